This design comes from an exercise in tuning for small area and a short achievable clock period on the open sky130 flow, not from production work.
At most, simulation tests tie the RTL to the original design; equivalence was not proved.
Order is by start time. A run may have started before the one above it ended, and the first run may already hold edits.
Not every run is shown, and edits may drop behaviour that the tests do not exercise.
For runs 1, 4 to 8, 10, 11, 14 to 16, 21 to 23, 32, 33, 38, 39, 41, 43 and 53, only the layout was checked, not whether the RTL still works.
The clock input has no modelled driver; a real chip could not lean on it and would need a root buffer or a full tree.
No activity file was given, so power comes from the tool's default toggle rates.

[flow/design.v]
module moving_avg_filt(
  input clk,
  input signed [7:0] signal_in,
  output reg signed [7:0] signal_out
  );
  parameter N = 64;  
  reg signed [7:0] input_signal_queue [0:N-1];
  reg signed [13:0] signal_in_sum;
  integer iter;
  always @ (posedge clk) begin
    input_signal_queue[0] <= signal_in;
    for (iter = 0; iter < N - 1; iter = iter + 1)
    begin
      input_signal_queue[iter + 1] <= input_signal_queue[iter];
    end  
  end
  always @(*) begin
    signal_in_sum = 0;
    for (iter = 0; iter < N; iter = iter + 1) begin
      signal_in_sum = signal_in_sum + input_signal_queue[iter];
    end
  end
  always@(posedge clk) begin
    signal_out <= signal_in_sum >>> 6;
  end  
endmodule
[flow/config.mk]
export PLATFORM = sky130hd
export DESIGN_NAME = moving_avg_filt
export DESIGN_NICKNAME = moving_avg_filt
export VERILOG_FILES = /design/flow/design.v
export SDC_FILE = /design/flow/constraint.sdc
export NUM_CORES = 4
export LEC_CHECK = 0
export CAP_MARGIN = 20
export CORE_MARGIN = 2
export CORE_UTILIZATION = 40
export SLEW_MARGIN = 20
[flow/constraint.sdc]
create_clock -name core_clock -period 8.0 [get_ports {clk}]
set_input_delay 1.6000 -clock core_clock [delete_from_list [all_inputs] [get_ports {clk}]]
set_output_delay 1.6000 -clock core_clock [all_outputs]
set_load 0.01 [all_outputs]
[flow/run.sh]
#!/bin/bash
# synth_recipe.tcl (not shown) runs the flow's synth.tcl, then flattens the netlist and writes it again
# the make line also repeats each setting of config.mk as NAME=value (left out here)
make -C /OpenROAD-flow-scripts/flow DESIGN_CONFIG=/design/flow/config.mk WORK_HOME=/design/flow/orfs CLKGATE_MAP_FILE= SYNTH_SCRIPT=/design/flow/synth_recipe.tcl finish
==> summary.md, run 1 <==
| Metric | Value |
|---|---|
| Status | complete, no violations |
| Reg-to-Reg Start | input_signal_queue[51][4] |
| Final Cycle Share | 92.9% |
| Htree depth | 2 |
| Share of cells above drive strength 1 | 5.07% |
| Worst Max-Slew Pin Slew | 395 ps |
| Diodes inserted | 0 |
| Critical Path End Type | register |
| Crit Path Class | register to register |
| Worst setup SP type | register |
| CTS max path bufs | 3 |
| Non-Filler Instances | 2828 |
| Commonest non-fill, non-tap cells in the layout | inv_1, fa_1, dfxtp_1 |
| Drt total wl | 34.8 mm |
| Fill count | 5563 |
| Hold Path Stages | 0 |
| Fmax | 0.135 GHz |
| RSZ-0062 raised after global routing | false |
| Sequential share of the synthesized area | 41.8% |
| FF-to-FF End | signal_out[7] |
| Die H | 253 µm |
| Initial Utilization | 40.4% |
| Hold endpoint | input_signal_queue[38][4] |
| Number of core rows | 91 |
| Total CTS buffers | 55 |
| Number of remaining DRC errors | 0 |
| Clock root buffer master | clkbuf_16 |
| Critical Path AT | 7900 ps |
| Worst Skew | 27.0 ps |
| Vias | 11000 |
| Post-synth net total | 2471 |
| TritonCTS Sinks | 520 |
| PortBufs | 16 |
| Worst Hold Launch | input_signal_queue[37][4] |
| Post-CTS setup buffer count | 0 |
| Placed Cells | 2725 |
| First-pass GRT wire length | 63.5 mm |
| ANT nets after route | 0 |
| Total GRT Usage | 12.4% |
| YS warnings | 2 |
| Final Max Slew Viols | 0 |
| Final TNS setup | 0 ps |
| Number of cells on the worst reg-to-reg path | 23 |
| Unique cell type count in the Yosys netlist | 24 |
| Num ports | 17 |
| Synth-to-layout area growth | 12.9% |
| Multi-input gate area | 11800 µm² |
| DR WL/cell | 12.3 µm |
| Endpoints failing hold | 0 |
| Clock latency on the worst-skew pair | 610 ps |
| Largest net degree at the start of global routing | 16 |
| Core area | 61600 µm² |
| DRT iter0 DRCs | 310 |
| Final setup vio count | 0 |
| Flop2flop setup slack | 570 ps |
| Total congestion overflow | 0 |
| Initial antenna violation count | 0 |
| Vias in the first global route | 13300 |
| CTS Hold Bufs | 0 |
| Hold WC Path Type | register to register |
| Critical Path Fanout Max | 3 |
| Post-CTS Resized | 0 |
| Count of state elements after synthesis | 520 |
| CTS tree | yes |
| Die W | 253 µm |
| Reg clk slew, reported paths | 60 ps |
| Syn Inst Count | 1872 |
| Reg area | 10400 µm² |
| Max_cap viols | 0 |
| Die area | 64200 µm² |
| Syn Area/Cell | 13.3 µm² |
| Most common cell after layout, fill and taps aside | inv_1 |
| Gpl congestion | 0.765 |
| Cell area after synthesis | 24900 µm² |
| DP HPWL | 28.9 mm |
| CP Data Required Time | 8470 ps |
| Post-layout net count | 2544 |
| Slew Limit Headroom | 73.6% |
| Crit path time final | 7430 ps |
| Vias per std cell | 3.89 |
| WHS | 329 ps |
| Detailed-router iteration count before antenna repair | 4 |
## worst max-delay path by stage
| stage | startpoint | to | slack [ps] |
|---|---|---|---|
| finish | input_signal_queue[51][4] | signal_out[7] | 570 |
| global route | input_signal_queue[51][4] | signal_out[7] | 290 |
| CTS | input_signal_queue[51][4] | signal_out[7] | 520 |
| detailed placement | input_signal_queue[51][4] | signal_out[7] | 580 |
| global placement | input_signal_queue[48][4] | signal_out[7] | 720 |
| floorplan | input_signal_queue[39][7] | signal_out[5] | 960 |
## sequential cells by signal, indices dropped and copies added, names as in the netlist
register / flops
input_signal_queue: 512
signal_out: 8
## synth_stat cells
cell type,number,area (µm²)
nand3_1,1,5.00
a221o_1,1,10.0
nor2_1,5,18.8
ha_1,49,613
fa_1,541,10800
and2_4,1,8.76
a21oi_1,2,10.0
nand4_1,1,6.26
dfxtp_1,520,10400
nand2_1,1,3.75
nor3_1,3,15.0
a21o_1,2,15.0
o21a_1,2,15.0
xnor2_1,16,140
o21ai_2,1,8.76
and2_1,1,6.26
a21oi_2,1,8.76
a22oi_1,2,15.0
inv_1,716,2690
a31o_1,1,8.76
nand2b_1,2,12.5
a311o_1,1,10.0
a31oi_2,1,12.5
o21ai_0,1,5.00
## cell type report
| type | count | share of cell area (%) |
|---|---|---|
| multi-input combinational | 636 | 41.9 |
| clock buffer | 71 | 5.47 |
| inverter | 716 | 9.57 |
| sequential | 520 | 37.1 |
| timing repair buffer | 16 | 0.570 |
| tap | 837 | 3.73 |
| clock inverter | 32 | 1.64 |
## routing by layer
layer	part of all wire, %	GRT usage, %	up-vias
met5	0	0	-
met4	2.4	4.02	0
met3	3.4	2.00	62
met2	54	22.2	85
met1	40	15.3	5633
li1	-	-	5216
## critical path: stages (launching register included)
cell	delay (ps)
dfxtp_1	320
inv_1	60
fa_1	530
inv_1	50
fa_1	530
fa_1	460
fa_1	580
inv_1	60
fa_1	470
fa_1	570
inv_1	70
fa_1	510
fa_1	430
fa_1	510
inv_1	40
fa_1	470
inv_1	40
ha_1	310
and2_4	180
a221o_1	330
a31oi_2	250
o21ai_2	140
a31o_1	250
xnor2_1	120
## stage by stage
| step | setup slack, ps | utilization, % | cell area, µm² |
|---|---|---|---|
| 6_report | 570 | 45.6 | 28100 |
| 5_1_grt | 287 | 45.6 | 28100 |
| 4_1_cts | 525 | 45.6 | 28100 |
| 3_5_place_dp | 582 | 42.3 | 26100 |
| 3_3_place_gp | 722 | 42.3 | 26100 |
| 2_1_floorplan | 956 | - | 24900 |
## logic make-up (layout without fill, tap and decap cells)
logic type      Yosys count  in the layout  synth area share (%)
buf+inv                 716            835                  10.8
fa+ha+maj               590            590                  46.0
flops                   520            520                  41.8
xor+xnor                 16             16                 0.563
compound gates           15             15                 0.478
simple gates             15             15                 0.307
Power of run 1 is not shown: default switching activity piles up to over one toggle a cycle in this logic, so the estimate is an artifact.
==> run 2, diff against run 1 <==
==> flow/design.v (replaced) <==
module moving_avg_filt(
  input clk,
  input signed [7:0] signal_in,
  output signed [7:0] signal_out
  );
  parameter N = 64;  
  reg signed [7:0] q [0:N];
  reg signed [13:0] sum;
  reg signed [13:0] acc;
  reg [5:0] phase;
  integer i;
  wire load = &phase;
  wire signed [13:0] base = load ? acc : (sum - q[N]);
  always @(posedge clk) begin
    q[0] <= signal_in;
    for (i = 0; i < N; i = i + 1)
      q[i + 1] <= q[i];
    phase <= phase + 6'd1;
    sum <= base + q[0];
    acc <= load ? 14'sd0 : acc + q[0];
  end
  assign signal_out = sum[13:6];
endmodule
==> run 2 against run 1 <==
  * First-iteration DRC count up 9.4%
  * Synthesized area fell by 47%
  * Critical path type unchanged
  * Critical path depth decreased by 8
  * Via count down 50%
  * Synthesized cell count down 55%
  * Non-clock buffer count unchanged
  * Count of clock-buffer cells in the layout shrank 2
  * Hold slack worse by 17 ps
  * Global-route usage fell by 3.0 points
  * Largest cell class is now sequential cells
  * Register-to-register slack gained 3700 ps
  * Still clean on timing, DRC and antenna
==> summary.md, run 2 <==
| Metric | Value |
|---|---|
| Status | complete, no violations (unchanged) |
| Number of core rows | 66 (was 91) |
| Post-CTS Resized | 0 (unchanged) |
| CTS max path bufs | 3 (unchanged) |
| Share of cells above drive strength 1 | 10.0% (was 5.07%) |
| Sequential share of the synthesized area | 84.7% (was 41.8%) |
| Main flop type after synthesis | dfxtp_1 (unchanged) |
| Reg-to-Reg Start | phase[0] (was input_signal_queue[51][4]) |
| Number of remaining DRC errors | 0 (unchanged) |
| Hold WC Path Type | register to register (unchanged) |
| Most common cell after layout, fill and taps aside | dfxtp_1 (was inv_1) |
| Largest net degree at the start of global routing | 23 (was 16) |
| Num ports | 17 (unchanged) |
| DR WL/cell | 11.0 µm (was 12.3 µm) |
| Synth cell count leaders | dfxtp_1, ha_1, nor2_1, a21oi_1, o21ai_0 (was inv_1, fa_1, dfxtp_1, ha_1, xnor2_1) |
| Total congestion overflow | 0 (unchanged) |
| Post-synth EDFFs | 0 (unchanged) |
| Post-layout net count | 952 (was 2544) |
| YS warnings | 2 (unchanged) |
| Synth top area cells | dfxtp_1, ha_1, xor2_1, a21oi_1, xnor2_1 (was fa_1, dfxtp_1, inv_1, ha_1, xnor2_1) |
| CP Data Required Time | 8460 ps (was 8470 ps) |
| DRT iter0 DRCs | 339 (was 310) |
| Crit Path Class | register to register (unchanged) |
| Launch point of the worst path | phase[0] (was input_signal_queue[51][4]) |
| Commonest non-fill, non-tap cells in the layout | dfxtp_1, clkbuf_16, ha_1 (was inv_1, fa_1, dfxtp_1) |
| Cell area after synthesis | 13100 µm² (was 24900 µm²) |
| CTS tree | yes (unchanged) |
| Crit path time final | 3690 ps (was 7430 ps) |
| Final TNS setup | 0 ps (unchanged) |
| Non-Filler Instances | 1382 (was 2828) |
| Worst Max-Slew Pin Slew | 861 ps (was 395 ps) |
| Critical Path AT | 4150 ps (was 7900 ps) |
| Die W | 185 µm (was 253 µm) |
| Count leader, synth | dfxtp_1 (was inv_1) |
| Endpoints failing hold | 0 (unchanged) |
| Post-synth net total | 896 (was 2471) |
| Worst Skew | 16.6 ps (was 27.0 ps) |
| Top Registers | q (520), acc (14), sum (14) (was input_signal_queue (512), signal_out (8)) |
| Fmax | 0.271 GHz (was 0.135 GHz) |
| PortBufs | 16 (unchanged) |
| Post-CTS setup buffer count | 0 (unchanged) |
| Vias | 5527 (was 11000) |
| Gpl congestion | 0.747 (was 0.765) |
| First-pass GRT wire length | 25.7 mm (was 63.5 mm) |
| Total CTS buffers | 50 (was 55) |
| Fill count | 2819 (was 5563) |
| RSZ-0062 raised after global routing | false (unchanged) |
| Critical Path Fanout Max | 20 (was 3) |
| Core area | 32400 µm² (was 61600 µm²) |
| Placement Setup Slack | 4310 ps (was 582 ps) |
| Slew Limit Headroom | 42.6% (was 73.6%) |
| Vias in the first global route | 5299 (was 13300) |
| Detailed-router iteration count before antenna repair | 4 (unchanged) |
| Max_cap viols | 0 (unchanged) |
| Synth-to-layout area growth | 18.5% (was 12.9%) |
| Syn Inst Count | 843 (was 1872) |
| Final worst setup slack | 4310 ps (was 570 ps) |
| Area share of the leading cell type in the synthesized netlist | 84.7% (was 43.5%) |
| TritonCTS Sinks | 554 (was 520) |
| Die H | 185 µm (was 253 µm) |
| Initial Utilization | 40.4% (about the same) |
| Reg clk slew, reported paths | 70 ps (was 60 ps) |
| Drt total wl | 15.2 mm (was 34.8 mm) |
| Syn Area/Cell | 15.5 µm² (was 13.3 µm²) |
| Largest reg by FF count | q (was input_signal_queue) |
| Count of state elements after synthesis | 554 (was 520) |
| Worst setup SP type | register (unchanged) |
| Htree depth | 2 (unchanged) |
| Total GRT Usage | 9.42% (was 12.4%) |
| Max reg flops | 520 (was 512) |
| Vias per std cell | 4.00 (was 3.89) |
[run 2: cell count changes after synthesis, sizes merged, moves of 9 or more]
cell / previous run / this run
xor2: 0 / 19
nand2: 1 / 16
dfxtp: 520 / 554
o21ai: 2 / 21
buf: 0 / 9
nor2: 5 / 34
a21oi: 3 / 32
inv: 716 / 17
nand3: 1 / 12
fa: 541 / 3
[run 2: worst max-delay path, stage by stage, from the launching register on]
cell     delay (ps)
dfxtp_1         370
ha_1            190
and3_1          210
nand3_1         500
nor2_1          260
a21oi_1          70
ha_1            240
fa_1            410
a21o_1          170
a21oi_1         250
o21ai_0         130
a21oi_1         230
nor2b_1          70
o21ai_0         200
nor2b_1         180
xnor2_1         130
[run 2: where the power goes]
part | internal (µW) | switching (µW)
clock | 1480 | 976
sequential | 2950 | 70.8
combinational | 320 | 358
total | 4750 | 1410
[run 2: cell families after synthesis]
| kind of cell | share of synthesized area, % |
|---|---|
| AO/OA/AOI/OAI | 3.94 |
| XOR/XNOR | 2.41 |
| adder cells (fa/ha/maj) | 4.38 |
| buffers and inverters | 1.06 |
| flip-flops | 84.7 |
| AND/OR/NAND/NOR | 3.50 |
[run 2: path summary, 6_finish.rpt]
path	to	slack, ps	depth (start not counted)
setup / recovery	sum[10]	4310	15
hold / removal	q[9][6]	310	0
setup reg to reg	sum[10]	4310	15
hold reg to reg	q[9][6]	310	0
[run 2: layout make-up]
class / instances / area (µm²) / share of cell area, %
multi-input cells: 260 / 1860 / 12.0
inverters: 17 / 63.8 / 0.411
clock inverters: 24 / 327 / 2.11
flip-flops and latches: 554 / 11100 / 71.5
well taps: 442 / 553 / 3.57
repair buffers: 16 / 160 / 1.03
clock buffers: 69 / 1450 / 9.37
[run 2: stage by stage]
step | utilization, % | cell area, µm² | total power, µW | hold slack, ps
finish | 47.9 | 15500 | 6150 | 312
global route | 47.9 | 15500 | 6460 | 319
CTS | 47.9 | 15500 | 6230 | 312
detailed placement | 42.4 | 13700 | 3750 | 312
global placement | 42.4 | 13700 | 3740 | 310
floorplan | - | 13100 | 3600 | 310
[run 2: per-layer routing]
layer | track usage, % | share of wire (%) | vias to the layer above
met2 | 12.6 | 38 | 95
met1 | 13.7 | 54 | 2534
li1 | - | - | 2856
met3 | 2.93 | 5.0 | 42
met5 | 0 | 0 | -
met4 | 4.29 | 2.8 | 0
==> run 3, diff against run 2 <==
--- a/flow/config.mk
+++ b/flow/config.mk
@@ -5,7 +5,11 @@
 export SDC_FILE = /design/flow/constraint.sdc
 export NUM_CORES = 4
 export LEC_CHECK = 0
+export ABC_CLOCK_PERIOD_IN_PS = 2000
 export CAP_MARGIN = 20
 export CORE_MARGIN = 2
-export CORE_UTILIZATION = 40
+export CORE_UTILIZATION = 60
+export HOLD_SLACK_MARGIN = 0
+export PLACE_DENSITY = 0.75
+export SETUP_SLACK_MARGIN = 5
 export SLEW_MARGIN = 20
==> run 3 against run 2 <==
  * Critical path type unchanged
  * Maximum frequency increased by 16%
  * Highest routed layer unchanged
  * Combinational power rose by 16%
  * Setup slack improved by 500 ps
==> summary.md, run 3 <==
| Metric | Value |
|---|---|
| Largest reg by FF count | q (unchanged) |
| Slew Limit Headroom | 52.8% (was 42.6%) |
| Initial Utilization | 60.5% (was 40.4%) |
| Non-Filler Instances | 1232 (was 1382) |
| Post-layout net count | 968 (was 952) |
| Max_cap viols | 0 (unchanged) |
| DRT iter0 DRCs | 221 (was 339) |
| Count leader, synth | dfxtp_1 (unchanged) |
| Die area | 23000 µm² (was 34200 µm²) |
| Vias in the first global route | 5774 (was 5299) |
| Initial antenna violation count | 0 (unchanged) |
| Commonest non-fill, non-tap cells in the layout | dfxtp_1, clkbuf_16, ha_1 (unchanged) |
| Vias per std cell | 4.58 (was 4.00) |
| Die W | 152 µm (was 185 µm) |
| Sequential share of the synthesized area | 84.7% (unchanged) |
| Largest stage delay, worst path | 350 ps (was 500 ps) |
| Most common cell after layout, fill and taps aside | dfxtp_1 (unchanged) |
| Worst Max-Slew Pin Slew | 708 ps (was 861 ps) |
| FFs w/ async S/R, synth | 0% (unchanged) |
| Placed Cells | 1128 (was 1289) |
| Crit Path Class | register to register (unchanged) |
| Critical Path End Type | register (unchanged) |
| Largest net degree at the start of global routing | 18 (was 23) |
| Top Registers | q (520), acc (14), sum (14) (unchanged) |
| Flop2flop setup slack | 4810 ps (was 4310 ps) |
| Crit path time final | 3190 ps (was 3690 ps) |
| Synth top area cells | dfxtp_1, ha_1, xor2_1, a21oi_1, xnor2_1 (unchanged) |
| Hold WC Path Type | register to register (unchanged) |
| Placement Setup Slack | 4320 ps (was 4310 ps) |
| Critical Path, Cell by Cell | inv_2 > ha_4 > fa_2 > nor2b_2 > o31a_1 > o21ai_1 > nand2b_1 > xnor2_2 > o21ai_1 > ha_1 > a211o_1 > o21a_1 > o21ai_1 > nand2b_1 > a21o_1 > a21oi_2 > xnor2_1 (was ha_1 > and3_1 > nand3_1 > nor2_1 > a21oi_1 > ha_1 > fa_1 > a21o_1 > a21oi_1 > o21ai_0 > a21oi_1 > nor2b_1 > o21ai_0 > nor2b_1 > xnor2_1) |
| Unique cell type count in the Yosys netlist | 40 (unchanged) |
| Gpl congestion | 0.790 (was 0.747) |
| Syn Area/Cell | 15.5 µm² (unchanged) |
| Num ports | 17 (unchanged) |
| Final setup vio count | 0 (unchanged) |
| Status | complete, no violations (unchanged) |
| Clock latency on the worst-skew pair | 560 ps (was 550 ps) |
| CTS Hold Bufs | 0 (unchanged) |
| Synth cell count leaders | dfxtp_1, ha_1, nor2_1, a21oi_1, o21ai_0 (unchanged) |
| Critical Path Fanout Max | 3 (was 20) |
| Htree depth | 2 (unchanged) |
| DR WL/cell | 14.5 µm (was 11.0 µm) |
| Diodes inserted | 0 (unchanged) |
| RSZ-0062 raised after global routing | true (was false) |
| Drt total wl | 17.8 mm (was 15.2 mm) |
| DP HPWL | 8.74 mm (was 8.52 mm) |
| Reg clk slew, reported paths | 70 ps (about the same) |
| Fmax | 0.313 GHz (was 0.271 GHz) |
| Design Power | 6180 µW (was 6150 µW) |
| CP Data Required Time | 8480 ps (was 8460 ps) |
| Total CTS buffers | 47 (was 50) |
| Total GRT Usage | 15.9% (was 9.42%) |
| Most used cell, CP | o21ai_1 (was a21oi_1) |
| Post-synth EDFFs | 0 (unchanged) |
| Final TNS setup | 0 ps (unchanged) |
| ANT nets after route | 0 (unchanged) |
| WHS | 309 ps (was 312 ps) |
| Worst setup SP type | register (unchanged) |
| Max reg flops | 520 (unchanged) |
| CTS max path bufs | 3 (unchanged) |
| PortBufs | 16 (unchanged) |
| Number of core rows | 54 (was 66) |
| Number of remaining DRC errors | 0 (unchanged) |
| Critical Path AT | 3670 ps (was 4150 ps) |
| Hold Path Stages | 0 (unchanged) |
| Endpoints failing hold | 0 (unchanged) |
| Syn Inst Count | 843 (unchanged) |
| Final Cycle Share | 39.9% (was 46.1%) |
| Area share of the leading cell type in the synthesized netlist | 84.7% (unchanged) |
| First-pass GRT wire length | 28.4 mm (was 25.7 mm) |
| Number of cells on the worst reg-to-reg path | 17 (was 15) |
==> run 3: cell counts after synthesis <==
Identical to the previous run, type by type.
==> run 3: final cells by class <==
| type | instances | area, µm² |
|---|---|---|
| inverter | 17 | 63.8 |
| multi-input combinational | 261 | 2050 |
| sequential | 554 | 11100 |
| clock buffer | 68 | 1370 |
| clock inverter | 18 | 299 |
| tap | 280 | 350 |
| timing repair buffer | 34 | 289 |
| fill | 1333 | 6110 |
==> run 3: critical path: cells and delay by family, from the launching register on <==
kind,cells,cell delay [ps]
buf+inv,1,40
flops,1,320
simple gates,3,380
xor+xnor,2,260
compound gates,8,1290
fa+ha+maj,3,830
==> run 3: where the power goes <==
group	switching [µW]	internal, µW
clock network	964	1400
registers	81.4	2950
logic	410	379
total	1450	4720
==> run 3: what timing repair did <==
action,in CTS,in global routing
endpoints found under the setup margin,15,6
pin swaps,18,19
cloned,1,0
buffers inserted,11,6
gates resized for setup,29,22
==> run 3: path summary, 6_finish.rpt <==
check	startpoint	to
setup / recovery	sum[0]	sum[11]
hold / removal	q[25][7]	q[26][7]
setup reg to reg	sum[0]	sum[11]
hold reg to reg	q[25][7]	q[26][7]
==> run 3: logic make-up (layout without fill, tap and decap cells) <==
kind of cell	Yosys count	after routing	share of synthesized area, %
xor gates and xnor gates	36	36	2.41
DFF	554	554	84.7
AOI/OAI and AO/OA	84	84	3.94
and+or+nand+nor	96	97	3.50
adders and majority gates	44	44	4.38
buffers and inverters	29	137	1.06
==> run 3: stage by stage <==
step | utilization (%) | area (µm²)
6_report | 71.7 | 15500
5_1_grt | 71.7 | 15500
4_1_cts | 71.1 | 15400
3_5_place_dp | 62.6 | 13500
3_3_place_gp | 62.6 | 13500
2_1_floorplan | - | 13100
==> run 3: routing by layer <==
layer | up-vias | wire [µm] | share of wire [%] | track usage, %
met5 | - | 0 | 0 | 0
met4 | 0 | 281 | 1.6 | 5.51
met3 | 26 | 685 | 3.8 | 4.13
met2 | 82 | 8280 | 46 | 25.6
met1 | 2643 | 8600 | 48 | 21.1
li1 | 2887 | - | - | -
==> run 4, diff against run 3 <==
==> flow/design.v (replaced) <==
module moving_avg_filt(
  input clk,
  input signed [7:0] signal_in,
  output signed [7:0] signal_out
  );
  parameter N = 64;  
  reg signed [7:0] q [0:N-1];
  reg signed [8:0] d;
  reg signed [13:0] sum;
  reg signed [13:0] acc;
  reg [5:0] phase;
  integer i;
  wire load = &phase;
  always @(posedge clk) begin
    q[0] <= signal_in;
    for (i = 0; i < N - 1; i = i + 1)
      q[i + 1] <= q[i];
    d <= signal_in - q[N-1];
    phase <= phase + 6'd1;
    sum <= (load ? acc : sum) + d;
    acc <= (load ? 14'sd0 : acc) + q[0];
  end
  assign signal_out = sum[13:6];
endmodule
--- a/flow/config.mk
+++ b/flow/config.mk
@@ -9,6 +9,9 @@
 export CAP_MARGIN = 20
 export CORE_MARGIN = 2
 export CORE_UTILIZATION = 60
+export CTS_BUF_LIST = sky130_fd_sc_hd__clkbuf_8 sky130_fd_sc_hd__clkbuf_16
+export CTS_CLUSTER_DIAMETER = 50
+export CTS_CLUSTER_SIZE = 20
 export HOLD_SLACK_MARGIN = 0
 export PLACE_DENSITY = 0.75
 export SETUP_SLACK_MARGIN = 5
==> run 4 against run 3 <==
  * Synthesized area barely moved
  * Core utilization is 3.8 points lower
  * Via count is 5.7% lower
  * Non-clock buffer count down 11
  * Global-route usage is 1.1 points lower
  * Largest power group unchanged
  * Highest routed layer is now met5
==> summary.md, run 4 <==
| Metric | Value |
|---|---|
| Largest net degree at the start of global routing | 29 (was 18) |
| Final Cycle Share | 36.6% (was 39.9%) |
| Main flop type after synthesis | dfxtp_1 (unchanged) |
| Slew Limit Headroom | 69.6% (was 52.8%) |
| DP HPWL | 8.80 mm (was 8.74 mm) |
| Vias in the first global route | 5210 (was 5774) |
| Critical Path AT | 3340 ps (was 3670 ps) |
| Final TNS setup | 0 ps (unchanged) |
| YS warnings | 2 (unchanged) |
| Detailed-router iteration count before antenna repair | 4 (unchanged) |
| Critical Path End Type | register (unchanged) |
| Vias per std cell | 4.59 (was 4.58) |
| Max reg flops | 512 (was 520) |
| VDD IR max | 0.239 mV (was 0.254 mV) |
| Total CTS buffers | 36 (was 47) |
| Fmax | 0.341 GHz (was 0.313 GHz) |
| Final Max Slew Viols | 0 (unchanged) |
| Leak | 0.00616 µW (was 0.00654 µW) |
| Post-synth net total | 868 (was 896) |
| Synth top area cells | dfxtp_1, ha_1, xnor2_1, mux2_2, nor2b_1 (was dfxtp_1, ha_1, xor2_1, a21oi_1, xnor2_1) |
| Max_cap viols | 0 (unchanged) |
| Status | complete, no violations (unchanged) |
| Count leader, synth | dfxtp_1 (unchanged) |
| Worst setup SP type | primary input (was register) |
| Final Util | 67.9% (was 71.7%) |
| Final setup vio count | 0 (unchanged) |
| Commonest non-fill, non-tap cells in the layout | dfxtp_1, clkbuf_16, ha_1 (unchanged) |
| Post-layout net count | 918 (was 968) |
| Initial antenna violation count | 1 (was 0) |
| Worst Max-Slew Pin Slew | 456 ps (was 708 ps) |
| Clock root buffer master | clkbuf_16 (unchanged) |
| Cell area after synthesis | 13100 µm² (about the same) |
| Worst Skew | 19.6 ps (was 27.3 ps) |
| Clock latency on the worst-skew pair | 520 ps (was 560 ps) |
| Initial Utilization | 60.5% (about the same) |
| Num ports | 17 (unchanged) |
| Core area | 21600 µm² (unchanged) |
| Post-synth EDFFs | 0 (unchanged) |
| DRT iter0 DRCs | 190 (was 221) |
| Die W | 152 µm (about the same) |
| Synth area leader | dfxtp_1 (unchanged) |
| Placement Setup Slack | 4420 ps (was 4320 ps) |
| Die area | 23000 µm² (about the same) |
| Endpoints failing hold | 0 (unchanged) |
| Diodes inserted | 0 (unchanged) |
| Most common cell after layout, fill and taps aside | dfxtp_1 (unchanged) |
| Count of state elements after synthesis | 555 (was 554) |
| FFs w/ async S/R, synth | 0% (unchanged) |
| First-pass GRT wire length | 26.5 mm (was 28.4 mm) |
| Syn Inst Count | 818 (was 843) |
| Crit path time final | 2930 ps (was 3190 ps) |
| Total GRT Usage | 14.8% (was 15.9%) |
| Die H | 152 µm (about the same) |
| CTS Hold Bufs | 0 (unchanged) |
| Syn Area/Cell | 16.0 µm² (was 15.5 µm²) |
| Unique cell type count in the Yosys netlist | 44 (was 40) |
| Area share of the leading cell type in the synthesized netlist | 84.9% (was 84.7%) |
| TritonCTS Sinks | 555 (was 554) |
| Power per cell area | 371 nW/µm² (was 398 nW/µm²) |
| Reg clk slew, reported paths | 80 ps (was 70 ps) |
| Flop2flop setup slack | 5140 ps (was 4810 ps) |
| CTS max path bufs | 3 (unchanged) |
| Top Registers | q (512), acc (14), sum (14) (was q (520), acc (14), sum (14)) |
| ANT nets after route | 0 (unchanged) |
| Crit Path Class | primary input to register (was register to register) |
| Share of cells above drive strength 1 | 9.78% (was 14.0%) |
| Drt total wl | 16.4 mm (was 17.8 mm) |
| Htree depth | 2 (unchanged) |
| Number of core rows | 54 (unchanged) |
| Hold WC Path Type | register to register (unchanged) |
| Final worst setup slack | 5070 ps (was 4810 ps) |
| Gpl congestion | 0.806 (was 0.790) |
| Vias | 5318 (was 5638) |
| Number of remaining DRC errors | 0 (unchanged) |
| RSZ-0062 raised after global routing | true (unchanged) |
| CTS tree | yes (unchanged) |
| DR WL/cell | 14.1 µm (was 14.5 µm) |
| Total congestion overflow | 0 (unchanged) |
| Critical Path Fanout Max | 3 (unchanged) |
| Largest reg by FF count | q (unchanged) |
| Sequential share of the synthesized area | 84.9% (was 84.7%) |
| CP Data Required Time | 8410 ps (was 8480 ps) |
| Synth cell count leaders | dfxtp_1, ha_1, xnor2_1, nor2_1, inv_1 (was dfxtp_1, ha_1, nor2_1, a21oi_1, o21ai_0) |
| PortBufs | 16 (unchanged) |
| Synth-to-layout area growth | 12.3% (was 18.5%) |
run 4: cell types whose count changed after synthesis, moves of 4 or more:
cell | previous run | this run
a21oi_1 | 30 | 17
mux2_2 | 0 | 13
nor2_1 | 34 | 21
nor2b_1 | 7 | 19
xor2_1 | 19 | 7
xnor2_1 | 17 | 25
nand2_1 | 16 | 10
nand3_1 | 12 | 7
nor3_1 | 9 | 4
o21ai_0 | 20 | 16
run 4: cells by family (layout without fill, tap and decap cells):
| group | count (synthesis) | in the layout | share of synthesized area, % |
|---|---|---|---|
| adder cells (fa/ha/maj) | 41 | 41 | 4.09 |
| flip-flops | 555 | 555 | 84.9 |
| multiplexers | 14 | 14 | 1.20 |
| AND/OR/NAND/NOR | 77 | 77 | 3.00 |
| buffers and inverters | 31 | 92 | 1.16 |
| XOR/XNOR | 32 | 32 | 2.14 |
| AO/OA/AOI/OAI | 68 | 68 | 3.47 |
run 4: stage by stage:
stage	instances	hold WS (ps)	instance area, µm²	total power, µW
after floorplan	818	310	13100	3620
after global placement	1104	311	13500	3740
after detailed placement	1104	312	13500	3760
after CTS	1155	312	14600	5500
after global routing	1159	322	14700	5700
final	1159	315	14700	5450
run 4: final timing paths:
path              endpoint  depth (start not counted)          from
setup reg to reg   sum[12]                         11      phase[1]
hold / removal    q[35][4]                          0      q[34][4]
setup / recovery      d[6]                          8  signal_in[2]
hold reg to reg   q[35][4]                          0      q[34][4]
run 4: final cells by class:
class                      instances  area [µm²]
clock buffer                      39         942
clock inverter                    10         128
fill                            1430        6930
inverter                          20        75.1
multi-input combinational        232        1840
sequential                       555       11100
tap                              280         350
timing repair buffer              23         239
run 4: repair_timing:
item / 4_1_cts / 5_1_grt
buffers inserted: 2 / 3
setup endpoints to repair: 12 / 10
gates resized for setup: 12 / 14
pin swaps: 4 / 4
gates cloned: 0 / 1
run 4: power by group:
part           total [µW]  internal, µW  switching [µW]
sequential           3020          2960            67.1
clock                1750           892             859
combinational         672           336             336
run 4: routing by layer:
metal	part of all wire, %	up-vias	GRT usage (%)
li1	-	2733	-
met1	51	2495	21.4
met2	43	58	21.8
met3	3.5	30	3.71
met4	2.0	2	5.46
met5	0.061	-	0
run 4: critical path, stage by stage:
cell and delay, ps:
clkdlybuf4s50_1 450, ha_1 370, nor2b_2 170, o21a_1 200
buf_4 140, o21a_1 180, o21ai_0 140, a21oi_1 80
==> run 5, diff against run 4 <==
==> flow/flow/run.sh (new file) <==
#!/bin/bash
# Standard ORFS layout with port buffers of a plain buffer cell and no CTS dummy loads.
set -euo pipefail
bash standard.sh \
  BUFFER_PORTS_ARGS="-buffer_cell sky130_fd_sc_hd__buf_2" \
  CTS_ARGS="-sink_clustering_enable -repair_clock_nets -dont_use_dummy_load -sink_clustering_size 20 -sink_clustering_max_diameter 50 -buf_list {sky130_fd_sc_hd__clkbuf_8 sky130_fd_sc_hd__clkbuf_16}" \
  finish > flow.log 2>&1
==> flow/standard.sh (new file) <==
#!/bin/bash
# synth_recipe.tcl (not shown) runs the flow's synth.tcl, then flattens the netlist and writes it again
# the make line also repeats each setting of config.mk as NAME=value (left out here)
make -C /OpenROAD-flow-scripts/flow DESIGN_CONFIG=/design/flow/config.mk WORK_HOME=/design/flow/orfs CLKGATE_MAP_FILE= SYNTH_SCRIPT=/design/flow/synth_recipe.tcl "${@:-finish}"
removed: flow/run.sh
==> run 5 against run 4 <==
  * Still clean on timing, DRC and antenna
  * First-iteration DRC count is 8.9% lower
  * Synthesized area stayed put
  * Combinational power is 0.9% lower
  * Register-to-register slack hardly changed
  * Critical path depth is 3 higher
  * Hold slack worse by 26 ps
  * Sequential share of layout area is 1.6 points higher
  * Non-clock buffer count is 5 lower
  * Global-route usage is 0.28 points lower
==> summary.md, run 5 <==
| Metric | Value |
|---|---|
| Status | complete, no violations (unchanged) |
| Design area | 14400 µm² (was 14700 µm²) |
| Largest net degree at the start of global routing | 21 (was 29) |
| CP Data Required Time | 8350 ps (was 8410 ps) |
| Clock latency on the worst-skew pair | 520 ps (about the same) |
| Leak | 0.00602 µW (was 0.00616 µW) |
| Number of cells on the worst reg-to-reg path | 11 (unchanged) |
| Synth top area cells | dfxtp_1, ha_1, xnor2_1, mux2_2, nor2b_1 (unchanged) |
| Cell area after synthesis | 13100 µm² (unchanged) |
| Worst Max-Slew Pin Slew | 497 ps (was 456 ps) |
| Count leader, synth | dfxtp_1 (unchanged) |
| ANT nets after route | 0 (unchanged) |
| Diodes inserted | 0 (unchanged) |
| Post-synth EDFFs | 0 (unchanged) |
| Top Registers | q (512), acc (14), sum (14) (unchanged) |
| Synth area leader | dfxtp_1 (unchanged) |
| Drt total wl | 16.2 mm (was 16.4 mm) |
| Die area | 23000 µm² (unchanged) |
| Fmax | 0.351 GHz (was 0.341 GHz) |
| TritonCTS Sinks | 555 (unchanged) |
| Post-CTS setup buffer count | 0 (was 2) |
| Area share of the leading cell type in the synthesized netlist | 84.9% (unchanged) |
| Area post-placement | 13400 µm² (was 13500 µm²) |
| Sequential share of the synthesized area | 84.9% (unchanged) |
| CTS tree | yes (unchanged) |
| Final Cycle Share | 35.6% (was 36.6%) |
| Max reg flops | 512 (unchanged) |
| Share of cells above drive strength 1 | 9.42% (was 9.78%) |
| Critical Path End Type | register (unchanged) |
| Htree depth | 2 (unchanged) |
| Vias per std cell | 4.54 (was 4.59) |
| Endpoints failing hold | 0 (unchanged) |
| Worst setup SP type | register (was primary input) |
| YS warnings | 2 (unchanged) |
| Count of state elements after synthesis | 555 (unchanged) |
| Final TNS setup | 0 ps (unchanged) |
| Vias in the first global route | 5211 (was 5210) |
| Most common cell after layout, fill and taps aside | dfxtp_1 (unchanged) |
| Number of remaining DRC errors | 0 (unchanged) |
| Vias | 5171 (was 5318) |
| VDD IR max | 0.251 mV (was 0.239 mV) |
| Hold Path Stages | 0 (unchanged) |
| Total congestion overflow | 0 (unchanged) |
| Gpl congestion | 0.787 (was 0.806) |
| First-pass GRT wire length | 26.1 mm (was 26.5 mm) |
| Initial antenna violation count | 1 (unchanged) |
| Syn Area/Cell | 16.0 µm² (unchanged) |
| Critical Path AT | 3200 ps (was 3340 ps) |
| Clock root buffer master | clkbuf_16 (unchanged) |
| Total GRT Usage | 14.6% (was 14.8%) |
| Worst Skew | 53.4 ps (was 19.6 ps) |
| RSZ-0062 raised after global routing | false (was true) |
| Die W | 152 µm (unchanged) |
| Synth-to-layout area growth | 9.97% (was 12.3%) |
| Reg clk slew, reported paths | 70 ps (was 80 ps) |
| Commonest non-fill, non-tap cells in the layout | dfxtp_1, ha_1, clkbuf_16 (was dfxtp_1, clkbuf_16, ha_1) |
| Crit Path Class | register to register (was primary input to register) |
| Power per cell area | 365 nW/µm² (was 371 nW/µm²) |
| Number of core rows | 54 (unchanged) |
| Largest reg by FF count | q (unchanged) |
| CTS max path bufs | 3 (unchanged) |
| Detailed-router iteration count before antenna repair | 4 (unchanged) |
| Critical Path Fanout Max | 14 (was 3) |
| Final Max Slew Viols | 0 (unchanged) |
| DRT iter0 DRCs | 173 (was 190) |
| Main flop type after synthesis | dfxtp_1 (unchanged) |
| Syn Inst Count | 818 (unchanged) |
| Slew Limit Headroom | 66.9% (was 69.6%) |
| Unique cell type count in the Yosys netlist | 44 (unchanged) |
| Hold WC Path Type | register to register (unchanged) |
| Num ports | 17 (unchanged) |
| Die H | 152 µm (unchanged) |
| Flop2flop setup slack | 5150 ps (was 5140 ps) |
| DR WL/cell | 14.2 µm (was 14.1 µm) |
| Final setup vio count | 0 (unchanged) |
| Core area | 21600 µm² (unchanged) |
| Post-synth net total | 868 (unchanged) |
| Total CTS buffers | 35 (was 36) |
| CTS Hold Bufs | 0 (unchanged) |
| Initial Utilization | 60.5% (unchanged) |
| Post-layout net count | 912 (was 918) |
| PortBufs | 16 (unchanged) |
| Max_cap viols | 0 (unchanged) |
| Crit path time final | 2850 ps (was 2930 ps) |
| DP HPWL | 9.01 mm (was 8.80 mm) |
| Synth cell count leaders | dfxtp_1, ha_1, xnor2_1, nor2_1, inv_1 (unchanged) |
| FFs w/ async S/R, synth | 0% (unchanged) |
-- run 5: cell types whose count changed in the layout (fill, tap and decap cells not counted), moves of 3 or more --
cell,change
buf_2,+16
clkdlybuf4s50_1,-7
dlygate4sd2_1,-7
buf_4,-5
clkbuf_8,-3
-- run 5: stage by stage --
step,std cells,utilization (%),hold slack [ps],setup slack [ps],total power (µW)
finish,1140,66.5,289,5150,5250
global route,1140,66.5,296,5010,5500
CTS,1140,66.5,289,5010,5290
detailed placement,1104,62.2,312,4850,3740
global placement,1104,62.2,310,4880,3720
floorplan,818,-,310,5080,3620
-- run 5: critical path, cell delays in order, from the launching register on --
cell     delay (ps)
dfxtp_2         350
ha_2            200
and3_4          230
buf_12          150
mux2_2          340
ha_1            210
fa_2            360
a21o_1          230
a22o_1          200
o21ai_0         160
o21ai_0         130
xor2_1          150
-- run 5: kinds of logic (layout without fill, tap and decap cells) --
| logic type | Yosys count | count (layout) | synth area share, % |
|---|---|---|---|
| xor gates and xnor gates | 32 | 32 | 2.14 |
| AOI/OAI and AO/OA | 68 | 68 | 3.47 |
| adders and majority gates | 41 | 41 | 4.09 |
| and+or+nand+nor | 77 | 77 | 3.00 |
| DFF | 555 | 555 | 84.9 |
| buffers and inverters | 31 | 73 | 1.16 |
| muxes | 14 | 14 | 1.20 |
-- run 5: report_power, final --
part           leakage (µW)  total [µW]  switching (µW)  internal (µW)
Clock              0.000431        1560             786            777
Combinational      0.000946         666             341            324
Sequential          0.00464        3020            64.3           2960
Total               0.00602        5250            1190           4060
-- run 5: timing repair --
item	CTS	global route
cloned	1	0
setup endpoints to repair	4	4
gates resized for setup	6	8
pin swaps	1	1
-- run 5: layout make-up --
class	count	area, µm²
sequential	555	11100
fill	1500	7240
multi-input combinational	232	1840
clock buffer	35	876
tap	280	350
timing repair buffer	18	133
inverter	20	75.1
-- run 5: path summary, 6_finish.rpt --
| kind | to | startpoint |
|---|---|---|
| setup / recovery | sum[12] | phase[0] |
| hold / removal | q[50][0] | q[49][0] |
| setup reg to reg | sum[12] | phase[0] |
| hold reg to reg | q[50][0] | q[49][0] |
-- run 5: layer usage --
metal  up-vias  GRT usage, %  part of all wire [%]
met5         -             0                 0.080
met4         2          5.42                   2.6
met3        35          3.38                   3.6
met2        57          22.0                    42
met1      2374          20.6                    51
li1       2703             -                     -
==> run 6, diff against run 5 <==
--- a/flow/design.v
+++ b/flow/design.v
@@ -9,14 +9,15 @@
   reg signed [13:0] sum;
   reg signed [13:0] acc;
   reg [5:0] phase;
+  reg load;    
   integer i;
-  wire load = &phase;
   always @(posedge clk) begin
     q[0] <= signal_in;
     for (i = 0; i < N - 1; i = i + 1)
       q[i + 1] <= q[i];
     d <= signal_in - q[N-1];
     phase <= phase + 6'd1;
+    load <= (phase == 6'd62);
     sum <= (load ? acc : sum) + d;
     acc <= (load ? 14'sd0 : acc) + q[0];
   end
==> flow/flow/run.sh (replaced) <==
#!/bin/bash
# Standard ORFS layout (standard synthesis unchanged) with port buffers of a
# plain buffer cell, no CTS dummy loads, and a tighter setup repair target.
set -euo pipefail
bash standard.sh \
  BUFFER_PORTS_ARGS="-buffer_cell sky130_fd_sc_hd__buf_2" \
  CTS_ARGS="-sink_clustering_enable -repair_clock_nets -dont_use_dummy_load -sink_clustering_size 20 -sink_clustering_max_diameter 50 -buf_list {sky130_fd_sc_hd__clkbuf_8 sky130_fd_sc_hd__clkbuf_16}" \
  SETUP_SLACK_MARGIN=5.6 \
  finish > flow.log 2>&1
--- a/flow/config.mk
+++ b/flow/config.mk
@@ -9,10 +9,6 @@
 export CAP_MARGIN = 20
 export CORE_MARGIN = 2
 export CORE_UTILIZATION = 60
-export CTS_BUF_LIST = sky130_fd_sc_hd__clkbuf_8 sky130_fd_sc_hd__clkbuf_16
-export CTS_CLUSTER_DIAMETER = 50
-export CTS_CLUSTER_SIZE = 20
 export HOLD_SLACK_MARGIN = 0
 export PLACE_DENSITY = 0.75
-export SETUP_SLACK_MARGIN = 5
 export SLEW_MARGIN = 20
==> run 6 against run 5 <==
  * Cell count is 1.9% higher
  * Die area is 0.50% higher
  * Setup slack better by 330 ps
  * Critical path type is now register to output pin
  * Largest power group unchanged
==> summary.md, run 6 <==
| Metric | Value |
|---|---|
| Status | complete, no violations (unchanged) |
| FFs w/ async S/R, synth | 0% (unchanged) |
| Worst Skew | 66.4 ps (was 53.4 ps) |
| Gpl congestion | 0.843 (was 0.787) |
| Final Max Slew Viols | 0 (unchanged) |
| Main flop type after synthesis | dfxtp_1 (unchanged) |
| Placement Setup Slack | 4890 ps (was 4850 ps) |
| Sequential share of the synthesized area | 84.7% (was 84.9%) |
| Crit Path Class | register to output pin (was register to register) |
| Synth cell count leaders | dfxtp_1, ha_1, inv_1, xnor2_1 (was dfxtp_1, ha_1, xnor2_1, nor2_1, inv_1) |
| Hold WC Path Type | register to register (unchanged) |
| Fill count | 1436 (was 1500) |
| DRT iter0 DRCs | 181 (was 173) |
| Die W | 152 µm (about the same) |
| Fmax | 0.396 GHz (was 0.351 GHz) |
| Flop2flop setup slack | 5620 ps (was 5150 ps) |
| Initial Utilization | 60.6% (was 60.5%) |
| Final TNS setup | 0 ps (unchanged) |
| Largest stage delay, worst path | 330 ps (was 360 ps) |
| Synth Area in Adders | 3.88% (was 4.09%) |
| TritonCTS Sinks | 556 (was 555) |
| Largest family of logic cells by synthesized area | adder cells (unchanged) |
| Design area | 14800 µm² (was 14400 µm²) |
| Detailed-router iteration count before antenna repair | 4 (unchanged) |
| Vias per std cell | 4.62 (was 4.54) |
| VDD IR max | 0.239 mV (was 0.251 mV) |
| Die area | 23100 µm² (was 23000 µm²) |
| Critical Path Fanout Max | 2 (was 14) |
| Post-synthesis xor/xnor area fraction | 1.87% (was 2.14%) |
| Worst setup path end | signal_out[4] (was sum[12]) |
| Power per cell area | 365 nW/µm² (about the same) |
| Post-layout net count | 932 (was 912) |
| Core area | 21700 µm² (was 21600 µm²) |
| Leak | 0.00616 µW (was 0.00602 µW) |
| PortBufs | 16 (unchanged) |
| WP depth | 1 (was 11) |
| Die H | 152 µm (about the same) |
| Endpoints failing hold | 0 (unchanged) |
| Worst Max-Slew Pin Slew | 425 ps (was 497 ps) |
| Number of cells on the worst reg-to-reg path | 10 (was 11) |
| RSZ-0062 raised after global routing | true (was false) |
| DR WL/cell | 13.9 µm (was 14.2 µm) |
| Area post-placement | 13600 µm² (was 13400 µm²) |
| Most common cell after layout, fill and taps aside | dfxtp_1 (unchanged) |
| Reg-to-Reg Start | load (was phase[0]) |
| Slew Limit Headroom | 71.6% (was 66.9%) |
| Reg area | 11100 µm² (about the same) |
| Post-synth net total | 880 (was 868) |
| Count of state elements after synthesis | 556 (was 555) |
| Crit path time final | 2520 ps (was 2850 ps) |
| Mux cell area share after synthesis | 1.26% (was 1.20%) |
| Initial antenna violation count | 0 (was 1) |
| Final Cycle Share | 31.6% (was 35.6%) |
| Drt total wl | 16.1 mm (was 16.2 mm) |
| YS warnings | 2 (unchanged) |
| CP Data Required Time | 6400 ps (was 8350 ps) |
| Count leader, synth | dfxtp_1 (unchanged) |
| DP HPWL | 8.85 mm (was 9.01 mm) |
| Vias | 5371 (was 5171) |
| Critical Path AT | 920 ps (was 3200 ps) |
| Vias in the first global route | 5367 (was 5211) |
| FF-to-FF End | acc[10] (was sum[12]) |
| Delay-heaviest family, CP | flip-flops (was adder cells) |
| Synth area leader | dfxtp_1 (unchanged) |
| Total congestion overflow | 0 (unchanged) |
| ANT nets after route | 0 (unchanged) |
| Launch point of the worst path | sum[10] (was phase[0]) |
| Final Util | 68.0% (was 66.5%) |
| Reg clk slew, reported paths | 70 ps (about the same) |
| Synth top area cells | dfxtp_1, ha_1, xnor2_1, nor2b_1, mux2_1 (was dfxtp_1, ha_1, xnor2_1, mux2_2, nor2b_1) |
| Syn Area/Cell | 15.8 µm² (was 16.0 µm²) |
run 6: changes by cell type in the layout (fill, tap and decap cells not counted), moves of 5 or more:
cell,delta
mux2_2,-11
mux2_1,+10
o21ai_0,-10
buf_2,-9
buf_4,+8
buf_6,+8
ha_1,-7
a21oi_2,+5
inv_1,+5
nand2b_1,+5
run 6: what timing repair did:
action                                  in CTS  in global routing
cloned                                       1                  1
hold buffers                                 0                  0
setup buffers                                3                  5
gates resized for setup                     25                 18
pin swaps                                    6                  3
endpoints found under the setup margin      21                 19
run 6: kinds of logic (layout without fill, tap and decap cells):
| logic type | after synthesis | after routing |
|---|---|---|
| AO/OA/AOI/OAI | 63 | 63 |
| multiplexers | 15 | 15 |
| flip-flops | 556 | 556 |
| AND/OR/NAND/NOR | 90 | 90 |
| XOR/XNOR | 28 | 28 |
| adder cells (fa/ha/maj) | 39 | 39 |
| buffers and inverters | 41 | 91 |
run 6: worst min path at each step:
stage / start / end / slack [ps]
after floorplan: q[9][0] / q[10][0] / 310
after global placement: q[50][7] / q[51][7] / 310
after detailed placement: q[22][7] / q[23][7] / 310
after CTS: q[25][0] / q[26][0] / 280
after global routing: q[33][1] / q[34][1] / 290
final: q[22][1] / q[23][1] / 290
run 6: power breakdown:
group / internal (µW) / switching [µW] / leakage, µW
sequential: 2970 / 72.6 / 0.00465
combinational: 370 / 370 / 0.00105
clock: 819 / 793 / 0.000456
run 6: metal layers:
metal / track usage (%) / vias to the layer above / routed length (µm)
li1: - / 2761 / -
met1: 21.2 / 2488 / 8410
met2: 20.7 / 78 / 6660
met3: 3.02 / 44 / 579
met4: 5.07 / 0 / 470
met5: 0 / - / 0
run 6: area by class of cell:
type	instances	area share, %
Inverter	27	0.738
Timing Repair Buffer	27	1.88
Sequential cell	556	75.5
Multi-Input combinational cell	235	13.2
Tap cell	280	2.37
Clock buffer	37	6.27
run 6: worst register-to-register path, delay by kind of cell, from the launching register on:
family                     cells  cell delay [ps]
AOI/OAI and AO/OA              2              720
buffers and inverters          2              190
and+or+nand+nor                4              610
adders and majority gates      2              420
DFF                            1              390
run 6: metrics by stage:
stage                     cells  hold slack, ps
final                      1162             286
after global placement     1115             310
after CTS                  1156             285
after floorplan             832             310
after detailed placement   1115             312
after global routing       1162             292
==> run 7, diff against run 6 <==
==> flow/flow/run.sh (replaced) <==
#!/bin/bash
set -euo pipefail
bash standard.sh \
  BUFFER_PORTS_ARGS="-buffer_cell sky130_fd_sc_hd__buf_2" \
  CTS_ARGS="-sink_clustering_enable -repair_clock_nets -dont_use_dummy_load -sink_clustering_size 30 -sink_clustering_max_diameter 60 -buf_list {sky130_fd_sc_hd__clkbuf_16}" \
  SETUP_SLACK_MARGIN=5.6 \
  finish > flow.log 2>&1
==> run 7 against run 6 <==
  * Still clean
  * Via count down 2.3%
  * Synthesized area is the same
  * Setup slack lost 36 ps
  * Maximum frequency fell by 1.4%
  * Flip-flop and latch count unchanged
  * Non-clock buffer count fell by 2
  * Die area stayed put
  * Clock skew down 13 ps
  * Count of clock-buffer cells in the layout down 10
  * Critical endpoint unchanged
  * Largest cell class unchanged
==> summary.md, run 7 <==
| Metric | Value |
|---|---|
| Final Max Slew Viols | 0 (unchanged) |
| Mux cell area share after synthesis | 1.26% (unchanged) |
| Unique cell type count in the Yosys netlist | 51 (unchanged) |
| Worst Max-Slew Pin Slew | 446 ps (was 425 ps) |
| Synth area leader | dfxtp_1 (unchanged) |
| DR WL/cell | 13.5 µm (was 13.9 µm) |
| Design area | 14500 µm² (was 14800 µm²) |
| Flop2flop setup slack | 5620 ps (about the same) |
| WHS | 267 ps (was 286 ps) |
| ANT nets after route | 0 (unchanged) |
| Critical Path AT | 960 ps (was 920 ps) |
| PortBufs | 16 (unchanged) |
| Worst setup SP type | register (unchanged) |
| Gpl congestion | 0.843 (unchanged) |
| Slowest cell on the critical path | dfxtp_2 (unchanged) |
| Critical Path Fanout Max | 2 (unchanged) |
| CP Data Required Time | 6400 ps (about the same) |
| Critical Path End Type | output pin (unchanged) |
| DP HPWL | 8.85 mm (unchanged) |
| Critical Path, Cell by Cell | buf_6 (unchanged) |
| Crit path time final | 2560 ps (was 2520 ps) |
| Top Registers | q (512), acc (14), sum (14) (unchanged) |
| Main flop type after synthesis | dfxtp_1 (unchanged) |
| FF-to-FF End | acc[10] (unchanged) |
| Hold endpoint | q[23][1] (unchanged) |
| Largest reg by FF count | q (unchanged) |
| Die W | 152 µm (unchanged) |
| FFs w/ async S/R, synth | 0% (unchanged) |
| Leak | 0.00602 µW (was 0.00616 µW) |
| Cell area after synthesis | 13100 µm² (unchanged) |
| Fill count | 1488 (was 1436) |
| Synth top area cells | dfxtp_1, ha_1, xnor2_1, nor2b_1, mux2_1 (unchanged) |
| Syn Area/Cell | 15.8 µm² (unchanged) |
| Synth Area in Adders | 3.88% (unchanged) |
| Initial Utilization | 60.6% (unchanged) |
| Count of state elements after synthesis | 556 (unchanged) |
| TritonCTS Sinks | 556 (unchanged) |
| Total CTS buffers | 27 (was 37) |
| YS warnings | 2 (unchanged) |
| Max_cap viols | 0 (unchanged) |
| VDD IR max | 0.201 mV (was 0.239 mV) |
| Delay-heaviest family, CP | flip-flops (unchanged) |
| First-pass GRT wire length | 26.0 mm (was 26.7 mm) |
| Vias | 5248 (was 5371) |
| Buffers & Inverters on Critical Path | 1 (unchanged) |
| Worst Skew | 53.5 ps (was 66.4 ps) |
| Post-layout net count | 920 (was 932) |
| Design Power | 5120 µW (was 5390 µW) |
| RSZ-0062 raised after global routing | true (unchanged) |
| Crit Path Class | register to output pin (unchanged) |
| Final Cycle Share | 32.0% (was 31.6%) |
| Worst Hold Launch | q[22][1] (unchanged) |
| Core area | 21700 µm² (unchanged) |
| Htree depth | 1 (was 2) |
| Commonest non-fill, non-tap cells in the layout | dfxtp_1, ha_1, clkbuf_16 (was dfxtp_1, clkbuf_16, ha_1) |
| Die H | 152 µm (unchanged) |
| Post-synth EDFFs | 0 (unchanged) |
| Simple-gate area share of the yosys netlist | 3.74% (unchanged) |
| Most common cell after layout, fill and taps aside | dfxtp_1 (unchanged) |
| Power per cell area | 354 nW/µm² (was 365 nW/µm²) |
| Total GRT Usage | 13.6% (was 14.2%) |
| WP depth | 1 (unchanged) |
| Hold WC Path Type | register to register (unchanged) |
| Synth Area in Compound Gates | 3.19% (unchanged) |
| Status | complete, no violations (unchanged) |
| Reg clk slew, reported paths | 100 ps (was 70 ps) |
| Syn Inst Count | 832 (unchanged) |
| Endpoints failing hold | 0 (unchanged) |
| Slew Limit Headroom | 70.2% (was 71.6%) |
| CTS max path bufs | 3 (unchanged) |
| Largest family of logic cells by synthesized area | adder cells (unchanged) |
[run 7: cell types whose count changed in the layout (fill, tap and decap cells not counted), sizes merged]
cell    before  now
clkbuf      38   27
buf         25   24
[run 7: timing repair]
item | 4_1_cts | 5_1_grt
gates cloned | 1 | 0
pin swaps | 6 | 7
buffers inserted | 2 | 5
setup endpoints to repair | 20 | 19
resized for setup | 26 | 12
[run 7: worst max-delay path by stage]
stage	from	endpoint	slack [ps]
final	sum[10]	signal_out[4]	5440
after global placement	signal_in[0]	d[8]	4890
after CTS	sum[10]	signal_out[4]	5420
after floorplan	signal_in[0]	d[8]	5160
after global routing	sum[10]	signal_out[4]	5410
after detailed placement	signal_in[0]	d[8]	4890
[run 7: routing by layer]
metal / GRT usage (%) / wire [µm]
met2: 20.4 / 6300
met3: 2.62 / 471
met5: 0 / 0
met1: 20.8 / 8500
met4: 3.25 / 313
[run 7: through the flow]
stage               setup WS (ps)  utilization, %  cells
floorplan                    5160               -    832
global placement             4890            62.5   1115
detailed placement           4890            62.5   1115
CTS                          5420            66.3   1145
global route                 5410            66.7   1150
finish                       5440            66.7   1150
[run 7: where the power goes]
group	switching (µW)	total [µW]	internal, µW
registers	72.5	3040	2970
logic	367	730	363
clock network	751	1350	601
total	1190	5120	3930
[run 7: area by class of cell]
cell class | instances | area (µm²) | share of cell area (%)
Timing Repair Buffer | 25 | 258 | 1.78
Inverter | 27 | 109 | 0.752
Clock buffer | 27 | 676 | 4.67
Tap cell | 280 | 350 | 2.42
Sequential cell | 556 | 11100 | 77.0
Multi-Input combinational cell | 235 | 1930 | 13.3
[run 7: kinds of logic after synthesis]
group | after synthesis
fa+ha+maj | 39
mux | 15
xor+xnor | 28
simple gates | 90
compound gates | 63
buf+inv | 41
flops | 556
==> run 8, diff against run 7 <==
==> flow/flow/run.sh (replaced) <==
#!/bin/bash
set -euo pipefail
bash standard.sh \
  BUFFER_PORTS_ARGS="-buffer_cell sky130_fd_sc_hd__buf_2" \
  CTS_ARGS="-sink_clustering_enable -repair_clock_nets -dont_use_dummy_load -sink_clustering_size 34 -sink_clustering_max_diameter 70 -buf_list {sky130_fd_sc_hd__clkbuf_16}" \
  SETUP_SLACK_MARGIN=5.6 \
  finish > flow.log 2>&1
==> run 8 against run 7 <==
  * Still clean
  * Critical path depth unchanged
  * Via count decreased by 0.42%
  * Register-to-register slack improved by 30 ps
  * Clock power is 11% lower
  * Die area unchanged
  * Critical path type unchanged
  * Critical endpoint is now signal_out[0]
==> summary.md, run 8 <==
| Metric | Value |
|---|---|
| Reg area | 11100 µm² (unchanged) |
| RSZ-0062 raised after global routing | true (unchanged) |
| Vias in the first global route | 5095 (was 5256) |
| Delay-heaviest family, CP | flip-flops (unchanged) |
| Critical Path, Cell by Cell | buf_6 (unchanged) |
| Non-Filler Instances | 1147 (was 1150) |
| GR peak layer | met1 (unchanged) |
| Count leader, synth | dfxtp_1 (unchanged) |
| Cell area after synthesis | 13100 µm² (unchanged) |
| Total congestion overflow | 0 (unchanged) |
| DRT iter0 DRCs | 173 (was 170) |
| GRT met1 Usage | 21.2% (was 20.8%) |
| Slew Limit Headroom | 70.0% (was 70.2%) |
| Detailed-router iteration count before antenna repair | 4 (unchanged) |
| Buffers & Inverters on Critical Path | 1 (unchanged) |
| FFs w/ async S/R, synth | 0% (unchanged) |
| Num ports | 17 (unchanged) |
| Fill count | 1490 (was 1488) |
| WHS | 289 ps (was 267 ps) |
| Unique cell type count in the Yosys netlist | 51 (unchanged) |
| Vias per std cell | 4.56 (about the same) |
| Max_cap viols | 0 (unchanged) |
| Initial antenna violation count | 0 (unchanged) |
| Initial Utilization | 60.6% (unchanged) |
| Clock latency on the worst-skew pair | 530 ps (was 550 ps) |
| DR WL/cell | 13.6 µm (was 13.5 µm) |
| Core area | 21700 µm² (unchanged) |
| Reg clk slew, reported paths | 110 ps (was 100 ps) |
| First-pass GRT wire length | 25.5 mm (was 26.0 mm) |
| Placed Cells | 1115 (unchanged) |
| Share of cells above drive strength 1 | 10.0% (was 9.77%) |
| Fmax | 0.393 GHz (was 0.391 GHz) |
| Critical Path Fanout Max | 2 (unchanged) |
| Post-synth net total | 880 (unchanged) |
| Diodes inserted | 0 (unchanged) |
| Multi-input gate area | 1970 µm² (was 1930 µm²) |
| Worst Skew | 43.5 ps (was 53.5 ps) |
| Final Util | 66.3% (was 66.7%) |
| Leak | 0.00597 µW (was 0.00602 µW) |
| Synth top area cells | dfxtp_1, ha_1, xnor2_1, nor2b_1, mux2_1 (unchanged) |
| Post-synth EDFFs | 0 (unchanged) |
| Worst setup SP type | register (unchanged) |
| Hold WC Path Type | register to register (unchanged) |
| TritonCTS Sinks | 556 (unchanged) |
| Critical Path End Type | output pin (unchanged) |
| Area share of the leading cell type in the synthesized netlist | 84.7% (unchanged) |
| Die area | 23100 µm² (unchanged) |
| Htree depth | 1 (unchanged) |
| Synth cell count leaders | dfxtp_1, ha_1, inv_1, xnor2_1 (unchanged) |
| Total CTS buffers | 21 (was 27) |
| VDD IR max | 0.211 mV (was 0.201 mV) |
| Synth-to-layout area growth | 9.39% (was 10.0%) |
| Count of state elements after synthesis | 556 (unchanged) |
| Status | complete, no violations (unchanged) |
| Largest reg by FF count | q (unchanged) |
| YS warnings | 2 (unchanged) |
| Top Registers | q (512), acc (14), sum (14) (unchanged) |
| Final Cycle Share | 31.8% (was 32.0%) |
| Most common cell after layout, fill and taps aside | dfxtp_1 (unchanged) |
| CTS tree | yes (unchanged) |
| Sequential share of the synthesized area | 84.7% (unchanged) |
| Die W | 152 µm (unchanged) |
| Met2 usage | 19.0% (was 20.4%) |
| DP HPWL | 8.85 mm (unchanged) |
| Largest net degree at the start of global routing | 35 (was 31) |
| Slowest cell on the critical path | dfxtp_2 (unchanged) |
| Syn Area/Cell | 15.8 µm² (unchanged) |
| Synth area leader | dfxtp_1 (unchanged) |
| ANT nets after route | 0 (unchanged) |
| Gpl congestion | 0.843 (unchanged) |
| Post-layout net count | 917 (was 920) |
run 8: area by class of cell:
cell class | count | share of cell area [%]
inverters | 27 | 0.757
clock buffers | 21 | 3.65
well taps | 280 | 2.44
multi-input cells | 235 | 13.7
repair buffers | 28 | 1.98
flip-flops and latches | 556 | 77.5
run 8: timing repair:
| item | in CTS | in global routing |
|---|---|---|
| pin swaps | 6 | 7 |
| hold buffers | 0 | 0 |
| buffers inserted | 3 | 6 |
| resized for setup | 26 | 20 |
| endpoints found under the setup margin | 20 | 19 |
| gates cloned | 1 | 1 |
run 8: per-stage QoR:
stage | worst slack [ps] | power [µW]
2_1_floorplan | 5160 | 3630
3_3_place_gp | 4890 | 3730
3_5_place_dp | 4890 | 3750
4_1_cts | 5420 | 4980
5_1_grt | 5410 | 5220
6_report | 5450 | 4980
run 8: where the power goes:
part | switching, µW | leakage [µW] | total, µW | internal (µW)
combinational | 371 | 0.00106 | 745 | 374
clock | 724 | 0.000259 | 1200 | 476
sequential | 72.1 | 0.00465 | 3040 | 2970
total | 1170 | 0.00597 | 4980 | 3820
run 8: kinds of logic (layout without fill, tap and decap cells):
group,count (synthesis),in the layout,synth area share (%)
adder cells (fa/ha/maj),39,39,3.88
flip-flops,556,556,84.7
multiplexers,15,15,1.26
AND/OR/NAND/NOR,90,90,3.74
buffers and inverters,41,76,1.41
XOR/XNOR,28,28,1.87
AO/OA/AOI/OAI,63,63,3.19
run 8: worst paths after layout:
path              startpoint            end  cells after the start
setup / recovery      sum[6]  signal_out[0]                      1
hold / removal       q[7][1]        q[8][1]                      0
setup reg to reg        load        acc[10]                     10
hold reg to reg      q[7][1]        q[8][1]                      0
run 8: worst reg2reg max path: stages, from the launching register on:
cell and delay (ps):
dfxtp_4 400, buf_12 130, nor2b_1 50, ha_1 190
inv_1 80, fa_2 240, nor2b_4 50, o31a_1 280
o32a_1 370, or4_1 420, nand3_1 100
run 8: routing by layer:
layer | vias to the layer above | part of all wire [%]
met2 | 44 | 40
met1 | 2421 | 55
met3 | 29 | 2.5
met4 | 0 | 2.5
li1 | 2732 | -
met5 | - | 0
==> run 9, diff against run 8 <==
==> flow/design.v (replaced) <==
module moving_avg_filt(
  input clk,
  input signed [7:0] signal_in,
  output signed [7:0] signal_out
  );
  parameter N = 64;  
  reg signed [7:0] q [0:N-1];
  reg signed [8:0] d;
  reg signed [13:0] sum;
  reg [13:0] acc;
  reg [5:0] phase;
  reg load;    
  wire signed [13:0] acc_sum = {~acc[13], acc[12:0]};
  integer i;
  always @(posedge clk) begin
    q[0] <= signal_in;
    for (i = 0; i < N - 1; i = i + 1)
      q[i + 1] <= q[i];
    d <= signal_in - q[N-1];
    phase <= phase + 6'd1;
    load <= (phase == 6'd62);
    sum <= (load ? acc_sum : sum) + d;
    acc <= (load ? 14'd0 : acc) + {~q[0][7], q[0][6:0]};
  end
  assign signal_out = sum[13:6];
endmodule
==> run 9 against run 8 <==
  * Maximum frequency shrank 2.4%
  * Flip-flop and latch count unchanged
  * Largest cell class unchanged
  * Count of clock-buffer cells in the layout increased by 1
  * Sequential share of layout area fell by 0.16 points
  * Clock skew is 0.70 ps lower
  * Core utilization increased by 0.35 points
  * Via count increased by 3.8%
  * Die area fell by 0.14%
  * Non-clock buffer count increased by 5
  * Synthesized cell count stayed put
  * Critical path depth unchanged
==> summary.md, run 9 <==
| Metric | Value |
|---|---|
| Worst Hold Launch | q[40][5] (was q[7][1]) |
| Power per cell area | 349 nW/µm² (was 347 nW/µm²) |
| Cell area after synthesis | 13100 µm² (about the same) |
| CTS tree | yes (unchanged) |
| Max reg flops | 512 (unchanged) |
| Vias | 5426 (was 5226) |
| Sequential share of the synthesized area | 84.8% (was 84.7%) |
| Detailed-router iteration count before antenna repair | 4 (unchanged) |
| Reg clk slew, reported paths | 110 ps (about the same) |
| Final Max Slew Viols | 0 (unchanged) |
| Number of cells on the worst reg-to-reg path | 9 (was 10) |
| WP depth | 1 (unchanged) |
| Non-Filler Instances | 1156 (was 1147) |
| Status | complete, no violations (unchanged) |
| Drt total wl | 15.9 mm (was 15.6 mm) |
| Initial Utilization | 60.7% (was 60.6%) |
| Clock root buffer master | clkbuf_16 (unchanged) |
| Crit path time final | 2610 ps (was 2550 ps) |
| Final setup vio count | 0 (unchanged) |
| Reg area | 11100 µm² (unchanged) |
| Endpoints failing hold | 0 (unchanged) |
| Hold endpoint | q[41][5] (was q[8][1]) |
| Syn Area/Cell | 15.8 µm² (about the same) |
| Unique cell type count in the Yosys netlist | 49 (was 51) |
| Count of state elements after synthesis | 556 (unchanged) |
| Worst Skew | 42.8 ps (was 43.5 ps) |
| TritonCTS Sinks | 556 (unchanged) |
| Total GRT Usage | 13.8% (was 13.4%) |
| Largest reg by FF count | q (unchanged) |
| Synth area leader | dfxtp_1 (unchanged) |
| Flop2flop setup slack | 5480 ps (was 5650 ps) |
| Critical Path End Type | output pin (unchanged) |
| ANT nets after route | 0 (unchanged) |
| Synth-to-layout area growth | 9.78% (was 9.39%) |
| Post-synth EDFFs | 0 (unchanged) |
| Crit Path Class | register to output pin (unchanged) |
| Total congestion overflow | 0 (unchanged) |
| Total CTS buffers | 22 (was 21) |
| Synth top area cells | dfxtp_1, ha_1, xnor2_1, mux2_2, nor2b_1 (was dfxtp_1, ha_1, xnor2_1, nor2b_1, mux2_1) |
| Buffers & Inverters on Critical Path | 1 (unchanged) |
| CTS max path bufs | 3 (unchanged) |
| Die area | 23100 µm² (about the same) |
| Top Registers | q (512), acc (14), sum (14) (unchanged) |
| Placed Cells | 1117 (was 1115) |
| FF-to-FF End | sum[12] (was acc[10]) |
| Hold Path Stages | 0 (unchanged) |
| Slowest cell on the critical path | dfxtp_2 (unchanged) |
| Htree depth | 1 (unchanged) |
| Main flop type after synthesis | dfxtp_1 (unchanged) |
| Synth cell count leaders | dfxtp_1, ha_1, inv_1, nor2_1 (was dfxtp_1, ha_1, inv_1, xnor2_1) |
| First-pass GRT wire length | 26.3 mm (was 25.5 mm) |
| Critical Path Fanout Max | 2 (unchanged) |
| Initial antenna violation count | 1 (was 0) |
| Commonest non-fill, non-tap cells in the layout | dfxtp_1, inv_1, ha_1 (was dfxtp_1, ha_1, inv_1) |
| Fill count | 1516 (was 1490) |
| DR WL/cell | 13.7 µm (was 13.6 µm) |
| Post-synth net total | 875 (was 880) |
| Number of core rows | 54 (unchanged) |
| Num ports | 17 (unchanged) |
| Critical Path, Cell by Cell | buf_6 (unchanged) |
| Largest net degree at the start of global routing | 35 (unchanged) |
| Syn Inst Count | 832 (unchanged) |
| VDD IR max | 0.258 mV (was 0.211 mV) |
| Vias in the first global route | 5360 (was 5095) |
| DRT iter0 DRCs | 290 (was 173) |
| Largest stage delay, worst path | 370 ps (was 350 ps) |
| Delay-heaviest family, CP | flip-flops (unchanged) |
| Area share of the leading cell type in the synthesized netlist | 84.8% (was 84.7%) |
| DP HPWL | 9.02 mm (was 8.85 mm) |
| Vias per std cell | 4.69 (was 4.56) |
| Core area | 21600 µm² (was 21700 µm²) |
[run 9: report_power, final]
group | total, µW | internal [µW] | switching (µW) | leakage [µW]
combinational | 756 | 377 | 379 | 0.00103
clock | 1230 | 497 | 736 | 0.000271
sequential | 3050 | 2960 | 82.0 | 0.00465
[run 9: worst max-delay path by stage]
stage                      start       endpoint  slack, ps
floorplan           signal_in[0]           d[8]       5160
global placement    signal_in[0]           d[8]       4920
detailed placement  signal_in[0]           d[8]       4880
CTS                       sum[6]  signal_out[0]       5350
global route              sum[6]  signal_out[0]       5340
finish                    sum[6]  signal_out[0]       5390
[run 9: cell families after synthesis]
kind of cell | Yosys count | share of synthesized area (%)
and+or+nand+nor | 92 | 3.67
DFF | 556 | 84.8
adders and majority gates | 34 | 3.41
xor gates and xnor gates | 20 | 1.33
muxes | 16 | 1.38
AOI/OAI and AO/OA | 75 | 4.08
buffers and inverters | 39 | 1.34
[run 9: per-layer routing]
layer	share of wire, %	global-route usage, %	up-vias
li1	-	-	2772
met1	52	20.4	2524
met2	41	21.0	94
met3	4.0	2.65	36
met4	2.9	3.78	0
met5	0	0	-
[run 9: cell type report]
type                       instances  share of cell area, %
timing repair buffer              33                   1.91
sequential                       556                   77.3
multi-input combinational        237                   13.7
clock buffer                      22                   3.82
inverter                          28                  0.781
tap                              280                   2.43
[run 9: metrics by stage]
stage / area (µm²) / power [µW] / setup slack (ps) / util, %
floorplan: 13200 / 3610 / 5160 / -
global placement: 13500 / 3720 / 4920 / 62.6
detailed placement: 13500 / 3730 / 4880 / 62.6
CTS: 14300 / 5010 / 5350 / 66.1
global route: 14400 / 5260 / 5340 / 66.7
finish: 14400 / 5040 / 5390 / 66.7
[run 9: timing repair]
item / 4_1_cts / 5_1_grt
gates resized for setup: 29 / 16
setup endpoints to repair: 23 / 16
hold buffers: 0 / 0
buffers inserted: 10 / 7
gates cloned: 0 / 0
pin swaps: 8 / 12
==> run 10, diff against run 9 <==
==> flow/design.v (replaced) <==
module moving_avg_filt(
  input clk,
  input signed [7:0] signal_in,
  output signed [7:0] signal_out
  );
  parameter N = 64;  
  reg signed [7:0] q [0:N-1];
  reg signed [8:0] d;
  reg signed [13:0] sum;
  reg [13:0] acc;
  reg [5:0] phase;
  reg load;    
  integer i;
  wire [13:0] sum_base = load ? {~acc[13], acc[12:0]} : sum;
  wire [13:0] sum_next;
  wire [13:0] acc_next;
  bk_add #(.W(14)) sum_add (.a(sum_base), .b({{5{d[8]}}, d}), .s(sum_next));
  bk_add #(.W(14)) acc_add (.a(load ? 14'd0 : acc), .b({6'd0, ~q[0][7], q[0][6:0]}), .s(acc_next));
  always @(posedge clk) begin
    q[0] <= signal_in;
    for (i = 0; i < N - 1; i = i + 1)
      q[i + 1] <= q[i];
    d <= signal_in - q[N-1];
    phase <= phase + 6'd1;
    load <= (phase == 6'd62);
    sum <= sum_next;
    acc <= acc_next;
  end
  assign signal_out = sum[13:6];
endmodule
module bk_add #(parameter W = 14) (
  input [W-1:0] a,
  input [W-1:0] b,
  output [W-1:0] s
  );
  localparam M = 1 << $clog2(W);
  wire [W-1:0] p0 = a ^ b;
  wire [W-1:0] g0 = a & b;
  reg [M-1:0] g, p;
  integer i, k;
  always @* begin
    g = 0; p = 0;
    g[W-1:0] = g0; p[W-1:0] = p0;
    for (k = 1; k < M; k = k * 2)
      for (i = 2*k - 1; i < M; i = i + 2*k) begin
        g[i] = g[i] | (p[i] & g[i-k]);
        p[i] = p[i] & p[i-k];
      end
    for (k = M / 4; k >= 1; k = k / 2)
      for (i = 3*k - 1; i < M; i = i + 2*k) begin
        g[i] = g[i] | (p[i] & g[i-k]);
        p[i] = p[i] & p[i-k];
      end
  end
  assign s = p0 ^ {g[W-2:0], 1'b0};
endmodule
==> run 10 against run 9 <==
  * Global-route usage is 0.29 points higher
  * Core utilization is 1.5 points higher
  * Count of clock-buffer cells in the layout fell by 2
  * Critical path type is now register to register
  * Largest cell class unchanged
  * Wire length is 4.0% lower
  * Critical path depth grew 10
  * Register-to-register slack worse by 140 ps
==> summary.md, run 10 <==
| Metric | Value |
|---|---|
| Status | complete, no violations (unchanged) |
| VDD IR max | 0.222 mV (was 0.258 mV) |
| Slew Limit Headroom | 66.1% (was 72.7%) |
| Reg clk slew, reported paths | 110 ps (about the same) |
| Core area | 21000 µm² (was 21600 µm²) |
| Synth cell count leaders | dfxtp_1, inv_1, ha_1, xnor2_1 (was dfxtp_1, ha_1, inv_1, nor2_1) |
| Vias per std cell | 4.42 (was 4.69) |
| Main flop type after synthesis | dfxtp_1 (unchanged) |
| Max reg flops | 512 (unchanged) |
| CTS tree | yes (unchanged) |
| ANT nets after route | 0 (unchanged) |
| TritonCTS Sinks | 556 (unchanged) |
| Die W | 150 µm (was 152 µm) |
| Area share of the leading cell type in the synthesized netlist | 87.1% (was 84.8%) |
| Syn Inst Count | 752 (was 832) |
| Buffers & Inverters on Critical Path | 0 (was 1) |
| Vias | 4774 (was 5426) |
| YS warnings | 3 (was 2) |
| Worst setup SP type | register (unchanged) |
| Initial antenna violation count | 0 (was 1) |
| Detailed-router iteration count before antenna repair | 4 (unchanged) |
| Post-synth EDFFs | 0 (unchanged) |
| Clock root buffer master | clkbuf_16 (unchanged) |
| Max_cap viols | 0 (unchanged) |
| Slowest cell on the critical path | dfxtp_4 (was dfxtp_2) |
| Critical Path End Type | register (was output pin) |
| Total congestion overflow | 0 (unchanged) |
| Final TNS setup | 0 ps (unchanged) |
| Die area | 22500 µm² (was 23100 µm²) |
| DP HPWL | 8.11 mm (was 9.02 mm) |
| Most common cell after layout, fill and taps aside | dfxtp_1 (unchanged) |
| Largest reg by FF count | q (unchanged) |
| Total GRT Usage | 14.1% (was 13.8%) |
| Synth top area cells | dfxtp_1, ha_1, fa_1, xnor2_1, inv_1 (was dfxtp_1, ha_1, xnor2_1, mux2_2, nor2b_1) |
| Vias in the first global route | 5083 (was 5360) |
| Commonest non-fill, non-tap cells in the layout | dfxtp_1, inv_1, clkbuf_16, buf_4, xnor2_1 (was dfxtp_1, inv_1, ha_1) |
| Largest stage delay, worst path | 420 ps (was 370 ps) |
| CTS Hold Bufs | 0 (unchanged) |
| Syn Area/Cell | 17.0 µm² (was 15.8 µm²) |
| Critical Path, Cell by Cell | mux2_4 > ha_4 > fa_2 > a21o_1 > a21oi_2 > o21ai_2 > a31oi_4 > o21ai_2 > fa_2 > xor2_1 > xnor2_1 (was buf_6) |
| Fmax | 0.375 GHz (was 0.383 GHz) |
| Critical Path Fanout Max | 6 (was 2) |
| Die H | 150 µm (was 152 µm) |
| Worst Skew | 23.9 ps (was 42.8 ps) |
| RSZ-0062 raised after global routing | true (unchanged) |
| Worst Max-Slew Pin Slew | 507 ps (was 400 ps) |
| Crit Path Class | register to register (was register to output pin) |
| Final setup vio count | 0 (unchanged) |
| Fill count | 1380 (was 1516) |
| Crit path time final | 2660 ps (was 2610 ps) |
| Power per cell area | 342 nW/µm² (was 349 nW/µm²) |
| Number of remaining DRC errors | 0 (unchanged) |
| Hold WC Path Type | register to register (unchanged) |
| Post-synth net total | 804 (was 875) |
| Share of cells above drive strength 1 | 16.3% (was 12.0%) |
| DRT iter0 DRCs | 144 (was 290) |
| CP Data Required Time | 8400 ps (was 6400 ps) |
| Clock latency on the worst-skew pair | 520 ps (was 540 ps) |
| First-pass GRT wire length | 25.4 mm (was 26.3 mm) |
| Final worst setup slack | 5340 ps (was 5390 ps) |
| Post-layout net count | 859 (was 921) |
| Design Power | 4890 µW (was 5040 µW) |
| Cell area after synthesis | 12800 µm² (was 13100 µm²) |
| Final Util | 68.2% (was 66.7%) |
| Synth-to-layout area growth | 11.8% (was 9.78%) |
| Leak | 0.00596 µW (was 0.00595 µW) |
| Top Registers | q (512), acc (14), sum (14) (unchanged) |
| Count leader, synth | dfxtp_1 (unchanged) |
| Largest net degree at the start of global routing | 35 (unchanged) |
| Final Max Slew Viols | 0 (unchanged) |
| PortBufs | 16 (unchanged) |
| Final Cycle Share | 33.3% (was 32.6%) |
| Unique cell type count in the Yosys netlist | 37 (was 49) |
| Endpoints failing hold | 0 (unchanged) |
| FFs w/ async S/R, synth | 0% (unchanged) |
| Total CTS buffers | 20 (was 22) |
| Count of state elements after synthesis | 556 (unchanged) |
| Diodes inserted | 0 (unchanged) |
| Placement Setup Slack | 4860 ps (was 4880 ps) |
| Initial Utilization | 61.0% (was 60.7%) |
| Drt total wl | 15.3 mm (was 15.9 mm) |
| CTS max path bufs | 3 (unchanged) |
| Num ports | 17 (unchanged) |
| Htree depth | 1 (unchanged) |
| Critical Path AT | 3070 ps (was 1010 ps) |
| Delay-heaviest family, CP | adder cells (was flip-flops) |
| Sequential share of the synthesized area | 87.1% (was 84.8%) |
| DR WL/cell | 14.1 µm (was 13.7 µm) |
| Gpl congestion | 0.731 (was 0.808) |
| Synth area leader | dfxtp_1 (unchanged) |
| Number of core rows | 53 (was 54) |
## run 10: repair_timing
item	in CTS	in global routing
gates resized for setup	52	26
pin swaps	16	18
setup endpoints to repair	30	29
buffers inserted	17	11
## run 10: power by group
part           internal, µW  switching (µW)
combinational           365             306
sequential             2970            84.4
clock                   455             715
total                  3790            1110
## run 10: worst paths after layout
path | slack [ps] | cells after the start | endpoint | from
min reg2reg | 310 | 0 | q[4][4] | q[3][4]
max reg2reg | 5340 | 11 | sum[13] | load
min | 310 | 0 | q[4][4] | q[3][4]
max | 5340 | 11 | sum[13] | load
## run 10: metrics by stage
stage | hold slack [ps] | std cells | cell area (µm²)
2_1_floorplan | 310 | 752 | 12900
3_3_place_gp | 312 | 1032 | 13200
3_5_place_dp | 312 | 1032 | 13200
4_1_cts | 313 | 1069 | 14100
5_1_grt | 315 | 1080 | 14300
6_report | 308 | 1080 | 14300
## run 10: cell type report
class / instances / area [µm²] / area share [%]
inverter: 38 / 150 / 1.05
tap: 275 / 344 / 2.41
timing repair buffer: 44 / 383 / 2.68
multi-input combinational: 147 / 1770 / 12.4
sequential: 556 / 11100 / 78.0
clock buffer: 20 / 500 / 3.50
## run 10: logic make-up after synthesis
family                   share of synthesized area [%]
adder cells (fa/ha/maj)                           4.91
buffers and inverters                             1.70
multiplexers                                      1.18
AND/OR/NAND/NOR                                   1.70
flip-flops                                        87.1
AO/OA/AOI/OAI                                     1.83
XOR/XNOR                                          1.58
## run 10: metal layers
| metal | wire length, µm | global-route usage [%] | vias up |
|---|---|---|---|
| li1 | - | - | 2427 |
| met5 | 0 | 0 | - |
| met2 | 6740 | 21.6 | 43 |
| met3 | 492 | 2.65 | 20 |
| met4 | 332 | 4.39 | 0 |
| met1 | 7700 | 20.5 | 2284 |
==> run 11, diff against run 10 <==
==> flow/design.v (replaced) <==
module moving_avg_filt(
  input clk,
  input signed [7:0] signal_in,
  output signed [7:0] signal_out
  );
  parameter N = 64;  
  reg signed [7:0] q [0:N-1];
  reg signed [8:0] d;
  reg signed [13:0] sum;
  reg [13:0] acc;
  reg [5:0] phase;
  reg load;    
  integer i;
  wire [13:0] base = load ? {~acc[13], acc[12:0]} : sum;
  wire [9:0] lo = {1'b0, base[8:0]} + {1'b0, d[8:0]};
  wire [4:0] hi_up = base[13:9] + 5'd1;
  wire [4:0] hi_dn = base[13:9] - 5'd1;
  wire [4:0] hi = (lo[9] == d[8]) ? base[13:9] : (lo[9] ? hi_up : hi_dn);
  wire [7:0] acc_lo = load ? 8'd0 : acc[7:0];
  wire [8:0] alo = {1'b0, acc_lo} + {1'b0, ~q[0][7], q[0][6:0]};
  wire [5:0] ahi_up = acc[13:8] + 6'd1;
  wire [5:0] ahi = load ? 6'd0 : (alo[8] ? ahi_up : acc[13:8]);
  always @(posedge clk) begin
    q[0] <= signal_in;
    for (i = 0; i < N - 1; i = i + 1)
      q[i + 1] <= q[i];
    d <= signal_in - q[N-1];
    phase <= phase + 6'd1;
    load <= (phase == 6'd62);
    sum <= {hi, lo[8:0]};
    acc <= {ahi, alo[7:0]};
  end
  assign signal_out = sum[13:6];
endmodule
==> run 11 against run 10 <==
  * Power rose by 5.0%
  * Sequential share of layout area fell by 0.82 points
  * Cell count rose by 3.7%
  * Non-clock buffer count rose by 2
  * Wire length rose by 6.1%
  * Hold slack got worse by 2.6 ps
  * Core utilization rose by 0.30 points
  * Sequential power barely moved
  * Clock skew rose by 4.5 ps
  * Critical path type unchanged
  * Largest cell class unchanged
  * Largest power group unchanged
==> summary.md, run 11 <==
| Metric | Value |
|---|---|
| FFs w/ async S/R, synth | 0% (unchanged) |
| Count of state elements after synthesis | 556 (unchanged) |
| Vias in the first global route | 5310 (was 5083) |
| CP Data Required Time | 8400 ps (about the same) |
| Status | complete, no violations (unchanged) |
| Largest stage delay, worst path | 430 ps (was 420 ps) |
| Unique cell type count in the Yosys netlist | 42 (was 37) |
| Drt total wl | 16.2 mm (was 15.3 mm) |
| ANT nets after route | 0 (unchanged) |
| Synth cell count leaders | dfxtp_1, ha_1, inv_1, nor2_1, xnor2_1 (was dfxtp_1, inv_1, ha_1, xnor2_1) |
| DRT iter0 DRCs | 159 (was 144) |
| Number of remaining DRC errors | 0 (unchanged) |
| Htree depth | 1 (unchanged) |
| Total congestion overflow | 0 (unchanged) |
| Reg area | 11100 µm² (unchanged) |
| Synth-to-layout area growth | 11.7% (was 11.8%) |
| Cell area after synthesis | 12900 µm² (was 12800 µm²) |
| Initial Utilization | 61.3% (was 61.0%) |
| TritonCTS Sinks | 556 (unchanged) |
| Buffers & Inverters on Critical Path | 3 (was 0) |
| Initial antenna violation count | 0 (unchanged) |
| VDD IR max | 0.224 mV (was 0.222 mV) |
| PortBufs | 16 (unchanged) |
| Worst setup SP type | register (unchanged) |
| Syn Inst Count | 789 (was 752) |
| Post-synth net total | 833 (was 804) |
| Endpoints failing hold | 0 (unchanged) |
| Non-Filler Instances | 1120 (was 1080) |
| Crit Path Class | register to register (unchanged) |
| WHS | 306 ps (was 308 ps) |
| CTS max path bufs | 3 (unchanged) |
| Slew Limit Headroom | 54.7% (was 66.1%) |
| Die H | 151 µm (was 150 µm) |
| Critical Path AT | 3400 ps (was 3070 ps) |
| Die area | 22700 µm² (was 22500 µm²) |
| Power per cell area | 356 nW/µm² (was 342 nW/µm²) |
| Gpl congestion | 0.761 (was 0.731) |
| Final worst setup slack | 4990 ps (was 5340 ps) |
| Max_cap viols | 0 (unchanged) |
| CTS tree | yes (unchanged) |
| DR WL/cell | 14.5 µm (was 14.1 µm) |
| Placed Cells | 1069 (was 1032) |
| First-pass GRT wire length | 26.3 mm (was 25.4 mm) |
| Die W | 151 µm (was 150 µm) |
| Diodes inserted | 0 (unchanged) |
| Placement Setup Slack | 4390 ps (was 4860 ps) |
| Top Registers | q (512), acc (14), sum (14) (unchanged) |
| Critical Path End Type | register (unchanged) |
| Share of cells above drive strength 1 | 15.9% (was 16.3%) |
| Final setup vio count | 0 (unchanged) |
| Total CTS buffers | 21 (was 20) |
| Worst Skew | 28.4 ps (was 23.9 ps) |
| Synth area leader | dfxtp_1 (unchanged) |
| Total GRT Usage | 14.5% (was 14.1%) |
| Leak | 0.00600 µW (was 0.00596 µW) |
| Detailed-router iteration count before antenna repair | 4 (unchanged) |
| Final Cycle Share | 37.6% (was 33.3%) |
| Delay-heaviest family, CP | simple AND/OR/NAND/NOR gates (was adder cells) |
| Slowest cell on the critical path | or4_4 (was dfxtp_4) |
| Vias per std cell | 4.53 (was 4.42) |
| RSZ-0062 raised after global routing | true (unchanged) |
| Count leader, synth | dfxtp_1 (unchanged) |
| Clock root buffer master | clkbuf_16 (unchanged) |
| Multi-input gate area | 1900 µm² (was 1770 µm²) |
| Crit path time final | 3010 ps (was 2660 ps) |
| DP HPWL | 8.87 mm (was 8.11 mm) |
| Synth top area cells | dfxtp_1, ha_1, xnor2_1, mux2_2, inv_1 (was dfxtp_1, ha_1, fa_1, xnor2_1, inv_1) |
| Most common cell after layout, fill and taps aside | dfxtp_1 (unchanged) |
| Commonest non-fill, non-tap cells in the layout | dfxtp_1, inv_1, buf_4 (was dfxtp_1, inv_1, clkbuf_16, buf_4, xnor2_1) |
| Critical Path Fanout Max | 6 (unchanged) |
| Syn Area/Cell | 16.4 µm² (was 17.0 µm²) |
## run 11: where the power goes
part | switching [µW] | internal (µW) | total [µW] | leakage (µW)
clock | 729 | 476 | 1210 | 0.000259
combinational | 412 | 469 | 882 | 0.00109
sequential | 81.9 | 2960 | 3050 | 0.00465
## run 11: cell type report
cell class | count | area share, %
clock buffer | 21 | 3.64
inverter | 29 | 0.823
multi-input combinational | 193 | 13.2
sequential | 556 | 77.2
tap | 275 | 2.38
timing repair buffer | 46 | 2.82
## run 11: stage by stage
step | util, % | power, µW | area (µm²)
final | 68.5 | 5130 | 14400
after global routing | 68.5 | 5360 | 14400
after CTS | 67.6 | 5080 | 14300
after detailed placement | 63.8 | 3800 | 13500
after global placement | 63.8 | 3740 | 13500
after floorplan | - | 3660 | 13100
## run 11: cell families after synthesis
logic type                 Yosys count  synth area share (%)
adders and majority gates           35                  3.62
AOI/OAI and AO/OA                   46                  2.62
buffers and inverters               40                  1.47
and+or+nand+nor                     64                  2.56
muxes                               20                  1.73
xor gates and xnor gates            28                  1.90
DFF                                556                  86.1
## run 11: path summary, 6_finish.rpt
path	start	endpoint	slack, ps	depth (start not counted)
hold reg to reg	q[43][3]	q[44][3]	310	0
setup reg to reg	load	sum[13]	4990	14
setup / recovery	load	sum[13]	4990	14
hold / removal	q[43][3]	q[44][3]	310	0
## run 11: what timing repair did
item | CTS | global route
hold buffers | 0 | 0
pin swaps | 21 | 22
buffers inserted | 20 | 10
setup endpoints to repair | 20 | 25
gates cloned | 0 | 0
gates resized for setup | 28 | 27
## run 11: worst register-to-register path: stages (launching register included)
cell and delay [ps]:
dfxtp_4 390, buf_12 150, buf_12 120, mux2_4 300, ha_4 300, nand2_4 70
or4_4 430, o211ai_4 130, inv_4 80, ha_4 270, nor2b_4 130, o21ai_2 70
a21oi_1 170, mux2i_1 130, xnor2_1 150
## run 11: per-layer routing
layer  track usage, %  vias up  share of wire [%]
li1                 -     2587                  -
met1             20.7     2401                 49
met2             23.0       52                 45
met3             2.38       38                2.6
met4             4.63        0                3.2
met5                0        -                  0
==> run 12, diff against run 11 <==
==> flow/design.v (replaced) <==
module moving_avg_filt(
  input clk,
  input signed [7:0] signal_in,
  output signed [7:0] signal_out
  );
  parameter N = 64;  
  reg signed [7:0] q [0:N-1];
  reg signed [8:0] d;
  reg signed [13:0] sum;
  reg [13:0] acc;
  reg [5:0] phase;
  reg load;    
  wire signed [13:0] acc_sum = {~acc[13], acc[12:0]};
  integer i;
  always @(posedge clk) begin
    q[0] <= signal_in;
    for (i = 0; i < N - 1; i = i + 1)
      q[i + 1] <= q[i];
    d <= signal_in - q[N-1];
    phase <= phase + 6'd1;
    load <= (phase == 6'd62);
    sum <= (load ? acc_sum : sum) + d;
    acc <= (load ? 14'd0 : acc) + {~q[0][7], q[0][6:0]};
  end
  assign signal_out = sum[13:6];
endmodule
==> flow/flow/run.sh (replaced) <==
#!/bin/bash
set -euo pipefail
bash standard.sh \
  BUFFER_PORTS_ARGS="-buffer_cell sky130_fd_sc_hd__buf_2" \
  CTS_ARGS="-sink_clustering_enable -repair_clock_nets -dont_use_dummy_load -sink_clustering_size 34 -sink_clustering_max_diameter 70 -buf_list {sky130_fd_sc_hd__clkbuf_16}" \
  SETUP_SLACK_MARGIN=5.2 \
  finish > flow.log 2>&1
==> run 12 against run 11 <==
  * Synthesized area increased by 1.5%
  * Setup slack improved by 310 ps
  * Count of clock-buffer cells in the layout unchanged
  * Core utilization decreased by 3.5 points
  * Power decreased by 4.8%
  * Critical path type unchanged
  * Sequential power about the same
  * Non-clock buffer count decreased by 29
  * Flip-flop and latch count unchanged
  * Combinational power decreased by 27%
  * Critical path depth decreased by 4
  * Largest cell class unchanged
  * Hold slack got worse by 12 ps
  * Still clean on timing, DRC and antenna
  * First-iteration DRC count increased by 120%
==> summary.md, run 12 <==
| Metric | Value |
|---|---|
| ANT nets after route | 0 (unchanged) |
| Hold Path Stages | 0 (unchanged) |
| Post-CTS setup buffer count | 0 (was 20) |
| VDD IR max | 0.251 mV (was 0.224 mV) |
| Diodes inserted | 0 (unchanged) |
| Delay-heaviest family, CP | compound AO/OA/AOI/OAI gates (was simple AND/OR/NAND/NOR gates) |
| Worst Max-Slew Pin Slew | 544 ps (was 673 ps) |
| Final TNS setup | 0 ps (unchanged) |
| Vias in the first global route | 5270 (was 5310) |
| Synth cell count leaders | dfxtp_1, ha_1, inv_1, nor2_1 (was dfxtp_1, ha_1, inv_1, nor2_1, xnor2_1) |
| Post-layout net count | 904 (was 891) |
| Num ports | 17 (unchanged) |
| RSZ-0062 raised after global routing | false (was true) |
| Buffers & Inverters on Critical Path | 2 (was 3) |
| Power per cell area | 348 nW/µm² (was 356 nW/µm²) |
| Reg-to-Reg Start | load (unchanged) |
| Synth-to-layout area growth | 7.03% (was 11.7%) |
| First-pass GRT wire length | 26.1 mm (was 26.3 mm) |
| Max reg flops | 512 (unchanged) |
| Final setup vio count | 0 (unchanged) |
| Die W | 152 µm (was 151 µm) |
| Leak | 0.00581 µW (was 0.00600 µW) |
| Critical Path, Cell by Cell | buf_8 > mux2_2 > ha_1 > inv_1 > fa_1 > nor2b_4 > o31a_1 > o21a_1 > o311ai_0 > nand3_1 (was buf_12 > buf_12 > mux2_4 > ha_4 > nand2_4 > or4_4 > o211ai_4 > inv_4 > ha_4 > nor2b_4 > o21ai_2 > a21oi_1 > mux2i_1 > xnor2_1) |
| Count of state elements after synthesis | 556 (unchanged) |
| Syn Inst Count | 832 (was 789) |
| Top Registers | q (512), acc (14), sum (14) (unchanged) |
| Number of core rows | 54 (was 53) |
| Worst Hold Launch | q[1][2] (was q[43][3]) |
| Unique cell type count in the Yosys netlist | 49 (was 42) |
| Slew Limit Headroom | 63.7% (was 54.7%) |
| Number of cells on the worst reg-to-reg path | 10 (was 14) |
| Status | complete, no violations (unchanged) |
| Critical Path Fanout Max | 34 (was 6) |
| Clock latency on the worst-skew pair | 520 ps (about the same) |
| Initial antenna violation count | 1 (was 0) |
| CTS max path bufs | 3 (unchanged) |
| Hold endpoint | q[2][2] (was q[44][3]) |
| Die area | 23100 µm² (was 22700 µm²) |
| Synth area leader | dfxtp_1 (unchanged) |
| Largest stage delay, worst path | 410 ps (was 430 ps) |
| TritonCTS Sinks | 556 (unchanged) |
| DRT iter0 DRCs | 344 (was 159) |
| Total CTS buffers | 21 (unchanged) |
| Total congestion overflow | 0 (unchanged) |
| Number of remaining DRC errors | 0 (unchanged) |
| Worst Skew | 57.4 ps (was 28.4 ps) |
| Fill count | 1566 (was 1356) |
| Most common cell after layout, fill and taps aside | dfxtp_1 (unchanged) |
| Sequential share of the synthesized area | 84.8% (was 86.1%) |
| Largest net degree at the start of global routing | 35 (unchanged) |
| Crit Path Class | register to register (unchanged) |
| Share of cells above drive strength 1 | 6.98% (was 15.9%) |
| Endpoints failing hold | 0 (unchanged) |
| DP HPWL | 9.05 mm (was 8.87 mm) |
| Initial Utilization | 60.7% (was 61.3%) |
| Slowest cell on the critical path | o311ai_0 (was or4_4) |
| Worst setup SP type | register (unchanged) |
| Final Cycle Share | 33.8% (was 37.6%) |
| Critical Path AT | 3040 ps (was 3400 ps) |
| Core area | 21600 µm² (was 21100 µm²) |
| Drt total wl | 15.6 mm (was 16.2 mm) |
| Post-synth EDFFs | 0 (unchanged) |
| DR WL/cell | 13.7 µm (was 14.5 µm) |
| Hold WC Path Type | register to register (unchanged) |
| Crit path time final | 2700 ps (was 3010 ps) |
| Critical Path End Type | register (unchanged) |
| Gpl congestion | 0.819 (was 0.761) |
| CP Data Required Time | 8340 ps (was 8400 ps) |
| Syn Area/Cell | 15.8 µm² (was 16.4 µm²) |
| Largest reg by FF count | q (unchanged) |
| Total GRT Usage | 13.7% (was 14.5%) |
-- run 12: cell type report --
class / instances / area, µm² / share of cell area [%]
clock buffers: 21 / 526 / 3.74
inverters: 28 / 113 / 0.801
multi-input cells: 237 / 1840 / 13.1
flip-flops and latches: 556 / 11100 / 79.2
well taps: 280 / 350 / 2.49
repair buffers: 17 / 95.1 / 0.677
-- run 12: per-layer routing --
metal	part of all wire (%)	wire (µm)	up-vias	GRT usage, %
met5	0	0	-	0
met4	2.4	380	0	3.83
met3	3.2	497	35	2.45
met2	41	6340	60	20.2
met1	54	8400	2486	20.9
li1	-	-	2739	-
-- run 12: worst max-delay path by stage --
stage                     cells after the start  slack (ps)         start       to
final                                        10        5300          load  sum[12]
after global routing                         10        5210          load  sum[12]
after CTS                                    10        5220          load  sum[12]
after detailed placement                      9        4820  signal_in[0]     d[8]
after global placement                        9        4910  signal_in[0]     d[8]
after floorplan                               8        5160  signal_in[0]     d[8]
-- run 12: logic make-up after synthesis --
family                     after synthesis  share of synthesized area [%]
AOI/OAI and AO/OA                       75                           4.08
xor gates and xnor gates                20                           1.33
adders and majority gates               34                           3.41
buffers and inverters                   39                           1.34
DFF                                    556                           84.8
muxes                                   16                           1.38
and+or+nand+nor                         92                           3.67
-- run 12: worst reg2reg max path, stage by stage, from the launching register on --
cell and delay (ps):
dfxtp_1 330, buf_8 230, mux2_2 390, ha_1 190, inv_1 70, fa_1 250
nor2b_4 60, o31a_1 290, o21a_1 240, o311ai_0 410, nand3_1 110
-- run 12: what timing repair did --
item                                    in CTS  in global routing
hold endpoints to repair                     0                  0
gates resized for setup                      0                  3
endpoints found under the setup margin       0                  4
-- run 12: through the flow --
step	total power (µW)	std cells	utilization, %	area (µm²)	setup WS [ps]
floorplan	3610	832	-	13200	5160
global placement	3710	1118	62.5	13500	4910
detailed placement	3730	1118	62.5	13500	4820
CTS	4920	1139	65.0	14000	5220
global route	5120	1139	65.0	14100	5210
finish	4890	1139	65.0	14100	5300
-- run 12: where the power goes --
| group | internal (µW) | switching [µW] | total [µW] |
|---|---|---|---|
| clock | 476 | 731 | 1210 |
| combinational | 298 | 350 | 648 |
| sequential | 2960 | 73.3 | 3030 |
==> run 13, diff against run 12 <==
==> flow/flow/run.sh (replaced) <==
#!/bin/bash
set -euo pipefail
bash standard.sh \
  BUFFER_PORTS_ARGS="-buffer_cell sky130_fd_sc_hd__buf_2" \
  CTS_ARGS="-sink_clustering_enable -repair_clock_nets -dont_use_dummy_load -sink_clustering_size 34 -sink_clustering_max_diameter 70 -buf_list {sky130_fd_sc_hd__clkbuf_16}" \
  SETUP_SLACK_MARGIN=5.4 \
  finish > flow.log 2>&1
==> run 13 against run 12 <==
  * Maximum frequency is 5.5% higher
  * Combinational power is 2% higher
  * Critical path type is now register to output pin
  * Hold slack worse by 19 ps
  * Non-clock buffer count is 2 higher
  * Count of clock-buffer cells in the layout is 1 lower
  * Wire length hardly changed
  * Synthesized area stayed put
  * Largest power group unchanged
  * Cell count hardly changed
  * Critical endpoint is now signal_out[7]
  * Sequential share of layout area is 0.34 points lower
  * Clock skew is 2.9 ps lower
==> summary.md, run 13 <==
| Metric | Value |
|---|---|
| Endpoints failing hold | 0 (unchanged) |
| Slew Limit Headroom | 70.7% (was 63.7%) |
| Gpl congestion | 0.774 (was 0.819) |
| Count leader, synth | dfxtp_1 (unchanged) |
| CTS Hold Bufs | 0 (unchanged) |
| Commonest non-fill, non-tap cells in the layout | dfxtp_1, ha_1, inv_1 (unchanged) |
| Count of state elements after synthesis | 556 (unchanged) |
| Leak | 0.00583 µW (was 0.00581 µW) |
| ANT nets after route | 0 (unchanged) |
| Worst setup SP type | register (unchanged) |
| Clk pwr share | 24.1% (was 24.7%) |
| Cell area after synthesis | 13100 µm² (unchanged) |
| Max reg flops | 512 (unchanged) |
| Top Registers | q (512), acc (14), sum (14) (unchanged) |
| Reg power frac | 62.3% (was 62.1%) |
| Most common cell after layout, fill and taps aside | dfxtp_1 (unchanged) |
| Clock root buffer master | clkbuf_16 (unchanged) |
| Critical Path, Cell by Cell | buf_2 (was buf_8 > mux2_2 > ha_1 > inv_1 > fa_1 > nor2b_4 > o31a_1 > o21a_1 > o311ai_0 > nand3_1) |
| Largest family of logic cells by synthesized area | compound AO/OA/AOI/OAI gates (unchanged) |
| Hold WC Path Type | register to register (unchanged) |
| Core area | 21600 µm² (unchanged) |
| Total GRT Usage | 13.5% (was 13.7%) |
| Mux cell area share after synthesis | 1.38% (unchanged) |
| Vias | 5225 (was 5320) |
| Synth area leader | dfxtp_1 (unchanged) |
| Initial antenna violation count | 0 (was 1) |
| Combinational fraction of design power | 13.6% (was 13.3%) |
| Final Cycle Share | 32.0% (was 33.8%) |
| DP HPWL | 8.96 mm (was 9.05 mm) |
| Unique cell type count in the Yosys netlist | 49 (unchanged) |
| Syn Area/Cell | 15.8 µm² (unchanged) |
| Initial Utilization | 60.7% (unchanged) |
| Buffers & Inverters on Critical Path | 1 (was 2) |
| Num ports | 17 (unchanged) |
| Detailed-router iteration count before antenna repair | 4 (unchanged) |
| First-pass GRT wire length | 25.6 mm (was 26.1 mm) |
| DR WL/cell | 13.7 µm (about the same) |
| Status | complete, no violations (unchanged) |
| Share of cells above drive strength 1 | 9.19% (was 6.98%) |
| Fmax | 0.391 GHz (was 0.370 GHz) |
| Drt total wl | 15.6 mm (about the same) |
| CTS tree | yes (unchanged) |
| Placement Setup Slack | 4900 ps (was 4820 ps) |
| Sequential share of the synthesized area | 84.8% (unchanged) |
| Largest stage delay, worst path | 340 ps (was 410 ps) |
| Simple-gate area share of the yosys netlist | 3.67% (unchanged) |
| Final setup vio count | 0 (unchanged) |
| Critical Path End Type | output pin (was register) |
| Diodes inserted | 0 (unchanged) |
| Crit Path Class | register to output pin (was register to register) |
| Post-layout net count | 905 (was 904) |
| PortBufs | 16 (unchanged) |
| Post-synth EDFFs | 0 (unchanged) |
| YS warnings | 2 (unchanged) |
| Synth-to-layout area growth | 7.62% (was 7.03%) |
| Syn Inst Count | 832 (unchanged) |
| CP Data Required Time | 6400 ps (was 8340 ps) |
| Vias per std cell | 4.58 (was 4.67) |
| Main flop type after synthesis | dfxtp_1 (unchanged) |
| Die W | 152 µm (unchanged) |
| Crit path time final | 2560 ps (was 2700 ps) |
| RSZ-0062 raised after global routing | false (unchanged) |
| Synth cell count leaders | dfxtp_1, ha_1, inv_1, nor2_1 (unchanged) |
| Power per cell area | 345 nW/µm² (was 348 nW/µm²) |
| Vias in the first global route | 5142 (was 5270) |
| Post-synth net total | 875 (unchanged) |
| Critical Path AT | 960 ps (was 3040 ps) |
| Die area | 23100 µm² (unchanged) |
| Largest reg by FF count | q (unchanged) |
| Worst Skew | 54.5 ps (was 57.4 ps) |
| Area share of the leading cell type in the synthesized netlist | 84.8% (unchanged) |
[run 13: final timing paths]
kind | cells past startpoint | startpoint | slack, ps | endpoint
setup / recovery | 1 | sum[13] | 5440 | signal_out[7]
hold / removal | 0 | q[1][7] | 270 | q[2][7]
setup reg to reg | 8 | load | 5520 | sum[10]
hold reg to reg | 0 | q[1][7] | 270 | q[2][7]
[run 13: logic make-up (layout without fill, tap and decap cells)]
family,Yosys count,count (layout)
AO/OA/AOI/OAI,75,75
XOR/XNOR,20,20
multiplexers,16,16
buffers and inverters,39,67
flip-flops,556,556
adder cells (fa/ha/maj),34,34
AND/OR/NAND/NOR,92,92
[run 13: layout make-up]
| type | instances | area (µm²) | share of cell area (%) |
|---|---|---|---|
| Clock buffer | 20 | 500 | 3.54 |
| Inverter | 28 | 113 | 0.797 |
| Multi-Input combinational cell | 237 | 1880 | 13.3 |
| Sequential cell | 556 | 11100 | 78.9 |
| Tap cell | 280 | 350 | 2.48 |
| Timing Repair Buffer | 19 | 141 | 1.00 |
[run 13: power by group through the flow]
stage	clock network (µW)	registers (µW)	logic [µW]
floorplan	0	3060	545
global placement	0	3090	616
detailed placement	0	3090	636
CTS	1210	3040	644
global route	1300	3060	739
finish	1180	3040	662
[run 13: per-layer routing]
metal	share of wire, %	global-route usage (%)
met1	54	20.7
met2	41	20.1
met3	2.4	2.22
met4	2.3	3.56
met5	0	0
[run 13: repair_timing]
item | 4_1_cts | 5_1_grt
setup endpoints to repair | 10 | 12
setup buffers | 0 | 1
pin swaps | 0 | 3
gates cloned | 0 | 1
resized for setup | 11 | 15
[run 13: per-stage QoR]
step                      area [µm²]  utilization, %  power (µW)  hold slack [ps]
after global placement         13500            62.6        3710              310
after detailed placement       13500            62.6        3730              312
final                          14100            65.4        4880              275
after floorplan                13200               -        3610              310
after CTS                      14100            65.0        4900              280
after global routing           14100            65.4        5100              277
==> run 14, diff against run 13 <==
==> flow/design.v (replaced) <==
module moving_avg_filt(
  input clk,
  input signed [7:0] signal_in,
  output signed [7:0] signal_out
  );
  parameter N = 64;  
  reg signed [7:0] q [0:N];
  reg signed [13:0] sum;
  reg [13:0] acc;
  reg [5:0] phase;
  reg load;    
  integer i;
  wire signed [13:0] acc_sum = {~acc[13], acc[12:0]};
  always @(posedge clk) begin
    q[0] <= signal_in;
    for (i = 0; i < N; i = i + 1)
      q[i + 1] <= q[i];
    phase <= phase + 6'd1;
    load <= (phase == 6'd62);
    sum <= (load ? acc_sum : sum) + q[0] - q[N];
    acc <= (load ? 14'd0 : acc) + {~q[0][7], q[0][6:0]};
  end
  assign signal_out = sum[13:6];
endmodule
==> run 14 against run 13 <==
  * Sequential power about the same
  * Largest cell class unchanged
  * Global-route usage up 0.79 points
  * Combinational power up 49%
==> summary.md, run 14 <==
| Metric | Value |
|---|---|
| DRT iter0 DRCs | 167 (was 256) |
| Fmax | 0.357 GHz (was 0.391 GHz) |
| Endpoints failing hold | 0 (unchanged) |
| FF-to-FF End | sum[13] (was sum[10]) |
| Critical Path AT | 3200 ps (was 960 ps) |
| Delay-heaviest family, CP | adder cells (was flip-flops) |
| Die W | 151 µm (was 152 µm) |
| Final setup vio count | 0 (unchanged) |
| Critical Path, Cell by Cell | buf_12 > buf_4 > mux2i_1 > fa_1 > inv_1 > ha_1 > a21oi_2 > o21ai_1 > a21o_1 > nor3_1 > o31ai_1 > and3_1 (was buf_2) |
| Buffers & Inverters on Critical Path | 3 (was 1) |
| Vias | 4965 (was 5225) |
| Final Max Slew Viols | 0 (unchanged) |
| Synth cell count leaders | dfxtp_1, inv_1, ha_1, xnor2_1 (was dfxtp_1, ha_1, inv_1, nor2_1) |
| Diodes inserted | 0 (unchanged) |
| Unique cell type count in the Yosys netlist | 38 (was 49) |
| YS warnings | 2 (unchanged) |
| Leak | 0.00590 µW (was 0.00583 µW) |
| Clk pwr share | 22.5% (was 24.1%) |
| Core area | 21000 µm² (was 21600 µm²) |
| Hold WC Path Type | register to register (unchanged) |
| Max reg flops | 520 (was 512) |
| PortBufs | 16 (unchanged) |
| Total GRT Usage | 14.3% (was 13.5%) |
| Area share of the leading cell type in the synthesized netlist | 86.2% (was 84.8%) |
| Synth top area cells | dfxtp_1, ha_1, fa_1, inv_1, xnor2_1 (was dfxtp_1, ha_1, xnor2_1, mux2_2, nor2b_1) |
| Commonest non-fill, non-tap cells in the layout | dfxtp_1, inv_1, ha_1, clkbuf_16, buf_4 (was dfxtp_1, ha_1, inv_1) |
| Status | complete, no violations (unchanged) |
| Number of core rows | 53 (was 54) |
| Worst Max-Slew Pin Slew | 461 ps (was 428 ps) |
| Most common cell after layout, fill and taps aside | dfxtp_1 (unchanged) |
| DP HPWL | 8.83 mm (was 8.96 mm) |
| VDD IR max | 0.219 mV (was 0.229 mV) |
| Count of state elements after synthesis | 555 (was 556) |
| Vias in the first global route | 5253 (was 5142) |
| Number of remaining DRC errors | 0 (unchanged) |
| ANT nets after route | 0 (unchanged) |
| CTS max path bufs | 3 (unchanged) |
| Slew Limit Headroom | 69.2% (was 70.7%) |
| Reg clk slew, reported paths | 120 ps (was 110 ps) |
| Max_cap viols | 0 (unchanged) |
| RSZ-0062 raised after global routing | true (was false) |
| CP Data Required Time | 8400 ps (was 6400 ps) |
| Initial antenna violation count | 0 (unchanged) |
| Initial Utilization | 61.3% (was 60.7%) |
| Final TNS setup | 0 ps (unchanged) |
| Drt total wl | 15.3 mm (was 15.6 mm) |
| Hold endpoint | q[4][3] (was q[2][7]) |
| Share of cells above drive strength 1 | 10.6% (was 9.19%) |
| Top Registers | q (520), acc (14), sum (14) (was q (512), acc (14), sum (14)) |
| Synth-to-layout area growth | 9.38% (was 7.62%) |
| Post-synth EDFFs | 0 (unchanged) |
| Worst Hold Launch | q[3][3] (was q[1][7]) |
| Clock root buffer master | clkbuf_16 (unchanged) |
| Clock latency on the worst-skew pair | 530 ps (was 540 ps) |
| Largest reg by FF count | q (unchanged) |
| Synth area leader | dfxtp_1 (unchanged) |
| Flop2flop setup slack | 5200 ps (was 5520 ps) |
| Worst Skew | 40.0 ps (was 54.5 ps) |
| Largest stage delay, worst path | 490 ps (was 340 ps) |
| Hold Path Stages | 0 (unchanged) |
| CTS Hold Bufs | 0 (unchanged) |
| Final Cycle Share | 35.0% (was 32.0%) |
| Cell area after synthesis | 12900 µm² (was 13100 µm²) |
| Total congestion overflow | 0 (unchanged) |
| Count leader, synth | dfxtp_1 (unchanged) |
| Die H | 151 µm (was 152 µm) |
| DR WL/cell | 13.8 µm (was 13.7 µm) |
| Sequential share of the synthesized area | 86.2% (was 84.8%) |
| Worst setup SP type | register (unchanged) |
| Syn Area/Cell | 16.4 µm² (was 15.8 µm²) |
| FFs w/ async S/R, synth | 0% (unchanged) |
## run 14: layout make-up
type	instances	area (µm²)
flip-flops and latches	555	11100
repair buffers	37	305
multi-input cells	178	1670
clock buffers	20	500
well taps	275	344
inverters	41	154
fillers	1376	6930
## run 14: metrics by stage
stage               total power [µW]  instances  worst slack [ps]  area (µm²)
floorplan                       3720        785              5290       13000
global placement                3840       1065              4960       13300
detailed placement              3890       1065              4860       13300
CTS                             5140       1100              5280       14000
global route                    5460       1106              5070       14100
finish                          5210       1106              5200       14100
## run 14: worst max-delay path by stage
stage                     startpoint       to  slack [ps]  depth (start not counted)
after CTS                       load  sum[12]        5280                         11
after floorplan                 load  sum[13]        5290                         12
after global routing            load  sum[10]        5070                         11
after detailed placement        load  sum[12]        4860                         12
final                           load  sum[13]        5200                         12
after global placement          load  sum[12]        4960                         12
## run 14: layer usage
metal	wire [µm]	GRT usage [%]
met1	8020	21.4
met2	6430	21.5
met3	551	2.76
met4	293	3.77
met5	0	0
## run 14: power groups by stage
stage	Combinational [µW]	Sequential [µW]	Clock, µW
after floorplan	659	3060	0
after global placement	740	3100	0
after detailed placement	783	3100	0
after CTS	889	3050	1200
after global routing	1090	3070	1300
final	987	3050	1170
## run 14: kinds of logic after synthesis
family	synth area share, %
flip-flops	86.2
AND/OR/NAND/NOR	2.10
buffers and inverters	1.78
AO/OA/AOI/OAI	2.40
adder cells (fa/ha/maj)	4.60
XOR/XNOR	1.89
multiplexers	1.01
## run 14: repair_timing
action | 4_1_cts | 5_1_grt
setup buffers | 15 | 6
endpoints found under the setup margin | 21 | 18
resized for setup | 21 | 14
pin swaps | 12 | 2
hold endpoints to repair | 0 | 0
==> run 15, diff against run 14 <==
--- a/flow/design.v
+++ b/flow/design.v
@@ -11,13 +11,18 @@
   reg load;    
   integer i;
   wire signed [13:0] acc_sum = {~acc[13], acc[12:0]};
+  wire [13:0] base = load ? acc_sum : sum;
+  wire [13:0] x = {{6{q[0][7]}}, q[0]};
+  wire [13:0] y = ~{{6{q[N][7]}}, q[N]};
+  wire [13:0] s3 = base ^ x ^ y;
+  wire [13:0] c3 = (base & x) | (base & y) | (x & y);
   always @(posedge clk) begin
     q[0] <= signal_in;
     for (i = 0; i < N; i = i + 1)
       q[i + 1] <= q[i];
     phase <= phase + 6'd1;
     load <= (phase == 6'd62);
-    sum <= (load ? acc_sum : sum) + q[0] - q[N];
+    sum <= s3 + {c3[12:0], 1'b1};
     acc <= (load ? 14'd0 : acc) + {~q[0][7], q[0][6:0]};
   end
   assign signal_out = sum[13:6];
==> run 15 against run 14 <==
  * Synthesized area up 0.39%
  * Register-to-register slack better by 180 ps
  * Global-route usage up 0.22 points
  * Largest power group unchanged
==> summary.md, run 15 <==
| Metric | Value |
|---|---|
| Status | complete, no violations (unchanged) |
| Worst Max-Slew Pin Slew | 437 ps (was 461 ps) |
| Vias | 5050 (was 4965) |
| CTS tree | yes (unchanged) |
| Post-synth EDFFs | 0 (unchanged) |
| Count leader, synth | dfxtp_1 (unchanged) |
| Largest reg by FF count | q (unchanged) |
| Critical Path End Type | output pin (was register) |
| Max reg flops | 520 (unchanged) |
| Detailed-router iteration count before antenna repair | 5 (was 4) |
| Total CTS buffers | 20 (unchanged) |
| Design area | 14100 µm² (about the same) |
| Final TNS setup | 0 ps (unchanged) |
| Delay-heaviest family, CP | flip-flops (was adder cells) |
| CTS Hold Bufs | 0 (unchanged) |
| Commonest non-fill, non-tap cells in the layout | dfxtp_1, inv_1, clkbuf_16 (was dfxtp_1, inv_1, ha_1, clkbuf_16, buf_4) |
| Final Cycle Share | 32.7% (was 35.0%) |
| Largest stage delay, worst path | 350 ps (was 490 ps) |
| Syn Area/Cell | 16.3 µm² (was 16.4 µm²) |
| Unique cell type count in the Yosys netlist | 39 (was 38) |
| Sequential share of the synthesized area | 85.9% (was 86.2%) |
| Area share of the leading cell type in the synthesized netlist | 85.9% (was 86.2%) |
| CTS max path bufs | 3 (unchanged) |
| Area post-placement | 13300 µm² (about the same) |
| Critical Path AT | 1020 ps (was 3200 ps) |
| Post-layout net count | 885 (was 881) |
| Max_cap viols | 0 (unchanged) |
| Core area | 21100 µm² (was 21000 µm²) |
| Post-synth net total | 841 (was 833) |
| Gpl congestion | 0.763 (was 0.800) |
| Diodes inserted | 0 (unchanged) |
| Power per cell area | 365 nW/µm² (was 370 nW/µm²) |
| Fmax | 0.382 GHz (was 0.357 GHz) |
| Vias per std cell | 4.54 (was 4.49) |
| Cell area after synthesis | 12900 µm² (about the same) |
| Slowest cell on the critical path | dfxtp_2 (was fa_1) |
| TritonCTS Sinks | 555 (unchanged) |
| Critical Path Fanout Max | 2 (was 5) |
| Die area | 22800 µm² (was 22700 µm²) |
| Hold WC Path Type | register to register (unchanged) |
| Main flop type after synthesis | dfxtp_1 (unchanged) |
| Final Max Slew Viols | 0 (unchanged) |
| Worst Skew | 76.9 ps (was 40.0 ps) |
| Syn Inst Count | 795 (was 785) |
| Synth-to-layout area growth | 9.10% (was 9.38%) |
| Die W | 151 µm (about the same) |
| Num ports | 17 (unchanged) |
| Final Util | 66.9% (was 67.0%) |
| Die H | 151 µm (about the same) |
| DRT iter0 DRCs | 202 (was 167) |
| Clock latency on the worst-skew pair | 550 ps (was 530 ps) |
| Leak | 0.00586 µW (was 0.00590 µW) |
| FFs w/ async S/R, synth | 0% (unchanged) |
| Clock root buffer master | clkbuf_16 (unchanged) |
| Initial Utilization | 61.3% (about the same) |
| Synth cell count leaders | dfxtp_1, inv_1, ha_1, xnor2_1, a21oi_1 (was dfxtp_1, inv_1, ha_1, xnor2_1) |
| Total congestion overflow | 0 (unchanged) |
| Largest net degree at the start of global routing | 35 (unchanged) |
| First-pass GRT wire length | 26.1 mm (was 25.9 mm) |
| Crit path time final | 2620 ps (was 2800 ps) |
| DR WL/cell | 14.2 µm (was 13.8 µm) |
| Initial antenna violation count | 0 (unchanged) |
| Endpoints failing hold | 0 (unchanged) |
| PortBufs | 16 (unchanged) |
| Count of state elements after synthesis | 555 (unchanged) |
| Drt total wl | 15.8 mm (was 15.3 mm) |
| YS warnings | 2 (unchanged) |
| Top Registers | q (520), acc (14), sum (14) (unchanged) |
| Buffers & Inverters on Critical Path | 1 (was 3) |
| Slew Limit Headroom | 70.8% (was 69.2%) |
| Number of remaining DRC errors | 0 (unchanged) |
| CP Data Required Time | 6400 ps (was 8400 ps) |
| Share of cells above drive strength 1 | 10.2% (was 10.6%) |
| Total GRT Usage | 14.5% (was 14.3%) |
| Critical Path, Cell by Cell | buf_6 (was buf_12 > buf_4 > mux2i_1 > fa_1 > inv_1 > ha_1 > a21oi_2 > o21ai_1 > a21o_1 > nor3_1 > o31ai_1 > and3_1) |
| ANT nets after route | 0 (unchanged) |
| Synth area leader | dfxtp_1 (unchanged) |
| Crit Path Class | register to output pin (was register to register) |
| Most common cell after layout, fill and taps aside | dfxtp_1 (unchanged) |
| Synth top area cells | dfxtp_1, fa_1, ha_1, xnor2_1, inv_1 (was dfxtp_1, ha_1, fa_1, inv_1, xnor2_1) |
| Vias in the first global route | 5236 (was 5253) |
| DP HPWL | 9.46 mm (was 8.83 mm) |
| Number of core rows | 53 (unchanged) |
| Worst setup SP type | register (unchanged) |
| Final setup vio count | 0 (unchanged) |
| Reg clk slew, reported paths | 120 ps (about the same) |
| RSZ-0062 raised after global routing | true (unchanged) |
| Htree depth | 1 (unchanged) |
| Design Power | 5150 µW (was 5210 µW) |
| VDD IR max | 0.239 mV (was 0.219 mV) |
run 15: changes by cell type after synthesis, sizes merged, moves of 3 or more:
cell,before,now
o211ai,1,5
a211oi,1,4
ha,25,22
nand3,9,6
o21a,4,0
o31ai,4,0
o21ai,9,15
nor2,14,9
nor3,3,0
nand2,8,11
nand2b,1,5
a21oi,14,17
run 15: worst paths after layout:
kind	startpoint	slack [ps]	cells past startpoint	endpoint
setup / recovery	sum[13]	5380	1	signal_out[7]
hold reg to reg	q[56][7]	300	0	q[57][7]
setup reg to reg	load	5380	11	sum[12]
hold / removal	q[56][7]	300	0	q[57][7]
run 15: final cells by class:
class,instances,area (µm²)
tap,275,344
clock buffer,20,500
multi-input combinational,187,1670
timing repair buffer,33,313
inverter,42,161
sequential,555,11100
fill,1419,6970
run 15: stage by stage:
step / hold WS [ps] / std cells / setup WS (ps)
final: 297 / 1112 / 5380
after floorplan: 310 / 795 / 5410
after global routing: 303 / 1112 / 5260
after global placement: 312 / 1076 / 5230
after CTS: 303 / 1106 / 5350
after detailed placement: 312 / 1076 / 5150
run 15: logic make-up (layout without fill, tap and decap cells):
group           Yosys count  after routing  share of synthesized area, %
mux                      14             14                          1.09
compound gates           54             54                          2.70
fa+ha+maj                37             37                          4.45
flops                   555            555                          85.9
xor+xnor                 27             27                          1.83
simple gates             55             55                          2.25
buf+inv                  53             95                          1.79
run 15: what timing repair did:
action	CTS	global route
setup buffers	9	5
pin swaps	4	4
resized for setup	35	7
cloned	1	1
endpoints found under the setup margin	17	15
run 15: where the power goes:
part           total, µW  internal [µW]  switching [µW]
Clock               1170            454             716
Sequential          3050           2960            84.3
Combinational        930            449             481
Total               5150           3860            1280
run 15: metal layers:
metal  up-vias  share of wire (%)  GRT usage [%]
met2        70                 44           22.9
met4         0                2.9           4.39
li1       2563                  -              -
met5         -                  0              0
met1      2387                 50           20.9
met3        30                3.1           2.20
==> run 16, diff against run 15 <==
==> flow/design.v (replaced) <==
module moving_avg_filt(
  input clk,
  input signed [7:0] signal_in,
  output signed [7:0] signal_out
  );
  parameter N = 64;  
  reg signed [7:0] q [0:N-1];
  reg signed [8:0] d;
  reg signed [13:0] sum;
  reg [13:0] acc;
  reg [5:0] phase;
  reg load;    
  wire signed [13:0] acc_sum = {~acc[13], acc[12:0]};
  wire [7:0] acc_lo = load ? 8'd0 : acc[7:0];
  wire [8:0] alo = {1'b0, acc_lo} + {1'b0, ~q[0][7], q[0][6:0]};
  wire [5:0] ahi_up = acc[13:8] + 6'd1;
  wire [5:0] ahi = load ? 6'd0 : (alo[8] ? ahi_up : acc[13:8]);
  integer i;
  always @(posedge clk) begin
    q[0] <= signal_in;
    for (i = 0; i < N - 1; i = i + 1)
      q[i + 1] <= q[i];
    d <= signal_in - q[N-1];
    phase <= phase + 6'd1;
    load <= (phase == 6'd62);
    sum <= (load ? acc_sum : sum) + d;
    acc <= {ahi, alo[7:0]};
  end
  assign signal_out = sum[13:6];
endmodule
==> run 16 against run 15 <==
  * Synthesized cell count down 0.25%
  * Clock skew down 38 ps
  * Power down 5.5%
  * Global-route usage up 0.30 points
  * Critical path depth unchanged
  * Via count down 0.57%
  * Flip-flop and latch count up 1
  * Critical path type unchanged
  * Critical endpoint unchanged
  * Largest cell class unchanged
  * Largest power group unchanged
  * Highest routed layer unchanged
==> summary.md, run 16 <==
| Metric | Value |
|---|---|
| Gpl congestion | 0.812 (was 0.763) |
| Non-Filler Instances | 1095 (was 1112) |
| Number of core rows | 53 (unchanged) |
| Cell area after synthesis | 12900 µm² (about the same) |
| Top Registers | q (512), acc (14), sum (14) (was q (520), acc (14), sum (14)) |
| Synth area leader | dfxtp_1 (unchanged) |
| Die H | 151 µm (about the same) |
| Detailed-router iteration count before antenna repair | 4 (was 5) |
| Placed Cells | 1071 (was 1076) |
| Fill count | 1412 (was 1419) |
| Number of remaining DRC errors | 0 (unchanged) |
| Main flop type after synthesis | dfxtp_1 (unchanged) |
| RSZ-0062 raised after global routing | true (unchanged) |
| Critical Path Fanout Max | 2 (unchanged) |
| CP Data Required Time | 6400 ps (about the same) |
| Num ports | 17 (unchanged) |
| TritonCTS Sinks | 556 (was 555) |
| Core area | 21100 µm² (unchanged) |
| Buffers & Inverters on Critical Path | 1 (unchanged) |
| Crit Path Class | register to output pin (unchanged) |
| Unique cell type count in the Yosys netlist | 44 (was 39) |
| Initial antenna violation count | 0 (unchanged) |
| Reg clk slew, reported paths | 110 ps (was 120 ps) |
| DRT iter0 DRCs | 229 (was 202) |
| Syn Area/Cell | 16.3 µm² (about the same) |
| Largest stage delay, worst path | 340 ps (was 350 ps) |
| Design area | 13900 µm² (was 14100 µm²) |
| Post-synth EDFFs | 0 (unchanged) |
| Synth top area cells | dfxtp_1, ha_1, xnor2_1, inv_1, nor2_1 (was dfxtp_1, fa_1, ha_1, xnor2_1, inv_1) |
| Endpoints failing hold | 0 (unchanged) |
| Count leader, synth | dfxtp_1 (unchanged) |
| Worst Skew | 39.0 ps (was 76.9 ps) |
| Largest net degree at the start of global routing | 35 (unchanged) |
| Max_cap viols | 0 (unchanged) |
| Flop2flop setup slack | 5540 ps (was 5380 ps) |
| Multi-input gate area | 1670 µm² (about the same) |
| Post-synth net total | 837 (was 841) |
| Critical Path AT | 970 ps (was 1020 ps) |
| CTS tree | yes (unchanged) |
| Final Util | 66.0% (was 66.9%) |
| DR WL/cell | 14.6 µm (was 14.2 µm) |
| Worst setup SP type | register (unchanged) |
| Slew Limit Headroom | 71.8% (was 70.8%) |
| Vias in the first global route | 5231 (was 5236) |
| WHS | 284 ps (was 297 ps) |
| Total CTS buffers | 21 (was 20) |
| Final Max Slew Viols | 0 (unchanged) |
| Worst Max-Slew Pin Slew | 420 ps (was 437 ps) |
| Count of state elements after synthesis | 556 (was 555) |
| Delay-heaviest family, CP | flip-flops (unchanged) |
| Htree depth | 1 (unchanged) |
| Reg area | 11100 µm² (about the same) |
| Synth-to-layout area growth | 7.52% (was 9.10%) |
| Total congestion overflow | 0 (unchanged) |
| Hold WC Path Type | register to register (unchanged) |
| Clock latency on the worst-skew pair | 530 ps (was 550 ps) |
| CTS max path bufs | 3 (unchanged) |
| Slowest cell on the critical path | dfxtp_2 (unchanged) |
| Vias | 5021 (was 5050) |
| Critical Path End Type | output pin (unchanged) |
| Vias per std cell | 4.59 (was 4.54) |
| Fmax | 0.389 GHz (was 0.382 GHz) |
| PortBufs | 16 (unchanged) |
| Post-layout net count | 866 (was 885) |
| Power per cell area | 350 nW/µm² (was 365 nW/µm²) |
| Crit path time final | 2570 ps (was 2620 ps) |
| YS warnings | 2 (unchanged) |
| First-pass GRT wire length | 26.6 mm (was 26.1 mm) |
| Leak | 0.00577 µW (was 0.00586 µW) |
| Status | complete, no violations (unchanged) |
| VDD IR max | 0.223 mV (was 0.239 mV) |
run 16: cell count changes after synthesis, sizes merged, moves of 8 or more:
cell / change
fa: -12
ha: +10
inv: -18
mux2: +11
mux2i: -10
nor2: +15
o21a: +8
run 16: cell type report:
type / instances / share of cell area (%)
Inverter: 24 / 0.701
Multi-Input combinational cell: 200 / 12.0
Tap cell: 275 / 2.47
Clock buffer: 21 / 3.78
Sequential cell: 556 / 80.1
Timing Repair Buffer: 19 / 0.962
run 16: report_power, final:
group / leakage (µW) / internal (µW) / switching, µW
clock network: 0.000259 / 476 / 734
logic: 0.000860 / 296 / 315
registers: 0.00465 / 2970 / 77.1
total: 0.00577 / 3740 / 1130
run 16: logic make-up (layout without fill, tap and decap cells):
logic type | count (synthesis) | count (layout) | synth area share (%)
AO/OA/AOI/OAI | 50 | 50 | 3.00
adder cells (fa/ha/maj) | 35 | 35 | 3.56
AND/OR/NAND/NOR | 71 | 71 | 2.88
XOR/XNOR | 29 | 29 | 1.96
buffers and inverters | 37 | 64 | 1.32
flip-flops | 556 | 556 | 86.0
multiplexers | 15 | 15 | 1.28
run 16: through the flow:
stage / total power, µW / setup slack (ps)
final: 4860 / 5430
after global routing: 5080 / 5300
after CTS: 4880 / 5400
after detailed placement: 3680 / 4860
after global placement: 3640 / 4890
after floorplan: 3570 / 5160
run 16: per-layer routing:
metal  up-vias  share of wire (%)  global-route usage (%)
li1       2561                  -                       -
met1      2372                 51                    21.6
met2        58                 44                    23.0
met3        30                2.9                    2.47
met4         0                2.2                    4.35
met5         -                  0                       0
run 16: final timing paths:
kind | startpoint | endpoint | cells after the start
worst max-delay path | sum[13] | signal_out[7] | 1
worst min-delay path | q[50][0] | q[51][0] | 0
worst max register to register | load | sum[12] | 9
worst min register to register | q[50][0] | q[51][0] | 0
run 16: what timing repair did:
item | 4_1_cts | 5_1_grt
setup buffers | 0 | 3
pin swaps | 1 | 3
gates resized for setup | 10 | 7
endpoints found under the setup margin | 26 | 13
==> run 17, diff against run 16 <==
==> flow/design.v (replaced) <==
module moving_avg_filt(
  input clk,
  input signed [7:0] signal_in,
  output signed [7:0] signal_out
  );
  parameter N = 64;  
  reg signed [7:0] q [0:N-1];
  reg signed [8:0] d;
  reg signed [13:0] sum;
  reg [13:0] acc;
  reg [5:0] phase;
  reg load;    
  wire signed [13:0] acc_sum = {~acc[13], acc[12:0]};
  integer i;
  always @(posedge clk) begin
    q[0] <= signal_in;
    for (i = 0; i < N - 1; i = i + 1)
      q[i + 1] <= q[i];
    d <= signal_in - q[N-1];
    phase <= phase + 6'd1;
    load <= (phase == 6'd62);
    sum <= (load ? acc_sum : sum) + d;
    acc <= (load ? 14'd0 : acc) + {~q[0][7], q[0][6:0]};
  end
  assign signal_out = sum[13:6];
endmodule
==> flow/flow/run.sh (replaced) <==
#!/bin/bash
set -euo pipefail
bash standard.sh \
  BUFFER_PORTS_ARGS="-buffer_cell sky130_fd_sc_hd__buf_2" \
  CTS_ARGS="-sink_clustering_enable -repair_clock_nets -dont_use_dummy_load -branching_point_buffers_distance 1000 -distance_between_buffers 1000 -sink_clustering_size 34 -sink_clustering_max_diameter 70 -buf_list {sky130_fd_sc_hd__clkbuf_16}" \
  SETUP_SLACK_MARGIN=5.4 \
  finish > flow.log 2>&1
==> run 17 against run 16 <==
  * Register-to-register slack got worse by 20 ps
  * Core utilization decreased by 0.64 points
  * Highest routed layer unchanged
  * Global-route usage decreased by 1.3 points
  * Hold slack got worse by 9.8 ps
  * Largest power group unchanged
  * Sequential share of layout area decreased by 1.2 points
  * Maximum frequency increased by 0.35%
  * Die area increased by 1.4%
  * Critical path depth unchanged
  * Flip-flop and latch count unchanged
==> summary.md, run 17 <==
| Metric | Value |
|---|---|
| Final TNS setup | 0 ps (unchanged) |
| Reg area | 11100 µm² (unchanged) |
| Number of core rows | 54 (was 53) |
| Sequential share of the synthesized area | 84.8% (was 86.0%) |
| CP Data Required Time | 6400 ps (about the same) |
| Diodes inserted | 0 (unchanged) |
| Worst Skew | 54.5 ps (was 39.0 ps) |
| Clock latency on the worst-skew pair | 540 ps (was 530 ps) |
| Final Cycle Share | 32.0% (was 32.1%) |
| CTS Hold Bufs | 0 (unchanged) |
| Largest reg by FF count | q (unchanged) |
| Commonest non-fill, non-tap cells in the layout | dfxtp_1, ha_1, inv_1 (was dfxtp_1, ha_1, nor2_1) |
| Critical Path Fanout Max | 2 (unchanged) |
| CTS max path bufs | 3 (unchanged) |
| VDD IR max | 0.229 mV (was 0.223 mV) |
| Die area | 23100 µm² (was 22800 µm²) |
| Syn Area/Cell | 15.8 µm² (was 16.3 µm²) |
| CTS tree | yes (unchanged) |
| Synth top area cells | dfxtp_1, ha_1, xnor2_1, mux2_2, nor2b_1 (was dfxtp_1, ha_1, xnor2_1, inv_1, nor2_1) |
| Count leader, synth | dfxtp_1 (unchanged) |
| Worst Max-Slew Pin Slew | 428 ps (was 420 ps) |
| Die H | 152 µm (was 151 µm) |
| Most common cell after layout, fill and taps aside | dfxtp_1 (unchanged) |
| First-pass GRT wire length | 25.6 mm (was 26.6 mm) |
| Launch point of the worst path | sum[13] (unchanged) |
| Critical Path End Type | output pin (unchanged) |
| Max reg flops | 512 (unchanged) |
| Reg clk slew, reported paths | 110 ps (about the same) |
| DRT iter0 DRCs | 256 (was 229) |
| Clock root buffer master | clkbuf_16 (unchanged) |
| Buffers & Inverters on Critical Path | 1 (unchanged) |
| WHS | 275 ps (was 284 ps) |
| Final worst setup slack | 5440 ps (was 5430 ps) |
| Final setup vio count | 0 (unchanged) |
| Critical Path, Cell by Cell | buf_2 (unchanged) |
| Num ports | 17 (unchanged) |
| Final Max Slew Viols | 0 (unchanged) |
| Total CTS buffers | 20 (was 21) |
| Gpl congestion | 0.774 (was 0.812) |
| Detailed-router iteration count before antenna repair | 4 (unchanged) |
| Crit path time final | 2560 ps (was 2570 ps) |
| Design Power | 4880 µW (was 4860 µW) |
| ANT nets after route | 0 (unchanged) |
| Top Registers | q (512), acc (14), sum (14) (unchanged) |
| Hold WC Path Type | register to register (unchanged) |
| Placed Cells | 1118 (was 1071) |
| Post-layout net count | 905 (was 866) |
| Crit Path Class | register to output pin (unchanged) |
| Vias per std cell | 4.58 (was 4.59) |
| Largest net degree at the start of global routing | 35 (unchanged) |
| Die W | 152 µm (was 151 µm) |
| TritonCTS Sinks | 556 (unchanged) |
| Drt total wl | 15.6 mm (was 16.0 mm) |
| Slew Limit Headroom | 70.7% (was 71.8%) |
| Worst setup SP type | register (unchanged) |
| Vias | 5225 (was 5021) |
| Leak | 0.00583 µW (was 0.00577 µW) |
| Total congestion overflow | 0 (unchanged) |
| Share of cells above drive strength 1 | 9.19% (was 8.41%) |
| RSZ-0062 raised after global routing | false (was true) |
| Post-synth net total | 875 (was 837) |
| DP HPWL | 8.96 mm (was 9.27 mm) |
| Multi-input gate area | 1880 µm² (was 1670 µm²) |
| Cell area after synthesis | 13100 µm² (was 12900 µm²) |
| Critical Path AT | 960 ps (was 970 ps) |
| PortBufs | 16 (unchanged) |
| Placement Setup Slack | 4900 ps (was 4860 ps) |
| Endpoints failing hold | 0 (unchanged) |
| YS warnings | 2 (unchanged) |
| Status | complete, no violations (unchanged) |
| Worst Hold Launch | q[1][7] (was q[50][0]) |
run 17: changes by cell type after synthesis, moves of 6 or more:
cell	previous run	this run
nand2_1	6	13
mux2_1	7	0
nand2b_1	2	8
o21ai_0	5	12
mux2_2	5	13
nor3_1	2	10
run 17: layout make-up:
cell class / instances / share of cell area [%]
clock buffer: 20 / 3.54
multi-input combinational: 237 / 13.3
inverter: 28 / 0.797
timing repair buffer: 19 / 1.00
sequential: 556 / 78.9
tap: 280 / 2.48
run 17: logic make-up (layout without fill, tap and decap cells):
logic type               count (synthesis)  count (layout)  share of synthesized area (%)
AO/OA/AOI/OAI                           75              75                           4.08
XOR/XNOR                                20              20                           1.33
adder cells (fa/ha/maj)                 34              34                           3.41
buffers and inverters                   39              67                           1.34
flip-flops                             556             556                           84.8
multiplexers                            16              16                           1.38
AND/OR/NAND/NOR                         92              92                           3.67
run 17: metal layers:
layer  part of all wire [%]  track usage [%]  vias to the layer above
met3                    2.4             2.22                       24
met5                      0                0                        -
met4                    2.3             3.56                        0
met2                     41             20.1                       52
met1                     54             20.7                     2419
li1                       -                -                     2730
run 17: power by group:
group / leakage [µW] / switching (µW) / internal (µW)
combinational: 0.000936 / 353 / 309
clock: 0.000246 / 722 / 455
sequential: 0.00465 / 73.3 / 2960
total: 0.00583 / 1150 / 3730
run 17: path summary, 6_finish.rpt:
kind                                      end  slack, ps  cells past startpoint
worst min-delay path                  q[2][7]        270                      0
worst min register to register        q[2][7]        270                      0
worst max register to register        sum[10]       5520                      8
worst max-delay path            signal_out[7]       5440                      1
run 17: stage by stage:
step	util (%)	area, µm²
finish	65.4	14100
global route	65.4	14100
CTS	65.0	14100
detailed placement	62.6	13500
global placement	62.6	13500
floorplan	-	13200
run 17: what timing repair did:
item / in CTS / in global routing
gates resized for setup: 11 / 15
cloned: 0 / 1
setup endpoints to repair: 10 / 12
setup buffers: 0 / 1
pin swaps: 0 / 3
==> run 18, diff against run 17 <==
==> flow/flow/run.sh (replaced) <==
#!/bin/bash
# Standard ORFS layout (standard synthesis unchanged) with port buffers of a
# plain buffer cell, no CTS dummy loads, a tighter setup repair target, and
# the clock tree's branch level removed after CTS (flow/collapse.tcl).
set -euo pipefail
bash standard.sh \
  BUFFER_PORTS_ARGS="-buffer_cell sky130_fd_sc_hd__buf_2" \
  CTS_ARGS="-sink_clustering_enable -repair_clock_nets -dont_use_dummy_load -sink_clustering_size 34 -sink_clustering_max_diameter 70 -buf_list {sky130_fd_sc_hd__clkbuf_16}" \
  POST_CTS_TCL="$PWD/flow/collapse.tcl" \
  SETUP_SLACK_MARGIN=5.4 \
  finish > flow.log 2>&1
==> flow/flow/collapse.tcl (new file) <==
# Remove the branch level of the clock tree: every clock buffer that the root
# buffer drives and that itself drives only clock buffers is taken out, and the
# buffers it drove are fed by the root buffer directly. All leaf buffers stay
# one level below the root, so every register's clock keeps the same depth.
set block [ord::get_db_block]
set clk_net [$block findNet clk]
set root ""
foreach it [$clk_net getITerms] {
  if {[$it isInputSignal]} { set root [$it getInst] }
}
set root_out [[$root findITerm X] getNet]
set removed 0
foreach it [$root_out getITerms] {
  set inst [$it getInst]
  if {$inst == $root} { continue }
  set x [$inst findITerm X]
  if {$x == "NULL" || $x == ""} { continue }
  set out [$x getNet]
  set loads {}
  set all_bufs 1
  foreach lt [$out getITerms] {
    if {[$lt getInst] == $inst} { continue }
    if {![string match "sky130_fd_sc_hd__clkbuf_*" [[[$lt getInst] getMaster] getName]]} { set all_bufs 0 }
    lappend loads $lt
  }
  if {!$all_bufs} { continue }
  foreach lt $loads {
    $lt disconnect
    $lt connect $root_out
  }
  $x disconnect
  $it disconnect
  odb::dbInst_destroy $inst
  odb::dbNet_destroy $out
  incr removed
}
puts "collapse.tcl: removed $removed branch clock buffers"
estimate_parasitics -placement
report_clock_skew
==> run 18 against run 17 <==
  * Still clean
  * Setup slack better by 15 ps
  * Non-clock buffer count did not move
  * Sequential power hardly changed
  * Hold slack gained 30 ps
  * Synthesized area did not move
  * Largest cell class unchanged
==> summary.md, run 18 <==
| Metric | Value |
|---|---|
| Final setup vio count | 0 (unchanged) |
| Die H | 152 µm (unchanged) |
| Final Max Slew Viols | 0 (unchanged) |
| Initial antenna violation count | 0 (unchanged) |
| Num ports | 17 (unchanged) |
| Number of remaining DRC errors | 0 (unchanged) |
| PortBufs | 16 (unchanged) |
| Area share of the leading cell type in the synthesized netlist | 84.8% (unchanged) |
| RSZ-0062 raised after global routing | false (unchanged) |
| YS warnings | 2 (unchanged) |
| Reg clk slew, reported paths | 110 ps (about the same) |
| Syn Area/Cell | 15.8 µm² (unchanged) |
| Worst Skew | 26.6 ps (was 54.5 ps) |
| Die W | 152 µm (unchanged) |
| Initial Utilization | 60.7% (unchanged) |
| DR WL/cell | 13.6 µm (was 13.7 µm) |
| Critical Path Fanout Max | 2 (unchanged) |
| Post-synth net total | 875 (unchanged) |
| Post-synth EDFFs | 0 (unchanged) |
| Final Util | 65.1% (was 65.4%) |
| Leak | 0.00581 µW (was 0.00583 µW) |
| Crit path time final | 2550 ps (was 2560 ps) |
| Most common cell after layout, fill and taps aside | dfxtp_1 (unchanged) |
| Vias | 5194 (was 5225) |
| Hold WC Path Type | register to register (unchanged) |
| Total congestion overflow | 0 (unchanged) |
| Synth cell count leaders | dfxtp_1, ha_1, inv_1, nor2_1 (unchanged) |
| Top Registers | q (512), acc (14), sum (14) (unchanged) |
| Delay-heaviest family, CP | flip-flops (unchanged) |
| VDD IR max | 0.228 mV (was 0.229 mV) |
| Synth top area cells | dfxtp_1, ha_1, xnor2_1, mux2_2, nor2b_1 (unchanged) |
| Drt total wl | 15.5 mm (was 15.6 mm) |
| TritonCTS Sinks | 556 (unchanged) |
| Detailed-router iteration count before antenna repair | 4 (unchanged) |
| Die area | 23100 µm² (unchanged) |
| Final Cycle Share | 31.8% (was 32.0%) |
| Flop2flop setup slack | 5520 ps (about the same) |
| Critical Path End Type | output pin (unchanged) |
| Synth-to-layout area growth | 7.24% (was 7.62%) |
| Post-layout net count | 903 (was 905) |
| Buffers & Inverters on Critical Path | 1 (unchanged) |
| ANT nets after route | 0 (unchanged) |
| Worst Max-Slew Pin Slew | 445 ps (was 428 ps) |
| Max_cap viols | 0 (unchanged) |
| Count of state elements after synthesis | 556 (unchanged) |
| Fill count | 1544 (was 1537) |
| Critical Path AT | 950 ps (was 960 ps) |
| Worst setup SP type | register (unchanged) |
| Final TNS setup | 0 ps (unchanged) |
| Diodes inserted | 0 (unchanged) |
| Vias in the first global route | 5110 (was 5142) |
| Syn Inst Count | 832 (unchanged) |
| Hold Path Stages | 0 (unchanged) |
| WP depth | 1 (unchanged) |
| Power per cell area | 342 nW/µm² (was 345 nW/µm²) |
| DP HPWL | 8.96 mm (unchanged) |
| Largest stage delay, worst path | 340 ps (about the same) |
| Count leader, synth | dfxtp_1 (unchanged) |
| Vias per std cell | 4.56 (was 4.58) |
| Max reg flops | 512 (unchanged) |
| Core area | 21600 µm² (unchanged) |
| CP Data Required Time | 6400 ps (about the same) |
| Critical Path, Cell by Cell | buf_2 (unchanged) |
| Status | complete, no violations (unchanged) |
| Fmax | 0.393 GHz (was 0.391 GHz) |
| Number of cells on the worst reg-to-reg path | 8 (unchanged) |
| Clock latency on the worst-skew pair | 490 ps (was 540 ps) |
| Total GRT Usage | 14.3% (was 13.5%) |
| Slowest cell on the critical path | dfxtp_2 (unchanged) |
| Number of core rows | 54 (unchanged) |
| Largest net degree at the start of global routing | 35 (unchanged) |
| DRT iter0 DRCs | 206 (was 256) |
| Share of cells above drive strength 1 | 8.97% (was 9.19%) |
| Main flop type after synthesis | dfxtp_1 (unchanged) |
| Unique cell type count in the Yosys netlist | 49 (unchanged) |
| Largest reg by FF count | q (unchanged) |
| First-pass GRT wire length | 25.5 mm (was 25.6 mm) |
| Sequential share of the synthesized area | 84.8% (unchanged) |
| FFs w/ async S/R, synth | 0% (unchanged) |
| Gpl congestion | 0.774 (unchanged) |
| Commonest non-fill, non-tap cells in the layout | dfxtp_1, ha_1, inv_1 (unchanged) |
| Slew Limit Headroom | 70.3% (was 70.7%) |
| Synth area leader | dfxtp_1 (unchanged) |
| Cell area after synthesis | 13100 µm² (unchanged) |
| Endpoints failing hold | 0 (unchanged) |
| Crit Path Class | register to output pin (unchanged) |
## run 18: layer usage
metal,part of all wire [%],global-route usage [%],wire (µm),vias up
li1,-,-,-,2726
met1,55,20.7,8450,2416
met2,41,20.1,6390,35
met3,2.2,3.94,343,17
met4,1.9,6.50,296,0
met5,0,0,0,-
## run 18: kinds of logic (layout without fill, tap and decap cells)
group | after synthesis | after routing | synth area share, %
mux | 16 | 16 | 1.38
fa+ha+maj | 34 | 34 | 3.41
flops | 556 | 556 | 84.8
buf+inv | 39 | 65 | 1.34
simple gates | 92 | 92 | 3.67
compound gates | 75 | 75 | 4.08
xor+xnor | 20 | 20 | 1.33
## run 18: area by class of cell
type | count | area [µm²] | share of cell area [%]
clock buffers | 18 | 450 | 3.20
inverters | 28 | 113 | 0.800
multi-input cells | 237 | 1880 | 13.4
flip-flops and latches | 556 | 11100 | 79.2
well taps | 280 | 350 | 2.49
repair buffers | 19 | 141 | 1.00
## run 18: final timing paths
kind         startpoint            end
min reg2reg     q[1][7]        q[2][7]
min             q[1][7]        q[2][7]
max             sum[13]  signal_out[7]
max reg2reg        load        sum[10]
## run 18: metrics by stage
stage                     instance area (µm²)  power [µW]  worst slack [ps]  hold slack [ps]  cells
after floorplan                         13200        3610              5160              310    832
after global placement                  13500        3710              4900              310   1118
after detailed placement                13500        3730              4900              312   1118
after global routing                    14100        5030              5400              310   1138
final                                   14100        4810              5450              304   1138
## run 18: power by group
group	leakage (µW)	total, µW	switching [µW]	internal (µW)
Combinational	0.000936	660	352	309
Clock	0.000222	1120	711	405
Sequential	0.00465	3040	73.4	2960
==> run 19, diff against run 18 <==
--- a/flow/design.v
+++ b/flow/design.v
@@ -9,8 +9,13 @@
   reg signed [13:0] sum;
   reg [13:0] acc;
   reg [5:0] phase;
-  reg load;    
+  reg load;
+  reg keep;
   wire signed [13:0] acc_sum = {~acc[13], acc[12:0]};
+  wire [7:0] acc_lo = keep ? acc[7:0] : 8'd0;
+  wire [8:0] alo = {1'b0, acc_lo} + {1'b0, ~q[0][7], q[0][6:0]};
+  wire [5:0] ahi_up = acc[13:8] + 6'd1;
+  wire [5:0] ahi = keep ? (alo[8] ? ahi_up : acc[13:8]) : 6'd0;
   integer i;
   always @(posedge clk) begin
     q[0] <= signal_in;
@@ -19,8 +24,9 @@
     d <= signal_in - q[N-1];
     phase <= phase + 6'd1;
     load <= (phase == 6'd62);
+    keep <= (phase != 6'd62);
     sum <= (load ? acc_sum : sum) + d;
-    acc <= (load ? 14'd0 : acc) + {~q[0][7], q[0][6:0]};
+    acc <= {ahi, alo[7:0]};
   end
   assign signal_out = sum[13:6];
 endmodule
==> flow/flow/run.sh (replaced) <==
#!/bin/bash
set -euo pipefail
bash standard.sh \
  BUFFER_PORTS_ARGS="-buffer_cell sky130_fd_sc_hd__buf_2" \
  CTS_ARGS="-sink_clustering_enable -repair_clock_nets -dont_use_dummy_load -sink_clustering_size 34 -sink_clustering_max_diameter 70 -buf_list {sky130_fd_sc_hd__clkbuf_16}" \
  SETUP_SLACK_MARGIN=5.4 \
  finish > flow.log 2>&1
removed: flow/flow/collapse.tcl
==> run 19 against run 18 <==
  * Highest routed layer unchanged
  * Die area decreased by 2.0%
  * Non-clock buffer count decreased by 1
  * Count of clock-buffer cells in the layout increased by 3
  * Critical path type unchanged
  * Global-route usage decreased by 0.49 points
  * Via count decreased by 5.2%
  * Flip-flop and latch count increased by 1
  * Core utilization increased by 0.57 points
  * Power decreased by 6.0%
  * Maximum frequency decreased by 0.40%
==> summary.md, run 19 <==
| Metric | Value |
|---|---|
| Num ports | 17 (unchanged) |
| Number of cells on the worst reg-to-reg path | 7 (was 8) |
| Share of cells above drive strength 1 | 8.57% (was 8.97%) |
| Total GRT Usage | 13.8% (was 14.3%) |
| Cell area after synthesis | 12900 µm² (was 13100 µm²) |
| Synth top area cells | dfxtp_1, ha_1, xnor2_1, mux2_2, a21oi_1 (was dfxtp_1, ha_1, xnor2_1, mux2_2, nor2b_1) |
| Met3 WL | 416 µm (was 343 µm) |
| Total congestion overflow | 0 (unchanged) |
| Hold Path Stages | 0 (unchanged) |
| Slowest cell on the critical path | dfxtp_2 (unchanged) |
| Core area | 21000 µm² (was 21600 µm²) |
| Final worst setup slack | 5440 ps (was 5450 ps) |
| Post-synth EDFFs | 0 (unchanged) |
| Worst Hold Launch | q[45][7] (was q[1][7]) |
| YS warnings | 2 (unchanged) |
| M1 wire length | 7.78 mm (was 8.45 mm) |
| Die H | 150 µm (was 152 µm) |
| Hold endpoint | q[46][7] (was q[2][7]) |
| Crit path time final | 2560 ps (was 2550 ps) |
| WHS | 283 ps (was 304 ps) |
| Post-layout net count | 863 (was 903) |
| Clock root buffer master | clkbuf_16 |
| Max reg flops | 512 (unchanged) |
| Crit Path Class | register to output pin (unchanged) |
| Largest stage delay, worst path | 340 ps (about the same) |
| Leak | 0.00573 µW (was 0.00581 µW) |
| Hold WC Path Type | register to register (unchanged) |
| Die area | 22600 µm² (was 23100 µm²) |
| DRT iter0 DRCs | 252 (was 206) |
| Slew Limit Headroom | 73.1% (was 70.3%) |
| Htree depth | 1 |
| Syn Inst Count | 789 (was 832) |
| Worst Skew | 46.9 ps (was 26.6 ps) |
| Fmax | 0.391 GHz (was 0.393 GHz) |
| Worst Max-Slew Pin Slew | 398 ps (was 445 ps) |
| Fill count | 1431 (was 1544) |
| Placed Cells | 1069 (was 1118) |
| Worst setup SP type | register (unchanged) |
| Synth cell count leaders | dfxtp_1, ha_1, xnor2_1, a21oi_1, inv_1 (was dfxtp_1, ha_1, inv_1, nor2_1) |
| Routed met2 length | 6.39 mm (unchanged) |
| CP Data Required Time | 6400 ps (about the same) |
| Top Registers | q (512), acc (14), sum (14) (unchanged) |
| Final Max Slew Viols | 0 (unchanged) |
| Endpoints failing hold | 0 (unchanged) |
| TritonCTS Sinks | 557 (was 556) |
| Main flop type after synthesis | dfxtp_1 (unchanged) |
| Max_cap viols | 0 (unchanged) |
| Final setup vio count | 0 (unchanged) |
| Vias | 4926 (was 5194) |
| Synth area leader | dfxtp_1 (unchanged) |
| Non-Filler Instances | 1092 (was 1138) |
| Critical Path AT | 960 ps (was 950 ps) |
| Number of remaining DRC errors | 0 (unchanged) |
| Status | complete, no violations (unchanged) |
| Vias per std cell | 4.51 (was 4.56) |
| Total CTS buffers | 21 |
| Drt total wl | 15.0 mm (was 15.5 mm) |
| ANT nets after route | 0 (unchanged) |
| Critical Path Fanout Max | 2 (unchanged) |
| Buffers & Inverters on Critical Path | 1 (unchanged) |
| Initial antenna violation count | 0 (unchanged) |
| First-pass GRT wire length | 24.7 mm (was 25.5 mm) |
| Critical Path, Cell by Cell | buf_2 (unchanged) |
| Detailed-router iteration count before antenna repair | 4 (unchanged) |
| Gpl congestion | 0.783 (was 0.774) |
| Most common cell after layout, fill and taps aside | dfxtp_1 (unchanged) |
| Reg clk slew, reported paths | 110 ps (about the same) |
| Diodes inserted | 0 (unchanged) |
| Reg-to-Reg Start | load (unchanged) |
| Syn Area/Cell | 16.3 µm² (was 15.8 µm²) |
| Final Cycle Share | 31.9% (was 31.8%) |
run 19: changes by cell type in the layout (fill, tap and decap cells not counted), sizes merged, moves of 6 or more:
cell	before	now
a21oi	13	19
and2	2	8
inv	28	19
nor2b	18	3
nor3	10	4
run 19: layout make-up:
type	count	area, µm²	area share [%]
Sequential cell	557	11200	80.8
Tap cell	275	344	2.49
Multi-Input combinational cell	202	1600	11.6
Timing Repair Buffer	18	97.6	0.707
Inverter	19	78.8	0.571
Clock buffer	21	526	3.81
run 19: through the flow:
step / area (µm²) / total power (µW)
3_3_place_gp: 13200 / 3380
6_report: 13800 / 4530
4_1_cts: 13800 / 4560
3_5_place_dp: 13200 / 3390
5_1_grt: 13800 / 4720
2_1_floorplan: 12900 / 3330
run 19: timing repair:
| action | in CTS | in global routing |
|---|---|---|
| setup endpoints to repair | 10 | 8 |
| gates resized for setup | 6 | 8 |
| pin swaps | 0 | 3 |
| setup buffers | 2 | 0 |
run 19: per-layer routing:
metal / global-route usage [%] / vias up
li1: - / 2564
met1: 20.2 / 2288
met2: 21.3 / 46
met3: 2.33 / 28
met4: 4.01 / 0
met5: 0 / -
run 19: power breakdown:
part           internal, µW  switching [µW]  total [µW]
sequential             2930            45.5        2980
clock                   476             721        1200
combinational           175             177         352
run 19: logic make-up (layout without fill, tap and decap cells):
kind of cell,after synthesis,after routing,share of synthesized area [%]
xor+xnor,27,27,1.84
fa+ha+maj,35,35,3.58
simple gates,70,70,2.86
mux,15,15,1.29
buf+inv,30,58,1.14
flops,557,557,86.7
compound gates,55,55,2.63
run 19: worst max path at each step:
stage / from / end / slack, ps / cells after the start
CTS: sum[11] / signal_out[5] / 5400 / 1
finish: sum[6] / signal_out[0] / 5440 / 1
global route: load / sum[10] / 5390 / 8
global placement: signal_in[0] / d[8] / 4920 / 9
detailed placement: signal_in[0] / d[8] / 4850 / 9
floorplan: signal_in[0] / d[8] / 5160 / 8
==> run 20, diff against run 19 <==
==> flow/flow/run.sh (replaced) <==
#!/bin/bash
# Standard ORFS layout (standard synthesis unchanged) with port buffers of a
# plain buffer cell, no CTS dummy loads, a tighter setup repair target, and
# the clock tree's branch level removed after CTS (flow/collapse.tcl).
set -euo pipefail
bash standard.sh \
  BUFFER_PORTS_ARGS="-buffer_cell sky130_fd_sc_hd__buf_2" \
  CTS_ARGS="-sink_clustering_enable -repair_clock_nets -dont_use_dummy_load -sink_clustering_size 34 -sink_clustering_max_diameter 70 -buf_list {sky130_fd_sc_hd__clkbuf_16}" \
  POST_CTS_TCL="$PWD/flow/collapse.tcl" \
  SETUP_SLACK_MARGIN=5.4 \
  finish > flow.log 2>&1
==> flow/flow/collapse.tcl (new file) <==
# Remove the branch level of the clock tree: every clock buffer that the root
# buffer drives and that itself drives only clock buffers is taken out, and the
# buffers it drove are fed by the root buffer directly. All leaf buffers stay
# one level below the root, so every register's clock keeps the same depth.
set block [ord::get_db_block]
set clk_net [$block findNet clk]
set root ""
foreach it [$clk_net getITerms] {
  if {[$it isInputSignal]} { set root [$it getInst] }
}
set root_out [[$root findITerm X] getNet]
set removed 0
foreach it [$root_out getITerms] {
  set inst [$it getInst]
  if {$inst == $root} { continue }
  set x [$inst findITerm X]
  if {$x == "NULL" || $x == ""} { continue }
  set out [$x getNet]
  set loads {}
  set all_bufs 1
  foreach lt [$out getITerms] {
    if {[$lt getInst] == $inst} { continue }
    if {![string match "sky130_fd_sc_hd__clkbuf_*" [[[$lt getInst] getMaster] getName]]} { set all_bufs 0 }
    lappend loads $lt
  }
  if {!$all_bufs} { continue }
  foreach lt $loads {
    $lt disconnect
    $lt connect $root_out
  }
  $x disconnect
  $it disconnect
  odb::dbInst_destroy $inst
  odb::dbNet_destroy $out
  incr removed
}
puts "collapse.tcl: removed $removed branch clock buffers"
estimate_parasitics -placement
report_clock_skew
==> run 20 against run 19 <==
  * Non-clock buffer count unchanged
  * Core utilization shrank 0.24 points
  * Highest routed layer unchanged
  * Maximum frequency grew 0.55%
  * Still clean on timing, DRC and antenna
==> summary.md, run 20 <==
| Metric | Value |
|---|---|
| Slowest cell on the critical path | dfxtp_2 (unchanged) |
| Power per cell area | 324 nW/µm² (was 328 nW/µm²) |
| Die W | 150 µm (unchanged) |
| Critical Path Fanout Max | 2 (unchanged) |
| Worst Max-Slew Pin Slew | 398 ps (about the same) |
| Gpl congestion | 0.783 (unchanged) |
| TritonCTS Sinks | 557 (unchanged) |
| FFs w/ async S/R, synth | 0% (unchanged) |
| Die area | 22600 µm² (unchanged) |
| Reg clk slew, reported paths | 110 ps (about the same) |
| First-pass GRT wire length | 24.7 mm (about the same) |
| Max reg flops | 512 (unchanged) |
| Initial antenna violation count | 0 (unchanged) |
| DP HPWL | 9.07 mm (unchanged) |
| CP Data Required Time | 6400 ps (about the same) |
| ANT nets after route | 0 (unchanged) |
| Synth-to-layout area growth | 6.93% (was 7.33%) |
| Most common cell after layout, fill and taps aside | dfxtp_1 (unchanged) |
| Fmax | 0.393 GHz (was 0.391 GHz) |
| Top Registers | q (512), acc (14), sum (14) (unchanged) |
| Number of core rows | 53 (unchanged) |
| Area share of the leading cell type in the synthesized netlist | 86.7% (unchanged) |
| Sequential share of the synthesized area | 86.7% (unchanged) |
| Critical Path End Type | output pin (unchanged) |
| Design area | 13800 µm² (about the same) |
| Final Max Slew Viols | 0 (unchanged) |
| Post-synth EDFFs | 0 (unchanged) |
| Largest net degree at the start of global routing | 35 (unchanged) |
| Delay-heaviest family, CP | flip-flops (unchanged) |
| VDD IR max | 0.252 mV (was 0.254 mV) |
| Crit Path Class | register to output pin (unchanged) |
| Buffers & Inverters on Critical Path | 1 (unchanged) |
| WP depth | 1 (unchanged) |
| Main flop type after synthesis | dfxtp_1 (unchanged) |
| PortBufs | 16 (unchanged) |
| Synth area leader | dfxtp_1 (unchanged) |
| Share of cells above drive strength 1 | 8.22% (was 8.57%) |
| Hold Path Stages | 0 (unchanged) |
| Cell area after synthesis | 12900 µm² (unchanged) |
| Vias per std cell | 4.51 (about the same) |
| Final setup vio count | 0 (unchanged) |
| Endpoints failing hold | 0 (unchanged) |
| Area post-placement | 13200 µm² (unchanged) |
| Count of state elements after synthesis | 557 (unchanged) |
| Unique cell type count in the Yosys netlist | 39 (unchanged) |
| Number of remaining DRC errors | 0 (unchanged) |
| Max_cap viols | 0 (unchanged) |
| Critical Path, Cell by Cell | buf_2 (unchanged) |
| RSZ-0062 raised after global routing | true (unchanged) |
| Vias in the first global route | 5101 (was 5125) |
| Critical Path AT | 940 ps (was 960 ps) |
| DR WL/cell | 13.7 µm (about the same) |
| Synth cell count leaders | dfxtp_1, ha_1, xnor2_1, a21oi_1, inv_1 (unchanged) |
| Slew Limit Headroom | 73.1% (unchanged) |
| Largest reg by FF count | q (unchanged) |
| Total congestion overflow | 0 (unchanged) |
| Syn Area/Cell | 16.3 µm² (unchanged) |
| Core area | 21000 µm² (unchanged) |
| Post-synth net total | 833 (unchanged) |
| Clock latency on the worst-skew pair | 510 ps (was 530 ps) |
| Commonest non-fill, non-tap cells in the layout | dfxtp_1, ha_1, xnor2_1 (was dfxtp_1, ha_1, clkbuf_16) |
| Syn Inst Count | 789 (unchanged) |
| Count leader, synth | dfxtp_1 (unchanged) |
| Die H | 150 µm (unchanged) |
| DRT iter0 DRCs | 282 (was 252) |
| Post-layout net count | 861 (was 863) |
| Leak | 0.00571 µW (was 0.00573 µW) |
| Placement Setup Slack | 4850 ps (unchanged) |
| Diodes inserted | 0 (unchanged) |
| Worst Skew | 34.2 ps (was 46.9 ps) |
| Detailed-router iteration count before antenna repair | 4 (unchanged) |
| Final worst setup slack | 5460 ps (was 5440 ps) |
| Synth top area cells | dfxtp_1, ha_1, xnor2_1, mux2_2, a21oi_1 (unchanged) |
| YS warnings | 2 (unchanged) |
| Final Cycle Share | 31.8% (was 31.9%) |
| Final TNS setup | 0 ps (unchanged) |
| Hold WC Path Type | register to register (unchanged) |
| Total GRT Usage | 14.7% (was 13.8%) |
| Vias | 4919 (was 4926) |
| Drt total wl | 14.9 mm (was 15.0 mm) |
| Status | complete, no violations (unchanged) |
| Worst setup SP type | register (unchanged) |
| Number of cells on the worst reg-to-reg path | 7 (unchanged) |
| Crit path time final | 2540 ps (was 2560 ps) |
| Largest stage delay, worst path | 340 ps (about the same) |
| Initial Utilization | 61.2% (unchanged) |
| Num ports | 17 (unchanged) |
## run 20: worst register-to-register path, delay by kind of cell, from the launching register on
family	cells	cell delay [ps]
compound gates	1	250
simple gates	3	1110
fa+ha+maj	1	210
flops	1	360
buf+inv	1	160
mux	1	350
## run 20: metal layers
metal	wire length (µm)	track usage, %	up-vias
met5	0	0	-
met4	335	7.12	0
met3	434	4.55	26
met2	6380	21.3	41
met1	7790	20.2	2298
li1	-	-	2554
## run 20: final timing paths
kind / startpoint / to / slack (ps)
worst max-delay path: sum[6] / signal_out[0] / 5460
worst min-delay path: q[45][7] / q[46][7] / 300
worst max register to register: load / sum[10] / 5520
worst min register to register: q[45][7] / q[46][7] / 300
## run 20: cells by family (layout without fill, tap and decap cells)
logic type                 Yosys count  count (layout)  share of synthesized area [%]
AOI/OAI and AO/OA                   55              55                           2.63
xor gates and xnor gates            27              27                           1.84
adders and majority gates           35              35                           3.58
buffers and inverters               30              56                           1.14
DFF                                557             557                           86.7
muxes                               15              15                           1.29
and+or+nand+nor                     70              70                           2.86
## run 20: metrics by stage
stage,util [%],cells,hold WS [ps],total power [µW]
2_1_floorplan,-,789,310,3330
3_3_place_gp,63.0,1069,312,3380
3_5_place_dp,63.0,1069,312,3390
5_1_grt,65.4,1090,306,4650
6_report,65.4,1090,298,4460
## run 20: cell type report
| type | instances | area (µm²) |
|---|---|---|
| Tap cell | 275 | 344 |
| Clock buffer | 19 | 475 |
| Sequential cell | 557 | 11200 |
| Timing Repair Buffer | 18 | 97.6 |
| Fill cell | 1436 | 7260 |
| Multi-Input combinational cell | 202 | 1600 |
| Inverter | 19 | 78.8 |
## run 20: power by group
part / total [µW] / internal (µW) / switching [µW]
Sequential: 2980 / 2930 / 45.4
Combinational: 352 / 175 / 177
Clock: 1140 / 425 / 711
Total: 4460 / 3530 / 933
==> run 21, diff against run 20 <==
--- a/flow/design.v
+++ b/flow/design.v
@@ -16,6 +16,11 @@
   wire [8:0] alo = {1'b0, acc_lo} + {1'b0, ~q[0][7], q[0][6:0]};
   wire [5:0] ahi_up = acc[13:8] + 6'd1;
   wire [5:0] ahi = keep ? (alo[8] ? ahi_up : acc[13:8]) : 6'd0;
+  wire [13:0] base = load ? acc_sum : sum;
+  wire [9:0] lo = {1'b0, base[8:0]} + {1'b0, d[8:0]};
+  wire [4:0] hi_up = base[13:9] + 5'd1;
+  wire [4:0] hi_dn = base[13:9] - 5'd1;
+  wire [4:0] hi = (lo[9] == d[8]) ? base[13:9] : (lo[9] ? hi_up : hi_dn);
   integer i;
   always @(posedge clk) begin
     q[0] <= signal_in;
@@ -25,7 +30,7 @@
     phase <= phase + 6'd1;
     load <= (phase == 6'd62);
     keep <= (phase != 6'd62);
-    sum <= (load ? acc_sum : sum) + d;
+    sum <= {hi, lo[8:0]};
     acc <= {ahi, alo[7:0]};
   end
   assign signal_out = sum[13:6];
==> run 21 against run 20 <==
  * Maximum frequency fell by 8.0%
  * Setup slack got worse by 220 ps
  * Largest cell class unchanged
  * Still clean on timing, DRC and antenna
  * Sequential share of layout area fell by 1.7 points
  * Count of clock-buffer cells in the layout did not move
  * Flip-flop and latch count did not move
  * Hold slack got worse by 39 ps
  * Sequential power barely moved
==> summary.md, run 21 <==
| Metric | Value |
|---|---|
| Psw | 1010 µW (was 933 µW) |
| Delay-heaviest family, CP | compound AO/OA/AOI/OAI gates (was flip-flops) |
| Slowest cell on the critical path | dfxtp_4 (was dfxtp_2) |
| ANT nets after route | 0 (unchanged) |
| Number of cells on the worst reg-to-reg path | 13 (was 7) |
| DRT iter0 DRCs | 154 (was 282) |
| Hold WC Path Type | register to register (unchanged) |
| Post-synth EDFFs | 0 (unchanged) |
| P_int | 3650 µW (was 3530 µW) |
| Worst setup SP type | register (unchanged) |
| Number of core rows | 53 (unchanged) |
| Diodes inserted | 0 (unchanged) |
| Final TNS setup | 0 ps (unchanged) |
| Synth area leader | dfxtp_1 (unchanged) |
| Critical Path, Cell by Cell | buf_6 > mux2_4 > ha_4 > a211oi_2 > nor2_2 > a211oi_4 > inv_2 > fa_2 > nand2b_4 > o2bb2ai_2 > and2_1 > mux2i_1 > xnor2_1 (was buf_2) |
| Leak | 0.00579 µW (was 0.00571 µW) |
| Design Power | 4670 µW (was 4460 µW) |
| Hold Path Stages | 0 (unchanged) |
| Most common cell after layout, fill and taps aside | dfxtp_1 (unchanged) |
| Vias per std cell | 4.47 (was 4.51) |
| RSZ-0062 raised after global routing | true (unchanged) |
| Count leader, synth | dfxtp_1 (unchanged) |
| Synth top area cells | dfxtp_1, ha_1, xnor2_1, mux2_2, inv_1 (was dfxtp_1, ha_1, xnor2_1, mux2_2, a21oi_1) |
| Total congestion overflow | 0 (unchanged) |
| Launch point of the worst path | load (was sum[6]) |
| Worst Hold Launch | q[38][0] (was q[45][7]) |
| Largest net degree at the start of global routing | 35 (unchanged) |
| Share of cells above drive strength 1 | 10.9% (was 8.22%) |
| Power per cell area | 332 nW/µm² (was 324 nW/µm²) |
| Fmax | 0.362 GHz (was 0.393 GHz) |
| Reg area | 11200 µm² (about the same) |
| Slew Limit Headroom | 68.9% (was 73.1%) |
| Clock latency on the worst-skew pair | 500 ps (was 510 ps) |
| Die area | 22700 µm² (was 22600 µm²) |
| Sequential share of the synthesized area | 86.5% (was 86.7%) |
| Num ports | 17 (unchanged) |
| Fill count | 1437 (was 1436) |
| Unique cell type count in the Yosys netlist | 38 (was 39) |
| Endpoints failing hold | 0 (unchanged) |
| Reg power frac | 63.9% (was 66.7%) |
| Clk pwr share | 24.4% (was 25.4%) |
| Hold endpoint | q[39][0] (was q[46][7]) |
| Critical Path AT | 3120 ps (was 940 ps) |
| FFs w/ async S/R, synth | 0% (unchanged) |
| Final Cycle Share | 34.5% (was 31.8%) |
| Largest stage delay, worst path | 360 ps (was 340 ps) |
| Count of state elements after synthesis | 557 (unchanged) |
| Final Max Slew Viols | 0 (unchanged) |
| Crit Path Class | register to register (was register to output pin) |
| Total GRT Usage | 15.0% (was 14.7%) |
| VDD IR max | 0.209 mV (was 0.252 mV) |
| Synth-to-layout area growth | 8.96% (was 6.93%) |
| Detailed-router iteration count before antenna repair | 4 (unchanged) |
| First-pass GRT wire length | 25.6 mm (was 24.7 mm) |
| Crit path time final | 2760 ps (was 2540 ps) |
| DP HPWL | 9.23 mm (was 9.07 mm) |
| Gpl congestion | 0.804 (was 0.783) |
| Cell area after synthesis | 12900 µm² (about the same) |
| Multi-input gate area | 1770 µm² (was 1600 µm²) |
| PortBufs | 16 (unchanged) |
| Die H | 151 µm (was 150 µm) |
| Area share of the leading cell type in the synthesized netlist | 86.5% (was 86.7%) |
| YS warnings | 2 (unchanged) |
| Post-layout net count | 875 (was 861) |
| Vias | 4937 (was 4919) |
| Drt total wl | 15.4 mm (was 14.9 mm) |
| Status | complete, no violations (unchanged) |
| Max reg flops | 512 (unchanged) |
| Buffers & Inverters on Critical Path | 2 (was 1) |
| Post-synth net total | 839 (was 833) |
| Syn Area/Cell | 16.2 µm² (was 16.3 µm²) |
## run 21: area by class of cell
cell class	count	share of cell area, %
Tap cell	275	2.45
Sequential cell	557	79.4
Clock buffer	19	3.38
Multi-Input combinational cell	198	12.6
Timing Repair Buffer	25	1.32
Inverter	30	0.855
## run 21: layer usage
layer	up-vias	global-route usage [%]	part of all wire (%)
li1	2559	-	-
met4	0	7.57	2.5
met1	2316	20.1	51
met5	-	0	0
met3	27	4.09	2.4
met2	35	22.8	44
## run 21: cell families after synthesis
kind of cell	Yosys count	synth area share, %
AO/OA/AOI/OAI	50	2.45
XOR/XNOR	26	1.82
adder cells (fa/ha/maj)	35	3.63
buffers and inverters	40	1.41
flip-flops	557	86.5
multiplexers	19	1.59
AND/OR/NAND/NOR	68	2.63
## run 21: power groups by stage
stage,Sequential (µW),Clock (µW),Combinational (µW)
after floorplan,3020,0,428
after global placement,3040,0,460
after detailed placement,3040,0,501
after global routing,3000,1260,599
final,2980,1140,544
## run 21: worst max-delay path by stage
stage	to	slack, ps	depth (start not counted)
final	sum[13]	5240	13
after global routing	sum[13]	5100	13
after detailed placement	sum[13]	4780	13
after global placement	sum[13]	4890	13
after floorplan	sum[13]	5070	15
## run 21: metrics by stage
| step | cells | util (%) | worst slack, ps | instance area, µm² | hold WS (ps) |
|---|---|---|---|---|---|
| after detailed placement | 1076 | 63.7 | 4780 | 13400 | 312 |
| after floorplan | 795 | - | 5070 | 13100 | 310 |
| after global placement | 1076 | 63.7 | 4890 | 13400 | 312 |
| final | 1104 | 66.6 | 5240 | 14100 | 259 |
| after global routing | 1104 | 66.6 | 5100 | 14100 | 258 |
==> run 22, diff against run 21 <==
==> flow/design.v (replaced) <==
module moving_avg_filt(
  input clk,
  input signed [7:0] signal_in,
  output signed [7:0] signal_out
  );
  parameter N = 64;  
  reg signed [7:0] q [0:N];
  reg signed [13:0] sum;
  reg [13:0] acc;
  reg [5:0] phase;
  reg load;
  reg keep;
  wire signed [13:0] acc_sum = {~acc[13], acc[12:0]};
  wire [13:0] base = load ? acc_sum : sum;
  wire [7:0] u = {~q[0][7], q[0][6:0]};
  wire [7:0] v = {q[N][7], ~q[N][6:0]};
  wire [7:0] s3 = base[7:0] ^ u ^ v;
  wire [7:0] c3 = (base[7:0] & u) | (base[7:0] & v) | (u & v);
  wire [7:0] acc_lo = keep ? acc[7:0] : 8'd0;
  wire [8:0] alo = {1'b0, acc_lo} + {1'b0, ~q[0][7], q[0][6:0]};
  wire [5:0] ahi_up = acc[13:8] + 6'd1;
  wire [5:0] ahi = keep ? (alo[8] ? ahi_up : acc[13:8]) : 6'd0;
  integer i;
  always @(posedge clk) begin
    q[0] <= signal_in;
    for (i = 0; i < N; i = i + 1)
      q[i + 1] <= q[i];
    phase <= phase + 6'd1;
    load <= (phase == 6'd62);
    keep <= (phase != 6'd62);
    sum <= {base[13:8] - 6'd1, s3} + {5'd0, c3, 1'b1};
    acc <= {ahi, alo[7:0]};
  end
  assign signal_out = sum[13:6];
endmodule
==> run 22 against run 21 <==
  * Sequential share of layout area up 1.8 points
  * First-iteration DRC count up 18%
  * Synthesized area down 1.4%
  * Synthesized cell count down 4.2%
  * Critical endpoint unchanged
  * Highest routed layer unchanged
==> summary.md, run 22 <==
| Metric | Value |
|---|---|
| Multi-input gate area | 1490 µm² (was 1770 µm²) |
| Syn Area/Cell | 16.7 µm² (was 16.2 µm²) |
| Clock latency on the worst-skew pair | 500 ps (about the same) |
| Worst Max-Slew Pin Slew | 490 ps (was 462 ps) |
| Status | complete, no violations (unchanged) |
| FF-to-FF End | sum[13] (unchanged) |
| Count leader, synth | dfxtp_1 (unchanged) |
| Synth-to-layout area growth | 7.94% (was 8.96%) |
| Core area | 20900 µm² (was 21100 µm²) |
| DR WL/cell | 13.9 µm (was 14.0 µm) |
| Critical Path Fanout Max | 6 (was 5) |
| Final Util | 65.7% (was 66.6%) |
| Reg power frac | 63.2% (was 63.9%) |
| CP Data Required Time | 8390 ps (was 8360 ps) |
| DP HPWL | 8.59 mm (was 9.23 mm) |
| Worst setup SP type | register (unchanged) |
| Most used cell, CP | mux2i_1 |
| ANT nets after route | 0 (unchanged) |
| Crit Path Class | register to register (unchanged) |
| Synth area leader | dfxtp_1 (unchanged) |
| Final Cycle Share | 35.0% (was 34.5%) |
| Die W | 150 µm (was 151 µm) |
| VDD IR max | 0.226 mV (was 0.209 mV) |
| Flop2flop setup slack | 5200 ps (was 5240 ps) |
| DRT iter0 DRCs | 182 (was 154) |
| Reg area | 11100 µm² (was 11200 µm²) |
| Sw Ratio | 22.8% (was 21.7%) |
| FFs w/ async S/R, synth | 0% (unchanged) |
| Final Max Slew Viols | 0 (unchanged) |
| Crit path time final | 2800 ps (was 2760 ps) |
| Combinational fraction of design power | 13.3% (was 11.7%) |
| Endpoints failing hold | 0 (unchanged) |
| Number of core rows | 53 (unchanged) |
| Synth cell count leaders | dfxtp_1, inv_1, ha_1, mux2i_1, xnor2_1 (was dfxtp_1, ha_1, inv_1, nor2_1, xnor2_1) |
| Hold Path Stages | 0 (unchanged) |
| Top Registers | q (520), acc (14), sum (14) (was q (512), acc (14), sum (14)) |
| Commonest non-fill, non-tap cells in the layout | dfxtp_1, inv_1, clkbuf_16 (was dfxtp_1, inv_1, xnor2_1) |
| Total GRT Usage | 14.6% (was 15.0%) |
| Design area | 13700 µm² (was 14100 µm²) |
| Initial antenna violation count | 0 (unchanged) |
| Drt total wl | 14.8 mm (was 15.4 mm) |
| Critical Path, Cell by Cell | buf_6 > mux2i_1 > fa_1 > inv_1 > ha_2 > o21a_1 > o31a_1 > o2111ai_2 > a31oi_2 > mux2i_1 > xnor2_1 (was buf_6 > mux2_4 > ha_4 > a211oi_2 > nor2_2 > a211oi_4 > inv_2 > fa_2 > nand2b_4 > o2bb2ai_2 > and2_1 > mux2i_1 > xnor2_1) |
| Largest stage delay, worst path | 480 ps (was 360 ps) |
| Syn Inst Count | 762 (was 795) |
| Final setup vio count | 0 (unchanged) |
| Num ports | 17 (unchanged) |
| Die H | 150 µm (was 151 µm) |
| Max_cap viols | 0 (unchanged) |
| Hold endpoint | q[9][1] (was q[39][0]) |
| Worst Hold Launch | q[8][1] (was q[38][0]) |
| Psw | 1080 µW (was 1010 µW) |
| Initial Utilization | 60.9% (was 61.2%) |
| WHS | 323 ps (was 259 ps) |
| Slowest cell on the critical path | fa_1 (was dfxtp_4) |
| TritonCTS Sinks | 556 (was 557) |
| Total congestion overflow | 0 (unchanged) |
| Critical Path AT | 3190 ps (was 3120 ps) |
| Most common cell after layout, fill and taps aside | dfxtp_1 (unchanged) |
| Max reg flops | 520 (was 512) |
| Number of remaining DRC errors | 0 (unchanged) |
| Number of cells on the worst reg-to-reg path | 11 (was 13) |
| Count of state elements after synthesis | 556 (was 557) |
| Area share of the leading cell type in the synthesized netlist | 87.6% (was 86.5%) |
| Largest reg by FF count | q (unchanged) |
| Largest net degree at the start of global routing | 35 (unchanged) |
| Slew Limit Headroom | 67.0% (was 68.9%) |
| Area post-placement | 13100 µm² (was 13400 µm²) |
| Post-layout net count | 834 (was 875) |
| Share of cells above drive strength 1 | 10.2% (was 10.9%) |
| Post-synth EDFFs | 0 (unchanged) |
| Vias in the first global route | 4837 (was 5152) |
run 22: metal layers:
metal	vias to the layer above	GRT usage, %	routed length, µm	share of wire [%]
met5	-	0	0	0
met1	2289	19.7	7470	50
met2	57	21.6	6490	44
li1	2423	-	-	-
met4	0	6.05	330	2.2
met3	29	5.27	529	3.6
run 22: cell families after synthesis:
family / after synthesis / share of synthesized area (%)
xor+xnor: 24 / 1.71
mux: 20 / 1.62
simple gates: 52 / 2.19
flops: 556 / 87.6
fa+ha+maj: 30 / 3.54
compound gates: 36 / 1.77
buf+inv: 44 / 1.59
run 22: worst max path at each step:
stage	slack [ps]	end	cells past startpoint	startpoint
final	5200	sum[13]	11	load
after global routing	5090	sum[13]	11	load
after detailed placement	4610	sum[12]	9	load
after global placement	4730	sum[12]	9	load
after floorplan	5210	sum[12]	11	load
run 22: stage by stage:
| step | setup WS [ps] | instances | total power, µW |
|---|---|---|---|
| 6_report | 5200 | 1069 | 4710 |
| 5_1_grt | 5090 | 1068 | 4930 |
| 3_5_place_dp | 4610 | 1041 | 3540 |
| 3_3_place_gp | 4730 | 1041 | 3510 |
| 2_1_floorplan | 5210 | 762 | 3440 |
run 22: area by class of cell:
| class | instances | area share [%] |
|---|---|---|
| Antenna cell | 1 | 0.0182 |
| Clock buffer | 18 | 3.28 |
| Inverter | 32 | 0.875 |
| Multi-Input combinational cell | 162 | 10.9 |
| Sequential cell | 556 | 81.2 |
| Tap cell | 275 | 2.51 |
| Timing Repair Buffer | 25 | 1.19 |
run 22: critical path, delay by kind of cell, from the launching register on:
kind	cells	cell delay, ps
fa+ha+maj	2	830
compound gates	4	760
flops	1	390
mux	2	390
buf+inv	2	190
xor+xnor	1	150
run 22: power groups by stage:
stage / clock network [µW] / logic [µW] / registers [µW]
finish: 1110 / 626 / 2980
detailed placement: 0 / 505 / 3040
floorplan: 0 / 426 / 3010
global route: 1240 / 689 / 3000
global placement: 0 / 477 / 3030
==> run 23, diff against run 22 <==
--- a/flow/design.v
+++ b/flow/design.v
@@ -12,10 +12,10 @@
   reg keep;
   wire signed [13:0] acc_sum = {~acc[13], acc[12:0]};
   wire [13:0] base = load ? acc_sum : sum;
-  wire [7:0] u = {~q[0][7], q[0][6:0]};
-  wire [7:0] v = {q[N][7], ~q[N][6:0]};
-  wire [7:0] s3 = base[7:0] ^ u ^ v;
-  wire [7:0] c3 = (base[7:0] & u) | (base[7:0] & v) | (u & v);
+  wire [13:0] x = {{6{q[0][7]}}, q[0]};
+  wire [13:0] y = ~{{6{q[N][7]}}, q[N]};
+  wire [13:0] s3 = base ^ x ^ y;
+  wire [13:0] c3 = (base & x) | (base & y) | (x & y);
   wire [7:0] acc_lo = keep ? acc[7:0] : 8'd0;
   wire [8:0] alo = {1'b0, acc_lo} + {1'b0, ~q[0][7], q[0][6:0]};
   wire [5:0] ahi_up = acc[13:8] + 6'd1;
@@ -28,7 +28,7 @@
     phase <= phase + 6'd1;
     load <= (phase == 6'd62);
     keep <= (phase != 6'd62);
-    sum <= {base[13:8] - 6'd1, s3} + {5'd0, c3, 1'b1};
+    sum <= s3 + {c3[12:0], 1'b1};
     acc <= {ahi, alo[7:0]};
   end
   assign signal_out = sum[13:6];
==> run 23 against run 22 <==
  * Still clean
  * Critical path depth shrank 3
  * Via count grew 3.5%
  * Cell count grew 4.0%
  * Register-to-register slack gained 140 ps
  * Setup slack gained 140 ps
  * Sequential power is essentially flat
  * Core utilization grew 0.90 points
  * Flip-flop and latch count is the same
  * Design area grew 2.3%
  * Synthesized cell count grew 5.4%
  * Hold slack lost 56 ps
  * Global-route usage grew 0.46 points
  * Critical endpoint unchanged
  * Largest power group unchanged
==> summary.md, run 23 <==
| Metric | Value |
|---|---|
| Slew Limit Headroom | 69.7% (was 67.0%) |
| CP Data Required Time | 8410 ps (was 8390 ps) |
| Critical Path AT | 3060 ps (was 3190 ps) |
| Most common cell after layout, fill and taps aside | dfxtp_1 (unchanged) |
| Gpl congestion | 0.813 (was 0.805) |
| Die area | 22800 µm² (was 22400 µm²) |
| Count of state elements after synthesis | 556 (unchanged) |
| Number of remaining DRC errors | 0 (unchanged) |
| Vias in the first global route | 5113 (was 4837) |
| Post-layout net count | 886 (was 834) |
| Clock latency on the worst-skew pair | 510 ps (was 500 ps) |
| Final TNS setup | 0 ps (unchanged) |
| DRT iter0 DRCs | 200 (was 182) |
| Max reg flops | 520 (unchanged) |
| Fill count | 1467 (was 1430) |
| WHS | 267 ps (was 323 ps) |
| ANT nets after route | 0 (unchanged) |
| DP HPWL | 9.12 mm (was 8.59 mm) |
| Non-Filler Instances | 1112 (was 1069) |
| Synth cell count leaders | dfxtp_1, inv_1, ha_1, xnor2_1, nor2_1 (was dfxtp_1, inv_1, ha_1, mux2i_1, xnor2_1) |
| Endpoints failing hold | 0 (unchanged) |
| FFs w/ async S/R, synth | 0% (unchanged) |
| Main flop type after synthesis | dfxtp_1 (unchanged) |
| Share of cells above drive strength 1 | 9.92% (was 10.2%) |
| Placement Setup Slack | 4720 ps (was 4610 ps) |
| Largest net degree at the start of global routing | 35 (unchanged) |
| Synth top area cells | dfxtp_1, fa_1, ha_1, xnor2_1, inv_1 (was dfxtp_1, ha_1, fa_1, mux2i_1, xnor2_1) |
| Max_cap viols | 0 (unchanged) |
| Commonest non-fill, non-tap cells in the layout | dfxtp_1, inv_1, xnor2_1, ha_1, clkbuf_16 (was dfxtp_1, inv_1, clkbuf_16) |
| Crit path time final | 2660 ps (was 2800 ps) |
| Power per cell area | 343 nW/µm² (about the same) |
| Largest reg by FF count | q (unchanged) |
| TritonCTS Sinks | 556 (unchanged) |
| Reg area | 11200 µm² (was 11100 µm²) |
| Worst Skew | 54.5 ps (was 29.4 ps) |
| Reg clk slew, reported paths | 110 ps (about the same) |
| Final Util | 66.6% (was 65.7%) |
| Drt total wl | 15.3 mm (was 14.8 mm) |
| Syn Area/Cell | 16.1 µm² (was 16.7 µm²) |
| Top Registers | q (520), acc (14), sum (14) (unchanged) |
| Synth area leader | dfxtp_1 (unchanged) |
| Total GRT Usage | 15.1% (was 14.6%) |
| Cell area after synthesis | 13000 µm² (was 12700 µm²) |
| Worst setup SP type | register (unchanged) |
| RSZ-0062 raised after global routing | true (unchanged) |
| Final setup vio count | 0 (unchanged) |
| Initial antenna violation count | 0 (unchanged) |
| Detailed-router iteration count before antenna repair | 4 (unchanged) |
| Post-synth EDFFs | 0 (unchanged) |
| Multi-input gate area | 1700 µm² (was 1490 µm²) |
| Fmax | 0.376 GHz (was 0.357 GHz) |
| Sequential share of the synthesized area | 85.9% (was 87.6%) |
| Final Max Slew Viols | 0 (unchanged) |
| Vias per std cell | 4.47 (was 4.49) |
| VDD IR max | 0.213 mV (was 0.226 mV) |
| Count leader, synth | dfxtp_1 (unchanged) |
| Crit Path Class | register to register (unchanged) |
| PortBufs | 16 (unchanged) |
| Critical Path End Type | register (unchanged) |
| Hold WC Path Type | register to register (unchanged) |
| Diodes inserted | 0 (was 1) |
| Core area | 21100 µm² (was 20900 µm²) |
| Status | complete, no violations (unchanged) |
| DR WL/cell | 13.8 µm (was 13.9 µm) |
| Synth-to-layout area growth | 8.34% (was 7.94%) |
| Final worst setup slack | 5340 ps (was 5200 ps) |
| Area share of the leading cell type in the synthesized netlist | 85.9% (was 87.6%) |
| Number of core rows | 53 (unchanged) |
| Critical Path Fanout Max | 8 (was 6) |
| Worst Max-Slew Pin Slew | 450 ps (was 490 ps) |
| Syn Inst Count | 803 (was 762) |
| Unique cell type count in the Yosys netlist | 39 (was 36) |
| Initial Utilization | 61.5% (was 60.9%) |
| Total congestion overflow | 0 (unchanged) |
| First-pass GRT wire length | 25.3 mm (was 24.4 mm) |
| Final Cycle Share | 33.2% (was 35.0%) |
| Die W | 151 µm (was 150 µm) |
| YS warnings | 2 (unchanged) |
| Num ports | 17 (unchanged) |
| Vias | 4967 (was 4798) |
| Leak | 0.00583 µW (was 0.00570 µW) |
| Placed Cells | 1081 (was 1041) |
| Post-synth net total | 850 (was 801) |
| Die H | 151 µm (was 150 µm) |
==> run 23: final timing paths <==
| kind | slack (ps) | start | endpoint | depth (start not counted) |
|---|---|---|---|---|
| hold / removal | 270 | q[22][0] | q[23][0] | 0 |
| setup reg to reg | 5340 | load | sum[13] | 8 |
| setup / recovery | 5340 | load | sum[13] | 8 |
| hold reg to reg | 270 | q[22][0] | q[23][0] | 0 |
==> run 23: per-stage QoR <==
stage	instance area, µm²	total power (µW)
global route	14000	5060
global placement	13300	3620
finish	14000	4810
floorplan	13000	3530
detailed placement	13300	3640
==> run 23: cells by family after synthesis <==
kind of cell / Yosys count / share of synthesized area (%)
AO/OA/AOI/OAI: 52 / 2.60
XOR/XNOR: 22 / 1.49
adder cells (fa/ha/maj): 38 / 4.54
buffers and inverters: 55 / 1.83
flip-flops: 556 / 85.9
multiplexers: 16 / 1.25
AND/OR/NAND/NOR: 64 / 2.42
==> run 23: metal layers <==
layer,global-route usage (%),vias up,part of all wire [%]
met5,0,-,0
met4,5.47,0,1.5
met3,5.78,20,3.5
met2,22.5,42,43
met1,20.2,2334,52
li1,-,2571,-
==> run 23: where the power goes <==
group	internal, µW	switching, µW
Clock	425	715
Sequential	2930	55.8
Combinational	333	354
==> run 23: layout make-up <==
cell class              count  area share [%]
flip-flops and latches    556            79.4
multi-input cells         192            12.1
repair buffers             28            1.53
inverters                  42            1.14
clock buffers              19            3.39
well taps                 275            2.45
==> run 23: worst max-delay path: stages, from the launching register on <==
cell and delay, ps:
dfxtp_4 430, mux2i_1 230, fa_1 440, inv_1 70
ha_2 310, a21o_1 200, a21o_1 190, or4_1 510
a32o_1 210
==> run 24, diff against run 23 <==
==> flow/design.v (replaced) <==
module moving_avg_filt(
  input clk,
  input signed [7:0] signal_in,
  output signed [7:0] signal_out
  );
  parameter N = 64;  
  reg signed [7:0] q [0:N-1];
  reg signed [8:0] d;
  reg signed [13:0] sum;
  reg [13:0] acc;
  reg [5:0] phase;
  reg load;
  reg keep;
  wire signed [13:0] acc_sum = {~acc[13], acc[12:0]};
  wire [7:0] acc_lo = keep ? acc[7:0] : 8'd0;
  wire [8:0] alo = {1'b0, acc_lo} + {1'b0, ~q[0][7], q[0][6:0]};
  wire [5:0] ahi_up = acc[13:8] + 6'd1;
  wire [5:0] ahi = keep ? (alo[8] ? ahi_up : acc[13:8]) : 6'd0;
  integer i;
  always @(posedge clk) begin
    q[0] <= signal_in;
    for (i = 0; i < N - 1; i = i + 1)
      q[i + 1] <= q[i];
    d <= signal_in - q[N-1];
    phase <= phase + 6'd1;
    load <= (phase == 6'd62);
    keep <= (phase != 6'd62);
    sum <= (load ? acc_sum : sum) + d;
    acc <= {ahi, alo[7:0]};
  end
  assign signal_out = sum[13:6];
endmodule
==> flow/flow/run.sh (replaced) <==
#!/bin/bash
# Standard ORFS layout (standard synthesis unchanged) with port buffers of a
# plain buffer cell, no CTS dummy loads, a tighter setup repair target, and
# the clock tree's branch level removed after CTS (flow/collapse.tcl).
set -euo pipefail
bash standard.sh \
  BUFFER_PORTS_ARGS="-buffer_cell sky130_fd_sc_hd__buf_2" \
  CTS_ARGS="-sink_clustering_enable -repair_clock_nets -dont_use_dummy_load -sink_clustering_size 28 -sink_clustering_max_diameter 60 -buf_list {sky130_fd_sc_hd__clkbuf_16}" \
  POST_CTS_TCL="$PWD/flow/collapse.tcl" \
  SETUP_SLACK_MARGIN=5.4 \
  finish > flow.log 2>&1
==> run 24 against run 23 <==
  * Still clean
  * Flip-flop and latch count rose by 1
  * Cell count fell by 1.5%
  * Wire length rose by 1.8%
  * Register-to-register slack improved by 150 ps
  * Die area fell by 0.71%
  * Critical path depth fell by 7
  * Core utilization fell by 0.43 points
  * Global-route usage rose by 0.45 points
  * Non-clock buffer count fell by 10
  * Combinational power fell by 47%
  * Critical endpoint is now signal_out[4]
  * Largest cell class unchanged
  * Largest power group unchanged
==> summary.md, run 24 <==
| Metric | Value |
|---|---|
| Final TNS setup | 0 ps (unchanged) |
| Leak | 0.00578 µW (was 0.00583 µW) |
| Worst Hold Launch | q[45][7] (was q[22][0]) |
| Vias | 4966 (was 4967) |
| Worst Skew | 43.4 ps (was 54.5 ps) |
| Post-synth net total | 833 (was 850) |
| Fmax | 0.390 GHz (was 0.376 GHz) |
| Critical Path, Cell by Cell | buf_2 (was mux2i_1 > fa_1 > inv_1 > ha_2 > a21o_1 > a21o_1 > or4_1 > a32o_1) |
| Max_cap viols | 0 (unchanged) |
| Endpoints failing hold | 0 (unchanged) |
| YS warnings | 2 (unchanged) |
| Number of core rows | 53 (unchanged) |
| Synth top area cells | dfxtp_1, ha_1, xnor2_1, mux2_2, a21oi_1 (was dfxtp_1, fa_1, ha_1, xnor2_1, inv_1) |
| Gpl congestion | 0.783 (was 0.813) |
| Synth area leader | dfxtp_1 (unchanged) |
| Worst Max-Slew Pin Slew | 394 ps (was 450 ps) |
| Count leader, synth | dfxtp_1 (unchanged) |
| First-pass GRT wire length | 25.8 mm (was 25.3 mm) |
| PortBufs | 16 (unchanged) |
| Share of cells above drive strength 1 | 9.15% (was 9.92%) |
| Buffers & Inverters on Critical Path | 1 (unchanged) |
| DRT iter0 DRCs | 220 (was 200) |
| VDD IR max | 0.206 mV (was 0.213 mV) |
| Die W | 150 µm (was 151 µm) |
| Status | complete, no violations (unchanged) |
| Hold Path Stages | 0 (unchanged) |
| Area share of the leading cell type in the synthesized netlist | 86.7% (was 85.9%) |
| Final Cycle Share | 32.1% (was 33.2%) |
| Drt total wl | 15.6 mm (was 15.3 mm) |
| Syn Inst Count | 789 (was 803) |
| Post-synth EDFFs | 0 (unchanged) |
| Crit path time final | 2560 ps (was 2660 ps) |
| Design area | 13900 µm² (was 14000 µm²) |
| Crit Path Class | register to output pin (was register to register) |
| Reg-to-Reg Start | load (unchanged) |
| Syn Area/Cell | 16.3 µm² (was 16.1 µm²) |
| Hold endpoint | q[46][7] (was q[23][0]) |
| Largest reg by FF count | q (unchanged) |
| Unique cell type count in the Yosys netlist | 39 (unchanged) |
| CP Data Required Time | 6400 ps (was 8410 ps) |
| Initial Utilization | 61.2% (was 61.5%) |
| Delay-heaviest family, CP | flip-flops (was adder cells) |
| Critical Path Fanout Max | 2 (was 8) |
| FF-to-FF End | sum[10] (was sum[13]) |
| Synth-to-layout area growth | 8.09% (was 8.34%) |
| Die H | 150 µm (was 151 µm) |
| Largest stage delay, worst path | 330 ps (was 510 ps) |
| Max reg flops | 512 (was 520) |
| Cell area after synthesis | 12900 µm² (was 13000 µm²) |
| Hold WC Path Type | register to register (unchanged) |
| Num ports | 17 (unchanged) |
| Initial antenna violation count | 0 (unchanged) |
| Final Max Slew Viols | 0 (unchanged) |
| DR WL/cell | 14.2 µm (was 13.8 µm) |
| Total congestion overflow | 0 (unchanged) |
| Most common cell after layout, fill and taps aside | dfxtp_1 (unchanged) |
| Slowest cell on the critical path | dfxtp_1 (was or4_1) |
| Final setup vio count | 0 (unchanged) |
| Fill count | 1430 (was 1467) |
| DP HPWL | 9.07 mm (was 9.12 mm) |
| Diodes inserted | 0 (unchanged) |
| Largest net degree at the start of global routing | 29 (was 35) |
| Reg clk slew, reported paths | 100 ps (was 110 ps) |
| Worst setup SP type | register (unchanged) |
| Synth cell count leaders | dfxtp_1, ha_1, xnor2_1, a21oi_1, inv_1 (was dfxtp_1, inv_1, ha_1, xnor2_1, nor2_1) |
| Detailed-router iteration count before antenna repair | 4 (unchanged) |
| Flop2flop setup slack | 5490 ps (was 5340 ps) |
| Reg area | 11200 µm² (about the same) |
| Main flop type after synthesis | dfxtp_1 (unchanged) |
| ANT nets after route | 0 (unchanged) |
| Sequential share of the synthesized area | 86.7% (was 85.9%) |
| Total GRT Usage | 15.5% (was 15.1%) |
| Area post-placement | 13200 µm² (was 13300 µm²) |
| Die area | 22600 µm² (was 22800 µm²) |
| FFs w/ async S/R, synth | 0% (unchanged) |
| Post-layout net count | 866 (was 886) |
| Vias per std cell | 4.54 (was 4.47) |
| Slew Limit Headroom | 73.7% (was 69.7%) |
| RSZ-0062 raised after global routing | true (unchanged) |
| Clock latency on the worst-skew pair | 540 ps (was 510 ps) |
| Number of remaining DRC errors | 0 (unchanged) |
| Critical Path AT | 960 ps (was 3060 ps) |
| TritonCTS Sinks | 557 (was 556) |
| Vias in the first global route | 5130 (was 5113) |
| Critical Path End Type | output pin (was register) |
| Multi-input gate area | 1620 µm² (was 1700 µm²) |
| Top Registers | q (512), acc (14), sum (14) (was q (520), acc (14), sum (14)) |
| Core area | 21000 µm² (was 21100 µm²) |
| Number of cells on the worst reg-to-reg path | 7 (was 8) |
| Commonest non-fill, non-tap cells in the layout | dfxtp_1, ha_1, clkbuf_16 (was dfxtp_1, inv_1, xnor2_1, ha_1, clkbuf_16) |
| Power per cell area | 332 nW/µm² (was 343 nW/µm²) |
| Count of state elements after synthesis | 557 (was 556) |
==> run 24: logic make-up (layout without fill, tap and decap cells) <==
family / Yosys count / in the layout / synth area share (%)
muxes: 15 / 15 / 1.29
buffers and inverters: 30 / 61 / 1.14
AOI/OAI and AO/OA: 55 / 55 / 2.63
and+or+nand+nor: 70 / 70 / 2.86
adders and majority gates: 35 / 35 / 3.58
xor gates and xnor gates: 27 / 27 / 1.84
DFF: 557 / 557 / 86.7
==> run 24: how the worst max path moves through the flow <==
stage / start / endpoint / cells past startpoint
final: sum[10] / signal_out[4] / 1
after global placement: signal_in[0] / d[8] / 9
after global routing: load / sum[10] / 8
after detailed placement: signal_in[0] / d[8] / 9
after floorplan: signal_in[0] / d[8] / 8
==> run 24: layout make-up <==
class / instances / area share [%]
clock buffers: 24 / 4.32
inverters: 19 / 0.567
multi-input cells: 202 / 11.6
flip-flops and latches: 557 / 80.3
well taps: 275 / 2.47
repair buffers: 18 / 0.747
==> run 24: per-layer routing <==
layer	GRT usage, %	share of wire [%]
met1	21.4	52
met3	4.73	2.6
met5	0	0
met4	7.83	2.1
met2	22.3	43
==> run 24: metrics by stage <==
stage	hold WS [ps]	power, µW	util, %	std cells	worst slack (ps)
5_1_grt	286	4810	66.2	1095	5350
3_3_place_gp	312	3380	63.0	1069	4920
6_report	286	4610	66.2	1095	5440
2_1_floorplan	310	3330	-	789	5160
3_5_place_dp	312	3390	63.0	1069	4850
==> run 24: power breakdown <==
part / internal [µW] / switching [µW] / leakage [µW]
Clock: 527 / 742 / 0.000296
Combinational: 182 / 182 / 0.000827
Sequential: 2930 / 46.7 / 0.00466
Total: 3640 / 971 / 0.00578
==> run 25, diff against run 24 <==
==> flow/flow/run.sh (replaced) <==
#!/bin/bash
# Standard ORFS layout (standard synthesis unchanged) with port buffers of a
# plain buffer cell, no CTS dummy loads, a tighter setup repair target, and
# the clock tree reshaped after CTS (flow/clocktree.tcl).
set -euo pipefail
bash standard.sh \
  BUFFER_PORTS_ARGS="-buffer_cell sky130_fd_sc_hd__buf_2" \
  CTS_ARGS="-sink_clustering_enable -repair_clock_nets -dont_use_dummy_load -sink_clustering_size 34 -sink_clustering_max_diameter 70 -buf_list {sky130_fd_sc_hd__clkbuf_16}" \
  POST_CTS_TCL="$PWD/flow/clocktree.tcl" \
  SETUP_SLACK_MARGIN=5.4 \
  finish > flow.log 2>&1
==> flow/flow/clocktree.tcl (new file) <==
# Reshape the clock tree that CTS built into two levels of equal depth:
# 1. every clock buffer that the root buffer drives and that itself drives
#    only clock buffers is taken out; the leaf buffers it drove move up to the
#    root's net;
# 2. the leaf buffers are split into NROOT groups by position, and each group
#    gets a root buffer of its own, placed at the group's centre and fed by
#    the clock port.
# Every register's clock still passes exactly one root and one leaf buffer.
set nroot 4
set block [ord::get_db_block]
set clk_net [$block findNet clk]
set root ""
foreach it [$clk_net getITerms] {
  if {[$it isInputSignal]} { set root [$it getInst] }
}
set root_in [$root findITerm A]
set root_out [[$root findITerm X] getNet]
set removed 0
foreach it [$root_out getITerms] {
  set inst [$it getInst]
  if {$inst == $root} { continue }
  set x [$inst findITerm X]
  if {$x == "NULL" || $x == ""} { continue }
  set out [$x getNet]
  set loads {}
  set all_bufs 1
  foreach lt [$out getITerms] {
    if {[$lt getInst] == $inst} { continue }
    if {![string match "sky130_fd_sc_hd__clkbuf_*" [[[$lt getInst] getMaster] getName]]} { set all_bufs 0 }
    lappend loads $lt
  }
  if {!$all_bufs} { continue }
  foreach lt $loads {
    $lt disconnect
    $lt connect $root_out
  }
  $x disconnect
  $it disconnect
  odb::dbInst_destroy $inst
  odb::dbNet_destroy $out
  incr removed
}
puts "clocktree.tcl: removed $removed branch clock buffers"

# leaf buffers now on the root's net, with their centres
set leaves {}
foreach it [$root_out getITerms] {
  set inst [$it getInst]
  if {$inst == $root} { continue }
  set bb [$inst getBBox]
  lappend leaves [list $it [expr {([$bb xMin] + [$bb xMax]) / 2}] [expr {([$bb yMin] + [$bb yMax]) / 2}]]
}
set n [llength $leaves]
# k-means on leaf positions, seeded by the leaves sorted by angle round the centre
set cx 0; set cy 0
foreach l $leaves { set cx [expr {$cx + [lindex $l 1]}]; set cy [expr {$cy + [lindex $l 2]}] }
set cx [expr {double($cx) / $n}]; set cy [expr {double($cy) / $n}]
set byang [lsort -real -index 3 [lmap l $leaves { list {*}$l [expr {atan2([lindex $l 2] - $cy, [lindex $l 1] - $cx)}] }]]
set cent {}
for {set g 0} {$g < $nroot} {incr g} {
  set l [lindex $byang [expr {int(($g + 0.5) * $n / $nroot)}]]
  lappend cent [list [lindex $l 1] [lindex $l 2]]
}
for {set iter 0} {$iter < 20} {incr iter} {
  set grp {}
  foreach l $leaves {
    set best 0; set bd 1e30
    for {set g 0} {$g < $nroot} {incr g} {
      set dx [expr {[lindex $l 1] - [lindex $cent $g 0]}]
      set dy [expr {[lindex $l 2] - [lindex $cent $g 1]}]
      set dd [expr {$dx * $dx + $dy * $dy}]
      if {$dd < $bd} { set bd $dd; set best $g }
    }
    lappend grp $best
  }
  set newc {}
  for {set g 0} {$g < $nroot} {incr g} {
    set sx 0; set sy 0; set k 0
    foreach l $leaves gg $grp { if {$gg == $g} { set sx [expr {$sx + [lindex $l 1]}]; set sy [expr {$sy + [lindex $l 2]}]; incr k } }
    if {$k == 0} { lappend newc [lindex $cent $g] } else { lappend newc [list [expr {$sx / $k}] [expr {$sy / $k}]] }
  }
  set cent $newc
}
set master [$root getMaster]
for {set g 0} {$g < $nroot} {incr g} {
  if {$g == 0} {
    set inst $root
    set net $root_out
  } else {
    set inst [odb::dbInst_create $block $master "clkbuf_root_$g"]
    set net [odb::dbNet_create $block "clknet_root_$g"]
    $net setSigType CLOCK
    [$inst findITerm A] connect $clk_net
    [$inst findITerm X] connect $net
  }
  set k 0
  foreach l $leaves gg $grp {
    if {$gg != $g} { continue }
    incr k
    if {$g != 0} { [lindex $l 0] disconnect; [lindex $l 0] connect $net }
  }
  set w [$master getWidth]; set h [$master getHeight]
  $inst setLocation [expr {int([lindex $cent $g 0] - $w / 2)}] [expr {int([lindex $cent $g 1] - $h / 2)}]
  $inst setPlacementStatus PLACED
  puts "clocktree.tcl: root $g drives $k leaf buffers"
}
detailed_placement
estimate_parasitics -placement
report_clock_skew
removed: flow/flow/collapse.tcl
==> run 25 against run 24 <==
  * Sequential power about the same
  * First-iteration DRC count up 7.7%
  * Wire length down 2.7%
  * Global-route usage down 1.1 points
  * Synthesized cell count unchanged
  * Clock power down 5%
  * Clock skew down 9.3 ps
  * Cell count about the same
  * Flip-flop and latch count unchanged
  * Synthesized area unchanged
  * Register-to-register slack better by 30 ps
  * Critical endpoint is now d[8]
  * Largest power group unchanged
  * Highest routed layer unchanged
==> summary.md, run 25 <==
| Metric | Value |
|---|---|
| Total GRT Usage | 14.4% (was 15.5%) |
| ANT nets after route | 0 (unchanged) |
| Initial antenna violation count | 0 (unchanged) |
| Critical Path AT | 2820 ps (was 960 ps) |
| Delay-heaviest family, CP | compound AO/OA/AOI/OAI gates (was flip-flops) |
| YS warnings | 2 (unchanged) |
| Vias | 4937 (was 4966) |
| Count of state elements after synthesis | 557 (unchanged) |
| Launch point of the worst path | signal_in[0] (was sum[10]) |
| Drt total wl | 15.1 mm (was 15.6 mm) |
| Num ports | 17 (unchanged) |
| Leak | 0.00575 µW (was 0.00578 µW) |
| Top Registers | q (512), acc (14), sum (14) (unchanged) |
| First-pass GRT wire length | 25.1 mm (was 25.8 mm) |
| Endpoints failing hold | 0 (unchanged) |
| Hold endpoint | q[46][7] (unchanged) |
| Worst Hold Launch | q[45][7] (unchanged) |
| Number of core rows | 53 (unchanged) |
| Critical Path Fanout Max | 3 (was 2) |
| Multi-input gate area | 1600 µm² (was 1620 µm²) |
| DRT iter0 DRCs | 237 (was 220) |
| Die H | 150 µm (unchanged) |
| Reg-to-Reg Start | load (unchanged) |
| Syn Inst Count | 789 (unchanged) |
| Post-synth net total | 833 (unchanged) |
| Final Cycle Share | 32.5% (was 32.1%) |
| Slew Limit Headroom | 73.1% (was 73.7%) |
| Die area | 22600 µm² (unchanged) |
| Worst Skew | 34.1 ps (was 43.4 ps) |
| Vias in the first global route | 5121 (was 5130) |
| Fmax | 0.385 GHz (was 0.390 GHz) |
| Sequential share of the synthesized area | 86.7% (unchanged) |
| FF-to-FF End | sum[10] (unchanged) |
| Syn Area/Cell | 16.3 µm² (unchanged) |
| Final Util | 65.9% (was 66.2%) |
| Reg clk slew, reported paths | 110 ps (was 100 ps) |
| Crit path time final | 2600 ps (was 2560 ps) |
| Post-layout net count | 865 (was 866) |
| Core area | 21000 µm² (unchanged) |
| RSZ-0062 raised after global routing | true (unchanged) |
| Largest stage delay, worst path | 340 ps (was 330 ps) |
| CP Data Required Time | 8220 ps (was 6400 ps) |
| Initial Utilization | 61.2% (unchanged) |
| Synth area leader | dfxtp_1 (unchanged) |
| Clock latency on the worst-skew pair | 340 ps (was 540 ps) |
| Flop2flop setup slack | 5520 ps (was 5490 ps) |
| Cell area after synthesis | 12900 µm² (unchanged) |
| Slowest cell on the critical path | fa_2 (was dfxtp_1) |
| Synth-to-layout area growth | 7.61% (was 8.09%) |
| Total congestion overflow | 0 (unchanged) |
| Share of cells above drive strength 1 | 8.30% (was 9.15%) |
| Synth cell count leaders | dfxtp_1, ha_1, xnor2_1, a21oi_1, inv_1 (unchanged) |
| Post-synth EDFFs | 0 (unchanged) |
| VDD IR max | 0.255 mV (was 0.206 mV) |
| Buffers & Inverters on Critical Path | 2 (was 1) |
| Max_cap viols | 0 (unchanged) |
| Max reg flops | 512 (unchanged) |
| Most common cell after layout, fill and taps aside | dfxtp_1 (unchanged) |
| Vias per std cell | 4.51 (was 4.54) |
| Die W | 150 µm (unchanged) |
| Number of remaining DRC errors | 0 (unchanged) |
| Number of cells on the worst reg-to-reg path | 7 (unchanged) |
| Largest reg by FF count | q (unchanged) |
| Crit Path Class | primary input to register (was register to output pin) |
| Largest net degree at the start of global routing | 35 (was 29) |
| Gpl congestion | 0.783 (unchanged) |
| Reg area | 11200 µm² (about the same) |
| Critical Path End Type | register (was output pin) |
| DR WL/cell | 13.8 µm (was 14.2 µm) |
| Count leader, synth | dfxtp_1 (unchanged) |
| Commonest non-fill, non-tap cells in the layout | dfxtp_1, ha_1, clkbuf_16 (unchanged) |
| Power per cell area | 328 nW/µm² (was 332 nW/µm²) |
| Hold WC Path Type | register to register (unchanged) |
| Final Max Slew Viols | 0 (unchanged) |
| TritonCTS Sinks | 557 (unchanged) |
| Synth top area cells | dfxtp_1, ha_1, xnor2_1, mux2_2, a21oi_1 (unchanged) |
| FFs w/ async S/R, synth | 0% (unchanged) |
| Fill count | 1407 (was 1430) |
| Area share of the leading cell type in the synthesized netlist | 86.7% (unchanged) |
| Critical Path, Cell by Cell | buf_8 > inv_8 > ha_4 > fa_2 > nor2b_1 > o21a_1 > o21ai_1 > a21oi_2 > o22ai_1 (was buf_2) |
| DP HPWL | 9.07 mm (unchanged) |
| Diodes inserted | 0 (unchanged) |
| Final TNS setup | 0 ps (unchanged) |
| Worst Max-Slew Pin Slew | 399 ps (was 394 ps) |
| Hold Path Stages | 0 (unchanged) |
| Unique cell type count in the Yosys netlist | 39 (unchanged) |
| Final setup vio count | 0 (unchanged) |
| Worst setup SP type | primary input (was register) |
| PortBufs | 16 (unchanged) |
| Main flop type after synthesis | dfxtp_1 (unchanged) |
| Detailed-router iteration count before antenna repair | 4 (unchanged) |
| Status | complete, no violations (unchanged) |
run 25: cell types whose count changed in the layout (fill, tap and decap cells not counted), moves of 2 or more:
cell / change
dfxtp_2: -4
o41ai_2: -2
dfxtp_1: +4
clkbuf_16: -2
o41ai_1: +2
run 25: kinds of logic (layout without fill, tap and decap cells):
group	after synthesis	in the layout	share of synthesized area (%)
flip-flops	557	557	86.7
AND/OR/NAND/NOR	70	70	2.86
AO/OA/AOI/OAI	55	55	2.63
adder cells (fa/ha/maj)	35	35	3.58
buffers and inverters	30	60	1.14
XOR/XNOR	27	27	1.84
multiplexers	15	15	1.29
run 25: area by class of cell, clock buffers not listed:
type	instances	area share, %
Multi-Input combinational cell	202	11.6
Tap cell	275	2.49
Inverter	19	0.569
Sequential cell	557	80.6
Buffer	3	0.542
Timing Repair Buffer	19	0.813
run 25: worst max-delay path by stage:
stage | slack, ps | cells after the start | to
floorplan | 5160 | 8 | d[8]
global placement | 4920 | 9 | d[8]
detailed placement | 4850 | 9 | d[8]
global route | 5310 | 9 | d[6]
finish | 5400 | 9 | d[8]
run 25: through the flow:
stage / instances / worst slack (ps) / power [µW] / area (µm²) / hold WS, ps
5_1_grt: 1094 / 5310 / 4730 / 13800 / 305
2_1_floorplan: 789 / 5160 / 3330 / 12900 / 310
3_3_place_gp: 1069 / 4920 / 3380 / 13200 / 312
6_report: 1094 / 5400 / 4540 / 13800 / 297
3_5_place_dp: 1069 / 4850 / 3390 / 13200 / 312
run 25: per-layer routing:
layer | track usage (%) | part of all wire, % | up-vias
met5 | 0 | 0 | -
met4 | 4.76 | 2.2 | 0
met3 | 4.21 | 3.3 | 30
met2 | 21.5 | 43 | 44
met1 | 20.4 | 51 | 2297
li1 | - | - | 2566
run 25: power breakdown:
part	leakage [µW]	internal, µW	switching [µW]
sequential	0.00466	2930	45.6
clock	0.000271	501	707
combinational	0.000823	176	178
==> run 26, diff against run 25 <==
--- a/flow/flow/run.sh
+++ b/flow/flow/run.sh
@@ -7,5 +7,5 @@
   BUFFER_PORTS_ARGS="-buffer_cell sky130_fd_sc_hd__buf_2" \
   CTS_ARGS="-sink_clustering_enable -repair_clock_nets -dont_use_dummy_load -sink_clustering_size 34 -sink_clustering_max_diameter 70 -buf_list {sky130_fd_sc_hd__clkbuf_16}" \
   POST_CTS_TCL="$PWD/flow/clocktree.tcl" \
-  SETUP_SLACK_MARGIN=5.4 \
+  SETUP_SLACK_MARGIN=5.75 \
   finish > flow.log 2>&1
==> run 26 against run 25 <==
  * Maximum frequency shrank 1.6%
  * Synthesized cell count is the same
  * Cell count grew 1.2%
  * Power grew 4.1%
  * Critical endpoint is now d[6]
  * Combinational power grew 48%
==> summary.md, run 26 <==
| Metric | Value |
|---|---|
| Final Max Slew Viols | 0 (unchanged) |
| Max_cap viols | 0 (unchanged) |
| Critical Path End Type | register (unchanged) |
| Core area | 21000 µm² (unchanged) |
| Crit path time final | 2640 ps (was 2600 ps) |
| Cell area after synthesis | 12900 µm² (unchanged) |
| Total GRT Usage | 15.3% (was 14.4%) |
| Diodes inserted | 0 (unchanged) |
| Die H | 150 µm (unchanged) |
| Num ports | 17 (unchanged) |
| Vias in the first global route | 5338 (was 5121) |
| Worst Max-Slew Pin Slew | 550 ps (was 399 ps) |
| Main flop type after synthesis | dfxtp_1 (unchanged) |
| Top Registers | q (512), acc (14), sum (14) (unchanged) |
| Post-synth net total | 833 (unchanged) |
| Placed Cells | 1069 (unchanged) |
| Critical Path Fanout Max | 3 (unchanged) |
| Commonest non-fill, non-tap cells in the layout | dfxtp_1, clkbuf_16, xnor2_1 (was dfxtp_1, ha_1, clkbuf_16) |
| Vias | 5072 (was 4937) |
| DR WL/cell | 14.4 µm (was 13.8 µm) |
| Worst Skew | 68.6 ps (was 34.1 ps) |
| Final worst setup slack | 5360 ps (was 5400 ps) |
| PortBufs | 16 (unchanged) |
| Initial antenna violation count | 0 (unchanged) |
| RSZ-0062 raised after global routing | true (unchanged) |
| Count leader, synth | dfxtp_1 (unchanged) |
| Reg clk slew, reported paths | 110 ps (about the same) |
| Max reg flops | 512 (unchanged) |
| Die area | 22600 µm² (unchanged) |
| Drt total wl | 16.0 mm (was 15.1 mm) |
| Final setup vio count | 0 (unchanged) |
| Synth area leader | dfxtp_1 (unchanged) |
| Worst setup SP type | primary input (unchanged) |
| Slew Limit Headroom | 63.3% (was 73.1%) |
| Most common cell after layout, fill and taps aside | dfxtp_1 (unchanged) |
| Share of cells above drive strength 1 | 14.3% (was 8.30%) |
| Area share of the leading cell type in the synthesized netlist | 86.7% (unchanged) |
| DP HPWL | 9.04 mm (was 9.07 mm) |
| First-pass GRT wire length | 26.7 mm (was 25.1 mm) |
| Count of state elements after synthesis | 557 (unchanged) |
| Status | complete, no violations (unchanged) |
| Reg power frac | 63.2% (was 65.6%) |
| YS warnings | 2 (unchanged) |
| TritonCTS Sinks | 557 (unchanged) |
| Endpoints failing hold | 0 (unchanged) |
| Synth-to-layout area growth | 10.9% (was 7.61%) |
| FFs w/ async S/R, synth | 0% (unchanged) |
| Detailed-router iteration count before antenna repair | 4 (unchanged) |
| Crit Path Class | primary input to register (unchanged) |
| Total congestion overflow | 0 (unchanged) |
| Largest reg by FF count | q (unchanged) |
| Die W | 150 µm (unchanged) |
| Leak | 0.00587 µW (was 0.00575 µW) |
| Clock latency on the worst-skew pair | 350 ps (was 340 ps) |
| Number of remaining DRC errors | 0 (unchanged) |
| Sequential share of the synthesized area | 86.7% (unchanged) |
| Unique cell type count in the Yosys netlist | 39 (unchanged) |
| Sw Ratio | 21.2% (was 20.5%) |
| Gpl congestion | 0.819 (was 0.783) |
| P_int | 3720 µW (was 3610 µW) |
| Placement Setup Slack | 4850 ps (about the same) |
| Syn Area/Cell | 16.3 µm² (unchanged) |
| VDD IR max | 0.235 mV (was 0.255 mV) |
| ANT nets after route | 0 (unchanged) |
| Largest net degree at the start of global routing | 35 (unchanged) |
| Final Util | 67.9% (was 65.9%) |
| Non-Filler Instances | 1107 (was 1094) |
| Clk pwr share | 25.7% (was 26.6%) |
| Power per cell area | 331 nW/µm² (was 328 nW/µm²) |
| Final Cycle Share | 33.0% (was 32.5%) |
| Critical Path AT | 2880 ps (was 2820 ps) |
| Initial Utilization | 61.2% (unchanged) |
| Combinational fraction of design power | 11.1% (was 7.8%) |
| Synth cell count leaders | dfxtp_1, ha_1, xnor2_1, a21oi_1, inv_1 (unchanged) |
| Hold WC Path Type | register to register (unchanged) |
| Psw | 1000 µW (was 930 µW) |
| Vias per std cell | 4.58 (was 4.51) |
| Synth top area cells | dfxtp_1, ha_1, xnor2_1, mux2_2, a21oi_1 (unchanged) |
| Final TNS setup | 0 ps (unchanged) |
| Syn Inst Count | 789 (unchanged) |
| Number of core rows | 53 (unchanged) |
| Post-synth EDFFs | 0 (unchanged) |
| Fmax | 0.379 GHz (was 0.385 GHz) |
| DRT iter0 DRCs | 243 (was 237) |
| Post-layout net count | 878 (was 865) |
| CP Data Required Time | 8240 ps (was 8220 ps) |
[run 26: per-layer routing]
layer | track usage, % | vias up | wire length [µm]
li1 | - | 2595 | -
met1 | 21.4 | 2395 | 7970
met2 | 23.4 | 56 | 7180
met3 | 3.24 | 26 | 481
met4 | 6.18 | 0 | 364
met5 | 0 | - | 0
[run 26: path summary, 6_finish.rpt]
check	start	cells past startpoint	slack, ps	endpoint
worst min register to register	q[5][6]	0	280	q[6][6]
worst max register to register	load	7	5640	sum[10]
worst max-delay path	signal_in[0]	9	5360	d[6]
worst min-delay path	q[5][6]	0	280	q[6][6]
[run 26: cell families (layout without fill, tap and decap cells)]
kind of cell | count (synthesis) | in the layout | share of synthesized area [%]
xor gates and xnor gates | 27 | 27 | 1.84
muxes | 15 | 15 | 1.29
and+or+nand+nor | 70 | 70 | 2.86
AOI/OAI and AO/OA | 55 | 55 | 2.63
adders and majority gates | 35 | 35 | 3.58
buffers and inverters | 30 | 73 | 1.14
DFF | 557 | 557 | 86.7
[run 26: worst max-delay path, cell delays in order]
cell	delay [ps]
buf_8	80
inv_8	30
ha_4	150
fa_2	350
nor2b_2	120
o21a_1	200
o21a_1	160
o21ai_1	70
a21oi_1	130
[run 26: per-stage QoR]
step | cell area, µm² | hold slack (ps) | total power (µW)
floorplan | 13000 | 310 | 3340
global placement | 13300 | 312 | 3390
detailed placement | 13300 | 312 | 3410
global route | 14300 | 271 | 4920
finish | 14300 | 279 | 4720
[run 26: final cells by class, clock buffers not listed]
type	count	area [µm²]
multi-input cells	202	1860
inverters	19	78.8
plain buffers	3	75.1
flip-flops and latches	557	11200
repair buffers	32	273
fillers	1374	6750
well taps	275	344
[run 26: power by group through the flow]
stage / registers [µW] / logic, µW / clock network, µW
final: 2990 / 523 / 1220
after global routing: 3000 / 570 / 1350
after detailed placement: 3040 / 371 / 0
after global placement: 3030 / 354 / 0
after floorplan: 3020 / 324 / 0
==> run 27, diff against run 26 <==
--- a/flow/flow/run.sh
+++ b/flow/flow/run.sh
@@ -7,5 +7,5 @@
   BUFFER_PORTS_ARGS="-buffer_cell sky130_fd_sc_hd__buf_2" \
   CTS_ARGS="-sink_clustering_enable -repair_clock_nets -dont_use_dummy_load -sink_clustering_size 34 -sink_clustering_max_diameter 70 -buf_list {sky130_fd_sc_hd__clkbuf_16}" \
   POST_CTS_TCL="$PWD/flow/clocktree.tcl" \
-  SETUP_SLACK_MARGIN=5.75 \
+  SETUP_SLACK_MARGIN=5.6 \
   finish > flow.log 2>&1
==> run 27 against run 26 <==
  * Still clean
  * Maximum frequency is 0.30% higher
  * Clock power hardly changed
  * Sequential power hardly changed
  * Cell count is 0.90% lower
  * Combinational power is 12% lower
  * Largest power group unchanged
==> summary.md, run 27 <==
| Metric | Value |
|---|---|
| Number of remaining DRC errors | 0 (unchanged) |
| Endpoints failing hold | 0 (unchanged) |
| VDD IR max | 0.197 mV (was 0.235 mV) |
| WHS | 308 ps (was 279 ps) |
| First-pass GRT wire length | 25.9 mm (was 26.7 mm) |
| Post-synth net total | 833 (unchanged) |
| Worst Skew | 45.2 ps (was 68.6 ps) |
| Max reg flops | 512 (unchanged) |
| Vias per std cell | 4.56 (was 4.58) |
| Hold Path Stages | 0 (unchanged) |
| Final TNS setup | 0 ps (unchanged) |
| Detailed-router iteration count before antenna repair | 4 (unchanged) |
| WP depth | 9 (unchanged) |
| Vias in the first global route | 5237 (was 5338) |
| Synth top area cells | dfxtp_1, ha_1, xnor2_1, mux2_2, a21oi_1 (unchanged) |
| Die W | 150 µm (unchanged) |
| FFs w/ async S/R, synth | 0% (unchanged) |
| Syn Area/Cell | 16.3 µm² (unchanged) |
| Largest reg by FF count | q (unchanged) |
| Critical Path AT | 2860 ps (was 2880 ps) |
| Total GRT Usage | 14.7% (was 15.3%) |
| Share of cells above drive strength 1 | 11.7% (was 14.3%) |
| Largest net degree at the start of global routing | 35 (unchanged) |
| Worst Max-Slew Pin Slew | 449 ps (was 550 ps) |
| Slew Limit Headroom | 69.7% (was 63.3%) |
| DP HPWL | 9.13 mm (was 9.04 mm) |
| Post-synth EDFFs | 0 (unchanged) |
| Initial Utilization | 61.2% (unchanged) |
| Gpl congestion | 0.774 (was 0.819) |
| Main flop type after synthesis | dfxtp_1 (unchanged) |
| Critical Path End Type | register (unchanged) |
| DR WL/cell | 14.1 µm (was 14.4 µm) |
| CP Data Required Time | 8230 ps (was 8240 ps) |
| Final Cycle Share | 32.9% (was 33.0%) |
| Crit path time final | 2630 ps (was 2640 ps) |
| ANT nets after route | 0 (unchanged) |
| DRT iter0 DRCs | 252 (was 243) |
| Design Power | 4650 µW (was 4720 µW) |
| RSZ-0062 raised after global routing | true (unchanged) |
| Count leader, synth | dfxtp_1 (unchanged) |
| Worst setup SP type | primary input (unchanged) |
| Cell area after synthesis | 12900 µm² (unchanged) |
| Slowest cell on the critical path | fa_2 (unchanged) |
| Most common cell after layout, fill and taps aside | dfxtp_1 (unchanged) |
| Unique cell type count in the Yosys netlist | 39 (unchanged) |
| Design area | 14100 µm² (was 14300 µm²) |
| Top Registers | q (512), acc (14), sum (14) (unchanged) |
| Fmax | 0.380 GHz (was 0.379 GHz) |
| Drt total wl | 15.5 mm (was 16.0 mm) |
| Num ports | 17 (unchanged) |
| Number of cells on the worst reg-to-reg path | 7 (unchanged) |
| Largest stage delay, worst path | 340 ps (was 350 ps) |
| Max_cap viols | 0 (unchanged) |
| TritonCTS Sinks | 557 (unchanged) |
| Die area | 22600 µm² (unchanged) |
| Final worst setup slack | 5370 ps (was 5360 ps) |
| Commonest non-fill, non-tap cells in the layout | dfxtp_1, ha_1, clkbuf_16 (was dfxtp_1, clkbuf_16, xnor2_1) |
| Syn Inst Count | 789 (unchanged) |
| Clock latency on the worst-skew pair | 330 ps (was 350 ps) |
| Count of state elements after synthesis | 557 (unchanged) |
| Buffers & Inverters on Critical Path | 2 (unchanged) |
| Initial antenna violation count | 1 (was 0) |
| Core area | 21000 µm² (unchanged) |
| Leak | 0.00581 µW (was 0.00587 µW) |
| Final setup vio count | 0 (unchanged) |
| Flop2flop setup slack | 5570 ps (was 5640 ps) |
| Reg clk slew, reported paths | 110 ps (about the same) |
| Placement Setup Slack | 4860 ps (was 4850 ps) |
| Die H | 150 µm (unchanged) |
| Delay-heaviest family, CP | compound AO/OA/AOI/OAI gates (unchanged) |
| Final Max Slew Viols | 0 (unchanged) |
| Critical Path Fanout Max | 3 (unchanged) |
| Synth cell count leaders | dfxtp_1, ha_1, xnor2_1, a21oi_1, inv_1 (unchanged) |
| Synth-to-layout area growth | 9.52% (was 10.9%) |
| YS warnings | 2 (unchanged) |
| Power per cell area | 330 nW/µm² (was 331 nW/µm²) |
| Crit Path Class | primary input to register (unchanged) |
| Critical Path, Cell by Cell | buf_8 > inv_8 > ha_4 > fa_2 > nor2b_1 > o21a_1 > o21ai_1 > a21oi_2 > o22ai_1 (was buf_8 > inv_8 > ha_4 > fa_2 > nor2b_2 > o21a_1 > o21a_1 > o21ai_1 > a21oi_1) |
| Total congestion overflow | 0 (unchanged) |
| Vias | 5000 (was 5072) |
| Fill count | 1375 (was 1374) |
| PortBufs | 16 (unchanged) |
| Number of core rows | 53 (unchanged) |
| Post-layout net count | 867 (was 878) |
| Area post-placement | 13300 µm² (about the same) |
| Synth area leader | dfxtp_1 (unchanged) |
| Sequential share of the synthesized area | 86.7% (unchanged) |
| Area share of the leading cell type in the synthesized netlist | 86.7% (unchanged) |
| Status | complete, no violations (unchanged) |
| Hold WC Path Type | register to register (unchanged) |
-- run 27: final timing paths --
check,from,end
worst max-delay path,signal_in[0],d[8]
worst min-delay path,q[1][0],q[2][0]
worst max register to register,load,sum[10]
worst min register to register,q[1][0],q[2][0]
-- run 27: cell families after synthesis --
family,Yosys count,synth area share [%]
xor+xnor,27,1.84
compound gates,55,2.63
simple gates,70,2.86
flops,557,86.7
mux,15,1.29
buf+inv,30,1.14
fa+ha+maj,35,3.58
-- run 27: area by class of cell, clock buffers not listed --
class                           count  area, µm²  share of cell area, %
Timing Repair Buffer               21        185                   1.31
Sequential cell                   557      11200                   79.2
Multi-Input combinational cell    202       1760                   12.5
Antenna cell                        1       2.50                 0.0178
Tap cell                          275        344                   2.44
Inverter                           19       78.8                  0.559
Buffer                              3       75.1                  0.533
-- run 27: through the flow --
| stage | std cells | utilization, % |
|---|---|---|
| floorplan | 789 | - |
| global placement | 1069 | 63.1 |
| detailed placement | 1069 | 63.1 |
| global route | 1096 | 67.0 |
| finish | 1097 | 67.0 |
-- run 27: power by group --
part / switching (µW) / internal, µW / total, µW
clock network: 705 / 501 / 1210
registers: 53.5 / 2930 / 2990
logic: 215 / 244 / 459
-- run 27: metal layers --
layer / track usage [%] / part of all wire [%] / wire, µm / vias to the layer above
li1: - / - / - / 2580
met4: 6.42 / 3.0 / 460 / 0
met5: 0 / 0 / 0 / -
met1: 21.1 / 51 / 7890 / 2327
met3: 3.00 / 2.6 / 399 / 33
met2: 22.0 / 43 / 6710 / 60
==> run 28, diff against run 27 <==
==> flow/flow/run.sh (replaced) <==
#!/bin/bash
# Standard ORFS layout (standard synthesis unchanged) with port buffers of a
# plain buffer cell, no CTS dummy loads, a tighter setup repair target, and
# the clock tree's branch level removed after CTS (flow/collapse.tcl).
set -euo pipefail
bash standard.sh \
  BUFFER_PORTS_ARGS="-buffer_cell sky130_fd_sc_hd__buf_2" \
  CTS_ARGS="-sink_clustering_enable -repair_clock_nets -dont_use_dummy_load -sink_clustering_size 34 -sink_clustering_max_diameter 70 -buf_list {sky130_fd_sc_hd__clkbuf_16}" \
  POST_CTS_TCL="$PWD/flow/collapse.tcl" \
  SETUP_SLACK_MARGIN=5.4 \
  finish > flow.log 2>&1
==> flow/flow/collapse.tcl (new file) <==
# Remove the branch level of the clock tree: every clock buffer that the root
# buffer drives and that itself drives only clock buffers is taken out, and the
# buffers it drove are fed by the root buffer directly. All leaf buffers stay
# one level below the root, so every register's clock keeps the same depth.
set block [ord::get_db_block]
set clk_net [$block findNet clk]
set root ""
foreach it [$clk_net getITerms] {
  if {[$it isInputSignal]} { set root [$it getInst] }
}
set root_out [[$root findITerm X] getNet]
set removed 0
foreach it [$root_out getITerms] {
  set inst [$it getInst]
  if {$inst == $root} { continue }
  set x [$inst findITerm X]
  if {$x == "NULL" || $x == ""} { continue }
  set out [$x getNet]
  set loads {}
  set all_bufs 1
  foreach lt [$out getITerms] {
    if {[$lt getInst] == $inst} { continue }
    if {![string match "sky130_fd_sc_hd__clkbuf_*" [[[$lt getInst] getMaster] getName]]} { set all_bufs 0 }
    lappend loads $lt
  }
  if {!$all_bufs} { continue }
  foreach lt $loads {
    $lt disconnect
    $lt connect $root_out
  }
  $x disconnect
  $it disconnect
  odb::dbInst_destroy $inst
  odb::dbNet_destroy $out
  incr removed
}
puts "collapse.tcl: removed $removed branch clock buffers"
estimate_parasitics -placement
report_clock_skew
--- a/flow/config.mk
+++ b/flow/config.mk
@@ -8,7 +8,7 @@
 export ABC_CLOCK_PERIOD_IN_PS = 2000
 export CAP_MARGIN = 20
 export CORE_MARGIN = 2
-export CORE_UTILIZATION = 60
+export CORE_UTILIZATION = 50
 export HOLD_SLACK_MARGIN = 0
-export PLACE_DENSITY = 0.75
+export PLACE_DENSITY = 0.65
 export SLEW_MARGIN = 20
removed: flow/flow/clocktree.tcl
==> run 28 against run 27 <==
  * Still clean on timing, DRC and antenna
  * Flip-flop and latch count did not move
  * Setup slack improved by 88 ps
  * Power fell by 3.9%
  * Clock skew rose by 1.7 ps
  * Sequential share of layout area rose by 1.3 points
  * Die area rose by 19%
  * Critical endpoint is now signal_out[0]
  * Largest cell class unchanged
==> summary.md, run 28 <==
| Metric | Value |
|---|---|
| Synth cell count leaders | dfxtp_1, ha_1, xnor2_1, a21oi_1, inv_1 (unchanged) |
| RSZ-0062 raised after global routing | true (unchanged) |
| Non-Filler Instances | 1149 (was 1097) |
| Num ports | 17 (unchanged) |
| Worst Skew | 46.9 ps (was 45.2 ps) |
| Crit Path Class | register to output pin (was primary input to register) |
| Fill count | 2038 (was 1375) |
| Die area | 27000 µm² (was 22600 µm²) |
| Endpoints failing hold | 0 (unchanged) |
| Buffers & Inverters on Critical Path | 1 (was 2) |
| Reg-to-Reg Start | load (unchanged) |
| ANT nets after route | 0 (unchanged) |
| Final TNS setup | 0 ps (unchanged) |
| Synth area leader | dfxtp_1 (unchanged) |
| Vias | 4899 (was 5000) |
| GR peak layer | met1 (was met2) |
| First-pass GRT wire length | 23.5 mm (was 25.9 mm) |
| Core area | 25300 µm² (was 21000 µm²) |
| Sequential share of the synthesized area | 86.7% (unchanged) |
| Slowest cell on the critical path | dfxtp_2 (was fa_2) |
| Synth-to-layout area growth | 7.71% (was 9.52%) |
| Power per cell area | 322 nW/µm² (was 330 nW/µm²) |
| Initial Utilization | 50.9% (was 61.2%) |
| DRT iter0 DRCs | 222 (was 252) |
| Detailed-router iteration count before antenna repair | 4 (unchanged) |
| Largest net degree at the start of global routing | 35 (unchanged) |
| VDD IR max | 0.205 mV (was 0.197 mV) |
| Syn Area/Cell | 16.3 µm² (unchanged) |
| Critical Path, Cell by Cell | buf_2 (was buf_8 > inv_8 > ha_4 > fa_2 > nor2b_1 > o21a_1 > o21ai_1 > a21oi_2 > o22ai_1) |
| Critical Path AT | 940 ps (was 2860 ps) |
| Fmax | 0.393 GHz (was 0.380 GHz) |
| Clock latency on the worst-skew pair | 510 ps (was 330 ps) |
| Post-synth EDFFs | 0 (unchanged) |
| GRT met1 Usage | 17.2% (was 21.1%) |
| Synth top area cells | dfxtp_1, ha_1, xnor2_1, mux2_2, a21oi_1 (unchanged) |
| Leak | 0.00572 µW (was 0.00581 µW) |
| Cell area after synthesis | 12900 µm² (unchanged) |
| Largest reg by FF count | q (unchanged) |
| Reg clk slew, reported paths | 110 ps (about the same) |
| Most common cell after layout, fill and taps aside | dfxtp_1 (unchanged) |
| Crit path time final | 2540 ps (was 2630 ps) |
| Total congestion overflow | 0 (unchanged) |
| Share of cells above drive strength 1 | 8.69% (was 11.7%) |
| Syn Inst Count | 789 (unchanged) |
| Worst Hold Launch | q[59][2] (was q[1][0]) |
| Area share of the leading cell type in the synthesized netlist | 86.7% (unchanged) |
| Drt total wl | 14.0 mm (was 15.5 mm) |
| Worst setup SP type | register (was primary input) |
| FF-to-FF End | sum[10] (unchanged) |
| Number of cells on the worst reg-to-reg path | 7 (unchanged) |
| Final setup vio count | 0 (unchanged) |
| DR WL/cell | 12.2 µm (was 14.1 µm) |
| Commonest non-fill, non-tap cells in the layout | dfxtp_1, ha_1, xnor2_1 (was dfxtp_1, ha_1, clkbuf_16) |
| Max reg flops | 512 (unchanged) |
| Final Cycle Share | 31.8% (was 32.9%) |
| Count leader, synth | dfxtp_1 (unchanged) |
| Number of remaining DRC errors | 0 (unchanged) |
| Post-layout net count | 863 (was 867) |
| Hold Path Stages | 0 (unchanged) |
| Worst Max-Slew Pin Slew | 410 ps (was 449 ps) |
| Critical Path End Type | output pin (was register) |
| Unique cell type count in the Yosys netlist | 39 (unchanged) |
| Number of core rows | 58 (was 53) |
| Met3 GRT Util | 4.29% (was 3.00%) |
| FFs w/ async S/R, synth | 0% (unchanged) |
| YS warnings | 2 (unchanged) |
| PortBufs | 16 (unchanged) |
| Vias in the first global route | 4774 (was 5237) |
| Final Max Slew Viols | 0 (unchanged) |
| Post-synth net total | 833 (unchanged) |
| Status | complete, no violations (unchanged) |
-- run 28: cell types whose count changed in the layout (fill, tap and decap cells not counted), moves of 4 or more --
| cell | previous run | this run |
|---|---|---|
| ha_1 | 24 | 31 |
| buf_6 | 8 | 1 |
| a21oi_1 | 13 | 17 |
| ha_4 | 7 | 1 |
| buf_2 | 7 | 15 |
| a21oi_2 | 6 | 2 |
-- run 28: how the worst max path moves through the flow --
stage               endpoint  slack, ps         start
3_3_place_gp            d[8]       4900  signal_in[0]
5_1_grt        signal_out[4]       5400       sum[10]
3_5_place_dp            d[8]       4890  signal_in[0]
6_report       signal_out[0]       5460        sum[6]
2_1_floorplan           d[8]       5160  signal_in[0]
-- run 28: cells by family (layout without fill, tap and decap cells) --
kind of cell | after synthesis | in the layout | share of synthesized area [%]
compound gates | 55 | 55 | 2.63
xor+xnor | 27 | 27 | 1.84
fa+ha+maj | 35 | 35 | 3.58
buf+inv | 30 | 58 | 1.14
flops | 557 | 557 | 86.7
mux | 15 | 15 | 1.29
other cells | 0 | 2 | 0
simple gates | 70 | 70 | 2.86
-- run 28: where the power goes --
group	internal [µW]	switching (µW)	leakage, µW
clock	425	713	0.000234
sequential	2930	46.4	0.00466
combinational	178	175	0.000828
total	3530	934	0.00572
-- run 28: area by class of cell --
cell class	instances	area (µm²)	share of cell area, %
inverters	19	78.8	0.569
multi-input cells	202	1610	11.6
repair buffers	20	116	0.840
flip-flops and latches	557	11200	80.6
diodes	2	5.00	0.0361
clock buffers	19	475	3.43
well taps	330	413	2.98
-- run 28: metrics by stage --
step | hold slack [ps] | area [µm²] | worst slack, ps | util (%)
finish | 309 | 13900 | 5460 | 54.9
floorplan | 310 | 12900 | 5160 | -
global route | 309 | 13900 | 5400 | 54.9
global placement | 310 | 13300 | 4900 | 52.7
detailed placement | 312 | 13300 | 4890 | 52.7
-- run 28: layer usage --
metal	vias to the layer above	routed length [µm]
met5	-	13
met4	2	380
met3	29	467
met2	29	5190
met1	2271	7930
li1	2568	-
==> run 29, diff against run 28 <==
--- a/flow/config.mk
+++ b/flow/config.mk
@@ -8,7 +8,7 @@
 export ABC_CLOCK_PERIOD_IN_PS = 2000
 export CAP_MARGIN = 20
 export CORE_MARGIN = 2
-export CORE_UTILIZATION = 50
+export CORE_UTILIZATION = 70
 export HOLD_SLACK_MARGIN = 0
-export PLACE_DENSITY = 0.65
+export PLACE_DENSITY = 0.85
 export SLEW_MARGIN = 20
==> run 29 against run 28 <==
  * Clock skew increased by 6.4 ps
  * Critical path depth unchanged
  * Die area decreased by 28%
  * Via count increased by 4.2%
  * Sequential share of layout area increased by 0.64 points
  * Setup slack got worse by 27 ps
  * Cell count decreased by 9.1%
  * Non-clock buffer count decreased by 1
  * Design area decreased by 0.78%
  * Critical endpoint unchanged
  * Largest cell class unchanged
==> summary.md, run 29 <==
| Metric | Value |
|---|---|
| Simple-gate area share of the yosys netlist | 2.86% (unchanged) |
| Fmax | 0.389 GHz (was 0.393 GHz) |
| Number of remaining DRC errors | 0 (unchanged) |
| Synth-to-layout area growth | 6.88% (was 7.71%) |
| Slew Limit Headroom | 67.0% (was 72.3%) |
| Count leader, synth | dfxtp_1 (unchanged) |
| RSZ-0062 raised after global routing | false (was true) |
| Placement Setup Slack | 4870 ps (was 4890 ps) |
| Delay-heaviest family, CP | flip-flops (unchanged) |
| PortBufs | 16 (unchanged) |
| Commonest non-fill, non-tap cells in the layout | dfxtp_1, ha_1, xnor2_1 (unchanged) |
| Design Power | 4530 µW (was 4470 µW) |
| Syn Inst Count | 789 (unchanged) |
| Num ports | 17 (unchanged) |
| Buffers & Inverters on Critical Path | 1 (unchanged) |
| Critical Path, Cell by Cell | buf_2 (unchanged) |
| Final TNS setup | 0 ps (unchanged) |
| Critical Path AT | 970 ps (was 940 ps) |
| Max_cap viols | 0 (unchanged) |
| Reg clk slew, reported paths | 110 ps (about the same) |
| Max reg flops | 512 (unchanged) |
| Post-layout net count | 862 (was 863) |
| YS warnings | 2 (unchanged) |
| Synth top area cells | dfxtp_1, ha_1, xnor2_1, mux2_2, a21oi_1 (unchanged) |
| Final Max Slew Viols | 0 (unchanged) |
| Initial Utilization | 71.4% (was 50.9%) |
| Largest stage delay, worst path | 350 ps (about the same) |
| Unique cell type count in the Yosys netlist | 39 (unchanged) |
| Area post-placement | 13200 µm² (was 13300 µm²) |
| Number of core rows | 49 (was 58) |
| DRT iter0 DRCs | 331 (was 222) |
| Die area | 19500 µm² (was 27000 µm²) |
| Worst Max-Slew Pin Slew | 489 ps (was 410 ps) |
| Initial antenna violation count | 0 (was 1) |
| Reg-to-Reg Start | load (unchanged) |
| Total GRT Usage | 19.3% (was 11.7%) |
| Final Cycle Share | 32.1% (was 31.8%) |
| Final setup vio count | 0 (unchanged) |
| Synth Area in Compound Gates | 2.63% (unchanged) |
| Endpoints failing hold | 0 (unchanged) |
| ANT nets after route | 0 (unchanged) |
| Most common cell after layout, fill and taps aside | dfxtp_1 (unchanged) |
| Cell area after synthesis | 12900 µm² (unchanged) |
| Vias per std cell | 4.88 (was 4.26) |
| TritonCTS Sinks | 557 (unchanged) |
| Clock latency on the worst-skew pair | 500 ps (was 510 ps) |
| Sequential share of the synthesized area | 86.7% (unchanged) |
| Post-synthesis xor/xnor area fraction | 1.84% (unchanged) |
| Worst Hold Launch | q[27][0] (was q[59][2]) |
| FF-to-FF End | sum[10] (unchanged) |
| Fill count | 973 (was 2038) |
| Hold endpoint | q[28][0] (was q[60][2]) |
| Design area | 13800 µm² (was 13900 µm²) |
| Vias in the first global route | 5303 (was 4774) |
| Share of cells above drive strength 1 | 9.19% (was 8.69%) |
| Hold Path Stages | 0 (unchanged) |
| Post-synth net total | 833 (unchanged) |
| Gpl congestion | 0.826 (was 0.764) |
| Largest net degree at the start of global routing | 35 (unchanged) |
| Main flop type after synthesis | dfxtp_1 (unchanged) |
| Critical Path End Type | output pin (unchanged) |
| Flop2flop setup slack | 5440 ps (was 5510 ps) |
| Status | complete, no violations (unchanged) |
| Total congestion overflow | 0 (unchanged) |
| Number of cells on the worst reg-to-reg path | 7 (unchanged) |
| Diodes inserted | 0 (was 2) |
| Largest reg by FF count | q (unchanged) |
| Vias | 5103 (was 4899) |
| Leak | 0.00572 µW (about the same) |
| Final Util | 76.3% (was 54.9%) |
| Power per cell area | 329 nW/µm² (was 322 nW/µm²) |
| Die H | 140 µm (was 164 µm) |
| Syn Area/Cell | 16.3 µm² (unchanged) |
| Post-synth EDFFs | 0 (unchanged) |
| Mux cell area share after synthesis | 1.29% (unchanged) |
| Largest family of logic cells by synthesized area | adder cells (unchanged) |
| Die W | 140 µm (was 164 µm) |
| Count of state elements after synthesis | 557 (unchanged) |
| Worst Skew | 53.3 ps (was 46.9 ps) |
| WP depth | 1 (unchanged) |
| Slowest cell on the critical path | dfxtp_2 (unchanged) |
| Synth Area in Adders | 3.58% (unchanged) |
| First-pass GRT wire length | 28.4 mm (was 23.5 mm) |
| VDD IR max | 0.277 mV (was 0.205 mV) |
| Crit path time final | 2570 ps (was 2540 ps) |
| Synth cell count leaders | dfxtp_1, ha_1, xnor2_1, a21oi_1, inv_1 (unchanged) |
| Final worst setup slack | 5430 ps (was 5460 ps) |
| Hold WC Path Type | register to register (unchanged) |
| Area share of the leading cell type in the synthesized netlist | 86.7% (unchanged) |
| Core area | 18000 µm² (was 25300 µm²) |
| Synth area leader | dfxtp_1 (unchanged) |
| Drt total wl | 17.7 mm (was 14.0 mm) |
| FFs w/ async S/R, synth | 0% (unchanged) |
| DP HPWL | 10.2 mm (was 8.00 mm) |
| DR WL/cell | 17.0 µm (was 12.2 µm) |
| Crit Path Class | register to output pin (unchanged) |
| Critical Path Fanout Max | 2 (unchanged) |
| Worst setup SP type | register (unchanged) |
| CP Data Required Time | 6400 ps (about the same) |
| Detailed-router iteration count before antenna repair | 4 (unchanged) |
| Top Registers | q (512), acc (14), sum (14) (unchanged) |
-- run 29: logic make-up (layout without fill, tap and decap cells) --
family / after synthesis / in the layout
XOR/XNOR: 27 / 27
multiplexers: 15 / 15
adder cells (fa/ha/maj): 35 / 35
flip-flops: 557 / 557
buffers and inverters: 30 / 57
AO/OA/AOI/OAI: 55 / 55
AND/OR/NAND/NOR: 70 / 70
-- run 29: worst max-delay path by stage --
stage	start	end
floorplan	signal_in[0]	d[8]
global route	signal_in[0]	d[8]
finish	sum[6]	signal_out[0]
detailed placement	signal_in[0]	d[8]
global placement	signal_in[0]	d[8]
-- run 29: power breakdown --
group	switching, µW	internal, µW
clock network	726	426
logic	200	189
registers	53.2	2930
total	979	3550
-- run 29: worst reg2reg max path: cells and delay by family (launching register included) --
family          cells  cell delay, ps
buf+inv             1             150
mux                 1             350
fa+ha+maj           1             220
compound gates      1             250
flops               1             380
simple gates        3            1150
-- run 29: layout make-up --
cell class | instances | area, µm² | area share (%)
Inverter | 19 | 78.8 | 0.573
Sequential cell | 557 | 11200 | 81.2
Tap cell | 229 | 287 | 2.08
Multi-Input combinational cell | 202 | 1630 | 11.8
Clock buffer | 19 | 475 | 3.46
Timing Repair Buffer | 19 | 119 | 0.864
-- run 29: metrics by stage --
stage	cells	hold WS [ps]
after detailed placement	1023	312
after global routing	1045	259
after floorplan	789	310
final	1045	265
after global placement	1023	311
-- run 29: metal layers --
metal | part of all wire [%] | global-route usage (%)
met1 | 47 | 25.8
met2 | 48 | 30.8
met3 | 3.2 | 4.89
met4 | 2.3 | 7.74
met5 | 0 | 0
==> run 30, diff against run 29 <==
--- a/flow/flow/run.sh
+++ b/flow/flow/run.sh
@@ -7,5 +7,5 @@
   BUFFER_PORTS_ARGS="-buffer_cell sky130_fd_sc_hd__buf_2" \
   CTS_ARGS="-sink_clustering_enable -repair_clock_nets -dont_use_dummy_load -sink_clustering_size 34 -sink_clustering_max_diameter 70 -buf_list {sky130_fd_sc_hd__clkbuf_16}" \
   POST_CTS_TCL="$PWD/flow/collapse.tcl" \
-  SETUP_SLACK_MARGIN=5.4 \
+  SETUP_SLACK_MARGIN=5.5 \
   finish > flow.log 2>&1
--- a/flow/config.mk
+++ b/flow/config.mk
@@ -8,7 +8,7 @@
 export ABC_CLOCK_PERIOD_IN_PS = 2000
 export CAP_MARGIN = 20
 export CORE_MARGIN = 2
-export CORE_UTILIZATION = 70
+export CORE_UTILIZATION = 60
 export HOLD_SLACK_MARGIN = 0
-export PLACE_DENSITY = 0.85
+export PLACE_DENSITY = 0.75
 export SLEW_MARGIN = 20
==> run 30 against run 29 <==
  * Still clean on timing, DRC and antenna
  * Maximum frequency increased by 1.4%
  * Power increased by 0.49%
  * Flip-flop and latch count unchanged
  * Non-clock buffer count increased by 2
  * Wire length down 6.4%
  * Design area up 1.0%
  * Core utilization decreased by 10 points
  * Critical path depth unchanged
  * Setup slack better by 35 ps
  * Die area rose by 16%
  * Sequential share of layout area is 0.82 points lower
  * Largest power group unchanged
==> summary.md, run 30 <==
| Metric | Value |
|---|---|
| Sequential share of the synthesized area | 86.7% (unchanged) |
| Total GRT Usage | 16.3% (was 19.3%) |
| Count leader, synth | dfxtp_1 (unchanged) |
| Largest stage delay, worst path | 360 ps (was 350 ps) |
| Design area | 13900 µm² (was 13800 µm²) |
| Die H | 150 µm (was 140 µm) |
| CP Data Required Time | 6400 ps (about the same) |
| Post-synth EDFFs | 0 (unchanged) |
| Gpl congestion | 0.770 (was 0.826) |
| Crit Path Class | register to output pin (unchanged) |
| FF-to-FF End | sum[10] (unchanged) |
| Combinational fraction of design power | 9.0% (was 8.6%) |
| Slowest cell on the critical path | dfxtp_2 (unchanged) |
| DP HPWL | 9.35 mm (was 10.2 mm) |
| Endpoints failing hold | 0 (unchanged) |
| DRT iter0 DRCs | 259 (was 331) |
| Initial Utilization | 61.2% (was 71.4%) |
| Design Power | 4550 µW (was 4530 µW) |
| Area post-placement | 13300 µm² (was 13200 µm²) |
| Crit path time final | 2540 ps (was 2570 ps) |
| Leak | 0.00575 µW (was 0.00572 µW) |
| Reg area | 11200 µm² (about the same) |
| Initial antenna violation count | 0 (unchanged) |
| Hold endpoint | q[17][0] (was q[28][0]) |
| Unique cell type count in the Yosys netlist | 39 (unchanged) |
| Final Cycle Share | 31.7% (was 32.1%) |
| Reg-to-Reg Start | load (unchanged) |
| VDD IR max | 0.244 mV (was 0.277 mV) |
| PortBufs | 16 (unchanged) |
| Flop2flop setup slack | 5470 ps (was 5440 ps) |
| Synth top area cells | dfxtp_1, ha_1, xnor2_1, mux2_2, a21oi_1 (unchanged) |
| Number of cells on the worst reg-to-reg path | 7 (unchanged) |
| Synth-to-layout area growth | 7.98% (was 6.88%) |
| Status | complete, no violations (unchanged) |
| Final TNS setup | 0 ps (unchanged) |
| Max reg flops | 512 (unchanged) |
| Sw Ratio | 21.6% (about the same) |
| Most common cell after layout, fill and taps aside | dfxtp_1 (unchanged) |
| Cell area after synthesis | 12900 µm² (unchanged) |
| Drt total wl | 16.6 mm (was 17.7 mm) |
| Number of core rows | 53 (was 49) |
| Worst Hold Launch | q[16][0] (was q[27][0]) |
| Syn Inst Count | 789 (unchanged) |
| Top Registers | q (512), acc (14), sum (14) (unchanged) |
| Main flop type after synthesis | dfxtp_1 (unchanged) |
| Delay-heaviest family, CP | flip-flops (unchanged) |
| Num ports | 17 (unchanged) |
| Synth cell count leaders | dfxtp_1, ha_1, xnor2_1, a21oi_1, inv_1 (unchanged) |
| Critical Path End Type | output pin (unchanged) |
| WHS | 299 ps (was 265 ps) |
| Clk pwr share | 25.3% (was 25.5%) |
| Final setup vio count | 0 (unchanged) |
| Post-layout net count | 864 (was 862) |
| Buffers & Inverters on Critical Path | 1 (unchanged) |
| Area share of the leading cell type in the synthesized netlist | 86.7% (unchanged) |
| TritonCTS Sinks | 557 (unchanged) |
| Clock latency on the worst-skew pair | 510 ps (was 500 ps) |
| Die area | 22600 µm² (was 19500 µm²) |
| Slew Limit Headroom | 74.5% (was 67.0%) |
| Post-synth net total | 833 (unchanged) |
| Vias per std cell | 4.61 (was 4.88) |
| ANT nets after route | 0 (unchanged) |
| DR WL/cell | 15.2 µm (was 17.0 µm) |
| Hold Path Stages | 0 (unchanged) |
| Total congestion overflow | 0 (unchanged) |
| Diodes inserted | 0 (unchanged) |
| Count of state elements after synthesis | 557 (unchanged) |
| Reg clk slew, reported paths | 110 ps (about the same) |
| Vias in the first global route | 5193 (was 5303) |
| Share of cells above drive strength 1 | 9.78% (was 9.19%) |
| Detailed-router iteration count before antenna repair | 4 (unchanged) |
| YS warnings | 2 (unchanged) |
| Vias | 5042 (was 5103) |
| Worst setup SP type | register (unchanged) |
| Fmax | 0.394 GHz (was 0.389 GHz) |
| Power per cell area | 327 nW/µm² (was 329 nW/µm²) |
| Psw | 982 µW (was 979 µW) |
| Die W | 150 µm (was 140 µm) |
| Multi-input gate area | 1640 µm² (was 1630 µm²) |
| Fill count | 1371 (was 973) |
| Critical Path, Cell by Cell | buf_6 (was buf_2) |
| Critical Path AT | 940 ps (was 970 ps) |
| Largest net degree at the start of global routing | 35 (unchanged) |
| Worst Skew | 42.5 ps (was 53.3 ps) |
| RSZ-0062 raised after global routing | true (was false) |
| Hold WC Path Type | register to register (unchanged) |
| Reg power frac | 65.7% (was 66.0%) |
| Synth area leader | dfxtp_1 (unchanged) |
| Core area | 21000 µm² (was 18000 µm²) |
| First-pass GRT wire length | 27.2 mm (was 28.4 mm) |
| Final Max Slew Viols | 0 (unchanged) |
| Max_cap viols | 0 (unchanged) |
| P_int | 3570 µW (was 3550 µW) |
| Syn Area/Cell | 16.3 µm² (unchanged) |
| Largest reg by FF count | q (unchanged) |
| Worst Max-Slew Pin Slew | 378 ps (was 489 ps) |
| FFs w/ async S/R, synth | 0% (unchanged) |
| Critical Path Fanout Max | 2 (unchanged) |
| Commonest non-fill, non-tap cells in the layout | dfxtp_1, ha_1, xnor2_1 (unchanged) |
| Number of remaining DRC errors | 0 (unchanged) |
## run 30: cell counts after synthesis
No cell type changed its count.
## run 30: metal layers
layer	share of wire [%]	global-route usage, %	vias up
met4	2.2	6.89	0
met1	50	22.6	2385
met3	3.1	4.94	29
li1	-	-	2573
met5	0	0	-
met2	45	24.2	55
## run 30: how the worst max path moves through the flow
stage                 start       endpoint  slack (ps)  cells after the start
2_1_floorplan  signal_in[0]           d[8]        5160                      8
3_3_place_gp   signal_in[0]           d[8]        4920                      9
3_5_place_dp   signal_in[0]           d[8]        4870                      9
5_1_grt                load        sum[10]        5360                      7
6_report             sum[6]  signal_out[0]        5460                      1
## run 30: kinds of logic (layout without fill, tap and decap cells)
kind of cell	count (synthesis)	in the layout	synth area share, %
buffers and inverters	30	59	1.14
AOI/OAI and AO/OA	55	55	2.63
adders and majority gates	35	35	3.58
muxes	15	15	1.29
and+or+nand+nor	70	70	2.86
xor gates and xnor gates	27	27	1.84
DFF	557	557	86.7
## run 30: metrics by stage
stage          util [%]  std cells  worst slack, ps
3_5_place_dp       63.1       1069             4870
2_1_floorplan         -        789             5160
3_3_place_gp       63.1       1069             4920
5_1_grt            66.1       1093             5360
6_report           66.1       1093             5460
## run 30: layout make-up
type	instances	area share (%)
sequential	557	80.4
multi-input combinational	202	11.8
clock buffer	19	3.42
tap	275	2.48
timing repair buffer	21	1.33
inverter	19	0.567
## run 30: power by group through the flow
stage                     clock [µW]  combinational, µW  sequential, µW
after floorplan                    0                310            3020
after global placement             0                343            3030
after detailed placement           0                358            3040
after global routing            1280                448            3000
final                           1150                408            2990
==> run 31, diff against run 30 <==
--- a/flow/flow/run.sh
+++ b/flow/flow/run.sh
@@ -7,5 +7,5 @@
   BUFFER_PORTS_ARGS="-buffer_cell sky130_fd_sc_hd__buf_2" \
   CTS_ARGS="-sink_clustering_enable -repair_clock_nets -dont_use_dummy_load -sink_clustering_size 34 -sink_clustering_max_diameter 70 -buf_list {sky130_fd_sc_hd__clkbuf_16}" \
   POST_CTS_TCL="$PWD/flow/collapse.tcl" \
-  SETUP_SLACK_MARGIN=5.5 \
+  SETUP_SLACK_MARGIN=5.3 \
   finish > flow.log 2>&1
==> run 31 against run 30 <==
  * Critical path type is now primary input to register
  * Sequential share of layout area rose by 0.75 points
  * Synthesized cell count did not move
  * Largest power group unchanged
  * Highest routed layer unchanged
  * Clock power barely moved
==> summary.md, run 31 <==
| Metric | Value |
|---|---|
| Synth-to-layout area growth | 6.88% (was 7.98%) |
| Clk pwr share | 25.5% (was 25.3%) |
| ANT nets after route | 0 (unchanged) |
| Number of core rows | 53 (unchanged) |
| PortBufs | 16 (unchanged) |
| Die W | 150 µm (unchanged) |
| Core area | 21000 µm² (unchanged) |
| Combinational fraction of design power | 8.0% (was 9.0%) |
| Post-layout net count | 862 (was 864) |
| Critical Path End Type | register (was output pin) |
| Psw | 945 µW (was 982 µW) |
| Number of remaining DRC errors | 0 (unchanged) |
| Vias in the first global route | 5001 (was 5193) |
| WHS | 301 ps (was 299 ps) |
| Num ports | 17 (unchanged) |
| Worst Max-Slew Pin Slew | 412 ps (was 378 ps) |
| DRT iter0 DRCs | 194 (was 259) |
| Clock latency on the worst-skew pair | 510 ps (about the same) |
| Drt total wl | 15.2 mm (was 16.6 mm) |
| Synth area leader | dfxtp_1 (unchanged) |
| Die area | 22600 µm² (unchanged) |
| Final Max Slew Viols | 0 (unchanged) |
| Fmax | 0.379 GHz (was 0.394 GHz) |
| Power per cell area | 325 nW/µm² (was 327 nW/µm²) |
| Leak | 0.00571 µW (was 0.00575 µW) |
| Syn Area/Cell | 16.3 µm² (unchanged) |
| First-pass GRT wire length | 24.8 mm (was 27.2 mm) |
| Count of state elements after synthesis | 557 (unchanged) |
| Gpl congestion | 0.776 (was 0.770) |
| Post-synth net total | 833 (unchanged) |
| CP Data Required Time | 8400 ps (was 6400 ps) |
| TritonCTS Sinks | 557 (unchanged) |
| VDD IR max | 0.206 mV (was 0.244 mV) |
| FFs w/ async S/R, synth | 0% (unchanged) |
| Unique cell type count in the Yosys netlist | 39 (unchanged) |
| Initial Utilization | 61.2% (unchanged) |
| Total congestion overflow | 0 (unchanged) |
| Hold WC Path Type | register to register (unchanged) |
| Cell area after synthesis | 12900 µm² (unchanged) |
| Share of cells above drive strength 1 | 7.35% (was 9.78%) |
| Detailed-router iteration count before antenna repair | 4 (unchanged) |
| Final Cycle Share | 33.0% (was 31.7%) |
| Worst Skew | 34.2 ps (was 42.5 ps) |
| Largest net degree at the start of global routing | 35 (unchanged) |
| Count leader, synth | dfxtp_1 (unchanged) |
| Endpoints failing hold | 0 (unchanged) |
| Design Power | 4470 µW (was 4550 µW) |
| YS warnings | 2 (unchanged) |
| Synth top area cells | dfxtp_1, ha_1, xnor2_1, mux2_2, a21oi_1 (unchanged) |
| Max reg flops | 512 (unchanged) |
| Top Registers | q (512), acc (14), sum (14) (unchanged) |
| Total GRT Usage | 14.6% (was 16.3%) |
| Largest reg by FF count | q (unchanged) |
| Slew Limit Headroom | 72.2% (was 74.5%) |
| Diodes inserted | 0 (unchanged) |
| Reg power frac | 66.5% (was 65.7%) |
| Sw Ratio | 21.1% (was 21.6%) |
| Worst setup SP type | primary input (was register) |
| Die H | 150 µm (unchanged) |
| RSZ-0062 raised after global routing | false (was true) |
| DP HPWL | 8.95 mm (was 9.35 mm) |
| Critical Path AT | 3040 ps (was 940 ps) |
| DR WL/cell | 13.9 µm (was 15.2 µm) |
| Crit Path Class | primary input to register (was register to output pin) |
| Initial antenna violation count | 0 (unchanged) |
| Commonest non-fill, non-tap cells in the layout | dfxtp_1, ha_1, xnor2_1 (unchanged) |
| Final TNS setup | 0 ps (unchanged) |
| Crit path time final | 2640 ps (was 2540 ps) |
| Area share of the leading cell type in the synthesized netlist | 86.7% (unchanged) |
| Max_cap viols | 0 (unchanged) |
| Final Util | 65.4% (was 66.1%) |
| Critical Path Fanout Max | 3 (was 2) |
| Vias | 4887 (was 5042) |
| Reg clk slew, reported paths | 110 ps (about the same) |
| Post-synth EDFFs | 0 (unchanged) |
| Syn Inst Count | 789 (unchanged) |
| Vias per std cell | 4.48 (was 4.61) |
| Main flop type after synthesis | dfxtp_1 (unchanged) |
| Synth cell count leaders | dfxtp_1, ha_1, xnor2_1, a21oi_1, inv_1 (unchanged) |
| Status | complete, no violations (unchanged) |
| Most common cell after layout, fill and taps aside | dfxtp_1 (unchanged) |
| Final setup vio count | 0 (unchanged) |
| P_int | 3530 µW (was 3570 µW) |
| Sequential share of the synthesized area | 86.7% (unchanged) |
## run 31: cell types whose count changed in the layout (fill, tap and decap cells not counted), moves of 3 or more
cell / before / now
a21oi_1: 15 / 18
o21ai_0: 9 / 12
o21ai_1: 4 / 1
buf_6: 8 / 0
dfxtp_1: 547 / 556
dfxtp_2: 9 / 0
a21oi_2: 4 / 1
buf_2: 7 / 16
## run 31: logic make-up after synthesis
kind of cell	Yosys count	synth area share, %
xor gates and xnor gates	27	1.84
buffers and inverters	30	1.14
adders and majority gates	35	3.58
AOI/OAI and AO/OA	55	2.63
and+or+nand+nor	70	2.86
DFF	557	86.7
muxes	15	1.29
## run 31: area by class of cell
cell class / count / area [µm²]
flip-flops and latches: 557 / 11200
fillers: 1432 / 7270
multi-input cells: 202 / 1600
clock buffers: 19 / 475
well taps: 275 / 344
repair buffers: 19 / 103
inverters: 19 / 78.8
## run 31: worst paths after layout
path | slack (ps) | start | cells after the start | end
max | 5360 | signal_in[0] | 9 | d[8]
min | 300 | q[48][7] | 0 | q[49][7]
max reg2reg | 5450 | load | 8 | sum[10]
min reg2reg | 300 | q[48][7] | 0 | q[49][7]
## run 31: routing by layer
metal,track usage [%],vias to the layer above,share of wire [%]
met2,20.8,40,42
met1,20.5,2271,54
met5,0,-,0
li1,-,2555,-
met4,6.79,0,1.9
met3,4.58,21,2.5
## run 31: power groups by stage
| stage | sequential (µW) | combinational (µW) | clock (µW) |
|---|---|---|---|
| 2_1_floorplan | 3020 | 310 | 0 |
| 3_3_place_gp | 3030 | 340 | 0 |
| 3_5_place_dp | 3040 | 353 | 0 |
| 5_1_grt | 2990 | 398 | 1260 |
| 6_report | 2970 | 356 | 1140 |
## run 31: per-stage QoR
stage / std cells / cell area (µm²) / setup slack [ps]
detailed placement: 1069 / 13200 / 4830
floorplan: 789 / 12900 / 5160
global route: 1091 / 13800 / 5320
global placement: 1069 / 13200 / 4920
finish: 1091 / 13800 / 5360
## run 31: critical path: stages
cell	delay, ps
buf_2	140
inv_8	30
ha_4	150
fa_2	390
nor2b_1	120
o21a_1	180
o21ai_1	110
a21oi_2	190
o22ai_1	110
==> run 32, diff against run 31 <==
==> flow/design.v (replaced) <==
module moving_avg_filt(
  input clk,
  input signed [7:0] signal_in,
  output reg signed [7:0] signal_out
  );
  parameter N = 64;  
  reg signed [7:0] q [0:N-1];
  reg [13:0] ss;
  reg [13:0] sc;
  reg [13:0] acc;
  reg [5:0] phase;
  reg load;
  reg clear;
  integer i;
  wire [7:0] xu = {~signal_in[7], signal_in[6:0]};       
  wire [7:0] q0u = {~q[0][7], q[0][6:0]};                
  wire [7:0] yn = {q[N-1][7], ~q[N-1][6:0]};             
  wire [13:0] a = load ? acc : ss;
  wire [13:0] b = load ? {6'd0, q0u} : sc;
  wire [13:0] k = load ? 14'h2000 : 14'h3f00;
  wire [13:0] r1c = {k[13:8], xu};
  wire [13:0] s1 = a ^ b ^ r1c;
  wire [14:0] c1 = {(a & b) | (a & r1c) | (b & r1c), ~load};    
  wire [13:0] r2c = {6'd0, load ? 8'd0 : yn};
  wire [13:0] s2 = s1 ^ c1[13:0] ^ r2c;
  wire [14:0] c2 = {(s1 & c1[13:0]) | (s1 & r2c) | (c1[13:0] & r2c), 1'b0};
  wire [13:0] sum = ss + sc;
  always @(posedge clk) begin
    q[0] <= signal_in;
    for (i = 0; i < N - 1; i = i + 1)
      q[i + 1] <= q[i];
    phase <= phase + 6'd1;
    load <= (phase == 6'd62);
    clear <= (phase == 6'd0);
    ss <= s2;
    sc <= c2[13:0];
    acc <= (clear ? 14'd0 : acc) + {6'd0, q0u};
    signal_out <= sum[13:6];
  end
endmodule
--- a/flow/flow/run.sh
+++ b/flow/flow/run.sh
@@ -7,5 +7,5 @@
   BUFFER_PORTS_ARGS="-buffer_cell sky130_fd_sc_hd__buf_2" \
   CTS_ARGS="-sink_clustering_enable -repair_clock_nets -dont_use_dummy_load -sink_clustering_size 34 -sink_clustering_max_diameter 70 -buf_list {sky130_fd_sc_hd__clkbuf_16}" \
   POST_CTS_TCL="$PWD/flow/collapse.tcl" \
-  SETUP_SLACK_MARGIN=5.3 \
+  SETUP_SLACK_MARGIN=5.4 \
   finish > flow.log 2>&1
==> run 32 against run 31 <==
  * Sequential power rose by 7.1%
  * Still clean on timing, DRC and antenna
  * Cell count increased by 2.7%
  * Non-clock buffer count down 2
  * Critical path type is now register to output pin
  * Count of clock-buffer cells in the layout unchanged
==> summary.md, run 32 <==
| Metric | Value |
|---|---|
| Worst setup SP type | register (was primary input) |
| Drt total wl | 14.5 mm (was 15.2 mm) |
| DRT iter0 DRCs | 170 (was 194) |
| Top Registers | q (512), acc (14), ss (14) (was q (512), acc (14), sum (14)) |
| Final worst setup slack | 5450 ps (was 5360 ps) |
| Power per cell area | 351 nW/µm² (was 325 nW/µm²) |
| Total GRT Usage | 13.4% (was 14.6%) |
| VDD IR max | 0.227 mV (was 0.206 mV) |
| Vias per std cell | 4.43 (was 4.48) |
| Die area | 23500 µm² (was 22600 µm²) |
| Final Cycle Share | 31.9% (was 33.0%) |
| Count of state elements after synthesis | 569 (was 557) |
| Final TNS setup | 0 ps (unchanged) |
| Worst Hold Launch | q[2][5] (was q[48][7]) |
| First-pass GRT wire length | 24.3 mm (was 24.8 mm) |
| Synth-to-layout area growth | 6.94% (was 6.88%) |
| Share of cells above drive strength 1 | 7.14% (was 7.35%) |
| Buffers & Inverters on Critical Path | 1 (was 2) |
| Clock latency on the worst-skew pair | 510 ps (about the same) |
| Die H | 153 µm (was 150 µm) |
| Crit path time final | 2550 ps (was 2640 ps) |
| Hold WC Path Type | register to register (unchanged) |
| TritonCTS Sinks | 569 (was 557) |
| Synth top area cells | dfxtp_1, ha_1, fa_1, xnor2_1, inv_1 (was dfxtp_1, ha_1, xnor2_1, mux2_2, a21oi_1) |
| Critical Path, Cell by Cell | buf_6 (was buf_2 > inv_8 > ha_4 > fa_2 > nor2b_1 > o21a_1 > o21ai_1 > a21oi_2 > o22ai_1) |
| Slowest cell on the critical path | dfxtp_2 (was fa_2) |
| Main flop type after synthesis | dfxtp_1 (unchanged) |
| Sequential share of the synthesized area | 85.1% (was 86.7%) |
| Worst Skew | 37.0 ps (was 34.2 ps) |
| Post-layout net count | 900 (was 862) |
| CP Data Required Time | 6400 ps (was 8400 ps) |
| Unique cell type count in the Yosys netlist | 43 (was 39) |
| Syn Area/Cell | 16.5 µm² (was 16.3 µm²) |
| Leak | 0.00603 µW (was 0.00571 µW) |
| Die W | 153 µm (was 150 µm) |
| Max_cap viols | 0 (unchanged) |
| Initial antenna violation count | 0 (unchanged) |
| Design Power | 5030 µW (was 4470 µW) |
| Endpoints failing hold | 0 (unchanged) |
| Slew Limit Headroom | 65.1% (was 72.2%) |
| FFs w/ async S/R, synth | 0% (unchanged) |
| Critical Path Fanout Max | 1 (was 3) |
| Fill count | 1584 (was 1432) |
| Num ports | 17 (unchanged) |
| Synth cell count leaders | dfxtp_1, ha_1, inv_1, xnor2_1, nor2_1 (was dfxtp_1, ha_1, xnor2_1, a21oi_1, inv_1) |
| Worst Max-Slew Pin Slew | 524 ps (was 412 ps) |
| Diodes inserted | 0 (unchanged) |
| Vias | 4963 (was 4887) |
| Status | complete, no violations (unchanged) |
| Cell area after synthesis | 13400 µm² (was 12900 µm²) |
| Core area | 21900 µm² (was 21000 µm²) |
| Delay-heaviest family, CP | flip-flops (was compound AO/OA/AOI/OAI gates) |
| Count leader, synth | dfxtp_1 (unchanged) |
| Launch point of the worst path | signal_out[6] (was signal_in[0]) |
| Max reg flops | 512 (unchanged) |
| Initial Utilization | 61.2% (about the same) |
| Total congestion overflow | 0 (unchanged) |
| Syn Inst Count | 810 (was 789) |
| Post-synth EDFFs | 0 (unchanged) |
| Area share of the leading cell type in the synthesized netlist | 85.1% (was 86.7%) |
| Reg clk slew, reported paths | 110 ps (about the same) |
| Fmax | 0.392 GHz (was 0.379 GHz) |
| Detailed-router iteration count before antenna repair | 4 (unchanged) |
| Critical Path End Type | output pin (was register) |
| Largest net degree at the start of global routing | 35 (unchanged) |
| Number of core rows | 54 (was 53) |
| Largest stage delay, worst path | 340 ps (was 390 ps) |
| Gpl congestion | 0.720 (was 0.776) |
| ANT nets after route | 0 (unchanged) |
| YS warnings | 2 (unchanged) |
| PortBufs | 16 (unchanged) |
| Vias in the first global route | 4879 (was 5001) |
| Placement Setup Slack | 5110 ps (was 4830 ps) |
| Final Max Slew Viols | 0 (unchanged) |
| Crit Path Class | register to output pin (was primary input to register) |
| Post-synth net total | 868 (was 833) |
| Most common cell after layout, fill and taps aside | dfxtp_1 (unchanged) |
| Critical Path AT | 950 ps (was 3040 ps) |
| DR WL/cell | 12.9 µm (was 13.9 µm) |
| Synth area leader | dfxtp_1 (unchanged) |
| Commonest non-fill, non-tap cells in the layout | dfxtp_1, ha_1, inv_1 (was dfxtp_1, ha_1, xnor2_1) |
| Final setup vio count | 0 (unchanged) |
| RSZ-0062 raised after global routing | true (was false) |
| Largest reg by FF count | q (unchanged) |
| Number of remaining DRC errors | 0 (unchanged) |
| Reg-to-Reg Start | load (unchanged) |
| DP HPWL | 8.13 mm (was 8.95 mm) |
run 32: layer usage:
metal,up-vias,GRT usage (%),wire [µm]
met5,-,0,0
li1,2596,-,-
met1,2308,19.9,8070
met4,0,6.90,371
met3,28,3.74,348
met2,31,18.0,5700
run 32: path summary, 6_finish.rpt:
check	cells past startpoint	to	slack (ps)
worst min-delay path	0	q[3][5]	310
worst max-delay path	1	signal_out[6]	5450
worst min register to register	0	q[3][5]	310
worst max register to register	4	ss[7]	5570
run 32: cell families (layout without fill, tap and decap cells):
family,Yosys count,count (layout),share of synthesized area (%)
buf+inv,36,66,1.03
xor+xnor,32,32,2.09
mux,19,19,1.50
simple gates,64,64,2.65
fa+ha+maj,49,49,5.48
compound gates,41,41,2.16
flops,569,569,85.1
run 32: per-stage QoR:
stage	area, µm²	std cells	util, %	hold slack [ps]
global placement	13800	1101	63.2	310
detailed placement	13800	1101	63.2	312
floorplan	13400	810	-	310
global route	14300	1120	65.4	322
finish	14300	1120	65.4	314
run 32: layout make-up:
class | instances | area, µm² | share of cell area [%]
flip-flops and latches | 569 | 11400 | 79.6
multi-input cells | 205 | 1880 | 13.1
clock buffers | 19 | 475 | 3.32
well taps | 280 | 350 | 2.45
inverters | 30 | 120 | 0.839
repair buffers | 17 | 97.6 | 0.682
run 32: report_power, final:
group,switching [µW],internal (µW),leakage [µW]
combinational,352,337,0.00104
sequential,102,3080,0.00476
clock,731,426,0.000234
total,1190,3840,0.00603
run 32: worst register-to-register path, cell delays in order, from the launching register on:
cell and delay [ps]:
dfxtp_2 610, buf_6 320, mux2_2 410, fa_1 470
fa_1 540
==> run 33, diff against run 32 <==
==> flow/flow/run.sh (replaced) <==
#!/bin/bash
# Standard ORFS layout (standard synthesis unchanged) with port buffers of a
# plain buffer cell, no CTS dummy loads, a tighter setup repair target, and
# the clock tree reshaped after CTS (flow/clocktree.tcl).
set -euo pipefail
bash standard.sh \
  BUFFER_PORTS_ARGS="-buffer_cell sky130_fd_sc_hd__buf_2" \
  CTS_ARGS="-sink_clustering_enable -repair_clock_nets -dont_use_dummy_load -sink_clustering_size 34 -sink_clustering_max_diameter 70 -buf_list {sky130_fd_sc_hd__clkbuf_16}" \
  POST_CTS_TCL="$PWD/flow/clocktree.tcl" \
  SETUP_SLACK_MARGIN=5.4 \
  finish > flow.log 2>&1
==> flow/flow/clocktree.tcl: back to that of run 25 <==
removed: flow/flow/collapse.tcl
==> run 33 against run 32 <==
  * Sequential power about the same
  * Hold slack got worse by 13 ps
  * Register-to-register slack about the same
  * Synthesized area unchanged
  * Critical endpoint is now ss[7]
==> summary.md, run 33 <==
| Metric | Value |
|---|---|
| Reg clk slew, reported paths | 100 ps (was 110 ps) |
| VDD IR max | 0.227 mV (about the same) |
| Final setup vio count | 0 (unchanged) |
| Syn Inst Count | 810 (unchanged) |
| Initial antenna violation count | 0 (unchanged) |
| PortBufs | 16 (unchanged) |
| Gpl congestion | 0.720 (unchanged) |
| Worst Skew | 65.4 ps (was 37.0 ps) |
| DRT iter0 DRCs | 195 (was 170) |
| YS warnings | 2 (unchanged) |
| Fmax | 0.398 GHz (was 0.392 GHz) |
| Power per cell area | 354 nW/µm² (was 351 nW/µm²) |
| Clk pwr share | 24.1% (was 23.0%) |
| Max_cap viols | 0 (unchanged) |
| Core area | 21900 µm² (unchanged) |
| Cell area after synthesis | 13400 µm² (unchanged) |
| Worst setup SP type | primary input (was register) |
| Reg power frac | 62.4% (was 63.2%) |
| Unique cell type count in the Yosys netlist | 43 (unchanged) |
| Die W | 153 µm (unchanged) |
| Final TNS setup | 0 ps (unchanged) |
| P_int | 3910 µW (was 3840 µW) |
| Leak | 0.00606 µW (was 0.00603 µW) |
| Number of remaining DRC errors | 0 (unchanged) |
| ANT nets after route | 0 (unchanged) |
| Max reg flops | 512 (unchanged) |
| Post-synth EDFFs | 0 (unchanged) |
| Psw | 1180 µW (was 1190 µW) |
| FFs w/ async S/R, synth | 0% (unchanged) |
| Syn Area/Cell | 16.5 µm² (unchanged) |
| Main flop type after synthesis | dfxtp_1 (unchanged) |
| Placement Setup Slack | 5110 ps (unchanged) |
| Status | complete, no violations (unchanged) |
| CP Data Required Time | 8170 ps (was 6400 ps) |
| Post-synth net total | 868 (unchanged) |
| Post-layout net count | 903 (was 900) |
| Share of cells above drive strength 1 | 7.24% (was 7.14%) |
| Most common cell after layout, fill and taps aside | dfxtp_1 (unchanged) |
| Vias per std cell | 4.45 (was 4.43) |
| Final Cycle Share | 31.4% (was 31.9%) |
| Hold Path Stages | 0 (unchanged) |
| RSZ-0062 raised after global routing | false (was true) |
| Critical Path Fanout Max | 2 (was 1) |
| Largest net degree at the start of global routing | 35 (unchanged) |
| Largest reg by FF count | q (unchanged) |
| DP HPWL | 8.13 mm (unchanged) |
| Crit path time final | 2510 ps (was 2550 ps) |
| Combinational fraction of design power | 13.5% (was 13.7%) |
| Die area | 23500 µm² (unchanged) |
| Diodes inserted | 0 (unchanged) |
| Final worst setup slack | 5490 ps (was 5450 ps) |
| Synth cell count leaders | dfxtp_1, ha_1, inv_1, xnor2_1, nor2_1 (unchanged) |
| Vias in the first global route | 4928 (was 4879) |
| Total congestion overflow | 0 (unchanged) |
| Drt total wl | 14.5 mm (about the same) |
| Top Registers | q (512), acc (14), ss (14) (unchanged) |
| Num ports | 17 (unchanged) |
| Commonest non-fill, non-tap cells in the layout | dfxtp_1, ha_1, inv_1 (unchanged) |
| Synth top area cells | dfxtp_1, ha_1, fa_1, xnor2_1, inv_1 (unchanged) |
| First-pass GRT wire length | 24.5 mm (was 24.3 mm) |
| DR WL/cell | 13.0 µm (was 12.9 µm) |
| TritonCTS Sinks | 569 (unchanged) |
| Synth area leader | dfxtp_1 (unchanged) |
| Endpoints failing hold | 0 (unchanged) |
| Worst Max-Slew Pin Slew | 521 ps (was 524 ps) |
| Hold WC Path Type | register to register (unchanged) |
| Final Max Slew Viols | 0 (unchanged) |
| Crit Path Class | primary input to register (was register to output pin) |
| Initial Utilization | 61.2% (unchanged) |
| Number of cells on the worst reg-to-reg path | 4 (unchanged) |
| Critical Path End Type | register (was output pin) |
| Detailed-router iteration count before antenna repair | 4 (unchanged) |
| Clock latency on the worst-skew pair | 350 ps (was 510 ps) |
| Count of state elements after synthesis | 569 (unchanged) |
| Die H | 153 µm (unchanged) |
| Critical Path AT | 2680 ps (was 950 ps) |
| Synth-to-layout area growth | 7.43% (was 6.94%) |
| Vias | 4997 (was 4963) |
| Slew Limit Headroom | 65.2% (was 65.1%) |
| Total GRT Usage | 13.1% (was 13.4%) |
| Number of core rows | 54 (unchanged) |
| Sequential share of the synthesized area | 85.1% (unchanged) |
| Count leader, synth | dfxtp_1 (unchanged) |
| Sw Ratio | 23.2% (was 23.6%) |
| Area share of the leading cell type in the synthesized netlist | 85.1% (unchanged) |
-- run 33: cell counts after synthesis --
No cell type changed its count.
-- run 33: path summary, 6_finish.rpt --
kind / start / end / slack, ps
hold reg to reg: q[2][5] / q[3][5] / 300
setup reg to reg: load / ss[7] / 5560
hold / removal: q[2][5] / q[3][5] / 300
setup / recovery: signal_in[7] / ss[7] / 5490
-- run 33: kinds of logic (layout without fill, tap and decap cells) --
family / count (synthesis) / count (layout) / share of synthesized area (%)
fa+ha+maj: 49 / 49 / 5.48
buf+inv: 36 / 69 / 1.03
compound gates: 41 / 41 / 2.16
simple gates: 64 / 64 / 2.65
xor+xnor: 32 / 32 / 2.09
mux: 19 / 19 / 1.50
flops: 569 / 569 / 85.1
-- run 33: area by class of cell, clock buffers not listed --
class                           instances  area [µm²]
Buffer                                  3        75.1
Fill cell                            1572        7510
Inverter                               30         120
Multi-Input combinational cell        205        1880
Sequential cell                       569       11400
Tap cell                              280         350
Timing Repair Buffer                   17        91.3
-- run 33: metal layers --
layer	track usage [%]	share of wire, %	vias up
met3	4.08	3.1	26
met1	19.8	55	2331
li1	-	-	2602
met4	4.15	2.1	0
met2	18.1	40	38
met5	0	0	-
-- run 33: per-stage QoR --
step / power, µW / hold slack (ps) / instance area (µm²) / utilization, % / cells
2_1_floorplan: 3760 / 310 / 13400 / - / 810
3_3_place_gp: 3910 / 310 / 13800 / 63.2 / 1101
3_5_place_dp: 3930 / 312 / 13800 / 63.2 / 1101
5_1_grt: 5370 / 306 / 14400 / 65.7 / 1123
6_report: 5090 / 301 / 14400 / 65.7 / 1123
-- run 33: power groups by stage --
stage | Combinational, µW | Clock (µW) | Sequential, µW
6_report | 686 | 1230 | 3180
5_1_grt | 801 | 1360 | 3200
3_5_place_dp | 696 | 0 | 3240
3_3_place_gp | 669 | 0 | 3240
2_1_floorplan | 549 | 0 | 3210
-- run 33: worst max-delay path, stage by stage --
cell and delay (ps):
buf_2 110, fa_1 490, inv_1 50, fa_1 430
==> run 34, diff against run 33 <==
==> flow/design.v (replaced) <==
module moving_avg_filt(
  input clk,
  input signed [7:0] signal_in,
  output signed [7:0] signal_out
  );
  parameter N = 64;  
  reg signed [7:0] q [0:N-1];
  reg signed [8:0] d;
  reg signed [13:0] sum;
  reg [13:0] acc;
  reg [5:0] phase;
  reg load;
  reg keep;
  wire signed [13:0] acc_sum = {~acc[13], acc[12:0]};
  wire [7:0] acc_lo = keep ? acc[7:0] : 8'd0;
  wire [8:0] alo = {1'b0, acc_lo} + {1'b0, ~q[0][7], q[0][6:0]};
  wire [5:0] ahi_up = acc[13:8] + 6'd1;
  wire [5:0] ahi = keep ? (alo[8] ? ahi_up : acc[13:8]) : 6'd0;
  integer i;
  always @(posedge clk) begin
    q[0] <= signal_in;
    for (i = 0; i < N - 1; i = i + 1)
      q[i + 1] <= q[i];
    d <= signal_in - q[N-1];
    phase <= phase + 6'd1;
    load <= (phase == 6'd62);
    keep <= (phase != 6'd62);
    sum <= (load ? acc_sum : sum) + d;
    acc <= {ahi, alo[7:0]};
  end
  assign signal_out = sum[13:6];
endmodule
==> flow/flow/run.sh (replaced) <==
#!/bin/bash
# Standard ORFS layout (standard synthesis unchanged) with port buffers of a
# plain buffer cell, no CTS dummy loads, a tighter setup repair target, and
# the clock tree's branch level removed after CTS (flow/collapse.tcl).
set -euo pipefail
bash standard.sh \
  BUFFER_PORTS_ARGS="-buffer_cell sky130_fd_sc_hd__buf_2" \
  CTS_ARGS="-sink_clustering_enable -repair_clock_nets -dont_use_dummy_load -sink_clustering_size 34 -sink_clustering_max_diameter 70 -buf_list {sky130_fd_sc_hd__clkbuf_16}" \
  POST_CTS_TCL="$PWD/flow/collapse.tcl" \
  SETUP_SLACK_MARGIN=5.4 \
  finish > flow.log 2>&1
==> flow/flow/collapse.tcl (new file) <==
# Remove the branch level of the clock tree: every clock buffer that the root
# buffer drives and that itself drives only clock buffers is taken out, and the
# buffers it drove are fed by the root buffer directly. All leaf buffers stay
# one level below the root, so every register's clock keeps the same depth.
set block [ord::get_db_block]
set clk_net [$block findNet clk]
set root ""
foreach it [$clk_net getITerms] {
  if {[$it isInputSignal]} { set root [$it getInst] }
}
set root_out [[$root findITerm X] getNet]
set removed 0
foreach it [$root_out getITerms] {
  set inst [$it getInst]
  if {$inst == $root} { continue }
  set x [$inst findITerm X]
  if {$x == "NULL" || $x == ""} { continue }
  set out [$x getNet]
  set loads {}
  set all_bufs 1
  foreach lt [$out getITerms] {
    if {[$lt getInst] == $inst} { continue }
    if {![string match "sky130_fd_sc_hd__clkbuf_*" [[[$lt getInst] getMaster] getName]]} { set all_bufs 0 }
    lappend loads $lt
  }
  if {!$all_bufs} { continue }
  foreach lt $loads {
    $lt disconnect
    $lt connect $root_out
  }
  $x disconnect
  $it disconnect
  odb::dbInst_destroy $inst
  odb::dbNet_destroy $out
  incr removed
}
puts "collapse.tcl: removed $removed branch clock buffers"
estimate_parasitics -placement
report_clock_skew
--- a/flow/config.mk
+++ b/flow/config.mk
@@ -9,6 +9,7 @@
 export CAP_MARGIN = 20
 export CORE_MARGIN = 2
 export CORE_UTILIZATION = 60
+export GPL_TIMING_DRIVEN = 1
 export HOLD_SLACK_MARGIN = 0
 export PLACE_DENSITY = 0.75
 export SLEW_MARGIN = 20
removed: flow/flow/clocktree.tcl
==> run 34 against run 33 <==
  * Clock power decreased by 7%
  * Clock skew decreased by 31 ps
  * Still clean
  * Synthesized cell count decreased by 2.6%
  * Die area decreased by 3.8%
  * Setup slack got worse by 29 ps
  * First-iteration DRC count increased by 45%
  * Register-to-register slack got worse by 40 ps
  * Largest cell class unchanged
==> summary.md, run 34 <==
| Metric | Value |
|---|---|
| Status | complete, no violations (unchanged) |
| Unique cell type count in the Yosys netlist | 39 (was 43) |
| Clock latency on the worst-skew pair | 510 ps (was 350 ps) |
| Final TNS setup | 0 ps (unchanged) |
| Sequential share of the synthesized area | 86.7% (was 85.1%) |
| Top Registers | q (512), acc (14), sum (14) (was q (512), acc (14), ss (14)) |
| Placed Cells | 1069 (was 1101) |
| Initial Utilization | 61.2% (about the same) |
| YS warnings | 2 (unchanged) |
| Crit Path Class | register to output pin (was primary input to register) |
| Main flop type after synthesis | dfxtp_1 (unchanged) |
| Most common cell after layout, fill and taps aside | dfxtp_1 (unchanged) |
| VDD IR max | 0.252 mV (was 0.227 mV) |
| Vias | 4919 (was 4997) |
| Drt total wl | 14.9 mm (was 14.5 mm) |
| Final Cycle Share | 31.8% (was 31.4%) |
| Core area | 21000 µm² (was 21900 µm²) |
| Fill count | 1436 (was 1572) |
| Leak | 0.00571 µW (was 0.00606 µW) |
| Worst Hold Launch | q[45][7] (was q[2][5]) |
| Critical Path End Type | output pin (was register) |
| Largest reg by FF count | q (unchanged) |
| Max_cap viols | 0 (unchanged) |
| Post-layout net count | 861 (was 903) |
| Slew Limit Headroom | 73.1% (was 65.2%) |
| Vias in the first global route | 5101 (was 4928) |
| Critical Path Fanout Max | 2 (unchanged) |
| Reg clk slew, reported paths | 110 ps (was 100 ps) |
| ANT nets after route | 0 (unchanged) |
| Non-Filler Instances | 1090 (was 1123) |
| Endpoints failing hold | 0 (unchanged) |
| Final worst setup slack | 5460 ps (was 5490 ps) |
| Die H | 150 µm (was 153 µm) |
| Power per cell area | 324 nW/µm² (was 354 nW/µm²) |
| Reg-to-Reg Start | load (unchanged) |
| Hold endpoint | q[46][7] (was q[3][5]) |
| Delay-heaviest family, CP | flip-flops (was adder cells) |
| DR WL/cell | 13.7 µm (was 13.0 µm) |
| Hold WC Path Type | register to register (unchanged) |
| Flop2flop setup slack | 5520 ps (was 5560 ps) |
| Initial antenna violation count | 0 (unchanged) |
| Detailed-router iteration count before antenna repair | 4 (unchanged) |
| Count leader, synth | dfxtp_1 (unchanged) |
| Max reg flops | 512 (unchanged) |
| Count of state elements after synthesis | 557 (was 569) |
| Number of remaining DRC errors | 0 (unchanged) |
| Largest net degree at the start of global routing | 35 (unchanged) |
| Worst Max-Slew Pin Slew | 398 ps (was 521 ps) |
| Worst setup SP type | register (was primary input) |
| Largest stage delay, worst path | 340 ps (was 490 ps) |
| Syn Area/Cell | 16.3 µm² (was 16.5 µm²) |
| Total GRT Usage | 14.7% (was 13.1%) |
| TritonCTS Sinks | 557 (was 569) |
| Final setup vio count | 0 (unchanged) |
| CP Data Required Time | 6400 ps (was 8170 ps) |
| Cell area after synthesis | 12900 µm² (was 13400 µm²) |
| Multi-input gate area | 1600 µm² (was 1880 µm²) |
| Buffers & Inverters on Critical Path | 1 (was 2) |
| Post-synth EDFFs | 0 (unchanged) |
| Hold Path Stages | 0 (unchanged) |
| FF-to-FF End | sum[10] (was ss[7]) |
| Slowest cell on the critical path | dfxtp_2 (was fa_1) |
| Num ports | 17 (unchanged) |
| Synth area leader | dfxtp_1 (unchanged) |
| Number of core rows | 53 (was 54) |
| Fmax | 0.393 GHz (was 0.398 GHz) |
| Synth cell count leaders | dfxtp_1, ha_1, xnor2_1, a21oi_1, inv_1 (was dfxtp_1, ha_1, inv_1, xnor2_1, nor2_1) |
| Synth-to-layout area growth | 6.93% (was 7.43%) |
| Critical Path, Cell by Cell | buf_2 (was buf_2 > fa_1 > inv_1 > fa_1) |
| Final Max Slew Viols | 0 (unchanged) |
| RSZ-0062 raised after global routing | true (was false) |
| Gpl congestion | 0.783 (was 0.720) |
| WHS | 298 ps (was 301 ps) |
| Placement Setup Slack | 4850 ps (was 5110 ps) |
| Vias per std cell | 4.51 (was 4.45) |
| Syn Inst Count | 789 (was 810) |
| Critical Path AT | 940 ps (was 2680 ps) |
| Synth top area cells | dfxtp_1, ha_1, xnor2_1, mux2_2, a21oi_1 (was dfxtp_1, ha_1, fa_1, xnor2_1, inv_1) |
| PortBufs | 16 (unchanged) |
| First-pass GRT wire length | 24.7 mm (was 24.5 mm) |
| Number of cells on the worst reg-to-reg path | 7 (was 4) |
| Area share of the leading cell type in the synthesized netlist | 86.7% (was 85.1%) |
| DRT iter0 DRCs | 282 (was 195) |
| Commonest non-fill, non-tap cells in the layout | dfxtp_1, ha_1, xnor2_1 (was dfxtp_1, ha_1, inv_1) |
| DP HPWL | 9.07 mm (was 8.13 mm) |
| Die W | 150 µm (was 153 µm) |
| Post-synth net total | 833 (was 868) |
| Diodes inserted | 0 (unchanged) |
| Reg area | 11200 µm² (was 11400 µm²) |
| Crit path time final | 2540 ps (was 2510 ps) |
| Die area | 22600 µm² (was 23500 µm²) |
| Worst Skew | 34.2 ps (was 65.4 ps) |
| Total congestion overflow | 0 (unchanged) |
| Share of cells above drive strength 1 | 8.22% (was 7.24%) |
| FFs w/ async S/R, synth | 0% (unchanged) |
-- run 34: logic make-up after synthesis --
logic type      after synthesis  synth area share [%]
fa+ha+maj                    35                  3.58
flops                       557                  86.7
compound gates               55                  2.63
buf+inv                      30                  1.14
xor+xnor                     27                  1.84
mux                          15                  1.29
simple gates                 70                  2.86
-- run 34: power breakdown --
part | internal, µW | switching [µW] | leakage [µW]
clock | 425 | 711 | 0.000234
sequential | 2930 | 45.4 | 0.00466
combinational | 175 | 177 | 0.000816
-- run 34: worst max path at each step --
stage | start | end | slack [ps] | depth (start not counted)
6_report | sum[6] | signal_out[0] | 5460 | 1
3_3_place_gp | signal_in[0] | d[8] | 4920 | 9
5_1_grt | load | sum[10] | 5390 | 8
2_1_floorplan | signal_in[0] | d[8] | 5160 | 8
3_5_place_dp | signal_in[0] | d[8] | 4850 | 9
-- run 34: routing by layer --
layer	GRT usage, %	vias up	share of wire, %
li1	-	2554	-
met1	20.2	2298	52
met2	21.3	41	43
met3	4.55	26	2.9
met4	7.12	0	2.2
met5	0	-	0
-- run 34: cell type report --
class | instances | area share, %
inverter | 19 | 0.573
sequential | 557 | 81.1
timing repair buffer | 18 | 0.709
tap | 275 | 2.50
multi-input combinational | 202 | 11.6
clock buffer | 19 | 3.46
-- run 34: per-stage QoR --
stage / power [µW] / instance area, µm² / util (%)
6_report: 4460 / 13800 / 65.4
5_1_grt: 4650 / 13800 / 65.4
3_5_place_dp: 3390 / 13200 / 63.0
3_3_place_gp: 3380 / 13200 / 63.0
2_1_floorplan: 3330 / 12900 / -
==> run 35, diff against run 34 <==
--- a/flow/config.mk
+++ b/flow/config.mk
@@ -9,7 +9,7 @@
 export CAP_MARGIN = 20
 export CORE_MARGIN = 2
 export CORE_UTILIZATION = 60
-export GPL_TIMING_DRIVEN = 1
+export GPL_TIMING_DRIVEN = 0
 export HOLD_SLACK_MARGIN = 0
 export PLACE_DENSITY = 0.75
 export SLEW_MARGIN = 20
==> run 35 against run 34 <==
  * Combinational power is 49% higher
  * Cell count is 2.2% higher
  * Register-to-register slack got worse by 140 ps
  * Sequential power is essentially flat
  * Global-route usage is 0.75 points higher
  * Hold slack improved by 14 ps
  * Clock skew fell by 13 ps
  * Critical path depth rose by 1
  * Flip-flop and latch count unchanged
  * Critical endpoint is now signal_out[3]
==> summary.md, run 35 <==
| Metric | Value |
|---|---|
| Status | complete, no violations (unchanged) |
| Critical Path End Type | output pin (unchanged) |
| Largest stage delay, worst path | 350 ps (was 340 ps) |
| Endpoints failing hold | 0 (unchanged) |
| Design Power | 4630 µW (was 4460 µW) |
| Final Max Slew Viols | 0 (unchanged) |
| Synth cell count leaders | dfxtp_1, ha_1, xnor2_1, a21oi_1, inv_1 (unchanged) |
| Reg clk slew, reported paths | 110 ps (about the same) |
| PortBufs | 16 (unchanged) |
| Die W | 150 µm (unchanged) |
| Total GRT Usage | 15.4% (was 14.7%) |
| Power per cell area | 329 nW/µm² (was 324 nW/µm²) |
| Launch point of the worst path | sum[9] (was sum[6]) |
| Met3 GRT Util | 4.00% (was 4.55%) |
| Initial antenna violation count | 0 (unchanged) |
| Share of cells above drive strength 1 | 11.8% (was 8.22%) |
| Final worst setup slack | 5360 ps (was 5460 ps) |
| Delay-heaviest family, CP | flip-flops (unchanged) |
| ANT nets after route | 0 (unchanged) |
| DP HPWL | 9.07 mm (about the same) |
| Top Registers | q (512), acc (14), sum (14) (unchanged) |
| Synth-to-layout area growth | 9.44% (was 6.93%) |
| DRT iter0 DRCs | 255 (was 282) |
| Vias per std cell | 4.57 (was 4.51) |
| FFs w/ async S/R, synth | 0% (unchanged) |
| Psw | 1010 µW (was 933 µW) |
| Syn Area/Cell | 16.3 µm² (unchanged) |
| Critical Path, Cell by Cell | buf_6 > buf_6 (was buf_2) |
| CP Data Required Time | 6400 ps (about the same) |
| Buffers & Inverters on Critical Path | 2 (was 1) |
| Fill count | 1350 (was 1436) |
| Met2 usage | 23.5% (was 21.3%) |
| Cell area after synthesis | 12900 µm² (unchanged) |
| Sequential share of the synthesized area | 86.7% (unchanged) |
| GRT met1 Usage | 20.6% (was 20.2%) |
| Gpl congestion | 0.797 (was 0.783) |
| Synth Area in Compound Gates | 2.63% (unchanged) |
| Clock latency on the worst-skew pair | 490 ps (was 510 ps) |
| Design area | 14100 µm² (was 13800 µm²) |
| First-pass GRT wire length | 26.6 mm (was 24.7 mm) |
| Flop2flop setup slack | 5380 ps (was 5520 ps) |
| Post-synthesis xor/xnor area fraction | 1.84% (unchanged) |
| Synth area leader | dfxtp_1 (unchanged) |
| Number of remaining DRC errors | 0 (unchanged) |
| Number of core rows | 53 (unchanged) |
| YS warnings | 2 (unchanged) |
| Post-layout net count | 885 (was 861) |
| Synth Area in Adders | 3.58% (unchanged) |
| Reg-to-Reg Start | load (unchanged) |
| Initial Utilization | 61.2% (unchanged) |
| Total congestion overflow | 0 (unchanged) |
| Leak | 0.00587 µW (was 0.00571 µW) |
| Post-synth EDFFs | 0 (unchanged) |
| Max reg flops | 512 (unchanged) |
| Vias | 5092 (was 4919) |
| Synth top area cells | dfxtp_1, ha_1, xnor2_1, mux2_2, a21oi_1 (unchanged) |
| WP depth | 2 (was 1) |
| Most used cell, CP | buf_6 |
| P_int | 3630 µW (was 3530 µW) |
| Main flop type after synthesis | dfxtp_1 (unchanged) |
| Worst Hold Launch | q[15][7] (was q[45][7]) |
| Final setup vio count | 0 (unchanged) |
| Slowest cell on the critical path | dfxtp_2 (unchanged) |
| Die H | 150 µm (unchanged) |
| Worst Skew | 21.5 ps (was 34.2 ps) |
| Critical Path Fanout Max | 2 (unchanged) |
| Number of cells on the worst reg-to-reg path | 10 (was 7) |
| Clk pwr share | 24.2% (was 25.4%) |
| Fmax | 0.379 GHz (was 0.393 GHz) |
| Count of state elements after synthesis | 557 (unchanged) |
| TritonCTS Sinks | 557 (unchanged) |
[run 35: through the flow]
stage	cells	utilization [%]
after global routing	1114	67.0
after global placement	1080	63.4
final	1114	67.0
after detailed placement	1080	63.4
after floorplan	789	-
[run 35: worst reg2reg max path: cells and delay by family, from the launching register on]
kind	cells	cell delay (ps)
compound gates	3	510
fa+ha+maj	2	520
buf+inv	2	250
flops	1	340
mux	1	310
simple gates	2	620
[run 35: power by group through the flow]
| stage | clock network [µW] | logic, µW | registers [µW] |
|---|---|---|---|
| after floorplan | 0 | 310 | 3020 |
| after global placement | 0 | 363 | 3030 |
| after detailed placement | 0 | 398 | 3040 |
| after global routing | 1230 | 569 | 3000 |
| final | 1120 | 526 | 2990 |
[run 35: logic make-up (layout without fill, tap and decap cells)]
group	after synthesis	after routing
flops	557	557
simple gates	70	70
compound gates	55	55
fa+ha+maj	35	35
buf+inv	30	80
xor+xnor	27	27
mux	15	15
[run 35: layout make-up]
| class | instances | area, µm² | share of cell area (%) |
|---|---|---|---|
| plain buffers | 11 | 126 | 0.897 |
| clock buffers | 18 | 450 | 3.20 |
| well taps | 275 | 344 | 2.44 |
| flip-flops and latches | 557 | 11200 | 79.3 |
| inverters | 19 | 78.8 | 0.560 |
| multi-input cells | 202 | 1660 | 11.8 |
| repair buffers | 32 | 256 | 1.82 |
[run 35: final timing paths]
check,to
setup / recovery,signal_out[3]
hold / removal,q[16][7]
setup reg to reg,sum[10]
hold reg to reg,q[16][7]
[run 35: per-layer routing]
layer	part of all wire [%]	vias to the layer above
met5	0	-
met4	2.7	0
met3	2.8	38
met2	44	82
met1	50	2369
li1	-	2603
==> run 36, diff against run 35 <==
--- a/flow/flow/run.sh
+++ b/flow/flow/run.sh
@@ -4,7 +4,7 @@
 # the clock tree's branch level removed after CTS (flow/collapse.tcl).
 set -euo pipefail
 bash standard.sh \
-  BUFFER_PORTS_ARGS="-buffer_cell sky130_fd_sc_hd__buf_2" \
+  BUFFER_PORTS_ARGS="-buffer_cell sky130_fd_sc_hd__buf_4" \
   CTS_ARGS="-sink_clustering_enable -repair_clock_nets -dont_use_dummy_load -sink_clustering_size 34 -sink_clustering_max_diameter 70 -buf_list {sky130_fd_sc_hd__clkbuf_16}" \
   POST_CTS_TCL="$PWD/flow/collapse.tcl" \
   SETUP_SLACK_MARGIN=5.4 \
--- a/flow/config.mk
+++ b/flow/config.mk
@@ -9,7 +9,6 @@
 export CAP_MARGIN = 20
 export CORE_MARGIN = 2
 export CORE_UTILIZATION = 60
-export GPL_TIMING_DRIVEN = 0
 export HOLD_SLACK_MARGIN = 0
 export PLACE_DENSITY = 0.75
 export SLEW_MARGIN = 20
==> run 36 against run 35 <==
  * Wire length fell by 5.6%
  * Core utilization fell by 1.3 points
  * Clock power barely moved
  * Sequential share of layout area rose by 1.6 points
  * Critical path depth rose by 7
  * Combinational power fell by about 30%
  * Hold slack got worse by 14 ps
  * Flip-flop and latch count did not move
  * Clock skew rose by 16 ps
  * Power fell by 3.0%
  * Non-clock buffer count fell by 24
  * Critical path type is now primary input to register
  * Critical endpoint is now d[8]
==> summary.md, run 36 <==
| Metric | Value |
|---|---|
| Status | complete, no violations (unchanged) |
| Vias per std cell | 4.53 (was 4.57) |
| Number of core rows | 53 (unchanged) |
| Gpl congestion | 0.791 (was 0.797) |
| Die W | 150 µm (unchanged) |
| Number of remaining DRC errors | 0 (unchanged) |
| Area share of the leading cell type in the synthesized netlist | 86.7% (unchanged) |
| Num ports | 17 (unchanged) |
| Hold Path Stages | 0 (unchanged) |
| Hold WC Path Type | register to register (unchanged) |
| DRT iter0 DRCs | 186 (was 255) |
| CP Data Required Time | 8400 ps (was 6400 ps) |
| GR peak layer | met2 (unchanged) |
| Commonest non-fill, non-tap cells in the layout | dfxtp_1, ha_1, xnor2_1 (unchanged) |
| Total congestion overflow | 0 (unchanged) |
| Crit path time final | 2560 ps (was 2640 ps) |
| FFs w/ async S/R, synth | 0% (unchanged) |
| Crit Path Class | primary input to register (was register to output pin) |
| Syn Inst Count | 789 (unchanged) |
| Core area | 21000 µm² (unchanged) |
| Count leader, synth | dfxtp_1 (unchanged) |
| Critical Path Fanout Max | 3 (was 2) |
| Cell area after synthesis | 12900 µm² (unchanged) |
| Syn Area/Cell | 16.3 µm² (unchanged) |
| Max_cap viols | 0 (unchanged) |
| Power per cell area | 325 nW/µm² (was 329 nW/µm²) |
| Post-synth net total | 833 (unchanged) |
| RSZ-0062 raised after global routing | false (was true) |
| Sequential share of the synthesized area | 86.7% (unchanged) |
| Final TNS setup | 0 ps (unchanged) |
| Critical Path, Cell by Cell | buf_4 > inv_8 > ha_4 > fa_2 > nor2b_2 > o21a_1 > o21ai_1 > a21oi_1 > o22ai_1 (was buf_6 > buf_6) |
| ANT nets after route | 0 (unchanged) |
| Fmax | 0.390 GHz (was 0.379 GHz) |
| Worst setup SP type | primary input (was register) |
| Critical Path End Type | register (was output pin) |
| Placed Cells | 1069 (was 1080) |
| Largest reg by FF count | q (unchanged) |
| WP depth | 9 (was 2) |
| Share of cells above drive strength 1 | 8.46% (was 11.8%) |
| Most common cell after layout, fill and taps aside | dfxtp_1 (unchanged) |
| PortBufs | 16 (unchanged) |
| WHS | 298 ps (was 312 ps) |
| Count of state elements after synthesis | 557 (unchanged) |
| Top Registers | q (512), acc (14), sum (14) (unchanged) |
| Buffers & Inverters on Critical Path | 2 (unchanged) |
| Largest net degree at the start of global routing | 35 (unchanged) |
| Design area | 13800 µm² (was 14100 µm²) |
| Met3 GRT Util | 5.00% (was 4.00%) |
| Post-layout net count | 862 (was 885) |
| Main flop type after synthesis | dfxtp_1 (unchanged) |
| Synth top area cells | dfxtp_1, ha_1, xnor2_1, mux2_2, a21oi_1 (unchanged) |
| Die area | 22600 µm² (unchanged) |
| Endpoints failing hold | 0 (unchanged) |
| YS warnings | 2 (unchanged) |
| Worst Skew | 37.3 ps (was 21.5 ps) |
| Reg clk slew, reported paths | 110 ps (about the same) |
| Unique cell type count in the Yosys netlist | 39 (unchanged) |
| DR WL/cell | 14.0 µm (was 14.6 µm) |
| Final setup vio count | 0 (unchanged) |
| Critical Path AT | 2960 ps (was 1040 ps) |
| TritonCTS Sinks | 557 (unchanged) |
| Fill count | 1387 (was 1350) |
| Delay-heaviest family, CP | adder cells (was flip-flops) |
| GRT met1 Usage | 21.0% (was 20.6%) |
| Max reg flops | 512 (unchanged) |
| Final Max Slew Viols | 0 (unchanged) |
| Met2 usage | 21.8% (was 23.5%) |
| Drt total wl | 15.3 mm (was 16.2 mm) |
| Synth-to-layout area growth | 7.33% (was 9.44%) |
| Final Util | 65.7% (was 67.0%) |
| Initial Utilization | 61.2% (unchanged) |
| Total GRT Usage | 15.1% (was 15.4%) |
| Initial antenna violation count | 0 (unchanged) |
| Slowest cell on the critical path | fa_2 (was dfxtp_2) |
| Largest stage delay, worst path | 400 ps (was 350 ps) |
| DP HPWL | 9.06 mm (was 9.07 mm) |
| Non-Filler Instances | 1091 (was 1114) |
| VDD IR max | 0.233 mV (was 0.204 mV) |
| Diodes inserted | 0 (unchanged) |
| Clock latency on the worst-skew pair | 510 ps (was 490 ps) |
| Worst Max-Slew Pin Slew | 422 ps (was 416 ps) |
| Leak | 0.00573 µW (was 0.00587 µW) |
| Synth area leader | dfxtp_1 (unchanged) |
| Detailed-router iteration count before antenna repair | 4 (unchanged) |
| Vias in the first global route | 5072 (was 5340) |
| Number of cells on the worst reg-to-reg path | 7 (was 10) |
| Synth cell count leaders | dfxtp_1, ha_1, xnor2_1, a21oi_1, inv_1 (unchanged) |
| Slew Limit Headroom | 71.5% (was 72.0%) |
| Area post-placement | 13300 µm² (about the same) |
| Die H | 150 µm (unchanged) |
| Post-synth EDFFs | 0 (unchanged) |
| First-pass GRT wire length | 25.5 mm (was 26.6 mm) |
| Vias | 4944 (was 5092) |
| Final Cycle Share | 32.0% (was 33.0%) |
==> run 36: cell counts after synthesis <==
Identical to the previous run, type by type.
==> run 36: cell type report <==
cell class	count	area [µm²]	area share (%)
flip-flops and latches	557	11200	80.8
multi-input cells	202	1610	11.6
clock buffers	19	475	3.44
well taps	275	344	2.49
repair buffers	19	143	1.03
inverters	19	78.8	0.571
==> run 36: path summary, 6_finish.rpt <==
kind               to         start  slack, ps
max              d[8]  signal_in[0]       5440
min          q[48][7]      q[47][7]        300
max reg2reg   sum[10]          load       5520
min reg2reg  q[48][7]      q[47][7]        300
==> run 36: power breakdown <==
group	switching, µW	leakage, µW	internal, µW
Combinational	181	0.000839	189
Clock	719	0.000234	425
Sequential	47.6	0.00466	2930
Total	948	0.00573	3550
==> run 36: routing by layer <==
| metal | part of all wire, % | vias up |
|---|---|---|
| li1 | - | 2558 |
| met1 | 53 | 2326 |
| met2 | 43 | 38 |
| met3 | 2.6 | 22 |
| met4 | 1.9 | 0 |
| met5 | 0 | - |
==> run 36: stage by stage <==
| step | setup WS (ps) | power, µW |
|---|---|---|
| floorplan | 5160 | 3330 |
| global placement | 4950 | 3390 |
| detailed placement | 4900 | 3400 |
| global route | 5400 | 4680 |
| finish | 5440 | 4490 |
==> run 36: worst reg2reg max path: stages (launching register included) <==
cell and delay [ps]:
dfxtp_4 360, buf_4 150, mux2_2 340, ha_1 220, or4_1 520, o22a_2 250, or4b_1 500, nand3_1 80
==> run 36: cell families after synthesis <==
family,share of synthesized area (%)
AOI/OAI and AO/OA,2.63
DFF,86.7
muxes,1.29
buffers and inverters,1.14
and+or+nand+nor,2.86
adders and majority gates,3.58
xor gates and xnor gates,1.84
==> run 37, diff against run 36 <==
--- a/flow/flow/run.sh
+++ b/flow/flow/run.sh
@@ -4,7 +4,7 @@
 # the clock tree's branch level removed after CTS (flow/collapse.tcl).
 set -euo pipefail
 bash standard.sh \
-  BUFFER_PORTS_ARGS="-buffer_cell sky130_fd_sc_hd__buf_4" \
+  BUFFER_PORTS_ARGS="-buffer_cell sky130_fd_sc_hd__buf_1" \
   CTS_ARGS="-sink_clustering_enable -repair_clock_nets -dont_use_dummy_load -sink_clustering_size 34 -sink_clustering_max_diameter 70 -buf_list {sky130_fd_sc_hd__clkbuf_16}" \
   POST_CTS_TCL="$PWD/flow/collapse.tcl" \
   SETUP_SLACK_MARGIN=5.4 \
==> run 37 against run 36 <==
  * Core utilization is 0.28 points lower
  * Combinational power down 3%
  * Still clean
  * Power shrank 0.61%
  * Non-clock buffer count is 2 lower
  * Largest power group unchanged
==> summary.md, run 37 <==
| Metric | Value |
|---|---|
| Status | complete, no violations (unchanged) |
| Slew Limit Headroom | 75.4% (was 71.5%) |
| FFs w/ async S/R, synth | 0% (unchanged) |
| Final Cycle Share | 31.9% (was 32.0%) |
| Final setup vio count | 0 (unchanged) |
| ANT nets after route | 0 (unchanged) |
| Leak | 0.00569 µW (was 0.00573 µW) |
| Area post-placement | 13200 µm² (was 13300 µm²) |
| Unique cell type count in the Yosys netlist | 39 (unchanged) |
| Fill count | 1450 (was 1387) |
| Critical Path Fanout Max | 2 (was 3) |
| Initial Utilization | 61.2% (unchanged) |
| Synth top area cells | dfxtp_1, ha_1, xnor2_1, mux2_2, a21oi_1 (unchanged) |
| Total congestion overflow | 0 (unchanged) |
| Syn Inst Count | 789 (unchanged) |
| Crit path time final | 2550 ps (was 2560 ps) |
| Commonest non-fill, non-tap cells in the layout | dfxtp_1, ha_1, xnor2_1 (unchanged) |
| Buffers & Inverters on Critical Path | 1 (was 2) |
| Max_cap viols | 0 (unchanged) |
| Synth area leader | dfxtp_1 (unchanged) |
| CP Data Required Time | 6400 ps (was 8400 ps) |
| First-pass GRT wire length | 24.8 mm (was 25.5 mm) |
| Post-layout net count | 860 (was 862) |
| Vias per std cell | 4.50 (was 4.53) |
| Syn Area/Cell | 16.3 µm² (unchanged) |
| Cell area after synthesis | 12900 µm² (unchanged) |
| Reg-to-Reg Start | load (unchanged) |
| Vias in the first global route | 4939 (was 5072) |
| Sequential share of the synthesized area | 86.7% (unchanged) |
| DRT iter0 DRCs | 165 (was 186) |
| VDD IR max | 0.216 mV (was 0.233 mV) |
| Count leader, synth | dfxtp_1 (unchanged) |
| Largest reg by FF count | q (unchanged) |
| Most common cell after layout, fill and taps aside | dfxtp_1 (unchanged) |
| Synth-to-layout area growth | 6.88% (was 7.33%) |
| DR WL/cell | 13.7 µm (was 14.0 µm) |
| Worst Max-Slew Pin Slew | 365 ps (was 422 ps) |
| Vias | 4903 (was 4944) |
| Drt total wl | 15.0 mm (was 15.3 mm) |
| Critical Path AT | 950 ps (was 2960 ps) |
| Core area | 21000 µm² (unchanged) |
| Detailed-router iteration count before antenna repair | 4 (unchanged) |
| Count of state elements after synthesis | 557 (unchanged) |
| Delay-heaviest family, CP | flip-flops (was adder cells) |
| TritonCTS Sinks | 557 (unchanged) |
| Launch point of the worst path | sum[8] (was signal_in[0]) |
| Die area | 22600 µm² (unchanged) |
| Top Registers | q (512), acc (14), sum (14) (unchanged) |
| Gpl congestion | 0.781 (was 0.791) |
| Share of cells above drive strength 1 | 7.25% (was 8.46%) |
| Total GRT Usage | 14.7% (was 15.1%) |
| Initial antenna violation count | 0 (unchanged) |
| YS warnings | 2 (unchanged) |
| Clock latency on the worst-skew pair | 510 ps (about the same) |
| Worst setup SP type | register (was primary input) |
| Post-synth net total | 833 (unchanged) |
| Final Max Slew Viols | 0 (unchanged) |
| Crit Path Class | register to output pin (was primary input to register) |
| Main flop type after synthesis | dfxtp_1 (unchanged) |
| Final Util | 65.4% (was 65.7%) |
| Power per cell area | 325 nW/µm² (about the same) |
| Area share of the leading cell type in the synthesized netlist | 86.7% (unchanged) |
| Largest stage delay, worst path | 340 ps (was 400 ps) |
| Worst Skew | 36.8 ps (was 37.3 ps) |
| Reg clk slew, reported paths | 110 ps (about the same) |
| Largest net degree at the start of global routing | 35 (unchanged) |
| Final TNS setup | 0 ps (unchanged) |
| RSZ-0062 raised after global routing | true (was false) |
| Slowest cell on the critical path | dfxtp_1 (was fa_2) |
| PortBufs | 16 (unchanged) |
| Max reg flops | 512 (unchanged) |
| Critical Path, Cell by Cell | buf_2 (was buf_4 > inv_8 > ha_4 > fa_2 > nor2b_2 > o21a_1 > o21ai_1 > a21oi_1 > o22ai_1) |
| Number of core rows | 53 (unchanged) |
| Number of remaining DRC errors | 0 (unchanged) |
| Post-synth EDFFs | 0 (unchanged) |
| Num ports | 17 (unchanged) |
| Endpoints failing hold | 0 (unchanged) |
| Critical Path End Type | output pin (was register) |
| Fmax | 0.392 GHz (was 0.390 GHz) |
| Synth cell count leaders | dfxtp_1, ha_1, xnor2_1, a21oi_1, inv_1 (unchanged) |
| Worst Hold Launch | q[3][7] (was q[47][7]) |
| DP HPWL | 8.91 mm (was 9.06 mm) |
| Diodes inserted | 0 (unchanged) |
| Die W | 150 µm (unchanged) |
| Design area | 13800 µm² (about the same) |
| Hold WC Path Type | register to register (unchanged) |
| Die H | 150 µm (unchanged) |
## run 37: cell types whose count changed in the layout (fill, tap and decap cells not counted), sizes merged
cell	delta
clkbuf	+1
buf	-3
## run 37: layout make-up
type | instances | area (µm²) | share of cell area, %
Inverter | 19 | 78.8 | 0.573
Tap cell | 275 | 344 | 2.50
Multi-Input combinational cell | 202 | 1610 | 11.7
Sequential cell | 557 | 11200 | 81.2
Clock buffer | 19 | 475 | 3.46
Timing Repair Buffer | 17 | 81.3 | 0.591
## run 37: path summary, 6_finish.rpt
kind	depth (start not counted)	slack, ps	end
max	1	5450	signal_out[2]
min	0	300	q[4][7]
max reg2reg	7	5460	sum[10]
min reg2reg	0	300	q[4][7]
## run 37: power by group
group	internal (µW)	switching, µW
Combinational	176	182
Sequential	2930	44.6
Clock	425	709
Total	3530	936
## run 37: kinds of logic after synthesis
logic type                 after synthesis  synth area share, %
and+or+nand+nor                         70                 2.86
AOI/OAI and AO/OA                       55                 2.63
adders and majority gates               35                 3.58
muxes                                   15                 1.29
DFF                                    557                 86.7
buffers and inverters                   30                 1.14
xor gates and xnor gates                27                 1.84
## run 37: through the flow
step / hold slack [ps] / total power (µW) / worst slack, ps / std cells
finish: 296 / 4470 / 5450 / 1089
global route: 302 / 4650 / 5380 / 1089
detailed placement: 312 / 3380 / 4740 / 1069
global placement: 312 / 3370 / 4840 / 1069
floorplan: 310 / 3330 / 5160 / 789
## run 37: layer usage
layer  vias up  routed length, µm  part of all wire (%)  track usage (%)
li1       2555                  -                     -                -
met1      2279               7880                    53             20.8
met5         -                  0                     0                0
met2        48               6400                    43             21.1
met4         0                254                   1.7             5.80
met3        21                442                   3.0             5.00
==> run 38, diff against run 37 <==
==> flow/design.v (replaced) <==
module moving_avg_filt(
  input clk,
  input signed [7:0] signal_in,
  output reg signed [7:0] signal_out
  );
  parameter N = 64;  
  reg signed [7:0] q [0:N-1];
  reg [13:0] ss;
  reg [13:0] sc;
  reg [13:0] acc;
  reg [5:0] phase;
  reg load_a;
  reg pre_b;
  reg load_b;
  reg keep;
  reg clear;
  integer i;
  wire [7:0] xu = {~signal_in[7], signal_in[6:0]};       
  wire [7:0] q0u = {~q[0][7], q[0][6:0]};                
  wire [7:0] yn = {q[N-1][7], ~q[N-1][6:0]};             
  wire [13:0] a = load_a ? acc : ss;
  wire [13:0] b = load_b ? {6'd0, q0u} : sc;
  wire [13:0] r1c = load_b ? 14'h2000 : {6'h3f, yn};
  wire [13:0] s1 = a ^ b ^ r1c;
  wire [14:0] c1 = {(a & b) | (a & r1c) | (b & r1c), keep};    
  wire [13:0] r2c = {6'd0, xu};
  wire [13:0] s2 = s1 ^ c1[13:0] ^ r2c;
  wire [14:0] c2 = {(s1 & c1[13:0]) | (s1 & r2c) | (c1[13:0] & r2c), 1'b0};
  wire [13:0] sum = ss + sc;
  always @(posedge clk) begin
    q[0] <= signal_in;
    for (i = 0; i < N - 1; i = i + 1)
      q[i + 1] <= q[i];
    phase <= phase + 6'd1;
    load_a <= (phase == 6'd62);
    pre_b <= (phase == 6'd61);
    load_b <= pre_b;
    keep <= (phase != 6'd62);
    clear <= (phase == 6'd0);
    ss <= s2;
    sc <= c2[13:0];
    acc <= (clear ? 14'd0 : acc) + {6'd0, q0u};
    signal_out <= sum[13:6];
  end
endmodule
==> flow/flow/run.sh (replaced) <==
#!/bin/bash
# Standard ORFS layout (standard synthesis unchanged) with port buffers of a
# plain buffer cell, no CTS dummy loads, a tighter setup repair target, and
# the clock tree reshaped after CTS (flow/clocktree.tcl).
set -euo pipefail
bash standard.sh \
  BUFFER_PORTS_ARGS="-buffer_cell sky130_fd_sc_hd__buf_2" \
  CTS_ARGS="-sink_clustering_enable -repair_clock_nets -dont_use_dummy_load -sink_clustering_size 34 -sink_clustering_max_diameter 70 -buf_list {sky130_fd_sc_hd__clkbuf_16}" \
  POST_CTS_TCL="$PWD/flow/clocktree.tcl" \
  SETUP_SLACK_MARGIN=5.4 \
  finish > flow.log 2>&1
==> flow/flow/clocktree.tcl: back to that of run 25 <==
removed: flow/flow/collapse.tcl
==> run 38 against run 37 <==
  * Core utilization fell by 0.46 points
  * Critical path depth did not move
  * Cell count rose by 7.3%
  * Combinational power rose to 2.5 times the previous value
  * Sequential power rose by 8.1%
  * Critical endpoint is now signal_out[1]
  * Highest routed layer unchanged
==> summary.md, run 38 <==
| Metric | Value |
|---|---|
| Critical Path AT | 800 ps (was 950 ps) |
| Worst Max-Slew Pin Slew | 793 ps (was 365 ps) |
| YS warnings | 2 (unchanged) |
| Final setup vio count | 0 (unchanged) |
| Top Registers | q (512), acc (14), ss (14) (was q (512), acc (14), sum (14)) |
| Most common cell after layout, fill and taps aside | dfxtp_1 (unchanged) |
| Final Max Slew Viols | 0 (unchanged) |
| PortBufs | 16 (unchanged) |
| Critical Path, Cell by Cell | buf_6 (was buf_2) |
| Die W | 155 µm (was 150 µm) |
| Core area | 22500 µm² (was 21000 µm²) |
| Slowest cell on the critical path | dfxtp_2 (was dfxtp_1) |
| Post-synth EDFFs | 0 (unchanged) |
| DP HPWL | 9.35 mm (was 8.91 mm) |
| Critical Path Fanout Max | 1 (was 2) |
| Slew Limit Headroom | 47.1% (was 75.4%) |
| Synth top area cells | dfxtp_1, ha_1, fa_1, mux2i_1, xnor2_1 (was dfxtp_1, ha_1, xnor2_1, mux2_2, a21oi_1) |
| Status | complete, no violations (unchanged) |
| Synth area leader | dfxtp_1 (unchanged) |
| Final Cycle Share | 30.0% (was 31.9%) |
| FFs w/ async S/R, synth | 0% (unchanged) |
| Leak | 0.00609 µW (was 0.00569 µW) |
| Vias in the first global route | 5333 (was 4939) |
| Vias per std cell | 4.56 (was 4.50) |
| Main flop type after synthesis | dfxtp_1 (unchanged) |
| Endpoints failing hold | 0 (unchanged) |
| Initial antenna violation count | 0 (unchanged) |
| Crit path time final | 2400 ps (was 2550 ps) |
| Post-layout net count | 945 (was 860) |
| Max_cap viols | 0 (unchanged) |
| Max reg flops | 512 (unchanged) |
| Commonest non-fill, non-tap cells in the layout | dfxtp_1, ha_1, inv_1 (was dfxtp_1, ha_1, xnor2_1) |
| VDD IR max | 0.231 mV (was 0.216 mV) |
| Fmax | 0.417 GHz (was 0.392 GHz) |
| TritonCTS Sinks | 572 (was 557) |
| Area share of the leading cell type in the synthesized netlist | 84.0% (was 86.7%) |
| Syn Area/Cell | 16.0 µm² (was 16.3 µm²) |
| ANT nets after route | 0 (unchanged) |
| Initial Utilization | 60.6% (was 61.2%) |
| Largest stage delay, worst path | 340 ps (about the same) |
| Reg clk slew, reported paths | 120 ps (was 110 ps) |
| CP Data Required Time | 6400 ps (about the same) |
| Sequential share of the synthesized area | 84.0% (was 86.7%) |
| Drt total wl | 15.9 mm (was 15.0 mm) |
| Clock latency on the worst-skew pair | 310 ps (was 510 ps) |
| Buffers & Inverters on Critical Path | 1 (unchanged) |
| Largest net degree at the start of global routing | 35 (unchanged) |
| Unique cell type count in the Yosys netlist | 46 (was 39) |
| RSZ-0062 raised after global routing | false (was true) |
| Total congestion overflow | 0 (unchanged) |
| Num ports | 17 (unchanged) |
| DR WL/cell | 13.6 µm (was 13.7 µm) |
| Detailed-router iteration count before antenna repair | 4 (unchanged) |
| Hold WC Path Type | register to register (unchanged) |
| Share of cells above drive strength 1 | 6.56% (was 7.25%) |
| Worst setup SP type | register (unchanged) |
| Final Util | 64.9% (was 65.4%) |
| Gpl congestion | 0.761 (was 0.781) |
| Synth cell count leaders | dfxtp_1, ha_1, inv_1, nor2_1, nor2b_1 (was dfxtp_1, ha_1, xnor2_1, a21oi_1, inv_1) |
| Final TNS setup | 0 ps (unchanged) |
| Diodes inserted | 0 (unchanged) |
| Number of remaining DRC errors | 0 (unchanged) |
| First-pass GRT wire length | 26.6 mm (was 24.8 mm) |
| Worst Skew | 57.9 ps (was 36.8 ps) |
| Die area | 23900 µm² (was 22600 µm²) |
| Number of core rows | 55 (was 53) |
| Count of state elements after synthesis | 572 (was 557) |
| Critical Path End Type | output pin (unchanged) |
| Count leader, synth | dfxtp_1 (unchanged) |
| Placement Setup Slack | 5610 ps (was 4740 ps) |
| Cell area after synthesis | 13600 µm² (was 12900 µm²) |
| Power per cell area | 366 nW/µm² (was 325 nW/µm²) |
| Largest reg by FF count | q (unchanged) |
| Vias | 5330 (was 4903) |
| Synth-to-layout area growth | 7.19% (was 6.88%) |
| Delay-heaviest family, CP | flip-flops (unchanged) |
| Syn Inst Count | 851 (was 789) |
| Post-synth net total | 910 (was 833) |
| Total GRT Usage | 14.0% (was 14.7%) |
| Die H | 155 µm (was 150 µm) |
| DRT iter0 DRCs | 206 (was 165) |
| Final worst setup slack | 5600 ps (was 5450 ps) |
| Design Power | 5360 µW (was 4470 µW) |
| Crit Path Class | register to output pin (unchanged) |
run 38: cell types whose count changed in the layout (fill, tap and decap cells not counted), moves of 14 or more:
cell,previous run,this run
dfxtp_1,552,569
fa_1,2,17
nor2b_1,2,20
inv_1,18,32
mux2i_1,2,16
run 38: area by class of cell, clock buffers not listed:
cell class / count / area, µm²
sequential: 572 / 11500
multi-input combinational: 241 / 2030
buffer: 3 / 75.1
tap: 285 / 357
inverter: 32 / 120
timing repair buffer: 17 / 100
fill: 1597 / 7890
run 38: worst paths after layout:
check | start | endpoint | slack (ps) | depth (start not counted)
setup / recovery | signal_out[1] | signal_out[1] | 5600 | 1
hold / removal | q[27][2] | q[28][2] | 260 | 0
setup reg to reg | load_a | ss[7] | 5640 | 3
hold reg to reg | q[27][2] | q[28][2] | 260 | 0
run 38: stage by stage:
step / cells / instance area [µm²] / hold WS, ps
2_1_floorplan: 851 / 13600 / 310
3_3_place_gp: 1147 / 14000 / 311
3_5_place_dp: 1147 / 14000 / 312
5_1_grt: 1169 / 14600 / 251
6_report: 1169 / 14600 / 259
run 38: where the power goes:
group | switching [µW] | internal (µW)
combinational | 493 | 418
clock | 731 | 502
sequential | 110 | 3100
run 38: per-layer routing:
metal | part of all wire (%) | track usage, % | vias up
li1 | - | - | 2772
met1 | 55 | 21.6 | 2477
met2 | 40 | 19.7 | 56
met3 | 3.0 | 2.83 | 25
met4 | 2.1 | 5.25 | 0
met5 | 0 | 0 | -
run 38: worst register-to-register path: cells and delay by family, from the launching register on:
family / cells / cell delay, ps
muxes: 1 / 430
DFF: 1 / 860
adders and majority gates: 2 / 980
run 38: cell families (layout without fill, tap and decap cells):
group	after synthesis	after routing	share of synthesized area [%]
compound gates	51	51	2.48
xor+xnor	22	22	1.41
fa+ha+maj	50	50	5.52
buf+inv	38	71	1.11
flops	572	572	84.0
mux	24	24	1.86
simple gates	94	94	3.63
==> run 39, diff against run 38 <==
--- a/flow/flow/clocktree.tcl
+++ b/flow/flow/clocktree.tcl
@@ -6,7 +6,7 @@
 #    gets a root buffer of its own, placed at the group's centre and fed by
 #    the clock port.
 # Every register's clock still passes exactly one root and one leaf buffer.
-set nroot 4
+set nroot 3
 set block [ord::get_db_block]
 set clk_net [$block findNet clk]
 set root ""
==> run 39 against run 38 <==
  * Flip-flop and latch count unchanged
  * Sequential share of layout area increased by 0.13 points
  * Clock skew increased by 1.4 ps
  * Largest cell class unchanged
  * Highest routed layer unchanged
==> summary.md, run 39 <==
| Metric | Value |
|---|---|
| Clock latency on the worst-skew pair | 370 ps (was 310 ps) |
| Syn Inst Count | 851 (unchanged) |
| Crit path time final | 2420 ps (was 2400 ps) |
| Synth top area cells | dfxtp_1, ha_1, fa_1, mux2i_1, xnor2_1 (unchanged) |
| Design area | 14600 µm² (about the same) |
| Crit Path Class | register to output pin (unchanged) |
| Worst setup SP type | register (unchanged) |
| Max_cap viols | 0 (unchanged) |
| Count of state elements after synthesis | 572 (unchanged) |
| DR WL/cell | 13.6 µm (about the same) |
| First-pass GRT wire length | 26.5 mm (was 26.6 mm) |
| Syn Area/Cell | 16.0 µm² (unchanged) |
| Post-synth EDFFs | 0 (unchanged) |
| Status | complete, no violations (unchanged) |
| Area post-placement | 14000 µm² (unchanged) |
| Critical Path Fanout Max | 1 (unchanged) |
| Final setup vio count | 0 (unchanged) |
| DRT iter0 DRCs | 237 (was 206) |
| Total congestion overflow | 0 (unchanged) |
| Worst Max-Slew Pin Slew | 791 ps (was 793 ps) |
| Final Max Slew Viols | 0 (unchanged) |
| RSZ-0062 raised after global routing | false (unchanged) |
| Diodes inserted | 0 (unchanged) |
| Main flop type after synthesis | dfxtp_1 (unchanged) |
| Max reg flops | 512 (unchanged) |
| Num ports | 17 (unchanged) |
| Flop2flop setup slack | 5620 ps (was 5640 ps) |
| Delay-heaviest family, CP | flip-flops (unchanged) |
| Vias | 5322 (was 5330) |
| FF-to-FF End | ss[7] (unchanged) |
| Met3 WL | 485 µm (was 470 µm) |
| Largest stage delay, worst path | 340 ps (about the same) |
| Final Util | 64.8% (was 64.9%) |
| Vias in the first global route | 5313 (was 5333) |
| Reg-to-Reg Start | load_a (unchanged) |
| Die H | 155 µm (unchanged) |
| Cell area after synthesis | 13600 µm² (unchanged) |
| Hold Path Stages | 0 (unchanged) |
| M1 wire length | 8.70 mm (was 8.73 mm) |
| Gpl congestion | 0.761 (unchanged) |
| Final TNS setup | 0 ps (unchanged) |
| Number of remaining DRC errors | 0 (unchanged) |
| Reg clk slew, reported paths | 110 ps (was 120 ps) |
| Commonest non-fill, non-tap cells in the layout | dfxtp_1, ha_1, inv_1 (unchanged) |
| Number of cells on the worst reg-to-reg path | 3 (unchanged) |
| Synth area leader | dfxtp_1 (unchanged) |
| Largest net degree at the start of global routing | 35 (unchanged) |
| Hold endpoint | q[33][2] (was q[28][2]) |
| VDD IR max | 0.231 mV (about the same) |
| Initial Utilization | 60.6% (unchanged) |
| Share of cells above drive strength 1 | 6.46% (was 6.56%) |
| Most common cell after layout, fill and taps aside | dfxtp_1 (unchanged) |
| Fmax | 0.413 GHz (was 0.417 GHz) |
| Critical Path End Type | output pin (unchanged) |
| FFs w/ async S/R, synth | 0% (unchanged) |
| Placement Setup Slack | 5610 ps (unchanged) |
| Detailed-router iteration count before antenna repair | 4 (unchanged) |
| Unique cell type count in the Yosys netlist | 46 (unchanged) |
| Core area | 22500 µm² (unchanged) |
| YS warnings | 2 (unchanged) |
| Sequential share of the synthesized area | 84.0% (unchanged) |
| Area share of the leading cell type in the synthesized netlist | 84.0% (unchanged) |
| PortBufs | 16 (unchanged) |
| Count leader, synth | dfxtp_1 (unchanged) |
| Endpoints failing hold | 0 (unchanged) |
| Vias per std cell | 4.56 (about the same) |
| Critical Path, Cell by Cell | buf_6 (unchanged) |
| Slowest cell on the critical path | dfxtp_2 (unchanged) |
| Final worst setup slack | 5580 ps (was 5600 ps) |
| Critical Path AT | 820 ps (was 800 ps) |
| TritonCTS Sinks | 572 (unchanged) |
| Post-layout net count | 944 (was 945) |
| Worst Skew | 59.3 ps (was 57.9 ps) |
| Top layer reached by signal wires | met4 (unchanged) |
| Total GRT Usage | 14.1% (was 14.0%) |
| Power per cell area | 366 nW/µm² (about the same) |
| Die area | 23900 µm² (unchanged) |
| Drt total wl | 15.8 mm (was 15.9 mm) |
| Die W | 155 µm (unchanged) |
| Hold WC Path Type | register to register (unchanged) |
| Slew Limit Headroom | 47.2% (was 47.1%) |
| ANT nets after route | 0 (unchanged) |
| Top Registers | q (512), acc (14), ss (14) (unchanged) |
| Largest reg by FF count | q (unchanged) |
| Post-synth net total | 910 (unchanged) |
| DP HPWL | 9.35 mm (unchanged) |
| Initial antenna violation count | 0 (unchanged) |
| Routed met2 length | 6.37 mm (was 6.33 mm) |
| Worst Hold Launch | q[32][2] (was q[27][2]) |
| Final Cycle Share | 30.3% (was 30.0%) |
| Synth-to-layout area growth | 7.00% (was 7.19%) |
| CP Data Required Time | 6400 ps (about the same) |
| Buffers & Inverters on Critical Path | 1 (unchanged) |
| Leak | 0.00608 µW (was 0.00609 µW) |
| Number of core rows | 55 (unchanged) |
| Synth cell count leaders | dfxtp_1, ha_1, inv_1, nor2_1, nor2b_1 (unchanged) |
## run 39: cell counts after synthesis
Identical to the previous run, type by type.
## run 39: cell families after synthesis
group,Yosys count,share of synthesized area [%]
xor+xnor,22,1.41
buf+inv,38,1.11
simple gates,94,3.63
flops,572,84.0
mux,24,1.86
fa+ha+maj,50,5.52
compound gates,51,2.48
## run 39: final cells by class, clock buffers not listed
type,instances,area (µm²)
Tap cell,285,357
Inverter,32,120
Buffer,2,50.0
Timing Repair Buffer,17,100
Fill cell,1594,7910
Sequential cell,572,11500
Multi-Input combinational cell,241,2030
## run 39: per-layer routing
metal,global-route usage (%),vias up
met5,0,-
met4,4.98,0
met3,3.28,22
met2,19.7,56
met1,21.6,2472
li1,-,2772
## run 39: where the power goes
part	internal (µW)	total [µW]	switching, µW
registers	3100	3210	110
logic	419	911	493
clock network	479	1210	734
total	4000	5340	1340
## run 39: per-stage QoR
step	hold WS, ps	total power (µW)	cells
after floorplan	310	3940	851
after global placement	311	4150	1147
after detailed placement	312	4180	1147
after global routing	253	5650	1168
final	258	5340	1168
## run 39: how the worst max path moves through the flow
stage                       start       endpoint  slack [ps]  depth (start not counted)
floorplan            signal_in[0]          ss[0]        5740                          3
detailed placement   signal_in[0]          ss[0]        5610                          4
global route               load_b          ss[5]        5480                          5
global placement     signal_in[0]          ss[0]        5610                          4
finish              signal_out[7]  signal_out[7]        5580                          1
==> run 40, diff against run 39 <==
--- a/flow/design.v
+++ b/flow/design.v
@@ -27,6 +27,10 @@
   wire [13:0] s2 = s1 ^ c1[13:0] ^ r2c;
   wire [14:0] c2 = {(s1 & c1[13:0]) | (s1 & r2c) | (c1[13:0] & r2c), 1'b0};
   wire [13:0] sum = ss + sc;
+  wire [7:0] acc_lo = clear ? 8'd0 : acc[7:0];
+  wire [8:0] alo = {1'b0, acc_lo} + {1'b0, q0u};
+  wire [5:0] ahi_up = acc[13:8] + 6'd1;
+  wire [5:0] ahi = clear ? 6'd0 : (alo[8] ? ahi_up : acc[13:8]);
   always @(posedge clk) begin
     q[0] <= signal_in;
     for (i = 0; i < N - 1; i = i + 1)
@@ -39,7 +43,7 @@
     clear <= (phase == 6'd0);
     ss <= s2;
     sc <= c2[13:0];
-    acc <= (clear ? 14'd0 : acc) + {6'd0, q0u};
+    acc <= {ahi, alo[7:0]};
     signal_out <= sum[13:6];
   end
 endmodule
--- a/flow/flow/clocktree.tcl
+++ b/flow/flow/clocktree.tcl
@@ -6,7 +6,7 @@
 #    gets a root buffer of its own, placed at the group's centre and fed by
 #    the clock port.
 # Every register's clock still passes exactly one root and one leaf buffer.
-set nroot 3
+set nroot 4
 set block [ord::get_db_block]
 set clk_net [$block findNet clk]
 set root ""
==> run 40 against run 39 <==
  * Sequential power barely moved
  * Die area fell by 0.81%
  * Critical path type unchanged
  * Hold slack improved by 51 ps
  * Critical path depth did not move
  * Wire length fell by 7.6%
  * Critical endpoint is now signal_out[0]
  * Maximum frequency rose by 1.1%
  * Via count fell by 4.6%
==> summary.md, run 40 <==
| Metric | Value |
|---|---|
| Status | complete, no violations (unchanged) |
| Post-synth EDFFs | 0 (unchanged) |
| Power per cell area | 365 nW/µm² (was 366 nW/µm²) |
| Total GRT Usage | 13.2% (was 14.1%) |
| Worst Max-Slew Pin Slew | 822 ps (was 791 ps) |
| Reg-to-Reg Start | load_a (unchanged) |
| Final setup vio count | 0 (unchanged) |
| Vias in the first global route | 5001 (was 5313) |
| Total congestion overflow | 0 (unchanged) |
| Core area | 22000 µm² (was 22500 µm²) |
| Most common cell after layout, fill and taps aside | dfxtp_1 (unchanged) |
| Die W | 154 µm (was 155 µm) |
| Hold Path Stages | 0 (unchanged) |
| Share of cells above drive strength 1 | 6.84% (was 6.46%) |
| DRT iter0 DRCs | 189 (was 237) |
| Worst Skew | 36.8 ps (was 59.3 ps) |
| Detailed-router iteration count before antenna repair | 4 (unchanged) |
| VDD IR max | 0.203 mV (was 0.231 mV) |
| Reg power frac | 60.8% (was 60.2%) |
| RSZ-0062 raised after global routing | false (unchanged) |
| Final Cycle Share | 30.0% (was 30.3%) |
| Gpl congestion | 0.782 (was 0.761) |
| DR WL/cell | 12.8 µm (was 13.6 µm) |
| Synth-to-layout area growth | 7.01% (was 7.00%) |
| Synth Area in Adders | 5.66% (was 5.52%) |
| ANT nets after route | 0 (unchanged) |
| Count leader, synth | dfxtp_1 (unchanged) |
| Critical Path AT | 800 ps (was 820 ps) |
| Diodes inserted | 0 (unchanged) |
| Largest net degree at the start of global routing | 35 (unchanged) |
| Synth cell count leaders | dfxtp_1, ha_1, inv_1, a21oi_1, fa_1 (was dfxtp_1, ha_1, inv_1, nor2_1, nor2b_1) |
| YS warnings | 2 (unchanged) |
| TritonCTS Sinks | 572 (unchanged) |
| Placed Cells | 1122 (was 1147) |
| Non-Filler Instances | 1143 (was 1168) |
| Top Registers | q (512), acc (14), ss (14) (unchanged) |
| Syn Inst Count | 831 (was 851) |
| Critical Path, Cell by Cell | buf_2 (was buf_6) |
| Crit Path Class | register to output pin (unchanged) |
| Endpoints failing hold | 0 (unchanged) |
| Count of state elements after synthesis | 572 (unchanged) |
| Simple-gate area share of the yosys netlist | 2.88% (was 3.63%) |
| Delay-heaviest family, CP | flip-flops (unchanged) |
| Hold WC Path Type | register to register (unchanged) |
| Clk pwr share | 22.8% (was 22.7%) |
| Fmax | 0.417 GHz (was 0.413 GHz) |
| Final Max Slew Viols | 0 (unchanged) |
| Final TNS setup | 0 ps (unchanged) |
| Die H | 154 µm (was 155 µm) |
| CP Data Required Time | 6400 ps (about the same) |
| Sw Ratio | 24.5% (was 25.1%) |
| FF-to-FF End | ss[7] (unchanged) |
| First-pass GRT wire length | 24.8 mm (was 26.5 mm) |
| Area share of the leading cell type in the synthesized netlist | 84.7% (was 84.0%) |
| Largest family of logic cells by synthesized area | adder cells (unchanged) |
| Crit path time final | 2400 ps (was 2420 ps) |
| Num ports | 17 (unchanged) |
| Leak | 0.00606 µW (was 0.00608 µW) |
| Number of core rows | 54 (was 55) |
| Drt total wl | 14.6 mm (was 15.8 mm) |
| Syn Area/Cell | 16.3 µm² (was 16.0 µm²) |
| Slew Limit Headroom | 45.1% (was 47.2%) |
| Die area | 23800 µm² (was 23900 µm²) |
| Commonest non-fill, non-tap cells in the layout | dfxtp_1, ha_1, inv_1 (unchanged) |
| Main flop type after synthesis | dfxtp_1 (unchanged) |
| Slowest cell on the critical path | dfxtp_1 (was dfxtp_2) |
| PortBufs | 16 (unchanged) |
| Vias | 5076 (was 5322) |
| Unique cell type count in the Yosys netlist | 41 (was 46) |
| Max_cap viols | 0 (unchanged) |
| Synth Area in Compound Gates | 2.31% (was 2.48%) |
[run 40: how the worst max path moves through the flow]
stage | from | end | slack [ps] | cells past startpoint
final | signal_out[0] | signal_out[0] | 5600 | 1
after global routing | clear | acc[9] | 5480 | 8
after detailed placement | load_b | ss[7] | 5470 | 4
after global placement | load_b | ss[7] | 5570 | 4
after floorplan | signal_in[0] | ss[0] | 5740 | 3
[run 40: per-layer routing]
metal	vias up	global-route usage, %	part of all wire [%]
met5	-	0	0
met4	0	6.19	2.8
met3	29	2.79	3.1
met2	52	17.1	36
met1	2320	20.9	58
li1	2675	-	-
[run 40: through the flow]
| step | utilization (%) | area (µm²) | setup slack [ps] | power [µW] | hold slack, ps |
|---|---|---|---|---|---|
| 2_1_floorplan | - | 13500 | 5740 | 3910 | 310 |
| 3_3_place_gp | 63.5 | 13900 | 5570 | 4100 | 310 |
| 3_5_place_dp | 63.5 | 13900 | 5470 | 4140 | 312 |
| 5_1_grt | 65.9 | 14500 | 5480 | 5580 | 320 |
| 6_report | 65.9 | 14500 | 5600 | 5280 | 309 |
[run 40: area by class of cell, clock buffers not listed]
cell class / instances / area, µm²
Tap cell: 280 / 350
Timing Repair Buffer: 17 / 93.8
Inverter: 28 / 105
Sequential cell: 572 / 11500
Buffer: 3 / 75.1
Fill cell: 1499 / 7490
Multi-Input combinational cell: 225 / 1940
[run 40: logic make-up after synthesis]
family / Yosys count
flops: 572
simple gates: 76
fa+ha+maj: 51
compound gates: 48
buf+inv: 34
xor+xnor: 27
mux: 23
[run 40: power by group through the flow]
| stage | Clock (µW) | Combinational (µW) | Sequential [µW] |
|---|---|---|---|
| global route | 1330 | 1020 | 3230 |
| floorplan | 0 | 674 | 3240 |
| global placement | 0 | 835 | 3270 |
| finish | 1200 | 869 | 3210 |
| detailed placement | 0 | 870 | 3270 |
==> run 41, diff against run 40 <==
--- a/flow/design.v
+++ b/flow/design.v
@@ -12,7 +12,6 @@
   reg load_a;
   reg pre_b;
   reg load_b;
-  reg keep;
   reg clear;
   integer i;
   wire [7:0] xu = {~signal_in[7], signal_in[6:0]};       
@@ -22,7 +21,7 @@
   wire [13:0] b = load_b ? {6'd0, q0u} : sc;
   wire [13:0] r1c = load_b ? 14'h2000 : {6'h3f, yn};
   wire [13:0] s1 = a ^ b ^ r1c;
-  wire [14:0] c1 = {(a & b) | (a & r1c) | (b & r1c), keep};    
+  wire [14:0] c1 = {(a & b) | (a & r1c) | (b & r1c), ~load_b};    
   wire [13:0] r2c = {6'd0, xu};
   wire [13:0] s2 = s1 ^ c1[13:0] ^ r2c;
   wire [14:0] c2 = {(s1 & c1[13:0]) | (s1 & r2c) | (c1[13:0] & r2c), 1'b0};
@@ -39,7 +38,6 @@
     load_a <= (phase == 6'd62);
     pre_b <= (phase == 6'd61);
     load_b <= pre_b;
-    keep <= (phase != 6'd62);
     clear <= (phase == 6'd0);
     ss <= s2;
     sc <= c2[13:0];
==> run 41 against run 40 <==
  * Still clean
  * Core utilization is 0.19 points lower
  * Sequential share of layout area up 0.34 points
  * Die area fell by 0.84%
  * Via count rose by 0.12%
  * Largest power group unchanged
==> summary.md, run 41 <==
| Metric | Value |
|---|---|
| Count of state elements after synthesis | 571 (was 572) |
| Diodes inserted | 0 (unchanged) |
| Endpoints failing hold | 0 (unchanged) |
| DP HPWL | 9.46 mm (was 8.43 mm) |
| Commonest non-fill, non-tap cells in the layout | dfxtp_1, ha_1, inv_1 (unchanged) |
| Num ports | 17 (unchanged) |
| Die area | 23600 µm² (was 23800 µm²) |
| Share of cells above drive strength 1 | 7.74% (was 6.84%) |
| Number of core rows | 54 (unchanged) |
| VDD IR max | 0.210 mV (was 0.203 mV) |
| Total congestion overflow | 0 (unchanged) |
| Worst Skew | 70.0 ps (was 36.8 ps) |
| Synth cell count leaders | dfxtp_1, ha_1, inv_1, fa_1 (was dfxtp_1, ha_1, inv_1, a21oi_1, fa_1) |
| Initial Utilization | 61.2% (was 61.6%) |
| Drt total wl | 15.7 mm (was 14.6 mm) |
| Final Util | 65.7% (was 65.9%) |
| Final setup vio count | 0 (unchanged) |
| Crit path time final | 2490 ps (was 2400 ps) |
| Post-layout net count | 902 (was 925) |
| WHS | 274 ps (was 309 ps) |
| Vias in the first global route | 5518 (was 5001) |
| Syn Inst Count | 807 (was 831) |
| Critical Path AT | 2670 ps (was 800 ps) |
| DR WL/cell | 14.0 µm (was 12.8 µm) |
| Largest net degree at the start of global routing | 35 (unchanged) |
| FFs w/ async S/R, synth | 0% (unchanged) |
| Worst Max-Slew Pin Slew | 809 ps (was 822 ps) |
| Vias per std cell | 4.54 (was 4.44) |
| Core area | 21900 µm² (was 22000 µm²) |
| Top Registers | q (512), acc (14), ss (14) (unchanged) |
| Synth top area cells | dfxtp_1, ha_1, fa_1, mux2i_1, xnor2_1 (unchanged) |
| Gpl congestion | 0.754 (was 0.782) |
| Fmax | 0.402 GHz (was 0.417 GHz) |
| Max reg flops | 512 (unchanged) |
| Fill count | 1520 (was 1499) |
| Slew Limit Headroom | 46.0% (was 45.1%) |
| YS warnings | 2 (unchanged) |
| Leak | 0.00605 µW (was 0.00606 µW) |
| Status | complete, no violations (unchanged) |
| Unique cell type count in the Yosys netlist | 38 (was 41) |
| CP Data Required Time | 8180 ps (was 6400 ps) |
| Critical Path Fanout Max | 15 (was 1) |
| PortBufs | 16 (unchanged) |
| Cell area after synthesis | 13400 µm² (was 13500 µm²) |
| Synth area leader | dfxtp_1 (unchanged) |
| Final Max Slew Viols | 0 (unchanged) |
| First-pass GRT wire length | 26.8 mm (was 24.8 mm) |
| Hold WC Path Type | register to register (unchanged) |
| Count leader, synth | dfxtp_1 (unchanged) |
| Area share of the leading cell type in the synthesized netlist | 85.3% (was 84.7%) |
| Total GRT Usage | 14.2% (was 13.2%) |
| DRT iter0 DRCs | 220 (was 189) |
| Synth-to-layout area growth | 7.30% (was 7.01%) |
| Largest reg by FF count | q (unchanged) |
| ANT nets after route | 0 (unchanged) |
| Crit Path Class | register to register (was register to output pin) |
| Main flop type after synthesis | dfxtp_1 (unchanged) |
| Post-synth net total | 867 (was 891) |
| Design Power | 5140 µW (was 5280 µW) |
| Syn Area/Cell | 16.6 µm² (was 16.3 µm²) |
| Final TNS setup | 0 ps (unchanged) |
| Initial antenna violation count | 0 (unchanged) |
| Sequential share of the synthesized area | 85.3% (was 84.7%) |
| TritonCTS Sinks | 571 (was 572) |
| Final Cycle Share | 31.1% (was 30.0%) |
| Max_cap viols | 0 (unchanged) |
| Post-synth EDFFs | 0 (unchanged) |
| Critical Path End Type | register (was output pin) |
| Die H | 153 µm (was 154 µm) |
| Reg clk slew, reported paths | 110 ps (was 120 ps) |
| Worst setup SP type | register (unchanged) |
| Vias | 5082 (was 5076) |
| Detailed-router iteration count before antenna repair | 4 (unchanged) |
| Flop2flop setup slack | 5510 ps (was 5600 ps) |
| Number of remaining DRC errors | 0 (unchanged) |
| Most common cell after layout, fill and taps aside | dfxtp_1 (unchanged) |
| Power per cell area | 358 nW/µm² (was 365 nW/µm²) |
| Die W | 153 µm (was 154 µm) |
| RSZ-0062 raised after global routing | false (unchanged) |
| Clock latency on the worst-skew pair | 350 ps (about the same) |
run 41: changes by cell type in the layout (fill, tap and decap cells not counted), moves of 3 or more:
cell / delta
nand2_1: -7
o21ai_0: +3
a21oi_1: -9
inv_1: -4
nand2b_1: +3
o21bai_1: -3
run 41: kinds of logic (layout without fill, tap and decap cells):
family	Yosys count	in the layout	share of synthesized area, %
flip-flops	571	571	85.3
AND/OR/NAND/NOR	69	69	2.81
adder cells (fa/ha/maj)	51	51	5.71
AO/OA/AOI/OAI	36	36	1.82
buffers and inverters	30	63	0.859
XOR/XNOR	28	28	1.83
multiplexers	22	22	1.71
run 41: final cells by class, clock buffers not listed:
cell class	count	area, µm²	share of cell area, %
Multi-Input combinational cell	206	1870	13.0
Sequential cell	571	11400	79.5
Inverter	24	90.1	0.626
Buffer	3	75.1	0.522
Timing Repair Buffer	17	87.6	0.609
Tap cell	280	350	2.44
run 41: per-layer routing:
metal  routed length [µm]  global-route usage (%)
met1                 7970                    19.5
met2                 6810                    21.9
met3                  585                    4.34
met4                  329                    4.76
met5                    0                       0
run 41: final timing paths:
| check | from | to | depth (start not counted) |
|---|---|---|---|
| worst max register to register | clear | acc[13] | 9 |
| worst max-delay path | clear | acc[13] | 9 |
| worst min-delay path | q[2][5] | q[3][5] | 0 |
| worst min register to register | q[2][5] | q[3][5] | 0 |
run 41: metrics by stage:
step / worst slack (ps) / instance area, µm² / std cells
final: 5510 / 14400 / 1120
after global routing: 5390 / 14400 / 1120
after detailed placement: 5310 / 13800 / 1098
after global placement: 5470 / 13800 / 1098
after floorplan: 5540 / 13400 / 807
run 41: power breakdown:
part | internal [µW] | switching (µW) | leakage [µW]
logic | 340 | 390 | 0.00101
registers | 3090 | 101 | 0.00477
clock network | 502 | 724 | 0.000271
total | 3930 | 1220 | 0.00605
run 41: critical path, stage by stage, from the launching register on:
cell,delay (ps)
dfxtp_4,420
nor2b_1,130
ha_1,190
fa_1,220
a21o_1,140
a21oi_2,80
o211ai_1,360
nand2_2,160
nor3b_2,260
mux2_2,370
==> run 42, diff against run 41 <==
--- a/flow/design.v
+++ b/flow/design.v
@@ -12,6 +12,7 @@
   reg load_a;
   reg pre_b;
   reg load_b;
+  reg keep;
   reg clear;
   integer i;
   wire [7:0] xu = {~signal_in[7], signal_in[6:0]};       
@@ -21,7 +22,7 @@
   wire [13:0] b = load_b ? {6'd0, q0u} : sc;
   wire [13:0] r1c = load_b ? 14'h2000 : {6'h3f, yn};
   wire [13:0] s1 = a ^ b ^ r1c;
-  wire [14:0] c1 = {(a & b) | (a & r1c) | (b & r1c), ~load_b};    
+  wire [14:0] c1 = {(a & b) | (a & r1c) | (b & r1c), keep};    
   wire [13:0] r2c = {6'd0, xu};
   wire [13:0] s2 = s1 ^ c1[13:0] ^ r2c;
   wire [14:0] c2 = {(s1 & c1[13:0]) | (s1 & r2c) | (c1[13:0] & r2c), 1'b0};
@@ -38,6 +39,7 @@
     load_a <= (phase == 6'd62);
     pre_b <= (phase == 6'd61);
     load_b <= pre_b;
+    keep <= (phase != 6'd62);
     clear <= (phase == 6'd0);
     ss <= s2;
     sc <= c2[13:0];
--- a/flow/flow/run.sh
+++ b/flow/flow/run.sh
@@ -7,5 +7,5 @@
   BUFFER_PORTS_ARGS="-buffer_cell sky130_fd_sc_hd__buf_2" \
   CTS_ARGS="-sink_clustering_enable -repair_clock_nets -dont_use_dummy_load -sink_clustering_size 34 -sink_clustering_max_diameter 70 -buf_list {sky130_fd_sc_hd__clkbuf_16}" \
   POST_CTS_TCL="$PWD/flow/clocktree.tcl" \
-  SETUP_SLACK_MARGIN=5.4 \
+  SETUP_SLACK_MARGIN=5.7 \
   finish > flow.log 2>&1
==> run 42 against run 41 <==
  * Still clean
  * Flip-flop and latch count increased by 1
  * Clock power about the same
  * Global-route usage down 1.1 points
  * Critical path depth fell by 8
  * Setup slack improved by 94 ps
  * Power grew 2.7%
  * Largest power group unchanged
==> summary.md, run 42 <==
| Metric | Value |
|---|---|
| Final TNS setup | 0 ps (unchanged) |
| Critical Path AT | 790 ps (was 2670 ps) |
| Number of remaining DRC errors | 0 (unchanged) |
| Commonest non-fill, non-tap cells in the layout | dfxtp_1, ha_1, inv_1 (unchanged) |
| Number of core rows | 54 (unchanged) |
| Power per cell area | 364 nW/µm² (was 358 nW/µm²) |
| Non-Filler Instances | 1143 (was 1120) |
| Synth area leader | dfxtp_1 (unchanged) |
| Main flop type after synthesis | dfxtp_1 (unchanged) |
| DRT iter0 DRCs | 211 (was 220) |
| Syn Inst Count | 831 (was 807) |
| Num ports | 17 (unchanged) |
| FFs w/ async S/R, synth | 0% (unchanged) |
| Initial Utilization | 61.6% (was 61.2%) |
| Critical Path End Type | output pin (was register) |
| Area share of the leading cell type in the synthesized netlist | 84.7% (was 85.3%) |
| Largest stage delay, worst path | 350 ps (was 420 ps) |
| Status | complete, no violations (unchanged) |
| Buffers & Inverters on Critical Path | 1 (was 0) |
| Hold WC Path Type | register to register (unchanged) |
| First-pass GRT wire length | 24.8 mm (was 26.8 mm) |
| Die H | 154 µm (was 153 µm) |
| Worst Max-Slew Pin Slew | 445 ps (was 809 ps) |
| Fill count | 1495 (was 1520) |
| Clock latency on the worst-skew pair | 340 ps (was 350 ps) |
| Initial antenna violation count | 0 (unchanged) |
| Vias | 5080 (was 5082) |
| PortBufs | 16 (unchanged) |
| Post-layout net count | 925 (was 902) |
| Top Registers | q (512), acc (14), ss (14) (unchanged) |
| YS warnings | 2 (unchanged) |
| Die area | 23800 µm² (was 23600 µm²) |
| CP Data Required Time | 6400 ps (was 8180 ps) |
| Gpl congestion | 0.782 (was 0.754) |
| Synth top area cells | dfxtp_1, ha_1, fa_1, mux2i_1, xnor2_1 (unchanged) |
| Reg clk slew, reported paths | 120 ps (was 110 ps) |
| Max_cap viols | 0 (unchanged) |
| Share of cells above drive strength 1 | 7.42% (was 7.74%) |
| Syn Area/Cell | 16.3 µm² (was 16.6 µm²) |
| Final Util | 66.0% (was 65.7%) |
| Unique cell type count in the Yosys netlist | 41 (was 38) |
| Design Power | 5280 µW (was 5140 µW) |
| Delay-heaviest family, CP | flip-flops (was compound AO/OA/AOI/OAI gates) |
| DR WL/cell | 12.8 µm (was 14.0 µm) |
| Final Max Slew Viols | 0 (unchanged) |
| Count of state elements after synthesis | 572 (was 571) |
| Crit Path Class | register to output pin (was register to register) |
| Count leader, synth | dfxtp_1 (unchanged) |
| Critical Path Fanout Max | 1 (was 15) |
| DP HPWL | 8.43 mm (was 9.46 mm) |
| Synth-to-layout area growth | 7.19% (was 7.30%) |
| Largest net degree at the start of global routing | 35 (unchanged) |
| Slowest cell on the critical path | dfxtp_2 (was dfxtp_4) |
| TritonCTS Sinks | 572 (was 571) |
| Placed Cells | 1122 (was 1098) |
| Core area | 22000 µm² (was 21900 µm²) |
| Diodes inserted | 0 (unchanged) |
| Vias per std cell | 4.44 (was 4.54) |
| Final Cycle Share | 29.9% (was 31.1%) |
| Slew Limit Headroom | 70.3% (was 46.0%) |
| Max reg flops | 512 (unchanged) |
| Critical Path, Cell by Cell | buf_6 (was nor2b_1 > ha_1 > fa_1 > a21o_1 > a21oi_2 > o211ai_1 > nand2_2 > nor3b_2 > mux2_2) |
| VDD IR max | 0.203 mV (was 0.210 mV) |
| Post-synth EDFFs | 0 (unchanged) |
| Worst setup SP type | register (unchanged) |
| Total GRT Usage | 13.2% (was 14.2%) |
| ANT nets after route | 0 (unchanged) |
| Vias in the first global route | 5003 (was 5518) |
| RSZ-0062 raised after global routing | true (was false) |
| Drt total wl | 14.6 mm (was 15.7 mm) |
| Cell area after synthesis | 13500 µm² (was 13400 µm²) |
| Post-synth net total | 891 (was 867) |
| Crit path time final | 2390 ps (was 2490 ps) |
| Worst Skew | 32.7 ps (was 70.0 ps) |
| Final setup vio count | 0 (unchanged) |
| Detailed-router iteration count before antenna repair | 4 (unchanged) |
| Leak | 0.00606 µW (was 0.00605 µW) |
| Most common cell after layout, fill and taps aside | dfxtp_1 (unchanged) |
| WHS | 316 ps (was 274 ps) |
| Die W | 154 µm (was 153 µm) |
| Sequential share of the synthesized area | 84.7% (was 85.3%) |
| Synth cell count leaders | dfxtp_1, ha_1, inv_1, a21oi_1, fa_1 (was dfxtp_1, ha_1, inv_1, fa_1) |
| Largest reg by FF count | q (unchanged) |
| Fmax | 0.418 GHz (was 0.402 GHz) |
| Total congestion overflow | 0 (unchanged) |
| Endpoints failing hold | 0 (unchanged) |
==> run 42: final cells by class, clock buffers not listed <==
type                    instances  area (µm²)  area share, %
plain buffers                   3        75.1          0.518
inverters                      28         105          0.725
multi-input cells             225        1940           13.4
flip-flops and latches        572       11500           79.1
well taps                     280         350           2.42
repair buffers                 17         106          0.734
==> run 42: cell families (layout without fill, tap and decap cells) <==
logic type / count (synthesis) / after routing / share of synthesized area [%]
adder cells (fa/ha/maj): 51 / 51 / 5.66
flip-flops: 572 / 572 / 84.7
AND/OR/NAND/NOR: 76 / 76 / 2.88
buffers and inverters: 34 / 66 / 0.953
AO/OA/AOI/OAI: 48 / 48 / 2.31
multiplexers: 23 / 23 / 1.77
XOR/XNOR: 27 / 27 / 1.75
==> run 42: per-stage QoR <==
step / instance area (µm²) / worst slack (ps)
6_report: 14500 / 5610
2_1_floorplan: 13500 / 5740
3_5_place_dp: 13900 / 5470
3_3_place_gp: 13900 / 5570
5_1_grt: 14500 / 5580
==> run 42: path summary, 6_finish.rpt <==
check | startpoint | to | slack (ps) | depth (start not counted)
min reg2reg | q[5][4] | q[6][4] | 320 | 0
min | q[5][4] | q[6][4] | 320 | 0
max reg2reg | load_b | ss[7] | 5820 | 4
max | signal_out[1] | signal_out[1] | 5610 | 1
==> run 42: layer usage <==
metal / part of all wire [%] / routed length (µm) / global-route usage (%)
met5: 0 / 0 / 0
met1: 58 / 8490 / 20.9
met2: 36 / 5340 / 17.0
met4: 2.8 / 416 / 6.32
met3: 2.7 / 397 / 2.71
==> run 42: report_power, final <==
part           internal [µW]  leakage [µW]  total (µW)  switching, µW
sequential              3100       0.00478        3210            109
combinational            410       0.00102         873            463
clock                    480      0.000259        1200            720
==> run 43, diff against run 42 <==
==> flow/design.v (replaced) <==
module moving_avg_filt(
  input clk,
  input signed [7:0] signal_in,
  output reg signed [7:0] signal_out
  );
  parameter N = 64;  
  reg signed [7:0] q [0:N-1];
  reg [7:0] ss;
  reg [7:0] sc;
  reg [5:0] hi;
  reg ca;
  reg cb;
  reg [13:0] acc;
  reg [5:0] phase;
  reg load_a;
  reg pre_b;
  reg load_b;
  reg keep;
  reg clear;
  integer i;
  wire [7:0] xu = {~signal_in[7], signal_in[6:0]};       
  wire [7:0] q0u = {~q[0][7], q[0][6:0]};                
  wire [7:0] yn = {q[N-1][7], ~q[N-1][6:0]};             
  wire [7:0] a = load_a ? acc[7:0] : ss;
  wire [7:0] b = load_b ? q0u : sc;
  wire [7:0] r1c = load_b ? 8'd0 : yn;
  wire [7:0] s1 = a ^ b ^ r1c;
  wire [8:0] c1 = {(a & b) | (a & r1c) | (b & r1c), keep};    
  wire [7:0] s2 = s1 ^ c1[7:0] ^ xu;
  wire [8:0] c2 = {(s1 & c1[7:0]) | (s1 & xu) | (c1[7:0] & xu), 1'b0};
  wire [5:0] hi_up = hi + 6'd1;
  wire [5:0] hi_dn = hi - 6'd1;
  wire [5:0] hi_next = load_a ? {~acc[13], acc[12:8]} :
                       (ca & cb) ? hi_up : ((ca | cb) ? hi : hi_dn);
  wire [8:0] lo_sum = {1'b0, ss} + {1'b0, sc};
  wire [5:0] hi_sum = hi + {5'd0, ca} + {5'd0, cb} + {5'd0, lo_sum[8]};
  wire [7:0] acc_lo = clear ? 8'd0 : acc[7:0];
  wire [8:0] alo = {1'b0, acc_lo} + {1'b0, q0u};
  wire [5:0] ahi_up = acc[13:8] + 6'd1;
  wire [5:0] ahi = clear ? 6'd0 : (alo[8] ? ahi_up : acc[13:8]);
  always @(posedge clk) begin
    q[0] <= signal_in;
    for (i = 0; i < N - 1; i = i + 1)
      q[i + 1] <= q[i];
    phase <= phase + 6'd1;
    load_a <= (phase == 6'd62);
    pre_b <= (phase == 6'd61);
    load_b <= pre_b;
    keep <= (phase != 6'd62);
    clear <= (phase == 6'd0);
    ss <= s2;
    sc <= c2[7:0];
    ca <= c1[8];
    cb <= c2[8];
    hi <= hi_next;
    acc <= {ahi, alo[7:0]};
    signal_out <= {hi_sum, lo_sum[7:6]};
  end
endmodule
--- a/flow/flow/run.sh
+++ b/flow/flow/run.sh
@@ -7,5 +7,5 @@
   BUFFER_PORTS_ARGS="-buffer_cell sky130_fd_sc_hd__buf_2" \
   CTS_ARGS="-sink_clustering_enable -repair_clock_nets -dont_use_dummy_load -sink_clustering_size 34 -sink_clustering_max_diameter 70 -buf_list {sky130_fd_sc_hd__clkbuf_16}" \
   POST_CTS_TCL="$PWD/flow/clocktree.tcl" \
-  SETUP_SLACK_MARGIN=5.7 \
+  SETUP_SLACK_MARGIN=5.4 \
   finish > flow.log 2>&1
==> run 43 against run 42 <==
  * Flip-flop and latch count shrank 4
  * Design area down 1.6%
  * Maximum frequency decreased by 10%
  * Register-to-register slack worse by 490 ps
  * Critical path depth is 11 higher
  * Setup slack got worse by 270 ps
  * First-iteration DRC count fell by 12%
  * Largest power group unchanged
==> summary.md, run 43 <==
| Metric | Value |
|---|---|
| Count leader, synth | dfxtp_1 (unchanged) |
| Fill count | 1389 (was 1495) |
| Slew Limit Headroom | 53.5% (was 70.3%) |
| Post-layout net count | 874 (was 925) |
| Hold endpoint | q[49][2] (was q[6][4]) |
| Clock latency on the worst-skew pair | 350 ps (was 340 ps) |
| Fmax | 0.375 GHz (was 0.418 GHz) |
| Reg area | 11400 µm² (was 11500 µm²) |
| Largest reg by FF count | q (unchanged) |
| Total GRT Usage | 13.7% (was 13.2%) |
| Routed met2 length | 6.71 mm (was 5.34 mm) |
| Die W | 152 µm (was 154 µm) |
| Critical Path Fanout Max | 2 (was 1) |
| Top Registers | q (512), acc (14) (was q (512), acc (14), ss (14)) |
| Reg clk slew, reported paths | 110 ps (was 120 ps) |
| DRT iter0 DRCs | 186 (was 211) |
| Power per cell area | 363 nW/µm² (was 364 nW/µm²) |
| Number of cells on the worst reg-to-reg path | 12 (was 4) |
| Initial antenna violation count | 0 (unchanged) |
| Num ports | 17 (unchanged) |
| RSZ-0062 raised after global routing | true (unchanged) |
| Post-synth EDFFs | 6 (was 0) |
| Critical Path End Type | register (was output pin) |
| Syn Area/Cell | 17.0 µm² (was 16.3 µm²) |
| Detailed-router iteration count before antenna repair | 4 (unchanged) |
| Worst Max-Slew Pin Slew | 696 ps (was 445 ps) |
| Crit path time final | 2670 ps (was 2390 ps) |
| Main flop type after synthesis | dfxtp_1 (unchanged) |
| Area share of the leading cell type in the synthesized netlist | 85.1% (was 84.7%) |
| Total congestion overflow | 0 (unchanged) |
| Endpoints failing hold | 0 (unchanged) |
| Number of core rows | 54 (unchanged) |
| Count of state elements after synthesis | 568 (was 572) |
| Final Cycle Share | 33.3% (was 29.9%) |
| Syn Inst Count | 778 (was 831) |
| FF-to-FF End | signal_out[7] (was ss[7]) |
| Vias in the first global route | 5236 (was 5003) |
| Commonest non-fill, non-tap cells in the layout | dfxtp_1, ha_1, clkbuf_16 (was dfxtp_1, ha_1, inv_1) |
| Synth area leader | dfxtp_1 (unchanged) |
| Max reg flops | 512 (unchanged) |
| Largest net degree at the start of global routing | 35 (unchanged) |
| Vias per std cell | 4.48 (was 4.44) |
| Post-synth net total | 832 (was 891) |
| Sequential share of the synthesized area | 86.5% (was 84.7%) |
| CP Data Required Time | 8260 ps (was 6400 ps) |
| Gpl congestion | 0.782 (about the same) |
| DP HPWL | 8.82 mm (was 8.43 mm) |
| Drt total wl | 15.1 mm (was 14.6 mm) |
| Reg-to-Reg Start | ss[3] (was load_b) |
| TritonCTS Sinks | 568 (was 572) |
| Number of remaining DRC errors | 0 (unchanged) |
| First-pass GRT wire length | 25.8 mm (was 24.8 mm) |
| Cell area after synthesis | 13200 µm² (was 13500 µm²) |
| Final Max Slew Viols | 0 (unchanged) |
| Crit Path Class | register to register (was register to output pin) |
| Top layer reached by signal wires | met4 (unchanged) |
| PortBufs | 16 (unchanged) |
| Leak | 0.00592 µW (was 0.00606 µW) |
| Multi-input gate area | 1740 µm² (was 1940 µm²) |
| Initial Utilization | 60.9% (was 61.6%) |
| Share of cells above drive strength 1 | 10.1% (was 7.42%) |
| Placement Setup Slack | 5080 ps (was 5470 ps) |
| YS warnings | 2 (unchanged) |
| Synth cell count leaders | dfxtp_1, ha_1, fa_1, inv_1, nor2_1 (was dfxtp_1, ha_1, inv_1, a21oi_1, fa_1) |
| Vias | 4923 (was 5080) |
| Final Util | 65.8% (was 66.0%) |
| Area post-placement | 13600 µm² (was 13900 µm²) |
| Die H | 152 µm (was 154 µm) |
| Final setup vio count | 0 (unchanged) |
| Final TNS setup | 0 ps (unchanged) |
| Hold Path Stages | 0 (unchanged) |
| VDD IR max | 0.230 mV (was 0.203 mV) |
| FFs w/ async S/R, synth | 0% (unchanged) |
| Flop2flop setup slack | 5330 ps (was 5820 ps) |
| Critical Path AT | 2930 ps (was 790 ps) |
| Synth top area cells | dfxtp_1, fa_1, ha_1, edfxtp_1, mux2_2 (was dfxtp_1, ha_1, fa_1, mux2i_1, xnor2_1) |
| Hold WC Path Type | register to register (unchanged) |
| Worst Skew | 32.2 ps (was 32.7 ps) |
| Met3 WL | 446 µm (was 397 µm) |
| Synth-to-layout area growth | 7.93% (was 7.19%) |
| ANT nets after route | 0 (unchanged) |
| Unique cell type count in the Yosys netlist | 39 (was 41) |
| Design area | 14300 µm² (was 14500 µm²) |
| Core area | 21700 µm² (was 22000 µm²) |
| Worst Hold Launch | q[48][2] (was q[5][4]) |
| M1 wire length | 7.78 mm (was 8.49 mm) |
| Die area | 23200 µm² (was 23800 µm²) |
| DR WL/cell | 13.8 µm (was 12.8 µm) |
| Final worst setup slack | 5330 ps (was 5610 ps) |
| Diodes inserted | 0 (unchanged) |
| Most common cell after layout, fill and taps aside | dfxtp_1 (unchanged) |
| Max_cap viols | 0 (unchanged) |
| Worst setup SP type | register (unchanged) |
| Status | complete, no violations (unchanged) |
## run 43: cell type report, clock buffers not listed
class	instances	share of cell area [%]
well taps	280	2.46
flip-flops and latches	568	80.2
plain buffers	3	0.526
inverters	20	0.526
repair buffers	24	0.982
multi-input cells	185	12.2
## run 43: routing by layer
| layer | global-route usage, % | vias up |
|---|---|---|
| met4 | 4.72 | 0 |
| met3 | 3.50 | 21 |
| met2 | 21.0 | 49 |
| met1 | 19.5 | 2332 |
| met5 | 0 | - |
| li1 | - | 2521 |
## run 43: logic make-up (layout without fill, tap and decap cells)
group,Yosys count,after routing,share of synthesized area [%]
compound gates,36,36,1.87
xor+xnor,20,20,1.33
fa+ha+maj,45,45,5.40
buf+inv,25,65,0.719
flops,568,568,86.5
mux,20,20,1.70
simple gates,64,64,2.50
## run 43: worst max-delay path by stage
stage | startpoint | end
6_report | ss[3] | signal_out[7]
5_1_grt | ss[3] | signal_out[7]
3_5_place_dp | ss[2] | signal_out[7]
3_3_place_gp | ss[2] | signal_out[7]
2_1_floorplan | ss[2] | signal_out[6]
## run 43: worst max-delay path: stages (launching register included)
cell and delay, ps:
dfxtp_2 350, ha_4 230, and4_1 210, o21ai_2 180, a21oi_2 90, o21ai_2 160, nand2b_1 110, fa_2 560
ha_4 150, a21oi_2 50, nor2b_1 140, and3_1 190, xor2_1 150
## run 43: report_power, final
group | internal [µW] | leakage, µW | total (µW) | switching [µW]
registers | 3090 | 0.00476 | 3200 | 111
logic | 391 | 0.000905 | 777 | 385
clock network | 480 | 0.000259 | 1200 | 717
total | 3960 | 0.00592 | 5180 | 1210
## run 43: stage by stage
step | hold WS (ps) | cells | total power (µW)
after detailed placement | 312 | 1069 | 3950
final | 299 | 1098 | 5180
after global routing | 312 | 1098 | 5430
after floorplan | 310 | 778 | 3750
after global placement | 312 | 1069 | 3900
==> run 44, diff against run 43 <==
--- a/flow/design.v
+++ b/flow/design.v
@@ -33,7 +33,11 @@
   wire [5:0] hi_next = load_a ? {~acc[13], acc[12:8]} :
                        (ca & cb) ? hi_up : ((ca | cb) ? hi : hi_dn);
   wire [8:0] lo_sum = {1'b0, ss} + {1'b0, sc};
-  wire [5:0] hi_sum = hi + {5'd0, ca} + {5'd0, cb} + {5'd0, lo_sum[8]};
+  wire [1:0] cab = {ca & cb, ca ^ cb};
+  wire [1:0] cab1 = {ca | cb, ~(ca ^ cb)};       
+  wire [5:0] hi_c0 = hi + {4'd0, cab};
+  wire [5:0] hi_c1 = hi + {4'd0, cab1};
+  wire [5:0] hi_sum = lo_sum[8] ? hi_c1 : hi_c0;
   wire [7:0] acc_lo = clear ? 8'd0 : acc[7:0];
   wire [8:0] alo = {1'b0, acc_lo} + {1'b0, q0u};
   wire [5:0] ahi_up = acc[13:8] + 6'd1;
==> run 44 against run 43 <==
  * Still clean
  * Sequential power about the same
  * Design area about the same
  * Synthesized area up 0.39%
  * Combinational power down 1%
  * Die area up 0.38%
  * Critical path depth down 2
  * Power up 0.27%
  * Clock power about the same
  * Flip-flop and latch count unchanged
  * Sequential share of layout area about the same
  * Cell count up 0.73%
  * Largest cell class unchanged
==> summary.md, run 44 <==
| Metric | Value |
|---|---|
| TritonCTS Sinks | 568 (unchanged) |
| Num ports | 17 (unchanged) |
| Worst Max-Slew Pin Slew | 618 ps (was 696 ps) |
| Hold Path Stages | 0 (unchanged) |
| Hold endpoint | q[26][5] (was q[49][2]) |
| Vias | 4991 (was 4923) |
| Slew Limit Headroom | 58.8% (was 53.5%) |
| VDD IR max | 0.214 mV (was 0.230 mV) |
| Most common cell after layout, fill and taps aside | dfxtp_1 (unchanged) |
| Synth-to-layout area growth | 7.49% (was 7.93%) |
| Count of state elements after synthesis | 568 (unchanged) |
| Critical Path Fanout Max | 2 (unchanged) |
| Share of cells above drive strength 1 | 8.23% (was 10.1%) |
| Final setup vio count | 0 (unchanged) |
| DP HPWL | 9.11 mm (was 8.82 mm) |
| Final worst setup slack | 5460 ps (was 5330 ps) |
| Slowest cell on the critical path | a311oi_2 (was fa_2) |
| Unique cell type count in the Yosys netlist | 38 (was 39) |
| Number of remaining DRC errors | 0 (unchanged) |
| Die W | 153 µm (was 152 µm) |
| Critical Path AT | 2740 ps (was 2930 ps) |
| Core area | 21800 µm² (was 21700 µm²) |
| Synth top area cells | dfxtp_1, fa_1, ha_1, edfxtp_1, mux2_2 (unchanged) |
| Delay-heaviest family, CP | adder cells (unchanged) |
| Syn Inst Count | 793 (was 778) |
| Area post-placement | 13700 µm² (was 13600 µm²) |
| Hold WC Path Type | register to register (unchanged) |
| Number of cells on the worst reg-to-reg path | 10 (was 12) |
| Vias in the first global route | 5120 (was 5236) |
| Largest net degree at the start of global routing | 35 (unchanged) |
| Synth area leader | dfxtp_1 (unchanged) |
| Leak | 0.00593 µW (was 0.00592 µW) |
| First-pass GRT wire length | 25.6 mm (was 25.8 mm) |
| Sequential share of the synthesized area | 86.2% (was 86.5%) |
| Synth cell count leaders | dfxtp_1, inv_1, ha_1, nor2_1, fa_1 (was dfxtp_1, ha_1, fa_1, inv_1, nor2_1) |
| RSZ-0062 raised after global routing | true (unchanged) |
| Diodes inserted | 0 (unchanged) |
| Final TNS setup | 0 ps (unchanged) |
| Initial Utilization | 61.0% (was 60.9%) |
| Syn Area/Cell | 16.7 µm² (was 17.0 µm²) |
| Top Registers | q (512), acc (14) (unchanged) |
| Area share of the leading cell type in the synthesized netlist | 84.8% (was 85.1%) |
| Post-synth EDFFs | 6 (unchanged) |
| Status | complete, no violations (unchanged) |
| DR WL/cell | 14.0 µm (was 13.8 µm) |
| Buffers & Inverters on Critical Path | 1 (was 0) |
| Max_cap viols | 0 (unchanged) |
| Cell area after synthesis | 13300 µm² (was 13200 µm²) |
| Detailed-router iteration count before antenna repair | 4 (unchanged) |
| PortBufs | 16 (unchanged) |
| Final Cycle Share | 31.7% (was 33.3%) |
| Crit path time final | 2540 ps (was 2670 ps) |
| Critical Path End Type | register (unchanged) |
| Reg-to-Reg Start | sc[3] (was ss[3]) |
| Worst setup SP type | register (unchanged) |
| Die H | 153 µm (was 152 µm) |
| Main flop type after synthesis | dfxtp_1 (unchanged) |
| Drt total wl | 15.5 mm (was 15.1 mm) |
| Total GRT Usage | 13.8% (was 13.7%) |
| Count leader, synth | dfxtp_1 (unchanged) |
| Worst Skew | 84.0 ps (was 32.2 ps) |
| Design area | 14300 µm² (about the same) |
| Gpl congestion | 0.803 (was 0.782) |
| Post-layout net count | 883 (was 874) |
| Worst Hold Launch | q[25][5] (was q[48][2]) |
| Die area | 23300 µm² (was 23200 µm²) |
| Max reg flops | 512 (unchanged) |
| Fmax | 0.394 GHz (was 0.375 GHz) |
| Clock latency on the worst-skew pair | 350 ps (about the same) |
| Flop2flop setup slack | 5460 ps (was 5330 ps) |
| ANT nets after route | 0 (unchanged) |
[run 44: cell count changes in the layout (fill, tap and decap cells not counted), sizes merged, moves of 3 or more]
cell / previous run / this run
inv: 20 / 28
a21oi: 11 / 14
xnor2: 11 / 14
buf: 24 / 16
nand2: 8 / 13
[run 44: worst max path at each step]
stage / start / endpoint / slack [ps] / cells past startpoint
after floorplan: ss[5] / signal_out[6] / 5690 / 10
after global placement: load_a / ss[7] / 5510 / 5
after detailed placement: ss[5] / signal_out[6] / 5440 / 9
after global routing: sc[3] / signal_out[6] / 5320 / 10
final: sc[3] / signal_out[6] / 5460 / 10
[run 44: cell type report, clock buffers not listed]
| class | instances | area [µm²] |
|---|---|---|
| tap | 280 | 350 |
| sequential | 568 | 11400 |
| buffer | 3 | 75.1 |
| multi-input combinational | 192 | 1730 |
| fill | 1447 | 7490 |
| timing repair buffer | 16 | 92.6 |
| inverter | 28 | 105 |
[run 44: layer usage]
layer / track usage [%] / wire [µm]
met2: 20.4 / 6670
met4: 4.50 / 305
met3: 3.70 / 511
met1: 20.0 / 7960
met5: 0 / 0
[run 44: kinds of logic (layout without fill, tap and decap cells)]
group / count (synthesis) / in the layout / synth area share [%]
AO/OA/AOI/OAI: 37 / 37 / 1.84
XOR/XNOR: 21 / 21 / 1.39
adder cells (fa/ha/maj): 46 / 46 / 5.41
buffers and inverters: 33 / 66 / 0.934
flip-flops: 568 / 568 / 86.2
multiplexers: 20 / 20 / 1.70
AND/OR/NAND/NOR: 68 / 68 / 2.57
[run 44: where the power goes]
part / switching (µW) / internal, µW
sequential: 110 / 3090
clock: 723 / 501
combinational: 402 / 365
total: 1230 / 3950
[run 44: stage by stage]
step	total power, µW	utilization [%]
3_3_place_gp	3950	62.9
5_1_grt	5460	65.6
3_5_place_dp	4000	62.9
6_report	5190	65.6
2_1_floorplan	3790	-
==> run 45, diff against run 44 <==
--- a/flow/flow/run.sh
+++ b/flow/flow/run.sh
@@ -7,5 +7,5 @@
   BUFFER_PORTS_ARGS="-buffer_cell sky130_fd_sc_hd__buf_2" \
   CTS_ARGS="-sink_clustering_enable -repair_clock_nets -dont_use_dummy_load -sink_clustering_size 34 -sink_clustering_max_diameter 70 -buf_list {sky130_fd_sc_hd__clkbuf_16}" \
   POST_CTS_TCL="$PWD/flow/clocktree.tcl" \
-  SETUP_SLACK_MARGIN=5.4 \
+  SETUP_SLACK_MARGIN=5.6 \
   finish > flow.log 2>&1
==> run 45 against run 44 <==
  * Hold slack barely moved
  * Core utilization is 0.55 points higher
  * Clock skew about the same
  * Clock power about the same
  * Design area is 0.84% higher
  * First-iteration DRC count increased by 3.7%
  * Wire length up 1.0%
  * Flip-flop and latch count unchanged
  * Sequential share of layout area shrank 0.60 points
  * Sequential power about the same
  * Register-to-register slack better by 150 ps
  * Largest cell class unchanged
  * Highest routed layer unchanged
==> summary.md, run 45 <==
| Metric | Value |
|---|---|
| Clock latency on the worst-skew pair | 350 ps (about the same) |
| Count of state elements after synthesis | 568 (unchanged) |
| Die H | 153 µm (unchanged) |
| Post-layout net count | 884 (was 883) |
| Worst setup SP type | register (unchanged) |
| WHS | 249 ps (about the same) |
| Hold WC Path Type | register to register (unchanged) |
| DP HPWL | 9.11 mm (unchanged) |
| Worst Skew | 83.7 ps (was 84.0 ps) |
| Sequential share of the synthesized area | 86.2% (unchanged) |
| Most common cell after layout, fill and taps aside | dfxtp_1 (unchanged) |
| Non-Filler Instances | 1107 (was 1106) |
| Critical Path End Type | register (unchanged) |
| Diodes inserted | 0 (unchanged) |
| Final TNS setup | 0 ps (unchanged) |
| YS warnings | 2 (unchanged) |
| Synth-to-layout area growth | 8.39% (was 7.49%) |
| Vias | 4998 (was 4991) |
| Largest reg by FF count | q (unchanged) |
| Cell area after synthesis | 13300 µm² (unchanged) |
| Area share of the leading cell type in the synthesized netlist | 84.8% (unchanged) |
| Fmax | 0.418 GHz (was 0.394 GHz) |
| Status | complete, no violations (unchanged) |
| Initial Utilization | 61.0% (unchanged) |
| Share of cells above drive strength 1 | 10.6% (was 8.23%) |
| Count leader, synth | dfxtp_1 (unchanged) |
| Syn Area/Cell | 16.7 µm² (unchanged) |
| Total congestion overflow | 0 (unchanged) |
| Endpoints failing hold | 0 (unchanged) |
| Final setup vio count | 0 (unchanged) |
| Worst Max-Slew Pin Slew | 444 ps (was 618 ps) |
| Number of core rows | 54 (unchanged) |
| Initial antenna violation count | 0 (unchanged) |
| Slew Limit Headroom | 70.0% (was 58.8%) |
| RSZ-0062 raised after global routing | true (unchanged) |
| Num ports | 17 (unchanged) |
| DRT iter0 DRCs | 225 (was 217) |
| Commonest non-fill, non-tap cells in the layout | dfxtp_1, inv_1, clkbuf_16 (was dfxtp_1, inv_1, ha_1) |
| Syn Inst Count | 793 (unchanged) |
| Max reg flops | 512 (unchanged) |
| Largest net degree at the start of global routing | 35 (unchanged) |
| Final Max Slew Viols | 0 (unchanged) |
| Post-synth net total | 848 (unchanged) |
| Leak | 0.00594 µW (was 0.00593 µW) |
| Placed Cells | 1084 (unchanged) |
| Drt total wl | 15.6 mm (was 15.5 mm) |
| Synth top area cells | dfxtp_1, fa_1, ha_1, edfxtp_1, mux2_2 (unchanged) |
| PortBufs | 16 (unchanged) |
| Core area | 21800 µm² (unchanged) |
| DR WL/cell | 14.1 µm (was 14.0 µm) |
| Synth cell count leaders | dfxtp_1, inv_1, ha_1, nor2_1, fa_1 (unchanged) |
| Vias in the first global route | 5127 (was 5120) |
| ANT nets after route | 0 (unchanged) |
| Critical Path Fanout Max | 2 (unchanged) |
| VDD IR max | 0.214 mV (about the same) |
| Gpl congestion | 0.803 (unchanged) |
| TritonCTS Sinks | 568 (unchanged) |
| Power per cell area | 367 nW/µm² (was 364 nW/µm²) |
| Final Cycle Share | 29.9% (was 31.7%) |
| Synth area leader | dfxtp_1 (unchanged) |
| Total GRT Usage | 13.8% (about the same) |
| Die area | 23300 µm² (unchanged) |
| Post-synth EDFFs | 6 (unchanged) |
| Detailed-router iteration count before antenna repair | 4 (unchanged) |
| CP Data Required Time | 8200 ps (about the same) |
| Critical Path AT | 2590 ps (was 2740 ps) |
| Crit path time final | 2390 ps (was 2540 ps) |
| Final Util | 66.1% (was 65.6%) |
| Reg clk slew, reported paths | 110 ps (was 120 ps) |
| Main flop type after synthesis | dfxtp_1 (unchanged) |
| Number of remaining DRC errors | 0 (unchanged) |
| FFs w/ async S/R, synth | 0% (unchanged) |
| Unique cell type count in the Yosys netlist | 38 (unchanged) |
| First-pass GRT wire length | 25.7 mm (was 25.6 mm) |
| Top Registers | q (512), acc (14) (unchanged) |
| Max_cap viols | 0 (unchanged) |
| Die W | 153 µm (unchanged) |
| Vias per std cell | 4.51 (about the same) |
| Crit Path Class | register to register (unchanged) |
## run 45: final timing paths
path             from             to  slack [ps]  depth (start not counted)
max reg2reg     ss[3]  signal_out[6]        5610                         10
min reg2reg  q[25][5]       q[26][5]         250                          0
min          q[25][5]       q[26][5]         250                          0
max             ss[3]  signal_out[6]        5610                         10
## run 45: worst max-delay path, cell delays in order, from the launching register on
cell,delay [ps]
dfxtp_2,350
ha_4,250
a21oi_4,120
a21oi_2,80
a311oi_2,360
xnor2_1,170
ha_2,220
inv_2,40
fa_2,370
nor2_2,110
xor2_1,170
## run 45: layout make-up, clock buffers not listed
cell class	count	area, µm²
Multi-Input combinational cell	192	1830
Timing Repair Buffer	17	100
Fill cell	1430	7370
Inverter	28	105
Tap cell	280	350
Buffer	3	75.1
Sequential cell	568	11400
## run 45: power breakdown
part	internal (µW)	leakage [µW]	total, µW	switching (µW)
Clock	501	0.000271	1230	724
Sequential	3090	0.00476	3210	122
Combinational	415	0.000909	842	427
Total	4010	0.00594	5280	1270
## run 45: cells by family (layout without fill, tap and decap cells)
group | Yosys count | after routing | share of synthesized area [%]
AO/OA/AOI/OAI | 37 | 37 | 1.84
multiplexers | 20 | 20 | 1.70
XOR/XNOR | 21 | 21 | 1.39
flip-flops | 568 | 568 | 86.2
AND/OR/NAND/NOR | 68 | 68 | 2.57
adder cells (fa/ha/maj) | 46 | 46 | 5.41
buffers and inverters | 33 | 67 | 0.934
## run 45: routing by layer
metal	vias to the layer above	global-route usage, %	part of all wire (%)
met5	-	0	0
met4	0	4.50	1.9
met3	29	3.70	3.3
met2	38	20.6	43
met1	2376	20.0	51
li1	2555	-	-
## run 45: metrics by stage
stage               total power, µW  setup WS (ps)  cell area, µm²
floorplan                      3790           5690           13300
global placement               3950           5510           13700
detailed placement             4000           5440           13700
global route                   5550           5500           14400
finish                         5280           5610           14400
==> run 46, diff against run 45 <==
==> flow/design.v (replaced) <==
module moving_avg_filt(
  input clk,
  input signed [7:0] signal_in,
  output reg signed [7:0] signal_out
  );
  parameter N = 64;  
  reg signed [7:0] q [0:N-1];
  reg [13:0] ss;
  reg [13:0] sc;
  reg [13:0] acc;
  reg [5:0] phase;
  reg load_a;
  reg pre_b;
  reg load_b;
  reg keep;
  reg clear;
  integer i;
  wire [7:0] xu = {~signal_in[7], signal_in[6:0]};       
  wire [7:0] q0u = {~q[0][7], q[0][6:0]};                
  wire [7:0] yn = {q[N-1][7], ~q[N-1][6:0]};             
  wire [13:0] a = load_a ? acc : ss;
  wire [13:0] b = load_b ? {6'd0, q0u} : sc;
  wire [13:0] r1c = load_b ? 14'h2000 : {6'h3f, yn};
  wire [13:0] s1 = a ^ b ^ r1c;
  wire [14:0] c1 = {(a & b) | (a & r1c) | (b & r1c), keep};    
  wire [13:0] r2c = {6'd0, xu};
  wire [13:0] s2 = s1 ^ c1[13:0] ^ r2c;
  wire [14:0] c2 = {(s1 & c1[13:0]) | (s1 & r2c) | (c1[13:0] & r2c), 1'b0};
  wire [13:0] sum = ss + sc;
  wire [7:0] acc_lo = clear ? 8'd0 : acc[7:0];
  wire [8:0] alo = {1'b0, acc_lo} + {1'b0, q0u};
  wire [5:0] ahi_up = acc[13:8] + 6'd1;
  wire [5:0] ahi = clear ? 6'd0 : (alo[8] ? ahi_up : acc[13:8]);
  always @(posedge clk) begin
    q[0] <= signal_in;
    for (i = 0; i < N - 1; i = i + 1)
      q[i + 1] <= q[i];
    phase <= phase + 6'd1;
    load_a <= (phase == 6'd62);
    pre_b <= (phase == 6'd61);
    load_b <= pre_b;
    keep <= (phase != 6'd62);
    clear <= (phase == 6'd0);
    ss <= s2;
    sc <= c2[13:0];
    acc <= {ahi, alo[7:0]};
    signal_out <= sum[13:6];
  end
endmodule
==> run 46 against run 45 <==
  * Core utilization down 0.075 points
  * Synthesized area up 1.9%
  * Critical path depth down 9
  * Design area up 0.82%
  * Sequential share of layout area down 0.53 points
  * Highest routed layer unchanged
==> summary.md, run 46 <==
| Metric | Value |
|---|---|
| Largest net degree at the start of global routing | 35 (unchanged) |
| VDD IR max | 0.203 mV (was 0.214 mV) |
| Top Registers | q (512), acc (14), ss (14) (was q (512), acc (14)) |
| Critical Path End Type | output pin (was register) |
| Largest stage delay, worst path | 350 ps (was 370 ps) |
| Count of state elements after synthesis | 572 (was 568) |
| Clock latency on the worst-skew pair | 350 ps (about the same) |
| Worst setup SP type | register (unchanged) |
| Post-synth EDFFs | 0 (was 6) |
| Final setup vio count | 0 (unchanged) |
| Initial Utilization | 61.6% (was 61.0%) |
| WP depth | 1 (was 10) |
| Cell area after synthesis | 13500 µm² (was 13300 µm²) |
| Number of core rows | 54 (unchanged) |
| Initial antenna violation count | 0 (unchanged) |
| Delay-heaviest family, CP | flip-flops (was adder cells) |
| Die area | 23800 µm² (was 23300 µm²) |
| Slowest cell on the critical path | dfxtp_2 (was fa_2) |
| Endpoints failing hold | 0 (unchanged) |
| Detailed-router iteration count before antenna repair | 4 (unchanged) |
| FF-to-FF End | ss[7] (was signal_out[6]) |
| Critical Path AT | 790 ps (was 2590 ps) |
| Reg-to-Reg Start | load_b (was ss[3]) |
| Hold WC Path Type | register to register (unchanged) |
| FFs w/ async S/R, synth | 0% (unchanged) |
| Final Max Slew Viols | 0 (unchanged) |
| Number of remaining DRC errors | 0 (unchanged) |
| Slew Limit Headroom | 70.4% (was 70.0%) |
| Vias per std cell | 4.44 (was 4.51) |
| Sequential share of the synthesized area | 84.7% (was 86.2%) |
| Critical Path, Cell by Cell | buf_6 (was ha_4 > a21oi_4 > a21oi_2 > a311oi_2 > xnor2_1 > ha_2 > inv_2 > fa_2 > nor2_2 > xor2_1) |
| Worst setup path end | signal_out[1] (was signal_out[6]) |
| Critical Path Fanout Max | 1 (was 2) |
| Buffers & Inverters on Critical Path | 1 (unchanged) |
| Crit path time final | 2390 ps (about the same) |
| DP HPWL | 8.43 mm (was 9.11 mm) |
| Final Cycle Share | 29.9% (about the same) |
| Area share of the leading cell type in the synthesized netlist | 84.7% (was 84.8%) |
| Final TNS setup | 0 ps (unchanged) |
| WHS | 312 ps (was 249 ps) |
| First-pass GRT wire length | 24.8 mm (was 25.7 mm) |
| Total congestion overflow | 0 (unchanged) |
| Crit Path Class | register to output pin (was register to register) |
| Status | complete, no violations (unchanged) |
| Worst Skew | 37.4 ps (was 83.7 ps) |
| RSZ-0062 raised after global routing | true (unchanged) |
| Synth cell count leaders | dfxtp_1, ha_1, inv_1, a21oi_1, fa_1 (was dfxtp_1, inv_1, ha_1, nor2_1, fa_1) |
| Fmax | 0.418 GHz (about the same) |
| Syn Inst Count | 831 (was 793) |
| Number of cells on the worst reg-to-reg path | 4 (was 10) |
| Reg clk slew, reported paths | 120 ps (was 110 ps) |
| Main flop type after synthesis | dfxtp_1 (unchanged) |
| Num ports | 17 (unchanged) |
| Post-layout net count | 925 (was 884) |
| YS warnings | 2 (unchanged) |
| CP Data Required Time | 6400 ps (was 8200 ps) |
| Synth top area cells | dfxtp_1, ha_1, fa_1, mux2i_1, xnor2_1 (was dfxtp_1, fa_1, ha_1, edfxtp_1, mux2_2) |
| Commonest non-fill, non-tap cells in the layout | dfxtp_1, ha_1, inv_1 (was dfxtp_1, inv_1, clkbuf_16) |
| Worst Max-Slew Pin Slew | 444 ps (about the same) |
| Vias in the first global route | 5006 (was 5127) |
| Die H | 154 µm (was 153 µm) |
| DR WL/cell | 12.8 µm (was 14.1 µm) |
| Diodes inserted | 0 (unchanged) |
| Synth area leader | dfxtp_1 (unchanged) |
| Unique cell type count in the Yosys netlist | 41 (was 38) |
| Design Power | 5290 µW (was 5280 µW) |
| TritonCTS Sinks | 572 (was 568) |
| PortBufs | 16 (unchanged) |
| Synth-to-layout area growth | 7.22% (was 8.39%) |
| Power per cell area | 365 nW/µm² (was 367 nW/µm²) |
| Drt total wl | 14.7 mm (was 15.6 mm) |
| Gpl congestion | 0.782 (was 0.803) |
| ANT nets after route | 0 (unchanged) |
| Post-synth net total | 891 (was 848) |
| Most common cell after layout, fill and taps aside | dfxtp_1 (unchanged) |
| DRT iter0 DRCs | 210 (was 225) |
| Syn Area/Cell | 16.3 µm² (was 16.7 µm²) |
| Total GRT Usage | 13.2% (was 13.8%) |
| Share of cells above drive strength 1 | 7.42% (was 10.6%) |
| Largest reg by FF count | q (unchanged) |
| Flop2flop setup slack | 5810 ps (was 5610 ps) |
| Core area | 22000 µm² (was 21800 µm²) |
| Leak | 0.00607 µW (was 0.00594 µW) |
| Die W | 154 µm (was 153 µm) |
| Max_cap viols | 0 (unchanged) |
| Vias | 5080 (was 4998) |
| Launch point of the worst path | signal_out[1] (was ss[3]) |
| Count leader, synth | dfxtp_1 (unchanged) |
| Max reg flops | 512 (unchanged) |
[run 46: cell types whose count changed in the layout (fill, tap and decap cells not counted), sizes merged, moves of 3 or more]
cell,before,now
xor2,7,12
mux2,17,7
dfxtp,562,572
or3,4,1
edfxtp,6,0
a21oi,14,17
nor2,20,16
ha,27,34
nor2b,10,16
or2,0,8
o21bai,1,7
mux2i,3,16
[run 46: cell families after synthesis]
kind of cell | count (synthesis) | synth area share (%)
buf+inv | 34 | 0.953
xor+xnor | 27 | 1.75
mux | 23 | 1.77
compound gates | 48 | 2.31
flops | 572 | 84.7
fa+ha+maj | 51 | 5.66
simple gates | 76 | 2.88
[run 46: worst min-delay path by stage]
stage | end | startpoint | slack [ps] | cells after the start
floorplan | load_b | pre_b | 310 | 0
global placement | q[43][6] | q[42][6] | 310 | 0
detailed placement | q[10][6] | q[9][6] | 310 | 0
global route | q[6][4] | q[5][4] | 320 | 0
finish | q[6][4] | q[5][4] | 310 | 0
[run 46: final cells by class, clock buffers not listed]
| cell class | instances | area, µm² |
|---|---|---|
| plain buffers | 3 | 75.1 |
| multi-input cells | 225 | 1940 |
| well taps | 280 | 350 |
| fillers | 1495 | 7460 |
| flip-flops and latches | 572 | 11500 |
| inverters | 28 | 105 |
| repair buffers | 17 | 113 |
[run 46: report_power, final]
group	leakage, µW	internal, µW	switching, µW
registers	0.00478	3100	109
clock network	0.000259	480	721
logic	0.00102	413	464
total	0.00607	3990	1290
[run 46: per-stage QoR]
step	utilization, %	std cells	setup WS [ps]	cell area, µm²
after floorplan	-	831	5740	13500
after global placement	63.5	1122	5570	13900
after detailed placement	63.5	1122	5470	13900
after global routing	66.0	1143	5580	14500
final	66.0	1143	5610	14500
[run 46: routing by layer]
layer / part of all wire [%] / vias to the layer above / track usage, %
met2: 37 / 50 / 17.1
met3: 2.9 / 28 / 2.71
met4: 2.8 / 0 / 6.32
li1: - / 2676 / -
met1: 58 / 2326 / 20.9
met5: 0 / - / 0
==> run 47, diff against run 46 <==
==> flow/flow/run.sh (replaced) <==
#!/bin/bash
# Standard ORFS layout (standard synthesis unchanged) with port buffers of a
# plain buffer cell, no CTS dummy loads, a tighter setup repair target, and
# the clock tree reshaped after CTS (flow/clocktree.tcl).
set -euo pipefail
bash standard.sh \
  BUFFER_PORTS_ARGS="-buffer_cell sky130_fd_sc_hd__buf_2" \
  CTS_ARGS="-sink_clustering_enable -repair_clock_nets -dont_use_dummy_load -sink_clustering_size 20 -sink_clustering_max_diameter 50 -buf_list {sky130_fd_sc_hd__clkbuf_8}" \
  POST_CTS_TCL="$PWD/flow/clocktree.tcl" \
  SETUP_SLACK_MARGIN=5.6 \
  finish > flow.log 2>&1
==> run 47 against run 46 <==
  * Design area down 0.38%
  * Flip-flop and latch count unchanged
  * First-iteration DRC count down 28%
  * Global-route usage up 0.30 points
  * Critical endpoint is now signal_out[0]
  * Largest cell class unchanged
  * Highest routed layer unchanged
==> summary.md, run 47 <==
| Metric | Value |
|---|---|
| WHS | 293 ps (was 312 ps) |
| Synth area leader | dfxtp_1 (unchanged) |
| Multi-input gate area | 1940 µm² (unchanged) |
| Met3 GRT Util | 3.44% (was 2.71%) |
| Total congestion overflow | 0 (unchanged) |
| Die H | 154 µm (unchanged) |
| ANT nets after route | 0 (unchanged) |
| Hold Path Stages | 0 (unchanged) |
| Synth cell count leaders | dfxtp_1, ha_1, inv_1, a21oi_1, fa_1 (unchanged) |
| Hold endpoint | q[6][4] (unchanged) |
| Vias in the first global route | 5148 (was 5006) |
| Worst Max-Slew Pin Slew | 454 ps (was 444 ps) |
| Post-synth EDFFs | 0 (unchanged) |
| Crit Path Class | register to output pin (unchanged) |
| Worst setup SP type | register (unchanged) |
| Gpl congestion | 0.782 (unchanged) |
| Critical Path AT | 830 ps (was 790 ps) |
| Clk pwr share | 21.4% (was 22.7%) |
| Slowest cell on the critical path | dfxtp_2 (unchanged) |
| DR WL/cell | 12.7 µm (was 12.8 µm) |
| Post-layout net count | 938 (was 925) |
| Reg-to-Reg Start | load_b (unchanged) |
| Max_cap viols | 0 (unchanged) |
| Flop2flop setup slack | 5810 ps (about the same) |
| Clock latency on the worst-skew pair | 380 ps (was 350 ps) |
| Initial antenna violation count | 0 (unchanged) |
| Synth top area cells | dfxtp_1, ha_1, fa_1, mux2i_1, xnor2_1 (unchanged) |
| Largest net degree at the start of global routing | 21 (was 35) |
| Psw | 1300 µW (was 1290 µW) |
| GRT met1 Usage | 21.0% (was 20.9%) |
| Unique cell type count in the Yosys netlist | 41 (unchanged) |
| Main flop type after synthesis | dfxtp_1 (unchanged) |
| Area post-placement | 13900 µm² (unchanged) |
| Status | complete, no violations (unchanged) |
| Largest stage delay, worst path | 340 ps (was 350 ps) |
| TritonCTS Sinks | 572 (unchanged) |
| Fill count | 1496 (was 1495) |
| Syn Area/Cell | 16.3 µm² (unchanged) |
| Reg area | 11500 µm² (about the same) |
| Leak | 0.00605 µW (was 0.00607 µW) |
| P_int | 3900 µW (was 3990 µW) |
| Synth-to-layout area growth | 6.81% (was 7.22%) |
| Final Cycle Share | 30.3% (was 29.9%) |
| RSZ-0062 raised after global routing | true (unchanged) |
| Max reg flops | 512 (unchanged) |
| DP HPWL | 8.43 mm (unchanged) |
| Critical Path Fanout Max | 1 (unchanged) |
| Critical Path End Type | output pin (unchanged) |
| Syn Inst Count | 831 (unchanged) |
| Crit path time final | 2430 ps (was 2390 ps) |
| Share of cells above drive strength 1 | 8.79% (was 7.42%) |
| YS warnings | 2 (unchanged) |
| Reg clk slew, reported paths | 110 ps (was 120 ps) |
| Cell area after synthesis | 13500 µm² (unchanged) |
| Non-Filler Instances | 1156 (was 1143) |
| Diodes inserted | 0 (unchanged) |
| Post-synth net total | 891 (unchanged) |
| Buffers & Inverters on Critical Path | 1 (unchanged) |
| Combinational fraction of design power | 16.9% (was 16.6%) |
| Final TNS setup | 0 ps (unchanged) |
| Design area | 14400 µm² (was 14500 µm²) |
| Area share of the leading cell type in the synthesized netlist | 84.7% (unchanged) |
| Placed Cells | 1122 (unchanged) |
| Met2 usage | 17.2% (was 17.1%) |
| Endpoints failing hold | 0 (unchanged) |
| Power per cell area | 360 nW/µm² (was 365 nW/µm²) |
| Sw Ratio | 25.0% (was 24.5%) |
| Final Max Slew Viols | 0 (unchanged) |
| Most common cell after layout, fill and taps aside | dfxtp_1 (unchanged) |
| Core area | 22000 µm² (unchanged) |
| Die W | 154 µm (unchanged) |
| Delay-heaviest family, CP | flip-flops (unchanged) |
| FF-to-FF End | ss[7] (unchanged) |
| Initial Utilization | 61.6% (unchanged) |
| Vias | 5144 (was 5080) |
| Count leader, synth | dfxtp_1 (unchanged) |
| Total GRT Usage | 13.5% (was 13.2%) |
| Final setup vio count | 0 (unchanged) |
| PortBufs | 16 (unchanged) |
| Hold WC Path Type | register to register (unchanged) |
| Number of core rows | 54 (unchanged) |
| Commonest non-fill, non-tap cells in the layout | dfxtp_1, ha_1, clkbuf_8 (was dfxtp_1, ha_1, inv_1) |
| Fmax | 0.412 GHz (was 0.418 GHz) |
| Drt total wl | 14.7 mm (about the same) |
| Die area | 23800 µm² (unchanged) |
| Number of remaining DRC errors | 0 (unchanged) |
| DRT iter0 DRCs | 151 (was 210) |
| GR peak layer | met1 (unchanged) |
| FFs w/ async S/R, synth | 0% (unchanged) |
| VDD IR max | 0.243 mV (was 0.203 mV) |
| First-pass GRT wire length | 25.2 mm (was 24.8 mm) |
| Number of cells on the worst reg-to-reg path | 4 (unchanged) |
| Reg power frac | 61.7% (was 60.7%) |
| Count of state elements after synthesis | 572 (unchanged) |
| Worst Hold Launch | q[5][4] (unchanged) |
| CP Data Required Time | 6400 ps (about the same) |
| Worst Skew | 51.8 ps (was 37.4 ps) |
| Vias per std cell | 4.45 (was 4.44) |
| Largest reg by FF count | q (unchanged) |
| Sequential share of the synthesized area | 84.7% (unchanged) |
| Num ports | 17 (unchanged) |
| Critical Path, Cell by Cell | buf_6 (unchanged) |
-- run 47: logic make-up (layout without fill, tap and decap cells) --
group / after synthesis / after routing / synth area share, %
AOI/OAI and AO/OA: 48 / 48 / 2.31
xor gates and xnor gates: 27 / 27 / 1.75
adders and majority gates: 51 / 51 / 5.66
buffers and inverters: 34 / 79 / 0.953
DFF: 572 / 572 / 84.7
muxes: 23 / 23 / 1.77
and+or+nand+nor: 76 / 76 / 2.88
-- run 47: per-layer routing --
layer / share of wire [%] / vias up
li1: - / 2703
met1: 58 / 2355
met2: 36 / 53
met3: 3.2 / 33
met4: 2.8 / 0
met5: 0 / -
-- run 47: how the worst max path moves through the flow --
stage                             start             to  slack (ps)  depth (start not counted)
after global placement           load_b          ss[7]        5570                          4
after global routing      signal_out[6]  signal_out[6]        5520                          1
final                     signal_out[0]  signal_out[0]        5570                          1
after floorplan            signal_in[0]          ss[0]        5740                          3
after detailed placement         load_b          ss[7]        5470                          4
-- run 47: cell type report, clock buffers not listed --
| class | instances | area share, % |
|---|---|---|
| plain buffers | 3 | 0.286 |
| inverters | 28 | 0.728 |
| multi-input cells | 225 | 13.5 |
| flip-flops and latches | 572 | 79.4 |
| well taps | 280 | 2.43 |
| repair buffers | 17 | 0.780 |
-- run 47: power groups by stage --
stage	logic, µW	registers (µW)	clock network [µW]
final	878	3210	1110
after global routing	1030	3240	1260
after detailed placement	870	3270	0
after global placement	835	3270	0
after floorplan	674	3240	0
-- run 47: stage by stage --
stage | util [%] | power [µW] | worst slack (ps)
3_5_place_dp | 63.5 | 4140 | 5470
6_report | 65.8 | 5200 | 5570
2_1_floorplan | - | 3910 | 5740
5_1_grt | 65.8 | 5530 | 5520
3_3_place_gp | 63.5 | 4100 | 5570
==> run 48, diff against run 47 <==
==> flow/flow/run.sh (replaced) <==
#!/bin/bash
# Standard ORFS layout (standard synthesis unchanged) with port buffers of a
# plain buffer cell, no CTS dummy loads, a tighter setup repair target, and
# the clock tree reshaped after CTS (flow/clocktree.tcl).
set -euo pipefail
bash standard.sh \
  BUFFER_PORTS_ARGS="-buffer_cell sky130_fd_sc_hd__buf_2" \
  CTS_ARGS="-sink_clustering_enable -repair_clock_nets -dont_use_dummy_load -sink_clustering_size 28 -sink_clustering_max_diameter 60 -buf_list {sky130_fd_sc_hd__clkbuf_16}" \
  POST_CTS_TCL="$PWD/flow/clocktree.tcl" \
  SETUP_SLACK_MARGIN=5.6 \
  finish > flow.log 2>&1
==> run 48 against run 47 <==
  * Register-to-register slack lost 20 ps
  * Maximum frequency increased by 2.4%
  * Largest power group unchanged
  * Highest routed layer unchanged
  * Wire length increased by 1.5%
==> summary.md, run 48 <==
| Metric | Value |
|---|---|
| Synth top area cells | dfxtp_1, ha_1, fa_1, mux2i_1, xnor2_1 (unchanged) |
| Final Cycle Share | 29.6% (was 30.3%) |
| Vias per std cell | 4.45 (about the same) |
| Total GRT Usage | 13.5% (about the same) |
| Cell area after synthesis | 13500 µm² (unchanged) |
| P_int | 4120 µW (was 3900 µW) |
| Initial antenna violation count | 0 (unchanged) |
| Power per cell area | 371 nW/µm² (was 360 nW/µm²) |
| First-pass GRT wire length | 25.3 mm (was 25.2 mm) |
| Crit path time final | 2370 ps (was 2430 ps) |
| Most common cell after layout, fill and taps aside | dfxtp_1 (unchanged) |
| VDD IR max | 0.209 mV (was 0.243 mV) |
| Synth cell count leaders | dfxtp_1, ha_1, inv_1, a21oi_1, fa_1 (unchanged) |
| Syn Inst Count | 831 (unchanged) |
| Hold WC Path Type | register to register (unchanged) |
| Status | complete, no violations (unchanged) |
| Critical Path Fanout Max | 1 (unchanged) |
| Max_cap viols | 0 (unchanged) |
| Number of core rows | 54 (unchanged) |
| Gpl congestion | 0.782 (unchanged) |
| Max reg flops | 512 (unchanged) |
| Psw | 1320 µW (was 1300 µW) |
| Share of cells above drive strength 1 | 8.06% (was 8.79%) |
| Leak | 0.00614 µW (was 0.00605 µW) |
| Core area | 22000 µm² (unchanged) |
| Clk pwr share | 24.9% (was 21.4%) |
| Critical Path End Type | output pin (unchanged) |
| Die area | 23800 µm² (unchanged) |
| Main flop type after synthesis | dfxtp_1 (unchanged) |
| Detailed-router iteration count before antenna repair | 4 (unchanged) |
| PortBufs | 16 (unchanged) |
| DRT iter0 DRCs | 202 (was 151) |
| Sequential share of the synthesized area | 84.7% (unchanged) |
| RSZ-0062 raised after global routing | false (was true) |
| DR WL/cell | 13.0 µm (was 12.7 µm) |
| Reg clk slew, reported paths | 100 ps (was 110 ps) |
| Initial Utilization | 61.6% (unchanged) |
| Final TNS setup | 0 ps (unchanged) |
| Largest stage delay, worst path | 330 ps (was 340 ps) |
| YS warnings | 2 (unchanged) |
| Largest reg by FF count | q (unchanged) |
| Unique cell type count in the Yosys netlist | 41 (unchanged) |
| Count of state elements after synthesis | 572 (unchanged) |
| Number of remaining DRC errors | 0 (unchanged) |
| Diodes inserted | 0 (unchanged) |
| Area share of the leading cell type in the synthesized netlist | 84.7% (unchanged) |
| Vias | 5113 (was 5144) |
| WHS | 305 ps (was 293 ps) |
| Fmax | 0.422 GHz (was 0.412 GHz) |
| Critical Path AT | 770 ps (was 830 ps) |
| Num ports | 17 (unchanged) |
| FFs w/ async S/R, synth | 0% (unchanged) |
| Multi-input gate area | 1940 µm² (unchanged) |
| Combinational fraction of design power | 16.0% (was 16.9%) |
| Top Registers | q (512), acc (14), ss (14) (unchanged) |
| Placement Setup Slack | 5470 ps (unchanged) |
| Slew Limit Headroom | 71.1% (was 69.7%) |
| Die H | 154 µm (unchanged) |
| Flop2flop setup slack | 5790 ps (was 5810 ps) |
| Crit Path Class | register to output pin (unchanged) |
| Synth-to-layout area growth | 8.24% (was 6.81%) |
| ANT nets after route | 0 (unchanged) |
| CP Data Required Time | 6400 ps (about the same) |
| Sw Ratio | 24.2% (was 25.0%) |
| Post-layout net count | 931 (was 938) |
| Critical Path, Cell by Cell | buf_6 (unchanged) |
| Total congestion overflow | 0 (unchanged) |
| Clock latency on the worst-skew pair | 340 ps (was 380 ps) |
| Delay-heaviest family, CP | flip-flops (unchanged) |
| Die W | 154 µm (unchanged) |
| Final Max Slew Viols | 0 (unchanged) |
| Worst setup SP type | register (unchanged) |
| TritonCTS Sinks | 572 (unchanged) |
| Reg area | 11500 µm² (about the same) |
| Syn Area/Cell | 16.3 µm² (unchanged) |
| Slowest cell on the critical path | dfxtp_2 (unchanged) |
| Count leader, synth | dfxtp_1 (unchanged) |
| Final worst setup slack | 5630 ps (was 5570 ps) |
| Post-synth EDFFs | 0 (unchanged) |
| Commonest non-fill, non-tap cells in the layout | dfxtp_1, ha_1, inv_1 (was dfxtp_1, ha_1, clkbuf_8) |
| DP HPWL | 8.43 mm (unchanged) |
| Largest net degree at the start of global routing | 29 (was 21) |
| Buffers & Inverters on Critical Path | 1 (unchanged) |
| Worst Max-Slew Pin Slew | 434 ps (was 454 ps) |
| Fill count | 1471 (was 1496) |
| Final setup vio count | 0 (unchanged) |
| Vias in the first global route | 5089 (was 5148) |
| Post-synth net total | 891 (unchanged) |
| Endpoints failing hold | 0 (unchanged) |
| Drt total wl | 14.9 mm (was 14.7 mm) |
| Synth area leader | dfxtp_1 (unchanged) |
| Reg power frac | 59.1% (was 61.7%) |
| Worst Skew | 26.6 ps (was 51.8 ps) |
[run 48: cell counts after synthesis]
Identical to the previous run, type by type.
[run 48: layout make-up, clock buffers not listed]
type	count	area share, %
flip-flops and latches	572	78.3
well taps	280	2.39
multi-input cells	225	13.3
inverters	28	0.718
plain buffers	3	0.513
repair buffers	17	0.709
[run 48: cell families after synthesis]
group / after synthesis / synth area share (%)
muxes: 23 / 1.77
adders and majority gates: 51 / 5.66
AOI/OAI and AO/OA: 48 / 2.31
buffers and inverters: 34 / 0.953
DFF: 572 / 84.7
xor gates and xnor gates: 27 / 1.75
and+or+nand+nor: 76 / 2.88
[run 48: path summary, 6_finish.rpt]
check,startpoint,end,depth (start not counted)
worst min register to register,q[51][1],q[52][1],0
worst max register to register,load_b,ss[7],4
worst min-delay path,q[51][1],q[52][1],0
worst max-delay path,signal_out[0],signal_out[0],1
[run 48: metal layers]
layer / vias up / GRT usage, % / part of all wire [%]
li1: 2695 / - / -
met1: 2347 / 21.0 / 57
met2: 43 / 18.0 / 38
met3: 28 / 3.24 / 2.8
met4: 0 / 5.70 / 2.5
met5: - / 0 / 0
[run 48: stage by stage]
stage / instances / power [µW] / utilization [%] / cell area, µm²
2_1_floorplan: 831 / 3910 / - / 13500
3_3_place_gp: 1122 / 4100 / 63.5 / 13900
3_5_place_dp: 1122 / 4140 / 63.5 / 13900
5_1_grt: 1149 / 5750 / 66.7 / 14600
6_report: 1149 / 5430 / 66.7 / 14600
[run 48: power groups by stage]
| stage | combinational [µW] | sequential, µW | clock, µW |
|---|---|---|---|
| floorplan | 674 | 3240 | 0 |
| global placement | 835 | 3270 | 0 |
| detailed placement | 870 | 3270 | 0 |
| global route | 1020 | 3240 | 1490 |
| finish | 870 | 3210 | 1350 |
==> run 49, diff against run 48 <==
==> flow/design.v (replaced) <==
module moving_avg_filt(
  input clk,
  input signed [7:0] signal_in,
  output reg signed [7:0] signal_out
  );
  parameter N = 64;  
  reg signed [7:0] q [0:N-1];
  reg [7:0] ss;
  reg [7:0] sc;
  reg [5:0] hi;
  reg ca;
  reg cb;
  reg [13:0] acc;
  reg [5:0] phase;
  reg load_a;
  reg pre_b;
  reg load_b;
  reg keep;
  reg clear;
  integer i;
  wire [7:0] xu = {~signal_in[7], signal_in[6:0]};       
  wire [7:0] q0u = {~q[0][7], q[0][6:0]};                
  wire [7:0] yn = {q[N-1][7], ~q[N-1][6:0]};             
  wire [7:0] a = load_a ? acc[7:0] : ss;
  wire [7:0] b = load_b ? q0u : sc;
  wire [7:0] r1c = load_b ? 8'd0 : yn;
  wire [7:0] s1 = a ^ b ^ r1c;
  wire [8:0] c1 = {(a & b) | (a & r1c) | (b & r1c), keep};    
  wire [7:0] s2 = s1 ^ c1[7:0] ^ xu;
  wire [8:0] c2 = {(s1 & c1[7:0]) | (s1 & xu) | (c1[7:0] & xu), 1'b0};
  wire [5:0] hi_up = hi + 6'd1;
  wire [5:0] hi_dn = hi - 6'd1;
  wire [5:0] hi_next = load_a ? {~acc[13], acc[12:8]} :
                       (ca & cb) ? hi_up : ((ca | cb) ? hi : hi_dn);
  wire [8:0] lo_sum = {1'b0, ss} + {1'b0, sc};
  wire [1:0] cab = {ca & cb, ca ^ cb};
  wire [1:0] cab1 = {ca | cb, ~(ca ^ cb)};       
  wire [5:0] hi_c0 = hi + {4'd0, cab};
  wire [5:0] hi_c1 = hi + {4'd0, cab1};
  wire [5:0] hi_sum = lo_sum[8] ? hi_c1 : hi_c0;
  wire [7:0] acc_lo = clear ? 8'd0 : acc[7:0];
  wire [8:0] alo = {1'b0, acc_lo} + {1'b0, q0u};
  wire [5:0] ahi_up = acc[13:8] + 6'd1;
  wire [5:0] ahi = clear ? 6'd0 : (alo[8] ? ahi_up : acc[13:8]);
  always @(posedge clk) begin
    q[0] <= signal_in;
    for (i = 0; i < N - 1; i = i + 1)
      q[i + 1] <= q[i];
    phase <= phase + 6'd1;
    load_a <= (phase == 6'd62);
    pre_b <= (phase == 6'd61);
    load_b <= pre_b;
    keep <= (phase != 6'd62);
    clear <= (phase == 6'd0);
    ss <= s2;
    sc <= c2[7:0];
    ca <= c1[8];
    cb <= c2[8];
    hi <= hi_next;
    acc <= {ahi, alo[7:0]};
    signal_out <= {hi_sum, lo_sum[7:6]};
  end
endmodule
==> run 49 against run 48 <==
  * Maximum frequency increased by 0.40%
  * Setup slack improved by 9.5 ps
  * Highest routed layer unchanged
  * Critical path depth unchanged
  * Clock skew increased by 14 ps
  * Register-to-register slack got worse by 60 ps
==> summary.md, run 49 <==
| Metric | Value |
|---|---|
| DRT iter0 DRCs | 204 (was 202) |
| Synth area leader | dfxtp_1 (unchanged) |
| Launch point of the worst path | signal_out[1] (was signal_out[0]) |
| Number of remaining DRC errors | 0 (unchanged) |
| Die H | 153 µm (was 154 µm) |
| Unique cell type count in the Yosys netlist | 38 (was 41) |
| Status | complete, no violations (unchanged) |
| Share of cells above drive strength 1 | 9.74% (was 8.06%) |
| Leak | 0.00600 µW (was 0.00614 µW) |
| Die W | 153 µm (was 154 µm) |
| Crit Path Class | register to output pin (unchanged) |
| Post-layout net count | 889 (was 931) |
| PortBufs | 16 (unchanged) |
| ANT nets after route | 0 (unchanged) |
| Final TNS setup | 0 ps (unchanged) |
| Final setup vio count | 0 (unchanged) |
| Commonest non-fill, non-tap cells in the layout | dfxtp_1, inv_1, clkbuf_16 (was dfxtp_1, ha_1, inv_1) |
| Worst Skew | 40.3 ps (was 26.6 ps) |
| Final Max Slew Viols | 0 (unchanged) |
| Reg clk slew, reported paths | 90 ps (was 100 ps) |
| Worst Hold Launch | q[25][5] (was q[51][1]) |
| Total GRT Usage | 14.3% (was 13.5%) |
| Gpl congestion | 0.803 (was 0.782) |
| Initial Utilization | 61.0% (was 61.6%) |
| Placed Cells | 1084 (was 1122) |
| Syn Area/Cell | 16.7 µm² (was 16.3 µm²) |
| Largest net degree at the start of global routing | 29 (unchanged) |
| Max_cap viols | 0 (unchanged) |
| Vias in the first global route | 5221 (was 5089) |
| Final Cycle Share | 29.5% (was 29.6%) |
| Reg-to-Reg Start | load_a (was load_b) |
| Vias per std cell | 4.50 (was 4.45) |
| Largest reg by FF count | q (unchanged) |
| RSZ-0062 raised after global routing | true (was false) |
| Total congestion overflow | 0 (unchanged) |
| DR WL/cell | 14.2 µm (was 13.0 µm) |
| Max reg flops | 512 (unchanged) |
| Top Registers | q (512), acc (14) (was q (512), acc (14), ss (14)) |
| Die area | 23300 µm² (was 23800 µm²) |
| Critical Path End Type | output pin (unchanged) |
| Count of state elements after synthesis | 568 (was 572) |
| Endpoints failing hold | 0 (unchanged) |
| Post-synth EDFFs | 6 (was 0) |
| Slowest cell on the critical path | dfxtp_2 (unchanged) |
| Fill count | 1437 (was 1471) |
| YS warnings | 2 (unchanged) |
| Delay-heaviest family, CP | flip-flops (unchanged) |
| Most common cell after layout, fill and taps aside | dfxtp_1 (unchanged) |
| Worst Max-Slew Pin Slew | 444 ps (was 434 ps) |
| Buffers & Inverters on Critical Path | 1 (unchanged) |
| Clock latency on the worst-skew pair | 340 ps (about the same) |
| FFs w/ async S/R, synth | 0% (unchanged) |
| Largest stage delay, worst path | 320 ps (was 330 ps) |
| Sequential share of the synthesized area | 86.2% (was 84.7%) |
| Post-synth net total | 848 (was 891) |
| Synth top area cells | dfxtp_1, fa_1, ha_1, edfxtp_1, mux2_2 (was dfxtp_1, ha_1, fa_1, mux2i_1, xnor2_1) |
| Drt total wl | 15.8 mm (was 14.9 mm) |
| Core area | 21800 µm² (was 22000 µm²) |
| Critical Path Fanout Max | 1 (unchanged) |
| Non-Filler Instances | 1112 (was 1149) |
| Main flop type after synthesis | dfxtp_1 (unchanged) |
| Crit path time final | 2360 ps (was 2370 ps) |
| Vias | 5004 (was 5113) |
| First-pass GRT wire length | 26.2 mm (was 25.3 mm) |
| Detailed-router iteration count before antenna repair | 4 (unchanged) |
| VDD IR max | 0.201 mV (was 0.209 mV) |
| Worst setup SP type | register (unchanged) |
| Synth cell count leaders | dfxtp_1, inv_1, ha_1, nor2_1, fa_1 (was dfxtp_1, ha_1, inv_1, a21oi_1, fa_1) |
| Area share of the leading cell type in the synthesized netlist | 84.8% (was 84.7%) |
| Final Util | 66.3% (was 66.7%) |
| Synth-to-layout area growth | 8.73% (was 8.24%) |
| Syn Inst Count | 793 (was 831) |
| Hold WC Path Type | register to register (unchanged) |
| Number of core rows | 54 (unchanged) |
| Initial antenna violation count | 0 (unchanged) |
| Count leader, synth | dfxtp_1 (unchanged) |
| Fmax | 0.424 GHz (was 0.422 GHz) |
| Cell area after synthesis | 13300 µm² (was 13500 µm²) |
| TritonCTS Sinks | 568 (was 572) |
| Critical Path, Cell by Cell | buf_6 (unchanged) |
| Diodes inserted | 0 (unchanged) |
| Num ports | 17 (unchanged) |
| Slew Limit Headroom | 70.0% (was 71.1%) |
| CP Data Required Time | 6400 ps (about the same) |
| DP HPWL | 9.11 mm (was 8.43 mm) |
| Power per cell area | 370 nW/µm² (was 371 nW/µm²) |
| Critical Path AT | 760 ps (was 770 ps) |
[run 49: cell types whose count changed after synthesis, moves of 3 or more]
cell	previous run	this run
mux2i_1	16	3
or3_1	1	4
mux2_2	7	16
xor2_1	12	7
a21oi_1	17	14
ha_1	34	27
or2_2	8	0
o21bai_1	7	1
nor2b_1	16	9
nor2_1	16	20
dfxtp_1	572	562
edfxtp_1	0	6
[run 49: kinds of logic after synthesis]
family | share of synthesized area (%)
XOR/XNOR | 1.39
buffers and inverters | 0.934
multiplexers | 1.70
adder cells (fa/ha/maj) | 5.41
flip-flops | 86.2
AND/OR/NAND/NOR | 2.57
AO/OA/AOI/OAI | 1.84
[run 49: worst paths after layout]
check	end	slack, ps	cells past startpoint
hold reg to reg	q[26][5]	280	0
setup / recovery	signal_out[1]	5640	1
setup reg to reg	ss[0]	5730	5
hold / removal	q[26][5]	280	0
[run 49: metal layers]
| layer | vias to the layer above | share of wire [%] | global-route usage [%] |
|---|---|---|---|
| met5 | - | 0 | 0 |
| met4 | 0 | 2.3 | 5.60 |
| li1 | 2571 | - | - |
| met2 | 41 | 44 | 21.5 |
| met1 | 2365 | 50 | 19.8 |
| met3 | 27 | 3.1 | 3.95 |
[run 49: per-stage QoR]
step	total power [µW]	setup WS, ps	hold WS (ps)	instance area (µm²)
floorplan	3790	5690	310	13300
global placement	3950	5510	310	13700
detailed placement	4000	5440	312	13700
global route	5610	5590	288	14400
finish	5340	5640	278	14400
[run 49: final cells by class, clock buffers not listed]
| type | instances | area (µm²) | share of cell area (%) |
|---|---|---|---|
| plain buffers | 3 | 75.1 | 0.520 |
| inverters | 28 | 105 | 0.729 |
| repair buffers | 17 | 100 | 0.694 |
| flip-flops and latches | 568 | 11400 | 79.3 |
| multi-input cells | 192 | 1750 | 12.2 |
| well taps | 280 | 350 | 2.43 |
[run 49: report_power, final]
group / internal, µW / switching, µW
Combinational: 378 / 407
Sequential: 3090 / 113
Clock: 608 / 747
==> run 50, diff against run 49 <==
==> flow/flow/run.sh (replaced) <==
#!/bin/bash
# Standard ORFS layout (standard synthesis unchanged) with port buffers of a
# plain buffer cell, no CTS dummy loads, a tighter setup repair target, and
# the clock tree reshaped after CTS (flow/clocktree.tcl).
set -euo pipefail
bash standard.sh \
  BUFFER_PORTS_ARGS="-buffer_cell sky130_fd_sc_hd__buf_2" \
  CTS_ARGS="-sink_clustering_enable -repair_clock_nets -dont_use_dummy_load -sink_clustering_size 24 -sink_clustering_max_diameter 50 -buf_list {sky130_fd_sc_hd__clkbuf_16}" \
  POST_CTS_TCL="$PWD/flow/clocktree.tcl" \
  SETUP_SLACK_MARGIN=5.6 \
  finish > flow.log 2>&1
==> run 50 against run 49 <==
  * Still clean on timing, DRC and antenna
  * Largest power group unchanged
  * Clock skew increased by 16 ps
  * Setup slack improved by 14 ps
  * Synthesized area unchanged
  * Critical path depth increased by 9
==> summary.md, run 50 <==
| Metric | Value |
|---|---|
| Status | complete, no violations (unchanged) |
| Cell area after synthesis | 13300 µm² (unchanged) |
| Top Registers | q (512), acc (14) (unchanged) |
| Fill count | 1415 (was 1437) |
| CP Data Required Time | 8240 ps (was 6400 ps) |
| DR WL/cell | 14.1 µm (was 14.2 µm) |
| Multi-input gate area | 1790 µm² (was 1750 µm²) |
| Unique cell type count in the Yosys netlist | 38 (unchanged) |
| Crit Path Class | register to register (was register to output pin) |
| Total GRT Usage | 14.2% (was 14.3%) |
| Hold Path Stages | 0 (unchanged) |
| Syn Inst Count | 793 (unchanged) |
| Synth-to-layout area growth | 10.3% (was 8.73%) |
| Slew Limit Headroom | 69.7% (was 70.0%) |
| Final Max Slew Viols | 0 (unchanged) |
| Reg area | 11400 µm² (about the same) |
| Endpoints failing hold | 0 (unchanged) |
| DRT iter0 DRCs | 217 (was 204) |
| FFs w/ async S/R, synth | 0% (unchanged) |
| TritonCTS Sinks | 568 (unchanged) |
| Max reg flops | 512 (unchanged) |
| DP HPWL | 9.11 mm (unchanged) |
| Max_cap viols | 0 (unchanged) |
| Clock latency on the worst-skew pair | 350 ps (was 340 ps) |
| Critical Path AT | 2580 ps (was 760 ps) |
| Worst setup SP type | register (unchanged) |
| Power per cell area | 379 nW/µm² (was 370 nW/µm²) |
| Critical Path End Type | register (was output pin) |
| Commonest non-fill, non-tap cells in the layout | dfxtp_1, clkbuf_16, inv_1 (was dfxtp_1, inv_1, clkbuf_16) |
| Fmax | 0.427 GHz (was 0.424 GHz) |
| Synth area leader | dfxtp_1 (unchanged) |
| Vias | 5066 (was 5004) |
| Total congestion overflow | 0 (unchanged) |
| Die W | 153 µm (unchanged) |
| Num ports | 17 (unchanged) |
| Main flop type after synthesis | dfxtp_1 (unchanged) |
| YS warnings | 2 (unchanged) |
| Drt total wl | 15.8 mm (about the same) |
| Post-synth EDFFs | 6 (unchanged) |
| Initial Utilization | 61.0% (unchanged) |
| Non-Filler Instances | 1119 (was 1112) |
| Synth top area cells | dfxtp_1, fa_1, ha_1, edfxtp_1, mux2_2 (unchanged) |
| Detailed-router iteration count before antenna repair | 4 (unchanged) |
| Final Cycle Share | 29.3% (was 29.5%) |
| Number of core rows | 54 (unchanged) |
| Most common cell after layout, fill and taps aside | dfxtp_1 (unchanged) |
| Largest reg by FF count | q (unchanged) |
| WHS | 297 ps (was 278 ps) |
| Count of state elements after synthesis | 568 (unchanged) |
| Syn Area/Cell | 16.7 µm² (unchanged) |
| Gpl congestion | 0.803 (unchanged) |
| Leak | 0.00609 µW (was 0.00600 µW) |
| Vias in the first global route | 5281 (was 5221) |
| Worst Skew | 56.6 ps (was 40.3 ps) |
| Critical Path Fanout Max | 2 (was 1) |
| First-pass GRT wire length | 26.4 mm (was 26.2 mm) |
| Synth cell count leaders | dfxtp_1, inv_1, ha_1, nor2_1, fa_1 (unchanged) |
| ANT nets after route | 0 (unchanged) |
| Largest net degree at the start of global routing | 25 (was 29) |
| Area share of the leading cell type in the synthesized netlist | 84.8% (unchanged) |
| PortBufs | 16 (unchanged) |
| Placed Cells | 1084 (unchanged) |
| Number of remaining DRC errors | 0 (unchanged) |
| Vias per std cell | 4.53 (was 4.50) |
| Post-synth net total | 848 (unchanged) |
| Worst Max-Slew Pin Slew | 449 ps (was 444 ps) |
| Diodes inserted | 0 (unchanged) |
| Die H | 153 µm (unchanged) |
| Hold WC Path Type | register to register (unchanged) |
| Number of cells on the worst reg-to-reg path | 10 (was 5) |
| Die area | 23300 µm² (unchanged) |
| Reg clk slew, reported paths | 80 ps (was 90 ps) |
| Share of cells above drive strength 1 | 11.1% (was 9.74%) |
| RSZ-0062 raised after global routing | true (unchanged) |
| Core area | 21800 µm² (unchanged) |
| VDD IR max | 0.190 mV (was 0.201 mV) |
| Initial antenna violation count | 0 (unchanged) |
| Final setup vio count | 0 (unchanged) |
| Post-layout net count | 896 (was 889) |
| Sequential share of the synthesized area | 86.2% (unchanged) |
| Count leader, synth | dfxtp_1 (unchanged) |
| Crit path time final | 2340 ps (was 2360 ps) |
| Final TNS setup | 0 ps (unchanged) |
==> run 50: cell counts after synthesis <==
No cell type changed its count.
==> run 50: routing by layer <==
metal  routed length [µm]  global-route usage, %  up-vias
met5                    0                      0        -
met4                  224                   4.45        0
met3                  618                   4.35       22
met2                 7060                   21.2       49
met1                 7880                   20.3     2407
li1                     -                      -     2588
==> run 50: cell type report, clock buffers not listed <==
| cell class | instances | share of cell area [%] |
|---|---|---|
| Sequential cell | 568 | 78.2 |
| Multi-Input combinational cell | 192 | 12.2 |
| Tap cell | 280 | 2.39 |
| Inverter | 28 | 0.718 |
| Timing Repair Buffer | 17 | 0.684 |
| Buffer | 3 | 0.513 |
==> run 50: worst paths after layout <==
| path | from | slack (ps) | to |
|---|---|---|---|
| worst max-delay path | sc[3] | 5660 | signal_out[6] |
| worst min-delay path | q[27][0] | 300 | q[28][0] |
| worst max register to register | sc[3] | 5660 | signal_out[6] |
| worst min register to register | q[27][0] | 300 | q[28][0] |
==> run 50: critical path, stage by stage, from the launching register on <==
cell and delay (ps):
dfxtp_2 350, ha_4 220, a21oi_4 150, a21oi_2 80, a311oi_2 360, xnor2_1 170, ha_2 210, inv_1 60
fa_2 370, nor2_2 110, xor2_1 170
==> run 50: report_power, final <==
group          total, µW  internal [µW]  switching, µW  leakage [µW]
clock               1520            756            766      0.000419
sequential          3210           3090            118       0.00476
combinational        810            393            417      0.000909
==> run 50: kinds of logic after synthesis <==
family | synth area share (%)
flops | 86.2
simple gates | 2.57
fa+ha+maj | 5.41
compound gates | 1.84
buf+inv | 0.934
xor+xnor | 1.39
mux | 1.70
==> run 50: metrics by stage <==
step	worst slack [ps]	utilization, %	total power, µW	cell area (µm²)
3_3_place_gp	5510	62.9	3950	13700
3_5_place_dp	5440	62.9	4000	13700
5_1_grt	5490	67.3	5830	14600
6_report	5660	67.3	5540	14600
2_1_floorplan	5690	-	3790	13300
==> run 51, diff against run 50 <==
==> flow/flow/run.sh (replaced) <==
#!/bin/bash
# Standard ORFS layout (standard synthesis unchanged) with port buffers of a
# plain buffer cell, no CTS dummy loads, a tighter setup repair target, and
# the clock tree reshaped after CTS (flow/clocktree.tcl).
set -euo pipefail
bash standard.sh \
  BUFFER_PORTS_ARGS="-buffer_cell sky130_fd_sc_hd__buf_2" \
  CTS_ARGS="-sink_clustering_enable -repair_clock_nets -dont_use_dummy_load -sink_clustering_size 20 -sink_clustering_max_diameter 50 -buf_list {sky130_fd_sc_hd__clkbuf_8}" \
  POST_CTS_TCL="$PWD/flow/clocktree.tcl" \
  SETUP_SLACK_MARGIN=5.6 \
  finish > flow.log 2>&1
--- a/flow/flow/clocktree.tcl
+++ b/flow/flow/clocktree.tcl
@@ -81,7 +81,9 @@
   }
   set cent $newc
 }
-set master [$root getMaster]
+# the root buffers are the strongest clock buffer, whatever CTS used
+set master [[ord::get_db] findMaster sky130_fd_sc_hd__clkbuf_16]
+$root swapMaster $master
 for {set g 0} {$g < $nroot} {incr g} {
   if {$g == 0} {
     set inst $root
==> run 51 against run 50 <==
  * Synthesized cell count is the same
  * Still clean
  * Setup slack lost 27 ps
  * Synthesized area is the same
  * Critical endpoint is now signal_out[5]
  * Largest cell class unchanged
  * Clock power shrank 22%
  * Combinational power grew 4.6%
  * Design area shrank 1.9%
==> summary.md, run 51 <==
| Metric | Value |
|---|---|
| Status | complete, no violations (unchanged) |
| Final worst setup slack | 5630 ps (was 5660 ps) |
| Num ports | 17 (unchanged) |
| Largest reg by FF count | q (unchanged) |
| Worst Skew | 88.0 ps (was 56.6 ps) |
| Flop2flop setup slack | 5630 ps (was 5660 ps) |
| Reg clk slew, reported paths | 100 ps (was 80 ps) |
| Endpoints failing hold | 0 (unchanged) |
| Total GRT Usage | 13.9% (was 14.2%) |
| Synth Area in Adders | 5.41% (unchanged) |
| Worst setup path end | signal_out[5] (was signal_out[6]) |
| Multi-input gate area | 1830 µm² (was 1790 µm²) |
| CP Data Required Time | 8180 ps (was 8240 ps) |
| Gpl congestion | 0.803 (unchanged) |
| Drt total wl | 15.5 mm (was 15.8 mm) |
| Largest net degree at the start of global routing | 22 (was 25) |
| Vias in the first global route | 5245 (was 5281) |
| Hold Path Stages | 0 (unchanged) |
| Top Registers | q (512), acc (14) (unchanged) |
| ANT nets after route | 0 (unchanged) |
| Main flop type after synthesis | dfxtp_1 (unchanged) |
| Final TNS setup | 0 ps (unchanged) |
| Post-synth EDFFs | 6 (unchanged) |
| Clock latency on the worst-skew pair | 350 ps (about the same) |
| Final Cycle Share | 29.6% (was 29.3%) |
| Most common cell after layout, fill and taps aside | dfxtp_1 (unchanged) |
| Number of cells on the worst reg-to-reg path | 10 (unchanged) |
| Sequential share of the synthesized area | 86.2% (unchanged) |
| WHS | 304 ps (was 297 ps) |
| Initial antenna violation count | 0 (unchanged) |
| Crit path time final | 2370 ps (was 2340 ps) |
| DR WL/cell | 13.9 µm (was 14.1 µm) |
| Synth-to-layout area growth | 8.28% (was 10.3%) |
| Worst Max-Slew Pin Slew | 443 ps (was 449 ps) |
| Critical Path End Type | register (unchanged) |
| Count leader, synth | dfxtp_1 (unchanged) |
| Reg area | 11400 µm² (about the same) |
| Die H | 153 µm (unchanged) |
| Fmax | 0.422 GHz (was 0.427 GHz) |
| Share of cells above drive strength 1 | 11.7% (was 11.1%) |
| Synth top area cells | dfxtp_1, fa_1, ha_1, edfxtp_1, mux2_2 (unchanged) |
| FFs w/ async S/R, synth | 0% (unchanged) |
| Area post-placement | 13700 µm² (unchanged) |
| RSZ-0062 raised after global routing | true (unchanged) |
| Fill count | 1438 (was 1415) |
| Syn Inst Count | 793 (unchanged) |
| Hold WC Path Type | register to register (unchanged) |
| DP HPWL | 9.11 mm (unchanged) |
| Synth Area in Compound Gates | 1.84% (unchanged) |
| Diodes inserted | 0 (unchanged) |
| TritonCTS Sinks | 568 (unchanged) |
| Cell area after synthesis | 13300 µm² (unchanged) |
| Count of state elements after synthesis | 568 (unchanged) |
| Reg-to-Reg Start | ss[3] (was sc[3]) |
| Detailed-router iteration count before antenna repair | 4 (unchanged) |
| Placement Setup Slack | 5440 ps (unchanged) |
| FF-to-FF End | signal_out[5] (was signal_out[6]) |
| Total congestion overflow | 0 (unchanged) |
| DRT iter0 DRCs | 198 (was 217) |
| Syn Area/Cell | 16.7 µm² (unchanged) |
| Max_cap viols | 0 (unchanged) |
| Area share of the leading cell type in the synthesized netlist | 84.8% (unchanged) |
| Commonest non-fill, non-tap cells in the layout | dfxtp_1, clkbuf_8, inv_1 (was dfxtp_1, clkbuf_16, inv_1) |
| Final Util | 66.0% (was 67.3%) |
| Largest family of logic cells by synthesized area | adder cells (unchanged) |
| Vias per std cell | 4.49 (was 4.53) |
| YS warnings | 2 (unchanged) |
| Critical Path Fanout Max | 2 (unchanged) |
| Post-synthesis xor/xnor area fraction | 1.39% (unchanged) |
| Synth cell count leaders | dfxtp_1, inv_1, ha_1, nor2_1, fa_1 (unchanged) |
| Final setup vio count | 0 (unchanged) |
| Critical Path AT | 2550 ps (was 2580 ps) |
| Slew Limit Headroom | 70.1% (was 69.7%) |
| Crit Path Class | register to register (unchanged) |
| Synth area leader | dfxtp_1 (unchanged) |
| Unique cell type count in the Yosys netlist | 38 (unchanged) |
| Number of remaining DRC errors | 0 (unchanged) |
| Vias | 5037 (was 5066) |
| Initial Utilization | 61.0% (unchanged) |
| Max reg flops | 512 (unchanged) |
| First-pass GRT wire length | 25.8 mm (was 26.4 mm) |
| Number of core rows | 54 (unchanged) |
| Die area | 23300 µm² (unchanged) |
| Simple-gate area share of the yosys netlist | 2.57% (unchanged) |
| PortBufs | 16 (unchanged) |
| Core area | 21800 µm² (unchanged) |
| VDD IR max | 0.187 mV (was 0.190 mV) |
| Design area | 14400 µm² (was 14600 µm²) |
| Die W | 153 µm (unchanged) |
| Worst setup SP type | register (unchanged) |
| Post-layout net count | 898 (was 896) |
| Power per cell area | 365 nW/µm² (was 379 nW/µm²) |
| Post-synth net total | 848 (unchanged) |
| Final Max Slew Viols | 0 (unchanged) |
| Launch point of the worst path | ss[3] (was sc[3]) |
| Mux cell area share after synthesis | 1.70% (unchanged) |
| Leak | 0.00595 µW (was 0.00609 µW) |
run 51: cell counts after synthesis:
Identical to the previous run, type by type.
run 51: area by class of cell, clock buffers not listed:
type | instances | area share, %
Sequential cell | 568 | 79.7
Multi-Input combinational cell | 192 | 12.7
Tap cell | 280 | 2.44
Inverter | 28 | 0.732
Timing Repair Buffer | 17 | 0.697
Buffer | 3 | 0.523
run 51: per-stage QoR:
step	total power (µW)	std cells
detailed placement	4000	1084
floorplan	3790	793
finish	5240	1121
global placement	3950	1084
global route	5520	1121
run 51: how the worst min path moves through the flow:
stage               startpoint  endpoint
floorplan                pre_b    load_b
global route          q[16][4]  q[17][4]
finish                q[18][4]  q[19][4]
global placement      q[62][7]  q[63][7]
detailed placement    q[20][6]  q[21][6]
run 51: power breakdown:
group | switching, µW | total (µW) | leakage (µW) | internal (µW)
sequential | 122 | 3210 | 0.00476 | 3090
combinational | 429 | 847 | 0.000911 | 418
clock | 726 | 1180 | 0.000279 | 454
total | 1280 | 5240 | 0.00595 | 3960
run 51: critical path, stage by stage (launching register included):
cell      delay [ps]
dfxtp_1          380
ha_4             240
a21oi_4          150
a21oi_2           80
a311oi_2         360
mux2i_1          300
buf_4            160
ha_4             190
a21o_1           190
nand2_1           80
xnor2_1          130
run 51: kinds of logic after synthesis:
family                     count (synthesis)
DFF                                      568
and+or+nand+nor                           68
adders and majority gates                 46
AOI/OAI and AO/OA                         37
buffers and inverters                     33
xor gates and xnor gates                  21
muxes                                     20
run 51: per-layer routing:
| layer | part of all wire, % | track usage [%] |
|---|---|---|
| met1 | 51 | 19.6 |
| met5 | 0 | 0 |
| met3 | 3.8 | 4.92 |
| met2 | 44 | 20.5 |
| met4 | 1.3 | 4.45 |
==> run 52, diff against run 51 <==
==> flow/flow/run.sh (replaced) <==
#!/bin/bash
# Standard ORFS layout (standard synthesis unchanged) with port buffers of a
# plain buffer cell, no CTS dummy loads, a tighter setup repair target, and
# the clock tree reshaped after CTS (flow/clocktree.tcl).
set -euo pipefail
bash standard.sh \
  BUFFER_PORTS_ARGS="-buffer_cell sky130_fd_sc_hd__buf_2" \
  CTS_ARGS="-sink_clustering_enable -repair_clock_nets -dont_use_dummy_load -sink_clustering_size 16 -sink_clustering_max_diameter 45 -buf_list {sky130_fd_sc_hd__clkbuf_8}" \
  POST_CTS_TCL="$PWD/flow/clocktree.tcl" \
  SETUP_SLACK_MARGIN=5.6 \
  finish > flow.log 2>&1
==> run 52 against run 51 <==
  * Design area increased by 0.85%
  * Flip-flop and latch count unchanged
  * Core utilization rose by 0.56 points
  * Register-to-register slack improved by 40 ps
  * Sequential share of layout area shrank 0.63 points
  * Clock power up 9%
  * Largest cell class unchanged
  * Global-route usage increased by 0.37 points
  * Synthesized cell count is the same
  * Synthesized area did not move
==> summary.md, run 52 <==
| Metric | Value |
|---|---|
| Total congestion overflow | 0 (unchanged) |
| Num ports | 17 (unchanged) |
| Most common cell after layout, fill and taps aside | dfxtp_1 (unchanged) |
| Main flop type after synthesis | dfxtp_1 (unchanged) |
| Design area | 14500 µm² (was 14400 µm²) |
| Critical Path End Type | output pin (was register) |
| RSZ-0062 raised after global routing | true (unchanged) |
| Crit Path Class | register to output pin (was register to register) |
| Worst Skew | 78.0 ps (was 88.0 ps) |
| Initial Utilization | 61.0% (unchanged) |
| Sw Ratio | 24.4% (about the same) |
| Initial antenna violation count | 0 (unchanged) |
| Combinational fraction of design power | 15.9% (was 16.2%) |
| Power per cell area | 370 nW/µm² (was 365 nW/µm²) |
| YS warnings | 2 (unchanged) |
| Psw | 1310 µW (was 1280 µW) |
| Final setup vio count | 0 (unchanged) |
| Max_cap viols | 0 (unchanged) |
| Buffers & Inverters on Critical Path | 1 (unchanged) |
| Design Power | 5360 µW (was 5240 µW) |
| Top Registers | q (512), acc (14) (unchanged) |
| Synth cell count leaders | dfxtp_1, inv_1, ha_1, nor2_1, fa_1 (unchanged) |
| Share of cells above drive strength 1 | 13.1% (was 11.7%) |
| Largest stage delay, worst path | 340 ps (was 380 ps) |
| Diodes inserted | 0 (unchanged) |
| Synth area leader | dfxtp_1 (unchanged) |
| Status | complete, no violations (unchanged) |
| Final TNS setup | 0 ps (unchanged) |
| Critical Path Fanout Max | 1 (was 2) |
| Slew Limit Headroom | 70.2% (was 70.1%) |
| Reg clk slew, reported paths | 90 ps (was 100 ps) |
| Max reg flops | 512 (unchanged) |
| Delay-heaviest family, CP | flip-flops (was compound AO/OA/AOI/OAI gates) |
| Largest net degree at the start of global routing | 22 (unchanged) |
| Vias | 5072 (was 5037) |
| Cell area after synthesis | 13300 µm² (unchanged) |
| Count leader, synth | dfxtp_1 (unchanged) |
| Total GRT Usage | 14.3% (was 13.9%) |
| Syn Inst Count | 793 (unchanged) |
| First-pass GRT wire length | 26.3 mm (was 25.8 mm) |
| Final Max Slew Viols | 0 (unchanged) |
| Unique cell type count in the Yosys netlist | 38 (unchanged) |
| Post-layout net count | 906 (was 898) |
| Die H | 153 µm (unchanged) |
| Post-synth net total | 848 (unchanged) |
| Largest reg by FF count | q (unchanged) |
| Worst setup SP type | register (unchanged) |
| Leak | 0.00601 µW (was 0.00595 µW) |
| TritonCTS Sinks | 568 (unchanged) |
| Synth top area cells | dfxtp_1, fa_1, ha_1, edfxtp_1, mux2_2 (unchanged) |
| VDD IR max | 0.157 mV (was 0.187 mV) |
| Worst Max-Slew Pin Slew | 441 ps (was 443 ps) |
| Synth-to-layout area growth | 9.20% (was 8.28%) |
| P_int | 4050 µW (was 3960 µW) |
| Core area | 21800 µm² (unchanged) |
| DP HPWL | 9.11 mm (unchanged) |
| DR WL/cell | 14.0 µm (was 13.9 µm) |
| Crit path time final | 2350 ps (was 2370 ps) |
| Clock latency on the worst-skew pair | 360 ps (was 350 ps) |
| Final Cycle Share | 29.4% (was 29.6%) |
| Die area | 23300 µm² (unchanged) |
| Area post-placement | 13700 µm² (unchanged) |
| Critical Path, Cell by Cell | buf_6 (was ha_4 > a21oi_4 > a21oi_2 > a311oi_2 > mux2i_1 > buf_4 > ha_4 > a21o_1 > nand2_1 > xnor2_1) |
| Vias per std cell | 4.49 (about the same) |
| PortBufs | 16 (unchanged) |
| Reg power frac | 60.0% (was 61.3%) |
| ANT nets after route | 0 (unchanged) |
| Sequential share of the synthesized area | 86.2% (unchanged) |
| Non-Filler Instances | 1129 (was 1121) |
| Number of remaining DRC errors | 0 (unchanged) |
| Slowest cell on the critical path | dfxtp_2 (was dfxtp_1) |
run 52: cell types whose count changed in the layout (fill, tap and decap cells not counted):
cell and delta:
buf_2 -1, dfxtp_1 -5, clkbuf_8 +8, dfxtp_2 +5, buf_6 +1
run 52: area by class of cell, clock buffers not listed:
type | count | area (µm²)
flip-flops and latches | 568 | 11400
multi-input cells | 192 | 1830
fillers | 1424 | 7270
repair buffers | 17 | 106
well taps | 280 | 350
plain buffers | 3 | 75.1
inverters | 28 | 105
run 52: kinds of logic (layout without fill, tap and decap cells):
family / Yosys count / after routing / share of synthesized area, %
buffers and inverters: 33 / 89 / 0.934
AOI/OAI and AO/OA: 37 / 37 / 1.84
muxes: 20 / 20 / 1.70
xor gates and xnor gates: 21 / 21 / 1.39
DFF: 568 / 568 / 86.2
and+or+nand+nor: 68 / 68 / 2.57
adders and majority gates: 46 / 46 / 5.41
run 52: power by group through the flow:
stage	Clock (µW)	Sequential, µW	Combinational (µW)
final	1290	3220	850
after floorplan	0	3230	565
after global placement	0	3250	694
after global routing	1430	3240	959
after detailed placement	0	3260	742
run 52: path summary, 6_finish.rpt:
path	start	end	slack, ps	depth (start not counted)
max	signal_out[6]	signal_out[6]	5650	1
min	q[8][1]	q[9][1]	260	0
max reg2reg	ss[2]	signal_out[6]	5670	10
min reg2reg	q[8][1]	q[9][1]	260	0
run 52: through the flow:
step                hold WS (ps)  util [%]  worst slack, ps
finish                       261      66.6             5650
global route                 247      66.6             5520
detailed placement           312      62.9             5440
global placement             310      62.9             5510
floorplan                    310         -             5690
run 52: metal layers:
layer,wire length (µm),share of wire (%),vias up,track usage [%]
met2,6750,43,65,20.6
met5,0,0,-,0
met4,473,3.0,0,6.83
met1,8060,51,2367,19.8
met3,569,3.6,41,4.52
li1,-,-,2599,-
run 52: worst reg2reg max path, delay by kind of cell (launching register included):
| kind | cells | cell delay [ps] |
|---|---|---|
| adders and majority gates | 3 | 860 |
| AOI/OAI and AO/OA | 2 | 440 |
| xor gates and xnor gates | 2 | 350 |
| DFF | 1 | 320 |
| and+or+nand+nor | 2 | 220 |
| buffers and inverters | 1 | 50 |
==> run 53, diff against run 52 <==
--- a/flow/design.v
+++ b/flow/design.v
@@ -15,7 +15,6 @@
   reg load_a;
   reg pre_b;
   reg load_b;
-  reg keep;
   reg clear;
   integer i;
   wire [7:0] xu = {~signal_in[7], signal_in[6:0]};       
@@ -25,7 +24,7 @@
   wire [7:0] b = load_b ? q0u : sc;
   wire [7:0] r1c = load_b ? 8'd0 : yn;
   wire [7:0] s1 = a ^ b ^ r1c;
-  wire [8:0] c1 = {(a & b) | (a & r1c) | (b & r1c), keep};    
+  wire [8:0] c1 = {(a & b) | (a & r1c) | (b & r1c), ~load_b};    
   wire [7:0] s2 = s1 ^ c1[7:0] ^ xu;
   wire [8:0] c2 = {(s1 & c1[7:0]) | (s1 & xu) | (c1[7:0] & xu), 1'b0};
   wire [5:0] hi_up = hi + 6'd1;
@@ -50,7 +49,6 @@
     load_a <= (phase == 6'd62);
     pre_b <= (phase == 6'd61);
     load_b <= pre_b;
-    keep <= (phase != 6'd62);
     clear <= (phase == 6'd0);
     ss <= s2;
     sc <= c2[7:0];
==> flow/flow/run.sh (replaced) <==
#!/bin/bash
# Standard ORFS layout (standard synthesis unchanged) with port buffers of a
# plain buffer cell, no CTS dummy loads, a tighter setup repair target, and
# the clock tree reshaped after CTS (flow/clocktree.tcl).
set -euo pipefail
bash standard.sh \
  BUFFER_PORTS_ARGS="-buffer_cell sky130_fd_sc_hd__buf_2" \
  CTS_ARGS="-sink_clustering_enable -repair_clock_nets -dont_use_dummy_load -sink_clustering_size 28 -sink_clustering_max_diameter 60 -buf_list {sky130_fd_sc_hd__clkbuf_16}" \
  POST_CTS_TCL="$PWD/flow/clocktree.tcl" \
  SETUP_SLACK_MARGIN=5.6 \
  finish > flow.log 2>&1
--- a/flow/flow/clocktree.tcl
+++ b/flow/flow/clocktree.tcl
@@ -81,9 +81,7 @@
   }
   set cent $newc
 }
-# the root buffers are the strongest clock buffer, whatever CTS used
-set master [[ord::get_db] findMaster sky130_fd_sc_hd__clkbuf_16]
-$root swapMaster $master
+set master [$root getMaster]
 for {set g 0} {$g < $nroot} {incr g} {
   if {$g == 0} {
     set inst $root
==> run 53 against run 52 <==
  * Still clean
  * Sequential power hardly changed
  * Design area grew 1.4%
  * Via count rose by 1.8%
  * Critical path type is now register to register
==> summary.md, run 53 <==
| Metric | Value |
|---|---|
| Status | complete, no violations (unchanged) |
| Initial antenna violation count | 0 (unchanged) |
| Synth-to-layout area growth | 10.2% (was 9.20%) |
| TritonCTS Sinks | 567 (was 568) |
| DP HPWL | 9.70 mm (was 9.11 mm) |
| Reg area | 11400 µm² (about the same) |
| Crit path time final | 2510 ps (was 2350 ps) |
| Die H | 153 µm (about the same) |
| VDD IR max | 0.197 mV (was 0.157 mV) |
| Count leader, synth | dfxtp_1 (unchanged) |
| Fill count | 1471 (was 1424) |
| Synth area leader | dfxtp_1 (unchanged) |
| Post-synth net total | 850 (was 848) |
| Worst Max-Slew Pin Slew | 444 ps (was 441 ps) |
| Die W | 153 µm (about the same) |
| Multi-input gate area | 1910 µm² (was 1830 µm²) |
| Diodes inserted | 0 (unchanged) |
| Final Max Slew Viols | 0 (unchanged) |
| DR WL/cell | 15.0 µm (was 14.0 µm) |
| PortBufs | 16 (unchanged) |
| Worst setup SP type | register (unchanged) |
| Largest net degree at the start of global routing | 29 (was 22) |
| Endpoints failing hold | 0 (unchanged) |
| Total GRT Usage | 15.3% (was 14.3%) |
| Total congestion overflow | 0 (unchanged) |
| Synth cell count leaders | dfxtp_1, ha_1, inv_1, nor2_1 (was dfxtp_1, inv_1, ha_1, nor2_1, fa_1) |
| Hold WC Path Type | register to register (unchanged) |
| Fmax | 0.399 GHz (was 0.425 GHz) |
| Most common cell after layout, fill and taps aside | dfxtp_1 (unchanged) |
| Drt total wl | 16.9 mm (was 15.9 mm) |
| Clock latency on the worst-skew pair | 350 ps (was 360 ps) |
| Power per cell area | 372 nW/µm² (was 370 nW/µm²) |
| Max_cap viols | 0 (unchanged) |
| Leak | 0.00614 µW (was 0.00601 µW) |
| Vias per std cell | 4.58 (was 4.49) |
| Number of core rows | 54 (unchanged) |
| Cell area after synthesis | 13300 µm² (about the same) |
| Post-synth EDFFs | 6 (unchanged) |
| Syn Inst Count | 795 (was 793) |
| Area post-placement | 13700 µm² (about the same) |
| Count of state elements after synthesis | 567 (was 568) |
| ANT nets after route | 0 (unchanged) |
| Worst Skew | 62.2 ps (was 78.0 ps) |
| Number of remaining DRC errors | 0 (unchanged) |
| Post-layout net count | 905 (was 906) |
| RSZ-0062 raised after global routing | true (unchanged) |
| First-pass GRT wire length | 28.0 mm (was 26.3 mm) |
| Final TNS setup | 0 ps (unchanged) |
| Reg clk slew, reported paths | 90 ps (about the same) |
| Main flop type after synthesis | dfxtp_1 (unchanged) |
| Max reg flops | 512 (unchanged) |
| Sequential share of the synthesized area | 85.6% (was 86.2%) |
| FFs w/ async S/R, synth | 0% (unchanged) |
| Gpl congestion | 0.759 (was 0.803) |
| Commonest non-fill, non-tap cells in the layout | dfxtp_1, clkbuf_16, inv_1, ha_1 (was dfxtp_1, clkbuf_8, inv_1) |
| Vias | 5165 (was 5072) |
| Critical Path Fanout Max | 3 (was 1) |
| Detailed-router iteration count before antenna repair | 6 (was 5) |
| CP Data Required Time | 8250 ps (was 6400 ps) |
| Num ports | 17 (unchanged) |
| Share of cells above drive strength 1 | 13.1% (about the same) |
| Critical Path End Type | register (was output pin) |
| Die area | 23400 µm² (was 23300 µm²) |
| Critical Path AT | 2760 ps (was 750 ps) |
| Final Cycle Share | 31.4% (was 29.4%) |
| Top Registers | q (512), acc (14) (unchanged) |
| Unique cell type count in the Yosys netlist | 40 (was 38) |
| Core area | 21800 µm² (about the same) |
| Area share of the leading cell type in the synthesized netlist | 84.3% (was 84.8%) |
| YS warnings | 2 (unchanged) |
| Initial Utilization | 61.1% (was 61.0%) |
| Largest reg by FF count | q (unchanged) |
| Final setup vio count | 0 (unchanged) |
| Slew Limit Headroom | 70.4% (was 70.2%) |
| DRT iter0 DRCs | 248 (was 168) |
| Design area | 14700 µm² (was 14500 µm²) |
| Synth top area cells | dfxtp_1, fa_1, ha_1, mux2_2, edfxtp_1 (was dfxtp_1, fa_1, ha_1, edfxtp_1, mux2_2) |
| Vias in the first global route | 5364 (was 5383) |
| Final Util | 67.3% (was 66.6%) |
| Crit Path Class | register to register (was register to output pin) |
| Syn Area/Cell | 16.8 µm² (was 16.7 µm²) |
-- run 53: cell types whose count changed after synthesis, moves of 3 or more --
cell	change
a21o_1	+3
xnor2_1	-4
inv_1	-3
a21oi_1	-4
xor2_1	+4
mux2_2	+3
-- run 53: power breakdown --
part	internal [µW]	switching, µW	leakage [µW]	total [µW]
combinational	435	432	0.00104	867
sequential	3080	122	0.00475	3200
clock	650	753	0.000357	1400
total	4170	1310	0.00614	5470
-- run 53: cell families after synthesis --
group,after synthesis,share of synthesized area [%]
xor+xnor,21,1.38
buf+inv,31,0.873
compound gates,37,2.10
flops,567,85.6
fa+ha+maj,46,5.39
simple gates,71,2.82
mux,22,1.84
-- run 53: final cells by class, clock buffers not listed --
cell class              count  area share (%)
flip-flops and latches    567            77.7
repair buffers             30            1.29
multi-input cells         197            13.0
plain buffers               3           0.511
well taps                 280            2.38
inverters                  25           0.639
-- run 53: metrics by stage --
| stage | total power, µW | hold WS (ps) | setup slack, ps | std cells |
|---|---|---|---|---|
| after floorplan | 3780 | 310 | 5640 | 795 |
| final | 5470 | 285 | 5490 | 1128 |
| after global routing | 5730 | 290 | 5410 | 1128 |
| after global placement | 3960 | 311 | 5400 | 1085 |
| after detailed placement | 4010 | 312 | 5360 | 1085 |
-- run 53: worst max-delay path: stages (launching register included) --
cell	delay [ps]
dfxtp_2	350
ha_4	240
a21oi_2	130
nand2_1	80
a211o_1	310
a21o_1	240
buf_4	140
mux2_2	270
fa_2	380
nor2_4	110
xor2_1	150
-- run 53: per-layer routing --
layer / GRT usage, % / share of wire [%]
met5: 0 / 0
met4: 5.07 / 2.3
met3: 4.56 / 3.6
met2: 22.2 / 43
met1: 22.2 / 51
-- run 53: path summary, 6_finish.rpt --
path | end | depth (start not counted) | from | slack [ps]
worst max-delay path | signal_out[6] | 10 | sc[3] | 5490
worst min-delay path | q[12][5] | 0 | q[11][5] | 290
worst max register to register | signal_out[6] | 10 | sc[3] | 5490
worst min register to register | q[12][5] | 0 | q[11][5] | 290
==> run 54, diff against run 53 <==
--- a/flow/design.v
+++ b/flow/design.v
@@ -15,6 +15,7 @@
   reg load_a;
   reg pre_b;
   reg load_b;
+  reg keep;
   reg clear;
   integer i;
   wire [7:0] xu = {~signal_in[7], signal_in[6:0]};       
@@ -24,7 +25,7 @@
   wire [7:0] b = load_b ? q0u : sc;
   wire [7:0] r1c = load_b ? 8'd0 : yn;
   wire [7:0] s1 = a ^ b ^ r1c;
-  wire [8:0] c1 = {(a & b) | (a & r1c) | (b & r1c), ~load_b};    
+  wire [8:0] c1 = {(a & b) | (a & r1c) | (b & r1c), keep};    
   wire [7:0] s2 = s1 ^ c1[7:0] ^ xu;
   wire [8:0] c2 = {(s1 & c1[7:0]) | (s1 & xu) | (c1[7:0] & xu), 1'b0};
   wire [5:0] hi_up = hi + 6'd1;
@@ -49,6 +50,7 @@
     load_a <= (phase == 6'd62);
     pre_b <= (phase == 6'd61);
     load_b <= pre_b;
+    keep <= (phase != 6'd62);
     clear <= (phase == 6'd0);
     ss <= s2;
     sc <= c2[7:0];
--- a/flow/config.mk
+++ b/flow/config.mk
@@ -8,7 +8,7 @@
 export ABC_CLOCK_PERIOD_IN_PS = 2000
 export CAP_MARGIN = 20
 export CORE_MARGIN = 2
-export CORE_UTILIZATION = 60
+export CORE_UTILIZATION = 70
 export HOLD_SLACK_MARGIN = 0
-export PLACE_DENSITY = 0.75
+export PLACE_DENSITY = 0.85
 export SLEW_MARGIN = 20
==> run 54 against run 53 <==
  * Wire length up 21%
  * Global-route usage up 5.3 points
  * Register-to-register slack gained 50 ps
  * Hold slack worse by 25 ps
  * Combinational power rose by 7.0%
==> summary.md, run 54 <==
| Metric | Value |
|---|---|
| Crit path time final | 2460 ps (was 2510 ps) |
| Fmax | 0.407 GHz (was 0.399 GHz) |
| Area share of the leading cell type in the synthesized netlist | 84.8% (was 84.3%) |
| Synth-to-layout area growth | 8.97% (was 10.2%) |
| Total congestion overflow | 0 (unchanged) |
| Worst Hold Launch | q[5][5] (was q[11][5]) |
| Max_cap viols | 0 (unchanged) |
| Power per cell area | 384 nW/µm² (was 372 nW/µm²) |
| Vias | 5265 (was 5165) |
| Synth Area in Adders | 5.41% (was 5.39%) |
| Sequential share of the synthesized area | 86.2% (was 85.6%) |
| First-pass GRT wire length | 30.9 mm (was 28.0 mm) |
| Flop2flop setup slack | 5540 ps (was 5490 ps) |
| Critical Path Fanout Max | 2 (was 3) |
| Reg-to-Reg Start | ss[3] (was sc[3]) |
| ANT nets after route | 0 (unchanged) |
| Post-synthesis xor/xnor area fraction | 1.39% (was 1.38%) |
| Leak | 0.00602 µW (was 0.00614 µW) |
| Crit Path Class | register to register (unchanged) |
| Syn Inst Count | 793 (was 795) |
| Top Registers | q (512), acc (14) (unchanged) |
| TritonCTS Sinks | 568 (was 567) |
| Initial antenna violation count | 0 (unchanged) |
| Number of core rows | 50 (was 54) |
| Commonest non-fill, non-tap cells in the layout | dfxtp_1, clkbuf_16, inv_1 (was dfxtp_1, clkbuf_16, inv_1, ha_1) |
| Simple-gate area share of the yosys netlist | 2.57% (was 2.82%) |
| FFs w/ async S/R, synth | 0% (unchanged) |
| Slew Limit Headroom | 69.4% (was 70.4%) |
| RSZ-0062 raised after global routing | true (unchanged) |
| Hold Path Stages | 0 (unchanged) |
| Worst setup SP type | register (unchanged) |
| Synth Area in Compound Gates | 1.84% (was 2.10%) |
| Count of state elements after synthesis | 568 (was 567) |
| Initial Utilization | 71.2% (was 61.1%) |
| Mux cell area share after synthesis | 1.70% (was 1.84%) |
| Number of remaining DRC errors | 0 (unchanged) |
| DR WL/cell | 19.2 µm (was 15.0 µm) |
| Largest reg by FF count | q (unchanged) |
| Main flop type after synthesis | dfxtp_1 (unchanged) |
| Final setup vio count | 0 (unchanged) |
| Endpoints failing hold | 0 (unchanged) |
| Status | complete, no violations (unchanged) |
| Vias per std cell | 4.93 (was 4.58) |
| Final Cycle Share | 30.7% (was 31.4%) |
| Top layer reached by signal wires | met4 (unchanged) |
| Post-synth EDFFs | 6 (unchanged) |
| Largest family of logic cells by synthesized area | adder cells (unchanged) |
| Synth area leader | dfxtp_1 (unchanged) |
| CP Data Required Time | 8200 ps (was 8250 ps) |
| Detailed-router iteration count before antenna repair | 4 (was 6) |
| Worst Max-Slew Pin Slew | 459 ps (was 444 ps) |
| Unique cell type count in the Yosys netlist | 38 (was 40) |
| Diodes inserted | 0 (unchanged) |
| Count leader, synth | dfxtp_1 (unchanged) |
| DP HPWL | 10.1 mm (was 9.70 mm) |
| Syn Area/Cell | 16.7 µm² (was 16.8 µm²) |
| Fill count | 974 (was 1471) |
| Total GRT Usage | 20.6% (was 15.3%) |
| YS warnings | 2 (unchanged) |
| Reg clk slew, reported paths | 100 ps (was 90 ps) |
| Synth top area cells | dfxtp_1, fa_1, ha_1, edfxtp_1, mux2_2 (was dfxtp_1, fa_1, ha_1, mux2_2, edfxtp_1) |
| Num ports | 17 (unchanged) |
| Drt total wl | 20.5 mm (was 16.9 mm) |
| Worst Skew | 69.5 ps (was 62.2 ps) |
| Largest net degree at the start of global routing | 29 (unchanged) |
| Gpl congestion | 0.751 (was 0.759) |
| WHS | 260 ps (was 285 ps) |
| Share of cells above drive strength 1 | 11.0% (was 13.1%) |
| Routed met2 length | 10.6 mm (was 7.23 mm) |
| Final TNS setup | 0 ps (unchanged) |
| Core area | 18600 µm² (was 21800 µm²) |
| VDD IR max | 0.244 mV (was 0.197 mV) |
| Clock latency on the worst-skew pair | 350 ps (about the same) |
| Hold WC Path Type | register to register (unchanged) |
| Cell area after synthesis | 13300 µm² (about the same) |
| Met3 WL | 606 µm (was 602 µm) |
| Vias in the first global route | 5687 (was 5364) |
| Most common cell after layout, fill and taps aside | dfxtp_1 (unchanged) |
| Synth cell count leaders | dfxtp_1, inv_1, ha_1, nor2_1, fa_1 (was dfxtp_1, ha_1, inv_1, nor2_1) |
| FF-to-FF End | signal_out[7] (was signal_out[6]) |
| PortBufs | 16 (unchanged) |
| Critical Path AT | 2660 ps (was 2760 ps) |
| Final Max Slew Viols | 0 (unchanged) |
| Hold endpoint | q[6][5] (was q[12][5]) |
| Post-synth net total | 848 (was 850) |
| Post-layout net count | 890 (was 905) |
| Max reg flops | 512 (unchanged) |
| M1 wire length | 8.52 mm (was 8.70 mm) |
| Die W | 142 µm (was 153 µm) |
| Die area | 20100 µm² (was 23400 µm²) |
| Die H | 142 µm (was 153 µm) |
| Number of cells on the worst reg-to-reg path | 10 (unchanged) |
| DRT iter0 DRCs | 293 (was 248) |
| Critical Path End Type | register (unchanged) |
-- run 54: layout make-up, clock buffers not listed --
type                    instances  area [µm²]  share of cell area (%)
inverters                      28         105                   0.727
plain buffers                   3        75.1                   0.519
well taps                     234         293                    2.03
flip-flops and latches        568       11400                    79.2
multi-input cells             192        1810                    12.5
repair buffers                 18         126                   0.874
-- run 54: cell families (layout without fill, tap and decap cells) --
group           Yosys count  in the layout
mux                      20             20
xor+xnor                 21             21
simple gates             68             68
fa+ha+maj                46             46
flops                   568            568
buf+inv                  33             73
compound gates           37             37
-- run 54: report_power, final --
part | switching [µW] | leakage (µW) | internal, µW
Combinational | 483 | 0.000927 | 446
Clock | 783 | 0.000333 | 610
Sequential | 136 | 0.00476 | 3090
-- run 54: metal layers --
| layer | GRT usage, % | vias to the layer above |
|---|---|---|
| met5 | 0 | - |
| li1 | - | 2575 |
| met4 | 7.89 | 0 |
| met3 | 3.04 | 44 |
| met2 | 36.0 | 103 |
| met1 | 26.4 | 2543 |
-- run 54: how the worst max path moves through the flow --
stage / start / end / slack, ps / cells past startpoint
floorplan: ss[5] / signal_out[6] / 5690 / 10
global placement: load_a / ss[7] / 5480 / 5
detailed placement: ss[5] / signal_out[6] / 5370 / 10
global route: sc[2] / signal_out[7] / 5430 / 10
finish: ss[3] / signal_out[7] / 5540 / 10
-- run 54: critical path: stages (launching register included) --
cell and delay (ps):
dfxtp_2 360, ha_4 260, a21oi_4 170, a21oi_4 80, a311oi_2 260, buf_4 170, mux2i_1 270, ha_1 310
a21o_1 190, nand4_1 110, xnor2_1 130
-- run 54: per-stage QoR --
stage                     instance area [µm²]  util, %  setup slack (ps)  total power, µW  std cells
after detailed placement                13600     73.1              5370             4010       1038
after floorplan                         13300        -              5690             3790        793
final                                   14500     77.6              5540             5550       1067
after global placement                  13600     73.1              5480             3940       1038
after global routing                    14500     77.6              5430             5780       1067
==> run 55, diff against run 54 <==
--- a/flow/flow/run.sh
+++ b/flow/flow/run.sh
@@ -7,5 +7,5 @@
   BUFFER_PORTS_ARGS="-buffer_cell sky130_fd_sc_hd__buf_2" \
   CTS_ARGS="-sink_clustering_enable -repair_clock_nets -dont_use_dummy_load -sink_clustering_size 28 -sink_clustering_max_diameter 60 -buf_list {sky130_fd_sc_hd__clkbuf_16}" \
   POST_CTS_TCL="$PWD/flow/clocktree.tcl" \
-  SETUP_SLACK_MARGIN=5.6 \
+  SETUP_SLACK_MARGIN=5.7 \
   finish > flow.log 2>&1
--- a/flow/config.mk
+++ b/flow/config.mk
@@ -8,7 +8,7 @@
 export ABC_CLOCK_PERIOD_IN_PS = 2000
 export CAP_MARGIN = 20
 export CORE_MARGIN = 2
-export CORE_UTILIZATION = 70
+export CORE_UTILIZATION = 60
 export HOLD_SLACK_MARGIN = 0
-export PLACE_DENSITY = 0.85
+export PLACE_DENSITY = 0.75
 export SLEW_MARGIN = 20
==> run 55 against run 54 <==
  * Global-route usage fell by 5.9 points
  * Sequential share of layout area down 0.47 points
  * Register-to-register slack better by 170 ps
  * Critical path depth fell by 9
  * Maximum frequency grew 4.1%
  * Clock power about the same
  * First-iteration DRC count down 41%
  * Clock skew down 17 ps
  * Combinational power shrank 8.1%
  * Critical path type is now register to output pin
  * Largest power group unchanged
==> summary.md, run 55 <==
| Metric | Value |
|---|---|
| Post-synth EDFFs | 6 (unchanged) |
| Number of core rows | 54 (was 50) |
| Most common cell after layout, fill and taps aside | dfxtp_1 (unchanged) |
| Initial Utilization | 61.0% (was 71.2%) |
| Crit Path Class | register to output pin (was register to register) |
| Syn Inst Count | 793 (unchanged) |
| Die W | 153 µm (was 142 µm) |
| Count of state elements after synthesis | 568 (unchanged) |
| Diodes inserted | 0 (unchanged) |
| Status | complete, no violations (unchanged) |
| Sw Ratio | 23.8% (was 25.3%) |
| Combinational fraction of design power | 15.7% (was 16.7%) |
| Reg clk slew, reported paths | 90 ps (was 100 ps) |
| Simple-gate area share of the yosys netlist | 2.57% (unchanged) |
| Hold WC Path Type | register to register (unchanged) |
| DP HPWL | 9.43 mm (was 10.1 mm) |
| Delay-heaviest family, CP | flip-flops (was compound AO/OA/AOI/OAI gates) |
| Reg power frac | 59.0% (was 58.2%) |
| Commonest non-fill, non-tap cells in the layout | dfxtp_1, clkbuf_16, inv_1 (unchanged) |
| Fmax | 0.423 GHz (was 0.407 GHz) |
| Clk pwr share | 25.3% (was 25.1%) |
| Unique cell type count in the Yosys netlist | 38 (unchanged) |
| Largest reg by FF count | q (unchanged) |
| Worst Skew | 52.7 ps (was 69.5 ps) |
| CP Data Required Time | 6400 ps (was 8200 ps) |
| Buffers & Inverters on Critical Path | 1 (unchanged) |
| Count leader, synth | dfxtp_1 (unchanged) |
| Largest family of logic cells by synthesized area | adder cells (unchanged) |
| Critical Path AT | 760 ps (was 2660 ps) |
| Sequential share of the synthesized area | 86.2% (unchanged) |
| Synth area leader | dfxtp_1 (unchanged) |
| Post-synth net total | 848 (unchanged) |
| Final setup vio count | 0 (unchanged) |
| Worst Max-Slew Pin Slew | 415 ps (was 459 ps) |
| First-pass GRT wire length | 27.4 mm (was 30.9 mm) |
| Synth Area in Compound Gates | 1.84% (unchanged) |
| Vias in the first global route | 5415 (was 5687) |
| ANT nets after route | 0 (unchanged) |
| Max reg flops | 512 (unchanged) |
| Vias | 5137 (was 5265) |
| Worst setup SP type | register (unchanged) |
| Vias per std cell | 4.60 (was 4.93) |
| Clock latency on the worst-skew pair | 340 ps (was 350 ps) |
| Max_cap viols | 0 (unchanged) |
| Leak | 0.00602 µW (about the same) |
| RSZ-0062 raised after global routing | true (unchanged) |
| Final TNS setup | 0 ps (unchanged) |
| Endpoints failing hold | 0 (unchanged) |
| TritonCTS Sinks | 568 (unchanged) |
| Largest net degree at the start of global routing | 29 (unchanged) |
| Post-synthesis xor/xnor area fraction | 1.39% (unchanged) |
| Synth-to-layout area growth | 9.63% (was 8.97%) |
| Critical Path, Cell by Cell | buf_2 (was ha_4 > a21oi_4 > a21oi_4 > a311oi_2 > buf_4 > mux2i_1 > ha_1 > a21o_1 > nand4_1 > xnor2_1) |
| Final worst setup slack | 5640 ps (was 5540 ps) |
| PortBufs | 16 (unchanged) |
| Core area | 21800 µm² (was 18600 µm²) |
| Drt total wl | 16.0 mm (was 20.5 mm) |
| Slowest cell on the critical path | dfxtp_1 (was dfxtp_2) |
| Die area | 23300 µm² (was 20100 µm²) |
| DR WL/cell | 14.4 µm (was 19.2 µm) |
| P_int | 4150 µW (about the same) |
| Power per cell area | 374 nW/µm² (was 384 nW/µm²) |
| Initial antenna violation count | 0 (unchanged) |
| Final Max Slew Viols | 0 (unchanged) |
| Synth Area in Adders | 5.41% (unchanged) |
| Largest stage delay, worst path | 310 ps (was 360 ps) |
| Critical Path Fanout Max | 1 (was 2) |
| Share of cells above drive strength 1 | 11.7% (was 11.0%) |
| YS warnings | 2 (unchanged) |
| Fill count | 1464 (was 974) |
| Crit path time final | 2360 ps (was 2460 ps) |
| Slew Limit Headroom | 72.3% (was 69.4%) |
| Critical Path End Type | output pin (was register) |
| DRT iter0 DRCs | 173 (was 293) |
| Mux cell area share after synthesis | 1.70% (unchanged) |
| Detailed-router iteration count before antenna repair | 6 (was 4) |
| Die H | 153 µm (was 142 µm) |
| FFs w/ async S/R, synth | 0% (unchanged) |
| VDD IR max | 0.193 mV (was 0.244 mV) |
| Top Registers | q (512), acc (14) (unchanged) |
| Placement Setup Slack | 5380 ps (was 5370 ps) |
| Gpl congestion | 0.791 (was 0.751) |
| Cell area after synthesis | 13300 µm² (unchanged) |
| Area share of the leading cell type in the synthesized netlist | 84.8% (unchanged) |
| Post-layout net count | 893 (was 890) |
| Main flop type after synthesis | dfxtp_1 (unchanged) |
| Psw | 1290 µW (was 1400 µW) |
| Number of remaining DRC errors | 0 (unchanged) |
| Synth cell count leaders | dfxtp_1, inv_1, ha_1, nor2_1, fa_1 (unchanged) |
| Num ports | 17 (unchanged) |
| Syn Area/Cell | 16.7 µm² (unchanged) |
| Final Cycle Share | 29.5% (was 30.7%) |
| Total GRT Usage | 14.7% (was 20.6%) |
| Synth top area cells | dfxtp_1, fa_1, ha_1, edfxtp_1, mux2_2 (unchanged) |
| Total congestion overflow | 0 (unchanged) |
run 55: power groups by stage:
stage	Clock (µW)	Combinational, µW	Sequential [µW]
final	1370	853	3210
after global routing	1510	970	3240
after detailed placement	0	743	3260
after global placement	0	703	3250
after floorplan	0	571	3230
run 55: final timing paths:
kind | start | to | slack (ps) | depth (start not counted)
worst max-delay path | signal_out[3] | signal_out[3] | 5640 | 1
worst max register to register | sc[3] | signal_out[6] | 5710 | 10
worst min register to register | q[33][0] | q[34][0] | 260 | 0
worst min-delay path | q[33][0] | q[34][0] | 260 | 0
run 55: stage by stage:
stage | utilization (%) | cells | power (µW) | hold WS, ps | cell area [µm²]
floorplan | - | 793 | 3800 | 310 | 13300
global placement | 62.9 | 1084 | 3960 | 311 | 13700
detailed placement | 62.9 | 1084 | 4000 | 312 | 13700
global route | 66.9 | 1116 | 5720 | 263 | 14500
finish | 66.9 | 1116 | 5440 | 262 | 14500
run 55: layout make-up, clock buffers not listed:
cell class / count / area [µm²] / share of cell area (%)
Tap cell: 280 / 350 / 2.41
Buffer: 3 / 75.1 / 0.516
Inverter: 28 / 105 / 0.723
Timing Repair Buffer: 20 / 123 / 0.843
Sequential cell: 568 / 11400 / 78.7
Multi-Input combinational cell: 192 / 1820 / 12.5
run 55: routing by layer:
| metal | vias up | part of all wire (%) | global-route usage, % |
|---|---|---|---|
| met4 | 0 | 2.2 | 4.89 |
| li1 | 2576 | - | - |
| met1 | 2468 | 50 | 20.7 |
| met2 | 63 | 44 | 22.5 |
| met3 | 30 | 3.8 | 4.04 |
| met5 | - | 0 | 0 |
run 55: logic make-up after synthesis:
group,after synthesis
mux,20
simple gates,68
xor+xnor,21
buf+inv,33
fa+ha+maj,46
compound gates,37
flops,568

separate check: timing with driven ports:
The results above use ideal ports. As a check the final layouts listed here were re-extracted and re-timed, cells and wires unchanged. Step 1 assumes that a clkbuf_16 drives the clock port and a buf_2 every other input. Step 2 adds t to the input delays and takes it off the output delays; t is the mean of the earliest and latest rising clock arrival at the registers after step 1. Input paths then give back, and output paths get back, about the clock's delay inside the block. a / b / c = ideal ports / drivers / drivers and shift; a / b = the first two.
run	shift t [ns]	slack for setup (ns)	hold WS [ns]	latest minus earliest clock arrival (ns)	worst slew at a driven data input, ns
run 1	0.651	0.570 / 0.570 / 0.570	0.329 / 0.329 / 0.329	0.028 / 0.028	0.04
run 2	0.591	4.310 / 4.310 / 4.310	0.312 / 0.312 / 0.312	0.024 / 0.023	0.03
run 3	0.587	4.810 / 4.810 / 4.810	0.309 / 0.309 / 0.309	0.030 / 0.031	0.04
run 4	0.556	5.071 / 5.095 / 4.539	0.315 / 0.315 / 0.315	0.020 / 0.020	0.10
run 5	0.540	5.148 / 5.148 / 4.800	0.289 / 0.289 / 0.289	0.054 / 0.054	0.08
run 6	0.536	5.476 / 5.431 / 5.004	0.286 / 0.286 / 0.286	0.067 / 0.067	0.09
run 7	0.567	5.440 / 5.394 / 4.978	0.267 / 0.267 / 0.267	0.057 / 0.057	0.08
run 8	0.557	5.453 / 5.405 / 5.014	0.289 / 0.289 / 0.289	0.045 / 0.046	0.08
run 9	0.560	5.390 / 5.347 / 5.073	0.298 / 0.298 / 0.298	0.045 / 0.045	0.09
run 10	0.556	5.336 / 5.336 / 4.954	0.308 / 0.308 / 0.308	0.025 / 0.025	0.06
run 11	0.564	4.992 / 4.992 / 4.920	0.306 / 0.306 / 0.306	0.047 / 0.047	0.05
run 12	0.549	5.298 / 5.277 / 4.841	0.293 / 0.293 / 0.293	0.073 / 0.073	0.09
run 13	0.556	5.440 / 5.395 / 4.947	0.275 / 0.275 / 0.275	0.061 / 0.062	0.08
run 14	0.558	5.196 / 5.196 / 5.196	0.303 / 0.303 / 0.303	0.043 / 0.042	0.03
run 15	0.553	5.380 / 5.340 / 5.381	0.297 / 0.297 / 0.297	0.078 / 0.078	0.03
run 16	0.560	5.431 / 5.386 / 4.887	0.284 / 0.284 / 0.284	0.042 / 0.042	0.07
run 17	0.556	5.440 / 5.395 / 4.947	0.275 / 0.275 / 0.275	0.061 / 0.062	0.08
run 18	0.528	5.455 / 5.410 / 4.997	0.304 / 0.304 / 0.304	0.035 / 0.035	0.08
run 19	0.556	5.445 / 5.399 / 4.946	0.283 / 0.283 / 0.283	0.051 / 0.051	0.06
run 20	0.538	5.459 / 5.412 / 4.953	0.298 / 0.298 / 0.298	0.038 / 0.037	0.06
run 21	0.516	5.237 / 5.237 / 5.009	0.259 / 0.259 / 0.259	0.070 / 0.070	0.07
run 22	0.528	5.198 / 5.198 / 5.198	0.323 / 0.323 / 0.323	0.034 / 0.033	0.03
run 23	0.528	5.341 / 5.341 / 5.341	0.267 / 0.267 / 0.267	0.056 / 0.056	0.03
run 24	0.568	5.435 / 5.389 / 4.938	0.286 / 0.286 / 0.286	0.048 / 0.048	0.06
run 25	0.422	5.401 / 5.446 / 5.024	0.297 / 0.297 / 0.297	0.037 / 0.037	0.06
run 26	0.409	5.359 / 5.402 / 4.992	0.279 / 0.280 / 0.280	0.075 / 0.075	0.05
run 27	0.402	5.367 / 5.404 / 5.001	0.308 / 0.308 / 0.308	0.049 / 0.049	0.07
run 28	0.534	5.455 / 5.409 / 4.959	0.309 / 0.309 / 0.309	0.048 / 0.047	0.09
run 29	0.524	5.429 / 5.383 / 4.982	0.265 / 0.265 / 0.265	0.058 / 0.058	0.04
run 30	0.532	5.464 / 5.421 / 4.933	0.299 / 0.299 / 0.299	0.043 / 0.043	0.05
run 31	0.542	5.361 / 5.378 / 4.844	0.301 / 0.301 / 0.301	0.044 / 0.043	0.07
run 32	0.536	5.448 / 5.402 / 5.103	0.314 / 0.314 / 0.314	0.038 / 0.037	0.07
run 33	0.415	5.488 / 5.519 / 5.104	0.301 / 0.301 / 0.301	0.065 / 0.066	0.07
run 34	0.538	5.459 / 5.412 / 4.953	0.298 / 0.298 / 0.298	0.038 / 0.037	0.06
run 35	0.524	5.361 / 5.317 / 4.972	0.312 / 0.312 / 0.312	0.024 / 0.025	0.06
run 36	0.540	5.439 / 5.408 / 4.916	0.298 / 0.298 / 0.298	0.038 / 0.038	0.07
run 37	0.535	5.451 / 5.406 / 4.942	0.296 / 0.296 / 0.296	0.038 / 0.038	0.08
run 38	0.400	5.603 / 5.504 / 5.640	0.259 / 0.259 / 0.259	0.100 / 0.101	0.05
run 39	0.416	5.576 / 5.501 / 5.618	0.258 / 0.258 / 0.258	0.061 / 0.061	0.05
run 40	0.423	5.603 / 5.506 / 5.604	0.309 / 0.309 / 0.309	0.042 / 0.043	0.05
run 41	0.417	5.513 / 5.513 / 5.513	0.274 / 0.274 / 0.274	0.071 / 0.070	0.06
run 42	0.425	5.607 / 5.507 / 5.627	0.316 / 0.316 / 0.316	0.041 / 0.041	0.05
run 43	0.418	5.332 / 5.332 / 5.332	0.299 / 0.299 / 0.299	0.039 / 0.038	0.06
run 44	0.410	5.463 / 5.463 / 5.463	0.249 / 0.249 / 0.249	0.088 / 0.088	0.07
run 45	0.409	5.609 / 5.517 / 5.609	0.249 / 0.249 / 0.249	0.088 / 0.088	0.07
run 46	0.425	5.607 / 5.508 / 5.624	0.312 / 0.312 / 0.312	0.042 / 0.042	0.05
run 47	0.431	5.575 / 5.497 / 5.629	0.293 / 0.293 / 0.293	0.059 / 0.059	0.05
run 48	0.420	5.633 / 5.539 / 5.609	0.305 / 0.305 / 0.305	0.028 / 0.028	0.05
run 49	0.423	5.642 / 5.546 / 5.557	0.278 / 0.278 / 0.278	0.049 / 0.050	0.06
run 50	0.423	5.656 / 5.563 / 5.567	0.297 / 0.297 / 0.297	0.057 / 0.056	0.07
run 51	0.402	5.629 / 5.589 / 5.605	0.304 / 0.304 / 0.304	0.088 / 0.088	0.06
run 52	0.415	5.649 / 5.553 / 5.589	0.261 / 0.260 / 0.260	0.080 / 0.079	0.06
run 53	0.419	5.491 / 5.491 / 5.491	0.285 / 0.286 / 0.286	0.065 / 0.065	0.07
run 54	0.413	5.540 / 5.508 / 5.535	0.260 / 0.260 / 0.260	0.075 / 0.075	0.05
run 55	0.413	5.637 / 5.542 / 5.612	0.262 / 0.262 / 0.262	0.066 / 0.067	0.07
After both steps setup and hold are still met in every run listed. For run 16, which loses most, drivers alone change the setup slack by -0.045 ns; drivers and shift together by -0.544 ns.
